Context: an optimization exercise on an open-source flow, tuned for small area. The choices shown serve that exercise and are no tape-out recipe. In this exercise RTL edits were held to simulation tests only and were not proved equivalent to the original. The runs stand in the order in which they began. Some may have run side by side, so a run need not build on the results above it, and the first need not be the original design. Some runs may be left out. An edit can pass the tests and still lose a function that they never use. Power is estimated from default activity; no workload was simulated.

**config.mk**
```make
export PLATFORM = sky130hd
export DESIGN_NAME = encode_top
export DESIGN_NICKNAME = encode_top
export VERILOG_FILES = /design/flow/design.v
export SDC_FILE = /design/flow/constraint.sdc
export NUM_CORES = 4
export LEC_CHECK = 0
export CAP_MARGIN = 20
export CORE_MARGIN = 2
export CORE_UTILIZATION = 20
export PLACE_DENSITY_LB_ADDON = 0.1
export SLEW_MARGIN = 20
```
**design.v**
```verilog
`timescale 1ns/1ps
module codebook_b0#(
	parameter										CODEBOOK_LENGTH_MAX	= 64,
    parameter										ENCODE_DATALENGTH	= 21
)(
	input	wire	[5 : 0]							ap_cnt_i			,
	input	wire	[CODEBOOK_LENGTH_MAX - 1 : 0]	ap_data_i			,
	output	wire									encode_match_o		,
	output	wire	[5 : 0]							encode_length_o		,
	output	wire	[ENCODE_DATALENGTH - 1 : 0]		encode_data_o
);
reg		[ENCODE_DATALENGTH - 1 : 0]		encode_data_b0_r	;
reg		[5 : 0]							encode_length_b0_r	;
reg										encode_match_b0_r	;
assign encode_data_o	= encode_data_b0_r		;
assign encode_length_o 	= encode_length_b0_r	;
assign encode_match_o 	= encode_match_b0_r		;
always @(ap_cnt_i, ap_data_i) begin
	case(ap_cnt_i)
		6'd1 : begin
			case(ap_data_i)
				'h1, 'h2, 'h3, 'h5, 'h6, 'h9, 'hA, 'hF, 'hB, 'hC : encode_match_b0_r = 1'd1;
				default : encode_match_b0_r = 1'd0;
			endcase
		end
		6'd2 : begin
			case(ap_data_i)
				'h00, 'h40, 'h41, 'h42, 'h43, 'h03, 'h04, 'h05, 'h06, 'h70, 'h71, 
				'h72, 'h80, 'h81, 'h82, 'h45, 'h46, 'h07, 'h08, 'h09, 'h0A, 'h0F, 
				'h73, 'h74, 'h75, 'h76, 'h83, 'h84, 'h85, 'h86, 'h47, 'h48, 'h4F, 
				'h0B, 'h0C, 'h77, 'h78, 'h87, 'h88, 'h49, 'h4A, 'h4B, 'h4C, 'h79, 
				'h7A, 'h7F, 'h89, 'h8A, 'h8F, 'h7B, 'h7C, 'h8B, 'h8C : encode_match_b0_r = 1'd1;
				default : encode_match_b0_r = 1'd0;
			endcase
		end
		6'd3 : begin
			case(ap_data_i)
				'h010, 'h011, 'h012, 'h020, 'h021, 'h022, 'h013, 'h014, 'h015, 'h016,
				'h440, 'h441, 'h442, 'h023, 'h024, 'h025, 'h026, 'h017, 'h018, 'h443,
				'h444, 'h445, 'h446, 'h027, 'h028, 'h019, 'h01A, 'h01F, 'h447, 'h448,
				'h029, 'h02A, 'h02F, 'h01B, 'h01C, 'h449, 'h44A, 'h44F, 'h02B, 'h02C,
				'h44B, 'h44C : encode_match_b0_r = 1'd1;
				default : encode_match_b0_r = 1'd0;
			endcase
		end
		default : encode_match_b0_r = 1'd0;
	endcase
end
always @(ap_cnt_i, ap_data_i) begin
	case(ap_cnt_i)
		6'd1 : begin
			case(ap_data_i)
				'h1, 'h2, 'h3 : encode_length_b0_r = 3;
				'h5, 'h6 : 		encode_length_b0_r = 4;
				'h9, 'hA, 'hF :	encode_length_b0_r = 5;
				'hB, 'hC : 		encode_length_b0_r = 6;
				default : encode_length_b0_r = 0;
			endcase
		end
		6'd2 : begin
			case(ap_data_i)
				'h00 : 																	encode_length_b0_r = 5;
				'h40,'h41,'h42,'h43,'h03,'h04,'h05,'h06 : 								encode_length_b0_r = 6;
				'h70,'h71,'h72,'h80,'h81,'h82,'h45,'h46,'h07,'h08 : 					encode_length_b0_r = 7;
				'h09,'h0A,'h0F,'h73,'h74,'h75,'h76,'h83,'h84,'h85,'h86,'h47,'h48,'h4F : encode_length_b0_r = 8;
				'h0B,'h0C,'h77,'h78,'h87,'h88,'h49,'h4A,'h4B,'h4C : 					encode_length_b0_r = 9;
				'h79,'h7A,'h7F,'h89,'h8A,'h8F : 										encode_length_b0_r = 10;
				'h7B,'h7C,'h8B,'h8C	: 													encode_length_b0_r = 11;
				default : encode_length_b0_r = 0;
			endcase
		end
		6'd3 : begin
			case(ap_data_i)
				'h010,'h011,'h012,'h020,'h021,'h022	: 								encode_length_b0_r = 8;
				'h013,'h014,'h015,'h016,'h440,'h441,'h442,'h023,'h024,'h025,'h026 : encode_length_b0_r = 9;
				'h017,'h018,'h443,'h444,'h445,'h446,'h027,'h028: 					encode_length_b0_r = 10;
				'h019,'h01A,'h01F,'h447,'h448,'h029,'h02A,'h02F: 					encode_length_b0_r = 11;
				'h01B,'h01C,'h449,'h44A,'h44F,'h02B,'h02C :							encode_length_b0_r = 12;
				'h44B,'h44C : 														encode_length_b0_r = 13;
				default : encode_length_b0_r = 0;
			endcase
		end
		default : encode_length_b0_r = 0;
	endcase
end
always @(ap_cnt_i, ap_data_i) begin
	case(ap_cnt_i)
		6'd1 : begin
			case(ap_data_i)
				'h1 : encode_data_b0_r = 'b000;
				'h2 : encode_data_b0_r = 'b001;
				'h3 : encode_data_b0_r = 'b010;
				'h5 : encode_data_b0_r = 'b0110;
				'h6 : encode_data_b0_r = 'b0111;
				'h9 : encode_data_b0_r = 'b10000;
				'hA : encode_data_b0_r = 'b10001;
				'hF : encode_data_b0_r = 'b10010;
				'hB : encode_data_b0_r = 'b101000;
				'hC : encode_data_b0_r = 'b101001;
				default : encode_data_b0_r = 'b0;
			endcase
		end
		6'd2 : begin
			case(ap_data_i)
				'h00 : encode_data_b0_r = 'b10011;
				'h40 : encode_data_b0_r = 'b101110;
				'h41 : encode_data_b0_r = 'b101111;
				'h42 : encode_data_b0_r = 'b110000;
				'h43 : encode_data_b0_r = 'b110001;
				'h03 : encode_data_b0_r = 'b101010;
				'h04 : encode_data_b0_r = 'b101011;
				'h05 : encode_data_b0_r = 'b101100;
				'h06 : encode_data_b0_r = 'b101101;
				'h70 : encode_data_b0_r = 'b1101000;
				'h71 : encode_data_b0_r = 'b1101001;
				'h72 : encode_data_b0_r = 'b1101010;
				'h80 : encode_data_b0_r = 'b1101011;
				'h81 : encode_data_b0_r = 'b1101100;
				'h82 : encode_data_b0_r = 'b1101101;
				'h45 : encode_data_b0_r = 'b1100110;
				'h46 : encode_data_b0_r = 'b1100111;
				'h07 : encode_data_b0_r = 'b1100100;
				'h08 : encode_data_b0_r = 'b1100101;
				'h09 : encode_data_b0_r = 'b11011100;
				'h0A : encode_data_b0_r = 'b11011101;
				'h0F : encode_data_b0_r = 'b11011110;
				'h73 : encode_data_b0_r = 'b11100010;
				'h74 : encode_data_b0_r = 'b11100011;
				'h75 : encode_data_b0_r = 'b11100100;
				'h76 : encode_data_b0_r = 'b11100101;
				'h83 : encode_data_b0_r = 'b11100110;
				'h84 : encode_data_b0_r = 'b11100111;
				'h85 : encode_data_b0_r = 'b11101000;
				'h86 : encode_data_b0_r = 'b11101001;
				'h47 : encode_data_b0_r = 'b11011111;
				'h48 : encode_data_b0_r = 'b11100000;
				'h4F : encode_data_b0_r = 'b11100001;
				'h0B : encode_data_b0_r = 'b111100000;
				'h0C : encode_data_b0_r = 'b111100001;
				'h77 : encode_data_b0_r = 'b111100110;
				'h78 : encode_data_b0_r = 'b111100111;
				'h87 : encode_data_b0_r = 'b111101000;
				'h88 : encode_data_b0_r = 'b111101001;
				'h49 : encode_data_b0_r = 'b111100010;
				'h4A : encode_data_b0_r = 'b111100011;
				'h4B : encode_data_b0_r = 'b111100100;
				'h4C : encode_data_b0_r = 'b111100101;
				'h79 : encode_data_b0_r = 'b1111101010;
				'h7A : encode_data_b0_r = 'b1111101011;
				'h7F : encode_data_b0_r = 'b1111101100;
				'h89 : encode_data_b0_r = 'b1111101101;
				'h8A : encode_data_b0_r = 'b1111101110;
				'h8F : encode_data_b0_r = 'b1111101111;
				'h7B : encode_data_b0_r = 'b11111110000;
				'h7C : encode_data_b0_r = 'b11111110001;
				'h8B : encode_data_b0_r = 'b11111110010;
				'h8C : encode_data_b0_r = 'b11111110011;
				default : encode_data_b0_r = 'b0;
			endcase
		end
		6'd3 : begin
			case(ap_data_i)
				'h010 : encode_data_b0_r =	'b11101010;
				'h011 : encode_data_b0_r =	'b11101011;
				'h012 : encode_data_b0_r =	'b11101100;
				'h020 : encode_data_b0_r =	'b11101101;
				'h021 : encode_data_b0_r =	'b11101110;
				'h022 : encode_data_b0_r =	'b11101111;
				'h013 : encode_data_b0_r =	'b111101010;
				'h014 : encode_data_b0_r =	'b111101011;
				'h015 : encode_data_b0_r =	'b111101100;
				'h016 : encode_data_b0_r =	'b111101101;
				'h440 : encode_data_b0_r =	'b111110010;
				'h441 : encode_data_b0_r =	'b111110011;
				'h442 : encode_data_b0_r =	'b111110100;
				'h023 : encode_data_b0_r =	'b111101110;
				'h024 : encode_data_b0_r =	'b111101111;
				'h025 : encode_data_b0_r =	'b111110000;
				'h026 : encode_data_b0_r =	'b111110001;
				'h017 : encode_data_b0_r =	'b1111110000;
				'h018 : encode_data_b0_r =	'b1111110001;
				'h443 : encode_data_b0_r =	'b1111110100;
				'h444 : encode_data_b0_r =	'b1111110101;
				'h445 : encode_data_b0_r =	'b1111110110;
				'h446 : encode_data_b0_r =	'b1111110111;
				'h027 : encode_data_b0_r =	'b1111110010;
				'h028 : encode_data_b0_r =	'b1111110011;
				'h019 : encode_data_b0_r =	'b11111110100;
				'h01A : encode_data_b0_r =	'b11111110101;
				'h01F : encode_data_b0_r =	'b11111110110;
				'h447 : encode_data_b0_r =	'b11111111010;
				'h448 : encode_data_b0_r =	'b11111111011;
				'h029 : encode_data_b0_r =	'b11111110111;
				'h02A : encode_data_b0_r =	'b11111111000;
				'h02F : encode_data_b0_r =	'b11111111001;
				'h01B : encode_data_b0_r =	'b111111111000;
				'h01C : encode_data_b0_r =	'b111111111001;
				'h449 : encode_data_b0_r =	'b111111111100;
				'h44A : encode_data_b0_r =	'b111111111101;
				'h44F : encode_data_b0_r =	'b111111111110;
				'h02B : encode_data_b0_r =	'b111111111010;
				'h02C : encode_data_b0_r =	'b111111111011;
				'h44B : encode_data_b0_r =	'b1111111111110;
				'h44C : encode_data_b0_r =	'b1111111111111;
				default : encode_data_b0_r = 'b0;
			endcase
		end
		default : encode_data_b0_r = 'b0;
	endcase
end
endmodule
`timescale 1ns/1ps
module codebook_b1#(
	parameter										CODEBOOK_LENGTH_MAX	= 64,
    parameter										ENCODE_DATALENGTH	= 21
)(
	input	wire	[5 : 0]							ap_cnt_i			,
	input	wire	[CODEBOOK_LENGTH_MAX - 1 : 0]	ap_data_i			,
	output	wire									encode_match_o		,
	output	wire	[5 : 0]							encode_length_o		,
	output	wire	[ENCODE_DATALENGTH - 1 : 0]		encode_data_o
);
reg		[ENCODE_DATALENGTH - 1 : 0]		encode_data_b1_r	;
reg		[5 : 0]							encode_length_b1_r	;
reg										encode_match_b1_r	;
assign encode_match_o 	= encode_match_b1_r		;
assign encode_length_o 	= encode_length_b1_r	;
assign encode_data_o 	= encode_data_b1_r		;
always @(ap_cnt_i, ap_data_i) begin
	case(ap_cnt_i)
		6'd1 : begin
			case(ap_data_i)
				'h3,'h4,'h5,'h6,'h7,'h8,'h9,'hF : encode_match_b1_r = 1'd1;
				default	: encode_match_b1_r = 1'd0;
			endcase
		end
		6'd2 : begin
			case(ap_data_i)
				'h01,'h02,'h20,'h21,'h22,'h10,'h11,'h12,'h24,'h14,
				'h05,'h06,'h26,'h07,'h08,'h27,'h28,'h17,'h18,'h0F,
				'h29,'h2A,'h2F,'hA0,'hA1,'hA2,'h19,'h1A,'h1F,'h09,
				'h0A,'hA3,'hA4,'hA5,'hA6,'hA7,'hA8,'hAF,'hA9,'hAA : encode_match_b1_r = 1'd1;
				default	: encode_match_b1_r = 1'd0;
			endcase
		end
		6'd3 : begin
			case(ap_data_i)
				'h000,'h001,'h002,'h130,'h131,'h132,'h003,'h004,'h030,
				'h031,'h032,'h040,'h041,'h042,'h230,'h231,'h232,'h233,
				'h234,'h133,'h134,'h005,'h006,'h250,'h251,'h252,'h150,
				'h151,'h152,'h033,'h034,'h035,'h036,'h160,'h161,'h162,
				'h043,'h044,'h045,'h235,'h236,'h135,'h136,'h007,'h008,
				'h253,'h254,'h153,'h154,'h155,'h037,'h163,'h164,'h046,
				'h237,'h238,'h137,'h138,'h009,'h00A,'h00F,'h255,'h256,
				'h156,'h038,'h03F,'h165,'h166,'h047,'h048,'h04F,'h239,
				'h23A,'h23F,'h139,'h13A,'h13F,'h257,'h258,'h157,'h158,
				'h039,'h03A,'h15F,'h167,'h168,'h049,'h04A,'h259,'h25A,
				'h25F,'h159,'h15A,'h169,'h16A,'h16F : encode_match_b1_r = 1'd1;
				default	: encode_match_b1_r = 1'd0;
			endcase
		end
		default : encode_match_b1_r = 1'd0;
	endcase
end
always @(ap_cnt_i, ap_data_i) begin
	case(ap_cnt_i)
		6'd1 : begin
			case(ap_data_i)
				'h3,'h4 : encode_length_b1_r = 3;
				'h5,'h6 : encode_length_b1_r = 4;
				'h7,'h8 : encode_length_b1_r = 5;
				'h9,'hF : encode_length_b1_r = 6;
				default : encode_length_b1_r = 0;
			endcase
		end
		6'd2 : begin
			case(ap_data_i)
			'h01,'h02,'h20,'h21,'h22,'h10,'h11,'h12 : 					encode_length_b1_r = 5;
			'h24,'h14,'h05,'h06 : 										encode_length_b1_r = 6;
			'h26,'h07,'h08 : 											encode_length_b1_r = 7;
			'h27,'h28,'h17,'h18,'h0F : 									encode_length_b1_r = 8;
			'h29,'h2A,'h2F,'hA0,'hA1,'hA2,'h19,'h1A,'h1F,'h09,'h0A : 	encode_length_b1_r = 9;
			'hA3,'hA4,'hA5,'hA6 : 										encode_length_b1_r = 10;
			'hA7 : 														encode_length_b1_r = 11;
			'hA8,'hAF : 												encode_length_b1_r = 12;
			'hA9,'hAA : 												encode_length_b1_r = 13;
			default : encode_length_b1_r = 0;
			endcase
		end
		6'd3 : begin
			case(ap_data_i)
				'h000,'h001,'h002 : 									encode_length_b1_r = 7;
				'h130,'h131,'h132,'h003,'h004,'h030,'h031,
				'h032,'h040,'h041,'h042,'h230,'h231,'h232 : 			encode_length_b1_r = 8;
				'h233,'h234,'h133,'h134,'h005,'h006,'h250,'h251,
				'h252,'h150,'h151,'h152,'h033,'h034,'h035,'h036,
				'h160,'h161,'h162,'h043,'h044,'h045 : 					encode_length_b1_r = 9;
				'h235,'h236,'h135,'h136,'h007,'h008,'h253,'h254,
				'h153,'h154,'h155,'h037,'h163,'h164,'h046 : 			encode_length_b1_r = 10;
				'h237,'h238,'h137,'h138,'h009,'h00A,'h00F,'h255,'h256,
				'h156,'h038,'h03F,'h165,'h166,'h047,'h048,'h04F : 		encode_length_b1_r = 11;
				'h239,'h23A,'h23F,'h139,'h13A,'h13F,'h257,'h258,'h157,
				'h158,'h039,'h03A,'h15F,'h167,'h168,'h049,'h04A : 		encode_length_b1_r = 12;
				'h259,'h25A,'h25F,'h159,'h15A,'h169,'h16A,'h16F : 		encode_length_b1_r = 13;
				default : encode_length_b1_r = 0;
			endcase
		end
		default : encode_length_b1_r = 0;
	endcase
end
always @(ap_cnt_i, ap_data_i) begin
	case(ap_cnt_i)
		6'd1 : begin
			case(ap_data_i)
				'h3 : encode_data_b1_r = 'b000				;
				'h4 : encode_data_b1_r = 'b001				;
				'h5 : encode_data_b1_r = 'b0100				;
				'h6 : encode_data_b1_r = 'b0101				;
				'h7 : encode_data_b1_r = 'b01100			;
				'h8 : encode_data_b1_r = 'b01101			;
				'h9 : encode_data_b1_r = 'b101100			;
				'hF : encode_data_b1_r = 'b101101			;
				default : encode_data_b1_r = 'b0;
			endcase
		end
		6'd2 : begin
			case(ap_data_i)
				'h01 : encode_data_b1_r = 'b01110			;
				'h02 : encode_data_b1_r = 'b01111			;
				'h20 : encode_data_b1_r = 'b10011			;
				'h21 : encode_data_b1_r = 'b10100			;
				'h22 : encode_data_b1_r = 'b10101			;
				'h10 : encode_data_b1_r = 'b10000			;
				'h11 : encode_data_b1_r = 'b10001			;
				'h12 : encode_data_b1_r = 'b10010			;
				'h24 : encode_data_b1_r = 'b110001			;
				'h14 : encode_data_b1_r = 'b110000			;
				'h05 : encode_data_b1_r = 'b101110			;
				'h06 : encode_data_b1_r = 'b101111			;
				'h26 : encode_data_b1_r = 'b1100110			;
				'h07 : encode_data_b1_r = 'b1100100			;
				'h08 : encode_data_b1_r = 'b1100101			;
				'h27 : encode_data_b1_r = 'b11010111		;
				'h28 : encode_data_b1_r = 'b11011000		;
				'h17 : encode_data_b1_r = 'b11010101		;
				'h18 : encode_data_b1_r = 'b11010110		;
				'h0F : encode_data_b1_r = 'b11010100		;
				'h29 : encode_data_b1_r = 'b111010011		;
				'h2A : encode_data_b1_r = 'b111010100		;
				'h2F : encode_data_b1_r = 'b111010101		;
				'hA0 : encode_data_b1_r = 'b111010110		;
				'hA1 : encode_data_b1_r = 'b111010111		;
				'hA2 : encode_data_b1_r = 'b111011000		;
				'h19 : encode_data_b1_r = 'b111010000		;
				'h1A : encode_data_b1_r = 'b111010001		;
				'h1F : encode_data_b1_r = 'b111010010		;
				'h09 : encode_data_b1_r = 'b111001110		;
				'h0A : encode_data_b1_r = 'b111001111		;
				'hA3 : encode_data_b1_r = 'b1111011110		;
				'hA4 : encode_data_b1_r = 'b1111011111		;
				'hA5 : encode_data_b1_r = 'b1111100000		;
				'hA6 : encode_data_b1_r = 'b1111100001		;
				'hA7 : encode_data_b1_r = 'b11111100010		;
				'hA8 : encode_data_b1_r = 'b111111101000	;
				'hAF : encode_data_b1_r = 'b111111101001	;
				'hA9 : encode_data_b1_r = 'b1111111110110	;
				'hAA : encode_data_b1_r = 'b1111111110111	;
				default : encode_data_b1_r = 'b0;
			endcase
		end
		6'd3 : begin
			case(ap_data_i)
				'h000 : encode_data_b1_r = 'b1100111		;
				'h001 : encode_data_b1_r = 'b1101000		;
				'h002 : encode_data_b1_r = 'b1101001		;
				'h130 : encode_data_b1_r = 'b11100001		;
				'h131 : encode_data_b1_r = 'b11100010		;
				'h132 : encode_data_b1_r = 'b11100011		;
				'h003 : encode_data_b1_r = 'b11011001		;
				'h004 : encode_data_b1_r = 'b11011010		;
				'h030 : encode_data_b1_r = 'b11011011		;
				'h031 : encode_data_b1_r = 'b11011100		;
				'h032 : encode_data_b1_r = 'b11011101		;
				'h040 : encode_data_b1_r = 'b11011110		;
				'h041 : encode_data_b1_r = 'b11011111		;
				'h042 : encode_data_b1_r = 'b11100000		;
				'h230 : encode_data_b1_r = 'b11100100		;
				'h231 : encode_data_b1_r = 'b11100101		;
				'h232 : encode_data_b1_r = 'b11100110		;
				'h233 : encode_data_b1_r = 'b111101010		;
				'h234 : encode_data_b1_r = 'b111101011		;
				'h133 : encode_data_b1_r = 'b111100010		;
				'h134 : encode_data_b1_r = 'b111100011		;
				'h005 : encode_data_b1_r = 'b111011001		;
				'h006 : encode_data_b1_r = 'b111011010		;
				'h250 : encode_data_b1_r = 'b111101100		;
				'h251 : encode_data_b1_r = 'b111101101		;
				'h252 : encode_data_b1_r = 'b111101110		;
				'h150 : encode_data_b1_r = 'b111100100		;
				'h151 : encode_data_b1_r = 'b111100101		;
				'h152 : encode_data_b1_r = 'b111100110		;
				'h033 : encode_data_b1_r = 'b111011011		;
				'h034 : encode_data_b1_r = 'b111011100		;
				'h035 : encode_data_b1_r = 'b111011101		;
				'h036 : encode_data_b1_r = 'b111011110		;
				'h160 : encode_data_b1_r = 'b111100111		;
				'h161 : encode_data_b1_r = 'b111101000		;
				'h162 : encode_data_b1_r = 'b111101001		;
				'h043 : encode_data_b1_r = 'b111011111		;
				'h044 : encode_data_b1_r = 'b111100000		;
				'h045 : encode_data_b1_r = 'b111100001		;
				'h235 : encode_data_b1_r = 'b1111101101		;
				'h236 : encode_data_b1_r = 'b1111101110		;
				'h135 : encode_data_b1_r = 'b1111100110		;
				'h136 : encode_data_b1_r = 'b1111100111		;
				'h007 : encode_data_b1_r = 'b1111100010		;
				'h008 : encode_data_b1_r = 'b1111100011		;
				'h253 : encode_data_b1_r = 'b1111101111		;
				'h254 : encode_data_b1_r = 'b1111110000		;
				'h153 : encode_data_b1_r = 'b1111101000		;
				'h154 : encode_data_b1_r = 'b1111101001		;
				'h155 : encode_data_b1_r = 'b1111101010		;
				'h037 : encode_data_b1_r = 'b1111100100		;
				'h163 : encode_data_b1_r = 'b1111101011		;
				'h164 : encode_data_b1_r = 'b1111101100		;
				'h046 : encode_data_b1_r = 'b1111100101		;
				'h237 : encode_data_b1_r = 'b11111110000	;
				'h238 : encode_data_b1_r = 'b11111110001	;
				'h137 : encode_data_b1_r = 'b11111101011	;
				'h138 : encode_data_b1_r = 'b11111101100	;
				'h009 : encode_data_b1_r = 'b11111100011	;
				'h00A : encode_data_b1_r = 'b11111100100	;
				'h00F : encode_data_b1_r = 'b11111100101	;
				'h255 : encode_data_b1_r = 'b11111110010	;
				'h256 : encode_data_b1_r = 'b11111110011	;
				'h156 : encode_data_b1_r = 'b11111101101	;
				'h038 : encode_data_b1_r = 'b11111100110	;
				'h03F : encode_data_b1_r = 'b11111100111	;
				'h165 : encode_data_b1_r = 'b11111101110	;
				'h166 : encode_data_b1_r = 'b11111101111	;
				'h047 : encode_data_b1_r = 'b11111101000	;
				'h048 : encode_data_b1_r = 'b11111101001	;
				'h04F : encode_data_b1_r = 'b11111101010	;
				'h239 : encode_data_b1_r = 'b111111110110	;
				'h23A : encode_data_b1_r = 'b111111110111	;
				'h23F : encode_data_b1_r = 'b111111111000	;
				'h139 : encode_data_b1_r = 'b111111101110	;
				'h13A : encode_data_b1_r = 'b111111101111	;
				'h13F : encode_data_b1_r = 'b111111110000	;
				'h257 : encode_data_b1_r = 'b111111111001	;
				'h258 : encode_data_b1_r = 'b111111111010	;
				'h157 : encode_data_b1_r = 'b111111110001	;
				'h158 : encode_data_b1_r = 'b111111110010	;
				'h039 : encode_data_b1_r = 'b111111101010	;
				'h03A : encode_data_b1_r = 'b111111101011	;
				'h15F : encode_data_b1_r = 'b111111110011	;
				'h167 : encode_data_b1_r = 'b111111110100	;
				'h168 : encode_data_b1_r = 'b111111110101	;
				'h049 : encode_data_b1_r = 'b111111101100	;
				'h04A : encode_data_b1_r = 'b111111101101	;
				'h259 : encode_data_b1_r = 'b1111111111101	;
				'h25A : encode_data_b1_r = 'b1111111111110	;
				'h25F : encode_data_b1_r = 'b1111111111111	;
				'h159 : encode_data_b1_r = 'b1111111111000	;
				'h15A : encode_data_b1_r = 'b1111111111001	;
				'h169 : encode_data_b1_r = 'b1111111111010	;
				'h16A : encode_data_b1_r = 'b1111111111011	;
				'h16F : encode_data_b1_r = 'b1111111111100	;
				default : encode_data_b1_r = 'b0;		
			endcase
		end
		default : encode_data_b1_r = 'b0;
	endcase
end
endmodule
`timescale 1ns/1ps
module codebook_b2#(
    parameter                                       CODEBOOK_LENGTH_MAX = 64,
    parameter                                       ENCODE_DATALENGTH   = 21
)(
    input   wire    [5 : 0]                         ap_cnt_i            ,
    input   wire    [CODEBOOK_LENGTH_MAX - 1 : 0]   ap_data_i           ,
    output  wire                                    encode_match_o      ,
    output  wire    [5 : 0]                         encode_length_o     ,
    output  wire    [ENCODE_DATALENGTH - 1 : 0]     encode_data_o
);
reg     [ENCODE_DATALENGTH - 1 : 0]     encode_data_b2_r    ;
reg     [5 : 0]                         encode_length_b2_r  ;
reg                                     encode_match_b2_r   ;
assign encode_data_o    = encode_data_b2_r      ;
assign encode_length_o  = encode_length_b2_r    ;
assign encode_match_o   = encode_match_b2_r     ;
always @(ap_cnt_i, ap_data_i) begin
    case(ap_cnt_i)
        6'd1 : begin
            case(ap_data_i)
                'h0,'h3,'h4,'h7,'h8,'hF : encode_match_b2_r = 1'd1;
                default : encode_match_b2_r = 1'd0;
            endcase
        end
        6'd2 : begin
            case(ap_data_i)
                'h10,'h22,'h50,'h15,'h16,'h25,'h26,'h51,'h52,'h60,
                'h61,'h62,'h17,'h27,'h53,'h54,'h63,'h64,'h18,'h1F,
                'h28,'h2F,'h55,'h56,'h65,'h66,'h57,'h58,'h5F,'h67,
                'h68,'h6F : encode_match_b2_r = 1'd1;
                default : encode_match_b2_r = 1'd0;
            endcase
        end
        6'd3 : begin
            case(ap_data_i)
                'h200,'h110,'h111,'h112,'h201,'h202,'h120,'h121,'h122,
                'h210,'h211,'h212,'h130,'h242,'h113,'h114,'h203,'h204,
                'h123,'h124,'h213,'h214,'h131,'h132,'h230,'h231,'h232,
                'h140,'h141,'h142,'h240,'h241,'h243,'h244,'h115,'h116,
                'h205,'h206,'h125,'h126,'h215,'h216,'h133,'h134,'h233,
                'h234,'h143,'h144,'h245,'h246,'h135,'h136,'h235,'h236,
                'h145,'h146,'h117,'h118,'h11F,'h207,'h208,'h20F,'h127,
                'h128,'h12F,'h217,'h218,'h21F,'h148,'h14F,'h247,'h248,
                'h24F,'h137,'h138,'h13F,'h237,'h238,'h23F,'h147 : encode_match_b2_r = 1'd1;
                default : encode_match_b2_r = 1'd0;
            endcase
        end
        default : encode_match_b2_r = 1'd0;
    endcase
end
always @(ap_cnt_i, ap_data_i) begin
    case(ap_cnt_i)
        6'd1 : begin
            case(ap_data_i)
                'h0 :           encode_length_b2_r = 2;
                'h3,'h4 :       encode_length_b2_r = 3;
                'h7,'h8,'hF :   encode_length_b2_r = 6;
                default : encode_length_b2_r = 0;
            endcase
        end
        6'd2 : begin
            case(ap_data_i)
                'h10 :                                              encode_length_b2_r = 4;
                'h22 :                                              encode_length_b2_r = 5;
                'h50 :                                              encode_length_b2_r = 6;
                'h15,'h16,'h25,'h26,'h51,'h52,'h60,'h61,'h62 :      encode_length_b2_r = 7;
                'h17,'h27,'h53,'h54,'h63,'h64 :                     encode_length_b2_r = 8;
                'h18,'h1F,'h28,'h2F,'h55,'h56,'h65,'h66 :           encode_length_b2_r = 9;
                'h57,'h58,'h5F,'h67,'h68,'h6F :                     encode_length_b2_r = 11;
                default : encode_length_b2_r = 0;
            endcase
        end
        6'd3 : begin
            case(ap_data_i)
                'h200 :                                             encode_length_b2_r = 6;
                'h110,'h111,'h112,'h201,'h202,'h120,'h121,'h122,
                'h210,'h211,'h212,'h130 :                           encode_length_b2_r = 7;
                'h242,'h113,'h114,'h203,'h204,'h123,'h124,'h213,
                'h214,'h131,'h132,'h230,'h231,'h232,'h140,'h141,
                'h142,'h240,'h241 :                                 encode_length_b2_r = 8;
                'h243,'h244,'h115,'h116,'h205,'h206,'h125,'h126,
                'h215,'h216,'h133,'h134,'h233,'h234,'h143,'h144 :   encode_length_b2_r = 9;
                'h245,'h246,'h135,'h136,'h235,'h236,'h145,'h146 :   encode_length_b2_r = 10;
                'h117,'h118,'h11F,'h207,'h208,'h20F,'h127,'h128,
                'h12F,'h217,'h218,'h21F :                           encode_length_b2_r = 11;
                'h148,'h14F,'h247,'h248,'h24F,'h137,'h138,'h13F,
                'h237,'h238,'h23F,'h147 :                           encode_length_b2_r = 12;
                default : encode_length_b2_r = 0;
            endcase
        end
        default : encode_length_b2_r = 0;
    endcase
end
always @(ap_cnt_i, ap_data_i) begin
    case(ap_cnt_i)
        6'd1 : begin
            case(ap_data_i)
                'h0 : encode_data_b2_r = 'b00    ;
                'h3 : encode_data_b2_r = 'b010   ;
                'h4 : encode_data_b2_r = 'b011   ;
                'h7 : encode_data_b2_r = 'b100110;
                'h8 : encode_data_b2_r = 'b100111;
                'hF : encode_data_b2_r = 'b101000;                
                default : encode_data_b2_r = 'b0;
            endcase
        end
        6'd2 : begin
            case(ap_data_i)
                'h10 : encode_data_b2_r = 'b1000        ;
                'h22 : encode_data_b2_r = 'b10010       ;
                'h50 : encode_data_b2_r = 'b101001      ;
                'h15 : encode_data_b2_r = 'b1010110     ;
                'h16 : encode_data_b2_r = 'b1010111     ;
                'h25 : encode_data_b2_r = 'b1011000     ;
                'h26 : encode_data_b2_r = 'b1011001     ;
                'h51 : encode_data_b2_r = 'b1011010     ;
                'h52 : encode_data_b2_r = 'b1011011     ;
                'h60 : encode_data_b2_r = 'b1011100     ;
                'h61 : encode_data_b2_r = 'b1011101     ;
                'h62 : encode_data_b2_r = 'b1011110     ;
                'h17 : encode_data_b2_r = 'b11010110    ;
                'h27 : encode_data_b2_r = 'b11010111    ;
                'h53 : encode_data_b2_r = 'b11011000    ;
                'h54 : encode_data_b2_r = 'b11011001    ;
                'h63 : encode_data_b2_r = 'b11011010    ;
                'h64 : encode_data_b2_r = 'b11011011    ;
                'h18 : encode_data_b2_r = 'b111011110   ;
                'h1F : encode_data_b2_r = 'b111011111   ;
                'h28 : encode_data_b2_r = 'b111100000   ;
                'h2F : encode_data_b2_r = 'b111100001   ;
                'h55 : encode_data_b2_r = 'b111100010   ;
                'h56 : encode_data_b2_r = 'b111100011   ;
                'h65 : encode_data_b2_r = 'b111100100   ;
                'h66 : encode_data_b2_r = 'b111100101   ;
                'h57 : encode_data_b2_r = 'b11111101000 ;
                'h58 : encode_data_b2_r = 'b11111101001 ;
                'h5F : encode_data_b2_r = 'b11111101010 ;
                'h67 : encode_data_b2_r = 'b11111101011 ;
                'h68 : encode_data_b2_r = 'b11111101100 ;
                'h6F : encode_data_b2_r = 'b11111101101 ;
                default : encode_data_b2_r = 'b0;
            endcase
        end
        6'd3 : begin
            case(ap_data_i)
                'h200 : encode_data_b2_r = 'b101010        ;
                'h110 : encode_data_b2_r = 'b1011111       ;
                'h111 : encode_data_b2_r = 'b1100000       ;
                'h112 : encode_data_b2_r = 'b1100001       ;
                'h201 : encode_data_b2_r = 'b1100110       ;
                'h202 : encode_data_b2_r = 'b1100111       ;
                'h120 : encode_data_b2_r = 'b1100010       ;
                'h121 : encode_data_b2_r = 'b1100011       ;
                'h122 : encode_data_b2_r = 'b1100100       ;
                'h210 : encode_data_b2_r = 'b1101000       ;
                'h211 : encode_data_b2_r = 'b1101001       ;
                'h212 : encode_data_b2_r = 'b1101010       ;
                'h130 : encode_data_b2_r = 'b1100101       ;
                'h242 : encode_data_b2_r = 'b11101110      ;
                'h113 : encode_data_b2_r = 'b11011100      ;
                'h114 : encode_data_b2_r = 'b11011101      ;
                'h203 : encode_data_b2_r = 'b11100101      ;
                'h204 : encode_data_b2_r = 'b11100110      ;
                'h123 : encode_data_b2_r = 'b11011110      ;
                'h124 : encode_data_b2_r = 'b11011111      ;
                'h213 : encode_data_b2_r = 'b11100111      ;
                'h214 : encode_data_b2_r = 'b11101000      ;
                'h131 : encode_data_b2_r = 'b11100000      ;
                'h132 : encode_data_b2_r = 'b11100001      ;
                'h230 : encode_data_b2_r = 'b11101001      ;
                'h231 : encode_data_b2_r = 'b11101010      ;
                'h232 : encode_data_b2_r = 'b11101011      ;
                'h140 : encode_data_b2_r = 'b11100010      ;
                'h141 : encode_data_b2_r = 'b11100011      ;
                'h142 : encode_data_b2_r = 'b11100100      ;
                'h240 : encode_data_b2_r = 'b11101100      ;
                'h241 : encode_data_b2_r = 'b11101101      ;
                'h243 : encode_data_b2_r = 'b111110100     ;
                'h244 : encode_data_b2_r = 'b111110101     ;
                'h115 : encode_data_b2_r = 'b111100110     ;
                'h116 : encode_data_b2_r = 'b111100111     ;
                'h205 : encode_data_b2_r = 'b111101110     ;
                'h206 : encode_data_b2_r = 'b111101111     ;
                'h125 : encode_data_b2_r = 'b111101000     ;
                'h126 : encode_data_b2_r = 'b111101001     ;
                'h215 : encode_data_b2_r = 'b111110000     ;
                'h216 : encode_data_b2_r = 'b111110001     ;
                'h133 : encode_data_b2_r = 'b111101010     ;
                'h134 : encode_data_b2_r = 'b111101011     ;
                'h233 : encode_data_b2_r = 'b111110010     ;
                'h234 : encode_data_b2_r = 'b111110011     ;
                'h143 : encode_data_b2_r = 'b111101100     ;
                'h144 : encode_data_b2_r = 'b111101101     ;
                'h245 : encode_data_b2_r = 'b1111110010    ;
                'h246 : encode_data_b2_r = 'b1111110011    ;
                'h135 : encode_data_b2_r = 'b1111101100    ;
                'h136 : encode_data_b2_r = 'b1111101101    ;
                'h235 : encode_data_b2_r = 'b1111110000    ;
                'h236 : encode_data_b2_r = 'b1111110001    ;
                'h145 : encode_data_b2_r = 'b1111101110    ;
                'h146 : encode_data_b2_r = 'b1111101111    ;
                'h117 : encode_data_b2_r = 'b11111101110   ;
                'h118 : encode_data_b2_r = 'b11111101111   ;
                'h11F : encode_data_b2_r = 'b11111110000   ;
                'h207 : encode_data_b2_r = 'b11111110100   ;
                'h208 : encode_data_b2_r = 'b11111110101   ;
                'h20F : encode_data_b2_r = 'b11111110110   ;
                'h127 : encode_data_b2_r = 'b11111110001   ;
                'h128 : encode_data_b2_r = 'b11111110010   ;
                'h12F : encode_data_b2_r = 'b11111110011   ;
                'h217 : encode_data_b2_r = 'b11111110111   ;
                'h218 : encode_data_b2_r = 'b11111111000   ;
                'h21F : encode_data_b2_r = 'b11111111001   ;
                'h148 : encode_data_b2_r = 'b111111111000  ;
                'h14F : encode_data_b2_r = 'b111111111001  ;
                'h247 : encode_data_b2_r = 'b111111111101  ;
                'h248 : encode_data_b2_r = 'b111111111110  ;
                'h24F : encode_data_b2_r = 'b111111111111  ;
                'h137 : encode_data_b2_r = 'b111111110100  ;
                'h138 : encode_data_b2_r = 'b111111110101  ;
                'h13F : encode_data_b2_r = 'b111111110110  ;
                'h237 : encode_data_b2_r = 'b111111111010  ;
                'h238 : encode_data_b2_r = 'b111111111011  ;
                'h23F : encode_data_b2_r = 'b111111111100  ;
                'h147 : encode_data_b2_r = 'b111111110111  ;
                default : encode_data_b2_r = 'b0;
            endcase
        end
        default : encode_data_b2_r = 'b0;
    endcase
end
endmodule
`timescale 1ns/1ps
module codebook_b3#(
    parameter                                       CODEBOOK_LENGTH_MAX = 64,
    parameter                                       ENCODE_DATALENGTH   = 21
)(
    input   wire    [5 : 0]                         ap_cnt_i            ,
    input   wire    [CODEBOOK_LENGTH_MAX - 1 : 0]   ap_data_i           ,
    output  wire                                    encode_match_o      ,
    output  wire    [5 : 0]                         encode_length_o     ,
    output  wire    [ENCODE_DATALENGTH - 1 : 0]     encode_data_o
);
reg     [ENCODE_DATALENGTH - 1 : 0]     encode_data_b3_r    ;
reg     [5 : 0]                         encode_length_b3_r  ;
reg                                     encode_match_b3_r   ;
assign encode_data_o    = encode_data_b3_r      ;
assign encode_length_o  = encode_length_b3_r    ;
assign encode_match_o   = encode_match_b3_r     ;
always @(ap_cnt_i, ap_data_i) begin
    case(ap_cnt_i)
        6'd1 : begin
            case(ap_data_i)
               'h1,'h5,'hF : encode_match_b3_r = 1'd1;
                default : encode_match_b3_r = 1'd0;
            endcase
        end
        6'd2 : begin
            case(ap_data_i)
                'h01, 'h02, 'h20, 'h40, 'h03, 'h04, 'h30, 'h42, 
                'h24, 'h33, 'h34, 'h43, 'h05, 'h44, 'h06, 'h60, 
                'h0F, 'h25, 'h26, 'h2F, 'h61, 'h62, 'h35, 'h36, 
                'h3F, 'h45, 'h46, 'h63, 'h64, 'h4F, 'h65, 'h66, 
                'h6F : encode_match_b3_r = 1'd1;
                default : encode_match_b3_r = 1'd0;
            endcase
        end
        6'd3 : begin
            case(ap_data_i)
                'h000,'h220,'h210,'h212,'h320,'h222,'h410,'h003,'h004,'h230,
                'h310,'h213,'h214,'h321,'h322,'h223,'h224,'h411,'h412,'h231,
                'h232,'h311,'h312,'h323,'h324,'h005,'h413,'h006,'h414,'h00F,
                'h233,'h234,'h313,'h314,'h215,'h216,'h225,'h226,'h316,'h21F,
                'h325,'h326,'h22F,'h415,'h416,'h235,'h236,'h315,'h31F,
                'h32F,'h41F,'h23F : encode_match_b3_r = 1'd1;
                default : encode_match_b3_r = 1'd0;
            endcase
        end
        6'd4 : begin
            case(ap_data_i)
                'h0010, 'h0020, 'h0011, 'h0012, 'h2210, 'h0021, 'h0022, 'h2110, 'h0013, 
                'h0014, 'h2211, 'h2212, 'h0023, 'h0024, 'h2111, 'h2112, 'h2213, 'h2214, 
                'h2113, 'h2114, 'h0015, 'h0016, 'h0025, 'h0026, 'h001F, 'h2215, 'h2216, 
                'h002F, 'h2115, 'h2116, 'h221F, 'h211F : encode_match_b3_r = 1'd1;
                default : encode_match_b3_r = 1'd0;
            endcase
        end
        default : encode_match_b3_r = 1'd0;
    endcase
end
always @(ap_cnt_i, ap_data_i) begin
    case(ap_cnt_i)
        6'd1 : begin
            case(ap_data_i)
                'h1 :   encode_length_b3_r = 2;
                'h5 :   encode_length_b3_r = 5;
                'hF :   encode_length_b3_r = 6;
                default : encode_length_b3_r = 0;
            endcase
        end
        6'd2 : begin
            case(ap_data_i)
                'h01, 'h02, 'h20 : encode_length_b3_r = 4;
                'h40, 'h03, 'h04, 'h30 : encode_length_b3_r = 5;
                'h42, 'h24 : encode_length_b3_r = 6;
                'h33, 'h34, 'h43, 'h05, 'h44, 'h06, 'h60 : encode_length_b3_r = 7;
                'h0F, 'h25, 'h26, 'h2F, 'h61, 'h62 : encode_length_b3_r = 8;
                'h35, 'h36, 'h3F, 'h45, 'h46, 'h63, 'h64 : encode_length_b3_r = 9;
                'h4F : encode_length_b3_r = 10;
                'h65, 'h66 : encode_length_b3_r = 11;
                'h6F : encode_length_b3_r = 12;
                default : encode_length_b3_r = 0;
            endcase
        end
        6'd3 : begin
            case(ap_data_i)
                'h000 : encode_length_b3_r = 5;
                'h220, 'h210 : encode_length_b3_r = 6;
                'h212, 'h320, 'h222, 'h410, 'h003, 'h004, 'h230, 'h310 : encode_length_b3_r = 7;
                'h213, 'h214, 'h321, 'h322, 'h223, 'h224, 'h411, 'h412, 
                'h231, 'h232, 'h311, 'h312 : encode_length_b3_r = 8;
                'h323, 'h324, 'h005, 'h413, 'h006, 'h414, 'h00F, 'h233, 
                'h234, 'h313, 'h314 : encode_length_b3_r = 9;
                'h215, 'h216, 'h225, 'h226 : encode_length_b3_r = 10;
                'h316, 'h21F, 'h325, 'h326, 'h22F, 'h415, 'h416, 'h235, 'h236, 'h315 : encode_length_b3_r = 11;
                'h31F, 'h32F, 'h41F, 'h23F : encode_length_b3_r = 12;
                default : encode_length_b3_r = 0;
            endcase
        end
        6'd4 : begin
            case(ap_data_i)
                'h0010, 'h0020 : encode_length_b3_r = 7;
                'h0011, 'h0012, 'h2210, 'h0021, 'h0022, 'h2110 : encode_length_b3_r = 8;
                'h0013, 'h0014, 'h2211, 'h2212, 'h0023, 'h0024, 'h2111, 'h2112 : encode_length_b3_r = 9;
                'h2213, 'h2214, 'h2113, 'h2114 : encode_length_b3_r = 10;
                'h0015, 'h0016, 'h0025, 'h0026 : encode_length_b3_r = 11;
                'h001F, 'h2215, 'h2216, 'h002F, 'h2115, 'h2116 : encode_length_b3_r = 12;
                'h221F, 'h211F : encode_length_b3_r = 13;
                default : encode_length_b3_r = 0;
            endcase
        end
        default : encode_length_b3_r = 0;
    endcase
end
always @(ap_cnt_i, ap_data_i) begin
    case(ap_cnt_i)
        6'd1 : begin
            case(ap_data_i)
               'h1 : encode_data_b3_r = 'b00;
               'h5 : encode_data_b3_r = 'b01110;
               'hF : encode_data_b3_r = 'b101000;
                default : encode_data_b3_r = 'b0;
            endcase
        end
        6'd2 : begin
            case(ap_data_i)
               'h01 : encode_data_b3_r = 'b0100;
               'h02 : encode_data_b3_r = 'b0101;
               'h20 : encode_data_b3_r = 'b0110;
               'h40 : encode_data_b3_r = 'b10010;
               'h03 : encode_data_b3_r = 'b01111;
               'h04 : encode_data_b3_r = 'b10000;
               'h30 : encode_data_b3_r = 'b10001;
               'h42 : encode_data_b3_r = 'b101010;
               'h24 : encode_data_b3_r = 'b101001;
               'h33 : encode_data_b3_r = 'b1011100;
               'h34 : encode_data_b3_r = 'b1011101;
               'h43 : encode_data_b3_r = 'b1011110;
               'h05 : encode_data_b3_r = 'b1011010;
               'h44 : encode_data_b3_r = 'b1011111;
               'h06 : encode_data_b3_r = 'b1011011;
               'h60 : encode_data_b3_r = 'b1100000;
               'h0F : encode_data_b3_r = 'b11010110;
               'h25 : encode_data_b3_r = 'b11010111;
               'h26 : encode_data_b3_r = 'b11011000;
               'h2F : encode_data_b3_r = 'b11011001;
               'h61 : encode_data_b3_r = 'b11011010;
               'h62 : encode_data_b3_r = 'b11011011;
               'h35 : encode_data_b3_r = 'b111011100;
               'h36 : encode_data_b3_r = 'b111011101;
               'h3F : encode_data_b3_r = 'b111011110;
               'h45 : encode_data_b3_r = 'b111011111;
               'h46 : encode_data_b3_r = 'b111100000;
               'h63 : encode_data_b3_r = 'b111100001;
               'h64 : encode_data_b3_r = 'b111100010;
               'h4F : encode_data_b3_r = 'b1111101100;
               'h65 : encode_data_b3_r = 'b11111101010;
               'h66 : encode_data_b3_r = 'b11111101011;
               'h6F : encode_data_b3_r = 'b111111110100;               
                default : encode_data_b3_r = 'b0;
            endcase
        end
        6'd3 : begin
            case(ap_data_i)
               'h000 : encode_data_b3_r = 'b10011;
               'h220 : encode_data_b3_r = 'b101100;
               'h210 : encode_data_b3_r = 'b101011;
               'h212 : encode_data_b3_r = 'b1100011;
               'h320 : encode_data_b3_r = 'b1100111;
               'h222 : encode_data_b3_r = 'b1100100;
               'h410 : encode_data_b3_r = 'b1101000;
               'h003 : encode_data_b3_r = 'b1100001;
               'h004 : encode_data_b3_r = 'b1100010;
               'h230 : encode_data_b3_r = 'b1100101;
               'h310 : encode_data_b3_r = 'b1100110;
               'h213 : encode_data_b3_r = 'b11011100;
               'h214 : encode_data_b3_r = 'b11011101;
               'h321 : encode_data_b3_r = 'b11100100;
               'h322 : encode_data_b3_r = 'b11100101;
               'h223 : encode_data_b3_r = 'b11011110;
               'h224 : encode_data_b3_r = 'b11011111;
               'h411 : encode_data_b3_r = 'b11100110;
               'h412 : encode_data_b3_r = 'b11100111;
               'h231 : encode_data_b3_r = 'b11100000;
               'h232 : encode_data_b3_r = 'b11100001;
               'h311 : encode_data_b3_r = 'b11100010;
               'h312 : encode_data_b3_r = 'b11100011;
               'h323 : encode_data_b3_r = 'b111101010;
               'h324 : encode_data_b3_r = 'b111101011;
               'h005 : encode_data_b3_r = 'b111100011;
               'h413 : encode_data_b3_r = 'b111101100;
               'h006 : encode_data_b3_r = 'b111100100;
               'h414 : encode_data_b3_r = 'b111101101;
               'h00F : encode_data_b3_r = 'b111100101;
               'h233 : encode_data_b3_r = 'b111100110;
               'h234 : encode_data_b3_r = 'b111100111;
               'h313 : encode_data_b3_r = 'b111101000;
               'h314 : encode_data_b3_r = 'b111101001;
               'h215 : encode_data_b3_r = 'b1111101101;
               'h216 : encode_data_b3_r = 'b1111101110;
               'h225 : encode_data_b3_r = 'b1111101111;
               'h226 : encode_data_b3_r = 'b1111110000;
               'h316 : encode_data_b3_r = 'b11111110001;
               'h21F : encode_data_b3_r = 'b11111101100;
               'h325 : encode_data_b3_r = 'b11111110010;
               'h326 : encode_data_b3_r = 'b11111110011;
               'h22F : encode_data_b3_r = 'b11111101101;
               'h415 : encode_data_b3_r = 'b11111110100;
               'h416 : encode_data_b3_r = 'b11111110101;
               'h235 : encode_data_b3_r = 'b11111101110;
               'h236 : encode_data_b3_r = 'b11111101111;
               'h315 : encode_data_b3_r = 'b11111110000;
               'h31F : encode_data_b3_r = 'b111111110110;
               'h32F : encode_data_b3_r = 'b111111110111;
               'h41F : encode_data_b3_r = 'b111111111000;
               'h23F : encode_data_b3_r = 'b111111110101;
                default : encode_data_b3_r = 'b0;
            endcase
        end
        6'd4 : begin
            case(ap_data_i)
               'h0010 : encode_data_b3_r = 'b1101001;
               'h0020 : encode_data_b3_r = 'b1101010;
               'h0011 : encode_data_b3_r = 'b11101000;
               'h0012 : encode_data_b3_r = 'b11101001;
               'h2210 : encode_data_b3_r = 'b11101101;
               'h0021 : encode_data_b3_r = 'b11101010;
               'h0022 : encode_data_b3_r = 'b11101011;
               'h2110 : encode_data_b3_r = 'b11101100;
               'h0013 : encode_data_b3_r = 'b111101110;
               'h0014 : encode_data_b3_r = 'b111101111;
               'h2211 : encode_data_b3_r = 'b111110100;
               'h2212 : encode_data_b3_r = 'b111110101;
               'h0023 : encode_data_b3_r = 'b111110000;
               'h0024 : encode_data_b3_r = 'b111110001;
               'h2111 : encode_data_b3_r = 'b111110010;
               'h2112 : encode_data_b3_r = 'b111110011;
               'h2213 : encode_data_b3_r = 'b1111110011;
               'h2214 : encode_data_b3_r = 'b1111110100;
               'h2113 : encode_data_b3_r = 'b1111110001;
               'h2114 : encode_data_b3_r = 'b1111110010;
               'h0015 : encode_data_b3_r = 'b11111110110;
               'h0016 : encode_data_b3_r = 'b11111110111;
               'h0025 : encode_data_b3_r = 'b11111111000;
               'h0026 : encode_data_b3_r = 'b11111111001;
               'h001F : encode_data_b3_r = 'b111111111001;
               'h2215 : encode_data_b3_r = 'b111111111101;
               'h2216 : encode_data_b3_r = 'b111111111110;
               'h002F : encode_data_b3_r = 'b111111111010;
               'h2115 : encode_data_b3_r = 'b111111111011;
               'h2116 : encode_data_b3_r = 'b111111111100;
               'h221F : encode_data_b3_r = 'b1111111111111;
               'h211F : encode_data_b3_r = 'b1111111111110;
                default : encode_data_b3_r = 'b0;
            endcase
        end
        default : encode_data_b3_r = 'b0;
    endcase
end
endmodule
`timescale 1ns/1ps
module codebook_b4#(
    parameter                                       CODEBOOK_LENGTH_MAX = 64,
    parameter                                       ENCODE_DATALENGTH   = 21
)(
    input   wire    [5 : 0]                         ap_cnt_i            ,
    input   wire    [CODEBOOK_LENGTH_MAX - 1 : 0]   ap_data_i           ,
    output  wire                                    encode_match_o      ,
    output  wire    [5 : 0]                         encode_length_o     ,
    output  wire    [ENCODE_DATALENGTH - 1 : 0]     encode_data_o
);
reg     [ENCODE_DATALENGTH - 1 : 0]     encode_data_b4_r    ;
reg     [5 : 0]                         encode_length_b4_r  ;
reg                                     encode_match_b4_r   ;
assign encode_data_o    = encode_data_b4_r      ;
assign encode_length_o  = encode_length_b4_r    ;
assign encode_match_o   = encode_match_b4_r     ;
always @(ap_cnt_i, ap_data_i) begin
    case(ap_cnt_i)
        6'd1 : begin
            case(ap_data_i)
                'h1,'h2,'h3,'h4,'h5,'h6,'hF : encode_match_b4_r = 1'd1;
                default : encode_match_b4_r = 1'd0;
            endcase
        end
        6'd2 : begin
            case(ap_data_i)
                'h05, 'h06, 'h0F : encode_match_b4_r = 1'd1;
                default : encode_match_b4_r = 1'd0;
            endcase
        end
        6'd3 : begin
            case(ap_data_i)
                'h000,'h002,'h020,'h030,'h003,'h004,'h040,
                'h024,'h031,'h032,'h013,'h014,'h041,'h042,
                'h023,'h033,'h005,'h025,'h034,'h015,'h016,
                'h006,'h00F,'h043,'h044,'h026,'h02F,'h01F,
                'h035,'h036,'h045,'h03F,'h046,'h04F : encode_match_b4_r = 1'd1;
                default : encode_match_b4_r = 1'd0;
            endcase
        end
        6'd4 : begin
            case (ap_data_i)
                'h0010,'h0100,'h0120,'h0011,'h0012,'h0210,'h0101,
                'h0102,'h0220,'h0110,'h0121,'h0122,'h0211,'h0212,
                'h0221,'h0111,'h0222,'h0112,'h0013,'h0014,'h0103,
                'h0104,'h0123,'h0124,'h0213,'h0214,'h0223,'h0113,
                'h0224,'h0114,'h0125,'h0015,'h0016,'h001F,'h0215,
                'h0105,'h0106,'h010F,'h0115,'h0126,'h012F,'h0216,
                'h021F,'h0225,'h0226,'h0116,'h022F,'h011F : encode_match_b4_r = 1'd1;
                default : encode_match_b4_r = 1'd0;
            endcase
        end
        default : encode_match_b4_r = 1'd0;
    endcase
end
always @(ap_cnt_i, ap_data_i) begin
    case(ap_cnt_i)
        6'd1 : begin
            case(ap_data_i)
                'h1, 'h2 : encode_length_b4_r = 2;
                'h3, 'h4 : encode_length_b4_r = 4;
                'h5, 'h6 : encode_length_b4_r = 7;
                'hF : encode_length_b4_r = 8;
                default : encode_length_b4_r = 0;
            endcase
        end
        6'd2 : begin
            case(ap_data_i)
                'h05, 'h06 : encode_length_b4_r = 8;
                'h0F : encode_length_b4_r = 9;
                default : encode_length_b4_r = 0;
            endcase
        end
        6'd3 : begin
            case(ap_data_i)
                'h000 : encode_length_b4_r = 4;
                'h002, 'h020 : encode_length_b4_r = 5;
                'h030, 'h003, 'h004, 'h040 : encode_length_b4_r = 7;
                'h024, 'h031, 'h032, 'h013, 'h014, 'h041, 'h042, 'h023 : encode_length_b4_r = 8;
                'h033, 'h005 : encode_length_b4_r =      9;
                'h025, 'h034, 'h015, 'h016, 'h006, 'h00F, 'h043, 'h044 : encode_length_b4_r = 10;
                'h026, 'h02F, 'h01F : encode_length_b4_r = 11;
                'h035, 'h036, 'h045 : encode_length_b4_r = 12;
                'h03F, 'h046, 'h04F : encode_length_b4_r = 13;                
                default : encode_length_b4_r = 0;
            endcase
        end
        6'd4 : begin
            case(ap_data_i)
                'h0010, 'h0100 : encode_length_b4_r =      6;
                'h0120, 'h0011, 'h0012, 'h0210, 'h0101, 'h0102, 'h0220, 'h0110 : encode_length_b4_r = 7;
                'h0121, 'h0122, 'h0211, 'h0212, 'h0221, 'h0111, 'h0222, 'h0112 : encode_length_b4_r = 8;
                'h0013, 'h0014, 'h0103, 'h0104 : encode_length_b4_r =      9;
                'h0123, 'h0124, 'h0213, 'h0214, 'h0223, 'h0113, 'h0224, 'h0114 : encode_length_b4_r = 10;
                'h0125, 'h0015, 'h0016, 'h001F, 'h0215, 'h0105, 'h0106, 'h010F, 'h0115 : encode_length_b4_r = 12;
                'h0126, 'h012F, 'h0216, 'h021F, 'h0225, 'h0226, 'h0116, 'h022F, 'h011F : encode_length_b4_r = 13;                
                default : encode_length_b4_r = 0;
            endcase
        end
        default : encode_length_b4_r = 0;
    endcase
end
always @(ap_cnt_i, ap_data_i) begin
    case(ap_cnt_i)
        6'd1 : begin
            case(ap_data_i)
                'h1 : encode_data_b4_r = 'b00              ;
                'h2 : encode_data_b4_r = 'b01              ;
                'h3 : encode_data_b4_r = 'b1000            ;
                'h4 : encode_data_b4_r = 'b1001            ;
                'h5 : encode_data_b4_r = 'b1100100         ;
                'h6 : encode_data_b4_r = 'b1100101         ;
                'hF : encode_data_b4_r = 'b11100100        ;
                default : encode_data_b4_r = 'b0;
            endcase
        end
        6'd2 : begin
            case(ap_data_i)
                'h05 : encode_data_b4_r = 'b11100101       ;
                'h06 : encode_data_b4_r = 'b11100110       ;
                'h0F : encode_data_b4_r = 'b111101110      ;                
                default : encode_data_b4_r = 'b0;
            endcase
        end
        6'd3 : begin
            case(ap_data_i)
                'h000 : encode_data_b4_r = 'b1010              ;     
                'h002 : encode_data_b4_r = 'b10110             ;     
                'h020 : encode_data_b4_r = 'b10111             ;     
                'h030 : encode_data_b4_r = 'b1101000           ;     
                'h003 : encode_data_b4_r = 'b1100110           ;     
                'h004 : encode_data_b4_r = 'b1100111           ;     
                'h040 : encode_data_b4_r = 'b1101001           ;     
                'h024 : encode_data_b4_r = 'b11101010          ;     
                'h031 : encode_data_b4_r = 'b11101011          ;     
                'h032 : encode_data_b4_r = 'b11101100          ;     
                'h013 : encode_data_b4_r = 'b11100111          ;     
                'h014 : encode_data_b4_r = 'b11101000          ;     
                'h041 : encode_data_b4_r = 'b11101101          ;     
                'h042 : encode_data_b4_r = 'b11101110          ;     
                'h023 : encode_data_b4_r = 'b11101001          ;     
                'h033 : encode_data_b4_r = 'b111110000         ;     
                'h005 : encode_data_b4_r = 'b111101111         ;     
                'h025 : encode_data_b4_r = 'b1111101110        ;     
                'h034 : encode_data_b4_r = 'b1111101111        ;     
                'h015 : encode_data_b4_r = 'b1111101100        ;     
                'h016 : encode_data_b4_r = 'b1111101101        ;     
                'h006 : encode_data_b4_r = 'b1111101010        ;     
                'h00F : encode_data_b4_r = 'b1111101011        ;     
                'h043 : encode_data_b4_r = 'b1111110000        ;     
                'h044 : encode_data_b4_r = 'b1111110001        ;     
                'h026 : encode_data_b4_r = 'b11111110101       ;     
                'h02F : encode_data_b4_r = 'b11111110110       ;     
                'h01F : encode_data_b4_r = 'b11111110100       ;     
                'h035 : encode_data_b4_r = 'b111111101110      ;     
                'h036 : encode_data_b4_r = 'b111111101111      ;     
                'h045 : encode_data_b4_r = 'b111111110000      ;     
                'h03F : encode_data_b4_r = 'b1111111110100     ;     
                'h046 : encode_data_b4_r = 'b1111111110101     ;     
                'h04F : encode_data_b4_r = 'b1111111110110     ;     
                default : encode_data_b4_r = 'b0;
            endcase
        end
        6'd4 : begin
            case(ap_data_i)
                'h0010 : encode_data_b4_r = 'b110000           ;
                'h0100 : encode_data_b4_r = 'b110001           ;
                'h0120 : encode_data_b4_r = 'b1101111          ;
                'h0011 : encode_data_b4_r = 'b1101010          ;
                'h0012 : encode_data_b4_r = 'b1101011          ;
                'h0210 : encode_data_b4_r = 'b1110000          ;
                'h0101 : encode_data_b4_r = 'b1101100          ;
                'h0102 : encode_data_b4_r = 'b1101101          ;
                'h0220 : encode_data_b4_r = 'b1110001          ;
                'h0110 : encode_data_b4_r = 'b1101110          ;
                'h0121 : encode_data_b4_r = 'b11110001         ;
                'h0122 : encode_data_b4_r = 'b11110010         ;
                'h0211 : encode_data_b4_r = 'b11110011         ;
                'h0212 : encode_data_b4_r = 'b11110100         ;
                'h0221 : encode_data_b4_r = 'b11110101         ;
                'h0111 : encode_data_b4_r = 'b11101111         ;
                'h0222 : encode_data_b4_r = 'b11110110         ;
                'h0112 : encode_data_b4_r = 'b11110000         ;
                'h0013 : encode_data_b4_r = 'b111110001        ;
                'h0014 : encode_data_b4_r = 'b111110010        ;
                'h0103 : encode_data_b4_r = 'b111110011        ;
                'h0104 : encode_data_b4_r = 'b111110100        ;
                'h0123 : encode_data_b4_r = 'b1111110100       ;
                'h0124 : encode_data_b4_r = 'b1111110101       ;
                'h0213 : encode_data_b4_r = 'b1111110110       ;
                'h0214 : encode_data_b4_r = 'b1111110111       ;
                'h0223 : encode_data_b4_r = 'b1111111000       ;
                'h0113 : encode_data_b4_r = 'b1111110010       ;
                'h0224 : encode_data_b4_r = 'b1111111001       ;
                'h0114 : encode_data_b4_r = 'b1111110011       ;
                'h0125 : encode_data_b4_r = 'b111111111000     ;
                'h0015 : encode_data_b4_r = 'b111111110001     ;
                'h0016 : encode_data_b4_r = 'b111111110010     ;
                'h001F : encode_data_b4_r = 'b111111110011     ;
                'h0215 : encode_data_b4_r = 'b111111111001     ;
                'h0105 : encode_data_b4_r = 'b111111110100     ;
                'h0106 : encode_data_b4_r = 'b111111110101     ;
                'h010F : encode_data_b4_r = 'b111111110110     ;
                'h0115 : encode_data_b4_r = 'b111111110111     ;
                'h0126 : encode_data_b4_r = 'b1111111111001    ;
                'h012F : encode_data_b4_r = 'b1111111111010    ;
                'h0216 : encode_data_b4_r = 'b1111111111011    ;
                'h021F : encode_data_b4_r = 'b1111111111100    ;
                'h0225 : encode_data_b4_r = 'b1111111111101    ;
                'h0226 : encode_data_b4_r = 'b1111111111110    ;
                'h0116 : encode_data_b4_r = 'b1111111110111    ;
                'h022F : encode_data_b4_r = 'b1111111111111    ;
                'h011F : encode_data_b4_r = 'b1111111111000    ;
                default : encode_data_b4_r = 'b0;
            endcase
        end
        default : encode_data_b4_r = 'b0;
    endcase
end
endmodule
`timescale 1ns/1ps
module codebook_b5#(
    parameter                                       CODEBOOK_LENGTH_MAX = 64,
    parameter                                       ENCODE_DATALENGTH   = 21
)(
    input   wire    [5 : 0]                         ap_cnt_i            ,
    input   wire    [CODEBOOK_LENGTH_MAX - 1 : 0]   ap_data_i           ,
    output  wire                                    encode_match_o      ,
    output  wire    [5 : 0]                         encode_length_o     ,
    output  wire    [ENCODE_DATALENGTH - 1 : 0]     encode_data_o
);
reg     [ENCODE_DATALENGTH - 1 : 0]     encode_data_b5_r    ;
reg     [5 : 0]                         encode_length_b5_r  ;
reg                                     encode_match_b5_r   ;
assign encode_data_o    = encode_data_b5_r      ;
assign encode_length_o  = encode_length_b5_r    ;
assign encode_match_o   = encode_match_b5_r     ;
always @(ap_cnt_i, ap_data_i) begin
    case(ap_cnt_i)
        6'd1 : begin
            case(ap_data_i)
                'h0, 'h1, 'h3, 'h4, 'hF : encode_match_b5_r = 1'd1;
                default : encode_match_b5_r = 1'd0;
            endcase
        end
        6'd2 : begin
            case(ap_data_i)
                'h23, 'h2F : encode_match_b5_r = 1'd1;
                default : encode_match_b5_r = 1'd0;
            endcase
        end
        6'd3 : begin
            case(ap_data_i)
                'h222, 'h203, 'h204, 'h240, 'h213, 'h214, 'h20F, 
                'h223, 'h224, 'h241, 'h242, 'h21F, 'h22F, 'h243, 
                'h244, 'h24F : encode_match_b5_r = 1'd1;
                default : encode_match_b5_r = 1'd0;
            endcase
        end
        6'd4 : begin
            case (ap_data_i)
                'h2000, 'h2021, 'h2022, 'h2201, 'h2202, 'h2210, 'h2101, 'h2102, 
                'h2110, 'h2011, 'h2012, 'h2120, 'h2211, 'h2212, 'h2003, 'h2111, 
                'h2112, 'h2121, 'h2122, 'h2004, 'h2023, 'h2024, 'h2203, 'h2204, 
                'h200F, 'h2103, 'h2104, 'h2013, 'h2014, 'h2123, 'h2124, 'h2213, 
                'h2214, 'h2113, 'h2114, 'h202F, 'h220F, 'h210F, 'h201F, 'h212F, 
                'h221F, 'h211F : encode_match_b5_r = 1'd1;
                default : encode_match_b5_r = 1'd0;
            endcase
        end
        6'd5 : begin
            case (ap_data_i)
                'h20200, 'h22000, 'h20020, 'h20201, 'h20202, 'h22001, 
                'h22002, 'h20011, 'h20012, 'h20021, 'h20022, 'h21001, 
                'h21002, 'h20101, 'h20102, 'h20203, 'h20204, 'h22003, 
                'h22004, 'h20013, 'h20014, 'h20023, 'h20024, 'h21003, 
                'h21004, 'h20103, 'h20104, 'h2020F, 'h2200F, 'h2001F, 
                'h2002F, 'h2100F, 'h2010F : encode_match_b5_r = 1'd1;
                default : encode_match_b5_r = 1'd0;
            endcase
        end
        6'd6 : begin
            case (ap_data_i)
                'h200100, 'h210000, 'h201000, 'h200101, 'h200102, 'h210001, 'h210002, 
                'h201001, 'h201002, 'h200103, 'h200104, 'h210003, 'h210004, 'h201003, 
                'h201004, 'h20010F, 'h21000F, 'h20100F : encode_match_b5_r = 1'd1;
                default : encode_match_b5_r = 1'd0;
            endcase
        end
        default : encode_match_b5_r = 1'd0;
    endcase
end
always @(ap_cnt_i, ap_data_i) begin
    case(ap_cnt_i)
        6'd1 : begin
            case(ap_data_i)
                'h0 : encode_length_b5_r = 1;
                'h1 : encode_length_b5_r = 2;
                'h3 : encode_length_b5_r = 5;
                'h4 : encode_length_b5_r = 5;
                'hF : encode_length_b5_r = 7;
                default : encode_length_b5_r = 0;
            endcase
        end
        6'd2 : begin
            case(ap_data_i)
                'h23 : encode_length_b5_r = 7;
                'h2F : encode_length_b5_r = 9;
                default : encode_length_b5_r = 0;
            endcase
        end
        6'd3 : begin
            case(ap_data_i)
                'h222 : encode_length_b5_r = 7;
                'h203 : encode_length_b5_r = 8;
                'h204 : encode_length_b5_r = 9;
                'h240 : encode_length_b5_r = 9;
                'h213 : encode_length_b5_r = 10;
                'h214 : encode_length_b5_r = 10;
                'h20F : encode_length_b5_r = 10;
                'h223 : encode_length_b5_r = 10;
                'h224 : encode_length_b5_r = 10;
                'h241 : encode_length_b5_r = 10;
                'h242 : encode_length_b5_r = 10;
                'h21F : encode_length_b5_r = 11;
                'h22F : encode_length_b5_r = 12;
                'h243 : encode_length_b5_r = 13;
                'h244 : encode_length_b5_r = 13;
                'h24F : encode_length_b5_r = 14;
                default : encode_length_b5_r = 0;
            endcase
        end
        6'd4 : begin
            case(ap_data_i)
                'h2000 : encode_length_b5_r = 5;
                'h2021 : encode_length_b5_r = 8;
                'h2022 : encode_length_b5_r = 8;
                'h2201 : encode_length_b5_r = 8;
                'h2202 : encode_length_b5_r = 8;
                'h2210 : encode_length_b5_r = 8;
                'h2101 : encode_length_b5_r = 8;
                'h2102 : encode_length_b5_r = 8;
                'h2110 : encode_length_b5_r = 8;
                'h2011 : encode_length_b5_r = 8;
                'h2012 : encode_length_b5_r = 8;
                'h2120 : encode_length_b5_r = 8;
                'h2211 : encode_length_b5_r = 9;
                'h2212 : encode_length_b5_r = 9;
                'h2003 : encode_length_b5_r = 9;
                'h2111 : encode_length_b5_r = 9;
                'h2112 : encode_length_b5_r = 9;
                'h2121 : encode_length_b5_r = 9;
                'h2122 : encode_length_b5_r = 9;
                'h2004 : encode_length_b5_r = 10;
                'h2023 : encode_length_b5_r = 11;
                'h2024 : encode_length_b5_r = 11;
                'h2203 : encode_length_b5_r = 11;
                'h2204 : encode_length_b5_r = 11;
                'h200F : encode_length_b5_r = 11;
                'h2103 : encode_length_b5_r = 11;
                'h2104 : encode_length_b5_r = 11;
                'h2013 : encode_length_b5_r = 11;
                'h2014 : encode_length_b5_r = 11;
                'h2123 : encode_length_b5_r = 12;
                'h2124 : encode_length_b5_r = 12;
                'h2213 : encode_length_b5_r = 12;
                'h2214 : encode_length_b5_r = 12;
                'h2113 : encode_length_b5_r = 12;
                'h2114 : encode_length_b5_r = 12;
                'h202F : encode_length_b5_r = 13;
                'h220F : encode_length_b5_r = 13;
                'h210F : encode_length_b5_r = 13;
                'h201F : encode_length_b5_r = 13;
                'h212F : encode_length_b5_r = 14;
                'h221F : encode_length_b5_r = 14;
                'h211F : encode_length_b5_r = 14;
                default : encode_length_b5_r = 0;
            endcase
        end
        6'd5 : begin
            case (ap_data_i)
                'h20200 : encode_length_b5_r = 8;
                'h22000 : encode_length_b5_r = 8;
                'h20020 : encode_length_b5_r = 8;
                'h20201 : encode_length_b5_r = 9;
                'h20202 : encode_length_b5_r = 9;
                'h22001 : encode_length_b5_r = 9;
                'h22002 : encode_length_b5_r = 9;
                'h20011 : encode_length_b5_r = 9;
                'h20012 : encode_length_b5_r = 9;
                'h20021 : encode_length_b5_r = 9;
                'h20022 : encode_length_b5_r = 9;
                'h21001 : encode_length_b5_r = 9;
                'h21002 : encode_length_b5_r = 9;
                'h20101 : encode_length_b5_r = 9;
                'h20102 : encode_length_b5_r = 9;
                'h20203 : encode_length_b5_r = 12;
                'h20204 : encode_length_b5_r = 12;
                'h22003 : encode_length_b5_r = 12;
                'h22004 : encode_length_b5_r = 12;
                'h20013 : encode_length_b5_r = 12;
                'h20014 : encode_length_b5_r = 12;
                'h20023 : encode_length_b5_r = 12;
                'h20024 : encode_length_b5_r = 12;
                'h21003 : encode_length_b5_r = 12;
                'h21004 : encode_length_b5_r = 12;
                'h20103 : encode_length_b5_r = 12;
                'h20104 : encode_length_b5_r = 12;
                'h2020F : encode_length_b5_r = 14;
                'h2200F : encode_length_b5_r = 14;
                'h2001F : encode_length_b5_r = 14;
                'h2002F : encode_length_b5_r = 14;
                'h2100F : encode_length_b5_r = 14;
                'h2010F : encode_length_b5_r = 14;
                default : encode_length_b5_r = 1'd0;
            endcase
        end
        6'd6 : begin
            case (ap_data_i)
                'h200100 : encode_length_b5_r = 9;
                'h210000 : encode_length_b5_r = 9;
                'h201000 : encode_length_b5_r = 9;
                'h200101 : encode_length_b5_r = 10;
                'h200102 : encode_length_b5_r = 10;
                'h210001 : encode_length_b5_r = 10;
                'h210002 : encode_length_b5_r = 10;
                'h201001 : encode_length_b5_r = 10;
                'h201002 : encode_length_b5_r = 10;
                'h200103 : encode_length_b5_r = 13;
                'h200104 : encode_length_b5_r = 13;
                'h210003 : encode_length_b5_r = 13;
                'h210004 : encode_length_b5_r = 13;
                'h201003 : encode_length_b5_r = 13;
                'h201004 : encode_length_b5_r = 13;
                'h20010F : encode_length_b5_r = 14;
                'h21000F : encode_length_b5_r = 15;
                'h20100F : encode_length_b5_r = 15;
                default : encode_length_b5_r = 1'd0;
            endcase
        end
        default : encode_length_b5_r = 0;
    endcase
end
always @(ap_cnt_i, ap_data_i) begin
    case(ap_cnt_i)
        6'd1 : begin
            case(ap_data_i)
                'h0 : encode_data_b5_r = 'b0;
                'h1 : encode_data_b5_r = 'b10;
                'h3 : encode_data_b5_r = 'b11000;
                'h4 : encode_data_b5_r = 'b11001;
                'hF : encode_data_b5_r = 'b1101100;
                default : encode_data_b5_r = 'b0;
            endcase
        end
        6'd2 : begin
            case(ap_data_i)
                'h23 : encode_data_b5_r = 'b1101101;
                'h2F : encode_data_b5_r = 'b111011010;
                default : encode_data_b5_r = 'b0;
            endcase
        end
        6'd3 : begin
            case(ap_data_i)
                'h222 : encode_data_b5_r = 'b1101110;
                'h203 : encode_data_b5_r = 'b11011110;
                'h204 : encode_data_b5_r = 'b111011011;
                'h240 : encode_data_b5_r = 'b111011100;
                'h213 : encode_data_b5_r = 'b1111100111;
                'h214 : encode_data_b5_r = 'b1111101000;
                'h20F : encode_data_b5_r = 'b1111100110;
                'h223 : encode_data_b5_r = 'b1111101001;
                'h224 : encode_data_b5_r = 'b1111101010;
                'h241 : encode_data_b5_r = 'b1111101011;
                'h242 : encode_data_b5_r = 'b1111101100;
                'h21F : encode_data_b5_r = 'b11111101000;
                'h22F : encode_data_b5_r = 'b111111100100;
                'h243 : encode_data_b5_r = 'b1111111101110;
                'h244 : encode_data_b5_r = 'b1111111101111;
                'h24F : encode_data_b5_r = 'b11111111110100;
                default : encode_data_b5_r = 'b0;
            endcase
        end
        6'd4 : begin
            case(ap_data_i)
                'h2000 : encode_data_b5_r = 'b11010;
                'h2021 : encode_data_b5_r = 'b11100001;
                'h2022 : encode_data_b5_r = 'b11100010;
                'h2201 : encode_data_b5_r = 'b11100111;
                'h2202 : encode_data_b5_r = 'b11101000;
                'h2210 : encode_data_b5_r = 'b11101001;
                'h2101 : encode_data_b5_r = 'b11100011;
                'h2102 : encode_data_b5_r = 'b11100100;
                'h2110 : encode_data_b5_r = 'b11100101;
                'h2011 : encode_data_b5_r = 'b11011111;
                'h2012 : encode_data_b5_r = 'b11100000;
                'h2120 : encode_data_b5_r = 'b11100110;
                'h2211 : encode_data_b5_r = 'b111100010;
                'h2212 : encode_data_b5_r = 'b111100011;
                'h2003 : encode_data_b5_r = 'b111011101;
                'h2111 : encode_data_b5_r = 'b111011110;
                'h2112 : encode_data_b5_r = 'b111011111;
                'h2121 : encode_data_b5_r = 'b111100000;
                'h2122 : encode_data_b5_r = 'b111100001;
                'h2004 : encode_data_b5_r = 'b1111101101;
                'h2023 : encode_data_b5_r = 'b11111101100;
                'h2024 : encode_data_b5_r = 'b11111101101;
                'h2203 : encode_data_b5_r = 'b11111110000;
                'h2204 : encode_data_b5_r = 'b11111110001;
                'h200F : encode_data_b5_r = 'b11111101001;
                'h2103 : encode_data_b5_r = 'b11111101110;
                'h2104 : encode_data_b5_r = 'b11111101111;
                'h2013 : encode_data_b5_r = 'b11111101010;
                'h2014 : encode_data_b5_r = 'b11111101011;
                'h2123 : encode_data_b5_r = 'b111111100111;
                'h2124 : encode_data_b5_r = 'b111111101000;
                'h2213 : encode_data_b5_r = 'b111111101001;
                'h2214 : encode_data_b5_r = 'b111111101010;
                'h2113 : encode_data_b5_r = 'b111111100101;
                'h2114 : encode_data_b5_r = 'b111111100110;
                'h202F : encode_data_b5_r = 'b1111111110001;
                'h220F : encode_data_b5_r = 'b1111111110011;
                'h210F : encode_data_b5_r = 'b1111111110010;
                'h201F : encode_data_b5_r = 'b1111111110000;
                'h212F : encode_data_b5_r = 'b11111111110110;
                'h221F : encode_data_b5_r = 'b11111111110111;
                'h211F : encode_data_b5_r = 'b11111111110101;
                default : encode_data_b5_r = 'b0;
            endcase
        end
        6'd5 : begin
            case(ap_data_i)
                'h20200 : encode_data_b5_r = 'b11101011;
                'h22000 : encode_data_b5_r = 'b11101100;
                'h20020 : encode_data_b5_r = 'b11101010;
                'h20201 : encode_data_b5_r = 'b111101010;
                'h20202 : encode_data_b5_r = 'b111101011;
                'h22001 : encode_data_b5_r = 'b111101110;
                'h22002 : encode_data_b5_r = 'b111101111;
                'h20011 : encode_data_b5_r = 'b111100100;
                'h20012 : encode_data_b5_r = 'b111100101;
                'h20021 : encode_data_b5_r = 'b111100110;
                'h20022 : encode_data_b5_r = 'b111100111;
                'h21001 : encode_data_b5_r = 'b111101100;
                'h21002 : encode_data_b5_r = 'b111101101;
                'h20101 : encode_data_b5_r = 'b111101000;
                'h20102 : encode_data_b5_r = 'b111101001;
                'h20203 : encode_data_b5_r = 'b111111110001;
                'h20204 : encode_data_b5_r = 'b111111110010;
                'h22003 : encode_data_b5_r = 'b111111110101;
                'h22004 : encode_data_b5_r = 'b111111110110;
                'h20013 : encode_data_b5_r = 'b111111101011;
                'h20014 : encode_data_b5_r = 'b111111101100;
                'h20023 : encode_data_b5_r = 'b111111101101;
                'h20024 : encode_data_b5_r = 'b111111101110;
                'h21003 : encode_data_b5_r = 'b111111110011;
                'h21004 : encode_data_b5_r = 'b111111110100;
                'h20103 : encode_data_b5_r = 'b111111101111;
                'h20104 : encode_data_b5_r = 'b111111110000;
                'h2020F : encode_data_b5_r = 'b11111111111011;
                'h2200F : encode_data_b5_r = 'b11111111111101;
                'h2001F : encode_data_b5_r = 'b11111111111000;
                'h2002F : encode_data_b5_r = 'b11111111111001;
                'h2100F : encode_data_b5_r = 'b11111111111100;
                'h2010F : encode_data_b5_r = 'b11111111111010;
                default : encode_data_b5_r = 'b0;
            endcase
        end
        6'd6 : begin
            case(ap_data_i)
                'h200100 : encode_data_b5_r = 'b111110000;
                'h210000 : encode_data_b5_r = 'b111110010;
                'h201000 : encode_data_b5_r = 'b111110001;
                'h200101 : encode_data_b5_r = 'b1111101110;
                'h200102 : encode_data_b5_r = 'b1111101111;
                'h210001 : encode_data_b5_r = 'b1111110010;
                'h210002 : encode_data_b5_r = 'b1111110011;
                'h201001 : encode_data_b5_r = 'b1111110000;
                'h201002 : encode_data_b5_r = 'b1111110001;
                'h200103 : encode_data_b5_r = 'b1111111110100;
                'h200104 : encode_data_b5_r = 'b1111111110101;
                'h210003 : encode_data_b5_r = 'b1111111111000;
                'h210004 : encode_data_b5_r = 'b1111111111001;
                'h201003 : encode_data_b5_r = 'b1111111110110;
                'h201004 : encode_data_b5_r = 'b1111111110111;
                'h20010F : encode_data_b5_r = 'b11111111111110;
                'h21000F : encode_data_b5_r = 'b111111111111111;
                'h20100F : encode_data_b5_r = 'b111111111111110;
                default : encode_data_b5_r = 'b0;
            endcase
        end
        default : encode_data_b5_r = 'b0;
    endcase
end
endmodule
`timescale 1ns/1ps
module codebook_b6#(
    parameter                                       CODEBOOK_LENGTH_MAX = 64,
    parameter                                       ENCODE_DATALENGTH   = 21
)(
    input   wire    [5 : 0]                         ap_cnt_i            ,
    input   wire    [CODEBOOK_LENGTH_MAX - 1 : 0]   ap_data_i           ,
    output  wire                                    encode_match_o      ,
    output  wire    [5 : 0]                         encode_length_o     ,
    output  wire    [ENCODE_DATALENGTH - 1 : 0]     encode_data_o
);
reg     [ENCODE_DATALENGTH - 1 : 0]     encode_data_b6_r    ;
reg     [5 : 0]                         encode_length_b6_r  ;
reg                                     encode_match_b6_r   ;
assign encode_data_o    = encode_data_b6_r      ;
assign encode_length_o  = encode_length_b6_r    ;
assign encode_match_o   = encode_match_b6_r     ;
always @(ap_cnt_i, ap_data_i) begin
    case(ap_cnt_i)
        6'd1 : begin
            case(ap_data_i)
                'h4, 'hF : encode_match_b6_r = 1'd1;
                default : encode_match_b6_r = 1'd0;
            endcase
        end
        6'd2 : begin
            case(ap_data_i)
                'h01, 'h10, 'h12, 'h21, 'h22, 'h03, 'h04, 'h30, 'h13, 
                'h14, 'h0F, 'h23, 'h24, 'h31, 'h32, 'h1F, 'h2F, 'h33, 
                'h34, 'h3F : encode_match_b6_r = 1'd1;
                default : encode_match_b6_r = 1'd0;
            endcase
        end
        6'd3 : begin
            case(ap_data_i)
                'h002, 'h200, 'h020, 'h022, 'h202, 'h111, 'h112, 'h003, 'h004, 
                'h00F, 'h023, 'h024, 'h203, 'h204, 'h113, 'h02F, 'h20F, 'h114, 
                'h11F : encode_match_b6_r = 1'd1;
                default : encode_match_b6_r = 1'd0;
            endcase
        end
        6'd4 : begin
            case (ap_data_i)
                'h0000, 'h0210, 'h1100, 'h0011, 'h0012, 'h0211, 'h0212, 
                'h2011, 'h2012, 'h1101, 'h1102, 'h0003, 'h0004, 'h0013, 
                'h0014, 'h000F, 'h0213, 'h0214, 'h2013, 'h2014, 'h1103, 
                'h1104, 'h001F, 'h021F, 'h201F, 'h110F : encode_match_b6_r = 1'd1;
                default : encode_match_b6_r = 1'd0;
            endcase
        end
        6'd5 : begin
            case (ap_data_i)
                'h00100, 'h20100, 'h00011, 'h00012, 'h00021, 'h00022, 'h00101, 
                'h00102, 'h20101, 'h20102, 'h00013, 'h00014, 'h00023, 'h00103, 
                'h00104, 'h00024, 'h20103, 'h20104, 'h0001F, 'h0002F, 'h0010F, 
                'h2010F : encode_match_b6_r = 1'd1;
                default : encode_match_b6_r = 1'd0;
            endcase
        end
        6'd6 : begin
            case (ap_data_i)
                'h000100, 'h000200, 'h000101, 'h000102, 'h000201, 'h000202, 'h000103, 
                'h000104, 'h000203, 'h000204, 'h00010F, 'h00020F : encode_match_b6_r = 1'd1;
                default : encode_match_b6_r = 1'd0;
            endcase
        end
        default : encode_match_b6_r = 1'd0;
    endcase
end
always @(ap_cnt_i, ap_data_i) begin
    case(ap_cnt_i)
        6'd1 : begin
            case(ap_data_i)
                'h4 : encode_length_b6_r = 7;
                'hF : encode_length_b6_r = 9;
                default : encode_length_b6_r = 0;
            endcase
        end
        6'd2 : begin
            case(ap_data_i)
                'h01 : encode_length_b6_r = 3;
                'h10 : encode_length_b6_r = 3;
                'h12 : encode_length_b6_r = 5;
                'h21 : encode_length_b6_r = 5;
                'h22 : encode_length_b6_r = 5;
                'h03 : encode_length_b6_r = 7;
                'h04 : encode_length_b6_r = 7;
                'h30 : encode_length_b6_r = 7;
                'h13 : encode_length_b6_r = 9;
                'h14 : encode_length_b6_r = 9;
                'h0F : encode_length_b6_r = 9;
                'h23 : encode_length_b6_r = 9;
                'h24 : encode_length_b6_r = 9;
                'h31 : encode_length_b6_r = 9;
                'h32 : encode_length_b6_r = 9;
                'h1F : encode_length_b6_r = 11;
                'h2F : encode_length_b6_r = 11;
                'h33 : encode_length_b6_r = 13;
                'h34 : encode_length_b6_r = 13;
                'h3F : encode_length_b6_r = 15;
                default : encode_length_b6_r = 0;
            endcase
        end
        6'd3 : begin
            case(ap_data_i)
                'h002 : encode_length_b6_r = 4;
                'h200 : encode_length_b6_r = 4;
                'h020 : encode_length_b6_r = 4;
                'h022 : encode_length_b6_r = 6;
                'h202 : encode_length_b6_r = 6;
                'h111 : encode_length_b6_r = 7;
                'h112 : encode_length_b6_r = 7;
                'h003 : encode_length_b6_r = 8;
                'h004 : encode_length_b6_r = 8;
                'h00F : encode_length_b6_r = 10;
                'h023 : encode_length_b6_r = 10;
                'h024 : encode_length_b6_r = 10;
                'h203 : encode_length_b6_r = 10;
                'h204 : encode_length_b6_r = 10;
                'h113 : encode_length_b6_r = 11;
                'h02F : encode_length_b6_r = 12;
                'h20F : encode_length_b6_r = 12;
                'h114 : encode_length_b6_r = 12;
                'h11F : encode_length_b6_r = 13;
                default : encode_length_b6_r = 0;
            endcase
        end
        6'd4 : begin
            case(ap_data_i)
                'h0000 : encode_length_b6_r = 3;
                'h0210 : encode_length_b6_r = 6;
                'h1100 : encode_length_b6_r = 6;
                'h0011 : encode_length_b6_r = 6;
                'h0012 : encode_length_b6_r = 6;
                'h0211 : encode_length_b6_r = 8;
                'h0212 : encode_length_b6_r = 8;
                'h2011 : encode_length_b6_r = 8;
                'h2012 : encode_length_b6_r = 8;
                'h1101 : encode_length_b6_r = 8;
                'h1102 : encode_length_b6_r = 8;
                'h0003 : encode_length_b6_r = 9;
                'h0004 : encode_length_b6_r = 9;
                'h0013 : encode_length_b6_r = 10;
                'h0014 : encode_length_b6_r = 11;
                'h000F : encode_length_b6_r = 11;
                'h0213 : encode_length_b6_r = 12;
                'h0214 : encode_length_b6_r = 12;
                'h2013 : encode_length_b6_r = 12;
                'h2014 : encode_length_b6_r = 12;
                'h1103 : encode_length_b6_r = 12;
                'h1104 : encode_length_b6_r = 12;
                'h001F : encode_length_b6_r = 13;
                'h021F : encode_length_b6_r = 14;
                'h201F : encode_length_b6_r = 14;
                'h110F : encode_length_b6_r = 14;
                default : encode_length_b6_r = 0;
            endcase
        end
        6'd5 : begin
            case (ap_data_i)
                'h00100 : encode_length_b6_r = 5;
                'h20100 : encode_length_b6_r = 7;
                'h00011 : encode_length_b6_r = 7;
                'h00012 : encode_length_b6_r = 7;
                'h00021 : encode_length_b6_r = 7;
                'h00022 : encode_length_b6_r = 7;
                'h00101 : encode_length_b6_r = 7;
                'h00102 : encode_length_b6_r = 7;
                'h20101 : encode_length_b6_r = 9;
                'h20102 : encode_length_b6_r = 9;
                'h00013 : encode_length_b6_r = 11;
                'h00014 : encode_length_b6_r = 11;
                'h00023 : encode_length_b6_r = 11;
                'h00103 : encode_length_b6_r = 11;
                'h00104 : encode_length_b6_r = 11;
                'h00024 : encode_length_b6_r = 12;
                'h20103 : encode_length_b6_r = 13;
                'h20104 : encode_length_b6_r = 13;
                'h0001F : encode_length_b6_r = 13;
                'h0002F : encode_length_b6_r = 13;
                'h0010F : encode_length_b6_r = 13;
                'h2010F : encode_length_b6_r = 15;
                default : encode_length_b6_r = 1'd0;
            endcase
        end
        6'd6 : begin
            case (ap_data_i)
                'h000100 : encode_length_b6_r = 6;
                'h000200 : encode_length_b6_r = 6;
                'h000101 : encode_length_b6_r = 8;
                'h000102 : encode_length_b6_r = 8;
                'h000201 : encode_length_b6_r = 8;
                'h000202 : encode_length_b6_r = 8;
                'h000103 : encode_length_b6_r = 12;
                'h000104 : encode_length_b6_r = 12;
                'h000203 : encode_length_b6_r = 12;
                'h000204 : encode_length_b6_r = 12;
                'h00010F : encode_length_b6_r = 14;
                'h00020F : encode_length_b6_r = 14;
                default : encode_length_b6_r = 1'd0;
            endcase
        end
        default : encode_length_b6_r = 0;
    endcase
end
always @(ap_cnt_i, ap_data_i) begin
    case(ap_cnt_i)
        6'd1 : begin
            case(ap_data_i)
                'h4 : encode_data_b6_r = 'b1101000;
                'hF : encode_data_b6_r = 'b111101100;
                default : encode_data_b6_r = 'b0;
            endcase
        end
        6'd2 : begin
            case(ap_data_i)
                'h01 : encode_data_b6_r = 'b000;
                'h10 : encode_data_b6_r = 'b001;
                'h12 : encode_data_b6_r = 'b10010;
                'h21 : encode_data_b6_r = 'b10011;
                'h22 : encode_data_b6_r = 'b10100;
                'h03 : encode_data_b6_r = 'b1101001;
                'h04 : encode_data_b6_r = 'b1101010;
                'h30 : encode_data_b6_r = 'b1101011;
                'h13 : encode_data_b6_r = 'b111101110;
                'h14 : encode_data_b6_r = 'b111101111;
                'h0F : encode_data_b6_r = 'b111101101;
                'h23 : encode_data_b6_r = 'b111110000;
                'h24 : encode_data_b6_r = 'b111110001;
                'h31 : encode_data_b6_r = 'b111110010;
                'h32 : encode_data_b6_r = 'b111110011;
                'h1F : encode_data_b6_r = 'b11111101100;
                'h2F : encode_data_b6_r = 'b11111101101;
                'h33 : encode_data_b6_r = 'b1111111110100;
                'h34 : encode_data_b6_r = 'b1111111110101;
                'h3F : encode_data_b6_r = 'b111111111111110;
                default : encode_data_b6_r = 'b0;
            endcase
        end
        6'd3 : begin
            case(ap_data_i)
                'h002 : encode_data_b6_r = 'b0110;
                'h200 : encode_data_b6_r = 'b1000;
                'h020 : encode_data_b6_r = 'b0111;
                'h022 : encode_data_b6_r = 'b101100;
                'h202 : encode_data_b6_r = 'b101101;
                'h111 : encode_data_b6_r = 'b1101100;
                'h112 : encode_data_b6_r = 'b1101101;
                'h003 : encode_data_b6_r = 'b11101010;
                'h004 : encode_data_b6_r = 'b11101011;
                'h00F : encode_data_b6_r = 'b1111110000;
                'h023 : encode_data_b6_r = 'b1111110001;
                'h024 : encode_data_b6_r = 'b1111110010;
                'h203 : encode_data_b6_r = 'b1111110011;
                'h204 : encode_data_b6_r = 'b1111110100;
                'h113 : encode_data_b6_r = 'b11111101110;
                'h02F : encode_data_b6_r = 'b111111101100;
                'h20F : encode_data_b6_r = 'b111111101110;
                'h114 : encode_data_b6_r = 'b111111101101;
                'h11F : encode_data_b6_r = 'b1111111110110;
                default : encode_data_b6_r = 'b0;
            endcase
        end
        6'd4 : begin
            case(ap_data_i)
                'h0000 : encode_data_b6_r = 'b010;
                'h0210 : encode_data_b6_r = 'b110000;
                'h1100 : encode_data_b6_r = 'b110001;
                'h0011 : encode_data_b6_r = 'b101110;
                'h0012 : encode_data_b6_r = 'b101111;
                'h0211 : encode_data_b6_r = 'b11101100;
                'h0212 : encode_data_b6_r = 'b11101101;
                'h2011 : encode_data_b6_r = 'b11110000;
                'h2012 : encode_data_b6_r = 'b11110001;
                'h1101 : encode_data_b6_r = 'b11101110;
                'h1102 : encode_data_b6_r = 'b11101111;
                'h0003 : encode_data_b6_r = 'b111110100;
                'h0004 : encode_data_b6_r = 'b111110101;
                'h0013 : encode_data_b6_r = 'b1111110101;
                'h0014 : encode_data_b6_r = 'b11111110000;
                'h000F : encode_data_b6_r = 'b11111101111;
                'h0213 : encode_data_b6_r = 'b111111101111;
                'h0214 : encode_data_b6_r = 'b111111110000;
                'h2013 : encode_data_b6_r = 'b111111110011;
                'h2014 : encode_data_b6_r = 'b111111110100;
                'h1103 : encode_data_b6_r = 'b111111110001;
                'h1104 : encode_data_b6_r = 'b111111110010;
                'h001F : encode_data_b6_r = 'b1111111110111;
                'h021F : encode_data_b6_r = 'b11111111111010;
                'h201F : encode_data_b6_r = 'b11111111111100;
                'h110F : encode_data_b6_r = 'b11111111111011;
                default : encode_data_b6_r = 'b0;
            endcase
        end
        6'd5 : begin
            case(ap_data_i)
                'h00100 : encode_data_b6_r = 'b10101;
                'h20100 : encode_data_b6_r = 'b1110100;
                'h00011 : encode_data_b6_r = 'b1101110;
                'h00012 : encode_data_b6_r = 'b1101111;
                'h00021 : encode_data_b6_r = 'b1110000;
                'h00022 : encode_data_b6_r = 'b1110001;
                'h00101 : encode_data_b6_r = 'b1110010;
                'h00102 : encode_data_b6_r = 'b1110011;
                'h20101 : encode_data_b6_r = 'b111110110;
                'h20102 : encode_data_b6_r = 'b111110111;
                'h00013 : encode_data_b6_r = 'b11111110001;
                'h00014 : encode_data_b6_r = 'b11111110010;
                'h00023 : encode_data_b6_r = 'b11111110011;
                'h00103 : encode_data_b6_r = 'b11111110100;
                'h00104 : encode_data_b6_r = 'b11111110101;
                'h00024 : encode_data_b6_r = 'b111111110101;
                'h20103 : encode_data_b6_r = 'b1111111111011;
                'h20104 : encode_data_b6_r = 'b1111111111100;
                'h0001F : encode_data_b6_r = 'b1111111111000;
                'h0002F : encode_data_b6_r = 'b1111111111001;
                'h0010F : encode_data_b6_r = 'b1111111111010;
                'h2010F : encode_data_b6_r = 'b111111111111111;
                default : encode_data_b6_r = 'b0;
            endcase
        end
        6'd6 : begin
            case(ap_data_i)
                'h000100 : encode_data_b6_r = 'b110010;
                'h000200 : encode_data_b6_r = 'b110011;
                'h000101 : encode_data_b6_r = 'b11110010;
                'h000102 : encode_data_b6_r = 'b11110011;
                'h000201 : encode_data_b6_r = 'b11110100;
                'h000202 : encode_data_b6_r = 'b11110101;
                'h000103 : encode_data_b6_r = 'b111111110110;
                'h000104 : encode_data_b6_r = 'b111111110111;
                'h000203 : encode_data_b6_r = 'b111111111000;
                'h000204 : encode_data_b6_r = 'b111111111001;
                'h00010F : encode_data_b6_r = 'b11111111111101;
                'h00020F : encode_data_b6_r = 'b11111111111110;
                default : encode_data_b6_r = 'b0;
            endcase
        end
        default : encode_data_b6_r = 'b0;
    endcase
end
endmodule
`timescale 1ns/1ps
module codebook_b7#(
    parameter                                       CODEBOOK_LENGTH_MAX = 64,
    parameter                                       ENCODE_DATALENGTH   = 21
)(
    input   wire    [5 : 0]                         ap_cnt_i            ,
    input   wire    [CODEBOOK_LENGTH_MAX - 1 : 0]   ap_data_i           ,
    output  wire                                    encode_match_o      ,
    output  wire    [5 : 0]                         encode_length_o     ,
    output  wire    [ENCODE_DATALENGTH - 1 : 0]     encode_data_o
);
reg     [ENCODE_DATALENGTH - 1 : 0]     encode_data_b7_r    ;
reg     [5 : 0]                         encode_length_b7_r  ;
reg                                     encode_match_b7_r   ;
assign encode_data_o    = encode_data_b7_r      ;
assign encode_length_o  = encode_length_b7_r    ;
assign encode_match_o   = encode_match_b7_r     ;
always @(ap_cnt_i, ap_data_i) begin
    case(ap_cnt_i)
        6'd1 : begin
            case(ap_data_i)
                'h2, 'h4, 'hF : encode_match_b7_r = 1'd1;
                default : encode_match_b7_r = 1'd0;
            endcase
        end
        6'd2 : begin
            case(ap_data_i)
                'h00, 'h12, 'h03, 'h04, 'h30, 'h0F, 'h13, 'h14, 
                'h31, 'h32, 'h1F, 'h33, 'h34, 'h3F : encode_match_b7_r = 1'd1;
                default : encode_match_b7_r = 1'd0;
            endcase
        end
        6'd3 : begin
            case(ap_data_i)
                'h020, 'h110, 'h011, 'h012, 'h021, 'h101, 'h102, 'h111, 
                'h103, 'h104, 'h023, 'h024, 'h013, 'h014, 'h10F, 'h02F, 
                'h113, 'h114, 'h01F, 'h11F : encode_match_b7_r = 1'd1;
                default : encode_match_b7_r = 1'd0;
            endcase
        end
        6'd4 : begin
            case (ap_data_i)
                'h0100, 'h1000, 'h0220, 'h1120, 'h0221, 'h0222, 'h1121, 'h1122, 
                'h0103, 'h0104, 'h1003, 'h1004, 'h010F, 'h100F, 'h0223, 'h0224, 
                'h022F, 'h1123, 'h1124, 'h112F : encode_match_b7_r = 1'd1;
                default : encode_match_b7_r = 1'd0;
            endcase
        end
        6'd5 : begin
            case (ap_data_i)
                'h01010, 'h01020, 'h10010, 'h10020, 'h01011, 'h01012, 'h01021, 
                'h10011, 'h10012, 'h10021, 'h01022, 'h10022, 'h01013, 'h01014, 
                'h01023, 'h01024, 'h10013, 'h10014, 'h10023, 'h10024, 'h1001F, 
                'h0101F, 'h0102F, 'h1002F : encode_match_b7_r = 1'd1;
                default : encode_match_b7_r = 1'd0;
            endcase
        end
        default : encode_match_b7_r = 1'd0;
    endcase
end
always @(ap_cnt_i, ap_data_i) begin
    case(ap_cnt_i)
        6'd1 : begin
            case(ap_data_i)
                'h2 : encode_length_b7_r = 3;
                'h4 : encode_length_b7_r = 9;
                'hF : encode_length_b7_r = 10;
                default : encode_length_b7_r = 0;
            endcase
        end
        6'd2 : begin
            case(ap_data_i)
                'h00 : encode_length_b7_r = 1;
                'h12 : encode_length_b7_r = 6;
                'h03 : encode_length_b7_r = 9;
                'h04 : encode_length_b7_r = 9;
                'h30 : encode_length_b7_r = 9;
                'h0F : encode_length_b7_r = 11;
                'h13 : encode_length_b7_r = 11;
                'h14 : encode_length_b7_r = 11;
                'h31 : encode_length_b7_r = 11;
                'h32 : encode_length_b7_r = 11;
                'h1F : encode_length_b7_r = 13;
                'h33 : encode_length_b7_r = 16;
                'h34 : encode_length_b7_r = 17;
                'h3F : encode_length_b7_r = 18;
                default : encode_length_b7_r = 0;
            endcase
        end
        6'd3 : begin
            case(ap_data_i)
                'h020 : encode_length_b7_r = 4;
                'h110 : encode_length_b7_r = 6;
                'h011 : encode_length_b7_r = 6;
                'h012 : encode_length_b7_r = 6;
                'h021 : encode_length_b7_r = 6;
                'h101 : encode_length_b7_r = 6;
                'h102 : encode_length_b7_r = 6;
                'h111 : encode_length_b7_r = 8;
                'h103 : encode_length_b7_r = 12;
                'h104 : encode_length_b7_r = 12;
                'h023 : encode_length_b7_r = 12;
                'h024 : encode_length_b7_r = 12;
                'h013 : encode_length_b7_r = 12;
                'h014 : encode_length_b7_r = 12;
                'h10F : encode_length_b7_r = 14;
                'h02F : encode_length_b7_r = 14;
                'h113 : encode_length_b7_r = 14;
                'h114 : encode_length_b7_r = 14;
                'h01F : encode_length_b7_r = 14;
                'h11F : encode_length_b7_r = 16;
                default : encode_length_b7_r = 0;
            endcase
        end
        6'd4 : begin
            case(ap_data_i)
                'h0100 : encode_length_b7_r = 4;
                'h1000 : encode_length_b7_r = 4;
                'h0220 : encode_length_b7_r = 7;
                'h1120 : encode_length_b7_r = 9;
                'h0221 : encode_length_b7_r = 9;
                'h0222 : encode_length_b7_r = 9;
                'h1121 : encode_length_b7_r = 11;
                'h1122 : encode_length_b7_r = 11;
                'h0103 : encode_length_b7_r = 12;
                'h0104 : encode_length_b7_r = 12;
                'h1003 : encode_length_b7_r = 12;
                'h1004 : encode_length_b7_r = 12;
                'h010F : encode_length_b7_r = 14;
                'h100F : encode_length_b7_r = 14;
                'h0223 : encode_length_b7_r = 15;
                'h0224 : encode_length_b7_r = 15;
                'h022F : encode_length_b7_r = 16;
                'h1123 : encode_length_b7_r = 16;
                'h1124 : encode_length_b7_r = 17;
                'h112F : encode_length_b7_r = 18;
                default : encode_length_b7_r = 0;
            endcase
        end
        6'd5 : begin
            case (ap_data_i)
                'h01010 : encode_length_b7_r = 7;
                'h01020 : encode_length_b7_r = 7;
                'h10010 : encode_length_b7_r = 7;
                'h10020 : encode_length_b7_r = 7;
                'h01011 : encode_length_b7_r = 9;
                'h01012 : encode_length_b7_r = 9;
                'h01021 : encode_length_b7_r = 9;
                'h10011 : encode_length_b7_r = 9;
                'h10012 : encode_length_b7_r = 9;
                'h10021 : encode_length_b7_r = 9;
                'h01022 : encode_length_b7_r = 10;
                'h10022 : encode_length_b7_r = 10;
                'h01013 : encode_length_b7_r = 15;
                'h01014 : encode_length_b7_r = 15;
                'h01023 : encode_length_b7_r = 15;
                'h01024 : encode_length_b7_r = 15;
                'h10013 : encode_length_b7_r = 15;
                'h10014 : encode_length_b7_r = 15;
                'h10023 : encode_length_b7_r = 15;
                'h10024 : encode_length_b7_r = 15;
                'h1001F : encode_length_b7_r = 16;
                'h0101F : encode_length_b7_r = 17;
                'h0102F : encode_length_b7_r = 17;
                'h1002F : encode_length_b7_r = 17;
                default : encode_length_b7_r = 1'd0;
            endcase
        end
        default : encode_length_b7_r = 0;
    endcase
end
always @(ap_cnt_i, ap_data_i) begin
    case(ap_cnt_i)
        6'd1 : begin
            case(ap_data_i)
                'h2 : encode_data_b7_r = 'b100;
                'h4 : encode_data_b7_r = 'b111101110;
                'hF : encode_data_b7_r = 'b1111110110;
                default : encode_data_b7_r = 'b0;
            endcase
        end
        6'd2 : begin
            case(ap_data_i)
                'h00 : encode_data_b7_r = 'b0;
                'h12 : encode_data_b7_r = 'b110100;
                'h03 : encode_data_b7_r = 'b111101111;
                'h04 : encode_data_b7_r = 'b111110000;
                'h30 : encode_data_b7_r = 'b111110001;
                'h0F : encode_data_b7_r = 'b11111110010;
                'h13 : encode_data_b7_r = 'b11111110011;
                'h14 : encode_data_b7_r = 'b11111110100;
                'h31 : encode_data_b7_r = 'b11111110101;
                'h32 : encode_data_b7_r = 'b11111110110;
                'h1F : encode_data_b7_r = 'b1111111111000;
                'h33 : encode_data_b7_r = 'b1111111111111000;
                'h34 : encode_data_b7_r = 'b11111111111111010;
                'h3F : encode_data_b7_r = 'b111111111111111110;
                default : encode_data_b7_r = 'b0;
            endcase
        end
        6'd3 : begin
            case(ap_data_i)
                'h020 : encode_data_b7_r = 'b1010;
                'h110 : encode_data_b7_r = 'b111010;
                'h011 : encode_data_b7_r = 'b110101;
                'h012 : encode_data_b7_r = 'b110110;
                'h021 : encode_data_b7_r = 'b110111;
                'h101 : encode_data_b7_r = 'b111000;
                'h102 : encode_data_b7_r = 'b111001;
                'h111 : encode_data_b7_r = 'b11110110;
                'h103 : encode_data_b7_r = 'b111111110110;
                'h104 : encode_data_b7_r = 'b111111110111;
                'h023 : encode_data_b7_r = 'b111111110100;
                'h024 : encode_data_b7_r = 'b111111110101;
                'h013 : encode_data_b7_r = 'b111111110010;
                'h014 : encode_data_b7_r = 'b111111110011;
                'h10F : encode_data_b7_r = 'b11111111110100;
                'h02F : encode_data_b7_r = 'b11111111110011;
                'h113 : encode_data_b7_r = 'b11111111110101;
                'h114 : encode_data_b7_r = 'b11111111110110;
                'h01F : encode_data_b7_r = 'b11111111110010;
                'h11F : encode_data_b7_r = 'b1111111111111001;
                default : encode_data_b7_r = 'b0;
            endcase
        end
        6'd4 : begin
            case(ap_data_i)
                'h0100 : encode_data_b7_r = 'b1011;
                'h1000 : encode_data_b7_r = 'b1100;
                'h0220 : encode_data_b7_r = 'b1110110;
                'h1120 : encode_data_b7_r = 'b111110100;
                'h0221 : encode_data_b7_r = 'b111110010;
                'h0222 : encode_data_b7_r = 'b111110011;
                'h1121 : encode_data_b7_r = 'b11111110111;
                'h1122 : encode_data_b7_r = 'b11111111000;
                'h0103 : encode_data_b7_r = 'b111111111000;
                'h0104 : encode_data_b7_r = 'b111111111001;
                'h1003 : encode_data_b7_r = 'b111111111010;
                'h1004 : encode_data_b7_r = 'b111111111011;
                'h010F : encode_data_b7_r = 'b11111111110111;
                'h100F : encode_data_b7_r = 'b11111111111000;
                'h0223 : encode_data_b7_r = 'b111111111110010;
                'h0224 : encode_data_b7_r = 'b111111111110011;
                'h022F : encode_data_b7_r = 'b1111111111111010;
                'h1123 : encode_data_b7_r = 'b1111111111111011;
                'h1124 : encode_data_b7_r = 'b11111111111111011;
                'h112F : encode_data_b7_r = 'b111111111111111111;
                default : encode_data_b7_r = 'b0;
            endcase
        end
        6'd5 : begin
            case(ap_data_i)
                'h01010 : encode_data_b7_r = 'b1110111;
                'h01020 : encode_data_b7_r = 'b1111000;
                'h10010 : encode_data_b7_r = 'b1111001;
                'h10020 : encode_data_b7_r = 'b1111010;
                'h01011 : encode_data_b7_r = 'b111110101;
                'h01012 : encode_data_b7_r = 'b111110110;
                'h01021 : encode_data_b7_r = 'b111110111;
                'h10011 : encode_data_b7_r = 'b111111000;
                'h10012 : encode_data_b7_r = 'b111111001;
                'h10021 : encode_data_b7_r = 'b111111010;
                'h01022 : encode_data_b7_r = 'b1111110111;
                'h10022 : encode_data_b7_r = 'b1111111000;
                'h01013 : encode_data_b7_r = 'b111111111110100;
                'h01014 : encode_data_b7_r = 'b111111111110101;
                'h01023 : encode_data_b7_r = 'b111111111110110;
                'h01024 : encode_data_b7_r = 'b111111111110111;
                'h10013 : encode_data_b7_r = 'b111111111111000;
                'h10014 : encode_data_b7_r = 'b111111111111001;
                'h10023 : encode_data_b7_r = 'b111111111111010;
                'h10024 : encode_data_b7_r = 'b111111111111011;
                'h1001F : encode_data_b7_r = 'b1111111111111100;
                'h0101F : encode_data_b7_r = 'b11111111111111100;
                'h0102F : encode_data_b7_r = 'b11111111111111101;
                'h1002F : encode_data_b7_r = 'b11111111111111110;
                default : encode_data_b7_r = 'b0;
            endcase
        end
        default : encode_data_b7_r = 'b0;
    endcase
end
endmodule
`timescale 1ns/1ps
module codebook_b8#(
    parameter                                       CODEBOOK_LENGTH_MAX = 64,
    parameter                                       ENCODE_DATALENGTH   = 21
)(
    input   wire    [5 : 0]                         ap_cnt_i            ,
    input   wire    [CODEBOOK_LENGTH_MAX - 1 : 0]   ap_data_i           ,
    output  wire                                    encode_match_o      ,
    output  wire    [5 : 0]                         encode_length_o     ,
    output  wire    [ENCODE_DATALENGTH - 1 : 0]     encode_data_o
);
reg     [ENCODE_DATALENGTH - 1 : 0]     encode_data_b8_r    ;
reg     [5 : 0]                         encode_length_b8_r  ;
reg                                     encode_match_b8_r   ;
assign encode_data_o    = encode_data_b8_r      ;
assign encode_length_o  = encode_length_b8_r    ;
assign encode_match_o   = encode_match_b8_r     ;
always @(ap_cnt_i, ap_data_i) begin
    case(ap_cnt_i)
        6'd1 : begin
            case(ap_data_i)
                'hF : encode_match_b8_r = 1'd1;
                default : encode_match_b8_r = 1'd0;
            endcase
        end
        6'd2 : begin
            case(ap_data_i)
                'h02, 'h12, 'h22, 'h0F, 'h1F, 'h2F : encode_match_b8_r = 1'd1;
                default : encode_match_b8_r = 1'd0;
            endcase
        end
        6'd3 : begin
            case(ap_data_i)
                'h010, 'h100, 'h200, 'h001, 'h002, 'h011, 'h012, 'h101, 'h102, 
                'h110, 'h201, 'h202, 'h210, 'h00F, 'h111, 'h112, 'h211, 'h212, 
                'h10F, 'h01F, 'h20F, 'h11F, 'h21F : encode_match_b8_r = 1'd1;
                default : encode_match_b8_r = 1'd0;
            endcase
        end
        6'd4 : begin
            case (ap_data_i)
                'h0001, 'h000F : encode_match_b8_r = 1'd1;
                default : encode_match_b8_r = 1'd0;
            endcase
        end
        6'd5 : begin
            case (ap_data_i)
                'h00022, 'h0000F, 'h0002F : encode_match_b8_r = 1'd1;
                default : encode_match_b8_r = 1'd0;
            endcase
        end
        6'd6 : begin
            case (ap_data_i)
                'h000001, 'h000002, 'h000010, 'h000020, 'h000200, 'h000011, 
                'h000012, 'h000021, 'h000022, 'h000201, 'h000202, 'h000210, 
                'h00000F, 'h000211, 'h000212, 'h00001F, 'h00002F, 'h00020F, 
                'h00021F : encode_match_b8_r = 1'd1;
                default : encode_match_b8_r = 1'd0;
            endcase
        end
        6'd7 : begin
            case (ap_data_i)
                'h0000001, 'h000000F : encode_match_b8_r = 1'd1;
                default : encode_match_b8_r = 1'd0;
            endcase
        end
        6'd8 : begin
            case (ap_data_i)
                'h00000021, 'h00000022, 'h0000000F, 'h0000002F : encode_match_b8_r = 1'd1;
                default : encode_match_b8_r = 1'd0;
            endcase
        end
        6'd9 : begin
            case (ap_data_i)
                'h000000001, 'h000000002, 'h000000020, 'h000000200, 'h000000011, 
                'h000000012, 'h000000021, 'h000000022, 'h000000201, 'h000000202, 
                'h00000000F, 'h00000001F, 'h00000020F, 'h00000002F : encode_match_b8_r = 1'd1;
                default : encode_match_b8_r = 1'd0;
            endcase
        end
        6'd10 : begin
            case (ap_data_i)
                'h0000000000, 'h0000000001, 'h0000000100, 'h0000000101, 'h0000000102, 
                'h000000000F, 'h000000010F : encode_match_b8_r = 1'd1;
                default : encode_match_b8_r = 1'd0;
            endcase
        end
        6'd11 : begin
            case (ap_data_i)
                'h00000000021, 'h00000000022, 'h0000000002F : encode_match_b8_r = 1'd1;
                default : encode_match_b8_r = 1'd0;
            endcase
        end
        6'd12 : begin
            case (ap_data_i)
                'h000000000200, 'h000000000201, 'h000000000202, 'h00000000020F : encode_match_b8_r = 1'd1;
                default : encode_match_b8_r = 1'd0;
            endcase
        end
        default : encode_match_b8_r = 1'd0;
    endcase
end
always @(ap_cnt_i, ap_data_i) begin
    case(ap_cnt_i)
        6'd1 : begin
            case(ap_data_i)
                'hF : encode_length_b8_r = 9;
                default : encode_length_b8_r = 0;
            endcase
        end
        6'd2 : begin
            case(ap_data_i)
                'h02 : encode_length_b8_r = 4;
                'h12 : encode_length_b8_r = 7;
                'h22 : encode_length_b8_r = 7;
                'h0F : encode_length_b8_r = 9;
                'h1F : encode_length_b8_r = 12;
                'h2F : encode_length_b8_r = 12;
                default : encode_length_b8_r = 0;
            endcase
        end
        6'd3 : begin
            case(ap_data_i)
                'h010 : encode_length_b8_r = 4;
                'h100 : encode_length_b8_r = 4;
                'h200 : encode_length_b8_r = 4;
                'h001 : encode_length_b8_r = 4;
                'h002 : encode_length_b8_r = 4;
                'h011 : encode_length_b8_r = 7;
                'h012 : encode_length_b8_r = 7;
                'h101 : encode_length_b8_r = 7;
                'h102 : encode_length_b8_r = 7;
                'h110 : encode_length_b8_r = 7;
                'h201 : encode_length_b8_r = 7;
                'h202 : encode_length_b8_r = 7;
                'h210 : encode_length_b8_r = 7;
                'h00F : encode_length_b8_r = 10;
                'h111 : encode_length_b8_r = 10;
                'h112 : encode_length_b8_r = 10;
                'h211 : encode_length_b8_r = 10;
                'h212 : encode_length_b8_r = 10;
                'h10F : encode_length_b8_r = 12;
                'h01F : encode_length_b8_r = 13;
                'h20F : encode_length_b8_r = 13;
                'h11F : encode_length_b8_r = 15;
                'h21F : encode_length_b8_r = 16;
                default : encode_length_b8_r = 0;
            endcase
        end
        6'd4 : begin
            case(ap_data_i)
                'h0001 : encode_length_b8_r = 4;
                'h000F : encode_length_b8_r = 10;
                default : encode_length_b8_r = 0;
            endcase
        end
        6'd5 : begin
            case (ap_data_i)
                'h00022 : encode_length_b8_r = 8;
                'h0000F : encode_length_b8_r = 10;
                'h0002F : encode_length_b8_r = 13;
                default : encode_length_b8_r = 1'd0;
            endcase
        end
        6'd6 : begin
            case (ap_data_i)
                'h000001 : encode_length_b8_r = 5;
                'h000002 : encode_length_b8_r = 5;
                'h000010 : encode_length_b8_r = 5;
                'h000020 : encode_length_b8_r = 5;
                'h000200 : encode_length_b8_r = 5;
                'h000011 : encode_length_b8_r = 8;
                'h000012 : encode_length_b8_r = 8;
                'h000021 : encode_length_b8_r = 8;
                'h000022 : encode_length_b8_r = 8;
                'h000201 : encode_length_b8_r = 8;
                'h000202 : encode_length_b8_r = 8;
                'h000210 : encode_length_b8_r = 8;
                'h00000F : encode_length_b8_r = 11;
                'h000211 : encode_length_b8_r = 11;
                'h000212 : encode_length_b8_r = 11;
                'h00001F : encode_length_b8_r = 13;
                'h00002F : encode_length_b8_r = 14;
                'h00020F : encode_length_b8_r = 14;
                'h00021F : encode_length_b8_r = 16;
                default : encode_length_b8_r = 1'd0;
            endcase
        end
        6'd7 : begin
            case(ap_data_i)
                'h0000001 : encode_length_b8_r = 5;
                'h000000F : encode_length_b8_r = 11;
                default : encode_length_b8_r = 0;
            endcase
        end
        6'd8 : begin
            case(ap_data_i)
                'h00000021 : encode_length_b8_r = 9;
                'h00000022 : encode_length_b8_r = 9;
                'h0000000F : encode_length_b8_r = 11;
                'h0000002F : encode_length_b8_r = 14;
                default : encode_length_b8_r = 0;
            endcase
        end
        6'd9 : begin
            case(ap_data_i)
                'h000000001 : encode_length_b8_r = 6;
                'h000000002 : encode_length_b8_r = 6;
                'h000000020 : encode_length_b8_r = 6;
                'h000000200 : encode_length_b8_r = 6;
                'h000000011 : encode_length_b8_r = 9;
                'h000000012 : encode_length_b8_r = 9;
                'h000000021 : encode_length_b8_r = 9;
                'h000000022 : encode_length_b8_r = 9;
                'h000000201 : encode_length_b8_r = 9;
                'h000000202 : encode_length_b8_r = 9;
                'h00000000F : encode_length_b8_r = 11;
                'h00000001F : encode_length_b8_r = 14;
                'h00000020F : encode_length_b8_r = 14;
                'h00000002F : encode_length_b8_r = 15;
                default : encode_length_b8_r = 0;
            endcase
        end
        6'd10 : begin
            case(ap_data_i)
                'h0000000000 : encode_length_b8_r = 3;
                'h0000000001 : encode_length_b8_r = 6;
                'h0000000100 : encode_length_b8_r = 6;
                'h0000000101 : encode_length_b8_r = 9;
                'h0000000102 : encode_length_b8_r = 9;
                'h000000000F : encode_length_b8_r = 12;
                'h000000010F : encode_length_b8_r = 15;
                default : encode_length_b8_r = 0;
            endcase
        end
        6'd11 : begin
            case (ap_data_i)
                'h00000000021 : encode_length_b8_r = 10;
                'h00000000022 : encode_length_b8_r = 10;
                'h0000000002F : encode_length_b8_r = 15;
                default : encode_length_b8_r = 1'd0;
            endcase
        end
        6'd12 : begin
            case (ap_data_i)
                'h000000000200 : encode_length_b8_r = 7;
                'h000000000201 : encode_length_b8_r = 10;
                'h000000000202 : encode_length_b8_r = 10;
                'h00000000020F : encode_length_b8_r = 15;
                default : encode_length_b8_r = 1'd0;
            endcase
        end
        default : encode_length_b8_r = 0;
    endcase
end
always @(ap_cnt_i, ap_data_i) begin
    case(ap_cnt_i)
        6'd1 : begin
            case(ap_data_i)
                'hF : encode_data_b8_r = 'b111101100;
                default : encode_data_b8_r = 'b0;
            endcase
        end
        6'd2 : begin
            case(ap_data_i)
                'h02 : encode_data_b8_r = 'b0010;
                'h12 : encode_data_b8_r = 'b1101100;
                'h22 : encode_data_b8_r = 'b1101101;
                'h0F : encode_data_b8_r = 'b111101101;
                'h1F : encode_data_b8_r = 'b111111111000;
                'h2F : encode_data_b8_r = 'b111111111001;
                default : encode_data_b8_r = 'b0;
            endcase
        end
        6'd3 : begin
            case(ap_data_i)
                'h010 : encode_data_b8_r = 'b0101;
                'h100 : encode_data_b8_r = 'b0110;
                'h200 : encode_data_b8_r = 'b0111;
                'h001 : encode_data_b8_r = 'b0011;
                'h002 : encode_data_b8_r = 'b0100;
                'h011 : encode_data_b8_r = 'b1101110;
                'h012 : encode_data_b8_r = 'b1101111;
                'h101 : encode_data_b8_r = 'b1110000;
                'h102 : encode_data_b8_r = 'b1110001;
                'h110 : encode_data_b8_r = 'b1110010;
                'h201 : encode_data_b8_r = 'b1110011;
                'h202 : encode_data_b8_r = 'b1110100;
                'h210 : encode_data_b8_r = 'b1110101;
                'h00F : encode_data_b8_r = 'b1111110000;
                'h111 : encode_data_b8_r = 'b1111110001;
                'h112 : encode_data_b8_r = 'b1111110010;
                'h211 : encode_data_b8_r = 'b1111110011;
                'h212 : encode_data_b8_r = 'b1111110100;
                'h10F : encode_data_b8_r = 'b111111111010;
                'h01F : encode_data_b8_r = 'b1111111111000;
                'h20F : encode_data_b8_r = 'b1111111111001;
                'h11F : encode_data_b8_r = 'b111111111111010;
                'h21F : encode_data_b8_r = 'b1111111111111110;
                default : encode_data_b8_r = 'b0;
            endcase
        end
        6'd4 : begin
            case(ap_data_i)
                'h0001 : encode_data_b8_r = 'b1000;
                'h000F : encode_data_b8_r = 'b1111110101;
                default : encode_data_b8_r = 'b0;
            endcase
        end
        6'd5 : begin
            case(ap_data_i)
                'h00022 : encode_data_b8_r = 'b11101110;
                'h0000F : encode_data_b8_r = 'b1111110110;
                'h0002F : encode_data_b8_r = 'b1111111111010;
                default : encode_data_b8_r = 'b0;
            endcase
        end
        6'd6 : begin
            case(ap_data_i)
                'h000001 : encode_data_b8_r = 'b10010;
                'h000002 : encode_data_b8_r = 'b10011;
                'h000010 : encode_data_b8_r = 'b10100;
                'h000020 : encode_data_b8_r = 'b10101;
                'h000200 : encode_data_b8_r = 'b10110;
                'h000011 : encode_data_b8_r = 'b11101111;
                'h000012 : encode_data_b8_r = 'b11110000;
                'h000021 : encode_data_b8_r = 'b11110001;
                'h000022 : encode_data_b8_r = 'b11110010;
                'h000201 : encode_data_b8_r = 'b11110011;
                'h000202 : encode_data_b8_r = 'b11110100;
                'h000210 : encode_data_b8_r = 'b11110101;
                'h00000F : encode_data_b8_r = 'b11111110110;
                'h000211 : encode_data_b8_r = 'b11111110111;
                'h000212 : encode_data_b8_r = 'b11111111000;
                'h00001F : encode_data_b8_r = 'b1111111111011;
                'h00002F : encode_data_b8_r = 'b11111111111000;
                'h00020F : encode_data_b8_r = 'b11111111111001;
                'h00021F : encode_data_b8_r = 'b1111111111111111;
                default : encode_data_b8_r = 'b0;
            endcase
        end
        6'd7 : begin
            case(ap_data_i)
                'h0000001 : encode_data_b8_r = 'b10111;
                'h000000F : encode_data_b8_r = 'b11111111001;
                default : encode_data_b8_r = 'b0;
            endcase
        end
        6'd8 : begin
            case(ap_data_i)
                'h00000021 : encode_data_b8_r = 'b111101110;
                'h00000022 : encode_data_b8_r = 'b111101111;
                'h0000000F : encode_data_b8_r = 'b11111111010;
                'h0000002F : encode_data_b8_r = 'b11111111111010;
                default : encode_data_b8_r = 'b0;
            endcase
        end
        6'd9 : begin
            case(ap_data_i)
                'h000000001 : encode_data_b8_r = 'b110000;
                'h000000002 : encode_data_b8_r = 'b110001;
                'h000000020 : encode_data_b8_r = 'b110010;
                'h000000200 : encode_data_b8_r = 'b110011;
                'h000000011 : encode_data_b8_r = 'b111110000;
                'h000000012 : encode_data_b8_r = 'b111110001;
                'h000000021 : encode_data_b8_r = 'b111110010;
                'h000000022 : encode_data_b8_r = 'b111110011;
                'h000000201 : encode_data_b8_r = 'b111110100;
                'h000000202 : encode_data_b8_r = 'b111110101;
                'h00000000F : encode_data_b8_r = 'b11111111011;
                'h00000001F : encode_data_b8_r = 'b11111111111011;
                'h00000020F : encode_data_b8_r = 'b11111111111100;
                'h00000002F : encode_data_b8_r = 'b111111111111011;
                default : encode_data_b8_r = 'b0;
            endcase
        end
        6'd10 : begin
            case(ap_data_i)
                'h0000000000 : encode_data_b8_r = 'b000;
                'h0000000001 : encode_data_b8_r = 'b110100;
                'h0000000100 : encode_data_b8_r = 'b110101;
                'h0000000101 : encode_data_b8_r = 'b111110110;
                'h0000000102 : encode_data_b8_r = 'b111110111;
                'h000000000F : encode_data_b8_r = 'b111111111011;
                'h000000010F : encode_data_b8_r = 'b111111111111100;
                default : encode_data_b8_r = 'b0;
            endcase
        end
        6'd11 : begin
            case(ap_data_i)
                'h00000000021 : encode_data_b8_r = 'b1111110111;
                'h00000000022 : encode_data_b8_r = 'b1111111000;
                'h0000000002F : encode_data_b8_r = 'b111111111111101;
                default : encode_data_b8_r = 'b0;
            endcase
        end
        6'd12 : begin
            case(ap_data_i)
                'h000000000200 : encode_data_b8_r = 'b1110110;
                'h000000000201 : encode_data_b8_r = 'b1111111001;
                'h000000000202 : encode_data_b8_r = 'b1111111010;
                'h00000000020F : encode_data_b8_r = 'b111111111111110;
                default : encode_data_b8_r = 'b0;
            endcase
        end
        default : encode_data_b8_r = 'b0;
    endcase
end
endmodule
`timescale 1ns/1ps
module codebook_b9#(
    parameter                                       CODEBOOK_LENGTH_MAX = 64,
    parameter                                       ENCODE_DATALENGTH   = 21
)(
    input   wire    [5 : 0]                         ap_cnt_i            ,
    input   wire    [CODEBOOK_LENGTH_MAX - 1 : 0]   ap_data_i           ,
    output  wire                                    encode_match_o      ,
    output  wire    [5 : 0]                         encode_length_o     ,
    output  wire    [ENCODE_DATALENGTH - 1 : 0]     encode_data_o
);
reg     [ENCODE_DATALENGTH - 1 : 0]     encode_data_b9_r    ;
reg     [5 : 0]                         encode_length_b9_r  ;
reg                                     encode_match_b9_r   ;
assign encode_data_o    = encode_data_b9_r      ;
assign encode_length_o  = encode_length_b9_r    ;
assign encode_match_o   = encode_match_b9_r     ;
always @(ap_cnt_i, ap_data_i) begin
    case(ap_cnt_i)
        6'd1 : begin
            case(ap_data_i)
                'h1, 'h2, 'hF : encode_match_b9_r = 1'd1;
                default : encode_match_b9_r = 1'd0;
            endcase
        end
        6'd2 : begin
            case(ap_data_i)
                'h01, 'h0F : encode_match_b9_r = 1'd1;
                default : encode_match_b9_r = 1'd0;
            endcase
        end
        6'd3 : begin
            case(ap_data_i)
                'h021, 'h022, 'h00F, 'h02F : encode_match_b9_r = 1'd1;
                default : encode_match_b9_r = 1'd0;
            endcase
        end
        6'd4 : begin
            case (ap_data_i)
                'h0011, 'h0012, 'h0021, 'h0201, 'h0022, 'h0202, 'h000F, 
                'h001F, 'h002F, 'h020F : encode_match_b9_r = 1'd1;
                default : encode_match_b9_r = 1'd0;
            endcase
        end
        6'd5 : begin
            case (ap_data_i)
                'h00200, 'h02000, 'h00002, 'h00020, 'h00101, 'h00011, 'h00102, 
                'h00201, 'h00202, 'h02001, 'h02002, 'h00012, 'h00021, 'h00022, 
                'h0000F, 'h0010F, 'h0200F, 'h0001F, 'h0020F, 'h0002F : encode_match_b9_r = 1'd1;
                default : encode_match_b9_r = 1'd0;
            endcase
        end
        6'd6 : begin
            case (ap_data_i)
                'h001000, 'h000001, 'h000002, 'h000010, 'h000100, 
                'h001001, 'h001002, 'h000011, 'h000012, 'h000101, 
                'h000102, 'h00000F, 'h00100F, 'h00001F, 'h00010F : encode_match_b9_r = 1'd1;
                default : encode_match_b9_r = 1'd0;
            endcase
        end
        6'd7 : begin
            case (ap_data_i)
                'h0000001, 'h000000F : encode_match_b9_r = 1'd1;
                default : encode_match_b9_r = 1'd0;
            endcase
        end
        6'd8 : begin
            case (ap_data_i)
                'h00000001, 'h00000021, 'h00000022, 'h0000000F, 'h0000002F : encode_match_b9_r = 1'd1;
                default : encode_match_b9_r = 1'd0;
            endcase
        end
        6'd9 : begin
            case (ap_data_i)
                'h000000021, 'h000000201, 'h000000022, 'h000000202, 
                'h00000000F, 'h00000002F, 'h00000020F : encode_match_b9_r = 1'd1;
                default : encode_match_b9_r = 1'd0;
            endcase
        end
        6'd10 : begin
            case (ap_data_i)
                'h0000002000, 'h0000000002, 'h0000000020, 'h0000000200, 
                'h0000000011, 'h0000002001, 'h0000002002, 'h0000000012, 
                'h0000000021, 'h0000000022, 'h0000000201, 'h0000000202, 
                'h000000000F, 'h000000200F, 'h000000001F, 'h000000020F, 
                'h000000002F : encode_match_b9_r = 1'd1;
                default : encode_match_b9_r = 1'd0;
            endcase
        end
        6'd11 : begin
            case (ap_data_i)
                'h00000000000, 'h00000000002, 'h00000000101, 'h00000000011, 
                'h00000000012, 'h00000000102, 'h0000000000F, 'h0000000001F, 
                'h0000000010F : encode_match_b9_r = 1'd1;
                default : encode_match_b9_r = 1'd0;
            endcase
        end
        6'd12 : begin
            case (ap_data_i)
                'h000000000010, 'h000000000100, 'h000000001000, 'h000000000011, 
                'h000000000012, 'h000000000101, 'h000000000102, 'h000000001001, 
                'h000000001002, 'h00000000001F, 'h00000000010F, 'h00000000100F : encode_match_b9_r = 1'd1;
                default : encode_match_b9_r = 1'd0;
            endcase
        end
        default : encode_match_b9_r = 1'd0;
    endcase
end
always @(ap_cnt_i, ap_data_i) begin
    case(ap_cnt_i)
        6'd1 : begin
            case(ap_data_i)
                'h1 : encode_length_b9_r = 4;
                'h2 : encode_length_b9_r = 4;
                'hF : encode_length_b9_r = 10;
                default : encode_length_b9_r = 0;
            endcase
        end
        6'd2 : begin
            case(ap_data_i)
                'h01 : encode_length_b9_r = 4;
                'h0F : encode_length_b9_r = 11;
                default : encode_length_b9_r = 0;
            endcase
        end
        6'd3 : begin
            case(ap_data_i)
                'h021 : encode_length_b9_r = 8;
                'h022 : encode_length_b9_r = 9;
                'h00F : encode_length_b9_r = 11;
                'h02F : encode_length_b9_r = 15;
                default : encode_length_b9_r = 0;
            endcase
        end
        6'd4 : begin
            case(ap_data_i)
                'h0011 : encode_length_b9_r = 8;
                'h0012 : encode_length_b9_r = 8;
                'h0021 : encode_length_b9_r = 8;
                'h0201 : encode_length_b9_r = 8;
                'h0022 : encode_length_b9_r = 9;
                'h0202 : encode_length_b9_r = 9;
                'h000F : encode_length_b9_r = 11;
                'h001F : encode_length_b9_r = 15;
                'h002F : encode_length_b9_r = 15;
                'h020F : encode_length_b9_r = 15;
                default : encode_length_b9_r = 0;
            endcase
        end
        6'd5 : begin
            case (ap_data_i)
                'h00200 : encode_length_b9_r = 5;
                'h02000 : encode_length_b9_r = 5;
                'h00002 : encode_length_b9_r = 5;
                'h00020 : encode_length_b9_r = 5;
                'h00101 : encode_length_b9_r = 8;
                'h00011 : encode_length_b9_r = 8;
                'h00102 : encode_length_b9_r = 9;
                'h00201 : encode_length_b9_r = 9;
                'h00202 : encode_length_b9_r = 9;
                'h02001 : encode_length_b9_r = 9;
                'h02002 : encode_length_b9_r = 9;
                'h00012 : encode_length_b9_r = 9;
                'h00021 : encode_length_b9_r = 9;
                'h00022 : encode_length_b9_r = 9;
                'h0000F : encode_length_b9_r = 11;
                'h0010F : encode_length_b9_r = 15;
                'h0200F : encode_length_b9_r = 15;
                'h0001F : encode_length_b9_r = 15;
                'h0020F : encode_length_b9_r = 16;
                'h0002F : encode_length_b9_r = 16;
                default : encode_length_b9_r = 1'd0;
            endcase
        end
        6'd6 : begin
            case (ap_data_i)
                'h001000 : encode_length_b9_r = 5;
                'h000001 : encode_length_b9_r = 5;
                'h000002 : encode_length_b9_r = 5;
                'h000010 : encode_length_b9_r = 5;
                'h000100 : encode_length_b9_r = 5;
                'h001001 : encode_length_b9_r = 9;
                'h001002 : encode_length_b9_r = 9;
                'h000011 : encode_length_b9_r = 9;
                'h000012 : encode_length_b9_r = 9;
                'h000101 : encode_length_b9_r = 9;
                'h000102 : encode_length_b9_r = 9;
                'h00000F : encode_length_b9_r = 12;
                'h00100F : encode_length_b9_r = 15;
                'h00001F : encode_length_b9_r = 15;
                'h00010F : encode_length_b9_r = 15;
                default : encode_length_b9_r = 1'd0;
            endcase
        end
        6'd7 : begin
            case(ap_data_i)
                'h0000001 : encode_length_b9_r = 5;
                'h000000F : encode_length_b9_r = 12;
                default : encode_length_b9_r = 0;
            endcase
        end
        6'd8 : begin
            case(ap_data_i)
                'h00000001 : encode_length_b9_r = 5;
                'h00000021 : encode_length_b9_r = 9;
                'h00000022 : encode_length_b9_r = 10;
                'h0000000F : encode_length_b9_r = 12;
                'h0000002F : encode_length_b9_r = 16;
                default : encode_length_b9_r = 0;
            endcase
        end
        6'd9 : begin
            case(ap_data_i)
                'h000000021 : encode_length_b9_r = 9;
                'h000000201 : encode_length_b9_r = 9;
                'h000000022 : encode_length_b9_r = 10;
                'h000000202 : encode_length_b9_r = 10;
                'h00000000F : encode_length_b9_r = 12;
                'h00000002F : encode_length_b9_r = 16;
                'h00000020F : encode_length_b9_r = 16;
                default : encode_length_b9_r = 0;
            endcase
        end
        6'd10 : begin
            case(ap_data_i)
                'h0000002000 : encode_length_b9_r = 6;
                'h0000000002 : encode_length_b9_r = 6;
                'h0000000020 : encode_length_b9_r = 6;
                'h0000000200 : encode_length_b9_r = 6;
                'h0000000011 : encode_length_b9_r = 9;
                'h0000002001 : encode_length_b9_r = 10;
                'h0000002002 : encode_length_b9_r = 10;
                'h0000000012 : encode_length_b9_r = 10;
                'h0000000021 : encode_length_b9_r = 10;
                'h0000000022 : encode_length_b9_r = 10;
                'h0000000201 : encode_length_b9_r = 10;
                'h0000000202 : encode_length_b9_r = 10;
                'h000000000F : encode_length_b9_r = 12;
                'h000000200F : encode_length_b9_r = 16;
                'h000000001F : encode_length_b9_r = 16;
                'h000000020F : encode_length_b9_r = 16;
                'h000000002F : encode_length_b9_r = 17;
                default : encode_length_b9_r = 0;
            endcase
        end
        6'd11 : begin
            case (ap_data_i)
                'h00000000000 : encode_length_b9_r = 2;
                'h00000000002 : encode_length_b9_r = 6;
                'h00000000101 : encode_length_b9_r = 9;
                'h00000000011 : encode_length_b9_r = 10;
                'h00000000012 : encode_length_b9_r = 10;
                'h00000000102 : encode_length_b9_r = 10;
                'h0000000000F : encode_length_b9_r = 12;
                'h0000000001F : encode_length_b9_r = 16;
                'h0000000010F : encode_length_b9_r = 16;
                default : encode_length_b9_r = 1'd0;
            endcase
        end
        6'd12 : begin
            case (ap_data_i)
                'h000000000010 : encode_length_b9_r = 6;
                'h000000000100 : encode_length_b9_r = 6;
                'h000000001000 : encode_length_b9_r = 6;
                'h000000000011 : encode_length_b9_r = 10;
                'h000000000012 : encode_length_b9_r = 10;
                'h000000000101 : encode_length_b9_r = 10;
                'h000000000102 : encode_length_b9_r = 10;
                'h000000001001 : encode_length_b9_r = 10;
                'h000000001002 : encode_length_b9_r = 10;
                'h00000000001F : encode_length_b9_r = 17;
                'h00000000010F : encode_length_b9_r = 17;
                'h00000000100F : encode_length_b9_r = 17;
                default : encode_length_b9_r = 1'd0;
            endcase
        end
        default : encode_length_b9_r = 0;
    endcase
end
always @(ap_cnt_i, ap_data_i) begin
    case(ap_cnt_i)
        6'd1 : begin
            case(ap_data_i)
                'h1 : encode_data_b9_r = 'b0100;
                'h2 : encode_data_b9_r = 'b0101;
                'hF : encode_data_b9_r = 'b1111101000;
                default : encode_data_b9_r = 'b0;
            endcase
        end
        6'd2 : begin
            case(ap_data_i)
                'h01 : encode_data_b9_r = 'b0110;
                'h0F : encode_data_b9_r = 'b11111111000;
                default : encode_data_b9_r = 'b0;
            endcase
        end
        6'd3 : begin
            case(ap_data_i)
                'h021 : encode_data_b9_r = 'b11101000;
                'h022 : encode_data_b9_r = 'b111011110;
                'h00F : encode_data_b9_r = 'b11111111001;
                'h02F : encode_data_b9_r = 'b111111111110000;
                default : encode_data_b9_r = 'b0;
            endcase
        end
        6'd4 : begin
            case(ap_data_i)
                'h0011 : encode_data_b9_r = 'b11101001;
                'h0012 : encode_data_b9_r = 'b11101010;
                'h0021 : encode_data_b9_r = 'b11101011;
                'h0201 : encode_data_b9_r = 'b11101100;
                'h0022 : encode_data_b9_r = 'b111011111;
                'h0202 : encode_data_b9_r = 'b111100000;
                'h000F : encode_data_b9_r = 'b11111111010;
                'h001F : encode_data_b9_r = 'b111111111110001;
                'h002F : encode_data_b9_r = 'b111111111110010;
                'h020F : encode_data_b9_r = 'b111111111110011;
                default : encode_data_b9_r = 'b0;
            endcase
        end
        6'd5 : begin
            case(ap_data_i)
                'h00200 : encode_data_b9_r = 'b10000;
                'h02000 : encode_data_b9_r = 'b10001;
                'h00002 : encode_data_b9_r = 'b01110;
                'h00020 : encode_data_b9_r = 'b01111;
                'h00101 : encode_data_b9_r = 'b11101110;
                'h00011 : encode_data_b9_r = 'b11101101;
                'h00102 : encode_data_b9_r = 'b111100100;
                'h00201 : encode_data_b9_r = 'b111100101;
                'h00202 : encode_data_b9_r = 'b111100110;
                'h02001 : encode_data_b9_r = 'b111100111;
                'h02002 : encode_data_b9_r = 'b111101000;
                'h00012 : encode_data_b9_r = 'b111100001;
                'h00021 : encode_data_b9_r = 'b111100010;
                'h00022 : encode_data_b9_r = 'b111100011;
                'h0000F : encode_data_b9_r = 'b11111111011;
                'h0010F : encode_data_b9_r = 'b111111111110101;
                'h0200F : encode_data_b9_r = 'b111111111110110;
                'h0001F : encode_data_b9_r = 'b111111111110100;
                'h0020F : encode_data_b9_r = 'b1111111111110101;
                'h0002F : encode_data_b9_r = 'b1111111111110100;
                default : encode_data_b9_r = 'b0;
            endcase
        end
        6'd6 : begin
            case(ap_data_i)
                'h001000 : encode_data_b9_r = 'b10110;
                'h000001 : encode_data_b9_r = 'b10010;
                'h000002 : encode_data_b9_r = 'b10011;
                'h000010 : encode_data_b9_r = 'b10100;
                'h000100 : encode_data_b9_r = 'b10101;
                'h001001 : encode_data_b9_r = 'b111101101;
                'h001002 : encode_data_b9_r = 'b111101110;
                'h000011 : encode_data_b9_r = 'b111101001;
                'h000012 : encode_data_b9_r = 'b111101010;
                'h000101 : encode_data_b9_r = 'b111101011;
                'h000102 : encode_data_b9_r = 'b111101100;
                'h00000F : encode_data_b9_r = 'b111111111000;
                'h00100F : encode_data_b9_r = 'b111111111111001;
                'h00001F : encode_data_b9_r = 'b111111111110111;
                'h00010F : encode_data_b9_r = 'b111111111111000;
                default : encode_data_b9_r = 'b0;
            endcase
        end
        6'd7 : begin
            case(ap_data_i)
                'h0000001 : encode_data_b9_r = 'b10111;
                'h000000F : encode_data_b9_r = 'b111111111001;
                default : encode_data_b9_r = 'b0;
            endcase
        end
        6'd8 : begin
            case(ap_data_i)
                'h00000001 : encode_data_b9_r = 'b11000;
                'h00000021 : encode_data_b9_r = 'b111101111;
                'h00000022 : encode_data_b9_r = 'b1111101001;
                'h0000000F : encode_data_b9_r = 'b111111111010;
                'h0000002F : encode_data_b9_r = 'b1111111111110110;
                default : encode_data_b9_r = 'b0;
            endcase
        end
        6'd9 : begin
            case(ap_data_i)
                'h000000021 : encode_data_b9_r = 'b111110000;
                'h000000201 : encode_data_b9_r = 'b111110001;
                'h000000022 : encode_data_b9_r = 'b1111101010;
                'h000000202 : encode_data_b9_r = 'b1111101011;
                'h00000000F : encode_data_b9_r = 'b111111111011;
                'h00000002F : encode_data_b9_r = 'b1111111111110111;
                'h00000020F : encode_data_b9_r = 'b1111111111111000;
                default : encode_data_b9_r = 'b0;
            endcase
        end
        6'd10 : begin
            case(ap_data_i)
                'h0000002000 : encode_data_b9_r = 'b110101;
                'h0000000002 : encode_data_b9_r = 'b110010;
                'h0000000020 : encode_data_b9_r = 'b110011;
                'h0000000200 : encode_data_b9_r = 'b110100;
                'h0000000011 : encode_data_b9_r = 'b111110010;
                'h0000002001 : encode_data_b9_r = 'b1111110001;
                'h0000002002 : encode_data_b9_r = 'b1111110010;
                'h0000000012 : encode_data_b9_r = 'b1111101100;
                'h0000000021 : encode_data_b9_r = 'b1111101101;
                'h0000000022 : encode_data_b9_r = 'b1111101110;
                'h0000000201 : encode_data_b9_r = 'b1111101111;
                'h0000000202 : encode_data_b9_r = 'b1111110000;
                'h000000000F : encode_data_b9_r = 'b111111111100;
                'h000000200F : encode_data_b9_r = 'b1111111111111011;
                'h000000001F : encode_data_b9_r = 'b1111111111111001;
                'h000000020F : encode_data_b9_r = 'b1111111111111010;
                'h000000002F : encode_data_b9_r = 'b11111111111111100;
                default : encode_data_b9_r = 'b0;
            endcase
        end
        6'd11 : begin
            case(ap_data_i)
                'h00000000000 : encode_data_b9_r = 'b00;
                'h00000000002 : encode_data_b9_r = 'b110110;
                'h00000000101 : encode_data_b9_r = 'b111110011;
                'h00000000011 : encode_data_b9_r = 'b1111110011;
                'h00000000012 : encode_data_b9_r = 'b1111110100;
                'h00000000102 : encode_data_b9_r = 'b1111110101;
                'h0000000000F : encode_data_b9_r = 'b111111111101;
                'h0000000001F : encode_data_b9_r = 'b1111111111111100;
                'h0000000010F : encode_data_b9_r = 'b1111111111111101;
                default : encode_data_b9_r = 'b0;
            endcase
        end
        6'd12 : begin
            case(ap_data_i)
                'h000000000010 : encode_data_b9_r = 'b110111;
                'h000000000100 : encode_data_b9_r = 'b111000;
                'h000000001000 : encode_data_b9_r = 'b111001;
                'h000000000011 : encode_data_b9_r = 'b1111110110;
                'h000000000012 : encode_data_b9_r = 'b1111110111;
                'h000000000101 : encode_data_b9_r = 'b1111111000;
                'h000000000102 : encode_data_b9_r = 'b1111111001;
                'h000000001001 : encode_data_b9_r = 'b1111111010;
                'h000000001002 : encode_data_b9_r = 'b1111111011;
                'h00000000001F : encode_data_b9_r = 'b11111111111111101;
                'h00000000010F : encode_data_b9_r = 'b11111111111111110;
                'h00000000100F : encode_data_b9_r = 'b11111111111111111;
                default : encode_data_b9_r = 'b0;
            endcase
        end
        default : encode_data_b9_r = 'b0;
    endcase
end
endmodule
`timescale 1ns/1ps
module codebook_b10#(
    parameter                                       CODEBOOK_LENGTH_MAX = 64,
    parameter                                       ENCODE_DATALENGTH   = 21
)(
    input   wire    [5 : 0]                         ap_cnt_i            ,
    input   wire    [CODEBOOK_LENGTH_MAX - 1 : 0]   ap_data_i           ,
    output  wire                                    encode_match_o      ,
    output  wire    [5 : 0]                         encode_length_o     ,
    output  wire    [ENCODE_DATALENGTH - 1 : 0]     encode_data_o
);
reg     [ENCODE_DATALENGTH - 1 : 0]     encode_data_b10_r    ;
reg     [5 : 0]                         encode_length_b10_r  ;
reg                                     encode_match_b10_r   ;
assign encode_data_o    = encode_data_b10_r      ;
assign encode_length_o  = encode_length_b10_r    ;
assign encode_match_o   = encode_match_b10_r     ;
always @(ap_cnt_i, ap_data_i) begin
    case(ap_cnt_i)
        6'd1 : begin
            case(ap_data_i)
                'h2, 'hF : encode_match_b10_r = 1'd1;
                default : encode_match_b10_r = 1'd0;
            endcase
        end
        6'd2 : begin
            case(ap_data_i)
                'h02, 'h11, 'h12, 'h0F, 'h1F : encode_match_b10_r = 1'd1;
                default : encode_match_b10_r = 1'd0;
            endcase
        end
        6'd3 : begin
            case(ap_data_i)
                'h002, 'h011, 'h101, 'h012, 'h102, 'h00F, 'h10F, 'h01F : encode_match_b10_r = 1'd1;
                default : encode_match_b10_r = 1'd0;
            endcase
        end
        6'd4 : begin
            case (ap_data_i)
                'h0001, 'h0002, 'h0010, 'h1000, 'h0100, 'h0011, 
                'h0012, 'h1001, 'h1002, 'h0101, 'h0102, 'h000F, 
                'h010F, 'h001F, 'h100F : encode_match_b10_r = 1'd1;
                default : encode_match_b10_r = 1'd0;
            endcase
        end
        6'd5 : begin
            case (ap_data_i)
                'h00001, 'h0000F : encode_match_b10_r = 1'd1;
                default : encode_match_b10_r = 1'd0;
            endcase
        end
        6'd6 : begin
            case (ap_data_i)
                'h000001, 'h000021, 'h000022, 'h00000F, 'h00002F : encode_match_b10_r = 1'd1;
                default : encode_match_b10_r = 1'd0;
            endcase
        end
        6'd7 : begin
            case (ap_data_i)
                'h0000001, 'h0000201, 'h0000202, 'h0000021, 
                'h0000022, 'h000000F, 'h000020F, 'h000002F : encode_match_b10_r = 1'd1;
                default : encode_match_b10_r = 1'd0;
            endcase
        end
        6'd8 : begin
            case (ap_data_i)
                'h00000201, 'h00000021, 'h00002001, 'h00000202, 
                'h00000022, 'h00002002, 'h0000000F, 'h0000020F, 
                'h0000002F, 'h0000200F : encode_match_b10_r = 1'd1;
                default : encode_match_b10_r = 1'd0;
            endcase
        end
        6'd9 : begin
            case (ap_data_i)
                'h000000000, 'h000000200, 'h000002000, 'h000020000, 'h000000201, 
                'h000000011, 'h000000012, 'h000000021, 'h000002001, 'h000020001, 
                'h000000202, 'h000000022, 'h000002002, 'h000020002, 'h00000000F, 
                'h00000020F, 'h00000001F, 'h00000002F, 'h00000200F, 'h00002000F : encode_match_b10_r = 1'd1;
                default : encode_match_b10_r = 1'd0;
            endcase
        end
        6'd10 : begin
            case (ap_data_i)
                'h0000000200, 'h0000000020, 'h0000000102, 'h0000000201, 
                'h0000000011, 'h0000000012, 'h0000000021, 'h0000000101, 
                'h0000000202, 'h0000000022, 'h000000010F, 'h000000020F, 
                'h000000001F, 'h000000002F : encode_match_b10_r = 1'd1;
                default : encode_match_b10_r = 1'd0;
            endcase
        end
        6'd11 : begin
            case (ap_data_i)
                'h00000001001, 'h00000000101, 'h00000000102, 'h00000001002, 
                'h0000000010F, 'h0000000100F : encode_match_b10_r = 1'd1;
                default : encode_match_b10_r = 1'd0;
            endcase
        end
        6'd12 : begin
            case (ap_data_i)
                'h000000001000, 'h000000010000, 'h000000001001, 
                'h000000010001, 'h000000001002, 'h000000010002, 
                'h00000000100F, 'h00000001000F : encode_match_b10_r = 1'd1;
                default : encode_match_b10_r = 1'd0;
            endcase
        end
        default : encode_match_b10_r = 1'd0;
    endcase
end
always @(ap_cnt_i, ap_data_i) begin
    case(ap_cnt_i)
        6'd1 : begin
            case(ap_data_i)
                'h2 : encode_length_b10_r = 5;
                'hF : encode_length_b10_r = 12;
                default : encode_length_b10_r = 0;
            endcase
        end
        6'd2 : begin
            case(ap_data_i)
                'h02 : encode_length_b10_r = 5;
                'h11 : encode_length_b10_r = 9;
                'h12 : encode_length_b10_r = 10;
                'h0F : encode_length_b10_r = 12;
                'h1F : encode_length_b10_r = 17;
                default : encode_length_b10_r = 0;
            endcase
        end
        6'd3 : begin
            case(ap_data_i)
                'h002 : encode_length_b10_r = 5;
                'h011, 'h101 : encode_length_b10_r = 9;
                'h012, 'h102 : encode_length_b10_r = 10;
                'h00F : encode_length_b10_r = 13;
                'h10F, 'h01F : encode_length_b10_r = 17;
                default : encode_length_b10_r = 0;
            endcase
        end
        6'd4 : begin
            case(ap_data_i)
                'h0001, 'h0002, 'h0010, 'h1000, 'h0100 : encode_length_b10_r = 5;
                'h0011, 'h0012, 'h1001, 'h1002, 'h0101, 'h0102 : encode_length_b10_r = 10;
                'h000F : encode_length_b10_r = 13;
                'h010F, 'h001F, 'h100F : encode_length_b10_r = 17;
                default : encode_length_b10_r = 0;
            endcase
        end
        6'd5 : begin
            case (ap_data_i)
                'h00001 : encode_length_b10_r = 5;
                'h0000F : encode_length_b10_r = 13;
                default : encode_length_b10_r = 1'd0;
            endcase
        end
        6'd6 : begin
            case (ap_data_i)
                'h000001 : encode_length_b10_r = 5;
                'h000021, 'h000022 : encode_length_b10_r = 10;
                'h00000F : encode_length_b10_r = 13;
                'h00002F : encode_length_b10_r = 17;
                default : encode_length_b10_r = 1'd0;
            endcase
        end
        6'd7 : begin
            case(ap_data_i)
                'h0000001 : encode_length_b10_r = 5;
                'h0000201, 'h0000202, 'h0000021, 'h0000022 : encode_length_b10_r = 10;
                'h000000F : encode_length_b10_r = 13;
                'h000020F, 'h000002F : encode_length_b10_r = 18;
                default : encode_length_b10_r = 0;
            endcase
        end
        6'd8 : begin
            case(ap_data_i)
                'h00000201, 'h00000021, 'h00002001 : encode_length_b10_r = 10;
                'h00000202, 'h00000022, 'h00002002 : encode_length_b10_r = 11;
                'h0000000F : encode_length_b10_r = 13;
                'h0000020F, 'h0000002F, 'h0000200F : encode_length_b10_r = 18;
                default : encode_length_b10_r = 0;
            endcase
        end
        6'd9 : begin
            case(ap_data_i)
                'h000000000 : encode_length_b10_r = 1;
                'h000000200, 'h000002000, 'h000020000 : encode_length_b10_r = 6;
                'h000000201, 'h000000011, 'h000000012, 'h000000021, 'h000002001, 'h000020001 : encode_length_b10_r = 10;
                'h000000202, 'h000000022, 'h000002002, 'h000020002 : encode_length_b10_r = 11;
                'h00000000F : encode_length_b10_r = 13;
                'h00000020F, 'h00000001F, 'h00000002F, 'h00000200F, 'h00002000F : encode_length_b10_r = 18;
                default : encode_length_b10_r = 0;
            endcase
        end
        6'd10 : begin
            case(ap_data_i)
                'h0000000200, 'h0000000020 : encode_length_b10_r = 6;
                'h0000000102, 'h0000000201, 'h0000000011, 'h0000000012, 'h0000000021, 'h0000000101 : encode_length_b10_r = 10;
                'h0000000202, 'h0000000022 : encode_length_b10_r = 11;
                'h000000010F, 'h000000020F, 'h000000001F, 'h000000002F : encode_length_b10_r = 18;
                default : encode_length_b10_r = 0;
            endcase
        end
        6'd11 : begin
            case (ap_data_i)
                'h00000001001, 'h00000000101 : encode_length_b10_r = 10;
                'h00000000102, 'h00000001002 : encode_length_b10_r = 11;
                'h0000000010F, 'h0000000100F : encode_length_b10_r = 18;
                default : encode_length_b10_r = 1'd0;
            endcase
        end
        6'd12 : begin
            case (ap_data_i)
                'h000000001000, 'h000000010000 : encode_length_b10_r = 6;
                'h000000001001, 'h000000010001 : encode_length_b10_r = 10;
                'h000000001002, 'h000000010002 : encode_length_b10_r = 11;
                'h00000000100F, 'h00000001000F : encode_length_b10_r = 18;
                default : encode_length_b10_r = 1'd0;
            endcase
        end
        default : encode_length_b10_r = 0;
    endcase
end
always @(ap_cnt_i, ap_data_i) begin
    case(ap_cnt_i)
        6'd1 : begin
            case(ap_data_i)
                'h2 : encode_data_b10_r = 'b10000;
                'hF : encode_data_b10_r = 'b111111111010;
                default : encode_data_b10_r = 'b0;
            endcase
        end
        6'd2 : begin
            case(ap_data_i)
                'h02 : encode_data_b10_r = 'b10001;
                'h11 : encode_data_b10_r = 'b111101000;
                'h12 : encode_data_b10_r = 'b1111010110;
                'h0F : encode_data_b10_r = 'b111111111011;
                'h1F : encode_data_b10_r = 'b11111111111110000;
                default : encode_data_b10_r = 'b0;
            endcase
        end
        6'd3 : begin
            case(ap_data_i)
                'h002 : encode_data_b10_r = 'b10010;
                'h011 : encode_data_b10_r = 'b111101001;
                'h101 : encode_data_b10_r = 'b111101010;
                'h012 : encode_data_b10_r = 'b1111010111;
                'h102 : encode_data_b10_r = 'b1111011000;
                'h00F : encode_data_b10_r = 'b1111111111000;
                'h10F : encode_data_b10_r = 'b11111111111110010;
                'h01F : encode_data_b10_r = 'b11111111111110001;
                default : encode_data_b10_r = 'b0;
            endcase
        end
        6'd4 : begin
            case(ap_data_i)
                'h0001 : encode_data_b10_r = 'b10011;
                'h0002 : encode_data_b10_r = 'b10100;
                'h0010 : encode_data_b10_r = 'b10101;
                'h1000 : encode_data_b10_r = 'b10111;
                'h0100 : encode_data_b10_r = 'b10110;
                'h0011 : encode_data_b10_r = 'b1111011001;
                'h0012 : encode_data_b10_r = 'b1111011010;
                'h1001 : encode_data_b10_r = 'b1111011101;
                'h1002 : encode_data_b10_r = 'b1111011110;
                'h0101 : encode_data_b10_r = 'b1111011011;
                'h0102 : encode_data_b10_r = 'b1111011100;
                'h000F : encode_data_b10_r = 'b1111111111001;
                'h010F : encode_data_b10_r = 'b11111111111110100;
                'h001F : encode_data_b10_r = 'b11111111111110011;
                'h100F : encode_data_b10_r = 'b11111111111110101;
                default : encode_data_b10_r = 'b0;
            endcase
        end
        6'd5 : begin
            case(ap_data_i)
                'h00001 : encode_data_b10_r = 'b11000;
                'h0000F : encode_data_b10_r = 'b1111111111010;
                default : encode_data_b10_r = 'b0;
            endcase
        end
        6'd6 : begin
            case(ap_data_i)
                'h000001 : encode_data_b10_r = 'b11001;
                'h000021 : encode_data_b10_r = 'b1111011111;
                'h000022 : encode_data_b10_r = 'b1111100000;
                'h00000F : encode_data_b10_r = 'b1111111111011;
                'h00002F : encode_data_b10_r = 'b11111111111110110;
                default : encode_data_b10_r = 'b0;
            endcase
        end
        6'd7 : begin
            case(ap_data_i)
                'h0000001 : encode_data_b10_r = 'b11010;
                'h0000201 : encode_data_b10_r = 'b1111100011;
                'h0000202 : encode_data_b10_r = 'b1111100100;
                'h0000021 : encode_data_b10_r = 'b1111100001;
                'h0000022 : encode_data_b10_r = 'b1111100010;
                'h000000F : encode_data_b10_r = 'b1111111111100;
                'h000020F : encode_data_b10_r = 'b111111111111101111;
                'h000002F : encode_data_b10_r = 'b111111111111101110;
                default : encode_data_b10_r = 'b0;
            endcase
        end
        6'd8 : begin
            case(ap_data_i)
                'h00000201 : encode_data_b10_r = 'b1111100110;
                'h00000021 : encode_data_b10_r = 'b1111100101;
                'h00002001 : encode_data_b10_r = 'b1111100111;
                'h00000202 : encode_data_b10_r = 'b11111110001;
                'h00000022 : encode_data_b10_r = 'b11111110000;
                'h00002002 : encode_data_b10_r = 'b11111110010;
                'h0000000F : encode_data_b10_r = 'b1111111111101;
                'h0000020F : encode_data_b10_r = 'b111111111111110001;
                'h0000002F : encode_data_b10_r = 'b111111111111110000;
                'h0000200F : encode_data_b10_r = 'b111111111111110010;
                default : encode_data_b10_r = 'b0;
            endcase
        end
        6'd9 : begin
            case(ap_data_i)
                'h000000000 : encode_data_b10_r = 'b0;
                'h000000200 : encode_data_b10_r = 'b110110;
                'h000002000 : encode_data_b10_r = 'b110111;
                'h000020000 : encode_data_b10_r = 'b111000;
                'h000000201 : encode_data_b10_r = 'b1111101011;
                'h000000011 : encode_data_b10_r = 'b1111101000;
                'h000000012 : encode_data_b10_r = 'b1111101001;
                'h000000021 : encode_data_b10_r = 'b1111101010;
                'h000002001 : encode_data_b10_r = 'b1111101100;
                'h000020001 : encode_data_b10_r = 'b1111101101;
                'h000000202 : encode_data_b10_r = 'b11111110100;
                'h000000022 : encode_data_b10_r = 'b11111110011;
                'h000002002 : encode_data_b10_r = 'b11111110101;
                'h000020002 : encode_data_b10_r = 'b11111110110;
                'h00000000F : encode_data_b10_r = 'b1111111111110;
                'h00000020F : encode_data_b10_r = 'b111111111111110101;
                'h00000001F : encode_data_b10_r = 'b111111111111110011;
                'h00000002F : encode_data_b10_r = 'b111111111111110100;
                'h00000200F : encode_data_b10_r = 'b111111111111110110;
                'h00002000F : encode_data_b10_r = 'b111111111111110111;
                default : encode_data_b10_r = 'b0;
            endcase
        end
        6'd10 : begin
            case(ap_data_i)
                'h0000000200 : encode_data_b10_r = 'b111010;
                'h0000000020 : encode_data_b10_r = 'b111001;
                'h0000000102 : encode_data_b10_r = 'b1111110010;
                'h0000000201 : encode_data_b10_r = 'b1111110011;
                'h0000000011 : encode_data_b10_r = 'b1111101110;
                'h0000000012 : encode_data_b10_r = 'b1111101111;
                'h0000000021 : encode_data_b10_r = 'b1111110000;
                'h0000000101 : encode_data_b10_r = 'b1111110001;
                'h0000000202 : encode_data_b10_r = 'b11111111000;
                'h0000000022 : encode_data_b10_r = 'b11111110111;
                'h000000010F : encode_data_b10_r = 'b111111111111111010;
                'h000000020F : encode_data_b10_r = 'b111111111111111011;
                'h000000001F : encode_data_b10_r = 'b111111111111111000;
                'h000000002F : encode_data_b10_r = 'b111111111111111001;
                default : encode_data_b10_r = 'b0;
            endcase
        end
        6'd11 : begin
            case(ap_data_i)
                'h00000001001 : encode_data_b10_r = 'b1111110101;
                'h00000000101 : encode_data_b10_r = 'b1111110100;
                'h00000000102 : encode_data_b10_r = 'b11111111001;
                'h00000001002 : encode_data_b10_r = 'b11111111010;
                'h0000000010F : encode_data_b10_r = 'b111111111111111100;
                'h0000000100F : encode_data_b10_r = 'b111111111111111101;
                default : encode_data_b10_r = 'b0;
            endcase
        end
        6'd12 : begin
            case(ap_data_i)
                'h000000001000 : encode_data_b10_r = 'b111011;
                'h000000010000 : encode_data_b10_r = 'b111100;
                'h000000001001 : encode_data_b10_r = 'b1111110110;
                'h000000010001 : encode_data_b10_r = 'b1111110111;
                'h000000001002 : encode_data_b10_r = 'b11111111011;
                'h000000010002 : encode_data_b10_r = 'b11111111100;
                'h00000000100F : encode_data_b10_r = 'b111111111111111110;
                'h00000001000F : encode_data_b10_r = 'b111111111111111111;
                default : encode_data_b10_r = 'b0;
            endcase
        end
        default : encode_data_b10_r = 'b0;
    endcase
end
endmodule
`timescale 1ns/1ps
module codebook_b11#(
    parameter                                       CODEBOOK_LENGTH_MAX = 64,
    parameter                                       ENCODE_DATALENGTH   = 21
)(
    input   wire    [5 : 0]                         ap_cnt_i            ,
    input   wire    [CODEBOOK_LENGTH_MAX - 1 : 0]   ap_data_i           ,
    output  wire                                    encode_match_o      ,
    output  wire    [5 : 0]                         encode_length_o     ,
    output  wire    [ENCODE_DATALENGTH - 1 : 0]     encode_data_o
);
reg     [ENCODE_DATALENGTH - 1 : 0]     encode_data_b11_r    ;
reg     [5 : 0]                         encode_length_b11_r  ;
reg                                     encode_match_b11_r   ;
assign encode_data_o    = encode_data_b11_r      ;
assign encode_length_o  = encode_length_b11_r    ;
assign encode_match_o   = encode_match_b11_r     ;
always @(ap_cnt_i, ap_data_i) begin
    case(ap_cnt_i)
        6'd1 : begin
            case(ap_data_i)
                'h1, 'hF : encode_match_b11_r = 1'd1;
                default : encode_match_b11_r = 1'd0;
            endcase
        end
        6'd2 : begin
            case(ap_data_i)
                'h21, 'h22, 'h0F, 'h2F : encode_match_b11_r = 1'd1;
                default : encode_match_b11_r = 1'd0;
            endcase
        end
        6'd3 : begin
            case(ap_data_i)
                'h002, 'h200, 'h020, 'h201, 'h011, 'h202, 'h012, 'h021, 
                'h022, 'h00F, 'h01F, 'h20F, 'h02F : encode_match_b11_r = 1'd1;
                default : encode_match_b11_r = 1'd0;
            endcase
        end
        6'd4 : begin
            case (ap_data_i)
                'h0002, 'h0102, 'h0011, 'h0012, 'h0101, 
                'h000F, 'h010F, 'h001F : encode_match_b11_r = 1'd1;
                default : encode_match_b11_r = 1'd0;
            endcase
        end
        6'd5 : begin
            case (ap_data_i)
                'h00002, 'h00102, 'h00011, 'h01001, 'h00012, 'h01002, 
                'h00101, 'h0000F, 'h0010F, 'h0100F, 'h0001F : encode_match_b11_r = 1'd1;
                default : encode_match_b11_r = 1'd0;
            endcase
        end
        6'd6 : begin
            case (ap_data_i)
                'h000002, 'h000101, 'h000102, 'h000011, 'h001001, 
                'h000012, 'h001002, 'h010001, 'h010002, 'h00000F, 
                'h00010F, 'h00100F, 'h00001F, 'h01000F : encode_match_b11_r = 1'd1;
                default : encode_match_b11_r = 1'd0;
            endcase
        end
        6'd7 : begin
            case (ap_data_i)
                'h0000002, 'h0001000, 'h0010000, 'h0000100, 'h0000101, 'h0000102, 
                'h0000011, 'h0001001, 'h0000012, 'h0001002, 'h0010001, 'h0010002, 
                'h0100001, 'h0100002, 'h000000F, 'h000010F, 'h000100F, 'h000001F, 
                'h001000F, 'h010000F : encode_match_b11_r = 1'd1;               
                default : encode_match_b11_r = 1'd0;
            endcase
        end
        6'd8 : begin
            case (ap_data_i)
                'h00000001, 'h00000002, 'h00000010, 'h01000000, 'h00000100, 'h00000101, 
                'h00000102, 'h00000011, 'h00000012, 'h01000001, 'h01000002, 'h0000000F, 
                'h0000010F, 'h0000001F, 'h0100000F : encode_match_b11_r = 1'd1;                
                default : encode_match_b11_r = 1'd0;
            endcase
        end
        6'd9 : begin
            case (ap_data_i)
                'h000000001, 'h000000002, 'h00000000F : encode_match_b11_r = 1'd1;
                default : encode_match_b11_r = 1'd0;
            endcase
        end
        6'd10 : begin
            case (ap_data_i)
                'h0000000001, 'h0000000002, 'h000000000F : encode_match_b11_r = 1'd1;
                default : encode_match_b11_r = 1'd0;
            endcase
        end
        6'd11 : begin
            case (ap_data_i)
                'h00000000001, 'h00000000002, 'h0000000000F : encode_match_b11_r = 1'd1;
                default : encode_match_b11_r = 1'd0;
            endcase
        end
        6'd12 : begin
            case (ap_data_i)
                'h000000000001, 'h00000000000F : encode_match_b11_r = 1'd1;
                default : encode_match_b11_r = 1'd0;
            endcase
        end
        6'd13 : begin
            case (ap_data_i)
                'h0000000000001, 'h0000000000021, 'h0000000000022, 'h000000000000F, 
                'h000000000002F : encode_match_b11_r = 1'd1;
                default : encode_match_b11_r = 1'd0;
            endcase
        end
        6'd14 : begin
            case (ap_data_i)
                'h00000000000001, 'h00000000000020, 'h00000000000201, 'h00000000000202, 
                'h00000000000021, 'h00000000000022, 'h0000000000000F, 'h0000000000020F, 
                'h0000000000002F : encode_match_b11_r = 1'd1;
                default : encode_match_b11_r = 1'd0;
            endcase
        end
        6'd15 : begin
            case (ap_data_i)
                'h000000000000001, 'h000000000000002, 'h000000000002000, 'h000000000000020, 
                'h000000000002001, 'h000000000002002, 'h000000000000021, 'h000000000000022, 
                'h00000000000000F, 'h00000000000200F, 'h00000000000002F : encode_match_b11_r = 1'd1;
                default : encode_match_b11_r = 1'd0;
            endcase
        end
        6'd16 : begin
            case (ap_data_i)
                'h0000000000000000, 'h0000000000000001, 'h0000000000000002, 
                'h000000000000000F : encode_match_b11_r = 1'd1;
                default : encode_match_b11_r = 1'd0;
            endcase
        end
        default : encode_match_b11_r = 1'd0;
    endcase
end
always @(ap_cnt_i, ap_data_i) begin
    case(ap_cnt_i)
        6'd1 : begin
            case(ap_data_i)
                'h1 : encode_length_b11_r = 5;
                'hF : encode_length_b11_r = 14;
                default : encode_length_b11_r = 0;
            endcase
        end
        6'd2 : begin
            case(ap_data_i)
                'h21, 'h22 : encode_length_b11_r = 11;
                'h0F : encode_length_b11_r = 14;
                'h2F : encode_length_b11_r = 20;
                default : encode_length_b11_r = 0;
            endcase
        end
        6'd3 : begin
            case(ap_data_i)
                'h002, 'h200, 'h020 : encode_length_b11_r = 6;
                'h201, 'h011, 'h202, 'h012, 'h021, 'h022 : encode_length_b11_r = 11;
                'h00F : encode_length_b11_r = 14;
                'h01F : encode_length_b11_r = 19;
                'h20F, 'h02F : encode_length_b11_r = 20;
                default : encode_length_b11_r = 0;
            endcase
        end
        6'd4 : begin
            case(ap_data_i)
                'h0002 : encode_length_b11_r = 6;
                'h0102, 'h0011, 'h0012, 'h0101 : encode_length_b11_r = 11;
                'h000F : encode_length_b11_r = 14;
                'h010F, 'h001F : encode_length_b11_r = 19;
                default : encode_length_b11_r = 0;
            endcase
        end
        6'd5 : begin
            case (ap_data_i)
                'h00002 : encode_length_b11_r = 6;
                'h00102, 'h00011, 'h01001, 'h00012, 'h01002, 'h00101 : encode_length_b11_r = 11;
                'h0000F : encode_length_b11_r = 14;
                'h0010F, 'h0100F, 'h0001F : encode_length_b11_r = 19;
                default : encode_length_b11_r = 1'd0;
            endcase
        end
        6'd6 : begin
            case (ap_data_i)
                'h000002 : encode_length_b11_r = 6;
                'h000101, 'h000102, 'h000011, 'h001001, 'h000012, 'h001002, 'h010001, 'h010002 : encode_length_b11_r = 11;
                'h00000F : encode_length_b11_r = 14;
                'h00010F, 'h00100F, 'h00001F, 'h01000F : encode_length_b11_r = 20;
                default : encode_length_b11_r = 1'd0;
            endcase
        end
        6'd7 : begin
            case(ap_data_i)
                'h0000002, 'h0001000, 'h0010000, 'h0000100 : encode_length_b11_r = 6;
                'h0000101, 'h0000102, 'h0000011, 'h0001001, 'h0000012, 'h0001002, 'h0010001, 'h0010002, 'h0100001, 'h0100002 : encode_length_b11_r = 11;
                'h000000F : encode_length_b11_r = 14;
                'h000010F, 'h000100F, 'h000001F, 'h001000F, 'h010000F : encode_length_b11_r = 20;
                default : encode_length_b11_r = 0;
            endcase
        end
        6'd8 : begin
            case(ap_data_i)
                'h00000001, 'h00000002, 'h00000010, 'h01000000, 'h00000100 : encode_length_b11_r = 6;
                'h00000101, 'h00000102, 'h00000011, 'h00000012, 'h01000001 : encode_length_b11_r = 11;
                'h01000002 : encode_length_b11_r = 12;
                'h0000000F : encode_length_b11_r = 15;
                'h0000010F, 'h0000001F, 'h0100000F : encode_length_b11_r = 20;
                default : encode_length_b11_r = 0;
            endcase
        end
        6'd9 : begin
            case(ap_data_i)
                'h000000001, 'h000000002 : encode_length_b11_r = 6;
                'h00000000F : encode_length_b11_r = 15;
                default : encode_length_b11_r = 0;
            endcase
        end
        6'd10 : begin
            case(ap_data_i)
                'h0000000001, 'h0000000002 : encode_length_b11_r = 6;
                'h000000000F : encode_length_b11_r = 15;
                default : encode_length_b11_r = 0;
            endcase
        end
        6'd11 : begin
            case (ap_data_i)
                'h00000000001, 'h00000000002 : encode_length_b11_r = 6;
                'h0000000000F : encode_length_b11_r = 15;
                default : encode_length_b11_r = 1'd0;
            endcase
        end
        6'd12 : begin
            case (ap_data_i)
                'h000000000001 : encode_length_b11_r = 6;
                'h00000000000F : encode_length_b11_r = 15;
                default : encode_length_b11_r = 1'd0;
            endcase
        end
        6'd13 : begin
            case(ap_data_i)
                'h0000000000001 : encode_length_b11_r = 6;
                'h0000000000021, 'h0000000000022 : encode_length_b11_r = 12;
                'h000000000000F : encode_length_b11_r = 15;
                'h000000000002F : encode_length_b11_r = 20;
                default : encode_length_b11_r = 0;
            endcase
        end
        6'd14 : begin
            case(ap_data_i)
                'h00000000000001 : encode_length_b11_r = 6;
                'h00000000000020 : encode_length_b11_r = 7;
                'h00000000000201, 'h00000000000202, 'h00000000000021, 'h00000000000022 : encode_length_b11_r = 12;
                'h0000000000000F : encode_length_b11_r = 15;
                'h0000000000020F, 'h0000000000002F : encode_length_b11_r = 20;
                default : encode_length_b11_r = 0;
            endcase
        end
        6'd15 : begin
            case (ap_data_i)
                'h000000000000001 : encode_length_b11_r = 6;
                'h000000000000002, 'h000000000002000, 'h000000000000020 : encode_length_b11_r = 7;
                'h000000000002001, 'h000000000002002, 'h000000000000021, 'h000000000000022 : encode_length_b11_r = 12;
                'h00000000000000F : encode_length_b11_r = 15;
                'h00000000000200F, 'h00000000000002F : encode_length_b11_r = 20;
                default : encode_length_b11_r = 1'd0;
            endcase
        end
        6'd16 : begin
            case (ap_data_i)
                'h0000000000000000 : encode_length_b11_r = 1;
                'h0000000000000001 : encode_length_b11_r = 6;
                'h0000000000000002 : encode_length_b11_r = 7;
                'h000000000000000F : encode_length_b11_r = 15;
                default : encode_length_b11_r = 1'd0;
            endcase
        end
        default : encode_length_b11_r = 0;
    endcase
end
always @(ap_cnt_i, ap_data_i) begin
    case(ap_cnt_i)
        6'd1 : begin
            case(ap_data_i)
                'h1 : encode_data_b11_r = 'b10000;
                'hF : encode_data_b11_r = 'b11111111110100;
                default : encode_data_b11_r = 'b0;
            endcase
        end
        6'd2 : begin
            case(ap_data_i)
                'h21 : encode_data_b11_r = 'b11111010000;
                'h22 : encode_data_b11_r = 'b11111010001;
                'h0F : encode_data_b11_r = 'b11111111110101;
                'h2F : encode_data_b11_r = 'b11111111111111101100;
                default : encode_data_b11_r = 'b0;
            endcase
        end
        6'd3 : begin
            case(ap_data_i)
                'h002 : encode_data_b11_r = 'b100010;
                'h200 : encode_data_b11_r = 'b100100;
                'h020 : encode_data_b11_r = 'b100011;
                'h201 : encode_data_b11_r = 'b11111010110;
                'h011 : encode_data_b11_r = 'b11111010010;
                'h202 : encode_data_b11_r = 'b11111010111;
                'h012 : encode_data_b11_r = 'b11111010011;
                'h021 : encode_data_b11_r = 'b11111010100;
                'h022 : encode_data_b11_r = 'b11111010101;
                'h00F : encode_data_b11_r = 'b11111111110110;
                'h01F : encode_data_b11_r = 'b1111111111111110000;
                'h20F : encode_data_b11_r = 'b11111111111111101110;
                'h02F : encode_data_b11_r = 'b11111111111111101101;
                default : encode_data_b11_r = 'b0;
            endcase
        end
        6'd4 : begin
            case(ap_data_i)
                'h0002 : encode_data_b11_r = 'b100101;
                'h0102 : encode_data_b11_r = 'b11111011011;
                'h0011 : encode_data_b11_r = 'b11111011000;
                'h0012 : encode_data_b11_r = 'b11111011001;
                'h0101 : encode_data_b11_r = 'b11111011010;
                'h000F : encode_data_b11_r = 'b11111111110111;
                'h010F : encode_data_b11_r = 'b1111111111111110010;
                'h001F : encode_data_b11_r = 'b1111111111111110001;
                default : encode_data_b11_r = 'b0;
            endcase
        end
        6'd5 : begin
            case(ap_data_i)
                'h00002 : encode_data_b11_r = 'b100110;
                'h00102 : encode_data_b11_r = 'b11111011111;
                'h00011 : encode_data_b11_r = 'b11111011100;
                'h01001 : encode_data_b11_r = 'b11111100000;
                'h00012 : encode_data_b11_r = 'b11111011101;
                'h01002 : encode_data_b11_r = 'b11111100001;
                'h00101 : encode_data_b11_r = 'b11111011110;
                'h0000F : encode_data_b11_r = 'b11111111111000;
                'h0010F : encode_data_b11_r = 'b1111111111111110100;
                'h0100F : encode_data_b11_r = 'b1111111111111110101;
                'h0001F : encode_data_b11_r = 'b1111111111111110011;
                default : encode_data_b11_r = 'b0;
            endcase
        end
        6'd6 : begin
            case(ap_data_i)
                'h000002 : encode_data_b11_r = 'b100111;
                'h000101 : encode_data_b11_r = 'b11111100100;
                'h000102 : encode_data_b11_r = 'b11111100101;
                'h000011 : encode_data_b11_r = 'b11111100010;
                'h001001 : encode_data_b11_r = 'b11111100110;
                'h000012 : encode_data_b11_r = 'b11111100011;
                'h001002 : encode_data_b11_r = 'b11111100111;
                'h010001 : encode_data_b11_r = 'b11111101000;
                'h010002 : encode_data_b11_r = 'b11111101001;
                'h00000F : encode_data_b11_r = 'b11111111111001;
                'h00010F : encode_data_b11_r = 'b11111111111111110000;
                'h00100F : encode_data_b11_r = 'b11111111111111110001;
                'h00001F : encode_data_b11_r = 'b11111111111111101111;
                'h01000F : encode_data_b11_r = 'b11111111111111110010;
                default : encode_data_b11_r = 'b0;
            endcase
        end
        6'd7 : begin
            case(ap_data_i)
                'h0000002 : encode_data_b11_r = 'b101000;
                'h0001000 : encode_data_b11_r = 'b101010;
                'h0010000 : encode_data_b11_r = 'b101011;
                'h0000100 : encode_data_b11_r = 'b101001;
                'h0000101 : encode_data_b11_r = 'b11111101100;
                'h0000102 : encode_data_b11_r = 'b11111101101;
                'h0000011 : encode_data_b11_r = 'b11111101010;
                'h0001001 : encode_data_b11_r = 'b11111101110;
                'h0000012 : encode_data_b11_r = 'b11111101011;
                'h0001002 : encode_data_b11_r = 'b11111101111;
                'h0010001 : encode_data_b11_r = 'b11111110000;
                'h0010002 : encode_data_b11_r = 'b11111110001;
                'h0100001 : encode_data_b11_r = 'b11111110010;
                'h0100002 : encode_data_b11_r = 'b11111110011;
                'h000000F : encode_data_b11_r = 'b11111111111010;
                'h000010F : encode_data_b11_r = 'b11111111111111110100;
                'h000100F : encode_data_b11_r = 'b11111111111111110101;
                'h000001F : encode_data_b11_r = 'b11111111111111110011;
                'h001000F : encode_data_b11_r = 'b11111111111111110110;
                'h010000F : encode_data_b11_r = 'b11111111111111110111;
                default : encode_data_b11_r = 'b0;
            endcase
        end
        6'd8 : begin
            case(ap_data_i)
                'h00000001 : encode_data_b11_r = 'b101100;
                'h00000002 : encode_data_b11_r = 'b101101;
                'h00000010 : encode_data_b11_r = 'b101110;
                'h01000000 : encode_data_b11_r = 'b110000;
                'h00000100 : encode_data_b11_r = 'b101111;
                'h00000101 : encode_data_b11_r = 'b11111110110;
                'h00000102 : encode_data_b11_r = 'b11111110111;
                'h00000011 : encode_data_b11_r = 'b11111110100;
                'h00000012 : encode_data_b11_r = 'b11111110101;
                'h01000001 : encode_data_b11_r = 'b11111111000;
                'h01000002 : encode_data_b11_r = 'b111111110010;
                'h0000000F : encode_data_b11_r = 'b111111111110110;
                'h0000010F : encode_data_b11_r = 'b11111111111111111001;
                'h0000001F : encode_data_b11_r = 'b11111111111111111000;
                'h0100000F : encode_data_b11_r = 'b11111111111111111010;
                default : encode_data_b11_r = 'b0;
            endcase
        end
        6'd9 : begin
            case(ap_data_i)
                'h000000001 : encode_data_b11_r = 'b110001;
                'h000000002 : encode_data_b11_r = 'b110010;
                'h00000000F : encode_data_b11_r = 'b111111111110111;
                default : encode_data_b11_r = 'b0;
            endcase
        end
        6'd10 : begin
            case(ap_data_i)
                'h0000000001 : encode_data_b11_r = 'b110011;
                'h0000000002 : encode_data_b11_r = 'b110100;
                'h000000000F : encode_data_b11_r = 'b111111111111000;
                default : encode_data_b11_r = 'b0;
            endcase
        end
        6'd11 : begin
            case(ap_data_i)
                'h00000000001 : encode_data_b11_r = 'b110101;
                'h00000000002 : encode_data_b11_r = 'b110110;
                'h0000000000F : encode_data_b11_r = 'b111111111111001;
                default : encode_data_b11_r = 'b0;
            endcase
        end
        6'd12 : begin
            case(ap_data_i)
                'h000000000001 : encode_data_b11_r = 'b110111;
                'h00000000000F : encode_data_b11_r = 'b111111111111010;
                default : encode_data_b11_r = 'b0;
            endcase
        end
        6'd13 : begin
            case(ap_data_i)
                'h0000000000001 : encode_data_b11_r = 'b111000;
                'h0000000000021 : encode_data_b11_r = 'b111111110011;
                'h0000000000022 : encode_data_b11_r = 'b111111110100;
                'h000000000000F : encode_data_b11_r = 'b111111111111011;
                'h000000000002F : encode_data_b11_r = 'b11111111111111111011;
                default : encode_data_b11_r = 'b0;
            endcase
        end
        6'd14 : begin
            case(ap_data_i)
                'h00000000000001 : encode_data_b11_r = 'b111001;
                'h00000000000020 : encode_data_b11_r = 'b1111000;
                'h00000000000201 : encode_data_b11_r = 'b111111110111;
                'h00000000000202 : encode_data_b11_r = 'b111111111000;
                'h00000000000021 : encode_data_b11_r = 'b111111110101;
                'h00000000000022 : encode_data_b11_r = 'b111111110110;
                'h0000000000000F : encode_data_b11_r = 'b111111111111100;
                'h0000000000020F : encode_data_b11_r = 'b11111111111111111101;
                'h0000000000002F : encode_data_b11_r = 'b11111111111111111100;
                default : encode_data_b11_r = 'b0;
            endcase
        end
        6'd15 : begin
            case(ap_data_i)
                'h000000000000001 : encode_data_b11_r = 'b111010;
                'h000000000000002 : encode_data_b11_r = 'b1111001;
                'h000000000002000 : encode_data_b11_r = 'b1111011;
                'h000000000000020 : encode_data_b11_r = 'b1111010;
                'h000000000002001 : encode_data_b11_r = 'b111111111011;
                'h000000000002002 : encode_data_b11_r = 'b111111111100;
                'h000000000000021 : encode_data_b11_r = 'b111111111001;
                'h000000000000022 : encode_data_b11_r = 'b111111111010;
                'h00000000000000F : encode_data_b11_r = 'b111111111111101;
                'h00000000000200F : encode_data_b11_r = 'b11111111111111111111;
                'h00000000000002F : encode_data_b11_r = 'b11111111111111111110;
                default : encode_data_b11_r = 'b0;
            endcase
        end
        6'd16 : begin
            case(ap_data_i)
                'h0000000000000000 : encode_data_b11_r = 'b0;
                'h0000000000000001 : encode_data_b11_r = 'b111011;
                'h0000000000000002 : encode_data_b11_r = 'b1111100;
                'h000000000000000F : encode_data_b11_r = 'b111111111111110;
                default : encode_data_b11_r = 'b0;
            endcase
        end
        default : encode_data_b11_r = 'b0;
    endcase
end
endmodule
`timescale 1ns/1ps
module codebook_b0_f#(
	parameter										CODEBOOK_LENGTH_MAX	= 64,
    parameter										ENCODE_DATALENGTH	= 21
)(
	input	wire	[5 : 0]							ap_cnt_i			,
	input	wire	[CODEBOOK_LENGTH_MAX - 1 : 0]	ap_data_i			,
	output	wire									encode_match_o		,
	output	wire	[5 : 0]							encode_length_o		,
	output	wire	[ENCODE_DATALENGTH - 1 : 0]		encode_data_o
);
reg		[ENCODE_DATALENGTH - 1 : 0]		encode_data_b0_r	;
reg		[5 : 0]							encode_length_b0_r	;
reg										encode_match_b0_r	;
assign encode_data_o	= encode_data_b0_r		;
assign encode_length_o 	= encode_length_b0_r	;
assign encode_match_o 	= encode_match_b0_r		;
always @(ap_cnt_i, ap_data_i) begin
	case(ap_cnt_i)
		6'd1 : begin
			case(ap_data_i)
				'hF : encode_match_b0_r = 1'd1;
				default : encode_match_b0_r = 1'd0;
			endcase
		end
		6'd2 : begin
			case(ap_data_i)
				'h0F, 'h4F, 'h7F, 'h8F : encode_match_b0_r = 1'd1;
				default : encode_match_b0_r = 1'd0;
			endcase
		end
		6'd3 : begin
			case(ap_data_i)
				'h01F, 'h02F, 'h44F : encode_match_b0_r = 1'd1;
				default : encode_match_b0_r = 1'd0;
			endcase
		end
		default : encode_match_b0_r = 1'd0;
	endcase
end
always @(ap_cnt_i, ap_data_i) begin
	case(ap_cnt_i)
		6'd1 : begin
			case(ap_data_i)
				'hF :	encode_length_b0_r = 5;
				default : encode_length_b0_r = 0;
			endcase
		end
		6'd2 : begin
			case(ap_data_i)
				'h0F, 'h4F : encode_length_b0_r = 8;
				'h7F, 'h8F : encode_length_b0_r = 10;
				default : encode_length_b0_r = 0;
			endcase
		end
		6'd3 : begin
			case(ap_data_i)
				'h01F, 'h02F: encode_length_b0_r = 11;
				'h44F :	encode_length_b0_r = 12;
				default : encode_length_b0_r = 0;
			endcase
		end
		default : encode_length_b0_r = 0;
	endcase
end
always @(ap_cnt_i, ap_data_i) begin
	case(ap_cnt_i)
		6'd1 : begin
			case(ap_data_i)
				'hF : encode_data_b0_r = 'b10010;
				default : encode_data_b0_r = 'b0;
			endcase
		end
		6'd2 : begin
			case(ap_data_i)
				'h0F : encode_data_b0_r = 'b11011110;
				'h4F : encode_data_b0_r = 'b11100001;
				'h7F : encode_data_b0_r = 'b1111101100;
				'h8F : encode_data_b0_r = 'b1111101111;
				default : encode_data_b0_r = 'b0;
			endcase
		end
		6'd3 : begin
			case(ap_data_i)
				'h01F : encode_data_b0_r =	'b11111110110;
				'h02F : encode_data_b0_r =	'b11111111001;
				'h44F : encode_data_b0_r =	'b111111111110;
				default : encode_data_b0_r = 'b0;
			endcase
		end
		default : encode_data_b0_r = 'b0;
	endcase
end
endmodule
`timescale 1ns/1ps
module codebook_b1_f#(
	parameter										CODEBOOK_LENGTH_MAX	= 64,
    parameter										ENCODE_DATALENGTH	= 21
)(
	input	wire	[5 : 0]							ap_cnt_i			,
	input	wire	[CODEBOOK_LENGTH_MAX - 1 : 0]	ap_data_i			,
	output	wire									encode_match_o		,
	output	wire	[5 : 0]							encode_length_o		,
	output	wire	[ENCODE_DATALENGTH - 1 : 0]		encode_data_o
);
reg		[ENCODE_DATALENGTH - 1 : 0]		encode_data_b1_r	;
reg		[5 : 0]							encode_length_b1_r	;
reg										encode_match_b1_r	;
assign encode_match_o 	= encode_match_b1_r		;
assign encode_length_o 	= encode_length_b1_r	;
assign encode_data_o 	= encode_data_b1_r		;
always @(ap_cnt_i, ap_data_i) begin
	case(ap_cnt_i)
		6'd1 : begin
			case(ap_data_i)
				'hF : encode_match_b1_r = 1'd1;
				default	: encode_match_b1_r = 1'd0;
			endcase
		end
		6'd2 : begin
			case(ap_data_i)
				'h0F,'h2F,'h1F,'hAF : encode_match_b1_r = 1'd1;
				default	: encode_match_b1_r = 1'd0;
			endcase
		end
		6'd3 : begin
			case(ap_data_i)
				'h00F,'h03F,'h04F,
				'h23F,'h13F,'h15F,'h25F,'h16F : encode_match_b1_r = 1'd1;
				default	: encode_match_b1_r = 1'd0;
			endcase
		end
		default : encode_match_b1_r = 1'd0;
	endcase
end
always @(ap_cnt_i, ap_data_i) begin
	case(ap_cnt_i)
		6'd1 : begin
			case(ap_data_i)
				'hF : encode_length_b1_r = 6;
				default : encode_length_b1_r = 0;
			endcase
		end
		6'd2 : begin
			case(ap_data_i)
			'h0F : encode_length_b1_r = 8;
			'h2F,'h1F : encode_length_b1_r = 9;
			'hAF : encode_length_b1_r = 12;
			default : encode_length_b1_r = 0;
			endcase
		end
		6'd3 : begin
			case(ap_data_i)
				'h00F,'h03F,'h04F : encode_length_b1_r = 11;
				'h23F,'h13F,'h15F : encode_length_b1_r = 12;
				'h25F,'h16F : 		encode_length_b1_r = 13;
				default : encode_length_b1_r = 0;
			endcase
		end
		default : encode_length_b1_r = 0;
	endcase
end
always @(ap_cnt_i, ap_data_i) begin
	case(ap_cnt_i)
		6'd1 : begin
			case(ap_data_i)
				'hF : encode_data_b1_r = 'b101101			;
				default : encode_data_b1_r = 'b0;
			endcase
		end
		6'd2 : begin
			case(ap_data_i)
				'h0F : encode_data_b1_r = 'b11010100		;
				'h2F : encode_data_b1_r = 'b111010101		;
				'h1F : encode_data_b1_r = 'b111010010		;
				'hAF : encode_data_b1_r = 'b111111101001	;
				default : encode_data_b1_r = 'b0;
			endcase
		end
		6'd3 : begin
			case(ap_data_i)
				'h00F : encode_data_b1_r = 'b11111100101	;
				'h03F : encode_data_b1_r = 'b11111100111	;
				'h04F : encode_data_b1_r = 'b11111101010	;
				'h23F : encode_data_b1_r = 'b111111111000	;
				'h13F : encode_data_b1_r = 'b111111110000	;
				'h15F : encode_data_b1_r = 'b111111110011	;
				'h25F : encode_data_b1_r = 'b1111111111111	;
				'h16F : encode_data_b1_r = 'b1111111111100	;
				default : encode_data_b1_r = 'b0;		
			endcase
		end
		default : encode_data_b1_r = 'b0;
	endcase
end
endmodule
`timescale 1ns/1ps
module codebook_b2_f#(
    parameter                                       CODEBOOK_LENGTH_MAX = 64,
    parameter                                       ENCODE_DATALENGTH   = 21
)(
    input   wire    [5 : 0]                         ap_cnt_i            ,
    input   wire    [CODEBOOK_LENGTH_MAX - 1 : 0]   ap_data_i           ,
    output  wire                                    encode_match_o      ,
    output  wire    [5 : 0]                         encode_length_o     ,
    output  wire    [ENCODE_DATALENGTH - 1 : 0]     encode_data_o
);
reg     [ENCODE_DATALENGTH - 1 : 0]     encode_data_b2_r    ;
reg     [5 : 0]                         encode_length_b2_r  ;
reg                                     encode_match_b2_r   ;
assign encode_data_o    = encode_data_b2_r      ;
assign encode_length_o  = encode_length_b2_r    ;
assign encode_match_o   = encode_match_b2_r     ;
always @(ap_cnt_i, ap_data_i) begin
    case(ap_cnt_i)
        6'd1 : begin
            case(ap_data_i)
                'hF : encode_match_b2_r = 1'd1;
                default : encode_match_b2_r = 1'd0;
            endcase
        end
        6'd2 : begin
            case(ap_data_i)
                'h1F,'h2F,'h5F,'h6F : encode_match_b2_r = 1'd1;
                default : encode_match_b2_r = 1'd0;
            endcase
        end
        6'd3 : begin
            case(ap_data_i)
                'h11F,'h20F,'h12F,'h21F,
                'h14F,'h24F,'h13F,'h23F : encode_match_b2_r = 1'd1;
                default : encode_match_b2_r = 1'd0;
            endcase
        end
        default : encode_match_b2_r = 1'd0;
    endcase
end
always @(ap_cnt_i, ap_data_i) begin
    case(ap_cnt_i)
        6'd1 : begin
            case(ap_data_i)
                'hF :   encode_length_b2_r = 6;
                default : encode_length_b2_r = 0;
            endcase
        end
        6'd2 : begin
            case(ap_data_i)
                'h1F,'h2F : encode_length_b2_r = 9;
                'h5F,'h6F : encode_length_b2_r = 11;
                default : encode_length_b2_r = 0;
            endcase
        end
        6'd3 : begin
            case(ap_data_i)
                'h11F,'h20F,'h12F,'h21F : encode_length_b2_r = 11;
                'h14F,'h24F,'h13F,'h23F : encode_length_b2_r = 12;
                default : encode_length_b2_r = 0;
            endcase
        end
        default : encode_length_b2_r = 0;
    endcase
end
always @(ap_cnt_i, ap_data_i) begin
    case(ap_cnt_i)
        6'd1 : begin
            case(ap_data_i)
                'hF : encode_data_b2_r = 'b101000;                
                default : encode_data_b2_r = 'b0;
            endcase
        end
        6'd2 : begin
            case(ap_data_i)
                'h1F : encode_data_b2_r = 'b111011111   ;
                'h2F : encode_data_b2_r = 'b111100001   ;
                'h5F : encode_data_b2_r = 'b11111101010 ;
                'h6F : encode_data_b2_r = 'b11111101101 ;
                default : encode_data_b2_r = 'b0;
            endcase
        end
        6'd3 : begin
            case(ap_data_i)
                'h11F : encode_data_b2_r = 'b11111110000   ;
                'h20F : encode_data_b2_r = 'b11111110110   ;
                'h12F : encode_data_b2_r = 'b11111110011   ;
                'h21F : encode_data_b2_r = 'b11111111001   ;
                'h14F : encode_data_b2_r = 'b111111111001  ;
                'h24F : encode_data_b2_r = 'b111111111111  ;
                'h13F : encode_data_b2_r = 'b111111110110  ;
                'h23F : encode_data_b2_r = 'b111111111100  ;
                default : encode_data_b2_r = 'b0;
            endcase
        end
        default : encode_data_b2_r = 'b0;
    endcase
end
endmodule
`timescale 1ns/1ps
module codebook_b3_f#(
    parameter                                       CODEBOOK_LENGTH_MAX = 64,
    parameter                                       ENCODE_DATALENGTH   = 21
)(
    input   wire    [5 : 0]                         ap_cnt_i            ,
    input   wire    [CODEBOOK_LENGTH_MAX - 1 : 0]   ap_data_i           ,
    output  wire                                    encode_match_o      ,
    output  wire    [5 : 0]                         encode_length_o     ,
    output  wire    [ENCODE_DATALENGTH - 1 : 0]     encode_data_o
);
reg     [ENCODE_DATALENGTH - 1 : 0]     encode_data_b3_r    ;
reg     [5 : 0]                         encode_length_b3_r  ;
reg                                     encode_match_b3_r   ;
assign encode_data_o    = encode_data_b3_r      ;
assign encode_length_o  = encode_length_b3_r    ;
assign encode_match_o   = encode_match_b3_r     ;
always @(ap_cnt_i, ap_data_i) begin
    case(ap_cnt_i)
        6'd1 : begin
            case(ap_data_i)
               'hF : encode_match_b3_r = 1'd1;
                default : encode_match_b3_r = 1'd0;
            endcase
        end
        6'd2 : begin
            case(ap_data_i)
                'h0F, 'h2F, 'h3F, 'h4F, 'h6F : encode_match_b3_r = 1'd1;
                default : encode_match_b3_r = 1'd0;
            endcase
        end
        6'd3 : begin
            case(ap_data_i)
                'h00F,'h21F,'h22F,'h31F,'h32F,'h41F,'h23F : encode_match_b3_r = 1'd1;
                default : encode_match_b3_r = 1'd0;
            endcase
        end
        6'd4 : begin
            case(ap_data_i)
                'h001F,'h002F,'h221F,'h211F : encode_match_b3_r = 1'd1;
                default : encode_match_b3_r = 1'd0;
            endcase
        end
        default : encode_match_b3_r = 1'd0;
    endcase
end
always @(ap_cnt_i, ap_data_i) begin
    case(ap_cnt_i)
        6'd1 : begin
            case(ap_data_i)
                'hF :   encode_length_b3_r = 6;
                default : encode_length_b3_r = 0;
            endcase
        end
        6'd2 : begin
            case(ap_data_i)
                'h0F, 'h2F : encode_length_b3_r = 8;
                'h3F : encode_length_b3_r = 9;
                'h4F : encode_length_b3_r = 10;
                'h6F : encode_length_b3_r = 12;
                default : encode_length_b3_r = 0;
            endcase
        end
        6'd3 : begin
            case(ap_data_i)
                'h00F : encode_length_b3_r = 9;
                'h21F, 'h22F : encode_length_b3_r = 11;
                'h31F, 'h32F, 'h41F, 'h23F : encode_length_b3_r = 12;
                default : encode_length_b3_r = 0;
            endcase
        end
        6'd4 : begin
            case(ap_data_i)
                'h001F, 'h002F : encode_length_b3_r = 12;
                'h221F, 'h211F : encode_length_b3_r = 13;
                default : encode_length_b3_r = 0;
            endcase
        end
        default : encode_length_b3_r = 0;
    endcase
end
always @(ap_cnt_i, ap_data_i) begin
    case(ap_cnt_i)
        6'd1 : begin
            case(ap_data_i)
               'hF : encode_data_b3_r = 'b101000;
                default : encode_data_b3_r = 'b0;
            endcase
        end
        6'd2 : begin
            case(ap_data_i)
               'h0F : encode_data_b3_r = 'b11010110;
               'h2F : encode_data_b3_r = 'b11011001;
               'h3F : encode_data_b3_r = 'b111011110;
               'h4F : encode_data_b3_r = 'b1111101100;
               'h6F : encode_data_b3_r = 'b111111110100;               
                default : encode_data_b3_r = 'b0;
            endcase
        end
        6'd3 : begin
            case(ap_data_i)
               'h00F : encode_data_b3_r = 'b111100101;
               'h21F : encode_data_b3_r = 'b11111101100;
               'h22F : encode_data_b3_r = 'b11111101101;
               'h31F : encode_data_b3_r = 'b111111110110;
               'h32F : encode_data_b3_r = 'b111111110111;
               'h41F : encode_data_b3_r = 'b111111111000;
               'h23F : encode_data_b3_r = 'b111111110101;
                default : encode_data_b3_r = 'b0;
            endcase
        end
        6'd4 : begin
            case(ap_data_i)
               'h001F : encode_data_b3_r = 'b111111111001;
               'h002F : encode_data_b3_r = 'b111111111010;
               'h221F : encode_data_b3_r = 'b1111111111111;
               'h211F : encode_data_b3_r = 'b1111111111110;
                default : encode_data_b3_r = 'b0;
            endcase
        end
        default : encode_data_b3_r = 'b0;
    endcase
end
endmodule
`timescale 1ns/1ps
module codebook_b4_f#(
    parameter                                       CODEBOOK_LENGTH_MAX = 64,
    parameter                                       ENCODE_DATALENGTH   = 21
)(
    input   wire    [5 : 0]                         ap_cnt_i            ,
    input   wire    [CODEBOOK_LENGTH_MAX - 1 : 0]   ap_data_i           ,
    output  wire                                    encode_match_o      ,
    output  wire    [5 : 0]                         encode_length_o     ,
    output  wire    [ENCODE_DATALENGTH - 1 : 0]     encode_data_o
);
reg     [ENCODE_DATALENGTH - 1 : 0]     encode_data_b4_r    ;
reg     [5 : 0]                         encode_length_b4_r  ;
reg                                     encode_match_b4_r   ;
assign encode_data_o    = encode_data_b4_r      ;
assign encode_length_o  = encode_length_b4_r    ;
assign encode_match_o   = encode_match_b4_r     ;
always @(ap_cnt_i, ap_data_i) begin
    case(ap_cnt_i)
        6'd1 : begin
            case(ap_data_i)
                'hF : encode_match_b4_r = 1'd1;
                default : encode_match_b4_r = 1'd0;
            endcase
        end
        6'd2 : begin
            case(ap_data_i)
                'h0F : encode_match_b4_r = 1'd1;
                default : encode_match_b4_r = 1'd0;
            endcase
        end
        6'd3 : begin
            case(ap_data_i)
                'h00F, 'h02F, 'h01F, 'h03F, 'h04F : encode_match_b4_r = 1'd1;
                default : encode_match_b4_r = 1'd0;
            endcase
        end
        6'd4 : begin
            case (ap_data_i)
                'h001F, 'h010F, 'h012F, 'h021F, 'h022F, 'h011F : encode_match_b4_r = 1'd1;
                default : encode_match_b4_r = 1'd0;
            endcase
        end
        default : encode_match_b4_r = 1'd0;
    endcase
end
always @(ap_cnt_i, ap_data_i) begin
    case(ap_cnt_i)
        6'd1 : begin
            case(ap_data_i)
                'hF : encode_length_b4_r = 8;
                default : encode_length_b4_r = 0;
            endcase
        end
        6'd2 : begin
            case(ap_data_i)
                'h0F : encode_length_b4_r = 9;
                default : encode_length_b4_r = 0;
            endcase
        end
        6'd3 : begin
            case(ap_data_i)
                'h00F : encode_length_b4_r = 10;
                'h02F, 'h01F : encode_length_b4_r = 11;
                'h03F, 'h04F : encode_length_b4_r = 13;                
                default : encode_length_b4_r = 0;
            endcase
        end
        6'd4 : begin
            case(ap_data_i)
                'h001F, 'h010F : encode_length_b4_r = 12;
                'h012F, 'h021F, 'h022F, 'h011F : encode_length_b4_r = 13;                
                default : encode_length_b4_r = 0;
            endcase
        end
        default : encode_length_b4_r = 0;
    endcase
end
always @(ap_cnt_i, ap_data_i) begin
    case(ap_cnt_i)
        6'd1 : begin
            case(ap_data_i)
                'hF : encode_data_b4_r = 'b11100100        ;
                default : encode_data_b4_r = 'b0;
            endcase
        end
        6'd2 : begin
            case(ap_data_i)
                'h0F : encode_data_b4_r = 'b111101110      ;                
                default : encode_data_b4_r = 'b0;
            endcase
        end
        6'd3 : begin
            case(ap_data_i)
                'h00F : encode_data_b4_r = 'b1111101011        ;     
                'h02F : encode_data_b4_r = 'b11111110110       ;     
                'h01F : encode_data_b4_r = 'b11111110100       ;     
                'h03F : encode_data_b4_r = 'b1111111110100     ;     
                'h04F : encode_data_b4_r = 'b1111111110110     ;     
                default : encode_data_b4_r = 'b0;
            endcase
        end
        6'd4 : begin
            case(ap_data_i)
                'h001F : encode_data_b4_r = 'b111111110011     ;
                'h010F : encode_data_b4_r = 'b111111110110     ;
                'h012F : encode_data_b4_r = 'b1111111111010    ;
                'h021F : encode_data_b4_r = 'b1111111111100    ;
                'h022F : encode_data_b4_r = 'b1111111111111    ;
                'h011F : encode_data_b4_r = 'b1111111111000    ;
                default : encode_data_b4_r = 'b0;
            endcase
        end
        default : encode_data_b4_r = 'b0;
    endcase
end
endmodule
`timescale 1ns/1ps
module codebook_b5_f#(
    parameter                                       CODEBOOK_LENGTH_MAX = 64,
    parameter                                       ENCODE_DATALENGTH   = 21
)(
    input   wire    [5 : 0]                         ap_cnt_i            ,
    input   wire    [CODEBOOK_LENGTH_MAX - 1 : 0]   ap_data_i           ,
    output  wire                                    encode_match_o      ,
    output  wire    [5 : 0]                         encode_length_o     ,
    output  wire    [ENCODE_DATALENGTH - 1 : 0]     encode_data_o
);
reg     [ENCODE_DATALENGTH - 1 : 0]     encode_data_b5_r    ;
reg     [5 : 0]                         encode_length_b5_r  ;
reg                                     encode_match_b5_r   ;
assign encode_data_o    = encode_data_b5_r      ;
assign encode_length_o  = encode_length_b5_r    ;
assign encode_match_o   = encode_match_b5_r     ;
always @(ap_cnt_i, ap_data_i) begin
    case(ap_cnt_i)
        6'd1 : begin
            case(ap_data_i)
                'hF : encode_match_b5_r = 1'd1;
                default : encode_match_b5_r = 1'd0;
            endcase
        end
        6'd2 : begin
            case(ap_data_i)
                'h2F : encode_match_b5_r = 1'd1;
                default : encode_match_b5_r = 1'd0;
            endcase
        end
        6'd3 : begin
            case(ap_data_i)
                'h20F, 'h21F, 'h22F, 'h24F : encode_match_b5_r = 1'd1;
                default : encode_match_b5_r = 1'd0;
            endcase
        end
        6'd4 : begin
            case (ap_data_i)
                'h200F, 'h202F, 'h220F, 'h210F, 'h201F, 'h212F, 
                'h221F, 'h211F : encode_match_b5_r = 1'd1;
                default : encode_match_b5_r = 1'd0;
            endcase
        end
        6'd5 : begin
            case (ap_data_i)
                'h2020F, 'h2200F, 'h2001F, 
                'h2002F, 'h2100F, 'h2010F : encode_match_b5_r = 1'd1;
                default : encode_match_b5_r = 1'd0;
            endcase
        end
        6'd6 : begin
            case (ap_data_i)
                'h20010F, 'h21000F, 'h20100F : encode_match_b5_r = 1'd1;
                default : encode_match_b5_r = 1'd0;
            endcase
        end
        default : encode_match_b5_r = 1'd0;
    endcase
end
always @(ap_cnt_i, ap_data_i) begin
    case(ap_cnt_i)
        6'd1 : begin
            case(ap_data_i)
                'hF : encode_length_b5_r = 7;
                default : encode_length_b5_r = 0;
            endcase
        end
        6'd2 : begin
            case(ap_data_i)
                'h2F : encode_length_b5_r = 9;
                default : encode_length_b5_r = 0;
            endcase
        end
        6'd3 : begin
            case(ap_data_i)
                'h20F : encode_length_b5_r = 10;
                'h21F : encode_length_b5_r = 11;
                'h22F : encode_length_b5_r = 12;
                'h24F : encode_length_b5_r = 14;
                default : encode_length_b5_r = 0;
            endcase
        end
        6'd4 : begin
            case(ap_data_i)
                'h200F : encode_length_b5_r = 11;
                'h202F : encode_length_b5_r = 13;
                'h220F : encode_length_b5_r = 13;
                'h210F : encode_length_b5_r = 13;
                'h201F : encode_length_b5_r = 13;
                'h212F : encode_length_b5_r = 14;
                'h221F : encode_length_b5_r = 14;
                'h211F : encode_length_b5_r = 14;
                default : encode_length_b5_r = 0;
            endcase
        end
        6'd5 : begin
            case (ap_data_i)
                'h2020F : encode_length_b5_r = 14;
                'h2200F : encode_length_b5_r = 14;
                'h2001F : encode_length_b5_r = 14;
                'h2002F : encode_length_b5_r = 14;
                'h2100F : encode_length_b5_r = 14;
                'h2010F : encode_length_b5_r = 14;
                default : encode_length_b5_r = 1'd0;
            endcase
        end
        6'd6 : begin
            case (ap_data_i)
                'h20010F : encode_length_b5_r = 14;
                'h21000F : encode_length_b5_r = 15;
                'h20100F : encode_length_b5_r = 15;
                default : encode_length_b5_r = 1'd0;
            endcase
        end
        default : encode_length_b5_r = 0;
    endcase
end
always @(ap_cnt_i, ap_data_i) begin
    case(ap_cnt_i)
        6'd1 : begin
            case(ap_data_i)
                'hF : encode_data_b5_r = 'b1101100;
                default : encode_data_b5_r = 'b0;
            endcase
        end
        6'd2 : begin
            case(ap_data_i)
                'h2F : encode_data_b5_r = 'b111011010;
                default : encode_data_b5_r = 'b0;
            endcase
        end
        6'd3 : begin
            case(ap_data_i)
                'h20F : encode_data_b5_r = 'b1111100110;
                'h21F : encode_data_b5_r = 'b11111101000;
                'h22F : encode_data_b5_r = 'b111111100100;
                'h24F : encode_data_b5_r = 'b11111111110100;
                default : encode_data_b5_r = 'b0;
            endcase
        end
        6'd4 : begin
            case(ap_data_i)
                'h200F : encode_data_b5_r = 'b11111101001;
                'h202F : encode_data_b5_r = 'b1111111110001;
                'h220F : encode_data_b5_r = 'b1111111110011;
                'h210F : encode_data_b5_r = 'b1111111110010;
                'h201F : encode_data_b5_r = 'b1111111110000;
                'h212F : encode_data_b5_r = 'b11111111110110;
                'h221F : encode_data_b5_r = 'b11111111110111;
                'h211F : encode_data_b5_r = 'b11111111110101;
                default : encode_data_b5_r = 'b0;
            endcase
        end
        6'd5 : begin
            case(ap_data_i)
                'h2020F : encode_data_b5_r = 'b11111111111011;
                'h2200F : encode_data_b5_r = 'b11111111111101;
                'h2001F : encode_data_b5_r = 'b11111111111000;
                'h2002F : encode_data_b5_r = 'b11111111111001;
                'h2100F : encode_data_b5_r = 'b11111111111100;
                'h2010F : encode_data_b5_r = 'b11111111111010;
                default : encode_data_b5_r = 'b0;
            endcase
        end
        6'd6 : begin
            case(ap_data_i)
                'h20010F : encode_data_b5_r = 'b11111111111110;
                'h21000F : encode_data_b5_r = 'b111111111111111;
                'h20100F : encode_data_b5_r = 'b111111111111110;
                default : encode_data_b5_r = 'b0;
            endcase
        end
        default : encode_data_b5_r = 'b0;
    endcase
end
endmodule
`timescale 1ns/1ps
module codebook_b6_f#(
    parameter                                       CODEBOOK_LENGTH_MAX = 64,
    parameter                                       ENCODE_DATALENGTH   = 21
)(
    input   wire    [5 : 0]                         ap_cnt_i            ,
    input   wire    [CODEBOOK_LENGTH_MAX - 1 : 0]   ap_data_i           ,
    output  wire                                    encode_match_o      ,
    output  wire    [5 : 0]                         encode_length_o     ,
    output  wire    [ENCODE_DATALENGTH - 1 : 0]     encode_data_o
);
reg     [ENCODE_DATALENGTH - 1 : 0]     encode_data_b6_r    ;
reg     [5 : 0]                         encode_length_b6_r  ;
reg                                     encode_match_b6_r   ;
assign encode_data_o    = encode_data_b6_r      ;
assign encode_length_o  = encode_length_b6_r    ;
assign encode_match_o   = encode_match_b6_r     ;
always @(ap_cnt_i, ap_data_i) begin
    case(ap_cnt_i)
        6'd1 : begin
            case(ap_data_i)
                'hF : encode_match_b6_r = 1'd1;
                default : encode_match_b6_r = 1'd0;
            endcase
        end
        6'd2 : begin
            case(ap_data_i)
                'h0F, 'h1F, 'h2F, 'h3F : encode_match_b6_r = 1'd1;
                default : encode_match_b6_r = 1'd0;
            endcase
        end
        6'd3 : begin
            case(ap_data_i)
                'h00F, 'h02F, 'h20F, 'h11F : encode_match_b6_r = 1'd1;
                default : encode_match_b6_r = 1'd0;
            endcase
        end
        6'd4 : begin
            case (ap_data_i)
                'h000F, 'h001F, 'h021F, 'h201F, 'h110F : encode_match_b6_r = 1'd1;
                default : encode_match_b6_r = 1'd0;
            endcase
        end
        6'd5 : begin
            case (ap_data_i)
                'h0001F, 'h0002F, 'h0010F, 'h2010F : encode_match_b6_r = 1'd1;
                default : encode_match_b6_r = 1'd0;
            endcase
        end
        6'd6 : begin
            case (ap_data_i)
                'h00010F, 'h00020F : encode_match_b6_r = 1'd1;
                default : encode_match_b6_r = 1'd0;
            endcase
        end
        default : encode_match_b6_r = 1'd0;
    endcase
end
always @(ap_cnt_i, ap_data_i) begin
    case(ap_cnt_i)
        6'd1 : begin
            case(ap_data_i)
                'hF : encode_length_b6_r = 9;
                default : encode_length_b6_r = 0;
            endcase
        end
        6'd2 : begin
            case(ap_data_i)
                'h0F : encode_length_b6_r = 9;
                'h1F : encode_length_b6_r = 11;
                'h2F : encode_length_b6_r = 11;
                'h3F : encode_length_b6_r = 15;
                default : encode_length_b6_r = 0;
            endcase
        end
        6'd3 : begin
            case(ap_data_i)
                'h00F : encode_length_b6_r = 10;
                'h02F : encode_length_b6_r = 12;
                'h20F : encode_length_b6_r = 12;
                'h11F : encode_length_b6_r = 13;
                default : encode_length_b6_r = 0;
            endcase
        end
        6'd4 : begin
            case(ap_data_i)
                'h000F : encode_length_b6_r = 11;
                'h001F : encode_length_b6_r = 13;
                'h021F : encode_length_b6_r = 14;
                'h201F : encode_length_b6_r = 14;
                'h110F : encode_length_b6_r = 14;
                default : encode_length_b6_r = 0;
            endcase
        end
        6'd5 : begin
            case (ap_data_i)
                'h0001F : encode_length_b6_r = 13;
                'h0002F : encode_length_b6_r = 13;
                'h0010F : encode_length_b6_r = 13;
                'h2010F : encode_length_b6_r = 15;
                default : encode_length_b6_r = 1'd0;
            endcase
        end
        6'd6 : begin
            case (ap_data_i)
                'h00010F : encode_length_b6_r = 14;
                'h00020F : encode_length_b6_r = 14;
                default : encode_length_b6_r = 1'd0;
            endcase
        end
        default : encode_length_b6_r = 0;
    endcase
end
always @(ap_cnt_i, ap_data_i) begin
    case(ap_cnt_i)
        6'd1 : begin
            case(ap_data_i)
                'hF : encode_data_b6_r = 'b111101100;
                default : encode_data_b6_r = 'b0;
            endcase
        end
        6'd2 : begin
            case(ap_data_i)
                'h0F : encode_data_b6_r = 'b111101101;
                'h1F : encode_data_b6_r = 'b11111101100;
                'h2F : encode_data_b6_r = 'b11111101101;
                'h3F : encode_data_b6_r = 'b111111111111110;
                default : encode_data_b6_r = 'b0;
            endcase
        end
        6'd3 : begin
            case(ap_data_i)
                'h00F : encode_data_b6_r = 'b1111110000;
                'h02F : encode_data_b6_r = 'b111111101100;
                'h20F : encode_data_b6_r = 'b111111101110;
                'h11F : encode_data_b6_r = 'b1111111110110;
                default : encode_data_b6_r = 'b0;
            endcase
        end
        6'd4 : begin
            case(ap_data_i)
                'h000F : encode_data_b6_r = 'b11111101111;
                'h001F : encode_data_b6_r = 'b1111111110111;
                'h021F : encode_data_b6_r = 'b11111111111010;
                'h201F : encode_data_b6_r = 'b11111111111100;
                'h110F : encode_data_b6_r = 'b11111111111011;
                default : encode_data_b6_r = 'b0;
            endcase
        end
        6'd5 : begin
            case(ap_data_i)
                'h0001F : encode_data_b6_r = 'b1111111111000;
                'h0002F : encode_data_b6_r = 'b1111111111001;
                'h0010F : encode_data_b6_r = 'b1111111111010;
                'h2010F : encode_data_b6_r = 'b111111111111111;
                default : encode_data_b6_r = 'b0;
            endcase
        end
        6'd6 : begin
            case(ap_data_i)
                'h00010F : encode_data_b6_r = 'b11111111111101;
                'h00020F : encode_data_b6_r = 'b11111111111110;
                default : encode_data_b6_r = 'b0;
            endcase
        end
        default : encode_data_b6_r = 'b0;
    endcase
end
endmodule
`timescale 1ns/1ps
module codebook_b7_f#(
    parameter                                       CODEBOOK_LENGTH_MAX = 64,
    parameter                                       ENCODE_DATALENGTH   = 21
)(
    input   wire    [5 : 0]                         ap_cnt_i            ,
    input   wire    [CODEBOOK_LENGTH_MAX - 1 : 0]   ap_data_i           ,
    output  wire                                    encode_match_o      ,
    output  wire    [5 : 0]                         encode_length_o     ,
    output  wire    [ENCODE_DATALENGTH - 1 : 0]     encode_data_o
);
reg     [ENCODE_DATALENGTH - 1 : 0]     encode_data_b7_r    ;
reg     [5 : 0]                         encode_length_b7_r  ;
reg                                     encode_match_b7_r   ;
assign encode_data_o    = encode_data_b7_r      ;
assign encode_length_o  = encode_length_b7_r    ;
assign encode_match_o   = encode_match_b7_r     ;
always @(ap_cnt_i, ap_data_i) begin
    case(ap_cnt_i)
        6'd1 : begin
            case(ap_data_i)
                'hF : encode_match_b7_r = 1'd1;
                default : encode_match_b7_r = 1'd0;
            endcase
        end
        6'd2 : begin
            case(ap_data_i)
                'h0F, 'h1F, 'h3F : encode_match_b7_r = 1'd1;
                default : encode_match_b7_r = 1'd0;
            endcase
        end
        6'd3 : begin
            case(ap_data_i)
                'h10F, 'h02F, 'h01F, 'h11F : encode_match_b7_r = 1'd1;
                default : encode_match_b7_r = 1'd0;
            endcase
        end
        6'd4 : begin
            case (ap_data_i)
                'h010F, 'h100F, 'h022F, 'h112F : encode_match_b7_r = 1'd1;
                default : encode_match_b7_r = 1'd0;
            endcase
        end
        6'd5 : begin
            case (ap_data_i)
                'h1001F, 'h0101F, 'h0102F, 'h1002F : encode_match_b7_r = 1'd1;
                default : encode_match_b7_r = 1'd0;
            endcase
        end
        default : encode_match_b7_r = 1'd0;
    endcase
end
always @(ap_cnt_i, ap_data_i) begin
    case(ap_cnt_i)
        6'd1 : begin
            case(ap_data_i)
                'hF : encode_length_b7_r = 10;
                default : encode_length_b7_r = 0;
            endcase
        end
        6'd2 : begin
            case(ap_data_i)
                'h0F : encode_length_b7_r = 11;
                'h1F : encode_length_b7_r = 13;
                'h3F : encode_length_b7_r = 18;
                default : encode_length_b7_r = 0;
            endcase
        end
        6'd3 : begin
            case(ap_data_i)
                'h10F : encode_length_b7_r = 14;
                'h02F : encode_length_b7_r = 14;
                'h01F : encode_length_b7_r = 14;
                'h11F : encode_length_b7_r = 16;
                default : encode_length_b7_r = 0;
            endcase
        end
        6'd4 : begin
            case(ap_data_i)
                'h010F : encode_length_b7_r = 14;
                'h100F : encode_length_b7_r = 14;
                'h022F : encode_length_b7_r = 16;
                'h112F : encode_length_b7_r = 18;
                default : encode_length_b7_r = 0;
            endcase
        end
        6'd5 : begin
            case (ap_data_i)
                'h1001F : encode_length_b7_r = 16;
                'h0101F : encode_length_b7_r = 17;
                'h0102F : encode_length_b7_r = 17;
                'h1002F : encode_length_b7_r = 17;
                default : encode_length_b7_r = 1'd0;
            endcase
        end
        default : encode_length_b7_r = 0;
    endcase
end
always @(ap_cnt_i, ap_data_i) begin
    case(ap_cnt_i)
        6'd1 : begin
            case(ap_data_i)
                'hF : encode_data_b7_r = 'b1111110110;
                default : encode_data_b7_r = 'b0;
            endcase
        end
        6'd2 : begin
            case(ap_data_i)
                'h0F : encode_data_b7_r = 'b11111110010;
                'h1F : encode_data_b7_r = 'b1111111111000;
                'h3F : encode_data_b7_r = 'b111111111111111110;
                default : encode_data_b7_r = 'b0;
            endcase
        end
        6'd3 : begin
            case(ap_data_i)
                'h10F : encode_data_b7_r = 'b11111111110100;
                'h02F : encode_data_b7_r = 'b11111111110011;
                'h01F : encode_data_b7_r = 'b11111111110010;
                'h11F : encode_data_b7_r = 'b1111111111111001;
                default : encode_data_b7_r = 'b0;
            endcase
        end
        6'd4 : begin
            case(ap_data_i)
                'h010F : encode_data_b7_r = 'b11111111110111;
                'h100F : encode_data_b7_r = 'b11111111111000;
                'h022F : encode_data_b7_r = 'b1111111111111010;
                'h112F : encode_data_b7_r = 'b111111111111111111;
                default : encode_data_b7_r = 'b0;
            endcase
        end
        6'd5 : begin
            case(ap_data_i)
                'h1001F : encode_data_b7_r = 'b1111111111111100;
                'h0101F : encode_data_b7_r = 'b11111111111111100;
                'h0102F : encode_data_b7_r = 'b11111111111111101;
                'h1002F : encode_data_b7_r = 'b11111111111111110;
                default : encode_data_b7_r = 'b0;
            endcase
        end
        default : encode_data_b7_r = 'b0;
    endcase
end
endmodule
`timescale 1ns/1ps
module codebook_b8_f#(
    parameter                                       CODEBOOK_LENGTH_MAX = 64,
    parameter                                       ENCODE_DATALENGTH   = 21
)(
    input   wire    [5 : 0]                         ap_cnt_i            ,
    input   wire    [CODEBOOK_LENGTH_MAX - 1 : 0]   ap_data_i           ,
    output  wire                                    encode_match_o      ,
    output  wire    [5 : 0]                         encode_length_o     ,
    output  wire    [ENCODE_DATALENGTH - 1 : 0]     encode_data_o
);
reg     [ENCODE_DATALENGTH - 1 : 0]     encode_data_b8_r    ;
reg     [5 : 0]                         encode_length_b8_r  ;
reg                                     encode_match_b8_r   ;
assign encode_data_o    = encode_data_b8_r      ;
assign encode_length_o  = encode_length_b8_r    ;
assign encode_match_o   = encode_match_b8_r     ;
always @(ap_cnt_i, ap_data_i) begin
    case(ap_cnt_i)
        6'd1 : begin
            case(ap_data_i)
                'hF : encode_match_b8_r = 1'd1;
                default : encode_match_b8_r = 1'd0;
            endcase
        end
        6'd2 : begin
            case(ap_data_i)
                'h0F, 'h1F, 'h2F : encode_match_b8_r = 1'd1;
                default : encode_match_b8_r = 1'd0;
            endcase
        end
        6'd3 : begin
            case(ap_data_i)
                'h00F, 'h10F, 'h01F, 'h20F, 'h11F, 'h21F : encode_match_b8_r = 1'd1;
                default : encode_match_b8_r = 1'd0;
            endcase
        end
        6'd4 : begin
            case (ap_data_i)
                'h000F : encode_match_b8_r = 1'd1;
                default : encode_match_b8_r = 1'd0;
            endcase
        end
        6'd5 : begin
            case (ap_data_i)
                'h0000F, 'h0002F : encode_match_b8_r = 1'd1;
                default : encode_match_b8_r = 1'd0;
            endcase
        end
        6'd6 : begin
            case (ap_data_i)
                'h00000F, 'h00001F, 'h00002F, 'h00020F, 'h00021F : encode_match_b8_r = 1'd1;
                default : encode_match_b8_r = 1'd0;
            endcase
        end
        6'd7 : begin
            case (ap_data_i)
                'h000000F : encode_match_b8_r = 1'd1;
                default : encode_match_b8_r = 1'd0;
            endcase
        end
        6'd8 : begin
            case (ap_data_i)
                'h0000000F, 'h0000002F : encode_match_b8_r = 1'd1;
                default : encode_match_b8_r = 1'd0;
            endcase
        end
        6'd9 : begin
            case (ap_data_i)
                'h00000000F, 'h00000001F, 'h00000020F, 'h00000002F : encode_match_b8_r = 1'd1;
                default : encode_match_b8_r = 1'd0;
            endcase
        end
        6'd10 : begin
            case (ap_data_i)
                'h000000000F, 'h000000010F : encode_match_b8_r = 1'd1;
                default : encode_match_b8_r = 1'd0;
            endcase
        end
        6'd11 : begin
            case (ap_data_i)
                'h0000000002F : encode_match_b8_r = 1'd1;
                default : encode_match_b8_r = 1'd0;
            endcase
        end
        6'd12 : begin
            case (ap_data_i)
                'h00000000020F : encode_match_b8_r = 1'd1;
                default : encode_match_b8_r = 1'd0;
            endcase
        end
        default : encode_match_b8_r = 1'd0;
    endcase
end
always @(ap_cnt_i, ap_data_i) begin
    case(ap_cnt_i)
        6'd1 : begin
            case(ap_data_i)
                'hF : encode_length_b8_r = 9;
                default : encode_length_b8_r = 0;
            endcase
        end
        6'd2 : begin
            case(ap_data_i)
                'h0F : encode_length_b8_r = 9;
                'h1F : encode_length_b8_r = 12;
                'h2F : encode_length_b8_r = 12;
                default : encode_length_b8_r = 0;
            endcase
        end
        6'd3 : begin
            case(ap_data_i)
                'h00F : encode_length_b8_r = 10;
                'h10F : encode_length_b8_r = 12;
                'h01F : encode_length_b8_r = 13;
                'h20F : encode_length_b8_r = 13;
                'h11F : encode_length_b8_r = 15;
                'h21F : encode_length_b8_r = 16;
                default : encode_length_b8_r = 0;
            endcase
        end
        6'd4 : begin
            case(ap_data_i)
                'h000F : encode_length_b8_r = 10;
                default : encode_length_b8_r = 0;
            endcase
        end
        6'd5 : begin
            case (ap_data_i)
                'h0000F : encode_length_b8_r = 10;
                'h0002F : encode_length_b8_r = 13;
                default : encode_length_b8_r = 1'd0;
            endcase
        end
        6'd6 : begin
            case (ap_data_i)
                'h00000F : encode_length_b8_r = 11;
                'h00001F : encode_length_b8_r = 13;
                'h00002F : encode_length_b8_r = 14;
                'h00020F : encode_length_b8_r = 14;
                'h00021F : encode_length_b8_r = 16;
                default : encode_length_b8_r = 1'd0;
            endcase
        end
        6'd7 : begin
            case(ap_data_i)
                'h000000F : encode_length_b8_r = 11;
                default : encode_length_b8_r = 0;
            endcase
        end
        6'd8 : begin
            case(ap_data_i)
                'h0000000F : encode_length_b8_r = 11;
                'h0000002F : encode_length_b8_r = 14;
                default : encode_length_b8_r = 0;
            endcase
        end
        6'd9 : begin
            case(ap_data_i)
                'h00000000F : encode_length_b8_r = 11;
                'h00000001F : encode_length_b8_r = 14;
                'h00000020F : encode_length_b8_r = 14;
                'h00000002F : encode_length_b8_r = 15;
                default : encode_length_b8_r = 0;
            endcase
        end
        6'd10 : begin
            case(ap_data_i)
                'h000000000F : encode_length_b8_r = 12;
                'h000000010F : encode_length_b8_r = 15;
                default : encode_length_b8_r = 0;
            endcase
        end
        6'd11 : begin
            case (ap_data_i)
                'h0000000002F : encode_length_b8_r = 15;
                default : encode_length_b8_r = 1'd0;
            endcase
        end
        6'd12 : begin
            case (ap_data_i)
                'h00000000020F : encode_length_b8_r = 15;
                default : encode_length_b8_r = 1'd0;
            endcase
        end
        default : encode_length_b8_r = 0;
    endcase
end
always @(ap_cnt_i, ap_data_i) begin
    case(ap_cnt_i)
        6'd1 : begin
            case(ap_data_i)
                'hF : encode_data_b8_r = 'b111101100;
                default : encode_data_b8_r = 'b0;
            endcase
        end
        6'd2 : begin
            case(ap_data_i)
                'h0F : encode_data_b8_r = 'b111101101;
                'h1F : encode_data_b8_r = 'b111111111000;
                'h2F : encode_data_b8_r = 'b111111111001;
                default : encode_data_b8_r = 'b0;
            endcase
        end
        6'd3 : begin
            case(ap_data_i)
                'h00F : encode_data_b8_r = 'b1111110000;
                'h10F : encode_data_b8_r = 'b111111111010;
                'h01F : encode_data_b8_r = 'b1111111111000;
                'h20F : encode_data_b8_r = 'b1111111111001;
                'h11F : encode_data_b8_r = 'b111111111111010;
                'h21F : encode_data_b8_r = 'b1111111111111110;
                default : encode_data_b8_r = 'b0;
            endcase
        end
        6'd4 : begin
            case(ap_data_i)
                'h000F : encode_data_b8_r = 'b1111110101;
                default : encode_data_b8_r = 'b0;
            endcase
        end
        6'd5 : begin
            case(ap_data_i)
                'h0000F : encode_data_b8_r = 'b1111110110;
                'h0002F : encode_data_b8_r = 'b1111111111010;
                default : encode_data_b8_r = 'b0;
            endcase
        end
        6'd6 : begin
            case(ap_data_i)
                'h00000F : encode_data_b8_r = 'b11111110110;
                'h00001F : encode_data_b8_r = 'b1111111111011;
                'h00002F : encode_data_b8_r = 'b11111111111000;
                'h00020F : encode_data_b8_r = 'b11111111111001;
                'h00021F : encode_data_b8_r = 'b1111111111111111;
                default : encode_data_b8_r = 'b0;
            endcase
        end
        6'd7 : begin
            case(ap_data_i)
                'h000000F : encode_data_b8_r = 'b11111111001;
                default : encode_data_b8_r = 'b0;
            endcase
        end
        6'd8 : begin
            case(ap_data_i)
                'h0000000F : encode_data_b8_r = 'b11111111010;
                'h0000002F : encode_data_b8_r = 'b11111111111010;
                default : encode_data_b8_r = 'b0;
            endcase
        end
        6'd9 : begin
            case(ap_data_i)
                'h00000000F : encode_data_b8_r = 'b11111111011;
                'h00000001F : encode_data_b8_r = 'b11111111111011;
                'h00000020F : encode_data_b8_r = 'b11111111111100;
                'h00000002F : encode_data_b8_r = 'b111111111111011;
                default : encode_data_b8_r = 'b0;
            endcase
        end
        6'd10 : begin
            case(ap_data_i)
                'h000000000F : encode_data_b8_r = 'b111111111011;
                'h000000010F : encode_data_b8_r = 'b111111111111100;
                default : encode_data_b8_r = 'b0;
            endcase
        end
        6'd11 : begin
            case(ap_data_i)
                'h0000000002F : encode_data_b8_r = 'b111111111111101;
                default : encode_data_b8_r = 'b0;
            endcase
        end
        6'd12 : begin
            case(ap_data_i)
                'h00000000020F : encode_data_b8_r = 'b111111111111110;
                default : encode_data_b8_r = 'b0;
            endcase
        end
        default : encode_data_b8_r = 'b0;
    endcase
end
endmodule
`timescale 1ns/1ps
module codebook_b9_f#(
    parameter                                       CODEBOOK_LENGTH_MAX = 64,
    parameter                                       ENCODE_DATALENGTH   = 21
)(
    input   wire    [5 : 0]                         ap_cnt_i            ,
    input   wire    [CODEBOOK_LENGTH_MAX - 1 : 0]   ap_data_i           ,
    output  wire                                    encode_match_o      ,
    output  wire    [5 : 0]                         encode_length_o     ,
    output  wire    [ENCODE_DATALENGTH - 1 : 0]     encode_data_o
);
reg     [ENCODE_DATALENGTH - 1 : 0]     encode_data_b9_r    ;
reg     [5 : 0]                         encode_length_b9_r  ;
reg                                     encode_match_b9_r   ;
assign encode_data_o    = encode_data_b9_r      ;
assign encode_length_o  = encode_length_b9_r    ;
assign encode_match_o   = encode_match_b9_r     ;
always @(ap_cnt_i, ap_data_i) begin
    case(ap_cnt_i)
        6'd1 : begin
            case(ap_data_i)
                'hF : encode_match_b9_r = 1'd1;
                default : encode_match_b9_r = 1'd0;
            endcase
        end
        6'd2 : begin
            case(ap_data_i)
                'h0F : encode_match_b9_r = 1'd1;
                default : encode_match_b9_r = 1'd0;
            endcase
        end
        6'd3 : begin
            case(ap_data_i)
                'h00F, 'h02F : encode_match_b9_r = 1'd1;
                default : encode_match_b9_r = 1'd0;
            endcase
        end
        6'd4 : begin
            case (ap_data_i)
                'h000F, 'h001F, 'h002F, 'h020F : encode_match_b9_r = 1'd1;
                default : encode_match_b9_r = 1'd0;
            endcase
        end
        6'd5 : begin
            case (ap_data_i)
                'h0000F, 'h0010F, 'h0200F, 'h0001F, 'h0020F, 'h0002F : encode_match_b9_r = 1'd1;
                default : encode_match_b9_r = 1'd0;
            endcase
        end
        6'd6 : begin
            case (ap_data_i)
                'h00000F, 'h00100F, 'h00001F, 'h00010F : encode_match_b9_r = 1'd1;
                default : encode_match_b9_r = 1'd0;
            endcase
        end
        6'd7 : begin
            case (ap_data_i)
                'h000000F : encode_match_b9_r = 1'd1;
                default : encode_match_b9_r = 1'd0;
            endcase
        end
        6'd8 : begin
            case (ap_data_i)
                'h0000000F, 'h0000002F : encode_match_b9_r = 1'd1;
                default : encode_match_b9_r = 1'd0;
            endcase
        end
        6'd9 : begin
            case (ap_data_i)
                'h00000000F, 'h00000002F, 'h00000020F : encode_match_b9_r = 1'd1;
                default : encode_match_b9_r = 1'd0;
            endcase
        end
        6'd10 : begin
            case (ap_data_i)
                'h000000000F, 'h000000200F, 'h000000001F, 'h000000020F, 
                'h000000002F : encode_match_b9_r = 1'd1;
                default : encode_match_b9_r = 1'd0;
            endcase
        end
        6'd11 : begin
            case (ap_data_i)
                'h0000000000F, 'h0000000001F, 'h0000000010F : encode_match_b9_r = 1'd1;
                default : encode_match_b9_r = 1'd0;
            endcase
        end
        6'd12 : begin
            case (ap_data_i)
                'h00000000001F, 'h00000000010F, 'h00000000100F : encode_match_b9_r = 1'd1;
                default : encode_match_b9_r = 1'd0;
            endcase
        end
        default : encode_match_b9_r = 1'd0;
    endcase
end
always @(ap_cnt_i, ap_data_i) begin
    case(ap_cnt_i)
        6'd1 : begin
            case(ap_data_i)
                'hF : encode_length_b9_r = 10;
                default : encode_length_b9_r = 0;
            endcase
        end
        6'd2 : begin
            case(ap_data_i)
                'h0F : encode_length_b9_r = 11;
                default : encode_length_b9_r = 0;
            endcase
        end
        6'd3 : begin
            case(ap_data_i)
                'h00F : encode_length_b9_r = 11;
                'h02F : encode_length_b9_r = 15;
                default : encode_length_b9_r = 0;
            endcase
        end
        6'd4 : begin
            case(ap_data_i)
                'h000F : encode_length_b9_r = 11;
                'h001F : encode_length_b9_r = 15;
                'h002F : encode_length_b9_r = 15;
                'h020F : encode_length_b9_r = 15;
                default : encode_length_b9_r = 0;
            endcase
        end
        6'd5 : begin
            case (ap_data_i)
                'h0000F : encode_length_b9_r = 11;
                'h0010F : encode_length_b9_r = 15;
                'h0200F : encode_length_b9_r = 15;
                'h0001F : encode_length_b9_r = 15;
                'h0020F : encode_length_b9_r = 16;
                'h0002F : encode_length_b9_r = 16;
                default : encode_length_b9_r = 1'd0;
            endcase
        end
        6'd6 : begin
            case (ap_data_i)
                'h00000F : encode_length_b9_r = 12;
                'h00100F : encode_length_b9_r = 15;
                'h00001F : encode_length_b9_r = 15;
                'h00010F : encode_length_b9_r = 15;
                default : encode_length_b9_r = 1'd0;
            endcase
        end
        6'd7 : begin
            case(ap_data_i)
                'h000000F : encode_length_b9_r = 12;
                default : encode_length_b9_r = 0;
            endcase
        end
        6'd8 : begin
            case(ap_data_i)
                'h0000000F : encode_length_b9_r = 12;
                'h0000002F : encode_length_b9_r = 16;
                default : encode_length_b9_r = 0;
            endcase
        end
        6'd9 : begin
            case(ap_data_i)
                'h00000000F : encode_length_b9_r = 12;
                'h00000002F : encode_length_b9_r = 16;
                'h00000020F : encode_length_b9_r = 16;
                default : encode_length_b9_r = 0;
            endcase
        end
        6'd10 : begin
            case(ap_data_i)
                'h000000000F : encode_length_b9_r = 12;
                'h000000200F : encode_length_b9_r = 16;
                'h000000001F : encode_length_b9_r = 16;
                'h000000020F : encode_length_b9_r = 16;
                'h000000002F : encode_length_b9_r = 17;
                default : encode_length_b9_r = 0;
            endcase
        end
        6'd11 : begin
            case (ap_data_i)
                'h0000000000F : encode_length_b9_r = 12;
                'h0000000001F : encode_length_b9_r = 16;
                'h0000000010F : encode_length_b9_r = 16;
                default : encode_length_b9_r = 1'd0;
            endcase
        end
        6'd12 : begin
            case (ap_data_i)
                'h00000000001F : encode_length_b9_r = 17;
                'h00000000010F : encode_length_b9_r = 17;
                'h00000000100F : encode_length_b9_r = 17;
                default : encode_length_b9_r = 1'd0;
            endcase
        end
        default : encode_length_b9_r = 0;
    endcase
end
always @(ap_cnt_i, ap_data_i) begin
    case(ap_cnt_i)
        6'd1 : begin
            case(ap_data_i)
                'hF : encode_data_b9_r = 'b1111101000;
                default : encode_data_b9_r = 'b0;
            endcase
        end
        6'd2 : begin
            case(ap_data_i)
                'h0F : encode_data_b9_r = 'b11111111000;
                default : encode_data_b9_r = 'b0;
            endcase
        end
        6'd3 : begin
            case(ap_data_i)
                'h00F : encode_data_b9_r = 'b11111111001;
                'h02F : encode_data_b9_r = 'b111111111110000;
                default : encode_data_b9_r = 'b0;
            endcase
        end
        6'd4 : begin
            case(ap_data_i)
                'h000F : encode_data_b9_r = 'b11111111010;
                'h001F : encode_data_b9_r = 'b111111111110001;
                'h002F : encode_data_b9_r = 'b111111111110010;
                'h020F : encode_data_b9_r = 'b111111111110011;
                default : encode_data_b9_r = 'b0;
            endcase
        end
        6'd5 : begin
            case(ap_data_i)
                'h0000F : encode_data_b9_r = 'b11111111011;
                'h0010F : encode_data_b9_r = 'b111111111110101;
                'h0200F : encode_data_b9_r = 'b111111111110110;
                'h0001F : encode_data_b9_r = 'b111111111110100;
                'h0020F : encode_data_b9_r = 'b1111111111110101;
                'h0002F : encode_data_b9_r = 'b1111111111110100;
                default : encode_data_b9_r = 'b0;
            endcase
        end
        6'd6 : begin
            case(ap_data_i)
                'h00000F : encode_data_b9_r = 'b111111111000;
                'h00100F : encode_data_b9_r = 'b111111111111001;
                'h00001F : encode_data_b9_r = 'b111111111110111;
                'h00010F : encode_data_b9_r = 'b111111111111000;
                default : encode_data_b9_r = 'b0;
            endcase
        end
        6'd7 : begin
            case(ap_data_i)
                'h000000F : encode_data_b9_r = 'b111111111001;
                default : encode_data_b9_r = 'b0;
            endcase
        end
        6'd8 : begin
            case(ap_data_i)
                'h0000000F : encode_data_b9_r = 'b111111111010;
                'h0000002F : encode_data_b9_r = 'b1111111111110110;
                default : encode_data_b9_r = 'b0;
            endcase
        end
        6'd9 : begin
            case(ap_data_i)
                'h00000000F : encode_data_b9_r = 'b111111111011;
                'h00000002F : encode_data_b9_r = 'b1111111111110111;
                'h00000020F : encode_data_b9_r = 'b1111111111111000;
                default : encode_data_b9_r = 'b0;
            endcase
        end
        6'd10 : begin
            case(ap_data_i)
                'h000000000F : encode_data_b9_r = 'b111111111100;
                'h000000200F : encode_data_b9_r = 'b1111111111111011;
                'h000000001F : encode_data_b9_r = 'b1111111111111001;
                'h000000020F : encode_data_b9_r = 'b1111111111111010;
                'h000000002F : encode_data_b9_r = 'b11111111111111100;
                default : encode_data_b9_r = 'b0;
            endcase
        end
        6'd11 : begin
            case(ap_data_i)
                'h0000000000F : encode_data_b9_r = 'b111111111101;
                'h0000000001F : encode_data_b9_r = 'b1111111111111100;
                'h0000000010F : encode_data_b9_r = 'b1111111111111101;
                default : encode_data_b9_r = 'b0;
            endcase
        end
        6'd12 : begin
            case(ap_data_i)
                'h00000000001F : encode_data_b9_r = 'b11111111111111101;
                'h00000000010F : encode_data_b9_r = 'b11111111111111110;
                'h00000000100F : encode_data_b9_r = 'b11111111111111111;
                default : encode_data_b9_r = 'b0;
            endcase
        end
        default : encode_data_b9_r = 'b0;
    endcase
end
endmodule
`timescale 1ns/1ps
module codebook_b10_f#(
    parameter                                       CODEBOOK_LENGTH_MAX = 64,
    parameter                                       ENCODE_DATALENGTH   = 21
)(
    input   wire    [5 : 0]                         ap_cnt_i            ,
    input   wire    [CODEBOOK_LENGTH_MAX - 1 : 0]   ap_data_i           ,
    output  wire                                    encode_match_o      ,
    output  wire    [5 : 0]                         encode_length_o     ,
    output  wire    [ENCODE_DATALENGTH - 1 : 0]     encode_data_o
);
reg     [ENCODE_DATALENGTH - 1 : 0]     encode_data_b10_r    ;
reg     [5 : 0]                         encode_length_b10_r  ;
reg                                     encode_match_b10_r   ;
assign encode_data_o    = encode_data_b10_r      ;
assign encode_length_o  = encode_length_b10_r    ;
assign encode_match_o   = encode_match_b10_r     ;
always @(ap_cnt_i, ap_data_i) begin
    case(ap_cnt_i)
        6'd1 : begin
            case(ap_data_i)
                'hF : encode_match_b10_r = 1'd1;
                default : encode_match_b10_r = 1'd0;
            endcase
        end
        6'd2 : begin
            case(ap_data_i)
                'h0F, 'h1F : encode_match_b10_r = 1'd1;
                default : encode_match_b10_r = 1'd0;
            endcase
        end
        6'd3 : begin
            case(ap_data_i)
                'h00F, 'h10F, 'h01F : encode_match_b10_r = 1'd1;
                default : encode_match_b10_r = 1'd0;
            endcase
        end
        6'd4 : begin
            case (ap_data_i)
                'h000F, 'h010F, 'h001F, 'h100F : encode_match_b10_r = 1'd1;
                default : encode_match_b10_r = 1'd0;
            endcase
        end
        6'd5 : begin
            case (ap_data_i)
                'h0000F : encode_match_b10_r = 1'd1;
                default : encode_match_b10_r = 1'd0;
            endcase
        end
        6'd6 : begin
            case (ap_data_i)
                'h00000F, 'h00002F : encode_match_b10_r = 1'd1;
                default : encode_match_b10_r = 1'd0;
            endcase
        end
        6'd7 : begin
            case (ap_data_i)
                'h000000F, 'h000020F, 'h000002F : encode_match_b10_r = 1'd1;
                default : encode_match_b10_r = 1'd0;
            endcase
        end
        6'd8 : begin
            case (ap_data_i)
                'h0000000F, 'h0000020F, 'h0000002F, 'h0000200F : encode_match_b10_r = 1'd1;
                default : encode_match_b10_r = 1'd0;
            endcase
        end
        6'd9 : begin
            case (ap_data_i)
                'h00000000F, 'h00000020F, 'h00000001F, 
                'h00000002F, 'h00000200F, 'h00002000F : encode_match_b10_r = 1'd1;
                default : encode_match_b10_r = 1'd0;
            endcase
        end
        6'd10 : begin
            case (ap_data_i)
                'h000000010F, 'h000000020F, 'h000000001F, 'h000000002F : encode_match_b10_r = 1'd1;
                default : encode_match_b10_r = 1'd0;
            endcase
        end
        6'd11 : begin
            case (ap_data_i)
                'h0000000010F, 'h0000000100F : encode_match_b10_r = 1'd1;
                default : encode_match_b10_r = 1'd0;
            endcase
        end
        6'd12 : begin
            case (ap_data_i)
                'h00000000100F, 'h00000001000F : encode_match_b10_r = 1'd1;
                default : encode_match_b10_r = 1'd0;
            endcase
        end
        default : encode_match_b10_r = 1'd0;
    endcase
end
always @(ap_cnt_i, ap_data_i) begin
    case(ap_cnt_i)
        6'd1 : begin
            case(ap_data_i)
                'hF : encode_length_b10_r = 12;
                default : encode_length_b10_r = 0;
            endcase
        end
        6'd2 : begin
            case(ap_data_i)
                'h0F : encode_length_b10_r = 12;
                'h1F : encode_length_b10_r = 17;
                default : encode_length_b10_r = 0;
            endcase
        end
        6'd3 : begin
            case(ap_data_i)
                'h00F : encode_length_b10_r = 13;
                'h10F, 'h01F : encode_length_b10_r = 17;
                default : encode_length_b10_r = 0;
            endcase
        end
        6'd4 : begin
            case(ap_data_i)
                'h000F : encode_length_b10_r = 13;
                'h010F, 'h001F, 'h100F : encode_length_b10_r = 17;
                default : encode_length_b10_r = 0;
            endcase
        end
        6'd5 : begin
            case (ap_data_i)
                'h0000F : encode_length_b10_r = 13;
                default : encode_length_b10_r = 1'd0;
            endcase
        end
        6'd6 : begin
            case (ap_data_i)
                'h00000F : encode_length_b10_r = 13;
                'h00002F : encode_length_b10_r = 17;
                default : encode_length_b10_r = 1'd0;
            endcase
        end
        6'd7 : begin
            case(ap_data_i)
                'h000000F : encode_length_b10_r = 13;
                'h000020F, 'h000002F : encode_length_b10_r = 18;
                default : encode_length_b10_r = 0;
            endcase
        end
        6'd8 : begin
            case(ap_data_i)
                'h0000000F : encode_length_b10_r = 13;
                'h0000020F, 'h0000002F, 'h0000200F : encode_length_b10_r = 18;
                default : encode_length_b10_r = 0;
            endcase
        end
        6'd9 : begin
            case(ap_data_i)
                'h00000000F : encode_length_b10_r = 13;
                'h00000020F, 'h00000001F, 'h00000002F, 'h00000200F, 'h00002000F : encode_length_b10_r = 18;
                default : encode_length_b10_r = 0;
            endcase
        end
        6'd10 : begin
            case(ap_data_i)
                'h000000010F, 'h000000020F, 'h000000001F, 'h000000002F : encode_length_b10_r = 18;
                default : encode_length_b10_r = 0;
            endcase
        end
        6'd11 : begin
            case (ap_data_i)
                'h0000000010F, 'h0000000100F : encode_length_b10_r = 18;
                default : encode_length_b10_r = 1'd0;
            endcase
        end
        6'd12 : begin
            case (ap_data_i)
                'h00000000100F, 'h00000001000F : encode_length_b10_r = 18;
                default : encode_length_b10_r = 1'd0;
            endcase
        end
        default : encode_length_b10_r = 0;
    endcase
end
always @(ap_cnt_i, ap_data_i) begin
    case(ap_cnt_i)
        6'd1 : begin
            case(ap_data_i)
                'hF : encode_data_b10_r = 'b111111111010;
                default : encode_data_b10_r = 'b0;
            endcase
        end
        6'd2 : begin
            case(ap_data_i)
                'h0F : encode_data_b10_r = 'b111111111011;
                'h1F : encode_data_b10_r = 'b11111111111110000;
                default : encode_data_b10_r = 'b0;
            endcase
        end
        6'd3 : begin
            case(ap_data_i)
                'h00F : encode_data_b10_r = 'b1111111111000;
                'h10F : encode_data_b10_r = 'b11111111111110010;
                'h01F : encode_data_b10_r = 'b11111111111110001;
                default : encode_data_b10_r = 'b0;
            endcase
        end
        6'd4 : begin
            case(ap_data_i)
                'h000F : encode_data_b10_r = 'b1111111111001;
                'h010F : encode_data_b10_r = 'b11111111111110100;
                'h001F : encode_data_b10_r = 'b11111111111110011;
                'h100F : encode_data_b10_r = 'b11111111111110101;
                default : encode_data_b10_r = 'b0;
            endcase
        end
        6'd5 : begin
            case(ap_data_i)
                'h0000F : encode_data_b10_r = 'b1111111111010;
                default : encode_data_b10_r = 'b0;
            endcase
        end
        6'd6 : begin
            case(ap_data_i)
                'h00000F : encode_data_b10_r = 'b1111111111011;
                'h00002F : encode_data_b10_r = 'b11111111111110110;
                default : encode_data_b10_r = 'b0;
            endcase
        end
        6'd7 : begin
            case(ap_data_i)
                'h000000F : encode_data_b10_r = 'b1111111111100;
                'h000020F : encode_data_b10_r = 'b111111111111101111;
                'h000002F : encode_data_b10_r = 'b111111111111101110;
                default : encode_data_b10_r = 'b0;
            endcase
        end
        6'd8 : begin
            case(ap_data_i)
                'h0000000F : encode_data_b10_r = 'b1111111111101;
                'h0000020F : encode_data_b10_r = 'b111111111111110001;
                'h0000002F : encode_data_b10_r = 'b111111111111110000;
                'h0000200F : encode_data_b10_r = 'b111111111111110010;
                default : encode_data_b10_r = 'b0;
            endcase
        end
        6'd9 : begin
            case(ap_data_i)
                'h00000000F : encode_data_b10_r = 'b1111111111110;
                'h00000020F : encode_data_b10_r = 'b111111111111110101;
                'h00000001F : encode_data_b10_r = 'b111111111111110011;
                'h00000002F : encode_data_b10_r = 'b111111111111110100;
                'h00000200F : encode_data_b10_r = 'b111111111111110110;
                'h00002000F : encode_data_b10_r = 'b111111111111110111;
                default : encode_data_b10_r = 'b0;
            endcase
        end
        6'd10 : begin
            case(ap_data_i)
                'h000000010F : encode_data_b10_r = 'b111111111111111010;
                'h000000020F : encode_data_b10_r = 'b111111111111111011;
                'h000000001F : encode_data_b10_r = 'b111111111111111000;
                'h000000002F : encode_data_b10_r = 'b111111111111111001;
                default : encode_data_b10_r = 'b0;
            endcase
        end
        6'd11 : begin
            case(ap_data_i)
                'h0000000010F : encode_data_b10_r = 'b111111111111111100;
                'h0000000100F : encode_data_b10_r = 'b111111111111111101;
                default : encode_data_b10_r = 'b0;
            endcase
        end
        6'd12 : begin
            case(ap_data_i)
                'h00000000100F : encode_data_b10_r = 'b111111111111111110;
                'h00000001000F : encode_data_b10_r = 'b111111111111111111;
                default : encode_data_b10_r = 'b0;
            endcase
        end
        default : encode_data_b10_r = 'b0;
    endcase
end
endmodule
`timescale 1ns/1ps
module codebook_b11_f#(
    parameter                                       CODEBOOK_LENGTH_MAX = 64,
    parameter                                       ENCODE_DATALENGTH   = 21
)(
    input   wire    [5 : 0]                         ap_cnt_i            ,
    input   wire    [CODEBOOK_LENGTH_MAX - 1 : 0]   ap_data_i           ,
    output  wire                                    encode_match_o      ,
    output  wire    [5 : 0]                         encode_length_o     ,
    output  wire    [ENCODE_DATALENGTH - 1 : 0]     encode_data_o
);
reg     [ENCODE_DATALENGTH - 1 : 0]     encode_data_b11_r    ;
reg     [5 : 0]                         encode_length_b11_r  ;
reg                                     encode_match_b11_r   ;
assign encode_data_o    = encode_data_b11_r      ;
assign encode_length_o  = encode_length_b11_r    ;
assign encode_match_o   = encode_match_b11_r     ;
always @(ap_cnt_i, ap_data_i) begin
    case(ap_cnt_i)
        6'd1 : begin
            case(ap_data_i)
                'hF : encode_match_b11_r = 1'd1;
                default : encode_match_b11_r = 1'd0;
            endcase
        end
        6'd2 : begin
            case(ap_data_i)
                'h0F, 'h2F : encode_match_b11_r = 1'd1;
                default : encode_match_b11_r = 1'd0;
            endcase
        end
        6'd3 : begin
            case(ap_data_i)
                'h00F, 'h01F, 'h20F, 'h02F : encode_match_b11_r = 1'd1;
                default : encode_match_b11_r = 1'd0;
            endcase
        end
        6'd4 : begin
            case (ap_data_i)
                'h000F, 'h010F, 'h001F : encode_match_b11_r = 1'd1;
                default : encode_match_b11_r = 1'd0;
            endcase
        end
        6'd5 : begin
            case (ap_data_i)
                'h0000F, 'h0010F, 'h0100F, 'h0001F : encode_match_b11_r = 1'd1;
                default : encode_match_b11_r = 1'd0;
            endcase
        end
        6'd6 : begin
            case (ap_data_i)
                'h00000F, 'h00010F, 'h00100F, 'h00001F, 'h01000F : encode_match_b11_r = 1'd1;
                default : encode_match_b11_r = 1'd0;
            endcase
        end
        6'd7 : begin
            case (ap_data_i)
                'h000000F, 'h000010F, 'h000100F, 'h000001F, 
                'h001000F, 'h010000F : encode_match_b11_r = 1'd1;               
                default : encode_match_b11_r = 1'd0;
            endcase
        end
        6'd8 : begin
            case (ap_data_i)
                'h0000000F, 'h0000010F, 'h0000001F, 'h0100000F : encode_match_b11_r = 1'd1;                
                default : encode_match_b11_r = 1'd0;
            endcase
        end
        6'd9 : begin
            case (ap_data_i)
                'h00000000F : encode_match_b11_r = 1'd1;
                default : encode_match_b11_r = 1'd0;
            endcase
        end
        6'd10 : begin
            case (ap_data_i)
                'h000000000F : encode_match_b11_r = 1'd1;
                default : encode_match_b11_r = 1'd0;
            endcase
        end
        6'd11 : begin
            case (ap_data_i)
                'h0000000000F : encode_match_b11_r = 1'd1;
                default : encode_match_b11_r = 1'd0;
            endcase
        end
        6'd12 : begin
            case (ap_data_i)
                'h00000000000F : encode_match_b11_r = 1'd1;
                default : encode_match_b11_r = 1'd0;
            endcase
        end
        6'd13 : begin
            case (ap_data_i)
                'h000000000000F, 'h000000000002F : encode_match_b11_r = 1'd1;
                default : encode_match_b11_r = 1'd0;
            endcase
        end
        6'd14 : begin
            case (ap_data_i)
                'h0000000000000F, 'h0000000000020F, 'h0000000000002F : encode_match_b11_r = 1'd1;
                default : encode_match_b11_r = 1'd0;
            endcase
        end
        6'd15 : begin
            case (ap_data_i)
                'h00000000000000F, 'h00000000000200F, 'h00000000000002F : encode_match_b11_r = 1'd1;
                default : encode_match_b11_r = 1'd0;
            endcase
        end
        6'd16 : begin
            case (ap_data_i)
                'h000000000000000F : encode_match_b11_r = 1'd1;
                default : encode_match_b11_r = 1'd0;
            endcase
        end
        default : encode_match_b11_r = 1'd0;
    endcase
end
always @(ap_cnt_i, ap_data_i) begin
    case(ap_cnt_i)
        6'd1 : begin
            case(ap_data_i)
                'hF : encode_length_b11_r = 14;
                default : encode_length_b11_r = 0;
            endcase
        end
        6'd2 : begin
            case(ap_data_i)
                'h0F : encode_length_b11_r = 14;
                'h2F : encode_length_b11_r = 20;
                default : encode_length_b11_r = 0;
            endcase
        end
        6'd3 : begin
            case(ap_data_i)
                'h00F : encode_length_b11_r = 14;
                'h01F : encode_length_b11_r = 19;
                'h20F, 'h02F : encode_length_b11_r = 20;
                default : encode_length_b11_r = 0;
            endcase
        end
        6'd4 : begin
            case(ap_data_i)
                'h000F : encode_length_b11_r = 14;
                'h010F, 'h001F : encode_length_b11_r = 19;
                default : encode_length_b11_r = 0;
            endcase
        end
        6'd5 : begin
            case (ap_data_i)
                'h0000F : encode_length_b11_r = 14;
                'h0010F, 'h0100F, 'h0001F : encode_length_b11_r = 19;
                default : encode_length_b11_r = 1'd0;
            endcase
        end
        6'd6 : begin
            case (ap_data_i)
                'h00000F : encode_length_b11_r = 14;
                'h00010F, 'h00100F, 'h00001F, 'h01000F : encode_length_b11_r = 20;
                default : encode_length_b11_r = 1'd0;
            endcase
        end
        6'd7 : begin
            case(ap_data_i)
                'h000000F : encode_length_b11_r = 14;
                'h000010F, 'h000100F, 'h000001F, 'h001000F, 'h010000F : encode_length_b11_r = 20;
                default : encode_length_b11_r = 0;
            endcase
        end
        6'd8 : begin
            case(ap_data_i)
                'h0000000F : encode_length_b11_r = 15;
                'h0000010F, 'h0000001F, 'h0100000F : encode_length_b11_r = 20;
                default : encode_length_b11_r = 0;
            endcase
        end
        6'd9 : begin
            case(ap_data_i)
                'h00000000F : encode_length_b11_r = 15;
                default : encode_length_b11_r = 0;
            endcase
        end
        6'd10 : begin
            case(ap_data_i)
                'h000000000F : encode_length_b11_r = 15;
                default : encode_length_b11_r = 0;
            endcase
        end
        6'd11 : begin
            case (ap_data_i)
                'h0000000000F : encode_length_b11_r = 15;
                default : encode_length_b11_r = 1'd0;
            endcase
        end
        6'd12 : begin
            case (ap_data_i)
                'h00000000000F : encode_length_b11_r = 15;
                default : encode_length_b11_r = 1'd0;
            endcase
        end
        6'd13 : begin
            case(ap_data_i)
                'h000000000000F : encode_length_b11_r = 15;
                'h000000000002F : encode_length_b11_r = 20;
                default : encode_length_b11_r = 0;
            endcase
        end
        6'd14 : begin
            case(ap_data_i)
                'h0000000000000F : encode_length_b11_r = 15;
                'h0000000000020F, 'h0000000000002F : encode_length_b11_r = 20;
                default : encode_length_b11_r = 0;
            endcase
        end
        6'd15 : begin
            case (ap_data_i)
                'h00000000000000F : encode_length_b11_r = 15;
                'h00000000000200F, 'h00000000000002F : encode_length_b11_r = 20;
                default : encode_length_b11_r = 1'd0;
            endcase
        end
        6'd16 : begin
            case (ap_data_i)
                'h000000000000000F : encode_length_b11_r = 15;
                default : encode_length_b11_r = 1'd0;
            endcase
        end
        default : encode_length_b11_r = 0;
    endcase
end
always @(ap_cnt_i, ap_data_i) begin
    case(ap_cnt_i)
        6'd1 : begin
            case(ap_data_i)
                'hF : encode_data_b11_r = 'b11111111110100;
                default : encode_data_b11_r = 'b0;
            endcase
        end
        6'd2 : begin
            case(ap_data_i)
                'h0F : encode_data_b11_r = 'b11111111110101;
                'h2F : encode_data_b11_r = 'b11111111111111101100;
                default : encode_data_b11_r = 'b0;
            endcase
        end
        6'd3 : begin
            case(ap_data_i)
                'h00F : encode_data_b11_r = 'b11111111110110;
                'h01F : encode_data_b11_r = 'b1111111111111110000;
                'h20F : encode_data_b11_r = 'b11111111111111101110;
                'h02F : encode_data_b11_r = 'b11111111111111101101;
                default : encode_data_b11_r = 'b0;
            endcase
        end
        6'd4 : begin
            case(ap_data_i)
                'h000F : encode_data_b11_r = 'b11111111110111;
                'h010F : encode_data_b11_r = 'b1111111111111110010;
                'h001F : encode_data_b11_r = 'b1111111111111110001;
                default : encode_data_b11_r = 'b0;
            endcase
        end
        6'd5 : begin
            case(ap_data_i)
                'h0000F : encode_data_b11_r = 'b11111111111000;
                'h0010F : encode_data_b11_r = 'b1111111111111110100;
                'h0100F : encode_data_b11_r = 'b1111111111111110101;
                'h0001F : encode_data_b11_r = 'b1111111111111110011;
                default : encode_data_b11_r = 'b0;
            endcase
        end
        6'd6 : begin
            case(ap_data_i)
                'h00000F : encode_data_b11_r = 'b11111111111001;
                'h00010F : encode_data_b11_r = 'b11111111111111110000;
                'h00100F : encode_data_b11_r = 'b11111111111111110001;
                'h00001F : encode_data_b11_r = 'b11111111111111101111;
                'h01000F : encode_data_b11_r = 'b11111111111111110010;
                default : encode_data_b11_r = 'b0;
            endcase
        end
        6'd7 : begin
            case(ap_data_i)
                'h000000F : encode_data_b11_r = 'b11111111111010;
                'h000010F : encode_data_b11_r = 'b11111111111111110100;
                'h000100F : encode_data_b11_r = 'b11111111111111110101;
                'h000001F : encode_data_b11_r = 'b11111111111111110011;
                'h001000F : encode_data_b11_r = 'b11111111111111110110;
                'h010000F : encode_data_b11_r = 'b11111111111111110111;
                default : encode_data_b11_r = 'b0;
            endcase
        end
        6'd8 : begin
            case(ap_data_i)
                'h0000000F : encode_data_b11_r = 'b111111111110110;
                'h0000010F : encode_data_b11_r = 'b11111111111111111001;
                'h0000001F : encode_data_b11_r = 'b11111111111111111000;
                'h0100000F : encode_data_b11_r = 'b11111111111111111010;
                default : encode_data_b11_r = 'b0;
            endcase
        end
        6'd9 : begin
            case(ap_data_i)
                'h00000000F : encode_data_b11_r = 'b111111111110111;
                default : encode_data_b11_r = 'b0;
            endcase
        end
        6'd10 : begin
            case(ap_data_i)
                'h000000000F : encode_data_b11_r = 'b111111111111000;
                default : encode_data_b11_r = 'b0;
            endcase
        end
        6'd11 : begin
            case(ap_data_i)
                'h0000000000F : encode_data_b11_r = 'b111111111111001;
                default : encode_data_b11_r = 'b0;
            endcase
        end
        6'd12 : begin
            case(ap_data_i)
                'h00000000000F : encode_data_b11_r = 'b111111111111010;
                default : encode_data_b11_r = 'b0;
            endcase
        end
        6'd13 : begin
            case(ap_data_i)
                'h000000000000F : encode_data_b11_r = 'b111111111111011;
                'h000000000002F : encode_data_b11_r = 'b11111111111111111011;
                default : encode_data_b11_r = 'b0;
            endcase
        end
        6'd14 : begin
            case(ap_data_i)
                'h0000000000000F : encode_data_b11_r = 'b111111111111100;
                'h0000000000020F : encode_data_b11_r = 'b11111111111111111101;
                'h0000000000002F : encode_data_b11_r = 'b11111111111111111100;
                default : encode_data_b11_r = 'b0;
            endcase
        end
        6'd15 : begin
            case(ap_data_i)
                'h00000000000000F : encode_data_b11_r = 'b111111111111101;
                'h00000000000200F : encode_data_b11_r = 'b11111111111111111111;
                'h00000000000002F : encode_data_b11_r = 'b11111111111111111110;
                default : encode_data_b11_r = 'b0;
            endcase
        end
        6'd16 : begin
            case(ap_data_i)
                'h000000000000000F : encode_data_b11_r = 'b111111111111110;
                default : encode_data_b11_r = 'b0;
            endcase
        end
        default : encode_data_b11_r = 'b0;
    endcase
end
endmodule
module codebook_select#(
	parameter										CODEBOOK_LENGTH_MAX	= 64,
    parameter										ENCODE_DATALENGTH	= 21
)(
    input   wire                                	clk_i           		,
    input   wire                                	rst_i           		,
    input	wire	[3 : 0]							codebook_select_i		,        
    input	wire	[5 : 0]							ap_cnt_i				,
	input	wire	[CODEBOOK_LENGTH_MAX - 1 : 0]	ap_data_i				,
    output	wire                                    encode_match_o          ,
    output	wire    [5 : 0]                         encode_match_length_o   ,
    output	wire    [ENCODE_DATALENGTH - 1 : 0]     encode_match_data_o     
);
reg										encode_match_r		;
reg		[5 : 0]							encode_length_r		;
reg		[ENCODE_DATALENGTH - 1 : 0]		encode_data_r		;
wire									encode_match_b0_w	;
wire	[5 : 0]							encode_length_b0_w	;
wire	[ENCODE_DATALENGTH - 1 : 0]		encode_data_b0_w	;
wire									encode_match_b1_w	;
wire	[5 : 0]							encode_length_b1_w	;
wire	[ENCODE_DATALENGTH - 1 : 0]		encode_data_b1_w	;
wire									encode_match_b2_w	;
wire	[5 : 0]							encode_length_b2_w	;
wire	[ENCODE_DATALENGTH - 1 : 0]		encode_data_b2_w	;
wire									encode_match_b3_w	;
wire	[5 : 0]							encode_length_b3_w	;
wire	[ENCODE_DATALENGTH - 1 : 0]		encode_data_b3_w	;
wire									encode_match_b4_w	;
wire	[5 : 0]							encode_length_b4_w	;
wire	[ENCODE_DATALENGTH - 1 : 0]		encode_data_b4_w	;
wire									encode_match_b5_w	;
wire	[5 : 0]							encode_length_b5_w	;
wire	[ENCODE_DATALENGTH - 1 : 0]		encode_data_b5_w	;
wire									encode_match_b6_w	;
wire	[5 : 0]							encode_length_b6_w	;
wire	[ENCODE_DATALENGTH - 1 : 0]		encode_data_b6_w	;
wire									encode_match_b7_w	;
wire	[5 : 0]							encode_length_b7_w	;
wire	[ENCODE_DATALENGTH - 1 : 0]		encode_data_b7_w	;
wire									encode_match_b8_w	;
wire	[5 : 0]							encode_length_b8_w	;
wire	[ENCODE_DATALENGTH - 1 : 0]		encode_data_b8_w	;
wire									encode_match_b9_w	;
wire	[5 : 0]							encode_length_b9_w	;
wire	[ENCODE_DATALENGTH - 1 : 0]		encode_data_b9_w	;
wire									encode_match_b10_w	;
wire	[5 : 0]							encode_length_b10_w	;
wire	[ENCODE_DATALENGTH - 1 : 0]		encode_data_b10_w	;
wire									encode_match_b11_w	;
wire	[5 : 0]							encode_length_b11_w	;
wire	[ENCODE_DATALENGTH - 1 : 0]		encode_data_b11_w	;
assign encode_match_o			= encode_match_r		;
assign encode_match_length_o	= encode_length_r		;
assign encode_match_data_o 		= encode_data_r			;
always @(*) begin
	case(codebook_select_i)
		4'd0  : begin
			encode_match_r	<= encode_match_b0_w		;
			encode_length_r	<= encode_length_b0_w	;
			encode_data_r	<= encode_data_b0_w		;
		end
		4'd1  : begin
			encode_match_r	<= encode_match_b1_w		;
			encode_length_r	<= encode_length_b1_w	;
			encode_data_r	<= encode_data_b1_w		;			
		end
		4'd2  : begin
			encode_match_r	<= encode_match_b2_w		;
			encode_length_r	<= encode_length_b2_w	;
			encode_data_r	<= encode_data_b2_w		;			
		end
		4'd3  : begin
			encode_match_r	<= encode_match_b3_w		;
			encode_length_r	<= encode_length_b3_w	;
			encode_data_r	<= encode_data_b3_w		;			
		end
		4'd4  : begin
			encode_match_r	<= encode_match_b4_w		;
			encode_length_r	<= encode_length_b4_w	;
			encode_data_r	<= encode_data_b4_w		;			
		end
		4'd5  : begin
			encode_match_r	<= encode_match_b5_w		;
			encode_length_r	<= encode_length_b5_w	;
			encode_data_r	<= encode_data_b5_w		;			
		end
		4'd6  : begin
			encode_match_r	<= encode_match_b6_w		;
			encode_length_r	<= encode_length_b6_w	;
			encode_data_r	<= encode_data_b6_w		;			
		end
		4'd7  : begin
			encode_match_r	<= encode_match_b7_w		;
			encode_length_r	<= encode_length_b7_w	;
			encode_data_r	<= encode_data_b7_w		;			
		end
		4'd8  : begin
			encode_match_r	<= encode_match_b8_w		;
			encode_length_r	<= encode_length_b8_w	;
			encode_data_r	<= encode_data_b8_w		;			
		end
		4'd9  : begin
			encode_match_r	<= encode_match_b9_w		;
			encode_length_r	<= encode_length_b9_w	;
			encode_data_r	<= encode_data_b9_w		;			
		end
		4'd10 : begin
			encode_match_r	<= encode_match_b10_w	;
			encode_length_r	<= encode_length_b10_w	;
			encode_data_r	<= encode_data_b10_w		;			
		end
		4'd11 : begin
			encode_match_r	<= encode_match_b11_w	;
			encode_length_r	<= encode_length_b11_w	;
			encode_data_r	<= encode_data_b11_w		;			
		end
		default : begin
			encode_match_r	<= 'd0;
			encode_length_r	<= 'd0;
			encode_data_r	<= 'd0;
		end
	endcase
end
codebook_b0 #(
	.CODEBOOK_LENGTH_MAX	(CODEBOOK_LENGTH_MAX	),
	.ENCODE_DATALENGTH		(ENCODE_DATALENGTH		)
) inst_codebook_b0 (
	.ap_cnt_i          		(ap_cnt_i				),
	.ap_data_i         		(ap_data_i				),
	.encode_match_o    		(encode_match_b0_w		),
	.encode_length_o   		(encode_length_b0_w		),
	.encode_data_o     		(encode_data_b0_w		)
);
codebook_b1 #(
	.CODEBOOK_LENGTH_MAX	(CODEBOOK_LENGTH_MAX	),
	.ENCODE_DATALENGTH		(ENCODE_DATALENGTH		)
) inst_codebook_b1 (
	.ap_cnt_i          		(ap_cnt_i				),
	.ap_data_i         		(ap_data_i				),
	.encode_match_o    		(encode_match_b1_w		),
	.encode_length_o   		(encode_length_b1_w		),
	.encode_data_o     		(encode_data_b1_w		)
);
codebook_b2 #(
	.CODEBOOK_LENGTH_MAX	(CODEBOOK_LENGTH_MAX	),
	.ENCODE_DATALENGTH		(ENCODE_DATALENGTH		)
) inst_codebook_b2 (
	.ap_cnt_i          		(ap_cnt_i				),
	.ap_data_i         		(ap_data_i				),
	.encode_match_o    		(encode_match_b2_w		),
	.encode_length_o   		(encode_length_b2_w		),
	.encode_data_o     		(encode_data_b2_w		)
);
codebook_b3 #(
	.CODEBOOK_LENGTH_MAX	(CODEBOOK_LENGTH_MAX	),
	.ENCODE_DATALENGTH		(ENCODE_DATALENGTH		)
) inst_codebook_b3 (
	.ap_cnt_i          		(ap_cnt_i				),
	.ap_data_i         		(ap_data_i				),
	.encode_match_o    		(encode_match_b3_w		),
	.encode_length_o   		(encode_length_b3_w		),
	.encode_data_o     		(encode_data_b3_w		)
);
codebook_b4 #(
	.CODEBOOK_LENGTH_MAX	(CODEBOOK_LENGTH_MAX	),
	.ENCODE_DATALENGTH		(ENCODE_DATALENGTH		)
) inst_codebook_b4 (
	.ap_cnt_i          		(ap_cnt_i				),
	.ap_data_i         		(ap_data_i				),
	.encode_match_o    		(encode_match_b4_w		),
	.encode_length_o   		(encode_length_b4_w		),
	.encode_data_o     		(encode_data_b4_w		)
);
codebook_b5 #(
	.CODEBOOK_LENGTH_MAX	(CODEBOOK_LENGTH_MAX	),
	.ENCODE_DATALENGTH		(ENCODE_DATALENGTH		)
) inst_codebook_b5 (
	.ap_cnt_i          		(ap_cnt_i				),
	.ap_data_i         		(ap_data_i				),
	.encode_match_o    		(encode_match_b5_w		),
	.encode_length_o   		(encode_length_b5_w		),
	.encode_data_o     		(encode_data_b5_w		)
);
codebook_b6 #(
	.CODEBOOK_LENGTH_MAX	(CODEBOOK_LENGTH_MAX	),
	.ENCODE_DATALENGTH		(ENCODE_DATALENGTH		)
) inst_codebook_b6 (
	.ap_cnt_i          		(ap_cnt_i				),
	.ap_data_i         		(ap_data_i				),
	.encode_match_o    		(encode_match_b6_w		),
	.encode_length_o   		(encode_length_b6_w		),
	.encode_data_o     		(encode_data_b6_w		)
);
codebook_b7 #(
	.CODEBOOK_LENGTH_MAX	(CODEBOOK_LENGTH_MAX	),
	.ENCODE_DATALENGTH		(ENCODE_DATALENGTH		)
) inst_codebook_b7 (
	.ap_cnt_i          		(ap_cnt_i				),
	.ap_data_i         		(ap_data_i				),
	.encode_match_o    		(encode_match_b7_w		),
	.encode_length_o   		(encode_length_b7_w		),
	.encode_data_o     		(encode_data_b7_w		)
);
codebook_b8 #(
	.CODEBOOK_LENGTH_MAX	(CODEBOOK_LENGTH_MAX	),
	.ENCODE_DATALENGTH		(ENCODE_DATALENGTH		)
) inst_codebook_b8 (
	.ap_cnt_i          		(ap_cnt_i				),
	.ap_data_i         		(ap_data_i				),
	.encode_match_o    		(encode_match_b8_w		),
	.encode_length_o   		(encode_length_b8_w		),
	.encode_data_o     		(encode_data_b8_w		)
);
codebook_b9 #(
	.CODEBOOK_LENGTH_MAX	(CODEBOOK_LENGTH_MAX	),
	.ENCODE_DATALENGTH		(ENCODE_DATALENGTH		)
) inst_codebook_b9 (
	.ap_cnt_i          		(ap_cnt_i				),
	.ap_data_i         		(ap_data_i				),
	.encode_match_o    		(encode_match_b9_w		),
	.encode_length_o   		(encode_length_b9_w		),
	.encode_data_o     		(encode_data_b9_w		)
);
codebook_b10 #(
	.CODEBOOK_LENGTH_MAX	(CODEBOOK_LENGTH_MAX	),
	.ENCODE_DATALENGTH		(ENCODE_DATALENGTH		)
) inst_codebook_b10 (
	.ap_cnt_i          		(ap_cnt_i				),
	.ap_data_i         		(ap_data_i				),
	.encode_match_o    		(encode_match_b10_w		),
	.encode_length_o   		(encode_length_b10_w	),
	.encode_data_o     		(encode_data_b10_w		)
);
codebook_b11 #(
	.CODEBOOK_LENGTH_MAX	(CODEBOOK_LENGTH_MAX	),
	.ENCODE_DATALENGTH		(ENCODE_DATALENGTH		)
) inst_codebook_b11 (
	.ap_cnt_i          		(ap_cnt_i				),
	.ap_data_i         		(ap_data_i				),
	.encode_match_o    		(encode_match_b11_w		),
	.encode_length_o   		(encode_length_b11_w	),
	.encode_data_o     		(encode_data_b11_w		)
);
endmodule
module codebook_select_f#(
	parameter										CODEBOOK_LENGTH_MAX	= 64,
    parameter										ENCODE_DATALENGTH	= 21
)(
    input   wire                                	clk_i           		,
    input   wire                                	rst_i           		,
    input	wire	[3 : 0]							codebook_select_i		,        
    input	wire	[5 : 0]							ap_cnt_i				,
	input	wire	[CODEBOOK_LENGTH_MAX - 1 : 0]	ap_data_i				,
    output	wire                                    encode_match_o          ,
    output	wire    [5 : 0]                         encode_match_length_o   ,
    output	wire    [ENCODE_DATALENGTH - 1 : 0]     encode_match_data_o     
);
reg										encode_match_r		;
reg		[5 : 0]							encode_length_r		;
reg		[ENCODE_DATALENGTH - 1 : 0]		encode_data_r		;
wire									encode_match_b0_w	;
wire	[5 : 0]							encode_length_b0_w	;
wire	[ENCODE_DATALENGTH - 1 : 0]		encode_data_b0_w	;
wire									encode_match_b1_w	;
wire	[5 : 0]							encode_length_b1_w	;
wire	[ENCODE_DATALENGTH - 1 : 0]		encode_data_b1_w	;
wire									encode_match_b2_w	;
wire	[5 : 0]							encode_length_b2_w	;
wire	[ENCODE_DATALENGTH - 1 : 0]		encode_data_b2_w	;
wire									encode_match_b3_w	;
wire	[5 : 0]							encode_length_b3_w	;
wire	[ENCODE_DATALENGTH - 1 : 0]		encode_data_b3_w	;
wire									encode_match_b4_w	;
wire	[5 : 0]							encode_length_b4_w	;
wire	[ENCODE_DATALENGTH - 1 : 0]		encode_data_b4_w	;
wire									encode_match_b5_w	;
wire	[5 : 0]							encode_length_b5_w	;
wire	[ENCODE_DATALENGTH - 1 : 0]		encode_data_b5_w	;
wire									encode_match_b6_w	;
wire	[5 : 0]							encode_length_b6_w	;
wire	[ENCODE_DATALENGTH - 1 : 0]		encode_data_b6_w	;
wire									encode_match_b7_w	;
wire	[5 : 0]							encode_length_b7_w	;
wire	[ENCODE_DATALENGTH - 1 : 0]		encode_data_b7_w	;
wire									encode_match_b8_w	;
wire	[5 : 0]							encode_length_b8_w	;
wire	[ENCODE_DATALENGTH - 1 : 0]		encode_data_b8_w	;
wire									encode_match_b9_w	;
wire	[5 : 0]							encode_length_b9_w	;
wire	[ENCODE_DATALENGTH - 1 : 0]		encode_data_b9_w	;
wire									encode_match_b10_w	;
wire	[5 : 0]							encode_length_b10_w	;
wire	[ENCODE_DATALENGTH - 1 : 0]		encode_data_b10_w	;
wire									encode_match_b11_w	;
wire	[5 : 0]							encode_length_b11_w	;
wire	[ENCODE_DATALENGTH - 1 : 0]		encode_data_b11_w	;
assign encode_match_o			= encode_match_r		;
assign encode_match_length_o	= encode_length_r		;
assign encode_match_data_o 		= encode_data_r			;
always @(*) begin
	case(codebook_select_i)
		4'd0  : begin
			encode_match_r	<= encode_match_b0_w		;
			encode_length_r	<= encode_length_b0_w	;
			encode_data_r	<= encode_data_b0_w		;
		end
		4'd1  : begin
			encode_match_r	<= encode_match_b1_w		;
			encode_length_r	<= encode_length_b1_w	;
			encode_data_r	<= encode_data_b1_w		;			
		end
		4'd2  : begin
			encode_match_r	<= encode_match_b2_w		;
			encode_length_r	<= encode_length_b2_w	;
			encode_data_r	<= encode_data_b2_w		;			
		end
		4'd3  : begin
			encode_match_r	<= encode_match_b3_w		;
			encode_length_r	<= encode_length_b3_w	;
			encode_data_r	<= encode_data_b3_w		;			
		end
		4'd4  : begin
			encode_match_r	<= encode_match_b4_w		;
			encode_length_r	<= encode_length_b4_w	;
			encode_data_r	<= encode_data_b4_w		;			
		end
		4'd5  : begin
			encode_match_r	<= encode_match_b5_w		;
			encode_length_r	<= encode_length_b5_w	;
			encode_data_r	<= encode_data_b5_w		;			
		end
		4'd6  : begin
			encode_match_r	<= encode_match_b6_w		;
			encode_length_r	<= encode_length_b6_w	;
			encode_data_r	<= encode_data_b6_w		;			
		end
		4'd7  : begin
			encode_match_r	<= encode_match_b7_w		;
			encode_length_r	<= encode_length_b7_w	;
			encode_data_r	<= encode_data_b7_w		;			
		end
		4'd8  : begin
			encode_match_r	<= encode_match_b8_w		;
			encode_length_r	<= encode_length_b8_w	;
			encode_data_r	<= encode_data_b8_w		;			
		end
		4'd9  : begin
			encode_match_r	<= encode_match_b9_w		;
			encode_length_r	<= encode_length_b9_w	;
			encode_data_r	<= encode_data_b9_w		;			
		end
		4'd10 : begin
			encode_match_r	<= encode_match_b10_w	;
			encode_length_r	<= encode_length_b10_w	;
			encode_data_r	<= encode_data_b10_w		;			
		end
		4'd11 : begin
			encode_match_r	<= encode_match_b11_w	;
			encode_length_r	<= encode_length_b11_w	;
			encode_data_r	<= encode_data_b11_w		;			
		end
		default : begin
			encode_match_r	<= 'd0;
			encode_length_r	<= 'd0;
			encode_data_r	<= 'd0;
		end
	endcase
end
codebook_b0_f #(
	.CODEBOOK_LENGTH_MAX	(CODEBOOK_LENGTH_MAX	),
	.ENCODE_DATALENGTH		(ENCODE_DATALENGTH		)
) inst_codebook_b0 (
	.ap_cnt_i          		(ap_cnt_i				),
	.ap_data_i         		(ap_data_i				),
	.encode_match_o    		(encode_match_b0_w		),
	.encode_length_o   		(encode_length_b0_w		),
	.encode_data_o     		(encode_data_b0_w		)
);
codebook_b1_f #(
	.CODEBOOK_LENGTH_MAX	(CODEBOOK_LENGTH_MAX	),
	.ENCODE_DATALENGTH		(ENCODE_DATALENGTH		)
) inst_codebook_b1 (
	.ap_cnt_i          		(ap_cnt_i				),
	.ap_data_i         		(ap_data_i				),
	.encode_match_o    		(encode_match_b1_w		),
	.encode_length_o   		(encode_length_b1_w		),
	.encode_data_o     		(encode_data_b1_w		)
);
codebook_b2_f #(
	.CODEBOOK_LENGTH_MAX	(CODEBOOK_LENGTH_MAX	),
	.ENCODE_DATALENGTH		(ENCODE_DATALENGTH		)
) inst_codebook_b2 (
	.ap_cnt_i          		(ap_cnt_i				),
	.ap_data_i         		(ap_data_i				),
	.encode_match_o    		(encode_match_b2_w		),
	.encode_length_o   		(encode_length_b2_w		),
	.encode_data_o     		(encode_data_b2_w		)
);
codebook_b3_f #(
	.CODEBOOK_LENGTH_MAX	(CODEBOOK_LENGTH_MAX	),
	.ENCODE_DATALENGTH		(ENCODE_DATALENGTH		)
) inst_codebook_b3 (
	.ap_cnt_i          		(ap_cnt_i				),
	.ap_data_i         		(ap_data_i				),
	.encode_match_o    		(encode_match_b3_w		),
	.encode_length_o   		(encode_length_b3_w		),
	.encode_data_o     		(encode_data_b3_w		)
);
codebook_b4_f #(
	.CODEBOOK_LENGTH_MAX	(CODEBOOK_LENGTH_MAX	),
	.ENCODE_DATALENGTH		(ENCODE_DATALENGTH		)
) inst_codebook_b4 (
	.ap_cnt_i          		(ap_cnt_i				),
	.ap_data_i         		(ap_data_i				),
	.encode_match_o    		(encode_match_b4_w		),
	.encode_length_o   		(encode_length_b4_w		),
	.encode_data_o     		(encode_data_b4_w		)
);
codebook_b5_f #(
	.CODEBOOK_LENGTH_MAX	(CODEBOOK_LENGTH_MAX	),
	.ENCODE_DATALENGTH		(ENCODE_DATALENGTH		)
) inst_codebook_b5 (
	.ap_cnt_i          		(ap_cnt_i				),
	.ap_data_i         		(ap_data_i				),
	.encode_match_o    		(encode_match_b5_w		),
	.encode_length_o   		(encode_length_b5_w		),
	.encode_data_o     		(encode_data_b5_w		)
);
codebook_b6_f #(
	.CODEBOOK_LENGTH_MAX	(CODEBOOK_LENGTH_MAX	),
	.ENCODE_DATALENGTH		(ENCODE_DATALENGTH		)
) inst_codebook_b6 (
	.ap_cnt_i          		(ap_cnt_i				),
	.ap_data_i         		(ap_data_i				),
	.encode_match_o    		(encode_match_b6_w		),
	.encode_length_o   		(encode_length_b6_w		),
	.encode_data_o     		(encode_data_b6_w		)
);
codebook_b7_f #(
	.CODEBOOK_LENGTH_MAX	(CODEBOOK_LENGTH_MAX	),
	.ENCODE_DATALENGTH		(ENCODE_DATALENGTH		)
) inst_codebook_b7 (
	.ap_cnt_i          		(ap_cnt_i				),
	.ap_data_i         		(ap_data_i				),
	.encode_match_o    		(encode_match_b7_w		),
	.encode_length_o   		(encode_length_b7_w		),
	.encode_data_o     		(encode_data_b7_w		)
);
codebook_b8_f #(
	.CODEBOOK_LENGTH_MAX	(CODEBOOK_LENGTH_MAX	),
	.ENCODE_DATALENGTH		(ENCODE_DATALENGTH		)
) inst_codebook_b8 (
	.ap_cnt_i          		(ap_cnt_i				),
	.ap_data_i         		(ap_data_i				),
	.encode_match_o    		(encode_match_b8_w		),
	.encode_length_o   		(encode_length_b8_w		),
	.encode_data_o     		(encode_data_b8_w		)
);
codebook_b9_f #(
	.CODEBOOK_LENGTH_MAX	(CODEBOOK_LENGTH_MAX	),
	.ENCODE_DATALENGTH		(ENCODE_DATALENGTH		)
) inst_codebook_b9 (
	.ap_cnt_i          		(ap_cnt_i				),
	.ap_data_i         		(ap_data_i				),
	.encode_match_o    		(encode_match_b9_w		),
	.encode_length_o   		(encode_length_b9_w		),
	.encode_data_o     		(encode_data_b9_w		)
);
codebook_b10_f #(
	.CODEBOOK_LENGTH_MAX	(CODEBOOK_LENGTH_MAX	),
	.ENCODE_DATALENGTH		(ENCODE_DATALENGTH		)
) inst_codebook_b10 (
	.ap_cnt_i          		(ap_cnt_i				),
	.ap_data_i         		(ap_data_i				),
	.encode_match_o    		(encode_match_b10_w		),
	.encode_length_o   		(encode_length_b10_w	),
	.encode_data_o     		(encode_data_b10_w		)
);
codebook_b11_f #(
	.CODEBOOK_LENGTH_MAX	(CODEBOOK_LENGTH_MAX	),
	.ENCODE_DATALENGTH		(ENCODE_DATALENGTH		)
) inst_codebook_b11 (
	.ap_cnt_i          		(ap_cnt_i				),
	.ap_data_i         		(ap_data_i				),
	.encode_match_o    		(encode_match_b11_w		),
	.encode_length_o   		(encode_length_b11_w	),
	.encode_data_o     		(encode_data_b11_w		)
);
endmodule
module encode#(
    parameter                           ZERO_NUM_MAN            = 16,
    parameter                           CODEBOOK_LENGTH_MAX     = 64,
    parameter                           CODE_DATALENGTH         = 20,      
    parameter                           ENCODE_DATALENGTH       = CODE_DATALENGTH + ZERO_NUM_MAN + 17+1  
)(
    input                               clk_i                       ,
    input                               rst_i                       ,
    input   [3 : 0]                     codebook_index_i            ,
    input   [16: 0]                     delta_i                     , 
    input   [3 : 0]                     residual_i                  ,
    input   [3 : 0]                     delta_max_i                 ,
    input                               en_x_i                      ,
    input                               codebook_residual_valid_i   ,
    input                               last_i                      ,                       
    output                              ap_empty_o                  ,
    output                              encode_match_o              ,
    output [5 : 0]                      encode_match_length_o       ,
    output [ENCODE_DATALENGTH - 1 : 0]  encode_match_data_o         
);
reg     [3 : 0]                         codebook_index_r;
reg     [5 : 0]                         ap_cnt_r    ;
reg     [CODEBOOK_LENGTH_MAX - 1 : 0]   ap_data_r   ;
reg                                     last_r      ;
reg     [16: 0]                         delta_r     ; 
reg     [3 : 0]                         delta_max_r ;
reg    [15: 0]                          R0_w        ;  
reg                                     en_x_r      ;
reg                                     encode_match_r;
reg     [5 : 0]                         encode_match_length_r;
reg     [ENCODE_DATALENGTH - 1 : 0]     encode_match_data_r;
reg                                     encode_match_d_r;
reg     [5 : 0]                         encode_match_length_d_r;
reg     [ENCODE_DATALENGTH - 1 : 0]     encode_match_data_d_r;
wire                                    match_w;
wire    [5 : 0]                         match_length_w;
wire    [CODE_DATALENGTH - 1 : 0]       match_data_w;
wire    [4: 0]                          zero_num_w  ;
reg     [5 : 0]                         ap_cnt_f_r    ;
reg     [CODEBOOK_LENGTH_MAX - 1 : 0]   ap_data_f_r   ;
wire                                    match_f_w;
wire    [5 : 0]                         match_length_f_w;
wire    [CODE_DATALENGTH - 1 : 0]       match_data_f_w;
assign  ap_empty_o              =   match_w | match_f_w;
assign  encode_match_o          =   encode_match_d_r;
assign  encode_match_length_o   =   encode_match_length_d_r;
assign  encode_match_data_o     =   encode_match_data_d_r;
always @(posedge clk_i or negedge rst_i) begin
    if (rst_i == 1'b0) begin
        codebook_index_r <= 'd0;
        last_r <= 'd0;
        en_x_r <= 'd0;
    end else begin
        codebook_index_r <= codebook_index_i;
        last_r <= last_i;
        en_x_r <= en_x_i;
    end
end
always @(posedge clk_i or negedge rst_i) begin
    if (rst_i == 1'b0) begin
        delta_r <= 'd0;
        delta_max_r <= 'd0;
        R0_w <=16'd0;
    end else if (en_x_i || last_i) begin
        delta_r <= delta_i;
        delta_max_r <= delta_max_i;
        R0_w <= delta_i - delta_max_i - 1;
    end else begin
        delta_r <= delta_r;
        delta_max_r <= delta_max_r;
        R0_w<=R0_w;
    end
end
reg [5:0] ext_cnt;
always @(*) begin
    if(R0_w >= 16'd16) begin
            if (en_x_r ) begin
                encode_match_r          <= match_w;
                encode_match_length_r   <= match_length_w + 'd34; 
                encode_match_data_r     <= {match_data_w[19:0], 17'd1, delta_r[16:0]}; 
                ext_cnt                 <= 6'd1;
            end else if (last_r && !match_w && (delta_r <= delta_max_r)) begin
                encode_match_r          <= match_f_w;
                encode_match_length_r   <= match_length_f_w;
                encode_match_data_r     <= match_data_f_w;  
                ext_cnt                 <= 6'd2;      
            end else if (last_r && !match_w) begin
                encode_match_r          <= match_f_w;
                encode_match_length_r   <= match_length_f_w + 5'd17;
                encode_match_data_r     <= (match_data_f_w << ('d17)) + 'd1;
                ext_cnt                 <= 6'd3;
            end else begin
                encode_match_r          <= match_w;
                encode_match_length_r   <= match_length_w;
                encode_match_data_r     <= match_data_w;
                ext_cnt                 <= 6'd4;
            end
    end 
    else begin
            if (en_x_r) begin
                encode_match_r          <= match_w;
                encode_match_length_r   <= match_length_w + R0_w[4:0] + 'd1;
				if(R0_w==16'd0)begin
					encode_match_data_r     <= (match_data_w << 1) + 'd1;
				end
				else if(R0_w==16'd1)begin
					encode_match_data_r     <= (match_data_w << 2) + 'd1;
				end
				else if(R0_w==16'd2)begin
					encode_match_data_r     <= (match_data_w << 3) + 'd1;
				end
				else if(R0_w==16'd3)begin
					encode_match_data_r     <= (match_data_w << 4) + 'd1;
				end
				else if(R0_w==16'd4)begin
					encode_match_data_r     <= (match_data_w << 5) + 'd1;
				end
				else if(R0_w==16'd5)begin
					encode_match_data_r     <= (match_data_w << 6) + 'd1;
				end
				else if(R0_w==16'd6)begin
					encode_match_data_r     <= (match_data_w << 7) + 'd1;
				end
				else if(R0_w==16'd7)begin
					encode_match_data_r     <= (match_data_w << 8) + 'd1;
				end
				else if(R0_w==16'd8)begin
					encode_match_data_r     <= (match_data_w << 9) + 'd1;
				end
				else if(R0_w==16'd9)begin
					encode_match_data_r     <= (match_data_w << 10) + 'd1;
				end
				else if(R0_w==16'd10)begin
					encode_match_data_r     <= (match_data_w << 11) + 'd1;
				end
				else if(R0_w==16'd11)begin
					encode_match_data_r     <= (match_data_w << 12) + 'd1;
				end
				else if(R0_w==16'd12)begin
					encode_match_data_r     <= (match_data_w << 13) + 'd1;
				end
				else if(R0_w==16'd13)begin
					encode_match_data_r     <= (match_data_w << 14) + 'd1;
				end
				else if(R0_w==16'd14)begin
					encode_match_data_r     <= (match_data_w << 15) + 'd1;
				end
				else begin
					encode_match_data_r     <= (match_data_w << 16) + 'd1;
				end
                ext_cnt                 <= 6'd5;
            end else if (last_r && !match_w && (delta_r <= delta_max_r)) begin
                encode_match_r          <= match_f_w;
                encode_match_length_r   <= match_length_f_w;
                encode_match_data_r     <= match_data_f_w;  
                ext_cnt                 <= 6'd6;      
            end else if (last_r && !match_w) begin
                encode_match_r          <= match_f_w;
                encode_match_length_r   <= match_length_f_w + R0_w[4:0] + 'd1;
				if(R0_w==16'd0)begin
					encode_match_data_r     <= (match_data_w << 1) + 'd1;
				end
				else if(R0_w==16'd1)begin
					encode_match_data_r     <= (match_data_w << 2) + 'd1;
				end
				else if(R0_w==16'd2)begin
					encode_match_data_r     <= (match_data_w << 3) + 'd1;
				end
				else if(R0_w==16'd3)begin
					encode_match_data_r     <= (match_data_w << 4) + 'd1;
				end
				else if(R0_w==16'd4)begin
					encode_match_data_r     <= (match_data_w << 5) + 'd1;
				end
				else if(R0_w==16'd5)begin
					encode_match_data_r     <= (match_data_w << 6) + 'd1;
				end
				else if(R0_w==16'd6)begin
					encode_match_data_r     <= (match_data_w << 7) + 'd1;
				end
				else if(R0_w==16'd7)begin
					encode_match_data_r     <= (match_data_w << 8) + 'd1;
				end
				else if(R0_w==16'd8)begin
					encode_match_data_r     <= (match_data_w << 9) + 'd1;
				end
				else if(R0_w==16'd9)begin
					encode_match_data_r     <= (match_data_w << 10) + 'd1;
				end
				else if(R0_w==16'd10)begin
					encode_match_data_r     <= (match_data_w << 11) + 'd1;
				end
				else if(R0_w==16'd11)begin
					encode_match_data_r     <= (match_data_w << 12) + 'd1;
				end
				else if(R0_w==16'd12)begin
					encode_match_data_r     <= (match_data_w << 13) + 'd1;
				end
				else if(R0_w==16'd13)begin
					encode_match_data_r     <= (match_data_w << 14) + 'd1;
				end
				else if(R0_w==16'd14)begin
					encode_match_data_r     <= (match_data_w << 15) + 'd1;
				end
				else begin
					encode_match_data_r     <= (match_data_w << 16) + 'd1;
				end
                ext_cnt                 <= 6'd7;
            end else begin
                encode_match_r          <= match_w;
                encode_match_length_r   <= match_length_w;
                encode_match_data_r     <= match_data_w;
                ext_cnt                 <= 6'd8;
            end
    end
end
always @(posedge clk_i or negedge rst_i) begin
    if (rst_i == 1'b0) begin
        encode_match_d_r        <= 'd0;
        encode_match_length_d_r <= 'd0;
        encode_match_data_d_r   <= 'd0;
    end else begin
        encode_match_d_r        <= encode_match_r;
        encode_match_length_d_r <= encode_match_length_r;
        encode_match_data_d_r   <= encode_match_data_r;
    end
end
always @(posedge clk_i or negedge rst_i) begin
    if (rst_i == 1'b0) begin
        ap_cnt_r <= 'd0;
    end else if (codebook_residual_valid_i && (match_w || match_f_w || last_r)) begin
        ap_cnt_r <= 'd1;     
    end else if (match_w || last_r) begin
        ap_cnt_r <= 'd0;
    end else if (codebook_residual_valid_i) begin
        ap_cnt_r <= ap_cnt_r + 'd1;
    end else begin
        ap_cnt_r <= ap_cnt_r;
    end
end
always @(posedge clk_i or negedge rst_i) begin
    if (rst_i == 1'b0) begin
        ap_data_r <= 'd0;
    end else if (codebook_residual_valid_i && (match_w || match_f_w || last_r)) begin
        ap_data_r <= residual_i[3:0];    
    end else if (match_w || last_r) begin
        ap_data_r <= 'd0;
    end else if (codebook_residual_valid_i) begin
        ap_data_r <= {ap_data_r[CODEBOOK_LENGTH_MAX-5:0], residual_i[3:0]};
    end else begin
        ap_data_r <= ap_data_r;
    end
end
codebook_select #(
    .CODEBOOK_LENGTH_MAX   (CODEBOOK_LENGTH_MAX),
    .ENCODE_DATALENGTH     (CODE_DATALENGTH)
) inst_codebook_select (
    .clk_i                 (clk_i              ),
    .rst_i                 (rst_i              ),
    .codebook_select_i     (codebook_index_r   ),
    .ap_cnt_i              (ap_cnt_r           ),
    .ap_data_i             (ap_data_r          ),
    .encode_match_o        (match_w            ),
    .encode_match_length_o (match_length_w     ),
    .encode_match_data_o   (match_data_w       )
);
always @(posedge clk_i or negedge rst_i) begin
    if (rst_i == 1'b0) begin
        ap_cnt_f_r <= 'd0;
    end else if (codebook_residual_valid_i && last_i && match_w) begin
        ap_cnt_f_r <= 'd2;
    end else if (codebook_residual_valid_i && last_i) begin
        ap_cnt_f_r <= ap_cnt_r + 'd2;
    end else begin
        ap_cnt_f_r <= 'd0;
    end
end
always @(posedge clk_i or negedge rst_i) begin
    if (rst_i == 1'b0) begin
        ap_data_f_r <= 'd0;
    end else if (codebook_residual_valid_i && last_i && match_w) begin
        ap_data_f_r <= {residual_i[3:0], 4'hf};
    end else if (codebook_residual_valid_i && last_i) begin
        ap_data_f_r <= {ap_data_r[CODEBOOK_LENGTH_MAX-9:0], residual_i[3:0], 4'hf};
    end else begin
        ap_data_f_r <= 'd0;
    end
end
codebook_select_f #(
    .CODEBOOK_LENGTH_MAX   (CODEBOOK_LENGTH_MAX),
    .ENCODE_DATALENGTH     (CODE_DATALENGTH)
) inst_codebook_select_f (
    .clk_i                 (clk_i              ),
    .rst_i                 (rst_i              ),
    .codebook_select_i     (codebook_index_r   ),
    .ap_cnt_i              (ap_cnt_f_r           ),
    .ap_data_i             (ap_data_f_r          ),
    .encode_match_o        (match_f_w            ),
    .encode_match_length_o (match_length_f_w     ),
    .encode_match_data_o   (match_data_f_w       )
);
endmodule
module encode_top#(
    parameter                           ZERO_NUM_MAN            = 16,
    parameter                           CODEBOOK_LENGTH_MAX     = 64,
    parameter                           CODE_DATALENGTH         = 21,
    parameter                           ENCODE_DATALENGTH       = CODE_DATALENGTH + ZERO_NUM_MAN + 17+1  
)(
    input                               clk_i                       ,
    input                               rst_i                       ,
    input                               en_i                        ,
    input   [3 : 0]                     index_i                     ,
    input   [16: 0]                     delta_i                     , 
    input                               last_i                      ,
    output [3:0]                        index_now_o                 ,
    output                              encode_match_o              ,
    output [5 : 0]                      encode_match_length_o       ,
    output [ENCODE_DATALENGTH - 1 : 0]  encode_match_data_o         
);
wire                                    ap_empty_w;
wire                                    codebook_residual_valid_w;
reg     [3:0]                           index_now_r;
reg     [3:0]                           index_now_d_r;
reg     [3:0]                           index_now_rp ;
reg     [3:0]                           index_now_rpp;
reg     [3:0]                           delta_max_r;
reg                                     en_x_r;
reg     [3:0]                           residual_r;
reg                                     en_d_r;
reg                                     en_d_r2;
reg                                     empty_flag_r;
reg                                     ap_empty_exist_r;
integer                                 file_index_now_r;
assign codebook_residual_valid_w = en_i && (index_now_r != 'hf); 
assign index_now_o = index_now_rpp;
always @(posedge clk_i or posedge rst_i) begin
    if (rst_i) begin
        en_d_r <= 'd0;
        en_d_r2<= 'd0;
    end else begin
        en_d_r <= en_i;
        en_d_r2<= en_d_r;
    end
end
always @(posedge clk_i or posedge rst_i) begin
    if (rst_i) begin
        index_now_rp <= 'd0;
    end else if(en_i) begin
        index_now_rp <= index_now_r;
    end
end
always @(posedge clk_i or posedge rst_i) begin
    if (rst_i) begin
        index_now_rpp <= 'd0;
    end else if(en_d_r) begin
        index_now_rpp <= index_now_rp;
    end
end
always @(posedge clk_i or posedge rst_i) begin
    if (rst_i) begin
        ap_empty_exist_r <= 'd1;
    end else if (en_i && empty_flag_r && index_i != 'hf) begin
        ap_empty_exist_r <= 'd0;
    end else if (ap_empty_w) begin
        ap_empty_exist_r <= 'd1;
    end else begin
        ap_empty_exist_r <= ap_empty_exist_r;
    end
end
always @(*) begin
    empty_flag_r = ap_empty_w | ap_empty_exist_r;
end
always @(posedge clk_i or posedge rst_i) begin
    if (rst_i) begin
        index_now_d_r <= 'd0;
    end else if(en_i) begin
        index_now_d_r <= index_now_r;
    end
end
always @(*) begin
    index_now_r = en_i && empty_flag_r ? index_i : index_now_d_r;
end
always @(*) begin
    case(index_now_r)
        4'd0 : begin
            delta_max_r <= 'd12;
            if (delta_i <= 'd12) begin
                residual_r <= delta_i[3:0];
                en_x_r <= 'd0;
            end else begin
                residual_r <= 4'hf;
                en_x_r <= 'd1;
            end
        end
        4'd1 : begin
            delta_max_r <= 'd10;
            if (delta_i <= 'd10) begin
                residual_r <= delta_i[3:0];
                en_x_r <= 'd0;
            end else begin
                residual_r <= 4'hf;
                en_x_r <= 'd1;
            end
        end
        4'd2 : begin
            delta_max_r <= 'd8;
            if (delta_i <= 'd8) begin
                residual_r <= delta_i[3:0];
                en_x_r <= 'd0;
            end else begin
                residual_r <= 4'hf;
                en_x_r <= 'd1;
            end
        end
        4'd3 : begin
            delta_max_r <= 'd6;
            if (delta_i <= 'd6) begin
                residual_r <= delta_i[3:0];
                en_x_r <= 'd0;
            end else begin
                residual_r <= 4'hf;
                en_x_r <= 'd1;
            end
        end
        4'd4 : begin
            delta_max_r <= 'd6;
            if (delta_i <= 'd6) begin
                residual_r <= delta_i[3:0];
                en_x_r <= 'd0;
            end else begin
                residual_r <= 4'hf;
                en_x_r <= 'd1;
            end
        end
        4'd5 : begin
            delta_max_r <= 'd4;
            if (delta_i <= 'd4) begin
                residual_r <= delta_i[3:0];
                en_x_r <= 'd0;
            end else begin
                residual_r <= 4'hf;
                en_x_r <= 'd1;
            end
        end
        4'd6 : begin
            delta_max_r <= 'd4;
            if (delta_i <= 'd4) begin
                residual_r <= delta_i[3:0];
                en_x_r <= 'd0;
            end else begin
                residual_r <= 4'hf;
                en_x_r <= 'd1;
            end
        end
        4'd7 : begin
            delta_max_r <= 'd4;
            if (delta_i <= 'd4) begin
                residual_r <= delta_i[3:0];
                en_x_r <= 'd0;
            end else begin
                residual_r <= 4'hf;
                en_x_r <= 'd1;
            end
        end
        4'd8 : begin
            delta_max_r <= 'd2;
            if (delta_i <= 'd2) begin
                residual_r <= delta_i[3:0];
                en_x_r <= 'd0;
            end else begin
                residual_r <= 4'hf;
                en_x_r <= 'd1;
            end
        end
        4'd9 : begin
            delta_max_r <= 'd2;
            if (delta_i <= 'd2) begin
                residual_r <= delta_i[3:0];
                en_x_r <= 'd0;
            end else begin
                residual_r <= 4'hf;
                en_x_r <= 'd1;
            end
        end
        4'd10 : begin
            delta_max_r <= 'd2;
            if (delta_i <= 'd2) begin
                residual_r <= delta_i[3:0];
                en_x_r <= 'd0;
            end else begin
                residual_r <= 4'hf;
                en_x_r <= 'd1;
            end
        end
        4'd11 : begin
            delta_max_r <= 'd2;
            if (delta_i <= 'd2) begin
                residual_r <= delta_i[3:0];
                en_x_r <= 'd0;
            end else begin
                residual_r <= 4'hf;
                en_x_r <= 'd1;
            end
        end
        default : begin
            delta_max_r <= 'd0;
            residual_r <= 'h0;
            en_x_r <= 'd0;
        end
    endcase
end
encode #(
    .ZERO_NUM_MAN               (ZERO_NUM_MAN               ),
    .CODEBOOK_LENGTH_MAX        (CODEBOOK_LENGTH_MAX        ),
    .CODE_DATALENGTH            (CODE_DATALENGTH            ),
    .ENCODE_DATALENGTH          (ENCODE_DATALENGTH          )
) inst_encode (
    .clk_i                      (clk_i                      ),
    .rst_i                      (~rst_i                      ),
    .codebook_index_i           (index_now_r                ),
    .delta_i                    (delta_i                    ),
    .residual_i                 (residual_r                 ),
    .delta_max_i                (delta_max_r                ),
    .en_x_i                     (en_x_r                     ),
    .codebook_residual_valid_i  (codebook_residual_valid_w  ),
    .last_i                     (last_i                     ),
    .ap_empty_o                 (ap_empty_w                 ),
    .encode_match_o             (encode_match_o             ),
    .encode_match_length_o      (encode_match_length_o      ),
    .encode_match_data_o        (encode_match_data_o        )
);
endmodule
```
**constraint.sdc**
```tcl
create_clock -name core_clock -period 12.0 [get_ports {clk_i}]
set_input_delay 2.4000 -clock core_clock [delete_from_list [all_inputs] [get_ports {clk_i}]]
set_output_delay 2.4000 -clock core_clock [all_outputs]
set_load 0.01 [all_outputs]
```
**run.sh**
```bash
#!/bin/bash
# synth_recipe.tcl (not shown) runs the flow's synth.tcl, then flattens the netlist and writes it again
# the make line also repeats each setting of config.mk as NAME=value (left out here)
make -C /OpenROAD-flow-scripts/flow DESIGN_CONFIG=/design/flow/config.mk WORK_HOME=/design/flow/orfs CLKGATE_MAP_FILE= SYNTH_SCRIPT=/design/flow/synth_recipe.tcl finish
```
==> results of run 1 <==
-- per-stage QoR --
stage / power [mW] / utilization (%) / cell area (um^2)
final: 11.9 / 24.2 / 54900
after detailed placement: 9.76 / 23.3 / 53000
after CTS: 11.0 / 23.9 / 54300
after global routing: 11.6 / 24.1 / 54700
after global placement: 9.89 / 23.2 / 52800
after floorplan: 5.02 / - / 45700
-- how the worst min path moves through the flow --
stage,to,cells after the start,start,slack (ns)
floorplan,inst_encode.encode_match_data_d_r[7],2,inst_encode.delta_r[7],0.48
global placement,inst_encode.R0_w[8],1,inst_encode.R0_w[8],0.50
detailed placement,inst_encode.R0_w[12],1,inst_encode.R0_w[12],0.50
CTS,inst_encode.R0_w[15],1,inst_encode.R0_w[15],0.52
global route,inst_encode.R0_w[7],1,inst_encode.R0_w[7],0.52
finish,inst_encode.R0_w[7],1,inst_encode.R0_w[7],0.51
-- cell families after synthesis --
kind of cell,count (synthesis),share of synthesized area (%)
AOI/OAI and AO/OA,2833,41.8
xor gates and xnor gates,38,0.728
adders and majority gates,42,1.20
buffers and inverters,722,7.46
DFF,250,13.7
muxes,79,2.11
other,1,0.00820
and+or+nand+nor,2905,33.0
-- routing by layer --
metal	vias up	GRT usage (%)	share of wire (%)	wire length, um
li1	27498	-	-	-
met1	38676	55.8	36	217000
met2	8199	70.1	39	240000
met3	3028	24.8	13	80800
met4	60	45.9	12	70600
met5	-	3.13	0.23	1410
-- worst reg2reg max path, delay by kind of cell (launching register included) --
family | cells | cell delay [ns]
AND/OR/NAND/NOR | 10 | 4.62
AO/OA/AOI/OAI | 5 | 1.68
buffers and inverters | 4 | 1.29
flip-flops | 1 | 0.88
multiplexers | 2 | 0.76
adder cells (fa/ha/maj) | 1 | 0.40
XOR/XNOR | 1 | 0.15
-- placed cells by master (no fill, tap or decap), types with 44 or more instances in the layout --
| master | count |
|---|---|
| a2111oi_0 | 58 |
| a211oi_1 | 77 |
| a21o_1 | 45 |
| a21oi_1 | 634 |
| a221oi_1 | 82 |
| a22o_1 | 93 |
| a22oi_1 | 72 |
| a31oi_1 | 173 |
| a32oi_1 | 44 |
| a41oi_1 | 53 |
| and2_1 | 115 |
| and3_1 | 55 |
| buf_4 | 623 |
| clkdlybuf4s50_1 | 89 |
| dfrtp_1 | 239 |
| diode_2 | 110 |
| nand2_1 | 703 |
| nand2b_1 | 53 |
| nand3_1 | 317 |
| nand4_1 | 167 |
| nor2_1 | 602 |
| nor3_1 | 272 |
| nor4_1 | 120 |
| nor4_2 | 53 |
| o2111ai_1 | 87 |
| o211ai_1 | 76 |
| o21ai_0 | 562 |
| o21ai_1 | 51 |
| o221ai_1 | 86 |
| o22ai_1 | 155 |
| o31ai_1 | 55 |
-- state kept, by name, indices dropped and copies added, names as in the netlist, 3 cells and up --
signal                               cells
inst_encode.ap_data_r                   64
inst_encode.ap_data_f_r                 61
inst_encode.encode_match_data_d_r       54
inst_encode.delta_r                     17
inst_encode.R0_w                        16
inst_encode.ap_cnt_f_r                   6
inst_encode.ap_cnt_r                     6
inst_encode.encode_match_length_d_r      6
index_now_rp                             4
index_now_rpp                            4
inst_encode.codebook_index_r             4
inst_encode.delta_max_r                  3
-- power groups by stage --
stage          Sequential (mW)  Clock [mW]  Combinational [mW]
2_1_floorplan             1.13           0                3.89
3_3_place_gp              1.35           0                8.54
3_5_place_dp              1.35           0                8.41
4_1_cts                   1.34        1.24                8.44
5_1_grt                   1.37        1.28                8.99
6_report                  1.35        1.22                9.37
-- layout make-up --
type / instances / area [um^2]
Clock buffer: 46 / 998
Inverter: 47 / 184
Clock inverter: 19 / 272
Tap cell: 3009 / 3760
Antenna cell: 110 / 275
Fill cell: 25855 / 172000
Timing Repair Buffer: 745 / 6130
Multi-Input combinational cell: 5898 / 37000
Sequential cell: 250 / 6280
-- Yosys cell counts (33+ instances only) --
library cell  count
o221ai_1         86
o22ai_1         156
ha_1             39
a22oi_1          72
clkbuf_1        357
nor4_1          158
buf_6            37
nor2_1          631
o211ai_1         76
buf_2           180
nor3_1          294
nor2b_1          41
or4_1            37
nand3_1         322
a2111oi_0        75
o21ai_0         584
a21o_1           45
o32ai_1          33
a211oi_1         80
a32oi_1          44
and2_1          117
o21ai_1          38
a21oi_1         637
nand2_1         710
buf_4            53
o2111ai_1        88
nand2b_1         53
inv_1            39
a41oi_1          54
a31oi_1         176
o31ai_1          58
a221oi_1         83
dfrtp_1         249
nand4_1         167
buf_1            47
and3_1           58
or3_1            41
a22o_1           93
==> summary.txt, run 1 <==
Outcome
  • Status: finished clean

Setup path
  • Crit. Startpoint: inst_encode.ap_data_r[16]
  • Critical Path Fanout Max: 35
  • Crit path DAT: 10.50 ns
  • Critical-path cell with the highest stage delay: or4_1
  • Worst setup EP type: register
  • Worst setup path endpoint: inst_encode.R0_w[13]
  • Crit-path leading delay family: simple AND/OR/NAND/NOR gates
  • Reg2reg end: inst_encode.R0_w[13]
  • CP Buf/Inv Count: 4
  • Slowest cell delay on critical path: 0.91 ns
  • CP dominant cell by count: o21ai_0
  • CP required: 12.56 ns
  • Worst R2R Setup Slack: 2.06 ns
  • Crit path launch type: register
  • Critical path class: reg2reg
  • Worst Reg-to-Reg Cells: 23
  • Reg-to-Reg Start: inst_encode.ap_data_r[16]
  • Critical path depth: 23
  • Crit-path cells: or4_1 -> nor4_4 -> buf_12 -> nand3_4 -> buf_4 -> nor3_2 -> buf_6 -> a311o_1 -> nor4_1 -> nor4b_4 -> nor2_2 -> or4_4 -> o31ai_4 -> buf_8 -> mux2i_1 -> o21ai_0 -> ha_1 -> a21oi_1 -> o21ai_0 -> nor3_1 -> nand3b_1 -> xnor2_1 -> mux2_4

Clocking
  • TritonCTS Sinks: 250
  • Clock-pin slew on the worst setup and hold paths: 0.06 ns
  • CTS H-tree lvls: 2
  • Hold Buf Count CTS: 0
  • Cts bufs inserted: 36
  • Worst-Skew Late Latency: 0.74 ns
  • Setup bufs post-CTS: 0
  • Post-CTS sizing: 0
  • CTS tree: built
  • CTS root buf: clkbuf_16
  • CTS Buffer Depth: 3

Place
  • Setup WS pre-CTS: 2.39 ns
  • Post-placement cell count: 9934
  • Dpl hpwl: 461 mm
  • I/O Buffers: 89
  • RD Place Congestion: 1.13

Drt
  • Routed WL: 610 mm
  • Via count: 77461
  • DRT iter0 DRCs: 15164
  • DRC Markers: 0
  • DR WL/cell: 60.2 um
  • Final ANT Viol Nets: 0
  • Drt first pass iters: 10
  • Via density: 7.65

Timing
  • Final hold violation count: 0
  • Final setup vio count: 0
  • Final worst setup slack: 2.06 ns
  • Fmax: 101 MHz
  • RSZ-0062 raised after global routing: false
  • Worst hold slack: 0.512 ns
  • Clock Skew: 0.101 ns
  • Max_slew headroom: 7.51%
  • Final min period: 9.94 ns
  • Sum Neg Setup Slack: 0 ns
  • Slew @ Worst Pin: 1.37 ns
  • Final slew viol count: 0
  • Crit share post-route: 82.9%

Power and ir drop
  • Sequential power share: 11.3%
  • Sw Ratio: 68.8%
  • Power Density: 217 nW/um^2
  • Worst VDD drop: 127 uV
  • Sw Pwr: 8.22 mW
  • Clock power share: 10.2%
  • Lkg Pwr: 19.2 nW
  • Cell Int Power: 3.73 mW
  • Logic pwr share: 78.5%

Floorplanning
  • Initial core utilization: 20.1%
  • Die area: 232000 um^2
  • I/O pin cnt: 91
  • Core Area: 227000 um^2
  • Die Width: 482 um
  • Die height: 482 um
  • FP Rows: 175

Synthesis
  • Ranking of synthesized cells by area: dfrtp_1 (14%), a21oi_1 (7.0%), o21ai_0 (6.4%)
  • #FFs+latches synth: 250
  • Synth top area share: 13.6%
  • Synth cell types: 131
  • Syn. warnings: 28
  • Top_reg_cell synth: dfrtp_1
  • Synth area leader: dfrtp_1
  • Number of flops mapped to enable cells by yosys: 0
  • Synthesized instance count: 6870
  • Synth Cell Area: 45700 um^2
  • Ys async rst share: 100%
  • Syn Area/Cell: 6.66 um^2
  • Sequential share of the synthesized area: 13.7%

Global route
  • Initial antenna violation count: 122
  • Pin count of the biggest net entering global routing: 95
  • Global route total overflow: 0
  • Vias in the first global route: 70413
  • GRT Util Overall: 50.4%
  • First-pass GRT wire length: 777 mm

Layout
  • NumNets Final: 7045
  • Share of layout cells above drive strength 1: 16.1%
  • Area grow syn2layout: 20.1%
  • Non-filler cells in the finished layout: 10124

Job
  • Max_cap viols: 0

Worst hold path
  • Hold WC Path Type: reg2reg
==> inputs of run 2 (changes only) <==
==> design.v (replaced) <==
module encode_top #(
    parameter ZERO_NUM_MAN = 16,
    parameter CODEBOOK_LENGTH_MAX = 64,
    parameter CODE_DATALENGTH = 21,
    parameter ENCODE_DATALENGTH = CODE_DATALENGTH + ZERO_NUM_MAN + 17 + 1
)(
    input                               clk_i,
    input                               rst_i,
    input                               en_i,
    input   [3:0]                       index_i,
    input   [16:0]                      delta_i,
    input                               last_i,
    output  [3:0]                       index_now_o,
    output                              encode_match_o,
    output  [5:0]                       encode_match_length_o,
    output  [ENCODE_DATALENGTH-1:0]     encode_match_data_o
);
localparam [6:0] ROOT = 7'd0;
reg  [3:0]  kr;         
reg  [3:0]  rpp;        
reg         en_d;
reg         exist;      
reg         emp;        
reg  [6:0]  g;          
reg  [3:0]  s;          
reg         stale;      
reg         fv;         
reg         last_r;
reg  [16:0] dl_r;       
assign index_now_o = rpp;
wire [7:0]  tr_w;       
wire [7:0]  trr_w;      
encode_tr  u_tr  (.k(kr), .n(g), .y(s), .q(tr_w));
encode_trr u_trr (.k(kr), .y(s), .q(trr_w));
wire [3:0]  dmax_kr;
dmax_of u_dm1 (.k(kr), .m(dmax_kr));
wire [7:0]  cn_w = stale ? trr_w : tr_w;
wire        match_w = !emp && !cn_w[7];
wire        match_f = fv && tr_w[7];
wire        enx_r = (kr < 4'd12) && (dl_r > {13'd0, dmax_kr});
wire [15:0] r0 = dl_r[15:0] - {12'd0, dmax_kr} - 16'd1;
wire        big = (r0[15:4] != 12'd0);
wire        sel_f = !enx_r && last_r && !match_w;
wire        om_n = sel_f ? match_f : match_w;
reg  [3:0]  ok_r;
reg  [6:0]  on_r;
reg  [3:0]  oy_r;
reg         om_r;
reg         oenx_r;
reg         obig_r;
reg  [16:0] od_r;      
wire [24:0] rom_w;
encode_rom u_rom (.k(ok_r), .n(on_r), .y(oy_r), .q(rom_w));
wire [4:0]  clen = rom_w[24:20];
wire [19:0] code = rom_w[19:0];
reg  [5:0]  olen;
reg  [53:0] odata;
always @(*) begin
    if (oenx_r) begin
        if (obig_r) begin
            olen = {1'b0, clen} + 6'd34;
            odata = {code, 16'd0, 1'b1, od_r};
        end else begin
            olen = {1'b0, clen} + {2'b0, od_r[3:0]} + 6'd1;
            odata = ({34'd0, code} << od_r[3:0] << 1) | 54'd1;
        end
    end else begin
        olen = {1'b0, clen};
        odata = {34'd0, code};
    end
end
assign encode_match_o = om_r;
assign encode_match_length_o = olen;
assign encode_match_data_o = {1'b0, odata};
wire        ap_empty = match_w | match_f;
wire        ef = ap_empty | exist;
wire [3:0]  inow = (en_i && ef) ? index_i : kr;
wire [3:0]  dmax;
dmax_of u_dm0 (.k(inow), .m(dmax));
wire        gt = (delta_i > {13'd0, dmax});
wire [3:0]  res = gt ? 4'hf : delta_i[3:0];
wire        valid = en_i && (inow != 4'hf);
wire        rst_word = match_w | last_r;
wire        staleset = valid && last_i && !match_w && last_r;
always @(posedge clk_i or posedge rst_i) begin
    if (rst_i) begin
        kr <= 4'd0; rpp <= 4'd0; en_d <= 1'b0; exist <= 1'b1;
        emp <= 1'b1; g <= ROOT; s <= 4'd0; stale <= 1'b0; fv <= 1'b0;
        last_r <= 1'b0; dl_r <= 17'd0;
        ok_r <= 4'd0; on_r <= 7'd0; oy_r <= 4'd0; om_r <= 1'b0; oenx_r <= 1'b0; obig_r <= 1'b0; od_r <= 17'd0;
    end else begin
        en_d <= en_i;
        if (en_d) rpp <= kr;
        if (en_i) kr <= inow;
        if (en_i && ef && index_i != 4'hf) exist <= 1'b0;
        else if (ap_empty) exist <= 1'b1;
        if (valid) begin
            emp <= 1'b0;
            s <= res;
            g <= (emp || (rst_word && !staleset)) ? ROOT : cn_w[6:0];
        end else if (rst_word) begin
            emp <= 1'b1;
        end
        stale <= staleset;
        fv <= valid && last_i;
        last_r <= last_i;
        dl_r <= delta_i;
        ok_r <= kr;
        on_r <= sel_f ? tr_w[6:0] : (stale ? ROOT : g);
        oy_r <= sel_f ? 4'hf : s;
        om_r <= om_n;
        oenx_r <= enx_r;
        obig_r <= big;
        od_r <= big ? dl_r : {13'd0, r0[3:0]};
    end
end
endmodule
module dmax_of(input [3:0] k, output reg [3:0] m);
always @(*) begin
    case (k)
        4'd0: m = 4'd12;
        4'd1: m = 4'd10;
        4'd2: m = 4'd8;
        4'd3, 4'd4: m = 4'd6;
        4'd5, 4'd6, 4'd7: m = 4'd4;
        default: m = 4'd2;
    endcase
end
endmodule
module encode_tr(input [3:0] k, input [6:0] n, input [3:0] y, output reg [7:0] q);
always @(*) begin
    case ({k, n, y})
        15'h0000: q = 8'h81;
        15'h0004: q = 8'h85;
        15'h0007: q = 8'h88;
        15'h0008: q = 8'h89;
        15'h0011: q = 8'h8c;
        15'h0012: q = 8'h8d;
        15'h0054: q = 8'ha0;
        15'h0800: q = 8'h81;
        15'h0801: q = 8'h82;
        15'h0802: q = 8'h83;
        15'h080a: q = 8'h8a;
        15'h0810: q = 8'h8b;
        15'h0813: q = 8'h8e;
        15'h0814: q = 8'h8f;
        15'h0823: q = 8'h93;
        15'h0825: q = 8'h95;
        15'h0826: q = 8'h96;
        15'h0833: q = 8'h9a;
        15'h0835: q = 8'h9c;
        15'h1001: q = 8'h82;
        15'h1002: q = 8'h83;
        15'h1005: q = 8'h86;
        15'h1006: q = 8'h87;
        15'h1021: q = 8'h91;
        15'h1022: q = 8'h92;
        15'h1023: q = 8'h93;
        15'h1024: q = 8'h94;
        15'h1030: q = 8'h97;
        15'h1031: q = 8'h98;
        15'h1033: q = 8'h9a;
        15'h1034: q = 8'h9b;
        15'h1800: q = 8'h81;
        15'h1802: q = 8'h83;
        15'h1803: q = 8'h84;
        15'h1804: q = 8'h85;
        15'h1806: q = 8'h87;
        15'h1810: q = 8'h8b;
        15'h1831: q = 8'h98;
        15'h1832: q = 8'h99;
        15'h1833: q = 8'h9a;
        15'h1841: q = 8'h9d;
        15'h1842: q = 8'h9e;
        15'h1851: q = 8'h9f;
        15'h18b1: q = 8'ha2;
        15'h18b2: q = 8'ha3;
        15'h1981: q = 8'hb1;
        15'h1991: q = 8'hb4;
        15'h2000: q = 8'h81;
        15'h2010: q = 8'h8b;
        15'h2011: q = 8'h8c;
        15'h2012: q = 8'h8d;
        15'h2013: q = 8'h8e;
        15'h2014: q = 8'h8f;
        15'h20b1: q = 8'ha2;
        15'h20c0: q = 8'ha4;
        15'h20c1: q = 8'ha5;
        15'h20c2: q = 8'ha6;
        15'h20d1: q = 8'ha8;
        15'h20d2: q = 8'ha9;
        15'h2802: q = 8'h83;
        15'h2830: q = 8'h97;
        15'h2831: q = 8'h98;
        15'h2832: q = 8'h99;
        15'h2834: q = 8'h9b;
        15'h2970: q = 8'had;
        15'h2971: q = 8'hae;
        15'h2972: q = 8'haf;
        15'h2980: q = 8'hb0;
        15'h2981: q = 8'hb1;
        15'h2982: q = 8'hb2;
        15'h2990: q = 8'hb3;
        15'h2991: q = 8'hb4;
        15'h2ad1: q = 8'hc0;
        15'h2ad2: q = 8'hc1;
        15'h2ae0: q = 8'hc2;
        15'h2af0: q = 8'hc3;
        15'h2b00: q = 8'hc4;
        15'h2b30: q = 8'hc5;
        15'h2c00: q = 8'hce;
        15'h2c20: q = 8'hcf;
        15'h2c40: q = 8'hd0;
        15'h3000: q = 8'h81;
        15'h3001: q = 8'h82;
        15'h3002: q = 8'h83;
        15'h3003: q = 8'h84;
        15'h3010: q = 8'h8b;
        15'h3012: q = 8'h8d;
        15'h3021: q = 8'h91;
        15'h3030: q = 8'h97;
        15'h30b0: q = 8'ha1;
        15'h30b1: q = 8'ha2;
        15'h30d1: q = 8'ha8;
        15'h3110: q = 8'hab;
        15'h3171: q = 8'hae;
        15'h3211: q = 8'hb6;
        15'h3212: q = 8'hb7;
        15'h3220: q = 8'hb8;
        15'h32e0: q = 8'hc2;
        15'h3360: q = 8'hc9;
        15'h3370: q = 8'hca;
        15'h3800: q = 8'h81;
        15'h3801: q = 8'h82;
        15'h3803: q = 8'h84;
        15'h3811: q = 8'h8c;
        15'h3812: q = 8'h8d;
        15'h3820: q = 8'h90;
        15'h3821: q = 8'h91;
        15'h38c0: q = 8'ha4;
        15'h38d2: q = 8'ha9;
        15'h3900: q = 8'haa;
        15'h3912: q = 8'hac;
        15'h3a41: q = 8'hbb;
        15'h3a42: q = 8'hbc;
        15'h3aa1: q = 8'hbe;
        15'h3aa2: q = 8'hbf;
        15'h4000: q = 8'h81;
        15'h4001: q = 8'h82;
        15'h4002: q = 8'h83;
        15'h4010: q = 8'h8b;
        15'h4011: q = 8'h8c;
        15'h4020: q = 8'h90;
        15'h4021: q = 8'h91;
        15'h4030: q = 8'h97;
        15'h4031: q = 8'h98;
        15'h40b0: q = 8'ha1;
        15'h4210: q = 8'hb5;
        15'h4212: q = 8'hb7;
        15'h4350: q = 8'hc6;
        15'h4351: q = 8'hc7;
        15'h4352: q = 8'hc8;
        15'h4370: q = 8'hca;
        15'h4371: q = 8'hcb;
        15'h4460: q = 8'hd1;
        15'h4510: q = 8'hd9;
        15'h4512: q = 8'hdb;
        15'h4590: q = 8'he0;
        15'h4591: q = 8'he1;
        15'h4592: q = 8'he2;
        15'h45b0: q = 8'he3;
        15'h4600: q = 8'he6;
        15'h4610: q = 8'he9;
        15'h4662: q = 8'hee;
        15'h46e0: q = 8'hf4;
        15'h4800: q = 8'h81;
        15'h4810: q = 8'h8b;
        15'h4812: q = 8'h8d;
        15'h48b0: q = 8'ha1;
        15'h48b1: q = 8'ha2;
        15'h48b2: q = 8'ha3;
        15'h48d0: q = 8'ha7;
        15'h4a10: q = 8'hb5;
        15'h4a11: q = 8'hb6;
        15'h4a12: q = 8'hb7;
        15'h4a20: q = 8'hb8;
        15'h4a30: q = 8'hb9;
        15'h4a70: q = 8'hbd;
        15'h4b50: q = 8'hc6;
        15'h4b51: q = 8'hc7;
        15'h4b60: q = 8'hc9;
        15'h4b80: q = 8'hcc;
        15'h4c60: q = 8'hd1;
        15'h4d10: q = 8'hd9;
        15'h4d12: q = 8'hdb;
        15'h4d90: q = 8'he0;
        15'h4d92: q = 8'he2;
        15'h4db0: q = 8'he3;
        15'h4e00: q = 8'he6;
        15'h4e01: q = 8'he7;
        15'h4e02: q = 8'he8;
        15'h4e20: q = 8'hea;
        15'h4e30: q = 8'heb;
        15'h4e60: q = 8'hec;
        15'h4e61: q = 8'hed;
        15'h4e70: q = 8'hef;
        15'h4ec1: q = 8'hf2;
        15'h4ed0: q = 8'hf3;
        15'h4ef0: q = 8'hf5;
        15'h5000: q = 8'h81;
        15'h5001: q = 8'h82;
        15'h5010: q = 8'h8b;
        15'h5011: q = 8'h8c;
        15'h5020: q = 8'h90;
        15'h50b0: q = 8'ha1;
        15'h50b1: q = 8'ha2;
        15'h50c0: q = 8'ha4;
        15'h5100: q = 8'haa;
        15'h5210: q = 8'hb5;
        15'h5350: q = 8'hc6;
        15'h5352: q = 8'hc8;
        15'h5460: q = 8'hd1;
        15'h5462: q = 8'hd3;
        15'h5480: q = 8'hd5;
        15'h5510: q = 8'hd9;
        15'h5512: q = 8'hdb;
        15'h5530: q = 8'hdd;
        15'h5550: q = 8'hde;
        15'h5590: q = 8'he0;
        15'h5591: q = 8'he1;
        15'h5592: q = 8'he2;
        15'h55b0: q = 8'he3;
        15'h55d0: q = 8'he4;
        15'h55e0: q = 8'he5;
        15'h5601: q = 8'he7;
        15'h5602: q = 8'he8;
        15'h5610: q = 8'he9;
        15'h5620: q = 8'hea;
        15'h5670: q = 8'hef;
        15'h5690: q = 8'hf0;
        15'h56f0: q = 8'hf5;
        15'h5700: q = 8'hf6;
        15'h5800: q = 8'h81;
        15'h5802: q = 8'h83;
        15'h5810: q = 8'h8b;
        15'h5811: q = 8'h8c;
        15'h5812: q = 8'h8d;
        15'h5830: q = 8'h97;
        15'h58b0: q = 8'ha1;
        15'h58b1: q = 8'ha2;
        15'h58c0: q = 8'ha4;
        15'h5a10: q = 8'hb5;
        15'h5a11: q = 8'hb6;
        15'h5a20: q = 8'hb8;
        15'h5a40: q = 8'hba;
        15'h5b50: q = 8'hc6;
        15'h5b51: q = 8'hc7;
        15'h5b60: q = 8'hc9;
        15'h5b80: q = 8'hcc;
        15'h5ba0: q = 8'hcd;
        15'h5c60: q = 8'hd1;
        15'h5c61: q = 8'hd2;
        15'h5c70: q = 8'hd4;
        15'h5c90: q = 8'hd6;
        15'h5cc0: q = 8'hd7;
        15'h5cd0: q = 8'hd8;
        15'h5d10: q = 8'hd9;
        15'h5d11: q = 8'hda;
        15'h5d20: q = 8'hdc;
        15'h5d80: q = 8'hdf;
        15'h5d90: q = 8'he0;
        15'h5e00: q = 8'he6;
        15'h5e60: q = 8'hec;
        15'h5ec0: q = 8'hf1;
        15'h5f10: q = 8'hf7;
        15'h5f12: q = 8'hf8;
        15'h5f70: q = 8'hf9;
        15'h5f72: q = 8'hfa;
        15'h5f80: q = 8'hfb;
        15'h5f90: q = 8'hfc;
        15'h5f92: q = 8'hfd;
        15'h5fb0: q = 8'hfe;
        15'h5fc0: q = 8'hff;
        default: q = 8'h00;
    endcase
end
endmodule
module encode_trr(input [3:0] k, input [3:0] y, output reg [7:0] q);
always @(*) begin
    case ({k, y})
        8'h00: q = 8'h81;
        8'h04: q = 8'h85;
        8'h07: q = 8'h88;
        8'h08: q = 8'h89;
        8'h10: q = 8'h81;
        8'h11: q = 8'h82;
        8'h12: q = 8'h83;
        8'h1a: q = 8'h8a;
        8'h21: q = 8'h82;
        8'h22: q = 8'h83;
        8'h25: q = 8'h86;
        8'h26: q = 8'h87;
        8'h30: q = 8'h81;
        8'h32: q = 8'h83;
        8'h33: q = 8'h84;
        8'h34: q = 8'h85;
        8'h36: q = 8'h87;
        8'h40: q = 8'h81;
        8'h52: q = 8'h83;
        8'h60: q = 8'h81;
        8'h61: q = 8'h82;
        8'h62: q = 8'h83;
        8'h63: q = 8'h84;
        8'h70: q = 8'h81;
        8'h71: q = 8'h82;
        8'h73: q = 8'h84;
        8'h80: q = 8'h81;
        8'h81: q = 8'h82;
        8'h82: q = 8'h83;
        8'h90: q = 8'h81;
        8'ha0: q = 8'h81;
        8'ha1: q = 8'h82;
        8'hb0: q = 8'h81;
        8'hb2: q = 8'h83;
        default: q = 8'h00;
    endcase
end
endmodule
module encode_rom(input [3:0] k, input [6:0] n, input [3:0] y, output reg [24:0] q);
always @(*) begin
    case ({y, k, n})
        15'h0001: q = {5'd5, 20'h00013};
        15'h0005: q = {5'd6, 20'h0002e};
        15'h0008: q = {5'd7, 20'h00068};
        15'h0009: q = {5'd7, 20'h0006b};
        15'h000c: q = {5'd8, 20'h000ea};
        15'h000d: q = {5'd8, 20'h000ed};
        15'h0020: q = {5'd9, 20'h001f2};
        15'h0082: q = {5'd5, 20'h00010};
        15'h0083: q = {5'd5, 20'h00013};
        15'h008a: q = {5'd9, 20'h001d6};
        15'h008b: q = {5'd7, 20'h00067};
        15'h008e: q = {5'd8, 20'h000db};
        15'h008f: q = {5'd8, 20'h000de};
        15'h0093: q = {5'd8, 20'h000e1};
        15'h0095: q = {5'd9, 20'h001e4};
        15'h0096: q = {5'd9, 20'h001e7};
        15'h009a: q = {5'd8, 20'h000e4};
        15'h009c: q = {5'd9, 20'h001ec};
        15'h0100: q = {5'd2, 20'h00000};
        15'h0102: q = {5'd4, 20'h00008};
        15'h0106: q = {5'd6, 20'h00029};
        15'h0107: q = {5'd7, 20'h0005c};
        15'h0111: q = {5'd7, 20'h0005f};
        15'h0112: q = {5'd7, 20'h00062};
        15'h0113: q = {5'd7, 20'h00065};
        15'h0114: q = {5'd8, 20'h000e2};
        15'h0117: q = {5'd6, 20'h0002a};
        15'h0118: q = {5'd7, 20'h00068};
        15'h011a: q = {5'd8, 20'h000e9};
        15'h011b: q = {5'd8, 20'h000ec};
        15'h0183: q = {5'd4, 20'h00006};
        15'h0184: q = {5'd5, 20'h00011};
        15'h0185: q = {5'd5, 20'h00012};
        15'h0187: q = {5'd7, 20'h00060};
        15'h018b: q = {5'd5, 20'h00013};
        15'h0198: q = {5'd6, 20'h0002b};
        15'h0199: q = {5'd6, 20'h0002c};
        15'h019a: q = {5'd7, 20'h00065};
        15'h019d: q = {5'd7, 20'h00066};
        15'h019e: q = {5'd7, 20'h00067};
        15'h019f: q = {5'd7, 20'h00068};
        15'h01a2: q = {5'd7, 20'h00069};
        15'h01a3: q = {5'd7, 20'h0006a};
        15'h01b1: q = {5'd8, 20'h000ec};
        15'h01b4: q = {5'd8, 20'h000ed};
        15'h020b: q = {5'd4, 20'h0000a};
        15'h020d: q = {5'd5, 20'h00017};
        15'h020e: q = {5'd7, 20'h00068};
        15'h020f: q = {5'd7, 20'h00069};
        15'h0222: q = {5'd6, 20'h00030};
        15'h0224: q = {5'd6, 20'h00031};
        15'h0225: q = {5'd7, 20'h0006e};
        15'h0226: q = {5'd7, 20'h0006f};
        15'h0228: q = {5'd7, 20'h00070};
        15'h0229: q = {5'd7, 20'h00071};
        15'h0280: q = {5'd1, 20'h00000};
        15'h029b: q = {5'd9, 20'h001dc};
        15'h02ad: q = {5'd5, 20'h0001a};
        15'h02b1: q = {5'd8, 20'h000e5};
        15'h02b2: q = {5'd8, 20'h000e6};
        15'h02b4: q = {5'd8, 20'h000e9};
        15'h02c1: q = {5'd8, 20'h000ea};
        15'h02c3: q = {5'd8, 20'h000eb};
        15'h02c5: q = {5'd8, 20'h000ec};
        15'h02ce: q = {5'd9, 20'h001f0};
        15'h02cf: q = {5'd9, 20'h001f1};
        15'h02d0: q = {5'd9, 20'h001f2};
        15'h0302: q = {5'd3, 20'h00001};
        15'h0304: q = {5'd7, 20'h0006b};
        15'h030d: q = {5'd4, 20'h00007};
        15'h0317: q = {5'd4, 20'h00008};
        15'h0321: q = {5'd3, 20'h00002};
        15'h0328: q = {5'd6, 20'h00030};
        15'h032b: q = {5'd6, 20'h00031};
        15'h0338: q = {5'd5, 20'h00015};
        15'h0342: q = {5'd7, 20'h00074};
        15'h0349: q = {5'd6, 20'h00032};
        15'h034a: q = {5'd6, 20'h00033};
        15'h0381: q = {5'd1, 20'h00000};
        15'h0384: q = {5'd9, 20'h001f1};
        15'h038d: q = {5'd4, 20'h0000a};
        15'h0391: q = {5'd6, 20'h0003a};
        15'h03a4: q = {5'd4, 20'h0000b};
        15'h03a9: q = {5'd7, 20'h00076};
        15'h03aa: q = {5'd4, 20'h0000c};
        15'h03ac: q = {5'd9, 20'h001f4};
        15'h03bb: q = {5'd7, 20'h00077};
        15'h03bc: q = {5'd7, 20'h00078};
        15'h03be: q = {5'd7, 20'h00079};
        15'h03bf: q = {5'd7, 20'h0007a};
        15'h040c: q = {5'd4, 20'h00005};
        15'h0410: q = {5'd4, 20'h00006};
        15'h0411: q = {5'd7, 20'h00072};
        15'h0417: q = {5'd4, 20'h00007};
        15'h0418: q = {5'd7, 20'h00075};
        15'h0447: q = {5'd5, 20'h00014};
        15'h0448: q = {5'd5, 20'h00015};
        15'h044a: q = {5'd5, 20'h00016};
        15'h044b: q = {5'd8, 20'h000f5};
        15'h0462: q = {5'd6, 20'h00032};
        15'h0463: q = {5'd6, 20'h00033};
        15'h0466: q = {5'd3, 20'h00000};
        15'h0469: q = {5'd6, 20'h00035};
        15'h0474: q = {5'd7, 20'h00076};
        15'h04b7: q = {5'd5, 20'h0000f};
        15'h04b9: q = {5'd5, 20'h00010};
        15'h04bd: q = {5'd5, 20'h00011};
        15'h04c7: q = {5'd5, 20'h00014};
        15'h04c9: q = {5'd5, 20'h00015};
        15'h04cc: q = {5'd5, 20'h00016};
        15'h04e8: q = {5'd6, 20'h00033};
        15'h04ea: q = {5'd6, 20'h00034};
        15'h04eb: q = {5'd6, 20'h00035};
        15'h04ec: q = {5'd2, 20'h00000};
        15'h04f2: q = {5'd6, 20'h00037};
        15'h04f3: q = {5'd6, 20'h00038};
        15'h04f5: q = {5'd6, 20'h00039};
        15'h0522: q = {5'd5, 20'h00015};
        15'h0524: q = {5'd5, 20'h00016};
        15'h052a: q = {5'd5, 20'h00017};
        15'h0560: q = {5'd1, 20'h00000};
        15'h0563: q = {5'd6, 20'h00036};
        15'h0564: q = {5'd6, 20'h00037};
        15'h0565: q = {5'd6, 20'h00038};
        15'h0568: q = {5'd6, 20'h00039};
        15'h056a: q = {5'd6, 20'h0003a};
        15'h0575: q = {5'd6, 20'h0003b};
        15'h0576: q = {5'd6, 20'h0003c};
        15'h058d: q = {5'd6, 20'h00023};
        15'h0597: q = {5'd6, 20'h00024};
        15'h05d4: q = {5'd6, 20'h00029};
        15'h05d6: q = {5'd6, 20'h0002a};
        15'h05d7: q = {5'd6, 20'h0002b};
        15'h05da: q = {5'd6, 20'h0002e};
        15'h05dc: q = {5'd6, 20'h0002f};
        15'h05df: q = {5'd6, 20'h00030};
        15'h05fa: q = {5'd7, 20'h00078};
        15'h05fd: q = {5'd7, 20'h0007a};
        15'h05fe: q = {5'd7, 20'h0007b};
        15'h05ff: q = {5'd1, 20'h00000};
        15'h0800: q = {5'd3, 20'h00000};
        15'h0805: q = {5'd6, 20'h0002f};
        15'h0808: q = {5'd7, 20'h00069};
        15'h0809: q = {5'd7, 20'h0006c};
        15'h080c: q = {5'd8, 20'h000eb};
        15'h080d: q = {5'd8, 20'h000ee};
        15'h0820: q = {5'd9, 20'h001f3};
        15'h0881: q = {5'd5, 20'h0000e};
        15'h0882: q = {5'd5, 20'h00011};
        15'h0883: q = {5'd5, 20'h00014};
        15'h088a: q = {5'd9, 20'h001d7};
        15'h088b: q = {5'd7, 20'h00068};
        15'h088e: q = {5'd8, 20'h000dc};
        15'h088f: q = {5'd8, 20'h000df};
        15'h0893: q = {5'd8, 20'h000e2};
        15'h0895: q = {5'd9, 20'h001e5};
        15'h0896: q = {5'd9, 20'h001e8};
        15'h089a: q = {5'd8, 20'h000e5};
        15'h089c: q = {5'd9, 20'h001ed};
        15'h0906: q = {5'd7, 20'h0005a};
        15'h0907: q = {5'd7, 20'h0005d};
        15'h0911: q = {5'd7, 20'h00060};
        15'h0912: q = {5'd7, 20'h00063};
        15'h0913: q = {5'd8, 20'h000e0};
        15'h0914: q = {5'd8, 20'h000e3};
        15'h0917: q = {5'd7, 20'h00066};
        15'h0918: q = {5'd7, 20'h00069};
        15'h091a: q = {5'd8, 20'h000ea};
        15'h091b: q = {5'd8, 20'h000ed};
        15'h0980: q = {5'd2, 20'h00000};
        15'h0981: q = {5'd4, 20'h00004};
        15'h0987: q = {5'd8, 20'h000da};
        15'h099a: q = {5'd8, 20'h000e0};
        15'h099d: q = {5'd8, 20'h000e2};
        15'h099e: q = {5'd8, 20'h000e4};
        15'h099f: q = {5'd8, 20'h000e6};
        15'h09a2: q = {5'd8, 20'h000e8};
        15'h09a3: q = {5'd8, 20'h000ea};
        15'h09b1: q = {5'd9, 20'h001f2};
        15'h09b4: q = {5'd9, 20'h001f4};
        15'h0a00: q = {5'd2, 20'h00000};
        15'h0a0e: q = {5'd8, 20'h000eb};
        15'h0a0f: q = {5'd8, 20'h000ed};
        15'h0a22: q = {5'd7, 20'h0006a};
        15'h0a24: q = {5'd7, 20'h0006c};
        15'h0a25: q = {5'd8, 20'h000ef};
        15'h0a26: q = {5'd8, 20'h000f1};
        15'h0a28: q = {5'd8, 20'h000f3};
        15'h0a29: q = {5'd8, 20'h000f5};
        15'h0a80: q = {5'd2, 20'h00002};
        15'h0a9b: q = {5'd10, 20'h003eb};
        15'h0aae: q = {5'd8, 20'h000df};
        15'h0aaf: q = {5'd8, 20'h000e1};
        15'h0ab0: q = {5'd8, 20'h000e3};
        15'h0ab1: q = {5'd9, 20'h001de};
        15'h0ab2: q = {5'd9, 20'h001e0};
        15'h0ab3: q = {5'd8, 20'h000e7};
        15'h0ab4: q = {5'd9, 20'h001e2};
        15'h0ac0: q = {5'd9, 20'h001e4};
        15'h0ac1: q = {5'd9, 20'h001e6};
        15'h0ac2: q = {5'd9, 20'h001e8};
        15'h0ac3: q = {5'd9, 20'h001ea};
        15'h0ac4: q = {5'd9, 20'h001ec};
        15'h0ac5: q = {5'd9, 20'h001ee};
        15'h0ace: q = {5'd10, 20'h003ee};
        15'h0acf: q = {5'd10, 20'h003f0};
        15'h0ad0: q = {5'd10, 20'h003f2};
        15'h0b01: q = {5'd3, 20'h00000};
        15'h0b03: q = {5'd5, 20'h00013};
        15'h0b04: q = {5'd9, 20'h001f2};
        15'h0b11: q = {5'd7, 20'h0006c};
        15'h0b22: q = {5'd6, 20'h0002e};
        15'h0b28: q = {5'd8, 20'h000ec};
        15'h0b2b: q = {5'd8, 20'h000ee};
        15'h0b2e: q = {5'd8, 20'h000f0};
        15'h0b36: q = {5'd7, 20'h0006e};
        15'h0b37: q = {5'd7, 20'h00070};
        15'h0b38: q = {5'd7, 20'h00072};
        15'h0b42: q = {5'd9, 20'h001f6};
        15'h0b49: q = {5'd8, 20'h000f2};
        15'h0b4a: q = {5'd8, 20'h000f4};
        15'h0b84: q = {5'd11, 20'h007f5};
        15'h0b8c: q = {5'd6, 20'h00035};
        15'h0b8d: q = {5'd6, 20'h00037};
        15'h0b90: q = {5'd6, 20'h00038};
        15'h0b91: q = {5'd8, 20'h000f6};
        15'h0ba9: q = {5'd9, 20'h001f2};
        15'h0bac: q = {5'd11, 20'h007f7};
        15'h0bbb: q = {5'd9, 20'h001f5};
        15'h0bbc: q = {5'd9, 20'h001f7};
        15'h0bbe: q = {5'd9, 20'h001f8};
        15'h0bbf: q = {5'd9, 20'h001fa};
        15'h0c0b: q = {5'd4, 20'h00003};
        15'h0c0c: q = {5'd7, 20'h0006e};
        15'h0c10: q = {5'd7, 20'h00070};
        15'h0c11: q = {5'd10, 20'h003f1};
        15'h0c17: q = {5'd7, 20'h00073};
        15'h0c18: q = {5'd10, 20'h003f3};
        15'h0c21: q = {5'd4, 20'h00008};
        15'h0c46: q = {5'd5, 20'h00012};
        15'h0c47: q = {5'd8, 20'h000ef};
        15'h0c48: q = {5'd8, 20'h000f1};
        15'h0c4a: q = {5'd8, 20'h000f3};
        15'h0c4b: q = {5'd11, 20'h007f7};
        15'h0c51: q = {5'd5, 20'h00017};
        15'h0c5b: q = {5'd9, 20'h001ee};
        15'h0c60: q = {5'd6, 20'h00030};
        15'h0c61: q = {5'd9, 20'h001f0};
        15'h0c62: q = {5'd9, 20'h001f2};
        15'h0c63: q = {5'd9, 20'h001f4};
        15'h0c66: q = {5'd6, 20'h00034};
        15'h0c69: q = {5'd9, 20'h001f6};
        15'h0c6e: q = {5'd10, 20'h003f7};
        15'h0c74: q = {5'd10, 20'h003f9};
        15'h0c80: q = {5'd4, 20'h00004};
        15'h0c81: q = {5'd4, 20'h00006};
        15'h0c8d: q = {5'd8, 20'h000e8};
        15'h0ca2: q = {5'd8, 20'h000e9};
        15'h0ca3: q = {5'd8, 20'h000eb};
        15'h0ca7: q = {5'd8, 20'h000ec};
        15'h0cb6: q = {5'd8, 20'h000ed};
        15'h0cb7: q = {5'd9, 20'h001e2};
        15'h0cb8: q = {5'd8, 20'h000ee};
        15'h0cb9: q = {5'd9, 20'h001e5};
        15'h0cbd: q = {5'd9, 20'h001e7};
        15'h0cc6: q = {5'd5, 20'h00012};
        15'h0cc7: q = {5'd9, 20'h001e9};
        15'h0cc9: q = {5'd9, 20'h001eb};
        15'h0ccc: q = {5'd9, 20'h001ed};
        15'h0cd1: q = {5'd5, 20'h00017};
        15'h0cd9: q = {5'd5, 20'h00018};
        15'h0cdb: q = {5'd9, 20'h001ef};
        15'h0ce2: q = {5'd9, 20'h001f0};
        15'h0ce3: q = {5'd9, 20'h001f1};
        15'h0ce7: q = {5'd9, 20'h001f2};
        15'h0ce8: q = {5'd10, 20'h003ed};
        15'h0cea: q = {5'd10, 20'h003ef};
        15'h0ceb: q = {5'd10, 20'h003f1};
        15'h0ced: q = {5'd10, 20'h003f3};
        15'h0cef: q = {5'd9, 20'h001f3};
        15'h0cf2: q = {5'd10, 20'h003f6};
        15'h0cf3: q = {5'd10, 20'h003f8};
        15'h0cf5: q = {5'd10, 20'h003fa};
        15'h0d02: q = {5'd9, 20'h001e8};
        15'h0d0c: q = {5'd9, 20'h001e9};
        15'h0d10: q = {5'd9, 20'h001ea};
        15'h0d21: q = {5'd5, 20'h00013};
        15'h0d22: q = {5'd10, 20'h003d9};
        15'h0d24: q = {5'd10, 20'h003db};
        15'h0d2a: q = {5'd10, 20'h003dd};
        15'h0d35: q = {5'd5, 20'h00018};
        15'h0d46: q = {5'd5, 20'h00019};
        15'h0d48: q = {5'd10, 20'h003df};
        15'h0d51: q = {5'd5, 20'h0001a};
        15'h0d53: q = {5'd10, 20'h003e1};
        15'h0d55: q = {5'd10, 20'h003e3};
        15'h0d5b: q = {5'd10, 20'h003e5};
        15'h0d5d: q = {5'd10, 20'h003e6};
        15'h0d5e: q = {5'd10, 20'h003e7};
        15'h0d61: q = {5'd10, 20'h003e8};
        15'h0d62: q = {5'd10, 20'h003ea};
        15'h0d63: q = {5'd10, 20'h003eb};
        15'h0d64: q = {5'd10, 20'h003ec};
        15'h0d65: q = {5'd10, 20'h003ed};
        15'h0d67: q = {5'd10, 20'h003ee};
        15'h0d68: q = {5'd10, 20'h003f0};
        15'h0d69: q = {5'd10, 20'h003f1};
        15'h0d6a: q = {5'd10, 20'h003f3};
        15'h0d6f: q = {5'd10, 20'h003f4};
        15'h0d70: q = {5'd10, 20'h003f5};
        15'h0d75: q = {5'd10, 20'h003f6};
        15'h0d76: q = {5'd10, 20'h003f7};
        15'h0d80: q = {5'd5, 20'h00010};
        15'h0d83: q = {5'd11, 20'h007d0};
        15'h0d8c: q = {5'd11, 20'h007d2};
        15'h0d8d: q = {5'd11, 20'h007d4};
        15'h0d97: q = {5'd11, 20'h007d6};
        15'h0da2: q = {5'd11, 20'h007d8};
        15'h0da4: q = {5'd11, 20'h007da};
        15'h0db6: q = {5'd11, 20'h007dc};
        15'h0db8: q = {5'd11, 20'h007de};
        15'h0dba: q = {5'd11, 20'h007e0};
        15'h0dc7: q = {5'd11, 20'h007e2};
        15'h0dc9: q = {5'd11, 20'h007e4};
        15'h0dcc: q = {5'd11, 20'h007e6};
        15'h0dcd: q = {5'd11, 20'h007e8};
        15'h0dd2: q = {5'd11, 20'h007ea};
        15'h0dd4: q = {5'd11, 20'h007ec};
        15'h0dd6: q = {5'd11, 20'h007ee};
        15'h0dd7: q = {5'd11, 20'h007f0};
        15'h0dd8: q = {5'd11, 20'h007f2};
        15'h0dd9: q = {5'd6, 20'h0002c};
        15'h0dda: q = {5'd11, 20'h007f4};
        15'h0ddc: q = {5'd11, 20'h007f6};
        15'h0ddf: q = {5'd11, 20'h007f8};
        15'h0de0: q = {5'd6, 20'h00031};
        15'h0de6: q = {5'd6, 20'h00033};
        15'h0dec: q = {5'd6, 20'h00035};
        15'h0df1: q = {5'd6, 20'h00037};
        15'h0df7: q = {5'd6, 20'h00038};
        15'h0df8: q = {5'd12, 20'h00ff3};
        15'h0df9: q = {5'd6, 20'h00039};
        15'h0dfa: q = {5'd12, 20'h00ff5};
        15'h0dfb: q = {5'd12, 20'h00ff7};
        15'h0dfc: q = {5'd6, 20'h0003a};
        15'h0dfd: q = {5'd12, 20'h00ff9};
        15'h0dfe: q = {5'd12, 20'h00ffb};
        15'h0dff: q = {5'd6, 20'h0003b};
        15'h1000: q = {5'd3, 20'h00001};
        15'h1005: q = {5'd6, 20'h00030};
        15'h1008: q = {5'd7, 20'h0006a};
        15'h1009: q = {5'd7, 20'h0006d};
        15'h100c: q = {5'd8, 20'h000ec};
        15'h100d: q = {5'd8, 20'h000ef};
        15'h1020: q = {5'd9, 20'h001f4};
        15'h1081: q = {5'd5, 20'h0000f};
        15'h1082: q = {5'd5, 20'h00012};
        15'h1083: q = {5'd5, 20'h00015};
        15'h108a: q = {5'd9, 20'h001d8};
        15'h108b: q = {5'd7, 20'h00069};
        15'h108e: q = {5'd8, 20'h000dd};
        15'h108f: q = {5'd8, 20'h000e0};
        15'h1093: q = {5'd8, 20'h000e3};
        15'h1095: q = {5'd9, 20'h001e6};
        15'h1096: q = {5'd9, 20'h001e9};
        15'h109a: q = {5'd8, 20'h000e6};
        15'h109c: q = {5'd9, 20'h001ee};
        15'h1103: q = {5'd5, 20'h00012};
        15'h1106: q = {5'd7, 20'h0005b};
        15'h1107: q = {5'd7, 20'h0005e};
        15'h1111: q = {5'd7, 20'h00061};
        15'h1112: q = {5'd7, 20'h00064};
        15'h1113: q = {5'd8, 20'h000e1};
        15'h1114: q = {5'd8, 20'h000e4};
        15'h1117: q = {5'd7, 20'h00067};
        15'h1118: q = {5'd7, 20'h0006a};
        15'h111a: q = {5'd8, 20'h000eb};
        15'h111b: q = {5'd8, 20'h000ee};
        15'h1181: q = {5'd4, 20'h00005};
        15'h1185: q = {5'd6, 20'h0002a};
        15'h1187: q = {5'd8, 20'h000db};
        15'h1198: q = {5'd7, 20'h00063};
        15'h1199: q = {5'd7, 20'h00064};
        15'h119a: q = {5'd8, 20'h000e1};
        15'h119d: q = {5'd8, 20'h000e3};
        15'h119e: q = {5'd8, 20'h000e5};
        15'h119f: q = {5'd8, 20'h000e7};
        15'h11a2: q = {5'd8, 20'h000e9};
        15'h11a3: q = {5'd8, 20'h000eb};
        15'h11b1: q = {5'd9, 20'h001f3};
        15'h11b4: q = {5'd9, 20'h001f5};
        15'h1200: q = {5'd2, 20'h00001};
        15'h120b: q = {5'd5, 20'h00016};
        15'h120e: q = {5'd8, 20'h000ec};
        15'h120f: q = {5'd8, 20'h000ee};
        15'h1222: q = {5'd7, 20'h0006b};
        15'h1224: q = {5'd7, 20'h0006d};
        15'h1225: q = {5'd8, 20'h000f0};
        15'h1226: q = {5'd8, 20'h000f2};
        15'h1228: q = {5'd8, 20'h000f4};
        15'h1229: q = {5'd8, 20'h000f6};
        15'h1299: q = {5'd7, 20'h0006e};
        15'h129b: q = {5'd10, 20'h003ec};
        15'h12ae: q = {5'd8, 20'h000e0};
        15'h12af: q = {5'd8, 20'h000e2};
        15'h12b0: q = {5'd8, 20'h000e4};
        15'h12b1: q = {5'd9, 20'h001df};
        15'h12b2: q = {5'd9, 20'h001e1};
        15'h12b3: q = {5'd8, 20'h000e8};
        15'h12b4: q = {5'd9, 20'h001e3};
        15'h12c0: q = {5'd9, 20'h001e5};
        15'h12c1: q = {5'd9, 20'h001e7};
        15'h12c2: q = {5'd9, 20'h001e9};
        15'h12c3: q = {5'd9, 20'h001eb};
        15'h12c4: q = {5'd9, 20'h001ed};
        15'h12c5: q = {5'd9, 20'h001ef};
        15'h12ce: q = {5'd10, 20'h003ef};
        15'h12cf: q = {5'd10, 20'h003f1};
        15'h12d0: q = {5'd10, 20'h003f3};
        15'h1302: q = {5'd5, 20'h00012};
        15'h1303: q = {5'd5, 20'h00014};
        15'h1304: q = {5'd9, 20'h001f3};
        15'h130b: q = {5'd4, 20'h00006};
        15'h130d: q = {5'd6, 20'h0002c};
        15'h1311: q = {5'd7, 20'h0006d};
        15'h1317: q = {5'd6, 20'h0002d};
        15'h1322: q = {5'd6, 20'h0002f};
        15'h1328: q = {5'd8, 20'h000ed};
        15'h132b: q = {5'd8, 20'h000ef};
        15'h132e: q = {5'd8, 20'h000f1};
        15'h1336: q = {5'd7, 20'h0006f};
        15'h1337: q = {5'd7, 20'h00071};
        15'h1338: q = {5'd7, 20'h00073};
        15'h1342: q = {5'd9, 20'h001f7};
        15'h1349: q = {5'd8, 20'h000f3};
        15'h134a: q = {5'd8, 20'h000f5};
        15'h1380: q = {5'd3, 20'h00004};
        15'h1382: q = {5'd6, 20'h00034};
        15'h1384: q = {5'd11, 20'h007f6};
        15'h138c: q = {5'd6, 20'h00036};
        15'h1390: q = {5'd6, 20'h00039};
        15'h13a9: q = {5'd9, 20'h001f3};
        15'h13ac: q = {5'd11, 20'h007f8};
        15'h13bb: q = {5'd9, 20'h001f6};
        15'h13bc: q = {5'd10, 20'h003f7};
        15'h13be: q = {5'd9, 20'h001f9};
        15'h13bf: q = {5'd10, 20'h003f8};
        15'h1401: q = {5'd4, 20'h00002};
        15'h1402: q = {5'd7, 20'h0006c};
        15'h1403: q = {5'd7, 20'h0006d};
        15'h140b: q = {5'd4, 20'h00004};
        15'h140c: q = {5'd7, 20'h0006f};
        15'h1410: q = {5'd7, 20'h00071};
        15'h1411: q = {5'd10, 20'h003f2};
        15'h1417: q = {5'd7, 20'h00074};
        15'h1418: q = {5'd10, 20'h003f4};
        15'h1437: q = {5'd8, 20'h000ee};
        15'h1446: q = {5'd5, 20'h00013};
        15'h1447: q = {5'd8, 20'h000f0};
        15'h1448: q = {5'd8, 20'h000f2};
        15'h144a: q = {5'd8, 20'h000f4};
        15'h144b: q = {5'd11, 20'h007f8};
        15'h145b: q = {5'd9, 20'h001ef};
        15'h1460: q = {5'd6, 20'h00031};
        15'h1461: q = {5'd9, 20'h001f1};
        15'h1462: q = {5'd9, 20'h001f3};
        15'h1463: q = {5'd9, 20'h001f5};
        15'h1469: q = {5'd9, 20'h001f7};
        15'h146e: q = {5'd10, 20'h003f8};
        15'h1474: q = {5'd10, 20'h003fa};
        15'h1480: q = {5'd4, 20'h00005};
        15'h148d: q = {5'd9, 20'h001de};
        15'h14a2: q = {5'd8, 20'h000ea};
        15'h14a3: q = {5'd9, 20'h001df};
        15'h14a7: q = {5'd9, 20'h001e0};
        15'h14b5: q = {5'd5, 20'h0000e};
        15'h14b6: q = {5'd9, 20'h001e1};
        15'h14b7: q = {5'd9, 20'h001e3};
        15'h14b8: q = {5'd9, 20'h001e4};
        15'h14b9: q = {5'd9, 20'h001e6};
        15'h14bd: q = {5'd9, 20'h001e8};
        15'h14c6: q = {5'd5, 20'h00013};
        15'h14c7: q = {5'd9, 20'h001ea};
        15'h14c9: q = {5'd9, 20'h001ec};
        15'h14cc: q = {5'd9, 20'h001ee};
        15'h14db: q = {5'd10, 20'h003e9};
        15'h14e2: q = {5'd10, 20'h003ea};
        15'h14e3: q = {5'd10, 20'h003eb};
        15'h14e6: q = {5'd6, 20'h00032};
        15'h14e7: q = {5'd10, 20'h003ec};
        15'h14e8: q = {5'd10, 20'h003ee};
        15'h14ea: q = {5'd10, 20'h003f0};
        15'h14eb: q = {5'd10, 20'h003f2};
        15'h14ec: q = {5'd6, 20'h00036};
        15'h14ed: q = {5'd10, 20'h003f4};
        15'h14ef: q = {5'd10, 20'h003f5};
        15'h14f2: q = {5'd10, 20'h003f7};
        15'h14f3: q = {5'd10, 20'h003f9};
        15'h14f5: q = {5'd10, 20'h003fb};
        15'h1500: q = {5'd5, 20'h00010};
        15'h1501: q = {5'd5, 20'h00011};
        15'h1502: q = {5'd10, 20'h003d6};
        15'h150b: q = {5'd5, 20'h00012};
        15'h150c: q = {5'd10, 20'h003d7};
        15'h1510: q = {5'd10, 20'h003d8};
        15'h1521: q = {5'd5, 20'h00014};
        15'h1522: q = {5'd10, 20'h003da};
        15'h1524: q = {5'd10, 20'h003dc};
        15'h152a: q = {5'd10, 20'h003de};
        15'h1548: q = {5'd10, 20'h003e0};
        15'h1553: q = {5'd10, 20'h003e2};
        15'h1555: q = {5'd10, 20'h003e4};
        15'h155b: q = {5'd11, 20'h007f0};
        15'h155d: q = {5'd11, 20'h007f1};
        15'h155e: q = {5'd11, 20'h007f2};
        15'h1561: q = {5'd10, 20'h003e9};
        15'h1562: q = {5'd11, 20'h007f3};
        15'h1563: q = {5'd11, 20'h007f4};
        15'h1564: q = {5'd11, 20'h007f5};
        15'h1565: q = {5'd11, 20'h007f6};
        15'h1567: q = {5'd10, 20'h003ef};
        15'h1568: q = {5'd11, 20'h007f7};
        15'h1569: q = {5'd10, 20'h003f2};
        15'h156a: q = {5'd11, 20'h007f8};
        15'h156f: q = {5'd11, 20'h007f9};
        15'h1570: q = {5'd11, 20'h007fa};
        15'h1575: q = {5'd11, 20'h007fb};
        15'h1576: q = {5'd11, 20'h007fc};
        15'h1583: q = {5'd11, 20'h007d1};
        15'h158b: q = {5'd6, 20'h00022};
        15'h158c: q = {5'd11, 20'h007d3};
        15'h158d: q = {5'd11, 20'h007d5};
        15'h1597: q = {5'd11, 20'h007d7};
        15'h15a1: q = {5'd6, 20'h00025};
        15'h15a2: q = {5'd11, 20'h007d9};
        15'h15a4: q = {5'd11, 20'h007db};
        15'h15b5: q = {5'd6, 20'h00026};
        15'h15b6: q = {5'd11, 20'h007dd};
        15'h15b8: q = {5'd11, 20'h007df};
        15'h15ba: q = {5'd11, 20'h007e1};
        15'h15c6: q = {5'd6, 20'h00027};
        15'h15c7: q = {5'd11, 20'h007e3};
        15'h15c9: q = {5'd11, 20'h007e5};
        15'h15cc: q = {5'd11, 20'h007e7};
        15'h15cd: q = {5'd11, 20'h007e9};
        15'h15d1: q = {5'd6, 20'h00028};
        15'h15d2: q = {5'd11, 20'h007eb};
        15'h15d4: q = {5'd11, 20'h007ed};
        15'h15d6: q = {5'd11, 20'h007ef};
        15'h15d7: q = {5'd11, 20'h007f1};
        15'h15d8: q = {5'd11, 20'h007f3};
        15'h15d9: q = {5'd6, 20'h0002d};
        15'h15da: q = {5'd11, 20'h007f5};
        15'h15dc: q = {5'd11, 20'h007f7};
        15'h15df: q = {5'd12, 20'h00ff2};
        15'h15e0: q = {5'd6, 20'h00032};
        15'h15e6: q = {5'd6, 20'h00034};
        15'h15ec: q = {5'd6, 20'h00036};
        15'h15f8: q = {5'd12, 20'h00ff4};
        15'h15fa: q = {5'd12, 20'h00ff6};
        15'h15fb: q = {5'd12, 20'h00ff8};
        15'h15fc: q = {5'd7, 20'h00079};
        15'h15fd: q = {5'd12, 20'h00ffa};
        15'h15fe: q = {5'd12, 20'h00ffc};
        15'h15ff: q = {5'd7, 20'h0007c};
        15'h1800: q = {5'd3, 20'h00002};
        15'h1801: q = {5'd6, 20'h0002a};
        15'h1805: q = {5'd6, 20'h00031};
        15'h1808: q = {5'd8, 20'h000e2};
        15'h1809: q = {5'd8, 20'h000e6};
        15'h180c: q = {5'd9, 20'h001ea};
        15'h180d: q = {5'd9, 20'h001ee};
        15'h1820: q = {5'd10, 20'h003f4};
        15'h1880: q = {5'd3, 20'h00000};
        15'h188a: q = {5'd10, 20'h003de};
        15'h188b: q = {5'd8, 20'h000d9};
        15'h188e: q = {5'd9, 20'h001db};
        15'h188f: q = {5'd9, 20'h001df};
        15'h1893: q = {5'd9, 20'h001e2};
        15'h1895: q = {5'd10, 20'h003e8};
        15'h1896: q = {5'd10, 20'h003eb};
        15'h189a: q = {5'd9, 20'h001ea};
        15'h189c: q = {5'd10, 20'h003ef};
        15'h1900: q = {5'd3, 20'h00002};
        15'h1906: q = {5'd8, 20'h000d8};
        15'h1907: q = {5'd8, 20'h000da};
        15'h1911: q = {5'd8, 20'h000dc};
        15'h1912: q = {5'd8, 20'h000de};
        15'h1913: q = {5'd9, 20'h001ea};
        15'h1914: q = {5'd9, 20'h001ec};
        15'h1917: q = {5'd8, 20'h000e5};
        15'h1918: q = {5'd8, 20'h000e7};
        15'h191a: q = {5'd9, 20'h001f2};
        15'h191b: q = {5'd9, 20'h001f4};
        15'h1981: q = {5'd5, 20'h0000f};
        15'h1984: q = {5'd7, 20'h0005c};
        15'h1985: q = {5'd7, 20'h0005e};
        15'h1987: q = {5'd9, 20'h001e1};
        15'h198b: q = {5'd7, 20'h00061};
        15'h1998: q = {5'd8, 20'h000dc};
        15'h1999: q = {5'd8, 20'h000de};
        15'h199a: q = {5'd9, 20'h001e6};
        15'h199d: q = {5'd9, 20'h001e8};
        15'h199e: q = {5'd9, 20'h001ea};
        15'h199f: q = {5'd9, 20'h001ec};
        15'h19a2: q = {5'd9, 20'h001ee};
        15'h19a3: q = {5'd9, 20'h001f0};
        15'h19b1: q = {5'd10, 20'h003f1};
        15'h19b4: q = {5'd10, 20'h003f3};
        15'h1a00: q = {5'd4, 20'h00008};
        15'h1a0b: q = {5'd7, 20'h00066};
        15'h1a0c: q = {5'd8, 20'h000e7};
        15'h1a0d: q = {5'd8, 20'h000e9};
        15'h1a0e: q = {5'd9, 20'h001f0};
        15'h1a0f: q = {5'd10, 20'h003f0};
        15'h1a22: q = {5'd9, 20'h001f1};
        15'h1a24: q = {5'd9, 20'h001f3};
        15'h1a25: q = {5'd10, 20'h003f2};
        15'h1a26: q = {5'd10, 20'h003f4};
        15'h1a28: q = {5'd10, 20'h003f6};
        15'h1a29: q = {5'd10, 20'h003f8};
        15'h1a80: q = {5'd5, 20'h00018};
        15'h1a83: q = {5'd7, 20'h0006d};
        15'h1a97: q = {5'd8, 20'h000de};
        15'h1a98: q = {5'd10, 20'h003e7};
        15'h1a99: q = {5'd10, 20'h003e9};
        15'h1a9b: q = {5'd13, 20'h01fee};
        15'h1aad: q = {5'd9, 20'h001dd};
        15'h1aae: q = {5'd11, 20'h007ea};
        15'h1aaf: q = {5'd11, 20'h007ec};
        15'h1ab0: q = {5'd11, 20'h007ee};
        15'h1ab1: q = {5'd12, 20'h00fe5};
        15'h1ab2: q = {5'd12, 20'h00fe7};
        15'h1ab3: q = {5'd11, 20'h007f0};
        15'h1ab4: q = {5'd12, 20'h00fe9};
        15'h1ac0: q = {5'd12, 20'h00feb};
        15'h1ac1: q = {5'd12, 20'h00fed};
        15'h1ac2: q = {5'd12, 20'h00fef};
        15'h1ac3: q = {5'd12, 20'h00ff1};
        15'h1ac4: q = {5'd12, 20'h00ff3};
        15'h1ac5: q = {5'd12, 20'h00ff5};
        15'h1ace: q = {5'd13, 20'h01ff4};
        15'h1acf: q = {5'd13, 20'h01ff6};
        15'h1ad0: q = {5'd13, 20'h01ff8};
        15'h1b01: q = {5'd7, 20'h00069};
        15'h1b02: q = {5'd9, 20'h001ee};
        15'h1b03: q = {5'd9, 20'h001f0};
        15'h1b04: q = {5'd13, 20'h01ff4};
        15'h1b0b: q = {5'd8, 20'h000ea};
        15'h1b0d: q = {5'd10, 20'h003f1};
        15'h1b11: q = {5'd11, 20'h007ee};
        15'h1b17: q = {5'd10, 20'h003f3};
        15'h1b21: q = {5'd9, 20'h001f4};
        15'h1b22: q = {5'd10, 20'h003f5};
        15'h1b28: q = {5'd12, 20'h00fef};
        15'h1b2b: q = {5'd12, 20'h00ff1};
        15'h1b2e: q = {5'd12, 20'h00ff3};
        15'h1b36: q = {5'd11, 20'h007f1};
        15'h1b37: q = {5'd11, 20'h007f3};
        15'h1b38: q = {5'd11, 20'h007f4};
        15'h1b42: q = {5'd13, 20'h01ffb};
        15'h1b49: q = {5'd12, 20'h00ff6};
        15'h1b4a: q = {5'd12, 20'h00ff8};
        15'h1b81: q = {5'd9, 20'h001ef};
        15'h1b82: q = {5'd11, 20'h007f3};
        15'h1b84: q = {5'd16, 20'h0fff8};
        15'h1b8c: q = {5'd12, 20'h00ff2};
        15'h1b8d: q = {5'd12, 20'h00ff4};
        15'h1b90: q = {5'd12, 20'h00ff6};
        15'h1b91: q = {5'd14, 20'h03ff5};
        15'h1ba4: q = {5'd12, 20'h00ff8};
        15'h1ba9: q = {5'd15, 20'h07ff2};
        15'h1baa: q = {5'd12, 20'h00ffa};
        15'h1bac: q = {5'd16, 20'h0fffb};
        15'h1bbb: q = {5'd15, 20'h07ff4};
        15'h1bbc: q = {5'd15, 20'h07ff6};
        15'h1bbe: q = {5'd15, 20'h07ff8};
        15'h1bbf: q = {5'd15, 20'h07ffa};
        15'h2001: q = {5'd6, 20'h0002b};
        15'h2008: q = {5'd8, 20'h000e3};
        15'h2009: q = {5'd8, 20'h000e7};
        15'h200c: q = {5'd9, 20'h001eb};
        15'h200d: q = {5'd9, 20'h001ef};
        15'h2020: q = {5'd10, 20'h003f5};
        15'h2080: q = {5'd3, 20'h00001};
        15'h2082: q = {5'd6, 20'h00030};
        15'h2083: q = {5'd6, 20'h00031};
        15'h208a: q = {5'd10, 20'h003df};
        15'h208b: q = {5'd8, 20'h000da};
        15'h208e: q = {5'd9, 20'h001dc};
        15'h208f: q = {5'd9, 20'h001e0};
        15'h2093: q = {5'd9, 20'h001e3};
        15'h2095: q = {5'd10, 20'h003e9};
        15'h2096: q = {5'd10, 20'h003ec};
        15'h209a: q = {5'd9, 20'h001eb};
        15'h209c: q = {5'd10, 20'h003f0};
        15'h2100: q = {5'd3, 20'h00003};
        15'h2106: q = {5'd8, 20'h000d9};
        15'h2107: q = {5'd8, 20'h000db};
        15'h2111: q = {5'd8, 20'h000dd};
        15'h2112: q = {5'd8, 20'h000df};
        15'h2113: q = {5'd9, 20'h001eb};
        15'h2114: q = {5'd9, 20'h001ed};
        15'h2117: q = {5'd8, 20'h000e6};
        15'h2118: q = {5'd8, 20'h000e8};
        15'h211a: q = {5'd9, 20'h001f3};
        15'h211b: q = {5'd9, 20'h001f5};
        15'h2181: q = {5'd5, 20'h00010};
        15'h2183: q = {5'd6, 20'h00029};
        15'h2184: q = {5'd7, 20'h0005d};
        15'h2185: q = {5'd7, 20'h0005f};
        15'h2187: q = {5'd9, 20'h001e2};
        15'h218b: q = {5'd7, 20'h00062};
        15'h2198: q = {5'd8, 20'h000dd};
        15'h2199: q = {5'd8, 20'h000df};
        15'h219a: q = {5'd9, 20'h001e7};
        15'h219d: q = {5'd9, 20'h001e9};
        15'h219e: q = {5'd9, 20'h001eb};
        15'h219f: q = {5'd9, 20'h001ed};
        15'h21a2: q = {5'd9, 20'h001ef};
        15'h21a3: q = {5'd9, 20'h001f1};
        15'h21b1: q = {5'd10, 20'h003f2};
        15'h21b4: q = {5'd10, 20'h003f4};
        15'h2200: q = {5'd4, 20'h00009};
        15'h220b: q = {5'd7, 20'h00067};
        15'h220c: q = {5'd8, 20'h000e8};
        15'h220d: q = {5'd8, 20'h000ea};
        15'h220e: q = {5'd10, 20'h003ef};
        15'h220f: q = {5'd10, 20'h003f1};
        15'h2222: q = {5'd9, 20'h001f2};
        15'h2224: q = {5'd9, 20'h001f4};
        15'h2225: q = {5'd10, 20'h003f3};
        15'h2226: q = {5'd10, 20'h003f5};
        15'h2228: q = {5'd10, 20'h003f7};
        15'h2229: q = {5'd10, 20'h003f9};
        15'h2280: q = {5'd5, 20'h00019};
        15'h2297: q = {5'd9, 20'h001db};
        15'h2298: q = {5'd10, 20'h003e8};
        15'h2299: q = {5'd10, 20'h003ea};
        15'h229b: q = {5'd13, 20'h01fef};
        15'h22ad: q = {5'd10, 20'h003ed};
        15'h22ae: q = {5'd11, 20'h007eb};
        15'h22af: q = {5'd11, 20'h007ed};
        15'h22b0: q = {5'd11, 20'h007ef};
        15'h22b1: q = {5'd12, 20'h00fe6};
        15'h22b2: q = {5'd12, 20'h00fe8};
        15'h22b3: q = {5'd11, 20'h007f1};
        15'h22b4: q = {5'd12, 20'h00fea};
        15'h22c0: q = {5'd12, 20'h00fec};
        15'h22c1: q = {5'd12, 20'h00fee};
        15'h22c2: q = {5'd12, 20'h00ff0};
        15'h22c3: q = {5'd12, 20'h00ff2};
        15'h22c4: q = {5'd12, 20'h00ff4};
        15'h22c5: q = {5'd12, 20'h00ff6};
        15'h22ce: q = {5'd13, 20'h01ff5};
        15'h22cf: q = {5'd13, 20'h01ff7};
        15'h22d0: q = {5'd13, 20'h01ff9};
        15'h2300: q = {5'd7, 20'h00068};
        15'h2301: q = {5'd7, 20'h0006a};
        15'h2302: q = {5'd9, 20'h001ef};
        15'h2303: q = {5'd9, 20'h001f1};
        15'h2304: q = {5'd13, 20'h01ff5};
        15'h230b: q = {5'd8, 20'h000eb};
        15'h230d: q = {5'd10, 20'h003f2};
        15'h2311: q = {5'd12, 20'h00fed};
        15'h2317: q = {5'd10, 20'h003f4};
        15'h2321: q = {5'd9, 20'h001f5};
        15'h2322: q = {5'd11, 20'h007f0};
        15'h2328: q = {5'd12, 20'h00ff0};
        15'h232b: q = {5'd12, 20'h00ff2};
        15'h232e: q = {5'd12, 20'h00ff4};
        15'h2336: q = {5'd11, 20'h007f2};
        15'h2337: q = {5'd12, 20'h00ff5};
        15'h2338: q = {5'd11, 20'h007f5};
        15'h2342: q = {5'd13, 20'h01ffc};
        15'h2349: q = {5'd12, 20'h00ff7};
        15'h234a: q = {5'd12, 20'h00ff9};
        15'h2380: q = {5'd9, 20'h001ee};
        15'h2381: q = {5'd9, 20'h001f0};
        15'h2382: q = {5'd11, 20'h007f4};
        15'h2384: q = {5'd17, 20'h1fffa};
        15'h238c: q = {5'd12, 20'h00ff3};
        15'h238d: q = {5'd12, 20'h00ff5};
        15'h2390: q = {5'd12, 20'h00ff7};
        15'h2391: q = {5'd14, 20'h03ff6};
        15'h23a4: q = {5'd12, 20'h00ff9};
        15'h23a9: q = {5'd15, 20'h07ff3};
        15'h23aa: q = {5'd12, 20'h00ffb};
        15'h23ac: q = {5'd17, 20'h1fffb};
        15'h23bb: q = {5'd15, 20'h07ff5};
        15'h23bc: q = {5'd15, 20'h07ff7};
        15'h23be: q = {5'd15, 20'h07ff9};
        15'h23bf: q = {5'd15, 20'h07ffb};
        15'h2800: q = {5'd4, 20'h00006};
        15'h2801: q = {5'd6, 20'h0002c};
        15'h2805: q = {5'd7, 20'h00066};
        15'h2808: q = {5'd8, 20'h000e4};
        15'h2809: q = {5'd8, 20'h000e8};
        15'h280c: q = {5'd9, 20'h001ec};
        15'h280d: q = {5'd9, 20'h001f0};
        15'h2820: q = {5'd10, 20'h003f6};
        15'h2880: q = {5'd4, 20'h00004};
        15'h2881: q = {5'd6, 20'h0002e};
        15'h288a: q = {5'd10, 20'h003e0};
        15'h288b: q = {5'd9, 20'h001d9};
        15'h288e: q = {5'd9, 20'h001dd};
        15'h288f: q = {5'd9, 20'h001e1};
        15'h2893: q = {5'd10, 20'h003e6};
        15'h2895: q = {5'd10, 20'h003ea};
        15'h2896: q = {5'd11, 20'h007ee};
        15'h289a: q = {5'd10, 20'h003ed};
        15'h289c: q = {5'd11, 20'h007f2};
        15'h2902: q = {5'd7, 20'h00056};
        15'h2903: q = {5'd7, 20'h00058};
        15'h2906: q = {5'd9, 20'h001e2};
        15'h2907: q = {5'd9, 20'h001e4};
        15'h2911: q = {5'd9, 20'h001e6};
        15'h2912: q = {5'd9, 20'h001e8};
        15'h2913: q = {5'd10, 20'h003ec};
        15'h2914: q = {5'd10, 20'h003ee};
        15'h2917: q = {5'd9, 20'h001ee};
        15'h2918: q = {5'd9, 20'h001f0};
        15'h291a: q = {5'd10, 20'h003f0};
        15'h291b: q = {5'd10, 20'h003f2};
        15'h2980: q = {5'd5, 20'h0000e};
        15'h2981: q = {5'd7, 20'h0005a};
        15'h2983: q = {5'd8, 20'h000d7};
        15'h2984: q = {5'd9, 20'h001dc};
        15'h2985: q = {5'd9, 20'h001df};
        15'h2987: q = {5'd11, 20'h007ea};
        15'h298b: q = {5'd9, 20'h001e3};
        15'h2998: q = {5'd10, 20'h003ed};
        15'h2999: q = {5'd10, 20'h003ef};
        15'h299a: q = {5'd11, 20'h007ee};
        15'h299d: q = {5'd11, 20'h007f0};
        15'h299e: q = {5'd11, 20'h007f2};
        15'h299f: q = {5'd11, 20'h007f4};
        15'h29a2: q = {5'd11, 20'h007f6};
        15'h29a3: q = {5'd11, 20'h007f8};
        15'h29b1: q = {5'd12, 20'h00ffb};
        15'h29b4: q = {5'd12, 20'h00ffd};
        15'h2a00: q = {5'd7, 20'h00064};
        15'h2a01: q = {5'd8, 20'h000e5};
        15'h2a0b: q = {5'd9, 20'h001ef};
        15'h2a0c: q = {5'd10, 20'h003ec};
        15'h2a0d: q = {5'd10, 20'h003ee};
        15'h2a0e: q = {5'd12, 20'h00fee};
        15'h2a0f: q = {5'd12, 20'h00ff0};
        15'h2a22: q = {5'd12, 20'h00ff1};
        15'h2a24: q = {5'd12, 20'h00ff4};
        15'h2a25: q = {5'd12, 20'h00ff7};
        15'h2a26: q = {5'd12, 20'h00ff8};
        15'h2a28: q = {5'd12, 20'h00ff9};
        15'h2a29: q = {5'd13, 20'h01ffd};
        15'h3000: q = {5'd4, 20'h00007};
        15'h3001: q = {5'd6, 20'h0002d};
        15'h3005: q = {5'd7, 20'h00067};
        15'h3008: q = {5'd8, 20'h000e5};
        15'h3009: q = {5'd8, 20'h000e9};
        15'h300c: q = {5'd9, 20'h001ed};
        15'h300d: q = {5'd9, 20'h001f1};
        15'h3020: q = {5'd10, 20'h003f7};
        15'h3080: q = {5'd4, 20'h00005};
        15'h3081: q = {5'd6, 20'h0002f};
        15'h3083: q = {5'd7, 20'h00066};
        15'h308a: q = {5'd10, 20'h003e1};
        15'h308b: q = {5'd9, 20'h001da};
        15'h308e: q = {5'd9, 20'h001de};
        15'h308f: q = {5'd10, 20'h003e5};
        15'h3093: q = {5'd10, 20'h003e7};
        15'h3095: q = {5'd11, 20'h007ed};
        15'h3096: q = {5'd11, 20'h007ef};
        15'h309a: q = {5'd10, 20'h003ee};
        15'h309c: q = {5'd11, 20'h007f3};
        15'h3102: q = {5'd7, 20'h00057};
        15'h3103: q = {5'd7, 20'h00059};
        15'h3106: q = {5'd9, 20'h001e3};
        15'h3107: q = {5'd9, 20'h001e5};
        15'h3111: q = {5'd9, 20'h001e7};
        15'h3112: q = {5'd9, 20'h001e9};
        15'h3113: q = {5'd10, 20'h003ed};
        15'h3114: q = {5'd10, 20'h003ef};
        15'h3117: q = {5'd9, 20'h001ef};
        15'h3118: q = {5'd9, 20'h001f1};
        15'h311a: q = {5'd10, 20'h003f1};
        15'h311b: q = {5'd10, 20'h003f3};
        15'h3181: q = {5'd7, 20'h0005b};
        15'h3183: q = {5'd8, 20'h000d8};
        15'h3184: q = {5'd9, 20'h001dd};
        15'h3185: q = {5'd9, 20'h001e0};
        15'h3187: q = {5'd11, 20'h007eb};
        15'h318b: q = {5'd9, 20'h001e4};
        15'h3198: q = {5'd10, 20'h003ee};
        15'h3199: q = {5'd10, 20'h003f0};
        15'h319a: q = {5'd11, 20'h007ef};
        15'h319d: q = {5'd11, 20'h007f1};
        15'h319e: q = {5'd11, 20'h007f3};
        15'h319f: q = {5'd11, 20'h007f5};
        15'h31a2: q = {5'd11, 20'h007f7};
        15'h31a3: q = {5'd11, 20'h007f9};
        15'h31b1: q = {5'd12, 20'h00ffc};
        15'h31b4: q = {5'd12, 20'h00ffe};
        15'h3200: q = {5'd7, 20'h00065};
        15'h3201: q = {5'd8, 20'h000e6};
        15'h320b: q = {5'd10, 20'h003ea};
        15'h320c: q = {5'd10, 20'h003ed};
        15'h320d: q = {5'd11, 20'h007f5};
        15'h320e: q = {5'd12, 20'h00fef};
        15'h320f: q = {5'd13, 20'h01ff5};
        15'h3222: q = {5'd12, 20'h00ff2};
        15'h3224: q = {5'd12, 20'h00ff5};
        15'h3225: q = {5'd13, 20'h01ff7};
        15'h3226: q = {5'd13, 20'h01ff9};
        15'h3228: q = {5'd13, 20'h01ffb};
        15'h3229: q = {5'd13, 20'h01ffe};
        15'h3801: q = {5'd7, 20'h00064};
        15'h3805: q = {5'd8, 20'h000df};
        15'h3808: q = {5'd9, 20'h001e6};
        15'h3809: q = {5'd9, 20'h001e8};
        15'h380c: q = {5'd10, 20'h003f0};
        15'h380d: q = {5'd10, 20'h003f2};
        15'h3820: q = {5'd11, 20'h007fa};
        15'h3880: q = {5'd5, 20'h0000c};
        15'h3881: q = {5'd7, 20'h00064};
        15'h3882: q = {5'd8, 20'h000d5};
        15'h3883: q = {5'd8, 20'h000d7};
        15'h388a: q = {5'd11, 20'h007e2};
        15'h388b: q = {5'd10, 20'h003e2};
        15'h388e: q = {5'd10, 20'h003e4};
        15'h388f: q = {5'd11, 20'h007e8};
        15'h3893: q = {5'd11, 20'h007eb};
        15'h3895: q = {5'd12, 20'h00ff1};
        15'h3896: q = {5'd12, 20'h00ff4};
        15'h389a: q = {5'd11, 20'h007f0};
        15'h389c: q = {5'd12, 20'h00ff9};
        15'h3900: q = {5'd6, 20'h00026};
        15'h3902: q = {5'd8, 20'h000d6};
        15'h3903: q = {5'd8, 20'h000d7};
        15'h3906: q = {5'd11, 20'h007e8};
        15'h3907: q = {5'd11, 20'h007eb};
        15'h3911: q = {5'd11, 20'h007ee};
        15'h3912: q = {5'd11, 20'h007f1};
        15'h3913: q = {5'd12, 20'h00ff4};
        15'h3914: q = {5'd12, 20'h00ff7};
        15'h3917: q = {5'd11, 20'h007f4};
        15'h3918: q = {5'd11, 20'h007f7};
        15'h391a: q = {5'd12, 20'h00ffa};
        15'h391b: q = {5'd12, 20'h00ffd};
        15'h4001: q = {5'd7, 20'h00065};
        15'h4005: q = {5'd8, 20'h000e0};
        15'h4008: q = {5'd9, 20'h001e7};
        15'h4009: q = {5'd9, 20'h001e9};
        15'h400c: q = {5'd10, 20'h003f1};
        15'h400d: q = {5'd10, 20'h003f3};
        15'h4020: q = {5'd11, 20'h007fb};
        15'h4080: q = {5'd5, 20'h0000d};
        15'h4081: q = {5'd7, 20'h00065};
        15'h4082: q = {5'd8, 20'h000d6};
        15'h4083: q = {5'd8, 20'h000d8};
        15'h408a: q = {5'd12, 20'h00fe8};
        15'h408b: q = {5'd10, 20'h003e3};
        15'h408e: q = {5'd11, 20'h007e6};
        15'h408f: q = {5'd11, 20'h007e9};
        15'h4093: q = {5'd11, 20'h007ec};
        15'h4095: q = {5'd12, 20'h00ff2};
        15'h4096: q = {5'd12, 20'h00ff5};
        15'h409a: q = {5'd11, 20'h007f1};
        15'h409c: q = {5'd12, 20'h00ffa};
        15'h4100: q = {5'd6, 20'h00027};
        15'h4102: q = {5'd9, 20'h001de};
        15'h4103: q = {5'd9, 20'h001e0};
        15'h4106: q = {5'd11, 20'h007e9};
        15'h4107: q = {5'd11, 20'h007ec};
        15'h4111: q = {5'd11, 20'h007ef};
        15'h4112: q = {5'd11, 20'h007f2};
        15'h4113: q = {5'd12, 20'h00ff5};
        15'h4114: q = {5'd12, 20'h00ff8};
        15'h4117: q = {5'd11, 20'h007f5};
        15'h4118: q = {5'd11, 20'h007f8};
        15'h411a: q = {5'd12, 20'h00ffb};
        15'h411b: q = {5'd12, 20'h00ffe};
        15'h4800: q = {5'd5, 20'h00010};
        15'h4801: q = {5'd8, 20'h000dc};
        15'h4805: q = {5'd9, 20'h001e2};
        15'h4808: q = {5'd10, 20'h003ea};
        15'h4809: q = {5'd10, 20'h003ed};
        15'h480c: q = {5'd11, 20'h007f4};
        15'h480d: q = {5'd11, 20'h007f7};
        15'h4820: q = {5'd12, 20'h00ffc};
        15'h4880: q = {5'd6, 20'h0002c};
        15'h4881: q = {5'd9, 20'h001ce};
        15'h4882: q = {5'd9, 20'h001d0};
        15'h4883: q = {5'd9, 20'h001d3};
        15'h488a: q = {5'd13, 20'h01ff6};
        15'h488b: q = {5'd11, 20'h007e3};
        15'h488e: q = {5'd12, 20'h00fea};
        15'h488f: q = {5'd12, 20'h00fec};
        15'h4893: q = {5'd12, 20'h00fee};
        15'h4895: q = {5'd13, 20'h01ff8};
        15'h4896: q = {5'd13, 20'h01ffa};
        15'h489a: q = {5'd12, 20'h00ff6};
        15'h489c: q = {5'd13, 20'h01ffd};
        15'h5000: q = {5'd5, 20'h00011};
        15'h5001: q = {5'd8, 20'h000dd};
        15'h5005: q = {5'd9, 20'h001e3};
        15'h5008: q = {5'd10, 20'h003eb};
        15'h5009: q = {5'd10, 20'h003ee};
        15'h500c: q = {5'd11, 20'h007f5};
        15'h500d: q = {5'd11, 20'h007f8};
        15'h5020: q = {5'd12, 20'h00ffd};
        15'h5081: q = {5'd9, 20'h001cf};
        15'h5082: q = {5'd9, 20'h001d1};
        15'h5083: q = {5'd9, 20'h001d4};
        15'h508a: q = {5'd13, 20'h01ff7};
        15'h508b: q = {5'd11, 20'h007e4};
        15'h508e: q = {5'd12, 20'h00feb};
        15'h508f: q = {5'd12, 20'h00fed};
        15'h5093: q = {5'd12, 20'h00fef};
        15'h5095: q = {5'd13, 20'h01ff9};
        15'h5096: q = {5'd13, 20'h01ffb};
        15'h509a: q = {5'd12, 20'h00ff7};
        15'h509c: q = {5'd13, 20'h01ffe};
        15'h5800: q = {5'd6, 20'h00028};
        15'h5801: q = {5'd9, 20'h001e0};
        15'h5805: q = {5'd9, 20'h001e4};
        15'h5808: q = {5'd11, 20'h007f0};
        15'h5809: q = {5'd11, 20'h007f2};
        15'h580c: q = {5'd12, 20'h00ff8};
        15'h580d: q = {5'd12, 20'h00ffa};
        15'h5820: q = {5'd13, 20'h01ffe};
        15'h6000: q = {5'd6, 20'h00029};
        15'h6001: q = {5'd9, 20'h001e1};
        15'h6005: q = {5'd9, 20'h001e5};
        15'h6008: q = {5'd11, 20'h007f1};
        15'h6009: q = {5'd11, 20'h007f3};
        15'h600c: q = {5'd12, 20'h00ff9};
        15'h600d: q = {5'd12, 20'h00ffb};
        15'h6020: q = {5'd13, 20'h01fff};
        15'h7800: q = {5'd5, 20'h00012};
        15'h7801: q = {5'd8, 20'h000de};
        15'h7805: q = {5'd8, 20'h000e1};
        15'h7808: q = {5'd10, 20'h003ec};
        15'h7809: q = {5'd10, 20'h003ef};
        15'h780c: q = {5'd11, 20'h007f6};
        15'h780d: q = {5'd11, 20'h007f9};
        15'h7820: q = {5'd12, 20'h00ffe};
        15'h7880: q = {5'd6, 20'h0002d};
        15'h7881: q = {5'd8, 20'h000d4};
        15'h7882: q = {5'd9, 20'h001d2};
        15'h7883: q = {5'd9, 20'h001d5};
        15'h788a: q = {5'd12, 20'h00fe9};
        15'h788b: q = {5'd11, 20'h007e5};
        15'h788e: q = {5'd11, 20'h007e7};
        15'h788f: q = {5'd11, 20'h007ea};
        15'h7893: q = {5'd12, 20'h00ff0};
        15'h7895: q = {5'd12, 20'h00ff3};
        15'h7896: q = {5'd13, 20'h01ffc};
        15'h789a: q = {5'd12, 20'h00ff8};
        15'h789c: q = {5'd13, 20'h01fff};
        15'h7900: q = {5'd6, 20'h00028};
        15'h7902: q = {5'd9, 20'h001df};
        15'h7903: q = {5'd9, 20'h001e1};
        15'h7906: q = {5'd11, 20'h007ea};
        15'h7907: q = {5'd11, 20'h007ed};
        15'h7911: q = {5'd11, 20'h007f0};
        15'h7912: q = {5'd11, 20'h007f3};
        15'h7913: q = {5'd12, 20'h00ff6};
        15'h7914: q = {5'd12, 20'h00ff9};
        15'h7917: q = {5'd11, 20'h007f6};
        15'h7918: q = {5'd11, 20'h007f9};
        15'h791a: q = {5'd12, 20'h00ffc};
        15'h791b: q = {5'd12, 20'h00fff};
        15'h7980: q = {5'd6, 20'h00028};
        15'h7981: q = {5'd8, 20'h000d6};
        15'h7983: q = {5'd8, 20'h000d9};
        15'h7984: q = {5'd9, 20'h001de};
        15'h7985: q = {5'd10, 20'h003ec};
        15'h7987: q = {5'd12, 20'h00ff4};
        15'h798b: q = {5'd9, 20'h001e5};
        15'h7998: q = {5'd11, 20'h007ec};
        15'h7999: q = {5'd11, 20'h007ed};
        15'h799a: q = {5'd12, 20'h00ff5};
        15'h799d: q = {5'd12, 20'h00ff6};
        15'h799e: q = {5'd12, 20'h00ff7};
        15'h799f: q = {5'd12, 20'h00ff8};
        15'h79a2: q = {5'd12, 20'h00ff9};
        15'h79a3: q = {5'd12, 20'h00ffa};
        15'h79b1: q = {5'd13, 20'h01ffe};
        15'h79b4: q = {5'd13, 20'h01fff};
        15'h7a00: q = {5'd8, 20'h000e4};
        15'h7a01: q = {5'd9, 20'h001ee};
        15'h7a0b: q = {5'd10, 20'h003eb};
        15'h7a0c: q = {5'd11, 20'h007f4};
        15'h7a0d: q = {5'd11, 20'h007f6};
        15'h7a0e: q = {5'd13, 20'h01ff4};
        15'h7a0f: q = {5'd13, 20'h01ff6};
        15'h7a22: q = {5'd12, 20'h00ff3};
        15'h7a24: q = {5'd12, 20'h00ff6};
        15'h7a25: q = {5'd13, 20'h01ff8};
        15'h7a26: q = {5'd13, 20'h01ffa};
        15'h7a28: q = {5'd13, 20'h01ffc};
        15'h7a29: q = {5'd13, 20'h01fff};
        15'h7a80: q = {5'd7, 20'h0006c};
        15'h7a83: q = {5'd9, 20'h001da};
        15'h7a97: q = {5'd10, 20'h003e6};
        15'h7a98: q = {5'd11, 20'h007e8};
        15'h7a99: q = {5'd12, 20'h00fe4};
        15'h7a9b: q = {5'd14, 20'h03ff4};
        15'h7aad: q = {5'd11, 20'h007e9};
        15'h7aae: q = {5'd13, 20'h01ff0};
        15'h7aaf: q = {5'd13, 20'h01ff1};
        15'h7ab0: q = {5'd13, 20'h01ff2};
        15'h7ab1: q = {5'd14, 20'h03ff5};
        15'h7ab2: q = {5'd14, 20'h03ff6};
        15'h7ab3: q = {5'd13, 20'h01ff3};
        15'h7ab4: q = {5'd14, 20'h03ff7};
        15'h7ac0: q = {5'd14, 20'h03ff8};
        15'h7ac1: q = {5'd14, 20'h03ff9};
        15'h7ac2: q = {5'd14, 20'h03ffa};
        15'h7ac3: q = {5'd14, 20'h03ffb};
        15'h7ac4: q = {5'd14, 20'h03ffc};
        15'h7ac5: q = {5'd14, 20'h03ffd};
        15'h7ace: q = {5'd14, 20'h03ffe};
        15'h7acf: q = {5'd15, 20'h07ffe};
        15'h7ad0: q = {5'd15, 20'h07fff};
        15'h7b00: q = {5'd9, 20'h001ec};
        15'h7b01: q = {5'd9, 20'h001ed};
        15'h7b02: q = {5'd11, 20'h007ec};
        15'h7b03: q = {5'd11, 20'h007ed};
        15'h7b04: q = {5'd15, 20'h07ffe};
        15'h7b0b: q = {5'd10, 20'h003f0};
        15'h7b0d: q = {5'd12, 20'h00fec};
        15'h7b11: q = {5'd13, 20'h01ff6};
        15'h7b17: q = {5'd12, 20'h00fee};
        15'h7b21: q = {5'd11, 20'h007ef};
        15'h7b22: q = {5'd13, 20'h01ff7};
        15'h7b28: q = {5'd14, 20'h03ffa};
        15'h7b2b: q = {5'd14, 20'h03ffb};
        15'h7b2e: q = {5'd14, 20'h03ffc};
        15'h7b36: q = {5'd13, 20'h01ff8};
        15'h7b37: q = {5'd13, 20'h01ff9};
        15'h7b38: q = {5'd13, 20'h01ffa};
        15'h7b42: q = {5'd15, 20'h07fff};
        15'h7b49: q = {5'd14, 20'h03ffd};
        15'h7b4a: q = {5'd14, 20'h03ffe};
        15'h7b80: q = {5'd10, 20'h003f6};
        15'h7b81: q = {5'd11, 20'h007f2};
        15'h7b82: q = {5'd13, 20'h01ff8};
        15'h7b84: q = {5'd18, 20'h3fffe};
        15'h7b8c: q = {5'd14, 20'h03ff2};
        15'h7b8d: q = {5'd14, 20'h03ff3};
        15'h7b90: q = {5'd14, 20'h03ff4};
        15'h7b91: q = {5'd16, 20'h0fff9};
        15'h7ba4: q = {5'd14, 20'h03ff7};
        15'h7ba9: q = {5'd16, 20'h0fffa};
        15'h7baa: q = {5'd14, 20'h03ff8};
        15'h7bac: q = {5'd18, 20'h3ffff};
        15'h7bbb: q = {5'd17, 20'h1fffc};
        15'h7bbc: q = {5'd17, 20'h1fffd};
        15'h7bbe: q = {5'd16, 20'h0fffc};
        15'h7bbf: q = {5'd17, 20'h1fffe};
        15'h7c00: q = {5'd9, 20'h001ec};
        15'h7c01: q = {5'd9, 20'h001ed};
        15'h7c02: q = {5'd12, 20'h00ff8};
        15'h7c03: q = {5'd12, 20'h00ff9};
        15'h7c0b: q = {5'd10, 20'h003f0};
        15'h7c0c: q = {5'd13, 20'h01ff8};
        15'h7c10: q = {5'd12, 20'h00ffa};
        15'h7c11: q = {5'd15, 20'h07ffa};
        15'h7c17: q = {5'd13, 20'h01ff9};
        15'h7c18: q = {5'd16, 20'h0fffe};
        15'h7c21: q = {5'd10, 20'h003f5};
        15'h7c35: q = {5'd10, 20'h003f6};
        15'h7c37: q = {5'd13, 20'h01ffa};
        15'h7c46: q = {5'd11, 20'h007f6};
        15'h7c47: q = {5'd13, 20'h01ffb};
        15'h7c48: q = {5'd14, 20'h03ff8};
        15'h7c4a: q = {5'd14, 20'h03ff9};
        15'h7c4b: q = {5'd16, 20'h0ffff};
        15'h7c51: q = {5'd11, 20'h007f9};
        15'h7c59: q = {5'd11, 20'h007fa};
        15'h7c5b: q = {5'd14, 20'h03ffa};
        15'h7c60: q = {5'd11, 20'h007fb};
        15'h7c61: q = {5'd14, 20'h03ffb};
        15'h7c62: q = {5'd15, 20'h07ffb};
        15'h7c63: q = {5'd14, 20'h03ffc};
        15'h7c66: q = {5'd12, 20'h00ffb};
        15'h7c69: q = {5'd15, 20'h07ffc};
        15'h7c6e: q = {5'd15, 20'h07ffd};
        15'h7c74: q = {5'd15, 20'h07ffe};
        15'h7c80: q = {5'd10, 20'h003e8};
        15'h7c81: q = {5'd11, 20'h007f8};
        15'h7c8b: q = {5'd11, 20'h007f9};
        15'h7c8d: q = {5'd15, 20'h07ff0};
        15'h7ca1: q = {5'd11, 20'h007fa};
        15'h7ca2: q = {5'd15, 20'h07ff1};
        15'h7ca3: q = {5'd15, 20'h07ff2};
        15'h7ca7: q = {5'd15, 20'h07ff3};
        15'h7cb5: q = {5'd11, 20'h007fb};
        15'h7cb6: q = {5'd15, 20'h07ff4};
        15'h7cb7: q = {5'd16, 20'h0fff4};
        15'h7cb8: q = {5'd15, 20'h07ff5};
        15'h7cb9: q = {5'd16, 20'h0fff5};
        15'h7cbd: q = {5'd15, 20'h07ff6};
        15'h7cc6: q = {5'd12, 20'h00ff8};
        15'h7cc7: q = {5'd15, 20'h07ff7};
        15'h7cc9: q = {5'd15, 20'h07ff8};
        15'h7ccc: q = {5'd15, 20'h07ff9};
        15'h7cd1: q = {5'd12, 20'h00ff9};
        15'h7cd9: q = {5'd12, 20'h00ffa};
        15'h7cdb: q = {5'd16, 20'h0fff6};
        15'h7ce0: q = {5'd12, 20'h00ffb};
        15'h7ce2: q = {5'd16, 20'h0fff7};
        15'h7ce3: q = {5'd16, 20'h0fff8};
        15'h7ce6: q = {5'd12, 20'h00ffc};
        15'h7ce7: q = {5'd16, 20'h0fff9};
        15'h7ce8: q = {5'd17, 20'h1fffc};
        15'h7cea: q = {5'd16, 20'h0fffa};
        15'h7ceb: q = {5'd16, 20'h0fffb};
        15'h7cec: q = {5'd12, 20'h00ffd};
        15'h7ced: q = {5'd16, 20'h0fffc};
        15'h7cef: q = {5'd16, 20'h0fffd};
        15'h7cf2: q = {5'd17, 20'h1fffd};
        15'h7cf3: q = {5'd17, 20'h1fffe};
        15'h7cf5: q = {5'd17, 20'h1ffff};
        15'h7d00: q = {5'd12, 20'h00ffa};
        15'h7d01: q = {5'd12, 20'h00ffb};
        15'h7d02: q = {5'd17, 20'h1fff0};
        15'h7d0b: q = {5'd13, 20'h01ff8};
        15'h7d0c: q = {5'd17, 20'h1fff1};
        15'h7d10: q = {5'd17, 20'h1fff2};
        15'h7d21: q = {5'd13, 20'h01ff9};
        15'h7d22: q = {5'd17, 20'h1fff3};
        15'h7d24: q = {5'd17, 20'h1fff4};
        15'h7d2a: q = {5'd17, 20'h1fff5};
        15'h7d35: q = {5'd13, 20'h01ffa};
        15'h7d46: q = {5'd13, 20'h01ffb};
        15'h7d48: q = {5'd17, 20'h1fff6};
        15'h7d51: q = {5'd13, 20'h01ffc};
        15'h7d53: q = {5'd18, 20'h3ffee};
        15'h7d55: q = {5'd18, 20'h3ffef};
        15'h7d59: q = {5'd13, 20'h01ffd};
        15'h7d5b: q = {5'd18, 20'h3fff0};
        15'h7d5d: q = {5'd18, 20'h3fff1};
        15'h7d5e: q = {5'd18, 20'h3fff2};
        15'h7d60: q = {5'd13, 20'h01ffe};
        15'h7d61: q = {5'd18, 20'h3fff3};
        15'h7d62: q = {5'd18, 20'h3fff4};
        15'h7d63: q = {5'd18, 20'h3fff5};
        15'h7d64: q = {5'd18, 20'h3fff6};
        15'h7d65: q = {5'd18, 20'h3fff7};
        15'h7d67: q = {5'd18, 20'h3fff8};
        15'h7d68: q = {5'd18, 20'h3fff9};
        15'h7d69: q = {5'd18, 20'h3fffa};
        15'h7d6a: q = {5'd18, 20'h3fffb};
        15'h7d6f: q = {5'd18, 20'h3fffc};
        15'h7d70: q = {5'd18, 20'h3fffd};
        15'h7d75: q = {5'd18, 20'h3fffe};
        15'h7d76: q = {5'd18, 20'h3ffff};
        15'h7d80: q = {5'd14, 20'h03ff4};
        15'h7d81: q = {5'd14, 20'h03ff5};
        15'h7d83: q = {5'd20, 20'hfffec};
        15'h7d8b: q = {5'd14, 20'h03ff6};
        15'h7d8c: q = {5'd19, 20'h7fff0};
        15'h7d8d: q = {5'd20, 20'hfffed};
        15'h7d97: q = {5'd20, 20'hfffee};
        15'h7da1: q = {5'd14, 20'h03ff7};
        15'h7da2: q = {5'd19, 20'h7fff1};
        15'h7da4: q = {5'd19, 20'h7fff2};
        15'h7db5: q = {5'd14, 20'h03ff8};
        15'h7db6: q = {5'd19, 20'h7fff3};
        15'h7db8: q = {5'd19, 20'h7fff4};
        15'h7dba: q = {5'd19, 20'h7fff5};
        15'h7dc6: q = {5'd14, 20'h03ff9};
        15'h7dc7: q = {5'd20, 20'hfffef};
        15'h7dc9: q = {5'd20, 20'hffff0};
        15'h7dcc: q = {5'd20, 20'hffff1};
        15'h7dcd: q = {5'd20, 20'hffff2};
        15'h7dd1: q = {5'd14, 20'h03ffa};
        15'h7dd2: q = {5'd20, 20'hffff3};
        15'h7dd4: q = {5'd20, 20'hffff4};
        15'h7dd6: q = {5'd20, 20'hffff5};
        15'h7dd7: q = {5'd20, 20'hffff6};
        15'h7dd8: q = {5'd20, 20'hffff7};
        15'h7dd9: q = {5'd15, 20'h07ff6};
        15'h7dda: q = {5'd20, 20'hffff8};
        15'h7ddc: q = {5'd20, 20'hffff9};
        15'h7ddf: q = {5'd20, 20'hffffa};
        15'h7de0: q = {5'd15, 20'h07ff7};
        15'h7de6: q = {5'd15, 20'h07ff8};
        15'h7dec: q = {5'd15, 20'h07ff9};
        15'h7df1: q = {5'd15, 20'h07ffa};
        15'h7df7: q = {5'd15, 20'h07ffb};
        15'h7df8: q = {5'd20, 20'hffffb};
        15'h7df9: q = {5'd15, 20'h07ffc};
        15'h7dfa: q = {5'd20, 20'hffffc};
        15'h7dfb: q = {5'd20, 20'hffffd};
        15'h7dfc: q = {5'd15, 20'h07ffd};
        15'h7dfd: q = {5'd20, 20'hffffe};
        15'h7dfe: q = {5'd20, 20'hfffff};
        15'h7dff: q = {5'd15, 20'h07ffe};
        default: q = 25'd0;
    endcase
end
endmodule
--- a/config.mk
+++ b/config.mk
@@ -10,3 +10,4 @@
 export CORE_UTILIZATION = 20
 export PLACE_DENSITY_LB_ADDON = 0.1
 export SLEW_MARGIN = 20
+export SYNTH_HIERARCHICAL = 1
==> summary.txt, run 2 <==
Worst hold path
  • WHS Endpoint: od_r[13]
  • Hold path depth: 0
  • HP Start: dl_r[13]
  • Hold WC Path Type: reg2reg

Timing
  • Final setup vio count: 0
  • Worst hold slack: 0.381 ns
  • Crit share post-route: 92.6%
  • Sum Neg Setup Slack: 0 ns
  • Slew @ Worst Pin: 1.46 ns
  • Clock Skew: 0.0211 ns
  • Final min period: 11.11 ns
  • Final hold violation count: 0
  • Fmax: 90.0 MHz
  • Final slew viol count: 0
  • Max_slew headroom: 1.92%
  • RSZ-0062 raised after global routing: false

Layout
  • Non-filler cells in the finished layout: 5025
  • Largest regs: dl_r x17, od_r x17
  • Most frequent cells in the layout: nand2_1 (426), buf_4 (303), nor2_1 (300), o22ai_1 (239), a21oi_1 (201)
  • Commonest non-fill, non-tap cell in the layout: nand2_1
  • NumNets Final: 3532
  • Area grow syn2layout: 21.5%
  • Share of layout cells above drive strength 1: 17.4%

Setup path
  • Crit path launch type: register
  • CP required: 9.60 ns
  • Reg-to-Reg Start: kr[1]
  • Worst Reg-to-Reg Cells: 24
  • Critical Path Fanout Max: 32
  • Worst setup EP type: output port
  • Worst R2R Setup Slack: 4.82 ns
  • Reg2reg end: s[1]
  • Critical path class: reg2out
  • Crit path DAT: 8.71 ns

Clocking
  • Clock-pin slew on the worst setup and hold paths: 0.09 ns
  • Setup bufs post-CTS: 0
  • Hold Buf Count CTS: 0
  • CTS tree: built
  • TritonCTS Sinks: 77
  • CTS Buffer Depth: 2
  • CTS H-tree lvls: 3
  • Post-CTS sizing: 0
  • CTS root buf: clkbuf_16
  • Worst-Skew Late Latency: 0.39 ns
  • Cts bufs inserted: 9

Drt
  • DRC Markers: 0
  • Routed WL: 317 mm
  • DR WL/cell: 63.1 um
  • DRT iter0 DRCs: 8614
  • Drt first pass iters: 15
  • Via density: 7.94
  • Final ANT Viol Nets: 0
  • Via count: 39885

Place
  • I/O Buffers: 89
  • Post-placement cell count: 4939
  • RD Place Congestion: 1.19
  • Dpl hpwl: 228 mm

Global route
  • Vias in the first global route: 35806
  • First-pass GRT wire length: 405 mm
  • Initial antenna violation count: 76
  • GRT Util Overall: 54.8%
  • Global route total overflow: 0
  • Pin count of the biggest net entering global routing: 78

Synthesis
  • Synth area leader: dfrtp_1
  • Adder-Cell Fraction of Synth Area: 1.25%
  • Post-synthesis mux area share: 4.66%
  • #FFs+latches synth: 77
  • XOR/XNOR share of the synthesized area: 0.753%
  • Number of flops mapped to enable cells by yosys: 0
  • Count leader, synth: nand2_1
  • Syn Area/Cell: 6.40 um^2
  • Ranking of synthesized cells by area: dfrtp_1 (8.5%), nand2_1 (7.5%), o22ai_1 (6.9%)
  • Synth top area share: 8.50%
  • Synth Cell Area: 22100 um^2
  • Top_reg_cell synth: dfrtp_1
  • Commonest cells in the netlist: nand2_1 (442), nor2_1 (308), o22ai_1 (245)
  • Ys async rst share: 100%
  • Synth Area in Compound Gates: 30.9%
  • Largest family of logic cells by synthesized area: simple AND/OR/NAND/NOR gates
  • Syn. warnings: 11
  • Post-Synth Simple-Gate Area: 44.4%
  • Synthesized instance count: 3452
  • Sequential share of the synthesized area: 8.74%
  • Synth cell types: 121

Power and ir drop
  • Power Density: 75.1 nW/um^2
  • Power, Total: 2.02 mW
  • Worst VDD drop: 71.3 uV
  • Lkg Pwr: 8.91 nW

Floorplanning
  • Initial core utilization: 20.2%
  • Core Area: 109000 um^2
  • Die Width: 336 um
  • Die height: 336 um
  • Die area: 113000 um^2
  • I/O pin cnt: 91
  • FP Rows: 121

Outcome
  • Status: failed layout checks
  • SO Faults: max-capacitance violations

Job
  • Max_cap viols: 1
## run 2: cell types whose count changed after synthesis, sizes merged, moves of 89 or more
cell / change
a21oi: -434
a22o: -92
a31oi: -132
and2: -107
buf: -122
clkbuf: -170
dfrtp: -174
nand2: -263
nand3: -155
nor2: -330
nor3: -156
o21ai: -498
o22ai: +89
## run 2: cell families (layout without fill, tap and decap cells)
family | after synthesis | in the layout
multiplexers | 78 | 78
buffers and inverters | 444 | 482
AO/OA/AOI/OAI | 1014 | 1014
adder cells (fa/ha/maj) | 21 | 21
XOR/XNOR | 19 | 19
flip-flops | 77 | 77
AND/OR/NAND/NOR | 1795 | 1795
other | 4 | 63
## run 2: per-stage QoR
| stage | area, um^2 | utilization [%] | setup slack (ns) |
|---|---|---|---|
| after floorplan | 22100 | - | 5.47 |
| after global placement | 26000 | 23.8 | 1.82 |
| after detailed placement | 26000 | 23.9 | 2.05 |
| after CTS | 26300 | 24.1 | 1.61 |
| after global routing | 26700 | 24.5 | 1.17 |
| final | 26800 | 24.6 | 0.889 |
## run 2: worst max path at each step
stage	from	end	slack [ns]
detailed placement	ok_r[1]	encode_match_data_o[12]	2.05
global route	ok_r[2]	encode_match_length_o[3]	1.17
floorplan	on_r[6]	encode_match_length_o[4]	5.47
global placement	ok_r[1]	encode_match_data_o[12]	1.82
CTS	ok_r[1]	encode_match_data_o[12]	1.61
finish	on_r[6]	encode_match_data_o[12]	0.89
## run 2: power by group
part / total (mW) / leakage (nW) / switching, mW / internal [mW]
registers: 0.335 / 0.891 / 0.0526 / 0.283
clock network: 0.298 / 0.134 / 0.153 / 0.145
logic: 1.38 / 7.88 / 0.954 / 0.427
## run 2: cell type report
class / instances / area, um^2
Timing Repair Buffer: 406 / 3340
Sequential cell: 77 / 1940
Antenna cell: 57 / 143
Clock buffer: 9 / 225
Tap cell: 1476 / 1850
Inverter: 60 / 226
Clock inverter: 7 / 67.6
Fill cell: 12541 / 82300
Multi-Input combinational cell: 2933 / 19000
## run 2: per-module statistics from Yosys, one instance, submodules excluded
module,area (um^2),cells inside
dmax_of,76.3,12
encode_tr,3350,525
encode_rom,13200,2341
encode_trr,414,58
encode_top,4950,504
## run 2: routing by layer
layer	track usage [%]	wire [um]	up-vias
met5	12.8	1720	-
met4	49.6	37400	89
met3	38.4	52100	1910
met2	70.0	116000	4599
met1	58.1	110000	19644
li1	-	-	13643
## run 2: worst max-delay path, stage by stage (launching register included)
cell and delay (ns):
dfrtp_1 0.80, buf_4 0.37, nor4b_2 0.08, buf_4 0.38
nand2_1 0.40, buf_4 0.54, o22ai_1 0.17, nor3_1 1.00
nand2_1 0.52, nor4_1 0.80, nand4_1 0.24, nor4_1 0.70
nand3_1 0.40, mux4_2 0.59, mux2i_1 0.29, nor2_1 0.09
a211oi_1 0.27, o22ai_1 0.13, clkdlybuf4s50_1 0.51
==> inputs of run 3 (changes only) <==
==> design.v (replaced) <==
module encode_top #(
    parameter ZERO_NUM_MAN = 16,
    parameter CODEBOOK_LENGTH_MAX = 64,
    parameter CODE_DATALENGTH = 21,
    parameter ENCODE_DATALENGTH = CODE_DATALENGTH + ZERO_NUM_MAN + 17 + 1
)(
    input                               clk_i,
    input                               rst_i,
    input                               en_i,
    input   [3:0]                       index_i,
    input   [16:0]                      delta_i,
    input                               last_i,
    output  [3:0]                       index_now_o,
    output                              encode_match_o,
    output  [5:0]                       encode_match_length_o,
    output  [ENCODE_DATALENGTH-1:0]     encode_match_data_o
);
localparam [6:0] ROOT = 7'd0;
reg  [3:0]  kr;         
reg  [3:0]  rpp;        
reg         en_d;
reg         exist;      
reg         emp;        
reg  [6:0]  g;          
reg  [3:0]  s;          
reg         stale;      
reg         fv;         
reg         last_r;
reg  [16:0] dl_r;       
assign index_now_o = rpp;
wire [7:0]  tr_w;       
wire [7:0]  trr_w;      
encode_tr  u_tr  (.k(kr), .n(g), .y(s), .q(tr_w));
encode_trr u_trr (.k(kr), .y(s), .q(trr_w));
wire [3:0]  dmax_kr;
dmax_of u_dm1 (.k(kr), .m(dmax_kr));
wire [7:0]  cn_w = stale ? trr_w : tr_w;
wire        match_w = !emp && !cn_w[7];
wire        match_f = fv && tr_w[7];
wire        enx_r = (kr < 4'd12) && (dl_r > {13'd0, dmax_kr});
wire [15:0] r0 = dl_r[15:0] - {12'd0, dmax_kr} - 16'd1;
wire        big = (r0[15:4] != 12'd0);
wire        sel_f = !enx_r && last_r && !match_w;
wire        om_n = sel_f ? match_f : match_w;
reg  [3:0]  ok_r;
reg  [6:0]  on_r;
reg  [3:0]  oy_r;
reg         om_r;
reg         obig_r;
reg  [16:0] od_r;      
wire [10:0] rom_w;
encode_rom u_rom (.k(ok_r), .n(on_r), .y(oy_r), .q(rom_w));
wire [4:0]  clen = rom_w[10:6];
wire [13:0] chigh;
encode_hi u_hi (.k(ok_r), .l(clen), .q(chigh));
wire [19:0] code = {chigh, rom_w[5:0]};
wire [4:0]  sh = od_r[4:0];
wire [35:0] shifted = {16'd0, code} << sh;
wire [53:0] odata;
assign odata[0] = obig_r ? od_r[0] : ((sh == 5'd0) ? code[0] : 1'b1);
assign odata[16:1] = obig_r ? od_r[16:1] : shifted[16:1];
assign odata[17] = obig_r | shifted[17];
assign odata[33:18] = obig_r ? 16'd0 : shifted[33:18];
assign odata[35:34] = obig_r ? code[1:0] : shifted[35:34];
assign odata[53:36] = code[19:2];
wire [5:0]  olen = {1'b0, clen} + (obig_r ? 6'd34 : {1'b0, sh});
assign encode_match_o = om_r;
assign encode_match_length_o = olen;
assign encode_match_data_o = {1'b0, odata};
wire        ap_empty = match_w | match_f;
wire        ef = ap_empty | exist;
wire [3:0]  inow = (en_i && ef) ? index_i : kr;
wire [3:0]  dmax;
dmax_of u_dm0 (.k(inow), .m(dmax));
wire        gt = (delta_i > {13'd0, dmax});
wire [3:0]  res = gt ? 4'hf : delta_i[3:0];
wire        valid = en_i && (inow != 4'hf);
wire        rst_word = match_w | last_r;
wire        staleset = valid && last_i && !match_w && last_r;
always @(posedge clk_i or posedge rst_i) begin
    if (rst_i) begin
        kr <= 4'd0; rpp <= 4'd0; en_d <= 1'b0; exist <= 1'b1;
        emp <= 1'b1; g <= ROOT; s <= 4'd0; stale <= 1'b0; fv <= 1'b0;
        last_r <= 1'b0; dl_r <= 17'd0;
        ok_r <= 4'd0; on_r <= 7'd0; oy_r <= 4'd0; om_r <= 1'b0; obig_r <= 1'b0; od_r <= 17'd0;
    end else begin
        en_d <= en_i;
        if (en_d) rpp <= kr;
        if (en_i) kr <= inow;
        if (en_i && ef && index_i != 4'hf) exist <= 1'b0;
        else if (ap_empty) exist <= 1'b1;
        if (valid) begin
            emp <= 1'b0;
            s <= res;
            g <= (emp || (rst_word && !staleset)) ? ROOT : cn_w[6:0];
        end else if (rst_word) begin
            emp <= 1'b1;
        end
        stale <= staleset;
        fv <= valid && last_i;
        last_r <= last_i;
        dl_r <= delta_i;
        ok_r <= kr;
        on_r <= sel_f ? tr_w[6:0] : (stale ? ROOT : g);
        oy_r <= sel_f ? 4'hf : s;
        om_r <= om_n;
        obig_r <= enx_r && big;
        od_r <= (enx_r && big) ? dl_r : {12'd0, enx_r ? {1'b0, r0[3:0]} + 5'd1 : 5'd0};
    end
end
endmodule
module dmax_of(input [3:0] k, output reg [3:0] m);
always @(*) begin
    case (k)
        4'd0: m = 4'd12;
        4'd1: m = 4'd10;
        4'd2: m = 4'd8;
        4'd3, 4'd4: m = 4'd6;
        4'd5, 4'd6, 4'd7: m = 4'd4;
        default: m = 4'd2;
    endcase
end
endmodule
module encode_tr(input [3:0] k, input [6:0] n, input [3:0] y, output reg [7:0] q);
always @(*) begin
    case ({k, n, y})
        15'h0000: q = 8'h81;
        15'h0004: q = 8'h85;
        15'h0007: q = 8'h88;
        15'h0008: q = 8'h89;
        15'h0011: q = 8'h8c;
        15'h0012: q = 8'h8d;
        15'h0054: q = 8'ha0;
        15'h0800: q = 8'h81;
        15'h0801: q = 8'h82;
        15'h0802: q = 8'h83;
        15'h080a: q = 8'h8a;
        15'h0810: q = 8'h8b;
        15'h0813: q = 8'h8e;
        15'h0814: q = 8'h8f;
        15'h0823: q = 8'h93;
        15'h0825: q = 8'h95;
        15'h0826: q = 8'h96;
        15'h0833: q = 8'h9a;
        15'h0835: q = 8'h9c;
        15'h1001: q = 8'h82;
        15'h1002: q = 8'h83;
        15'h1005: q = 8'h86;
        15'h1006: q = 8'h87;
        15'h1021: q = 8'h91;
        15'h1022: q = 8'h92;
        15'h1023: q = 8'h93;
        15'h1024: q = 8'h94;
        15'h1030: q = 8'h97;
        15'h1031: q = 8'h98;
        15'h1033: q = 8'h9a;
        15'h1034: q = 8'h9b;
        15'h1800: q = 8'h81;
        15'h1802: q = 8'h83;
        15'h1803: q = 8'h84;
        15'h1804: q = 8'h85;
        15'h1806: q = 8'h87;
        15'h1810: q = 8'h8b;
        15'h1831: q = 8'h98;
        15'h1832: q = 8'h99;
        15'h1833: q = 8'h9a;
        15'h1841: q = 8'h9d;
        15'h1842: q = 8'h9e;
        15'h1851: q = 8'h9f;
        15'h18b1: q = 8'ha2;
        15'h18b2: q = 8'ha3;
        15'h1981: q = 8'hb1;
        15'h1991: q = 8'hb4;
        15'h2000: q = 8'h81;
        15'h2010: q = 8'h8b;
        15'h2011: q = 8'h8c;
        15'h2012: q = 8'h8d;
        15'h2013: q = 8'h8e;
        15'h2014: q = 8'h8f;
        15'h20b1: q = 8'ha2;
        15'h20c0: q = 8'ha4;
        15'h20c1: q = 8'ha5;
        15'h20c2: q = 8'ha6;
        15'h20d1: q = 8'ha8;
        15'h20d2: q = 8'ha9;
        15'h2802: q = 8'h83;
        15'h2830: q = 8'h97;
        15'h2831: q = 8'h98;
        15'h2832: q = 8'h99;
        15'h2834: q = 8'h9b;
        15'h2970: q = 8'had;
        15'h2971: q = 8'hae;
        15'h2972: q = 8'haf;
        15'h2980: q = 8'hb0;
        15'h2981: q = 8'hb1;
        15'h2982: q = 8'hb2;
        15'h2990: q = 8'hb3;
        15'h2991: q = 8'hb4;
        15'h2ad1: q = 8'hc0;
        15'h2ad2: q = 8'hc1;
        15'h2ae0: q = 8'hc2;
        15'h2af0: q = 8'hc3;
        15'h2b00: q = 8'hc4;
        15'h2b30: q = 8'hc5;
        15'h2c00: q = 8'hce;
        15'h2c20: q = 8'hcf;
        15'h2c40: q = 8'hd0;
        15'h3000: q = 8'h81;
        15'h3001: q = 8'h82;
        15'h3002: q = 8'h83;
        15'h3003: q = 8'h84;
        15'h3010: q = 8'h8b;
        15'h3012: q = 8'h8d;
        15'h3021: q = 8'h91;
        15'h3030: q = 8'h97;
        15'h30b0: q = 8'ha1;
        15'h30b1: q = 8'ha2;
        15'h30d1: q = 8'ha8;
        15'h3110: q = 8'hab;
        15'h3171: q = 8'hae;
        15'h3211: q = 8'hb6;
        15'h3212: q = 8'hb7;
        15'h3220: q = 8'hb8;
        15'h32e0: q = 8'hc2;
        15'h3360: q = 8'hc9;
        15'h3370: q = 8'hca;
        15'h3800: q = 8'h81;
        15'h3801: q = 8'h82;
        15'h3803: q = 8'h84;
        15'h3811: q = 8'h8c;
        15'h3812: q = 8'h8d;
        15'h3820: q = 8'h90;
        15'h3821: q = 8'h91;
        15'h38c0: q = 8'ha4;
        15'h38d2: q = 8'ha9;
        15'h3900: q = 8'haa;
        15'h3912: q = 8'hac;
        15'h3a41: q = 8'hbb;
        15'h3a42: q = 8'hbc;
        15'h3aa1: q = 8'hbe;
        15'h3aa2: q = 8'hbf;
        15'h4000: q = 8'h81;
        15'h4001: q = 8'h82;
        15'h4002: q = 8'h83;
        15'h4010: q = 8'h8b;
        15'h4011: q = 8'h8c;
        15'h4020: q = 8'h90;
        15'h4021: q = 8'h91;
        15'h4030: q = 8'h97;
        15'h4031: q = 8'h98;
        15'h40b0: q = 8'ha1;
        15'h4210: q = 8'hb5;
        15'h4212: q = 8'hb7;
        15'h4350: q = 8'hc6;
        15'h4351: q = 8'hc7;
        15'h4352: q = 8'hc8;
        15'h4370: q = 8'hca;
        15'h4371: q = 8'hcb;
        15'h4460: q = 8'hd1;
        15'h4510: q = 8'hd9;
        15'h4512: q = 8'hdb;
        15'h4590: q = 8'he0;
        15'h4591: q = 8'he1;
        15'h4592: q = 8'he2;
        15'h45b0: q = 8'he3;
        15'h4600: q = 8'he6;
        15'h4610: q = 8'he9;
        15'h4662: q = 8'hee;
        15'h46e0: q = 8'hf4;
        15'h4800: q = 8'h81;
        15'h4810: q = 8'h8b;
        15'h4812: q = 8'h8d;
        15'h48b0: q = 8'ha1;
        15'h48b1: q = 8'ha2;
        15'h48b2: q = 8'ha3;
        15'h48d0: q = 8'ha7;
        15'h4a10: q = 8'hb5;
        15'h4a11: q = 8'hb6;
        15'h4a12: q = 8'hb7;
        15'h4a20: q = 8'hb8;
        15'h4a30: q = 8'hb9;
        15'h4a70: q = 8'hbd;
        15'h4b50: q = 8'hc6;
        15'h4b51: q = 8'hc7;
        15'h4b60: q = 8'hc9;
        15'h4b80: q = 8'hcc;
        15'h4c60: q = 8'hd1;
        15'h4d10: q = 8'hd9;
        15'h4d12: q = 8'hdb;
        15'h4d90: q = 8'he0;
        15'h4d92: q = 8'he2;
        15'h4db0: q = 8'he3;
        15'h4e00: q = 8'he6;
        15'h4e01: q = 8'he7;
        15'h4e02: q = 8'he8;
        15'h4e20: q = 8'hea;
        15'h4e30: q = 8'heb;
        15'h4e60: q = 8'hec;
        15'h4e61: q = 8'hed;
        15'h4e70: q = 8'hef;
        15'h4ec1: q = 8'hf2;
        15'h4ed0: q = 8'hf3;
        15'h4ef0: q = 8'hf5;
        15'h5000: q = 8'h81;
        15'h5001: q = 8'h82;
        15'h5010: q = 8'h8b;
        15'h5011: q = 8'h8c;
        15'h5020: q = 8'h90;
        15'h50b0: q = 8'ha1;
        15'h50b1: q = 8'ha2;
        15'h50c0: q = 8'ha4;
        15'h5100: q = 8'haa;
        15'h5210: q = 8'hb5;
        15'h5350: q = 8'hc6;
        15'h5352: q = 8'hc8;
        15'h5460: q = 8'hd1;
        15'h5462: q = 8'hd3;
        15'h5480: q = 8'hd5;
        15'h5510: q = 8'hd9;
        15'h5512: q = 8'hdb;
        15'h5530: q = 8'hdd;
        15'h5550: q = 8'hde;
        15'h5590: q = 8'he0;
        15'h5591: q = 8'he1;
        15'h5592: q = 8'he2;
        15'h55b0: q = 8'he3;
        15'h55d0: q = 8'he4;
        15'h55e0: q = 8'he5;
        15'h5601: q = 8'he7;
        15'h5602: q = 8'he8;
        15'h5610: q = 8'he9;
        15'h5620: q = 8'hea;
        15'h5670: q = 8'hef;
        15'h5690: q = 8'hf0;
        15'h56f0: q = 8'hf5;
        15'h5700: q = 8'hf6;
        15'h5800: q = 8'h81;
        15'h5802: q = 8'h83;
        15'h5810: q = 8'h8b;
        15'h5811: q = 8'h8c;
        15'h5812: q = 8'h8d;
        15'h5830: q = 8'h97;
        15'h58b0: q = 8'ha1;
        15'h58b1: q = 8'ha2;
        15'h58c0: q = 8'ha4;
        15'h5a10: q = 8'hb5;
        15'h5a11: q = 8'hb6;
        15'h5a20: q = 8'hb8;
        15'h5a40: q = 8'hba;
        15'h5b50: q = 8'hc6;
        15'h5b51: q = 8'hc7;
        15'h5b60: q = 8'hc9;
        15'h5b80: q = 8'hcc;
        15'h5ba0: q = 8'hcd;
        15'h5c60: q = 8'hd1;
        15'h5c61: q = 8'hd2;
        15'h5c70: q = 8'hd4;
        15'h5c90: q = 8'hd6;
        15'h5cc0: q = 8'hd7;
        15'h5cd0: q = 8'hd8;
        15'h5d10: q = 8'hd9;
        15'h5d11: q = 8'hda;
        15'h5d20: q = 8'hdc;
        15'h5d80: q = 8'hdf;
        15'h5d90: q = 8'he0;
        15'h5e00: q = 8'he6;
        15'h5e60: q = 8'hec;
        15'h5ec0: q = 8'hf1;
        15'h5f10: q = 8'hf7;
        15'h5f12: q = 8'hf8;
        15'h5f70: q = 8'hf9;
        15'h5f72: q = 8'hfa;
        15'h5f80: q = 8'hfb;
        15'h5f90: q = 8'hfc;
        15'h5f92: q = 8'hfd;
        15'h5fb0: q = 8'hfe;
        15'h5fc0: q = 8'hff;
        default: q = 8'h00;
    endcase
end
endmodule
module encode_trr(input [3:0] k, input [3:0] y, output reg [7:0] q);
always @(*) begin
    case ({k, y})
        8'h00: q = 8'h81;
        8'h04: q = 8'h85;
        8'h07: q = 8'h88;
        8'h08: q = 8'h89;
        8'h10: q = 8'h81;
        8'h11: q = 8'h82;
        8'h12: q = 8'h83;
        8'h1a: q = 8'h8a;
        8'h21: q = 8'h82;
        8'h22: q = 8'h83;
        8'h25: q = 8'h86;
        8'h26: q = 8'h87;
        8'h30: q = 8'h81;
        8'h32: q = 8'h83;
        8'h33: q = 8'h84;
        8'h34: q = 8'h85;
        8'h36: q = 8'h87;
        8'h40: q = 8'h81;
        8'h52: q = 8'h83;
        8'h60: q = 8'h81;
        8'h61: q = 8'h82;
        8'h62: q = 8'h83;
        8'h63: q = 8'h84;
        8'h70: q = 8'h81;
        8'h71: q = 8'h82;
        8'h73: q = 8'h84;
        8'h80: q = 8'h81;
        8'h81: q = 8'h82;
        8'h82: q = 8'h83;
        8'h90: q = 8'h81;
        8'ha0: q = 8'h81;
        8'ha1: q = 8'h82;
        8'hb0: q = 8'h81;
        8'hb2: q = 8'h83;
        default: q = 8'h00;
    endcase
end
endmodule
module encode_rom(input [3:0] k, input [6:0] n, input [3:0] y, output reg [10:0] q);
always @(*) begin
    case ({y, k, n})
        15'h0001: q = {5'd5, 6'h13};
        15'h0005: q = {5'd6, 6'h2e};
        15'h0008: q = {5'd7, 6'h28};
        15'h0009: q = {5'd7, 6'h2b};
        15'h000c: q = {5'd8, 6'h2a};
        15'h000d: q = {5'd8, 6'h2d};
        15'h0020: q = {5'd9, 6'h32};
        15'h0082: q = {5'd5, 6'h10};
        15'h0083: q = {5'd5, 6'h13};
        15'h008a: q = {5'd9, 6'h16};
        15'h008b: q = {5'd7, 6'h27};
        15'h008e: q = {5'd8, 6'h1b};
        15'h008f: q = {5'd8, 6'h1e};
        15'h0093: q = {5'd8, 6'h21};
        15'h0095: q = {5'd9, 6'h24};
        15'h0096: q = {5'd9, 6'h27};
        15'h009a: q = {5'd8, 6'h24};
        15'h009c: q = {5'd9, 6'h2c};
        15'h0100: q = {5'd2, 6'h00};
        15'h0102: q = {5'd4, 6'h08};
        15'h0106: q = {5'd6, 6'h29};
        15'h0107: q = {5'd7, 6'h1c};
        15'h0111: q = {5'd7, 6'h1f};
        15'h0112: q = {5'd7, 6'h22};
        15'h0113: q = {5'd7, 6'h25};
        15'h0114: q = {5'd8, 6'h22};
        15'h0117: q = {5'd6, 6'h2a};
        15'h0118: q = {5'd7, 6'h28};
        15'h011a: q = {5'd8, 6'h29};
        15'h011b: q = {5'd8, 6'h2c};
        15'h0183: q = {5'd4, 6'h06};
        15'h0184: q = {5'd5, 6'h11};
        15'h0185: q = {5'd5, 6'h12};
        15'h0187: q = {5'd7, 6'h20};
        15'h018b: q = {5'd5, 6'h13};
        15'h0198: q = {5'd6, 6'h2b};
        15'h0199: q = {5'd6, 6'h2c};
        15'h019a: q = {5'd7, 6'h25};
        15'h019d: q = {5'd7, 6'h26};
        15'h019e: q = {5'd7, 6'h27};
        15'h019f: q = {5'd7, 6'h28};
        15'h01a2: q = {5'd7, 6'h29};
        15'h01a3: q = {5'd7, 6'h2a};
        15'h01b1: q = {5'd8, 6'h2c};
        15'h01b4: q = {5'd8, 6'h2d};
        15'h020b: q = {5'd4, 6'h0a};
        15'h020d: q = {5'd5, 6'h17};
        15'h020e: q = {5'd7, 6'h28};
        15'h020f: q = {5'd7, 6'h29};
        15'h0222: q = {5'd6, 6'h30};
        15'h0224: q = {5'd6, 6'h31};
        15'h0225: q = {5'd7, 6'h2e};
        15'h0226: q = {5'd7, 6'h2f};
        15'h0228: q = {5'd7, 6'h30};
        15'h0229: q = {5'd7, 6'h31};
        15'h0280: q = {5'd1, 6'h00};
        15'h029b: q = {5'd9, 6'h1c};
        15'h02ad: q = {5'd5, 6'h1a};
        15'h02b1: q = {5'd8, 6'h25};
        15'h02b2: q = {5'd8, 6'h26};
        15'h02b4: q = {5'd8, 6'h29};
        15'h02c1: q = {5'd8, 6'h2a};
        15'h02c3: q = {5'd8, 6'h2b};
        15'h02c5: q = {5'd8, 6'h2c};
        15'h02ce: q = {5'd9, 6'h30};
        15'h02cf: q = {5'd9, 6'h31};
        15'h02d0: q = {5'd9, 6'h32};
        15'h0302: q = {5'd3, 6'h01};
        15'h0304: q = {5'd7, 6'h2b};
        15'h030d: q = {5'd4, 6'h07};
        15'h0317: q = {5'd4, 6'h08};
        15'h0321: q = {5'd3, 6'h02};
        15'h0328: q = {5'd6, 6'h30};
        15'h032b: q = {5'd6, 6'h31};
        15'h0338: q = {5'd5, 6'h15};
        15'h0342: q = {5'd7, 6'h34};
        15'h0349: q = {5'd6, 6'h32};
        15'h034a: q = {5'd6, 6'h33};
        15'h0381: q = {5'd1, 6'h00};
        15'h0384: q = {5'd9, 6'h31};
        15'h038d: q = {5'd4, 6'h0a};
        15'h0391: q = {5'd6, 6'h3a};
        15'h03a4: q = {5'd4, 6'h0b};
        15'h03a9: q = {5'd7, 6'h36};
        15'h03aa: q = {5'd4, 6'h0c};
        15'h03ac: q = {5'd9, 6'h34};
        15'h03bb: q = {5'd7, 6'h37};
        15'h03bc: q = {5'd7, 6'h38};
        15'h03be: q = {5'd7, 6'h39};
        15'h03bf: q = {5'd7, 6'h3a};
        15'h040c: q = {5'd4, 6'h05};
        15'h0410: q = {5'd4, 6'h06};
        15'h0411: q = {5'd7, 6'h32};
        15'h0417: q = {5'd4, 6'h07};
        15'h0418: q = {5'd7, 6'h35};
        15'h0447: q = {5'd5, 6'h14};
        15'h0448: q = {5'd5, 6'h15};
        15'h044a: q = {5'd5, 6'h16};
        15'h044b: q = {5'd8, 6'h35};
        15'h0462: q = {5'd6, 6'h32};
        15'h0463: q = {5'd6, 6'h33};
        15'h0466: q = {5'd3, 6'h00};
        15'h0469: q = {5'd6, 6'h35};
        15'h0474: q = {5'd7, 6'h36};
        15'h04b7: q = {5'd5, 6'h0f};
        15'h04b9: q = {5'd5, 6'h10};
        15'h04bd: q = {5'd5, 6'h11};
        15'h04c7: q = {5'd5, 6'h14};
        15'h04c9: q = {5'd5, 6'h15};
        15'h04cc: q = {5'd5, 6'h16};
        15'h04e8: q = {5'd6, 6'h33};
        15'h04ea: q = {5'd6, 6'h34};
        15'h04eb: q = {5'd6, 6'h35};
        15'h04ec: q = {5'd2, 6'h00};
        15'h04f2: q = {5'd6, 6'h37};
        15'h04f3: q = {5'd6, 6'h38};
        15'h04f5: q = {5'd6, 6'h39};
        15'h0522: q = {5'd5, 6'h15};
        15'h0524: q = {5'd5, 6'h16};
        15'h052a: q = {5'd5, 6'h17};
        15'h0560: q = {5'd1, 6'h00};
        15'h0563: q = {5'd6, 6'h36};
        15'h0564: q = {5'd6, 6'h37};
        15'h0565: q = {5'd6, 6'h38};
        15'h0568: q = {5'd6, 6'h39};
        15'h056a: q = {5'd6, 6'h3a};
        15'h0575: q = {5'd6, 6'h3b};
        15'h0576: q = {5'd6, 6'h3c};
        15'h058d: q = {5'd6, 6'h23};
        15'h0597: q = {5'd6, 6'h24};
        15'h05d4: q = {5'd6, 6'h29};
        15'h05d6: q = {5'd6, 6'h2a};
        15'h05d7: q = {5'd6, 6'h2b};
        15'h05da: q = {5'd6, 6'h2e};
        15'h05dc: q = {5'd6, 6'h2f};
        15'h05df: q = {5'd6, 6'h30};
        15'h05fa: q = {5'd7, 6'h38};
        15'h05fd: q = {5'd7, 6'h3a};
        15'h05fe: q = {5'd7, 6'h3b};
        15'h05ff: q = {5'd1, 6'h00};
        15'h0800: q = {5'd3, 6'h00};
        15'h0805: q = {5'd6, 6'h2f};
        15'h0808: q = {5'd7, 6'h29};
        15'h0809: q = {5'd7, 6'h2c};
        15'h080c: q = {5'd8, 6'h2b};
        15'h080d: q = {5'd8, 6'h2e};
        15'h0820: q = {5'd9, 6'h33};
        15'h0881: q = {5'd5, 6'h0e};
        15'h0882: q = {5'd5, 6'h11};
        15'h0883: q = {5'd5, 6'h14};
        15'h088a: q = {5'd9, 6'h17};
        15'h088b: q = {5'd7, 6'h28};
        15'h088e: q = {5'd8, 6'h1c};
        15'h088f: q = {5'd8, 6'h1f};
        15'h0893: q = {5'd8, 6'h22};
        15'h0895: q = {5'd9, 6'h25};
        15'h0896: q = {5'd9, 6'h28};
        15'h089a: q = {5'd8, 6'h25};
        15'h089c: q = {5'd9, 6'h2d};
        15'h0906: q = {5'd7, 6'h1a};
        15'h0907: q = {5'd7, 6'h1d};
        15'h0911: q = {5'd7, 6'h20};
        15'h0912: q = {5'd7, 6'h23};
        15'h0913: q = {5'd8, 6'h20};
        15'h0914: q = {5'd8, 6'h23};
        15'h0917: q = {5'd7, 6'h26};
        15'h0918: q = {5'd7, 6'h29};
        15'h091a: q = {5'd8, 6'h2a};
        15'h091b: q = {5'd8, 6'h2d};
        15'h0980: q = {5'd2, 6'h00};
        15'h0981: q = {5'd4, 6'h04};
        15'h0987: q = {5'd8, 6'h1a};
        15'h099a: q = {5'd8, 6'h20};
        15'h099d: q = {5'd8, 6'h22};
        15'h099e: q = {5'd8, 6'h24};
        15'h099f: q = {5'd8, 6'h26};
        15'h09a2: q = {5'd8, 6'h28};
        15'h09a3: q = {5'd8, 6'h2a};
        15'h09b1: q = {5'd9, 6'h32};
        15'h09b4: q = {5'd9, 6'h34};
        15'h0a00: q = {5'd2, 6'h00};
        15'h0a0e: q = {5'd8, 6'h2b};
        15'h0a0f: q = {5'd8, 6'h2d};
        15'h0a22: q = {5'd7, 6'h2a};
        15'h0a24: q = {5'd7, 6'h2c};
        15'h0a25: q = {5'd8, 6'h2f};
        15'h0a26: q = {5'd8, 6'h31};
        15'h0a28: q = {5'd8, 6'h33};
        15'h0a29: q = {5'd8, 6'h35};
        15'h0a80: q = {5'd2, 6'h02};
        15'h0a9b: q = {5'd10, 6'h2b};
        15'h0aae: q = {5'd8, 6'h1f};
        15'h0aaf: q = {5'd8, 6'h21};
        15'h0ab0: q = {5'd8, 6'h23};
        15'h0ab1: q = {5'd9, 6'h1e};
        15'h0ab2: q = {5'd9, 6'h20};
        15'h0ab3: q = {5'd8, 6'h27};
        15'h0ab4: q = {5'd9, 6'h22};
        15'h0ac0: q = {5'd9, 6'h24};
        15'h0ac1: q = {5'd9, 6'h26};
        15'h0ac2: q = {5'd9, 6'h28};
        15'h0ac3: q = {5'd9, 6'h2a};
        15'h0ac4: q = {5'd9, 6'h2c};
        15'h0ac5: q = {5'd9, 6'h2e};
        15'h0ace: q = {5'd10, 6'h2e};
        15'h0acf: q = {5'd10, 6'h30};
        15'h0ad0: q = {5'd10, 6'h32};
        15'h0b01: q = {5'd3, 6'h00};
        15'h0b03: q = {5'd5, 6'h13};
        15'h0b04: q = {5'd9, 6'h32};
        15'h0b11: q = {5'd7, 6'h2c};
        15'h0b22: q = {5'd6, 6'h2e};
        15'h0b28: q = {5'd8, 6'h2c};
        15'h0b2b: q = {5'd8, 6'h2e};
        15'h0b2e: q = {5'd8, 6'h30};
        15'h0b36: q = {5'd7, 6'h2e};
        15'h0b37: q = {5'd7, 6'h30};
        15'h0b38: q = {5'd7, 6'h32};
        15'h0b42: q = {5'd9, 6'h36};
        15'h0b49: q = {5'd8, 6'h32};
        15'h0b4a: q = {5'd8, 6'h34};
        15'h0b84: q = {5'd11, 6'h35};
        15'h0b8c: q = {5'd6, 6'h35};
        15'h0b8d: q = {5'd6, 6'h37};
        15'h0b90: q = {5'd6, 6'h38};
        15'h0b91: q = {5'd8, 6'h36};
        15'h0ba9: q = {5'd9, 6'h32};
        15'h0bac: q = {5'd11, 6'h37};
        15'h0bbb: q = {5'd9, 6'h35};
        15'h0bbc: q = {5'd9, 6'h37};
        15'h0bbe: q = {5'd9, 6'h38};
        15'h0bbf: q = {5'd9, 6'h3a};
        15'h0c0b: q = {5'd4, 6'h03};
        15'h0c0c: q = {5'd7, 6'h2e};
        15'h0c10: q = {5'd7, 6'h30};
        15'h0c11: q = {5'd10, 6'h31};
        15'h0c17: q = {5'd7, 6'h33};
        15'h0c18: q = {5'd10, 6'h33};
        15'h0c21: q = {5'd4, 6'h08};
        15'h0c46: q = {5'd5, 6'h12};
        15'h0c47: q = {5'd8, 6'h2f};
        15'h0c48: q = {5'd8, 6'h31};
        15'h0c4a: q = {5'd8, 6'h33};
        15'h0c4b: q = {5'd11, 6'h37};
        15'h0c51: q = {5'd5, 6'h17};
        15'h0c5b: q = {5'd9, 6'h2e};
        15'h0c60: q = {5'd6, 6'h30};
        15'h0c61: q = {5'd9, 6'h30};
        15'h0c62: q = {5'd9, 6'h32};
        15'h0c63: q = {5'd9, 6'h34};
        15'h0c66: q = {5'd6, 6'h34};
        15'h0c69: q = {5'd9, 6'h36};
        15'h0c6e: q = {5'd10, 6'h37};
        15'h0c74: q = {5'd10, 6'h39};
        15'h0c80: q = {5'd4, 6'h04};
        15'h0c81: q = {5'd4, 6'h06};
        15'h0c8d: q = {5'd8, 6'h28};
        15'h0ca2: q = {5'd8, 6'h29};
        15'h0ca3: q = {5'd8, 6'h2b};
        15'h0ca7: q = {5'd8, 6'h2c};
        15'h0cb6: q = {5'd8, 6'h2d};
        15'h0cb7: q = {5'd9, 6'h22};
        15'h0cb8: q = {5'd8, 6'h2e};
        15'h0cb9: q = {5'd9, 6'h25};
        15'h0cbd: q = {5'd9, 6'h27};
        15'h0cc6: q = {5'd5, 6'h12};
        15'h0cc7: q = {5'd9, 6'h29};
        15'h0cc9: q = {5'd9, 6'h2b};
        15'h0ccc: q = {5'd9, 6'h2d};
        15'h0cd1: q = {5'd5, 6'h17};
        15'h0cd9: q = {5'd5, 6'h18};
        15'h0cdb: q = {5'd9, 6'h2f};
        15'h0ce2: q = {5'd9, 6'h30};
        15'h0ce3: q = {5'd9, 6'h31};
        15'h0ce7: q = {5'd9, 6'h32};
        15'h0ce8: q = {5'd10, 6'h2d};
        15'h0cea: q = {5'd10, 6'h2f};
        15'h0ceb: q = {5'd10, 6'h31};
        15'h0ced: q = {5'd10, 6'h33};
        15'h0cef: q = {5'd9, 6'h33};
        15'h0cf2: q = {5'd10, 6'h36};
        15'h0cf3: q = {5'd10, 6'h38};
        15'h0cf5: q = {5'd10, 6'h3a};
        15'h0d02: q = {5'd9, 6'h28};
        15'h0d0c: q = {5'd9, 6'h29};
        15'h0d10: q = {5'd9, 6'h2a};
        15'h0d21: q = {5'd5, 6'h13};
        15'h0d22: q = {5'd10, 6'h19};
        15'h0d24: q = {5'd10, 6'h1b};
        15'h0d2a: q = {5'd10, 6'h1d};
        15'h0d35: q = {5'd5, 6'h18};
        15'h0d46: q = {5'd5, 6'h19};
        15'h0d48: q = {5'd10, 6'h1f};
        15'h0d51: q = {5'd5, 6'h1a};
        15'h0d53: q = {5'd10, 6'h21};
        15'h0d55: q = {5'd10, 6'h23};
        15'h0d5b: q = {5'd10, 6'h25};
        15'h0d5d: q = {5'd10, 6'h26};
        15'h0d5e: q = {5'd10, 6'h27};
        15'h0d61: q = {5'd10, 6'h28};
        15'h0d62: q = {5'd10, 6'h2a};
        15'h0d63: q = {5'd10, 6'h2b};
        15'h0d64: q = {5'd10, 6'h2c};
        15'h0d65: q = {5'd10, 6'h2d};
        15'h0d67: q = {5'd10, 6'h2e};
        15'h0d68: q = {5'd10, 6'h30};
        15'h0d69: q = {5'd10, 6'h31};
        15'h0d6a: q = {5'd10, 6'h33};
        15'h0d6f: q = {5'd10, 6'h34};
        15'h0d70: q = {5'd10, 6'h35};
        15'h0d75: q = {5'd10, 6'h36};
        15'h0d76: q = {5'd10, 6'h37};
        15'h0d80: q = {5'd5, 6'h10};
        15'h0d83: q = {5'd11, 6'h10};
        15'h0d8c: q = {5'd11, 6'h12};
        15'h0d8d: q = {5'd11, 6'h14};
        15'h0d97: q = {5'd11, 6'h16};
        15'h0da2: q = {5'd11, 6'h18};
        15'h0da4: q = {5'd11, 6'h1a};
        15'h0db6: q = {5'd11, 6'h1c};
        15'h0db8: q = {5'd11, 6'h1e};
        15'h0dba: q = {5'd11, 6'h20};
        15'h0dc7: q = {5'd11, 6'h22};
        15'h0dc9: q = {5'd11, 6'h24};
        15'h0dcc: q = {5'd11, 6'h26};
        15'h0dcd: q = {5'd11, 6'h28};
        15'h0dd2: q = {5'd11, 6'h2a};
        15'h0dd4: q = {5'd11, 6'h2c};
        15'h0dd6: q = {5'd11, 6'h2e};
        15'h0dd7: q = {5'd11, 6'h30};
        15'h0dd8: q = {5'd11, 6'h32};
        15'h0dd9: q = {5'd6, 6'h2c};
        15'h0dda: q = {5'd11, 6'h34};
        15'h0ddc: q = {5'd11, 6'h36};
        15'h0ddf: q = {5'd11, 6'h38};
        15'h0de0: q = {5'd6, 6'h31};
        15'h0de6: q = {5'd6, 6'h33};
        15'h0dec: q = {5'd6, 6'h35};
        15'h0df1: q = {5'd6, 6'h37};
        15'h0df7: q = {5'd6, 6'h38};
        15'h0df8: q = {5'd12, 6'h33};
        15'h0df9: q = {5'd6, 6'h39};
        15'h0dfa: q = {5'd12, 6'h35};
        15'h0dfb: q = {5'd12, 6'h37};
        15'h0dfc: q = {5'd6, 6'h3a};
        15'h0dfd: q = {5'd12, 6'h39};
        15'h0dfe: q = {5'd12, 6'h3b};
        15'h0dff: q = {5'd6, 6'h3b};
        15'h1000: q = {5'd3, 6'h01};
        15'h1005: q = {5'd6, 6'h30};
        15'h1008: q = {5'd7, 6'h2a};
        15'h1009: q = {5'd7, 6'h2d};
        15'h100c: q = {5'd8, 6'h2c};
        15'h100d: q = {5'd8, 6'h2f};
        15'h1020: q = {5'd9, 6'h34};
        15'h1081: q = {5'd5, 6'h0f};
        15'h1082: q = {5'd5, 6'h12};
        15'h1083: q = {5'd5, 6'h15};
        15'h108a: q = {5'd9, 6'h18};
        15'h108b: q = {5'd7, 6'h29};
        15'h108e: q = {5'd8, 6'h1d};
        15'h108f: q = {5'd8, 6'h20};
        15'h1093: q = {5'd8, 6'h23};
        15'h1095: q = {5'd9, 6'h26};
        15'h1096: q = {5'd9, 6'h29};
        15'h109a: q = {5'd8, 6'h26};
        15'h109c: q = {5'd9, 6'h2e};
        15'h1103: q = {5'd5, 6'h12};
        15'h1106: q = {5'd7, 6'h1b};
        15'h1107: q = {5'd7, 6'h1e};
        15'h1111: q = {5'd7, 6'h21};
        15'h1112: q = {5'd7, 6'h24};
        15'h1113: q = {5'd8, 6'h21};
        15'h1114: q = {5'd8, 6'h24};
        15'h1117: q = {5'd7, 6'h27};
        15'h1118: q = {5'd7, 6'h2a};
        15'h111a: q = {5'd8, 6'h2b};
        15'h111b: q = {5'd8, 6'h2e};
        15'h1181: q = {5'd4, 6'h05};
        15'h1185: q = {5'd6, 6'h2a};
        15'h1187: q = {5'd8, 6'h1b};
        15'h1198: q = {5'd7, 6'h23};
        15'h1199: q = {5'd7, 6'h24};
        15'h119a: q = {5'd8, 6'h21};
        15'h119d: q = {5'd8, 6'h23};
        15'h119e: q = {5'd8, 6'h25};
        15'h119f: q = {5'd8, 6'h27};
        15'h11a2: q = {5'd8, 6'h29};
        15'h11a3: q = {5'd8, 6'h2b};
        15'h11b1: q = {5'd9, 6'h33};
        15'h11b4: q = {5'd9, 6'h35};
        15'h1200: q = {5'd2, 6'h01};
        15'h120b: q = {5'd5, 6'h16};
        15'h120e: q = {5'd8, 6'h2c};
        15'h120f: q = {5'd8, 6'h2e};
        15'h1222: q = {5'd7, 6'h2b};
        15'h1224: q = {5'd7, 6'h2d};
        15'h1225: q = {5'd8, 6'h30};
        15'h1226: q = {5'd8, 6'h32};
        15'h1228: q = {5'd8, 6'h34};
        15'h1229: q = {5'd8, 6'h36};
        15'h1299: q = {5'd7, 6'h2e};
        15'h129b: q = {5'd10, 6'h2c};
        15'h12ae: q = {5'd8, 6'h20};
        15'h12af: q = {5'd8, 6'h22};
        15'h12b0: q = {5'd8, 6'h24};
        15'h12b1: q = {5'd9, 6'h1f};
        15'h12b2: q = {5'd9, 6'h21};
        15'h12b3: q = {5'd8, 6'h28};
        15'h12b4: q = {5'd9, 6'h23};
        15'h12c0: q = {5'd9, 6'h25};
        15'h12c1: q = {5'd9, 6'h27};
        15'h12c2: q = {5'd9, 6'h29};
        15'h12c3: q = {5'd9, 6'h2b};
        15'h12c4: q = {5'd9, 6'h2d};
        15'h12c5: q = {5'd9, 6'h2f};
        15'h12ce: q = {5'd10, 6'h2f};
        15'h12cf: q = {5'd10, 6'h31};
        15'h12d0: q = {5'd10, 6'h33};
        15'h1302: q = {5'd5, 6'h12};
        15'h1303: q = {5'd5, 6'h14};
        15'h1304: q = {5'd9, 6'h33};
        15'h130b: q = {5'd4, 6'h06};
        15'h130d: q = {5'd6, 6'h2c};
        15'h1311: q = {5'd7, 6'h2d};
        15'h1317: q = {5'd6, 6'h2d};
        15'h1322: q = {5'd6, 6'h2f};
        15'h1328: q = {5'd8, 6'h2d};
        15'h132b: q = {5'd8, 6'h2f};
        15'h132e: q = {5'd8, 6'h31};
        15'h1336: q = {5'd7, 6'h2f};
        15'h1337: q = {5'd7, 6'h31};
        15'h1338: q = {5'd7, 6'h33};
        15'h1342: q = {5'd9, 6'h37};
        15'h1349: q = {5'd8, 6'h33};
        15'h134a: q = {5'd8, 6'h35};
        15'h1380: q = {5'd3, 6'h04};
        15'h1382: q = {5'd6, 6'h34};
        15'h1384: q = {5'd11, 6'h36};
        15'h138c: q = {5'd6, 6'h36};
        15'h1390: q = {5'd6, 6'h39};
        15'h13a9: q = {5'd9, 6'h33};
        15'h13ac: q = {5'd11, 6'h38};
        15'h13bb: q = {5'd9, 6'h36};
        15'h13bc: q = {5'd10, 6'h37};
        15'h13be: q = {5'd9, 6'h39};
        15'h13bf: q = {5'd10, 6'h38};
        15'h1401: q = {5'd4, 6'h02};
        15'h1402: q = {5'd7, 6'h2c};
        15'h1403: q = {5'd7, 6'h2d};
        15'h140b: q = {5'd4, 6'h04};
        15'h140c: q = {5'd7, 6'h2f};
        15'h1410: q = {5'd7, 6'h31};
        15'h1411: q = {5'd10, 6'h32};
        15'h1417: q = {5'd7, 6'h34};
        15'h1418: q = {5'd10, 6'h34};
        15'h1437: q = {5'd8, 6'h2e};
        15'h1446: q = {5'd5, 6'h13};
        15'h1447: q = {5'd8, 6'h30};
        15'h1448: q = {5'd8, 6'h32};
        15'h144a: q = {5'd8, 6'h34};
        15'h144b: q = {5'd11, 6'h38};
        15'h145b: q = {5'd9, 6'h2f};
        15'h1460: q = {5'd6, 6'h31};
        15'h1461: q = {5'd9, 6'h31};
        15'h1462: q = {5'd9, 6'h33};
        15'h1463: q = {5'd9, 6'h35};
        15'h1469: q = {5'd9, 6'h37};
        15'h146e: q = {5'd10, 6'h38};
        15'h1474: q = {5'd10, 6'h3a};
        15'h1480: q = {5'd4, 6'h05};
        15'h148d: q = {5'd9, 6'h1e};
        15'h14a2: q = {5'd8, 6'h2a};
        15'h14a3: q = {5'd9, 6'h1f};
        15'h14a7: q = {5'd9, 6'h20};
        15'h14b5: q = {5'd5, 6'h0e};
        15'h14b6: q = {5'd9, 6'h21};
        15'h14b7: q = {5'd9, 6'h23};
        15'h14b8: q = {5'd9, 6'h24};
        15'h14b9: q = {5'd9, 6'h26};
        15'h14bd: q = {5'd9, 6'h28};
        15'h14c6: q = {5'd5, 6'h13};
        15'h14c7: q = {5'd9, 6'h2a};
        15'h14c9: q = {5'd9, 6'h2c};
        15'h14cc: q = {5'd9, 6'h2e};
        15'h14db: q = {5'd10, 6'h29};
        15'h14e2: q = {5'd10, 6'h2a};
        15'h14e3: q = {5'd10, 6'h2b};
        15'h14e6: q = {5'd6, 6'h32};
        15'h14e7: q = {5'd10, 6'h2c};
        15'h14e8: q = {5'd10, 6'h2e};
        15'h14ea: q = {5'd10, 6'h30};
        15'h14eb: q = {5'd10, 6'h32};
        15'h14ec: q = {5'd6, 6'h36};
        15'h14ed: q = {5'd10, 6'h34};
        15'h14ef: q = {5'd10, 6'h35};
        15'h14f2: q = {5'd10, 6'h37};
        15'h14f3: q = {5'd10, 6'h39};
        15'h14f5: q = {5'd10, 6'h3b};
        15'h1500: q = {5'd5, 6'h10};
        15'h1501: q = {5'd5, 6'h11};
        15'h1502: q = {5'd10, 6'h16};
        15'h150b: q = {5'd5, 6'h12};
        15'h150c: q = {5'd10, 6'h17};
        15'h1510: q = {5'd10, 6'h18};
        15'h1521: q = {5'd5, 6'h14};
        15'h1522: q = {5'd10, 6'h1a};
        15'h1524: q = {5'd10, 6'h1c};
        15'h152a: q = {5'd10, 6'h1e};
        15'h1548: q = {5'd10, 6'h20};
        15'h1553: q = {5'd10, 6'h22};
        15'h1555: q = {5'd10, 6'h24};
        15'h155b: q = {5'd11, 6'h30};
        15'h155d: q = {5'd11, 6'h31};
        15'h155e: q = {5'd11, 6'h32};
        15'h1561: q = {5'd10, 6'h29};
        15'h1562: q = {5'd11, 6'h33};
        15'h1563: q = {5'd11, 6'h34};
        15'h1564: q = {5'd11, 6'h35};
        15'h1565: q = {5'd11, 6'h36};
        15'h1567: q = {5'd10, 6'h2f};
        15'h1568: q = {5'd11, 6'h37};
        15'h1569: q = {5'd10, 6'h32};
        15'h156a: q = {5'd11, 6'h38};
        15'h156f: q = {5'd11, 6'h39};
        15'h1570: q = {5'd11, 6'h3a};
        15'h1575: q = {5'd11, 6'h3b};
        15'h1576: q = {5'd11, 6'h3c};
        15'h1583: q = {5'd11, 6'h11};
        15'h158b: q = {5'd6, 6'h22};
        15'h158c: q = {5'd11, 6'h13};
        15'h158d: q = {5'd11, 6'h15};
        15'h1597: q = {5'd11, 6'h17};
        15'h15a1: q = {5'd6, 6'h25};
        15'h15a2: q = {5'd11, 6'h19};
        15'h15a4: q = {5'd11, 6'h1b};
        15'h15b5: q = {5'd6, 6'h26};
        15'h15b6: q = {5'd11, 6'h1d};
        15'h15b8: q = {5'd11, 6'h1f};
        15'h15ba: q = {5'd11, 6'h21};
        15'h15c6: q = {5'd6, 6'h27};
        15'h15c7: q = {5'd11, 6'h23};
        15'h15c9: q = {5'd11, 6'h25};
        15'h15cc: q = {5'd11, 6'h27};
        15'h15cd: q = {5'd11, 6'h29};
        15'h15d1: q = {5'd6, 6'h28};
        15'h15d2: q = {5'd11, 6'h2b};
        15'h15d4: q = {5'd11, 6'h2d};
        15'h15d6: q = {5'd11, 6'h2f};
        15'h15d7: q = {5'd11, 6'h31};
        15'h15d8: q = {5'd11, 6'h33};
        15'h15d9: q = {5'd6, 6'h2d};
        15'h15da: q = {5'd11, 6'h35};
        15'h15dc: q = {5'd11, 6'h37};
        15'h15df: q = {5'd12, 6'h32};
        15'h15e0: q = {5'd6, 6'h32};
        15'h15e6: q = {5'd6, 6'h34};
        15'h15ec: q = {5'd6, 6'h36};
        15'h15f8: q = {5'd12, 6'h34};
        15'h15fa: q = {5'd12, 6'h36};
        15'h15fb: q = {5'd12, 6'h38};
        15'h15fc: q = {5'd7, 6'h39};
        15'h15fd: q = {5'd12, 6'h3a};
        15'h15fe: q = {5'd12, 6'h3c};
        15'h15ff: q = {5'd7, 6'h3c};
        15'h1800: q = {5'd3, 6'h02};
        15'h1801: q = {5'd6, 6'h2a};
        15'h1805: q = {5'd6, 6'h31};
        15'h1808: q = {5'd8, 6'h22};
        15'h1809: q = {5'd8, 6'h26};
        15'h180c: q = {5'd9, 6'h2a};
        15'h180d: q = {5'd9, 6'h2e};
        15'h1820: q = {5'd10, 6'h34};
        15'h1880: q = {5'd3, 6'h00};
        15'h188a: q = {5'd10, 6'h1e};
        15'h188b: q = {5'd8, 6'h19};
        15'h188e: q = {5'd9, 6'h1b};
        15'h188f: q = {5'd9, 6'h1f};
        15'h1893: q = {5'd9, 6'h22};
        15'h1895: q = {5'd10, 6'h28};
        15'h1896: q = {5'd10, 6'h2b};
        15'h189a: q = {5'd9, 6'h2a};
        15'h189c: q = {5'd10, 6'h2f};
        15'h1900: q = {5'd3, 6'h02};
        15'h1906: q = {5'd8, 6'h18};
        15'h1907: q = {5'd8, 6'h1a};
        15'h1911: q = {5'd8, 6'h1c};
        15'h1912: q = {5'd8, 6'h1e};
        15'h1913: q = {5'd9, 6'h2a};
        15'h1914: q = {5'd9, 6'h2c};
        15'h1917: q = {5'd8, 6'h25};
        15'h1918: q = {5'd8, 6'h27};
        15'h191a: q = {5'd9, 6'h32};
        15'h191b: q = {5'd9, 6'h34};
        15'h1981: q = {5'd5, 6'h0f};
        15'h1984: q = {5'd7, 6'h1c};
        15'h1985: q = {5'd7, 6'h1e};
        15'h1987: q = {5'd9, 6'h21};
        15'h198b: q = {5'd7, 6'h21};
        15'h1998: q = {5'd8, 6'h1c};
        15'h1999: q = {5'd8, 6'h1e};
        15'h199a: q = {5'd9, 6'h26};
        15'h199d: q = {5'd9, 6'h28};
        15'h199e: q = {5'd9, 6'h2a};
        15'h199f: q = {5'd9, 6'h2c};
        15'h19a2: q = {5'd9, 6'h2e};
        15'h19a3: q = {5'd9, 6'h30};
        15'h19b1: q = {5'd10, 6'h31};
        15'h19b4: q = {5'd10, 6'h33};
        15'h1a00: q = {5'd4, 6'h08};
        15'h1a0b: q = {5'd7, 6'h26};
        15'h1a0c: q = {5'd8, 6'h27};
        15'h1a0d: q = {5'd8, 6'h29};
        15'h1a0e: q = {5'd9, 6'h30};
        15'h1a0f: q = {5'd10, 6'h30};
        15'h1a22: q = {5'd9, 6'h31};
        15'h1a24: q = {5'd9, 6'h33};
        15'h1a25: q = {5'd10, 6'h32};
        15'h1a26: q = {5'd10, 6'h34};
        15'h1a28: q = {5'd10, 6'h36};
        15'h1a29: q = {5'd10, 6'h38};
        15'h1a80: q = {5'd5, 6'h18};
        15'h1a83: q = {5'd7, 6'h2d};
        15'h1a97: q = {5'd8, 6'h1e};
        15'h1a98: q = {5'd10, 6'h27};
        15'h1a99: q = {5'd10, 6'h29};
        15'h1a9b: q = {5'd13, 6'h2e};
        15'h1aad: q = {5'd9, 6'h1d};
        15'h1aae: q = {5'd11, 6'h2a};
        15'h1aaf: q = {5'd11, 6'h2c};
        15'h1ab0: q = {5'd11, 6'h2e};
        15'h1ab1: q = {5'd12, 6'h25};
        15'h1ab2: q = {5'd12, 6'h27};
        15'h1ab3: q = {5'd11, 6'h30};
        15'h1ab4: q = {5'd12, 6'h29};
        15'h1ac0: q = {5'd12, 6'h2b};
        15'h1ac1: q = {5'd12, 6'h2d};
        15'h1ac2: q = {5'd12, 6'h2f};
        15'h1ac3: q = {5'd12, 6'h31};
        15'h1ac4: q = {5'd12, 6'h33};
        15'h1ac5: q = {5'd12, 6'h35};
        15'h1ace: q = {5'd13, 6'h34};
        15'h1acf: q = {5'd13, 6'h36};
        15'h1ad0: q = {5'd13, 6'h38};
        15'h1b01: q = {5'd7, 6'h29};
        15'h1b02: q = {5'd9, 6'h2e};
        15'h1b03: q = {5'd9, 6'h30};
        15'h1b04: q = {5'd13, 6'h34};
        15'h1b0b: q = {5'd8, 6'h2a};
        15'h1b0d: q = {5'd10, 6'h31};
        15'h1b11: q = {5'd11, 6'h2e};
        15'h1b17: q = {5'd10, 6'h33};
        15'h1b21: q = {5'd9, 6'h34};
        15'h1b22: q = {5'd10, 6'h35};
        15'h1b28: q = {5'd12, 6'h2f};
        15'h1b2b: q = {5'd12, 6'h31};
        15'h1b2e: q = {5'd12, 6'h33};
        15'h1b36: q = {5'd11, 6'h31};
        15'h1b37: q = {5'd11, 6'h33};
        15'h1b38: q = {5'd11, 6'h34};
        15'h1b42: q = {5'd13, 6'h3b};
        15'h1b49: q = {5'd12, 6'h36};
        15'h1b4a: q = {5'd12, 6'h38};
        15'h1b81: q = {5'd9, 6'h2f};
        15'h1b82: q = {5'd11, 6'h33};
        15'h1b84: q = {5'd16, 6'h38};
        15'h1b8c: q = {5'd12, 6'h32};
        15'h1b8d: q = {5'd12, 6'h34};
        15'h1b90: q = {5'd12, 6'h36};
        15'h1b91: q = {5'd14, 6'h35};
        15'h1ba4: q = {5'd12, 6'h38};
        15'h1ba9: q = {5'd15, 6'h32};
        15'h1baa: q = {5'd12, 6'h3a};
        15'h1bac: q = {5'd16, 6'h3b};
        15'h1bbb: q = {5'd15, 6'h34};
        15'h1bbc: q = {5'd15, 6'h36};
        15'h1bbe: q = {5'd15, 6'h38};
        15'h1bbf: q = {5'd15, 6'h3a};
        15'h2001: q = {5'd6, 6'h2b};
        15'h2008: q = {5'd8, 6'h23};
        15'h2009: q = {5'd8, 6'h27};
        15'h200c: q = {5'd9, 6'h2b};
        15'h200d: q = {5'd9, 6'h2f};
        15'h2020: q = {5'd10, 6'h35};
        15'h2080: q = {5'd3, 6'h01};
        15'h2082: q = {5'd6, 6'h30};
        15'h2083: q = {5'd6, 6'h31};
        15'h208a: q = {5'd10, 6'h1f};
        15'h208b: q = {5'd8, 6'h1a};
        15'h208e: q = {5'd9, 6'h1c};
        15'h208f: q = {5'd9, 6'h20};
        15'h2093: q = {5'd9, 6'h23};
        15'h2095: q = {5'd10, 6'h29};
        15'h2096: q = {5'd10, 6'h2c};
        15'h209a: q = {5'd9, 6'h2b};
        15'h209c: q = {5'd10, 6'h30};
        15'h2100: q = {5'd3, 6'h03};
        15'h2106: q = {5'd8, 6'h19};
        15'h2107: q = {5'd8, 6'h1b};
        15'h2111: q = {5'd8, 6'h1d};
        15'h2112: q = {5'd8, 6'h1f};
        15'h2113: q = {5'd9, 6'h2b};
        15'h2114: q = {5'd9, 6'h2d};
        15'h2117: q = {5'd8, 6'h26};
        15'h2118: q = {5'd8, 6'h28};
        15'h211a: q = {5'd9, 6'h33};
        15'h211b: q = {5'd9, 6'h35};
        15'h2181: q = {5'd5, 6'h10};
        15'h2183: q = {5'd6, 6'h29};
        15'h2184: q = {5'd7, 6'h1d};
        15'h2185: q = {5'd7, 6'h1f};
        15'h2187: q = {5'd9, 6'h22};
        15'h218b: q = {5'd7, 6'h22};
        15'h2198: q = {5'd8, 6'h1d};
        15'h2199: q = {5'd8, 6'h1f};
        15'h219a: q = {5'd9, 6'h27};
        15'h219d: q = {5'd9, 6'h29};
        15'h219e: q = {5'd9, 6'h2b};
        15'h219f: q = {5'd9, 6'h2d};
        15'h21a2: q = {5'd9, 6'h2f};
        15'h21a3: q = {5'd9, 6'h31};
        15'h21b1: q = {5'd10, 6'h32};
        15'h21b4: q = {5'd10, 6'h34};
        15'h2200: q = {5'd4, 6'h09};
        15'h220b: q = {5'd7, 6'h27};
        15'h220c: q = {5'd8, 6'h28};
        15'h220d: q = {5'd8, 6'h2a};
        15'h220e: q = {5'd10, 6'h2f};
        15'h220f: q = {5'd10, 6'h31};
        15'h2222: q = {5'd9, 6'h32};
        15'h2224: q = {5'd9, 6'h34};
        15'h2225: q = {5'd10, 6'h33};
        15'h2226: q = {5'd10, 6'h35};
        15'h2228: q = {5'd10, 6'h37};
        15'h2229: q = {5'd10, 6'h39};
        15'h2280: q = {5'd5, 6'h19};
        15'h2297: q = {5'd9, 6'h1b};
        15'h2298: q = {5'd10, 6'h28};
        15'h2299: q = {5'd10, 6'h2a};
        15'h229b: q = {5'd13, 6'h2f};
        15'h22ad: q = {5'd10, 6'h2d};
        15'h22ae: q = {5'd11, 6'h2b};
        15'h22af: q = {5'd11, 6'h2d};
        15'h22b0: q = {5'd11, 6'h2f};
        15'h22b1: q = {5'd12, 6'h26};
        15'h22b2: q = {5'd12, 6'h28};
        15'h22b3: q = {5'd11, 6'h31};
        15'h22b4: q = {5'd12, 6'h2a};
        15'h22c0: q = {5'd12, 6'h2c};
        15'h22c1: q = {5'd12, 6'h2e};
        15'h22c2: q = {5'd12, 6'h30};
        15'h22c3: q = {5'd12, 6'h32};
        15'h22c4: q = {5'd12, 6'h34};
        15'h22c5: q = {5'd12, 6'h36};
        15'h22ce: q = {5'd13, 6'h35};
        15'h22cf: q = {5'd13, 6'h37};
        15'h22d0: q = {5'd13, 6'h39};
        15'h2300: q = {5'd7, 6'h28};
        15'h2301: q = {5'd7, 6'h2a};
        15'h2302: q = {5'd9, 6'h2f};
        15'h2303: q = {5'd9, 6'h31};
        15'h2304: q = {5'd13, 6'h35};
        15'h230b: q = {5'd8, 6'h2b};
        15'h230d: q = {5'd10, 6'h32};
        15'h2311: q = {5'd12, 6'h2d};
        15'h2317: q = {5'd10, 6'h34};
        15'h2321: q = {5'd9, 6'h35};
        15'h2322: q = {5'd11, 6'h30};
        15'h2328: q = {5'd12, 6'h30};
        15'h232b: q = {5'd12, 6'h32};
        15'h232e: q = {5'd12, 6'h34};
        15'h2336: q = {5'd11, 6'h32};
        15'h2337: q = {5'd12, 6'h35};
        15'h2338: q = {5'd11, 6'h35};
        15'h2342: q = {5'd13, 6'h3c};
        15'h2349: q = {5'd12, 6'h37};
        15'h234a: q = {5'd12, 6'h39};
        15'h2380: q = {5'd9, 6'h2e};
        15'h2381: q = {5'd9, 6'h30};
        15'h2382: q = {5'd11, 6'h34};
        15'h2384: q = {5'd17, 6'h3a};
        15'h238c: q = {5'd12, 6'h33};
        15'h238d: q = {5'd12, 6'h35};
        15'h2390: q = {5'd12, 6'h37};
        15'h2391: q = {5'd14, 6'h36};
        15'h23a4: q = {5'd12, 6'h39};
        15'h23a9: q = {5'd15, 6'h33};
        15'h23aa: q = {5'd12, 6'h3b};
        15'h23ac: q = {5'd17, 6'h3b};
        15'h23bb: q = {5'd15, 6'h35};
        15'h23bc: q = {5'd15, 6'h37};
        15'h23be: q = {5'd15, 6'h39};
        15'h23bf: q = {5'd15, 6'h3b};
        15'h2800: q = {5'd4, 6'h06};
        15'h2801: q = {5'd6, 6'h2c};
        15'h2805: q = {5'd7, 6'h26};
        15'h2808: q = {5'd8, 6'h24};
        15'h2809: q = {5'd8, 6'h28};
        15'h280c: q = {5'd9, 6'h2c};
        15'h280d: q = {5'd9, 6'h30};
        15'h2820: q = {5'd10, 6'h36};
        15'h2880: q = {5'd4, 6'h04};
        15'h2881: q = {5'd6, 6'h2e};
        15'h288a: q = {5'd10, 6'h20};
        15'h288b: q = {5'd9, 6'h19};
        15'h288e: q = {5'd9, 6'h1d};
        15'h288f: q = {5'd9, 6'h21};
        15'h2893: q = {5'd10, 6'h26};
        15'h2895: q = {5'd10, 6'h2a};
        15'h2896: q = {5'd11, 6'h2e};
        15'h289a: q = {5'd10, 6'h2d};
        15'h289c: q = {5'd11, 6'h32};
        15'h2902: q = {5'd7, 6'h16};
        15'h2903: q = {5'd7, 6'h18};
        15'h2906: q = {5'd9, 6'h22};
        15'h2907: q = {5'd9, 6'h24};
        15'h2911: q = {5'd9, 6'h26};
        15'h2912: q = {5'd9, 6'h28};
        15'h2913: q = {5'd10, 6'h2c};
        15'h2914: q = {5'd10, 6'h2e};
        15'h2917: q = {5'd9, 6'h2e};
        15'h2918: q = {5'd9, 6'h30};
        15'h291a: q = {5'd10, 6'h30};
        15'h291b: q = {5'd10, 6'h32};
        15'h2980: q = {5'd5, 6'h0e};
        15'h2981: q = {5'd7, 6'h1a};
        15'h2983: q = {5'd8, 6'h17};
        15'h2984: q = {5'd9, 6'h1c};
        15'h2985: q = {5'd9, 6'h1f};
        15'h2987: q = {5'd11, 6'h2a};
        15'h298b: q = {5'd9, 6'h23};
        15'h2998: q = {5'd10, 6'h2d};
        15'h2999: q = {5'd10, 6'h2f};
        15'h299a: q = {5'd11, 6'h2e};
        15'h299d: q = {5'd11, 6'h30};
        15'h299e: q = {5'd11, 6'h32};
        15'h299f: q = {5'd11, 6'h34};
        15'h29a2: q = {5'd11, 6'h36};
        15'h29a3: q = {5'd11, 6'h38};
        15'h29b1: q = {5'd12, 6'h3b};
        15'h29b4: q = {5'd12, 6'h3d};
        15'h2a00: q = {5'd7, 6'h24};
        15'h2a01: q = {5'd8, 6'h25};
        15'h2a0b: q = {5'd9, 6'h2f};
        15'h2a0c: q = {5'd10, 6'h2c};
        15'h2a0d: q = {5'd10, 6'h2e};
        15'h2a0e: q = {5'd12, 6'h2e};
        15'h2a0f: q = {5'd12, 6'h30};
        15'h2a22: q = {5'd12, 6'h31};
        15'h2a24: q = {5'd12, 6'h34};
        15'h2a25: q = {5'd12, 6'h37};
        15'h2a26: q = {5'd12, 6'h38};
        15'h2a28: q = {5'd12, 6'h39};
        15'h2a29: q = {5'd13, 6'h3d};
        15'h3000: q = {5'd4, 6'h07};
        15'h3001: q = {5'd6, 6'h2d};
        15'h3005: q = {5'd7, 6'h27};
        15'h3008: q = {5'd8, 6'h25};
        15'h3009: q = {5'd8, 6'h29};
        15'h300c: q = {5'd9, 6'h2d};
        15'h300d: q = {5'd9, 6'h31};
        15'h3020: q = {5'd10, 6'h37};
        15'h3080: q = {5'd4, 6'h05};
        15'h3081: q = {5'd6, 6'h2f};
        15'h3083: q = {5'd7, 6'h26};
        15'h308a: q = {5'd10, 6'h21};
        15'h308b: q = {5'd9, 6'h1a};
        15'h308e: q = {5'd9, 6'h1e};
        15'h308f: q = {5'd10, 6'h25};
        15'h3093: q = {5'd10, 6'h27};
        15'h3095: q = {5'd11, 6'h2d};
        15'h3096: q = {5'd11, 6'h2f};
        15'h309a: q = {5'd10, 6'h2e};
        15'h309c: q = {5'd11, 6'h33};
        15'h3102: q = {5'd7, 6'h17};
        15'h3103: q = {5'd7, 6'h19};
        15'h3106: q = {5'd9, 6'h23};
        15'h3107: q = {5'd9, 6'h25};
        15'h3111: q = {5'd9, 6'h27};
        15'h3112: q = {5'd9, 6'h29};
        15'h3113: q = {5'd10, 6'h2d};
        15'h3114: q = {5'd10, 6'h2f};
        15'h3117: q = {5'd9, 6'h2f};
        15'h3118: q = {5'd9, 6'h31};
        15'h311a: q = {5'd10, 6'h31};
        15'h311b: q = {5'd10, 6'h33};
        15'h3181: q = {5'd7, 6'h1b};
        15'h3183: q = {5'd8, 6'h18};
        15'h3184: q = {5'd9, 6'h1d};
        15'h3185: q = {5'd9, 6'h20};
        15'h3187: q = {5'd11, 6'h2b};
        15'h318b: q = {5'd9, 6'h24};
        15'h3198: q = {5'd10, 6'h2e};
        15'h3199: q = {5'd10, 6'h30};
        15'h319a: q = {5'd11, 6'h2f};
        15'h319d: q = {5'd11, 6'h31};
        15'h319e: q = {5'd11, 6'h33};
        15'h319f: q = {5'd11, 6'h35};
        15'h31a2: q = {5'd11, 6'h37};
        15'h31a3: q = {5'd11, 6'h39};
        15'h31b1: q = {5'd12, 6'h3c};
        15'h31b4: q = {5'd12, 6'h3e};
        15'h3200: q = {5'd7, 6'h25};
        15'h3201: q = {5'd8, 6'h26};
        15'h320b: q = {5'd10, 6'h2a};
        15'h320c: q = {5'd10, 6'h2d};
        15'h320d: q = {5'd11, 6'h35};
        15'h320e: q = {5'd12, 6'h2f};
        15'h320f: q = {5'd13, 6'h35};
        15'h3222: q = {5'd12, 6'h32};
        15'h3224: q = {5'd12, 6'h35};
        15'h3225: q = {5'd13, 6'h37};
        15'h3226: q = {5'd13, 6'h39};
        15'h3228: q = {5'd13, 6'h3b};
        15'h3229: q = {5'd13, 6'h3e};
        15'h3801: q = {5'd7, 6'h24};
        15'h3805: q = {5'd8, 6'h1f};
        15'h3808: q = {5'd9, 6'h26};
        15'h3809: q = {5'd9, 6'h28};
        15'h380c: q = {5'd10, 6'h30};
        15'h380d: q = {5'd10, 6'h32};
        15'h3820: q = {5'd11, 6'h3a};
        15'h3880: q = {5'd5, 6'h0c};
        15'h3881: q = {5'd7, 6'h24};
        15'h3882: q = {5'd8, 6'h15};
        15'h3883: q = {5'd8, 6'h17};
        15'h388a: q = {5'd11, 6'h22};
        15'h388b: q = {5'd10, 6'h22};
        15'h388e: q = {5'd10, 6'h24};
        15'h388f: q = {5'd11, 6'h28};
        15'h3893: q = {5'd11, 6'h2b};
        15'h3895: q = {5'd12, 6'h31};
        15'h3896: q = {5'd12, 6'h34};
        15'h389a: q = {5'd11, 6'h30};
        15'h389c: q = {5'd12, 6'h39};
        15'h3900: q = {5'd6, 6'h26};
        15'h3902: q = {5'd8, 6'h16};
        15'h3903: q = {5'd8, 6'h17};
        15'h3906: q = {5'd11, 6'h28};
        15'h3907: q = {5'd11, 6'h2b};
        15'h3911: q = {5'd11, 6'h2e};
        15'h3912: q = {5'd11, 6'h31};
        15'h3913: q = {5'd12, 6'h34};
        15'h3914: q = {5'd12, 6'h37};
        15'h3917: q = {5'd11, 6'h34};
        15'h3918: q = {5'd11, 6'h37};
        15'h391a: q = {5'd12, 6'h3a};
        15'h391b: q = {5'd12, 6'h3d};
        15'h4001: q = {5'd7, 6'h25};
        15'h4005: q = {5'd8, 6'h20};
        15'h4008: q = {5'd9, 6'h27};
        15'h4009: q = {5'd9, 6'h29};
        15'h400c: q = {5'd10, 6'h31};
        15'h400d: q = {5'd10, 6'h33};
        15'h4020: q = {5'd11, 6'h3b};
        15'h4080: q = {5'd5, 6'h0d};
        15'h4081: q = {5'd7, 6'h25};
        15'h4082: q = {5'd8, 6'h16};
        15'h4083: q = {5'd8, 6'h18};
        15'h408a: q = {5'd12, 6'h28};
        15'h408b: q = {5'd10, 6'h23};
        15'h408e: q = {5'd11, 6'h26};
        15'h408f: q = {5'd11, 6'h29};
        15'h4093: q = {5'd11, 6'h2c};
        15'h4095: q = {5'd12, 6'h32};
        15'h4096: q = {5'd12, 6'h35};
        15'h409a: q = {5'd11, 6'h31};
        15'h409c: q = {5'd12, 6'h3a};
        15'h4100: q = {5'd6, 6'h27};
        15'h4102: q = {5'd9, 6'h1e};
        15'h4103: q = {5'd9, 6'h20};
        15'h4106: q = {5'd11, 6'h29};
        15'h4107: q = {5'd11, 6'h2c};
        15'h4111: q = {5'd11, 6'h2f};
        15'h4112: q = {5'd11, 6'h32};
        15'h4113: q = {5'd12, 6'h35};
        15'h4114: q = {5'd12, 6'h38};
        15'h4117: q = {5'd11, 6'h35};
        15'h4118: q = {5'd11, 6'h38};
        15'h411a: q = {5'd12, 6'h3b};
        15'h411b: q = {5'd12, 6'h3e};
        15'h4800: q = {5'd5, 6'h10};
        15'h4801: q = {5'd8, 6'h1c};
        15'h4805: q = {5'd9, 6'h22};
        15'h4808: q = {5'd10, 6'h2a};
        15'h4809: q = {5'd10, 6'h2d};
        15'h480c: q = {5'd11, 6'h34};
        15'h480d: q = {5'd11, 6'h37};
        15'h4820: q = {5'd12, 6'h3c};
        15'h4880: q = {5'd6, 6'h2c};
        15'h4881: q = {5'd9, 6'h0e};
        15'h4882: q = {5'd9, 6'h10};
        15'h4883: q = {5'd9, 6'h13};
        15'h488a: q = {5'd13, 6'h36};
        15'h488b: q = {5'd11, 6'h23};
        15'h488e: q = {5'd12, 6'h2a};
        15'h488f: q = {5'd12, 6'h2c};
        15'h4893: q = {5'd12, 6'h2e};
        15'h4895: q = {5'd13, 6'h38};
        15'h4896: q = {5'd13, 6'h3a};
        15'h489a: q = {5'd12, 6'h36};
        15'h489c: q = {5'd13, 6'h3d};
        15'h5000: q = {5'd5, 6'h11};
        15'h5001: q = {5'd8, 6'h1d};
        15'h5005: q = {5'd9, 6'h23};
        15'h5008: q = {5'd10, 6'h2b};
        15'h5009: q = {5'd10, 6'h2e};
        15'h500c: q = {5'd11, 6'h35};
        15'h500d: q = {5'd11, 6'h38};
        15'h5020: q = {5'd12, 6'h3d};
        15'h5081: q = {5'd9, 6'h0f};
        15'h5082: q = {5'd9, 6'h11};
        15'h5083: q = {5'd9, 6'h14};
        15'h508a: q = {5'd13, 6'h37};
        15'h508b: q = {5'd11, 6'h24};
        15'h508e: q = {5'd12, 6'h2b};
        15'h508f: q = {5'd12, 6'h2d};
        15'h5093: q = {5'd12, 6'h2f};
        15'h5095: q = {5'd13, 6'h39};
        15'h5096: q = {5'd13, 6'h3b};
        15'h509a: q = {5'd12, 6'h37};
        15'h509c: q = {5'd13, 6'h3e};
        15'h5800: q = {5'd6, 6'h28};
        15'h5801: q = {5'd9, 6'h20};
        15'h5805: q = {5'd9, 6'h24};
        15'h5808: q = {5'd11, 6'h30};
        15'h5809: q = {5'd11, 6'h32};
        15'h580c: q = {5'd12, 6'h38};
        15'h580d: q = {5'd12, 6'h3a};
        15'h5820: q = {5'd13, 6'h3e};
        15'h6000: q = {5'd6, 6'h29};
        15'h6001: q = {5'd9, 6'h21};
        15'h6005: q = {5'd9, 6'h25};
        15'h6008: q = {5'd11, 6'h31};
        15'h6009: q = {5'd11, 6'h33};
        15'h600c: q = {5'd12, 6'h39};
        15'h600d: q = {5'd12, 6'h3b};
        15'h6020: q = {5'd13, 6'h3f};
        15'h7800: q = {5'd5, 6'h12};
        15'h7801: q = {5'd8, 6'h1e};
        15'h7805: q = {5'd8, 6'h21};
        15'h7808: q = {5'd10, 6'h2c};
        15'h7809: q = {5'd10, 6'h2f};
        15'h780c: q = {5'd11, 6'h36};
        15'h780d: q = {5'd11, 6'h39};
        15'h7820: q = {5'd12, 6'h3e};
        15'h7880: q = {5'd6, 6'h2d};
        15'h7881: q = {5'd8, 6'h14};
        15'h7882: q = {5'd9, 6'h12};
        15'h7883: q = {5'd9, 6'h15};
        15'h788a: q = {5'd12, 6'h29};
        15'h788b: q = {5'd11, 6'h25};
        15'h788e: q = {5'd11, 6'h27};
        15'h788f: q = {5'd11, 6'h2a};
        15'h7893: q = {5'd12, 6'h30};
        15'h7895: q = {5'd12, 6'h33};
        15'h7896: q = {5'd13, 6'h3c};
        15'h789a: q = {5'd12, 6'h38};
        15'h789c: q = {5'd13, 6'h3f};
        15'h7900: q = {5'd6, 6'h28};
        15'h7902: q = {5'd9, 6'h1f};
        15'h7903: q = {5'd9, 6'h21};
        15'h7906: q = {5'd11, 6'h2a};
        15'h7907: q = {5'd11, 6'h2d};
        15'h7911: q = {5'd11, 6'h30};
        15'h7912: q = {5'd11, 6'h33};
        15'h7913: q = {5'd12, 6'h36};
        15'h7914: q = {5'd12, 6'h39};
        15'h7917: q = {5'd11, 6'h36};
        15'h7918: q = {5'd11, 6'h39};
        15'h791a: q = {5'd12, 6'h3c};
        15'h791b: q = {5'd12, 6'h3f};
        15'h7980: q = {5'd6, 6'h28};
        15'h7981: q = {5'd8, 6'h16};
        15'h7983: q = {5'd8, 6'h19};
        15'h7984: q = {5'd9, 6'h1e};
        15'h7985: q = {5'd10, 6'h2c};
        15'h7987: q = {5'd12, 6'h34};
        15'h798b: q = {5'd9, 6'h25};
        15'h7998: q = {5'd11, 6'h2c};
        15'h7999: q = {5'd11, 6'h2d};
        15'h799a: q = {5'd12, 6'h35};
        15'h799d: q = {5'd12, 6'h36};
        15'h799e: q = {5'd12, 6'h37};
        15'h799f: q = {5'd12, 6'h38};
        15'h79a2: q = {5'd12, 6'h39};
        15'h79a3: q = {5'd12, 6'h3a};
        15'h79b1: q = {5'd13, 6'h3e};
        15'h79b4: q = {5'd13, 6'h3f};
        15'h7a00: q = {5'd8, 6'h24};
        15'h7a01: q = {5'd9, 6'h2e};
        15'h7a0b: q = {5'd10, 6'h2b};
        15'h7a0c: q = {5'd11, 6'h34};
        15'h7a0d: q = {5'd11, 6'h36};
        15'h7a0e: q = {5'd13, 6'h34};
        15'h7a0f: q = {5'd13, 6'h36};
        15'h7a22: q = {5'd12, 6'h33};
        15'h7a24: q = {5'd12, 6'h36};
        15'h7a25: q = {5'd13, 6'h38};
        15'h7a26: q = {5'd13, 6'h3a};
        15'h7a28: q = {5'd13, 6'h3c};
        15'h7a29: q = {5'd13, 6'h3f};
        15'h7a80: q = {5'd7, 6'h2c};
        15'h7a83: q = {5'd9, 6'h1a};
        15'h7a97: q = {5'd10, 6'h26};
        15'h7a98: q = {5'd11, 6'h28};
        15'h7a99: q = {5'd12, 6'h24};
        15'h7a9b: q = {5'd14, 6'h34};
        15'h7aad: q = {5'd11, 6'h29};
        15'h7aae: q = {5'd13, 6'h30};
        15'h7aaf: q = {5'd13, 6'h31};
        15'h7ab0: q = {5'd13, 6'h32};
        15'h7ab1: q = {5'd14, 6'h35};
        15'h7ab2: q = {5'd14, 6'h36};
        15'h7ab3: q = {5'd13, 6'h33};
        15'h7ab4: q = {5'd14, 6'h37};
        15'h7ac0: q = {5'd14, 6'h38};
        15'h7ac1: q = {5'd14, 6'h39};
        15'h7ac2: q = {5'd14, 6'h3a};
        15'h7ac3: q = {5'd14, 6'h3b};
        15'h7ac4: q = {5'd14, 6'h3c};
        15'h7ac5: q = {5'd14, 6'h3d};
        15'h7ace: q = {5'd14, 6'h3e};
        15'h7acf: q = {5'd15, 6'h3e};
        15'h7ad0: q = {5'd15, 6'h3f};
        15'h7b00: q = {5'd9, 6'h2c};
        15'h7b01: q = {5'd9, 6'h2d};
        15'h7b02: q = {5'd11, 6'h2c};
        15'h7b03: q = {5'd11, 6'h2d};
        15'h7b04: q = {5'd15, 6'h3e};
        15'h7b0b: q = {5'd10, 6'h30};
        15'h7b0d: q = {5'd12, 6'h2c};
        15'h7b11: q = {5'd13, 6'h36};
        15'h7b17: q = {5'd12, 6'h2e};
        15'h7b21: q = {5'd11, 6'h2f};
        15'h7b22: q = {5'd13, 6'h37};
        15'h7b28: q = {5'd14, 6'h3a};
        15'h7b2b: q = {5'd14, 6'h3b};
        15'h7b2e: q = {5'd14, 6'h3c};
        15'h7b36: q = {5'd13, 6'h38};
        15'h7b37: q = {5'd13, 6'h39};
        15'h7b38: q = {5'd13, 6'h3a};
        15'h7b42: q = {5'd15, 6'h3f};
        15'h7b49: q = {5'd14, 6'h3d};
        15'h7b4a: q = {5'd14, 6'h3e};
        15'h7b80: q = {5'd10, 6'h36};
        15'h7b81: q = {5'd11, 6'h32};
        15'h7b82: q = {5'd13, 6'h38};
        15'h7b84: q = {5'd18, 6'h3e};
        15'h7b8c: q = {5'd14, 6'h32};
        15'h7b8d: q = {5'd14, 6'h33};
        15'h7b90: q = {5'd14, 6'h34};
        15'h7b91: q = {5'd16, 6'h39};
        15'h7ba4: q = {5'd14, 6'h37};
        15'h7ba9: q = {5'd16, 6'h3a};
        15'h7baa: q = {5'd14, 6'h38};
        15'h7bac: q = {5'd18, 6'h3f};
        15'h7bbb: q = {5'd17, 6'h3c};
        15'h7bbc: q = {5'd17, 6'h3d};
        15'h7bbe: q = {5'd16, 6'h3c};
        15'h7bbf: q = {5'd17, 6'h3e};
        15'h7c00: q = {5'd9, 6'h2c};
        15'h7c01: q = {5'd9, 6'h2d};
        15'h7c02: q = {5'd12, 6'h38};
        15'h7c03: q = {5'd12, 6'h39};
        15'h7c0b: q = {5'd10, 6'h30};
        15'h7c0c: q = {5'd13, 6'h38};
        15'h7c10: q = {5'd12, 6'h3a};
        15'h7c11: q = {5'd15, 6'h3a};
        15'h7c17: q = {5'd13, 6'h39};
        15'h7c18: q = {5'd16, 6'h3e};
        15'h7c21: q = {5'd10, 6'h35};
        15'h7c35: q = {5'd10, 6'h36};
        15'h7c37: q = {5'd13, 6'h3a};
        15'h7c46: q = {5'd11, 6'h36};
        15'h7c47: q = {5'd13, 6'h3b};
        15'h7c48: q = {5'd14, 6'h38};
        15'h7c4a: q = {5'd14, 6'h39};
        15'h7c4b: q = {5'd16, 6'h3f};
        15'h7c51: q = {5'd11, 6'h39};
        15'h7c59: q = {5'd11, 6'h3a};
        15'h7c5b: q = {5'd14, 6'h3a};
        15'h7c60: q = {5'd11, 6'h3b};
        15'h7c61: q = {5'd14, 6'h3b};
        15'h7c62: q = {5'd15, 6'h3b};
        15'h7c63: q = {5'd14, 6'h3c};
        15'h7c66: q = {5'd12, 6'h3b};
        15'h7c69: q = {5'd15, 6'h3c};
        15'h7c6e: q = {5'd15, 6'h3d};
        15'h7c74: q = {5'd15, 6'h3e};
        15'h7c80: q = {5'd10, 6'h28};
        15'h7c81: q = {5'd11, 6'h38};
        15'h7c8b: q = {5'd11, 6'h39};
        15'h7c8d: q = {5'd15, 6'h30};
        15'h7ca1: q = {5'd11, 6'h3a};
        15'h7ca2: q = {5'd15, 6'h31};
        15'h7ca3: q = {5'd15, 6'h32};
        15'h7ca7: q = {5'd15, 6'h33};
        15'h7cb5: q = {5'd11, 6'h3b};
        15'h7cb6: q = {5'd15, 6'h34};
        15'h7cb7: q = {5'd16, 6'h34};
        15'h7cb8: q = {5'd15, 6'h35};
        15'h7cb9: q = {5'd16, 6'h35};
        15'h7cbd: q = {5'd15, 6'h36};
        15'h7cc6: q = {5'd12, 6'h38};
        15'h7cc7: q = {5'd15, 6'h37};
        15'h7cc9: q = {5'd15, 6'h38};
        15'h7ccc: q = {5'd15, 6'h39};
        15'h7cd1: q = {5'd12, 6'h39};
        15'h7cd9: q = {5'd12, 6'h3a};
        15'h7cdb: q = {5'd16, 6'h36};
        15'h7ce0: q = {5'd12, 6'h3b};
        15'h7ce2: q = {5'd16, 6'h37};
        15'h7ce3: q = {5'd16, 6'h38};
        15'h7ce6: q = {5'd12, 6'h3c};
        15'h7ce7: q = {5'd16, 6'h39};
        15'h7ce8: q = {5'd17, 6'h3c};
        15'h7cea: q = {5'd16, 6'h3a};
        15'h7ceb: q = {5'd16, 6'h3b};
        15'h7cec: q = {5'd12, 6'h3d};
        15'h7ced: q = {5'd16, 6'h3c};
        15'h7cef: q = {5'd16, 6'h3d};
        15'h7cf2: q = {5'd17, 6'h3d};
        15'h7cf3: q = {5'd17, 6'h3e};
        15'h7cf5: q = {5'd17, 6'h3f};
        15'h7d00: q = {5'd12, 6'h3a};
        15'h7d01: q = {5'd12, 6'h3b};
        15'h7d02: q = {5'd17, 6'h30};
        15'h7d0b: q = {5'd13, 6'h38};
        15'h7d0c: q = {5'd17, 6'h31};
        15'h7d10: q = {5'd17, 6'h32};
        15'h7d21: q = {5'd13, 6'h39};
        15'h7d22: q = {5'd17, 6'h33};
        15'h7d24: q = {5'd17, 6'h34};
        15'h7d2a: q = {5'd17, 6'h35};
        15'h7d35: q = {5'd13, 6'h3a};
        15'h7d46: q = {5'd13, 6'h3b};
        15'h7d48: q = {5'd17, 6'h36};
        15'h7d51: q = {5'd13, 6'h3c};
        15'h7d53: q = {5'd18, 6'h2e};
        15'h7d55: q = {5'd18, 6'h2f};
        15'h7d59: q = {5'd13, 6'h3d};
        15'h7d5b: q = {5'd18, 6'h30};
        15'h7d5d: q = {5'd18, 6'h31};
        15'h7d5e: q = {5'd18, 6'h32};
        15'h7d60: q = {5'd13, 6'h3e};
        15'h7d61: q = {5'd18, 6'h33};
        15'h7d62: q = {5'd18, 6'h34};
        15'h7d63: q = {5'd18, 6'h35};
        15'h7d64: q = {5'd18, 6'h36};
        15'h7d65: q = {5'd18, 6'h37};
        15'h7d67: q = {5'd18, 6'h38};
        15'h7d68: q = {5'd18, 6'h39};
        15'h7d69: q = {5'd18, 6'h3a};
        15'h7d6a: q = {5'd18, 6'h3b};
        15'h7d6f: q = {5'd18, 6'h3c};
        15'h7d70: q = {5'd18, 6'h3d};
        15'h7d75: q = {5'd18, 6'h3e};
        15'h7d76: q = {5'd18, 6'h3f};
        15'h7d80: q = {5'd14, 6'h34};
        15'h7d81: q = {5'd14, 6'h35};
        15'h7d83: q = {5'd20, 6'h2c};
        15'h7d8b: q = {5'd14, 6'h36};
        15'h7d8c: q = {5'd19, 6'h30};
        15'h7d8d: q = {5'd20, 6'h2d};
        15'h7d97: q = {5'd20, 6'h2e};
        15'h7da1: q = {5'd14, 6'h37};
        15'h7da2: q = {5'd19, 6'h31};
        15'h7da4: q = {5'd19, 6'h32};
        15'h7db5: q = {5'd14, 6'h38};
        15'h7db6: q = {5'd19, 6'h33};
        15'h7db8: q = {5'd19, 6'h34};
        15'h7dba: q = {5'd19, 6'h35};
        15'h7dc6: q = {5'd14, 6'h39};
        15'h7dc7: q = {5'd20, 6'h2f};
        15'h7dc9: q = {5'd20, 6'h30};
        15'h7dcc: q = {5'd20, 6'h31};
        15'h7dcd: q = {5'd20, 6'h32};
        15'h7dd1: q = {5'd14, 6'h3a};
        15'h7dd2: q = {5'd20, 6'h33};
        15'h7dd4: q = {5'd20, 6'h34};
        15'h7dd6: q = {5'd20, 6'h35};
        15'h7dd7: q = {5'd20, 6'h36};
        15'h7dd8: q = {5'd20, 6'h37};
        15'h7dd9: q = {5'd15, 6'h36};
        15'h7dda: q = {5'd20, 6'h38};
        15'h7ddc: q = {5'd20, 6'h39};
        15'h7ddf: q = {5'd20, 6'h3a};
        15'h7de0: q = {5'd15, 6'h37};
        15'h7de6: q = {5'd15, 6'h38};
        15'h7dec: q = {5'd15, 6'h39};
        15'h7df1: q = {5'd15, 6'h3a};
        15'h7df7: q = {5'd15, 6'h3b};
        15'h7df8: q = {5'd20, 6'h3b};
        15'h7df9: q = {5'd15, 6'h3c};
        15'h7dfa: q = {5'd20, 6'h3c};
        15'h7dfb: q = {5'd20, 6'h3d};
        15'h7dfc: q = {5'd15, 6'h3d};
        15'h7dfd: q = {5'd20, 6'h3e};
        15'h7dfe: q = {5'd20, 6'h3f};
        15'h7dff: q = {5'd15, 6'h3e};
        default: q = 11'd0;
    endcase
end
endmodule
module encode_hi(input [3:0] k, input [4:0] l, output reg [13:0] q);
always @(*) begin
    case ({k, l})
        9'h003: q = 14'h0000;
        9'h004: q = 14'h0000;
        9'h005: q = 14'h0000;
        9'h006: q = 14'h0000;
        9'h007: q = 14'h0001;
        9'h008: q = 14'h0003;
        9'h009: q = 14'h0007;
        9'h00a: q = 14'h000f;
        9'h00b: q = 14'h001f;
        9'h00c: q = 14'h003f;
        9'h00d: q = 14'h007f;
        9'h023: q = 14'h0000;
        9'h024: q = 14'h0000;
        9'h025: q = 14'h0000;
        9'h026: q = 14'h0000;
        9'h027: q = 14'h0001;
        9'h028: q = 14'h0003;
        9'h029: q = 14'h0007;
        9'h02a: q = 14'h000f;
        9'h02b: q = 14'h001f;
        9'h02c: q = 14'h003f;
        9'h02d: q = 14'h007f;
        9'h042: q = 14'h0000;
        9'h043: q = 14'h0000;
        9'h044: q = 14'h0000;
        9'h045: q = 14'h0000;
        9'h046: q = 14'h0000;
        9'h047: q = 14'h0001;
        9'h048: q = 14'h0003;
        9'h049: q = 14'h0007;
        9'h04a: q = 14'h000f;
        9'h04b: q = 14'h001f;
        9'h04c: q = 14'h003f;
        9'h062: q = 14'h0000;
        9'h064: q = 14'h0000;
        9'h065: q = 14'h0000;
        9'h066: q = 14'h0000;
        9'h067: q = 14'h0001;
        9'h068: q = 14'h0003;
        9'h069: q = 14'h0007;
        9'h06a: q = 14'h000f;
        9'h06b: q = 14'h001f;
        9'h06c: q = 14'h003f;
        9'h06d: q = 14'h007f;
        9'h082: q = 14'h0000;
        9'h084: q = 14'h0000;
        9'h085: q = 14'h0000;
        9'h086: q = 14'h0000;
        9'h087: q = 14'h0001;
        9'h088: q = 14'h0003;
        9'h089: q = 14'h0007;
        9'h08a: q = 14'h000f;
        9'h08b: q = 14'h001f;
        9'h08c: q = 14'h003f;
        9'h08d: q = 14'h007f;
        9'h0a1: q = 14'h0000;
        9'h0a2: q = 14'h0000;
        9'h0a5: q = 14'h0000;
        9'h0a7: q = 14'h0001;
        9'h0a8: q = 14'h0003;
        9'h0a9: q = 14'h0007;
        9'h0aa: q = 14'h000f;
        9'h0ab: q = 14'h001f;
        9'h0ac: q = 14'h003f;
        9'h0ad: q = 14'h007f;
        9'h0ae: q = 14'h00ff;
        9'h0af: q = 14'h01ff;
        9'h0c3: q = 14'h0000;
        9'h0c4: q = 14'h0000;
        9'h0c5: q = 14'h0000;
        9'h0c6: q = 14'h0000;
        9'h0c7: q = 14'h0001;
        9'h0c8: q = 14'h0003;
        9'h0c9: q = 14'h0007;
        9'h0ca: q = 14'h000f;
        9'h0cb: q = 14'h001f;
        9'h0cc: q = 14'h003f;
        9'h0cd: q = 14'h007f;
        9'h0ce: q = 14'h00ff;
        9'h0cf: q = 14'h01ff;
        9'h0e1: q = 14'h0000;
        9'h0e3: q = 14'h0000;
        9'h0e4: q = 14'h0000;
        9'h0e6: q = 14'h0000;
        9'h0e7: q = 14'h0001;
        9'h0e8: q = 14'h0003;
        9'h0e9: q = 14'h0007;
        9'h0ea: q = 14'h000f;
        9'h0eb: q = 14'h001f;
        9'h0ec: q = 14'h003f;
        9'h0ed: q = 14'h007f;
        9'h0ee: q = 14'h00ff;
        9'h0ef: q = 14'h01ff;
        9'h0f0: q = 14'h03ff;
        9'h0f1: q = 14'h07ff;
        9'h0f2: q = 14'h0fff;
        9'h103: q = 14'h0000;
        9'h104: q = 14'h0000;
        9'h105: q = 14'h0000;
        9'h106: q = 14'h0000;
        9'h107: q = 14'h0001;
        9'h108: q = 14'h0003;
        9'h109: q = 14'h0007;
        9'h10a: q = 14'h000f;
        9'h10b: q = 14'h001f;
        9'h10c: q = 14'h003f;
        9'h10d: q = 14'h007f;
        9'h10e: q = 14'h00ff;
        9'h10f: q = 14'h01ff;
        9'h110: q = 14'h03ff;
        9'h122: q = 14'h0000;
        9'h124: q = 14'h0000;
        9'h125: q = 14'h0000;
        9'h126: q = 14'h0000;
        9'h128: q = 14'h0003;
        9'h129: q = 14'h0007;
        9'h12a: q = 14'h000f;
        9'h12b: q = 14'h001f;
        9'h12c: q = 14'h003f;
        9'h12f: q = 14'h01ff;
        9'h130: q = 14'h03ff;
        9'h131: q = 14'h07ff;
        9'h141: q = 14'h0000;
        9'h145: q = 14'h0000;
        9'h146: q = 14'h0000;
        9'h149: q = 14'h0007;
        9'h14a: q = 14'h000f;
        9'h14b: q = 14'h001f;
        9'h14c: q = 14'h003f;
        9'h14d: q = 14'h007f;
        9'h151: q = 14'h07ff;
        9'h152: q = 14'h0fff;
        9'h161: q = 14'h0000;
        9'h165: q = 14'h0000;
        9'h166: q = 14'h0000;
        9'h167: q = 14'h0001;
        9'h16b: q = 14'h001f;
        9'h16c: q = 14'h003f;
        9'h16e: q = 14'h00ff;
        9'h16f: q = 14'h01ff;
        9'h173: q = 14'h1fff;
        9'h174: q = 14'h3fff;
        default: q = 14'd0;
    endcase
end
endmodule
==> summary.txt, run 3 <==
Outcome
  • Status: aborted with a tool error
  • Err: ERROR: TCL interpreter returned an error: Source files actually used in the design:
  • Stopped at: synthesis (1_2_yosys)

Synthesis
  • Syn. warnings: 6

-- static timing again, ports no longer ideal --
In the flow no input, the clock included, has a driving cell. The finished layouts below were timed again as built, in two steps. Step 1 (the two cells are an assumption about what drives the block):
set clk [get_ports {clk_i}]
set_driving_cell -lib_cell sky130_fd_sc_hd__clkbuf_16 $clk
set_driving_cell -lib_cell sky130_fd_sc_hd__buf_2 [delete_from_list [all_inputs] $clk]
Step 2 times the ports against the registers' clock, not the clock port: input delays grow and output delays shrink by t, the midpoint of the rising clock arrivals with the driver on. Three values: no drivers, after step 1, after step 2; two values: the first two.
run | shift t [ns] | setup slack, ns | slew at the worst register clock pin (ns) | pins driven straight from the clock port
run 1 | 0.802 | 2.056 / 2.056 / 2.056 | 0.10 / 0.10 | 1
run 2 | 0.434 | 0.889 / 0.834 / 1.268 | 0.09 / 0.09 | 1
